Source: an optimization exercise on an open RTL-to-GDS flow (aim: small area, a short achievable clock period and few clock cycles). Production flows keep margins and buffers that such runs may drop. At most, simulation tests tie the RTL to the original design; equivalence was not proved. Runs are listed by start time; runs that overlapped did not see each other's results, and the first one shown may already differ from the original design. Not every run is shown, and edits may drop behaviour that the tests do not exercise. For runs 3, 4, 15, 17, 19, 25 and 26, only the layout was checked, not whether the RTL still works. Power and IR drop assume default switching activity.

--- design/flow/run.sh ---
#!/bin/bash
# synth_recipe.tcl (not shown) runs the flow's synth.tcl, then flattens the netlist and writes it again
# the make line also repeats each setting of config.mk as NAME=value (left out here)
make -C /OpenROAD-flow-scripts/flow DESIGN_CONFIG=/design/flow/config.mk WORK_HOME=/design/flow/orfs CLKGATE_MAP_FILE= SYNTH_SCRIPT=/design/flow/synth_recipe.tcl finish
--- design/flow/config.mk ---
export PLATFORM = sky130hd
export DESIGN_NAME = happy_face
export DESIGN_NICKNAME = happy_face
export VERILOG_FILES = /design/flow/design.v
export SDC_FILE = /design/flow/constraint.sdc
export NUM_CORES = 4
export LEC_CHECK = 0
export CAP_MARGIN = 20
export CORE_MARGIN = 2
export CORE_UTILIZATION = 40
export SLEW_MARGIN = 20
--- design/flow/constraint.sdc ---
create_clock -name core_clock -period 20.0 [get_ports {__clock}]
set_input_delay 4.0000 -clock core_clock [delete_from_list [all_inputs] [get_ports {__clock}]]
set_output_delay 4.0000 -clock core_clock [all_outputs]
set_load 0.01 [all_outputs]
--- design/flow/design.v ---
module happy_face (
    input wire signed [31:0] s_x,
    input wire signed [31:0] s_y,
    input wire signed [31:0] height,
    input wire __clock,  
    input wire __reset,  
    input wire __start,  
    input wire __ready,  
    output reg __valid,  
    output reg __done,  
    output reg signed [31:0] __output_0,
    output reg signed [31:0] __output_1
);
    localparam _state0_assign0 = 0;
    localparam _state10_assign0 = 1;
    localparam _state11_while = 2;
    localparam _state11_while0_assign0 = 3;
    localparam _state11_while1 = 4;
    localparam _state11_while1_then1_assign0 = 5;
    localparam _state11_while2_assign0 = 6;
    localparam _state11_while3_assign0 = 7;
    localparam _state11_while4_assign0 = 8;
    localparam _state11_while5_assign0 = 9;
    localparam _state11_while6_assign0 = 10;
    localparam _state11_while7_assign0 = 11;
    localparam _state11_while8_assign0 = 12;
    localparam _state11_while9_assign0 = 13;
    localparam _state12_assign0 = 14;
    localparam _state13_assign0 = 15;
    localparam _state14_assign0 = 16;
    localparam _state15_assign0 = 17;
    localparam _state16_assign0 = 18;
    localparam _state17_while = 19;
    localparam _state17_while0_while = 20;
    localparam _state17_while0_while0_assign0 = 21;
    localparam _state17_while0_while1 = 22;
    localparam _state17_while1_assign0 = 23;
    localparam _state17_while2 = 24;
    localparam _state18_assign0 = 25;
    localparam _state19_assign0 = 26;
    localparam _state1_assign0 = 27;
    localparam _state20_assign0 = 28;
    localparam _state21_while = 29;
    localparam _state21_while0_while = 30;
    localparam _state21_while0_while0_assign0 = 31;
    localparam _state21_while0_while1 = 32;
    localparam _state21_while1_assign0 = 33;
    localparam _state21_while2 = 34;
    localparam _state2_assign0 = 35;
    localparam _state3_assign0 = 36;
    localparam _state4_assign0 = 37;
    localparam _state5_assign0 = 38;
    localparam _state6_assign0 = 39;
    localparam _state7_assign0 = 40;
    localparam _state8_assign0 = 41;
    localparam _state9_assign0 = 42;
    localparam _state_done = 43;
    localparam _state_done_assign0 = 44;
    localparam _state_idle = 45;
    reg [31:0] _state;
    reg signed [31:0] _x;
    reg signed [31:0] _y;
    reg signed [31:0] _d;
    reg signed [31:0] _rectangle_width;
    reg signed [31:0] _rectangle_height;
    reg signed [31:0] _i;
    reg signed [31:0] _j;
    reg signed [31:0] _s_x;
    reg signed [31:0] _s_y;
    reg signed [31:0] _height;
    always @(posedge __clock) begin
        if (__ready) begin
            __valid <= 0;
            __done <= 0;
        end
        if ((__reset || __start)) begin
            _state <= _state_idle;
            __done <= 0;
            __valid <= 0;
        end
        if (__start) begin
            _s_x <= s_x;
            _s_y <= s_y;
            _height <= height;
            _state <= _state0_assign0;
        end else begin
            if ((!__reset && (__ready || !(__valid)))) begin
                case (_state)
                    _state0_assign0: begin
                        _x <= $signed(0);
                        _state <= _state1_assign0;
                    end
                    _state1_assign0: begin
                        _y <= _height;
                        _state <= _state2_assign0;
                    end
                    _state2_assign0: begin
                        _d <= $signed($signed(3) - $signed($signed(2) * _height));
                        _state <= _state3_assign0;
                    end
                    _state3_assign0: begin
                        __output_0 <= $signed(_s_x + _x);
                        __output_1 <= $signed(_s_y + _y);
                        __valid <= 1;
                        _state <= _state4_assign0;
                    end
                    _state4_assign0: begin
                        __output_0 <= $signed(_s_x + _x);
                        __output_1 <= $signed(_s_y - _y);
                        __valid <= 1;
                        _state <= _state5_assign0;
                    end
                    _state5_assign0: begin
                        __output_0 <= $signed(_s_x - _x);
                        __output_1 <= $signed(_s_y + _y);
                        __valid <= 1;
                        _state <= _state6_assign0;
                    end
                    _state6_assign0: begin
                        __output_0 <= $signed(_s_x - _x);
                        __output_1 <= $signed(_s_y - _y);
                        __valid <= 1;
                        _state <= _state7_assign0;
                    end
                    _state7_assign0: begin
                        __output_0 <= $signed(_s_x + _y);
                        __output_1 <= $signed(_s_y + _x);
                        __valid <= 1;
                        _state <= _state8_assign0;
                    end
                    _state8_assign0: begin
                        __output_0 <= $signed(_s_x + _y);
                        __output_1 <= $signed(_s_y - _x);
                        __valid <= 1;
                        _state <= _state9_assign0;
                    end
                    _state9_assign0: begin
                        __output_0 <= $signed(_s_x - _y);
                        __output_1 <= $signed(_s_y + _x);
                        __valid <= 1;
                        _state <= _state10_assign0;
                    end
                    _state10_assign0: begin
                        __output_0 <= $signed(_s_x - _y);
                        __output_1 <= $signed(_s_y - _x);
                        __valid <= 1;
                        _state <= _state11_while;
                    end
                    _state11_while: begin
                        if ((_y >= _x)) begin
                            _state <= _state11_while0_assign0;
                        end else begin
                            _state <= _state12_assign0;
                        end
                    end
                    _state12_assign0: begin
                        _rectangle_width <= ($signed($signed(_height % $signed(3)) === $signed(0)) ? $signed(_height / $signed(3)) : $signed($signed(_height / $signed(3)) - $signed(($signed(_height < $signed(0)) ^ $signed($signed(3) < $signed(0))) & $signed(1))));
                        _state <= _state13_assign0;
                    end
                    _state13_assign0: begin
                        _rectangle_height <= ($signed($signed(_height % $signed(3)) === $signed(0)) ? $signed(_height / $signed(3)) : $signed($signed(_height / $signed(3)) - $signed(($signed(_height < $signed(0)) ^ $signed($signed(3) < $signed(0))) & $signed(1))));
                        _state <= _state14_assign0;
                    end
                    _state14_assign0: begin
                        _x <= $signed(_s_x + $signed(10));
                        _state <= _state15_assign0;
                    end
                    _state15_assign0: begin
                        _y <= $signed(_s_y + $signed(5));
                        _state <= _state16_assign0;
                    end
                    _state16_assign0: begin
                        _i <= $signed(0);
                        _j <= $signed(0);
                        _state <= _state17_while;
                    end
                    _state17_while: begin
                        if ((_i < _rectangle_width)) begin
                            _state <= _state17_while0_while;
                        end else begin
                            _state <= _state18_assign0;
                        end
                    end
                    _state18_assign0: begin
                        _x <= $signed(_s_x - $signed(10));
                        _state <= _state19_assign0;
                    end
                    _state19_assign0: begin
                        _y <= $signed(_s_y + $signed(5));
                        _state <= _state20_assign0;
                    end
                    _state20_assign0: begin
                        _i <= $signed(0);
                        _j <= $signed(0);
                        _state <= _state21_while;
                    end
                    _state21_while: begin
                        if ((_i < _rectangle_width)) begin
                            _state <= _state21_while0_while;
                        end else begin
                            _state <= _state_done_assign0;
                        end
                    end
                    _state_done_assign0: begin
                        __done <= 1;
                        __valid <= 1;
                        _state <= _state_idle;
                    end
                    _state21_while0_while: begin
                        if ((_j < _rectangle_height)) begin
                            _state <= _state21_while0_while0_assign0;
                        end else begin
                            _state <= _state21_while1_assign0;
                        end
                    end
                    _state21_while1_assign0: begin
                        _j <= $signed(0);
                        _state <= _state21_while2;
                    end
                    _state21_while2: begin
                        _i <= $signed(_i + $signed(1));
                        _state <= _state21_while;
                    end
                    _state21_while0_while0_assign0: begin
                        __output_0 <= $signed(_x + _i);
                        __output_1 <= $signed(_y + _j);
                        __valid <= 1;
                        _state <= _state21_while0_while1;
                    end
                    _state21_while0_while1: begin
                        _j <= $signed(_j + $signed(1));
                        _state <= _state21_while0_while;
                    end
                    _state17_while0_while: begin
                        if ((_j < _rectangle_height)) begin
                            _state <= _state17_while0_while0_assign0;
                        end else begin
                            _state <= _state17_while1_assign0;
                        end
                    end
                    _state17_while1_assign0: begin
                        _j <= $signed(0);
                        _state <= _state17_while2;
                    end
                    _state17_while2: begin
                        _i <= $signed(_i + $signed(1));
                        _state <= _state17_while;
                    end
                    _state17_while0_while0_assign0: begin
                        __output_0 <= $signed(_x + _i);
                        __output_1 <= $signed(_y + _j);
                        __valid <= 1;
                        _state <= _state17_while0_while1;
                    end
                    _state17_while0_while1: begin
                        _j <= $signed(_j + $signed(1));
                        _state <= _state17_while0_while;
                    end
                    _state11_while0_assign0: begin
                        _x <= $signed(_x + $signed(1));
                        _state <= _state11_while1;
                    end
                    _state11_while1: begin
                        if ((_d > $signed(0))) begin
                            _y <= $signed(_y - $signed(1));
                            _state <= _state11_while1_then1_assign0;
                        end else begin
                            _d <= $signed($signed(_d + $signed($signed(4) * _x)) + $signed(6));
                            _state <= _state11_while2_assign0;
                        end
                    end
                    _state11_while1_then1_assign0: begin
                        _d <= $signed($signed(_d + $signed($signed(4) * $signed(_x - _y))) + $signed(10));
                        _state <= _state11_while2_assign0;
                    end
                    _state11_while2_assign0: begin
                        __output_0 <= $signed(_s_x + _x);
                        __output_1 <= $signed(_s_y + _y);
                        __valid <= 1;
                        _state <= _state11_while3_assign0;
                    end
                    _state11_while3_assign0: begin
                        __output_0 <= $signed(_s_x + _x);
                        __output_1 <= $signed(_s_y - _y);
                        __valid <= 1;
                        _state <= _state11_while4_assign0;
                    end
                    _state11_while4_assign0: begin
                        __output_0 <= $signed(_s_x - _x);
                        __output_1 <= $signed(_s_y + _y);
                        __valid <= 1;
                        _state <= _state11_while5_assign0;
                    end
                    _state11_while5_assign0: begin
                        __output_0 <= $signed(_s_x - _x);
                        __output_1 <= $signed(_s_y - _y);
                        __valid <= 1;
                        _state <= _state11_while6_assign0;
                    end
                    _state11_while6_assign0: begin
                        __output_0 <= $signed(_s_x + _y);
                        __output_1 <= $signed(_s_y + _x);
                        __valid <= 1;
                        _state <= _state11_while7_assign0;
                    end
                    _state11_while7_assign0: begin
                        __output_0 <= $signed(_s_x + _y);
                        __output_1 <= $signed(_s_y - _x);
                        __valid <= 1;
                        _state <= _state11_while8_assign0;
                    end
                    _state11_while8_assign0: begin
                        __output_0 <= $signed(_s_x - _y);
                        __output_1 <= $signed(_s_y + _x);
                        __valid <= 1;
                        _state <= _state11_while9_assign0;
                    end
                    _state11_while9_assign0: begin
                        __output_0 <= $signed(_s_x - _y);
                        __output_1 <= $signed(_s_y - _x);
                        __valid <= 1;
                        _state <= _state11_while;
                    end
                endcase
            end
        end
    end
endmodule
==> results of run 1 <==
[stage by stage]
step | power (mW) | setup slack (ns) | hold WS, ns
2_1_floorplan | 3.89 | 7.19 | 0.408
6_report | 6.18 | 3.79 | 0.442
3_3_place_gp | 5.14 | 4.28 | 0.425
3_5_place_dp | 5.14 | 4.04 | 0.425
4_1_cts | 6.13 | 4.02 | 0.442
5_1_grt | 6.59 | 2.43 | 0.461
[cells in the final DEF (no fill, tap or decap), types with 12 or more instances in the layout]
cell type,synthesis,routed
sky130_fd_sc_hd__and4_1,15,15
sky130_fd_sc_hd__or3_1,40,40
sky130_fd_sc_hd__dfxtp_1,34,34
sky130_fd_sc_hd__clkdlybuf4s50_1,0,164
sky130_fd_sc_hd__nor2_1,407,401
sky130_fd_sc_hd__o21ai_0,382,381
sky130_fd_sc_hd__o221ai_1,13,13
sky130_fd_sc_hd__nor3_1,106,104
sky130_fd_sc_hd__mux2i_1,13,13
sky130_fd_sc_hd__a21boi_0,30,30
sky130_fd_sc_hd__nand4_1,62,62
sky130_fd_sc_hd__and2_1,73,74
sky130_fd_sc_hd__o21bai_1,73,73
sky130_fd_sc_hd__nand2b_1,76,75
sky130_fd_sc_hd__nand3_1,209,209
sky130_fd_sc_hd__a31oi_1,22,19
sky130_fd_sc_hd__nor4_1,31,29
sky130_fd_sc_hd__nor2b_1,48,48
sky130_fd_sc_hd__o21ai_1,12,12
sky130_fd_sc_hd__inv_1,383,382
sky130_fd_sc_hd__a21o_1,60,60
sky130_fd_sc_hd__a221oi_1,15,15
sky130_fd_sc_hd__a211oi_1,17,16
sky130_fd_sc_hd__ha_1,406,406
sky130_fd_sc_hd__xnor2_1,318,316
sky130_fd_sc_hd__clkbuf_16,0,51
sky130_fd_sc_hd__and3_1,42,42
sky130_fd_sc_hd__o311ai_0,15,15
sky130_fd_sc_hd__buf_4,5,80
sky130_fd_sc_hd__o211ai_1,16,16
sky130_fd_sc_hd__nand2_1,350,350
sky130_fd_sc_hd__xor2_1,161,160
sky130_fd_sc_hd__o31ai_1,38,38
sky130_fd_sc_hd__a21oi_1,363,360
sky130_fd_sc_hd__a2111oi_0,12,12
sky130_fd_sc_hd__a22oi_1,62,62
sky130_fd_sc_hd__edfxtp_1,384,384
sky130_fd_sc_hd__o22ai_1,68,68
sky130_fd_sc_hd__o21a_1,16,16
[power by group]
part           total, mW  internal [mW]  switching (mW)  leakage, nW
combinational       3.91           1.40            2.51         13.0
clock              0.961          0.540           0.421        0.800
sequential          1.31           1.17           0.136         3.85
[worst min-delay path by stage]
| stage | slack, ns | startpoint | cells after the start | end |
|---|---|---|---|---|
| final | 0.44 | _state[31] | 2 | _state[31] |
| after global routing | 0.46 | _state[31] | 2 | _state[31] |
| after CTS | 0.44 | _state[31] | 2 | _state[31] |
| after detailed placement | 0.43 | _state[31] | 2 | _state[31] |
| after global placement | 0.43 | _state[31] | 2 | _state[31] |
| after floorplan | 0.41 | _state[31] | 2 | _state[31] |
[critical path, delay by kind of cell, from the launching register on]
| kind | cells | cell delay [ns] |
|---|---|---|
| AOI/OAI and AO/OA | 15 | 4.62 |
| and+or+nand+nor | 23 | 6.31 |
| DFF | 1 | 0.70 |
| xor gates and xnor gates | 3 | 0.74 |
| adders and majority gates | 5 | 1.46 |
| buffers and inverters | 7 | 1.41 |
| muxes | 2 | 0.64 |
[area by class of cell]
type,instances,area share (%)
diodes,2,0.0111
clock buffers,57,2.87
clock inverters,38,0.854
inverters,386,3.20
multi-input cells,3784,57.4
flip-flops and latches,418,27.0
well taps,1298,3.59
repair buffers,247,5.12
[cell families (layout without fill, tap and decap cells)]
family | Yosys count | in the layout
buffers and inverters | 578 | 728
other | 0 | 2
DFF | 418 | 418
AOI/OAI and AO/OA | 1341 | 1341
muxes | 18 | 18
xor gates and xnor gates | 481 | 481
and+or+nand+nor | 1530 | 1530
adders and majority gates | 414 | 414
[metal layers]
metal / up-vias / global-route usage (%)
met5: - / 0
met4: 0 / 11.3
li1: 17600 / -
met1: 17600 / 40.9
met2: 1815 / 44.5
met3: 247 / 4.72
==> results.txt, run 1 <==
----------------------------------------------------
[Synthesis]
  Share of Yosys cell area claimed by the top area cell type ... 28.6%
  Number of enable-type register cells in the synthesized netlist ... 384
  Most repeated cell in the gate-level netlist after synthesis ... sky130_fd_sc_hd__nor2_1
  Cells taking the most area after synthesis ... sky130_fd_sc_hd__edfxtp_1, sky130_fd_sc_hd__ha_1, sky130_fd_sc_hd__xnor2_1
  Multiplexer fraction of the synthesized cell area ... 0.478%
  Share of flip-flops with an asynchronous set or reset after synthesis ... 0%
  Warning count from the yosys run ... 1
  Post-synthesis adder-cell area fraction ... 13.0%
  Library cell with the largest summed area after synthesis ... sky130_fd_sc_hd__edfxtp_1
  Most common library cells after synthesis ... sky130_fd_sc_hd__nor2_1, sky130_fd_sc_hd__ha_1, sky130_fd_sc_hd__edfxtp_1
  Proportion of synthesized chip area in sequential cells ... 30.3%
  Main flop type after synthesis ... sky130_fd_sc_hd__edfxtp_1
  Simple-gate share of the synthesized area ... 18.7%
  Post-Synthesis Cell Area ... 40,300 um2
  XOR/XNOR share of the synthesized area ... 10.5%
  Combinational family with the most area after synthesis ... compound AO/OA/AOI/OAI gates
  Number of nets in the synthesized netlist ... 5,294
  Flop and latch count out of synthesis ... 418
  Mean area per synthesized cell ... 8.43 um2
  Area fraction in compound gates after synthesis ... 21.4%
  Unique cell type count in the Yosys netlist ... 118
  Synthesized instance count ... 4,780

[Detailed routing]
  Detailed-route wire length per cell ... 24.6 um
  Number of design-rule violations left by the first detailed-router iteration ... 4,231
  Number of optimization iterations in the first detailed-route pass ... 8
  Post-route ant nets ... 0
  Routed metal-1 wire length ... 66.8 mm
  Number of design rule violations left after detail routing ... 0
  Via count ... 37,200
  Total met3 wirelength after detailed routing ... 14.0 mm
  Number of vias per cell after detailed routing ... 5.98
  WL final ... 153 mm
  Top layer in use ... met4
  Met2 routed WL ... 65.9 mm

[Clock network]
  Number of hold buffers added after cts ... 0
  Clock transition at the registers of the reported paths ... 0.07 ns
  Number of clock sinks ... 418
  TritonCTS clock tree ... yes
  Clock tree buffer depth ... 3
  Number of CTS-inserted buffers ... 51
  Clock latency reported for the late side of the worst-skew pair ... 0.66 ns
  H-tree depth reported by CTS ... 2
  Number of instances resized during post-cts repair ... 0
  Root buf cell ... sky130_fd_sc_hd__clkbuf_16
  Number of setup buffers added after CTS ... 0

[Timing]
  Unrepaired setup endpoints after global routing ... no
  Final setup violation count ... 0
  Final hold violations ... 0
  Worst Clk Skew ... 0.0264 ns
  Total negative setup slack ... 0 ns
  Share of the clock period used by the worst path after layout ... 81.0%
  Pins Over Slew Limit ... 0
  Slew at the pin with the worst max-slew slack ... 1.20 ns
  Clock period minus worst slack ... 16.21 ns
  Worst-case headroom to the max-slew limit ... 19.8%
  Highest attainable clock frequency ... 61.7 MHz

[Place]
  Cell Count Post-Placement ... 6,131
  Placer congestion estimate ... 0.983
  Buffers on Ports ... 165
  Placed Area ... 43,500 um2
  HPWL after DPL ... 122 mm

[Global routing]
  First-pass GRT wire length ... 226 mm
  Total GRT Usage ... 29.1%
  Maximum number of pins on one net before global-route repair ... 130
  Number of antenna violations at the first check in global routing ... 1
  Final global-route overflow total ... 0
  Vias in the first global route ... 34,700

[Floorplan]
  Die extent in x ... 321 um
  Cell row count ... 116
  Io pins ... 166
  Effective utilization at floorplan ... 40.3%
  Core Area ... 100,000 um2
  Die Height ... 321 um
  Die area ... 103,000 um2

[Worst setup path]
  Slowest cell on crit path ... sky130_fd_sc_hd__edfxtp_1
  Launch instance of the worst register-to-register path ... _height[0]
  Worst EP arrival ... 16.59 ns
  Crit path launch type ... register
  Worst reg2reg endpoint ... _rectangle_height[28]
  Category of the most critical setup path ... register to register
  Worst endpoint required time ... 20.38 ns
  Cell type with the highest occurrence count on the critical path ... sky130_fd_sc_hd__ha_1
  Endpoint of the worst setup timing path ... _rectangle_height[28]
  Critical path peak fanout ... 20
  Launching element of the worst setup path ... _height[0]
  Setup slack on the worst flop-to-flop path ... 3.79 ns
  Worst r2r path cells ... 55
  Worst path max stage delay ... 0.70 ns
  Type of destination of the critical path ... register

[Power and ir drop]
  Cell area power density ... 137 nW/um2
  Worst supply voltage drop on vdd ... 0.156 mV
  Leakage power total ... 17.6 nW

[Flow run]
  Max-cap check violation count ... 0

[Finish]
  Final standard cell utilization of the core ... 45.2%
  Post-route non-filler standard cell count ... 6,230
  Fraction of layout cells with a size suffix above 1 ... 5.50%
  Finished layout cell area ... 45,200 um2
  Final #Nets ... 5,402
  Multi-input logic area ... 26,000 um2
  Register cell area after layout ... 12,200 um2
  Number of inserted filler cells in the final layout ... 9,760
  Layout area overhead ... 12.3%

[Outcome]
  Status ... finished clean

[Worst hold path]
  Min-Delay Path Class ... register to register

----------------------------------------------------
Testbench counts, summed over its fixed seeds: cycles 82,970.
==> run 2, diff against run 1 <==
==> design/flow/design.v (replaced) <==
module happy_face (
    input wire signed [31:0] s_x,
    input wire signed [31:0] s_y,
    input wire signed [31:0] height,
    input wire __clock,
    input wire __reset,
    input wire __start,
    input wire __ready,
    output reg __valid,
    output reg __done,
    output reg signed [31:0] __output_0,
    output reg signed [31:0] __output_1
);
    localparam [2:0] IDLE = 3'd0, INIT = 3'd1, CIRC = 3'd2, EPRE = 3'd3,
                     EYE = 3'd4, ESW = 3'd5, DONE = 3'd6, NEGM = 3'd7;
    reg [2:0] ph;
    reg [2:0] k;       
    reg eye;           
    reg neg;           
    reg decf;          
    reg [9:0] x;       
    reg [10:0] y;      
    reg [11:0] g;      
    reg [8:0] q;       
    wire adv = __ready | ~__valid;
    wire [31:0] hfull = {neg, q, x, ~g[11], y};
    reg [9:0] div3;
    reg [1:0] r3;
    reg [2:0] t3;
    integer b;
    always @* begin
        r3 = 2'd0;
        for (b = 9; b >= 0; b = b - 1) begin
            t3 = {r3, y[b]};
            div3[b] = (t3 >= 3'd3);
            r3 = div3[b] ? (t3 - 3'd3) : t3[1:0];
        end
    end
    wire [9:0] xinc = x + 10'd1;
    wire dec = ~g[11] & (|g[10:0]);
    wire signed [11:0] ys = {y[10], y};
    wire signed [11:0] xs = {2'b00, x};
    wire cont = ys >= xs;
    wire [11:0] S = xs + ys;
    wire [11:0] Sd = S - {11'd0, dec};
    wire lastrow = (xinc == {1'b0, q});
    wire lastcol = (y == 11'd1);
    wire qz = (q == 9'd0);
    wire [3:0] n = {eye, k};
    wire [11:0] y2m = y[10] ? 12'd2 : {y, 1'b0};
    wire ysg = y[10];
    reg [11:0] p0, p1;
    reg hi0, hi1, inv0, inv1, c0, c1, en0, en1;
    always @* begin
        p0 = 12'd0; p1 = 12'd0;
        hi0 = 1'b0; hi1 = 1'b0;
        inv0 = 1'b0; inv1 = 1'b0;
        c0 = 1'b0; c1 = 1'b0;
        en0 = 1'b0; en1 = 1'b0;
        case (ph)
            INIT: begin
                p1 = hfull[11:0]; hi1 = 1'b1; en1 = 1'b1;
            end
            CIRC: begin
                en0 = 1'b1; en1 = 1'b1;
                case (k)
                    3'd0: begin p1 = y2m; inv1 = ~ysg; c1 = ~ysg; en0 = 1'b0; end
                    3'd1: begin p0 = {1'b0, x, 1'b0}; inv0 = 1'b1; c0 = 1'b1;
                                p1 = y2m; inv1 = ysg; c1 = ysg; end
                    3'd2: begin p1 = y2m; inv1 = ~ysg; c1 = ~ysg; en0 = 1'b0; end
                    3'd3: begin p0 = S; p1 = S; end
                    3'd4: begin p1 = {1'b0, x, 1'b0}; inv1 = 1'b1; c1 = 1'b1; en0 = 1'b0; end
                    3'd5: begin p0 = y2m; inv0 = ~ysg; c0 = ~ysg;
                                p1 = {1'b0, x, 1'b0}; end
                    3'd6: begin p1 = {1'b0, x, 1'b0}; inv1 = 1'b1; c1 = 1'b1; en0 = 1'b0; end
                    default: begin
                        if (cont) begin
                            p0 = S; c0 = 1'b1; p1 = Sd ^ {12{Sd[11]}}; inv1 = Sd[11];
                        end else begin
                            p0 = {1'b0, y}; p1 = {2'b00, x};
                            en0 = ~(neg | qz); en1 = ~(neg | qz);
                        end
                    end
                endcase
            end
            EPRE: begin
                p0 = 12'd10; p1 = 12'd5; en0 = 1'b1; en1 = 1'b1;
            end
            EYE: begin
                en0 = 1'b1; en1 = 1'b1;
                if (!lastrow) begin
                    c1 = 1'b1; en0 = 1'b0;
                end else if (!lastcol) begin
                    c0 = 1'b1; p1 = {2'b00, x}; inv1 = 1'b1; c1 = 1'b1;
                end else if (!eye) begin
                    p0 = {2'b00, x}; inv0 = 1'b1; c0 = 1'b1;
                    p1 = {2'b00, x}; inv1 = 1'b1; c1 = 1'b1;
                end else begin
                    en0 = 1'b0; en1 = 1'b0;
                end
            end
            ESW: begin
                p0 = 12'd20; inv0 = 1'b1; c0 = 1'b1; en0 = 1'b1;
            end
            NEGM: begin
                p0 = hfull[11:0]; p1 = hfull[11:0]; hi0 = 1'b1; hi1 = 1'b1;
                case (n)
                    4'd0, 4'd1, 4'd4, 4'd5: begin inv1 = 1'b1; c1 = 1'b1; en1 = 1'b1; end
                    4'd2, 4'd3: en1 = 1'b1;
                    4'd6: begin en0 = 1'b1; en1 = 1'b1; end
                    4'd8, 4'd9: begin inv0 = 1'b1; c0 = 1'b1; en0 = 1'b1; end
                    default: ;
                endcase
            end
            default: ;
        endcase
    end
    wire [19:0] hh = hfull[31:12] & {20{neg}};
    wire [31:0] d0 = {hi0 ? hh : 20'd0, p0} ^ {32{inv0}};
    wire [31:0] d1 = {hi1 ? hh : 20'd0, p1} ^ {32{inv1}};
    wire [31:0] sum0 = __output_0 + d0 + {31'd0, c0};
    wire [31:0] sum1 = __output_1 + d1 + {31'd0, c1};
    always @(posedge __clock) begin
        if (__start) begin
            __output_0 <= s_x;
            __output_1 <= s_y;
        end else if (!__reset && adv) begin
            if (en0) __output_0 <= sum0;
            if (en1) __output_1 <= sum1;
        end
    end
    always @(posedge __clock) begin
        if (__start) begin
            y <= height[10:0];
            g <= ~height[11:0];
            x <= height[21:12];
            q <= height[30:22];
            neg <= height[31];
            ph <= INIT;
            __valid <= 1'b0;
            __done <= 1'b0;
        end else if (__reset) begin
            ph <= IDLE;
            __valid <= 1'b0;
            __done <= 1'b0;
        end else if (adv) begin
            case (ph)
                INIT: begin
                    __valid <= 1'b1;
                    k <= 3'd0;
                    eye <= 1'b0;
                    decf <= 1'b0;
                    if (neg) begin
                        ph <= NEGM;
                    end else begin
                        ph <= CIRC;
                        q <= div3[8:0];
                    end
                end
                CIRC: begin
                    k <= k + 3'd1;
                    if (k == 3'd0) g <= g + {1'b0, xinc, 1'b1};
                    if (k == 3'd1 && decf) g <= g + 12'd4;
                    if (k == 3'd7) begin
                        if (cont) begin
                            x <= xinc;
                            y <= y - {10'd0, dec};
                            if (dec) g <= g + {~y, 1'b1} + 12'd1;
                            decf <= dec;
                        end else if (neg | qz) begin
                            ph <= DONE;
                            __done <= 1'b1;
                        end else begin
                            ph <= EPRE;
                            __valid <= 1'b0;
                            x <= 10'd0;
                            y <= {2'b00, q};
                        end
                    end
                end
                EPRE: begin
                    ph <= EYE;
                    __valid <= 1'b1;
                end
                EYE: begin
                    if (!lastrow) begin
                        x <= xinc;
                    end else if (!lastcol) begin
                        x <= 10'd0;
                        y <= y - 11'd1;
                    end else if (!eye) begin
                        ph <= ESW;
                        __valid <= 1'b0;
                        x <= 10'd0;
                        y <= {2'b00, q};
                        eye <= 1'b1;
                    end else begin
                        ph <= DONE;
                        __done <= 1'b1;
                    end
                end
                ESW: begin
                    ph <= EYE;
                    __valid <= 1'b1;
                end
                NEGM: begin
                    {eye, k} <= n + 4'd1;
                    case (n)
                        4'd0, 4'd2, 4'd4, 4'd8: __valid <= 1'b0;
                        4'd11: begin __done <= 1'b1; ph <= DONE; end
                        default: __valid <= 1'b1;
                    endcase
                end
                DONE: begin
                    ph <= IDLE;
                    __valid <= 1'b0;
                    __done <= 1'b0;
                end
                default: __valid <= 1'b0;
            endcase
        end
    end
endmodule
==> run 2 against run 1 <==
  * Still clean on timing, DRC and antenna
  * Non-clock buffer count down 60
  * Routed wire length down 68%
  * Synthesized area down 65%
  * Hold slack improved by 0.11 ns
  * Count of clock-buffer cells in the layout is 37 lower
  * Core utilization rose by 3.0 points
  * Die area is 64% lower
  * Combinational power shrank 84%
  * Critical path type unchanged
  * Highest routed layer unchanged
==> results.txt, run 2 <==
----------------------------------------------------
[Timing]
  Slew at the pin with the worst max-slew slack ... 0.988 ns (-0.208 ns)
  Pins Over Slew Limit ... 0 (unchanged)
  Final hold violations ... 0 (unchanged)
  Total negative setup slack ... 0 ns (unchanged)
  Post-route setup slack ... 12.19 ns (+8.39 ns)
  Share of the clock period used by the worst path after layout ... 39.1% (-42 points)
  Clock period minus worst slack ... 7.81 ns (-8.39 ns)
  Unrepaired setup endpoints after global routing ... no
  Highest attainable clock frequency ... 128 MHz (+110%)
  Worst Clk Skew ... 0.0178 ns (-0.00855 ns)
  Final setup violation count ... 0 (unchanged)
  Worst-case headroom to the max-slew limit ... 33.9% (+14 points)
  Min Hold Slack ... 0.557 ns (+0.115 ns)

[Place]
  Worst setup timing slack at the placement stage ... 12.40 ns (+8.37 ns)
  HPWL after DPL ... 37.1 mm (-70%)
  Placed Area ... 16,100 um2 (-63%)
  Buffers on Ports ... 165 (unchanged)
  Placer congestion estimate ... 1.01 (+2.3%)

[Detailed routing]
  Number of design-rule violations left by the first detailed-router iteration ... 1,295 (-69%)
  Number of optimization iterations in the first detailed-route pass ... 9 (+1)
  Routed metal-1 wire length ... 22.0 mm (-67%)
  Number of vias per cell after detailed routing ... 5.90 (-1.3%)
  Total met3 wirelength after detailed routing ... 3.49 mm (-75%)
  Via count ... 13,800 (-63%)
  Top layer in use ... met4
  Number of design rule violations left after detail routing ... 0 (unchanged)
  WL final ... 49.5 mm (-68%)
  Detailed-route wire length per cell ... 21.1 um (-14%)
  Post-route ant nets ... 0 (unchanged)
  Met2 routed WL ... 22.2 mm (-66%)

[Worst setup path]
  Critical path peak fanout ... 13 (-35%)
  Type of destination of the critical path ... register
  Worst path max stage delay ... 0.83 ns (+0.13 ns)
  Kind of cell adding the most delay to the critical path ... compound AO/OA/AOI/OAI gates
  Crit path launch type ... register
  Slowest cell on crit path ... sky130_fd_sc_hd__o31ai_2
  Buffers & Inverters on Critical Path ... 1 (-6)
  Setup slack on the worst flop-to-flop path ... 12.19 ns (+8.39 ns)
  Category of the most critical setup path ... register to register
  Worst endpoint required time ... 20.18 ns (-0.20 ns)
  Worst EP arrival ... 7.99 ns (-8.60 ns)

[Power and ir drop]
  Leakage power total ... 6.58 nW (-63%)
  Cell area power density ... 79.5 nW/um2 (-42%)
  Share of total power in the clock network ... 24.6% (+9.1 points)
  Internal power of the cells ... 0.800 mW (-74%)
  Switching power as a share of total power ... 39.6% (-10 points)
  Portion of total power attributed to combinational logic ... 47.3% (-16 points)
  Net switching power ... 0.525 mW (-83%)
  Seq pwr share ... 28.1% (+6.9 points)
  Worst supply voltage drop on vdd ... 0.0648 mV (-58%)

[Floorplan]
  Io pins ... 166 (unchanged)
  Die area ... 36,700 um2 (-64%)
  Cell row count ... 68 (-41%)
  Core Area ... 34,500 um2 (-65%)
  Effective utilization at floorplan ... 40.7% (+0.43 points)
  Die Height ... 191 um (-40%)
  Die extent in x ... 191 um (-40%)

[Finish]
  Fraction of layout cells with a size suffix above 1 ... 4.44% (-1.1 points)
  Biggest regs ... __output_0 x32, __output_1 x32, g x12
  Layout area overhead ... 18.5%
  Most frequent cells in the layout ... sky130_fd_sc_hd__nand2_1, sky130_fd_sc_hd__clkdlybuf4s50_1, sky130_fd_sc_hd__o21ai_0, sky130_fd_sc_hd__a21oi_1, sky130_fd_sc_hd__ha_1
  Leading cell type in the layout, fill and taps excluded ... sky130_fd_sc_hd__nand2_1
  Final standard cell utilization of the core ... 48.3% (+3.0 points)
  Number of diodes ... 0 (-2)
  Final #Nets ... 2,108 (-61%)
  Finished layout cell area ... 16,700 um2 (-63%)
  Number of inserted filler cells in the final layout ... 3,387 (-65%)

[Global routing]
  Total GRT Usage ... 27.2% (-1.8 points)
  Number of antenna violations at the first check in global routing ... 0 (-1)
  Final global-route overflow total ... 0 (unchanged)
  Maximum number of pins on one net before global-route repair ... 121 (-6.9%)
  First-pass GRT wire length ... 76.4 mm (-66%)
  Vias in the first global route ... 13,400 (-61%)

[Synthesis]
  Main flop type after synthesis ... sky130_fd_sc_hd__edfxtp_1
  Number of enable-type register cells in the synthesized netlist ... 112 (-71%)
  Warning count from the yosys run ... 1 (unchanged)
  Share of flip-flops with an asynchronous set or reset after synthesis ... 0% (unchanged)
  Most common library cells after synthesis ... sky130_fd_sc_hd__nand2_1, sky130_fd_sc_hd__o21ai_0, sky130_fd_sc_hd__a21oi_1
  Flop and latch count out of synthesis ... 117 (-72%)
  Cells taking the most area after synthesis ... sky130_fd_sc_hd__edfxtp_1, sky130_fd_sc_hd__ha_1, sky130_fd_sc_hd__xnor2_1
  Unique cell type count in the Yosys netlist ... 86 (-27%)
  Library cell with the largest summed area after synthesis ... sky130_fd_sc_hd__edfxtp_1
  Most repeated cell in the gate-level netlist after synthesis ... sky130_fd_sc_hd__nand2_1
  Mean area per synthesized cell ... 7.93 um2 (-5.8%)
  Post-Synthesis Cell Area ... 14,100 um2 (-65%)
  Proportion of synthesized chip area in sequential cells ... 24.6% (-5.7 points)
  Synthesized instance count ... 1,772 (-63%)
  Share of Yosys cell area claimed by the top area cell type ... 23.9% (-4.7 points)
  Number of nets in the synthesized netlist ... 2,001 (-62%)

[Clock network]
  Clock latency reported for the late side of the worst-skew pair ... 0.46 ns (-0.20 ns)
  Number of CTS-inserted buffers ... 17 (-67%)
  Number of clock sinks ... 117 (-72%)
  Number of instances resized during post-cts repair ... 0 (unchanged)
  TritonCTS clock tree ... yes
  H-tree depth reported by CTS ... 4 (+2)
  Root buf cell ... sky130_fd_sc_hd__clkbuf_16
  Number of setup buffers added after CTS ... 0 (unchanged)
  Number of hold buffers added after cts ... 0 (unchanged)
  Clock transition at the registers of the reported paths ... 0.06 ns (about the same)
  Clock tree buffer depth ... 2 (-1)

[Flow run]
  Max-cap check violation count ... 0 (unchanged)

[Worst hold path]
  Min-Delay Path Class ... register to register

[Outcome]
  Status ... finished clean

----------------------------------------------------
## run 2: cells by family after synthesis
family / share of synthesized area, %
compound gates: 27.2
buf+inv: 5.26
fa+ha+maj: 11.9
mux: 1.40
simple gates: 18.3
flops: 24.6
xor+xnor: 11.4
## run 2: final cells by class
cell class                 count  area [um2]  share of cell area, %
sequential                   117        3460                   20.8
multi-input combinational   1468        9880                   59.3
timing repair buffer         187        1830                   11.0
tap                          455         569                   3.42
inverter                      88         330                   1.98
clock buffer                  20         437                   2.62
clock inverter                12         160                  0.961
## run 2: final timing paths
kind,cells after the start,end,from
setup reg to reg,25,__output_1[28],x[2]
hold / removal,2,__done,__done
hold reg to reg,2,__done,__done
setup / recovery,25,__output_1[28],x[2]
## run 2: worst min-delay path, cell delays in order (launching register included)
cell and delay, ns:
sky130_fd_sc_hd__dfxtp_1 0.33, sky130_fd_sc_hd__a21oi_1 0.13, sky130_fd_sc_hd__nor4_1 0.05
## run 2: through the flow
stage | power (mW) | std cells
after global routing | 1.41 | 2347
after CTS | 1.32 | 2346
after global placement | 0.986 | 2314
final | 1.32 | 2347
after detailed placement | 0.990 | 2314
after floorplan | 0.790 | 1772
## run 2: power groups by stage
stage                     Combinational, mW  Clock [mW]  Sequential (mW)
final                                 0.626       0.326            0.372
after floorplan                       0.434           0            0.356
after global routing                  0.694       0.340            0.376
after CTS                             0.620       0.331            0.371
after global placement                0.612           0            0.374
after detailed placement              0.615           0            0.375
## run 2: routing by layer
layer,vias to the layer above,track usage [%]
met3,96,5.09
met4,0,11.0
met2,578,43.6
li1,6698,-
met1,6469,36.1
met5,-,0
Testbench counts for the RTL of run 2, summed over its fixed seeds: cycles 31,968.
==> run 3, diff against run 2 <==
--- a/design/flow/design.v
+++ b/design/flow/design.v
@@ -25,2 +25,25 @@
     wire adv = __ready | ~__valid;
+    function automatic [12:0] add12(input [11:0] a, input [11:0] b, input ci);
+        reg c;
+        integer i;
+        begin
+            c = ci;
+            for (i = 0; i < 12; i = i + 1) begin
+                add12[i] = a[i] ^ b[i] ^ c;
+                c = (a[i] & b[i]) | (c & (a[i] ^ b[i]));
+            end
+            add12[12] = c;
+        end
+    endfunction
+    function automatic [31:0] add32(input [31:0] a, input [31:0] b, input ci);
+        reg c;
+        integer i;
+        begin
+            c = ci;
+            for (i = 0; i < 32; i = i + 1) begin
+                add32[i] = a[i] ^ b[i] ^ c;
+                c = (a[i] & b[i]) | (c & (a[i] ^ b[i]));
+            end
+        end
+    endfunction
     wire [31:0] hfull = {neg, q, x, ~g[11], y};
@@ -38,3 +61,4 @@
     end
-    wire [9:0] xinc = x + 10'd1;
+    wire [12:0] xinc_f = add12({2'b00, x}, 12'd0, 1'b1);
+    wire [9:0] xinc = xinc_f[9:0];
     wire dec = ~g[11] & (|g[10:0]);
@@ -42,5 +66,8 @@
     wire signed [11:0] xs = {2'b00, x};
-    wire cont = ys >= xs;
-    wire [11:0] S = xs + ys;
-    wire [11:0] Sd = S - {11'd0, dec};
+    wire [12:0] cmp_f = add12(ys, ~xs, 1'b1);
+    wire cont = ~cmp_f[11];
+    wire [12:0] S_f = add12(xs, ys, 1'b0);
+    wire [11:0] S = S_f[11:0];
+    wire [12:0] Sd_f = add12(S, {12{dec}}, 1'b0);
+    wire [11:0] Sd = Sd_f[11:0];
     wire lastrow = (xinc == {1'b0, q});
@@ -49,2 +76,5 @@
     wire [3:0] n = {eye, k};
+    wire [11:0] gop = (k == 3'd0) ? {1'b0, xinc, 1'b1} : (k == 3'd1) ? 12'd4 : {~y, 1'b1};
+    wire [12:0] gsum = add12(g, gop, k[2]);
+    wire [12:0] ydec = add12({1'b0, y}, {12{dec | (ph == EYE)}}, 1'b0);
     wire [11:0] y2m = y[10] ? 12'd2 : {y, 1'b0};
@@ -120,4 +150,4 @@
     wire [31:0] d1 = {hi1 ? hh : 20'd0, p1} ^ {32{inv1}};
-    wire [31:0] sum0 = __output_0 + d0 + {31'd0, c0};
-    wire [31:0] sum1 = __output_1 + d1 + {31'd0, c1};
+    wire [31:0] sum0 = add32(__output_0, d0, c0);
+    wire [31:0] sum1 = add32(__output_1, d1, c1);
     always @(posedge __clock) begin
@@ -161,4 +191,3 @@
                     k <= k + 3'd1;
-                    if (k == 3'd0) g <= g + {1'b0, xinc, 1'b1};
-                    if (k == 3'd1 && decf) g <= g + 12'd4;
+                    if (k == 3'd0 || (k == 3'd1 && decf)) g <= gsum[11:0];
                     if (k == 3'd7) begin
@@ -166,4 +195,4 @@
                             x <= xinc;
-                            y <= y - {10'd0, dec};
-                            if (dec) g <= g + {~y, 1'b1} + 12'd1;
+                            y <= ydec[10:0];
+                            if (dec) g <= gsum[11:0];
                             decf <= dec;
@@ -189,3 +218,3 @@
                         x <= 10'd0;
-                        y <= y - 11'd1;
+                        y <= ydec[10:0];
                     end else if (!eye) begin
==> run 3 against run 2 <==
  * Maximum frequency shrank 60%
  * Global-route usage shrank 0.64 points
  * Sequential power grew 3%
  * Die area shrank 18%
  * Register-to-register slack lost 12 ns
  * Non-clock buffer count grew 20
  * Sequential share of layout area grew 3.3 points
  * First-iteration DRC count shrank 28%
  * Flip-flop and latch count is the same
  * Count of clock-buffer cells in the layout shrank 1
  * Critical endpoint is now __output_1[31]
==> results.txt, run 3 <==
----------------------------------------------------
[Outcome]
  Status ... finished clean

[Synthesis]
  Number of enable-type register cells in the synthesized netlist ... 112 (unchanged)
  Flop and latch count out of synthesis ... 117 (unchanged)
  Number of nets in the synthesized netlist ... 1,440 (-28%)
  Main flop type after synthesis ... sky130_fd_sc_hd__edfxtp_1
  Most repeated cell in the gate-level netlist after synthesis ... sky130_fd_sc_hd__inv_1
  Library cell with the largest summed area after synthesis ... sky130_fd_sc_hd__edfxtp_1
  Cells taking the most area after synthesis ... sky130_fd_sc_hd__edfxtp_1, sky130_fd_sc_hd__fa_1, sky130_fd_sc_hd__mux2i_1
  Warning count from the yosys run ... 1 (unchanged)
  Most common library cells after synthesis ... sky130_fd_sc_hd__inv_1, sky130_fd_sc_hd__edfxtp_1, sky130_fd_sc_hd__fa_1
  Mean area per synthesized cell ... 9.59 um2 (+21%)
  Proportion of synthesized chip area in sequential cells ... 30.0% (+5.4 points)
  Share of flip-flops with an asynchronous set or reset after synthesis ... 0% (unchanged)
  Unique cell type count in the Yosys netlist ... 73 (-15%)
  Synthesized instance count ... 1,204 (-32%)
  Share of Yosys cell area claimed by the top area cell type ... 29.1% (+5.2 points)
  Post-Synthesis Cell Area ... 11,500 um2 (-18%)

[Global routing]
  Total GRT Usage ... 26.6% (-0.64 points)
  Maximum number of pins on one net before global-route repair ... 86 (-29%)
  Number of antenna violations at the first check in global routing ... 0 (unchanged)
  First-pass GRT wire length ... 60.8 mm (-20%)
  Final global-route overflow total ... 0 (unchanged)
  Vias in the first global route ... 9,893 (-26%)

[Place]
  Buffers on Ports ... 165 (unchanged)
  HPWL after DPL ... 29.7 mm (-20%)
  Cell Count Post-Placement ... 1,708 (-26%)
  Placer congestion estimate ... 1.00 (-0.41%)

[Clock network]
  Clock transition at the registers of the reported paths ... 0.06 ns (about the same)
  TritonCTS clock tree ... yes
  Clock tree buffer depth ... 2 (unchanged)
  Number of CTS-inserted buffers ... 17 (unchanged)
  H-tree depth reported by CTS ... 4 (unchanged)
  Number of clock sinks ... 117 (unchanged)
  Root buf cell ... sky130_fd_sc_hd__clkbuf_16
  Number of hold buffers added after cts ... 0 (unchanged)
  Clock latency reported for the late side of the worst-skew pair ... 0.43 ns (-0.03 ns)

[Worst setup path]
  Worst path max stage delay ... 0.51 ns (-0.32 ns)
  Crit. path cell count ... 59 (+140%)
  Crit path launch type ... register
  Type of destination of the critical path ... register
  Kind of cell adding the most delay to the critical path ... adder cells
  Setup slack on the worst flop-to-flop path ... 0.63 ns (-11.56 ns)
  Slowest cell on crit path ... sky130_fd_sc_hd__fa_1
  Launch instance of the worst register-to-register path ... y[0]
  Worst r2r path cells ... 59 (+140%)
  Worst endpoint required time ... 20.15 ns (-0.03 ns)
  Cell type with the highest occurrence count on the critical path ... sky130_fd_sc_hd__fa_1
  Buffers & Inverters on Critical Path ... 5 (+4)
  Worst EP arrival ... 19.52 ns (+11.53 ns)
  Worst reg2reg endpoint ... __output_1[31]
  Category of the most critical setup path ... register to register
  Critical path peak fanout ... 5 (-8)

[Floorplan]
  Die Height ... 174 um (-9.2%)
  Die area ... 30,200 um2 (-18%)
  Die extent in x ... 174 um (-9.2%)
  Cell row count ... 62 (-8.8%)
  Core Area ... 28,500 um2 (-17%)
  Io pins ... 166 (unchanged)
  Effective utilization at floorplan ... 40.4% (-0.25 points)

[Finish]
  Number of diodes ... 0 (unchanged)
  Final #Nets ... 1,588 (-25%)
  Biggest regs ... __output_0 x32, __output_1 x32, g x12
  Post-route non-filler standard cell count ... 1,749 (-25%)
  Fraction of layout cells with a size suffix above 1 ... 7.77% (+3.3 points)
  Layout area overhead ... 24.5%
  Final standard cell utilization of the core ... 50.4% (+2.1 points)
  Leading cell type in the layout, fill and taps excluded ... sky130_fd_sc_hd__inv_1
  Most frequent cells in the layout ... sky130_fd_sc_hd__inv_1, sky130_fd_sc_hd__clkdlybuf4s50_1, sky130_fd_sc_hd__edfxtp_1, sky130_fd_sc_hd__fa_1, sky130_fd_sc_hd__nand2_1

[Worst hold path]
  Min-Delay Path Class ... register to register
  Launch point of the worst hold path ... __valid
  Number of stages on the worst hold path ... 2 (unchanged)
  Destination of the worst hold path ... __valid

[Timing]
  Slew at the pin with the worst max-slew slack ... 0.924 ns (-0.0641 ns)
  Worst-case headroom to the max-slew limit ... 38.0% (+4.1 points)
  Worst Clk Skew ... 0.0146 ns (-0.00324 ns)
  Share of the clock period used by the worst path after layout ... 96.9% (+58 points)
  Final hold violations ... 0 (unchanged)
  Highest attainable clock frequency ... 51.6 MHz (-60%)
  Final setup violation count ... 0 (unchanged)
  Min Hold Slack ... 0.501 ns (-0.0560 ns)
  Pins Over Slew Limit ... 0 (unchanged)
  Clock period minus worst slack ... 19.37 ns (+11.56 ns)

[Power and ir drop]
  Worst supply voltage drop on vdd ... 0.0497 mV (-23%)
  Cell area power density ... 91.9 nW/um2 (+16%)
  Leakage power total ... 5.75 nW (-13%)

[Detailed routing]
  Number of optimization iterations in the first detailed-route pass ... 6 (-3)
  Detailed-route wire length per cell ... 22.8 um (+8.0%)
  Number of vias per cell after detailed routing ... 5.51 (-6.5%)
  Number of design rule violations left after detail routing ... 0 (unchanged)
  Post-route ant nets ... 0 (unchanged)
  Via count ... 9,645 (-30%)
  WL final ... 39.8 mm (-20%)
  Number of design-rule violations left by the first detailed-router iteration ... 932 (-28%)

[Flow run]
  Max-cap check violation count ... 0 (unchanged)

----------------------------------------------------
## run 3: cell types whose count changed in the layout (fill, tap and decap cells not counted), sizes merged, moves of 25 or more
cell   delta
nand2   -121
o21ai   -104
inv      +96
fa       +93
a21oi    -89
ha       -86
mux2i    +61
xnor2    -40
nor2     -37
a21o     -35
nand3    -35
xor2     -25
## run 3: kinds of logic (layout without fill, tap and decap cells)
kind of cell / Yosys count / in the layout / synth area share, %
XOR/XNOR: 101 / 101 / 7.66
AND/OR/NAND/NOR: 266 / 266 / 10.3
flip-flops: 117 / 117 / 30.0
AO/OA/AOI/OAI: 248 / 248 / 15.2
adder cells (fa/ha/maj): 137 / 137 / 21.3
buffers and inverters: 259 / 420 / 8.79
multiplexers: 76 / 76 / 6.71
## run 3: metal layers
metal	GRT usage, %	vias to the layer above	routed length (um)
li1	-	4409	-
met1	36.2	4717	17100
met2	42.4	451	18500
met3	5.18	68	3030
met4	9.45	0	1190
met5	0	-	0
## run 3: worst max-delay path by stage
stage,start,endpoint,slack [ns]
after global routing,y[0],__output_1[31],-0.03
after floorplan,g[0],__output_1[31],0.59
final,y[0],__output_1[31],0.63
after detailed placement,y[0],__output_1[31],0.24
after CTS,y[0],__output_1[31],0.27
after global placement,y[0],__output_1[31],0.59
## run 3: timing repair
| action | in CTS | in global routing |
|---|---|---|
| gates resized for setup | 0 | 10 |
| buffers inserted | 0 | 9 |
| setup endpoints to repair | 0 | 2 |
## run 3: stage by stage
stage          worst slack (ns)  TNS, ns  area (um2)  power (mW)
2_1_floorplan             0.585        0       11500       0.747
3_3_place_gp              0.591        0       13600       0.969
3_5_place_dp              0.241        0       13600       0.978
4_1_cts                   0.269        0       14300        1.32
5_1_grt                 -0.0320  -0.0320       14400        1.41
6_report                  0.629        0       14400        1.32
## run 3: worst min-delay path, stage by stage, from the launching register on
cell and delay (ns):
sky130_fd_sc_hd__dfxtp_1 0.33, sky130_fd_sc_hd__nand3_1 0.06, sky130_fd_sc_hd__o21ai_0 0.07
## run 3: cell type report
type | instances | area, um2
clock buffer | 19 | 433
fill | 2679 | 14200
tap | 384 | 480
sequential | 117 | 3460
clock inverter | 13 | 180
inverter | 181 | 679
multi-input combinational | 828 | 7150
timing repair buffer | 207 | 1990
## run 3: power breakdown
| group | leakage (nW) | switching (mW) | internal [mW] |
|---|---|---|---|
| sequential | 1.14 | 0.0513 | 0.332 |
| combinational | 4.32 | 0.323 | 0.277 |
| clock | 0.295 | 0.128 | 0.209 |
==> run 4, diff against run 3 <==
==> design/flow/design.v (replaced) <==
module happy_face (
    input wire signed [31:0] s_x,
    input wire signed [31:0] s_y,
    input wire signed [31:0] height,
    input wire __clock,
    input wire __reset,
    input wire __start,
    input wire __ready,
    output reg __valid,
    output reg __done,
    output reg signed [31:0] __output_0,
    output reg signed [31:0] __output_1
);
    localparam [2:0] IDLE = 3'd0, INIT = 3'd1, CIRC = 3'd2, EPRE = 3'd3,
                     EYE = 3'd4, ESW = 3'd5, DONE = 3'd6, NEGM = 3'd7;
    reg [2:0] ph;
    reg [2:0] k;       
    reg eye;           
    reg neg;           
    reg decr;          
    reg contf;         
    reg lastcolf;      
    reg [9:0] x;       
    reg [10:0] y;      
    reg [11:0] s;      
    reg [11:0] g;      
    reg [9:0] q;       
    wire adv = __ready | ~__valid;
    wire go = ~__start & ~__reset & adv;
    wire iINIT = (ph == INIT);
    wire iCIRC = (ph == CIRC);
    wire iEPRE = (ph == EPRE);
    wire iEYE = (ph == EYE);
    wire iESW = (ph == ESW);
    wire iDONE = (ph == DONE);
    wire iNEGM = (ph == NEGM);
    wire k0 = (k == 3'd0), k1 = (k == 3'd1), k2 = (k == 3'd2), k3 = (k == 3'd3);
    wire k4 = (k == 3'd4), k5 = (k == 3'd5), k6 = (k == 3'd6), k7 = (k == 3'd7);
    wire [3:0] n = {eye, k};
    reg [9:0] div3;
    reg [1:0] r3;
    reg [2:0] t3;
    integer b;
    always @* begin
        r3 = 2'd0;
        for (b = 9; b >= 0; b = b - 1) begin
            t3 = {r3, y[b]};
            div3[b] = (t3 >= 3'd3);
            r3 = div3[b] ? (t3 - 3'd3) : t3[1:0];
        end
    end
    reg [9:0] xinc;
    reg [10:0] ydec;
    reg [11:0] sinc;
    reg [11:0] sd;
    reg [12:0] sz;     
    integer i;
    always @* begin
        for (i = 0; i < 10; i = i + 1) xinc[i] = x[i] ^ (&(x | ~((10'd1 << i) - 10'd1)));
        for (i = 0; i < 11; i = i + 1) ydec[i] = y[i] ^ (~|(y & ((11'd1 << i) - 11'd1)));
        for (i = 0; i < 12; i = i + 1) sinc[i] = s[i] ^ (&(s | ~((12'd1 << i) - 12'd1)));
        for (i = 0; i < 13; i = i + 1) sz[i] = ~|(s & ((13'd1 << i) - 13'd1));
        for (i = 0; i < 12; i = i + 1) sd[i] = s[i] ^ (decr & sz[i]);
    end
    wire bneg = decr & sz[12];
    wire dec_now = ~g[11] & (|g[10:0]);         
    wire [11:0] ycmp = {y[10], y} - {2'b00, x};
    wire cont_now = ~ycmp[11];                   
    wire qz = (q == 10'd0);
    wire [11:0] gop = k1 ? {~ydec, 1'b1} : {1'b0, xinc, 1'b1};
    wire [11:0] gsum;
    hf_add12 u_gadd (.a(g), .b(gop), .ci(k1), .s(gsum));
    wire [11:0] x2 = {1'b0, x, 1'b0};
    wire [11:0] y2 = y[10] ? 12'd2 : {y, 1'b0};    
    wire ysg = y[10];
    wire lastrow = (y == 11'd0);
    wire s0_x2 = iCIRC & k1;
    wire s0_s = (iCIRC & (k3 | (k7 & contf))) | iNEGM;
    wire s0_y2 = iCIRC & k5;
    wire s0_y = iCIRC & k7 & ~contf;
    wire s0_sd = iEYE & lastrow & lastcolf;
    wire [11:0] p0 = ({12{s0_x2}} & x2) | ({12{s0_s}} & s) | ({12{s0_y2}} & y2) |
                     ({12{s0_y}} & {1'b0, y}) | ({12{s0_sd}} & sd) |
                     (iEPRE ? 12'd10 : 12'd0) | (iESW ? 12'd20 : 12'd0);
    wire s1_y2 = iCIRC & (k0 | k1 | k2);
    wire s1_s = (iCIRC & k3) | iINIT | iNEGM;
    wire s1_x2 = iCIRC & (k4 | k5 | k6);
    wire s1_sd = (iCIRC & k7 & contf & ~bneg) | (iEYE & lastrow);
    wire s1_x = iCIRC & k7 & ~contf;
    wire [11:0] p1 = ({12{s1_y2}} & y2) | ({12{s1_s}} & s) | ({12{s1_x2}} & x2) |
                     ({12{s1_sd}} & sd) | ({12{s1_x}} & {2'b00, x}) |
                     (iEPRE ? 12'd5 : 12'd0);
    reg inv0, inv1, c0, c1, en0, en1;
    always @* begin
        inv0 = 1'b0; inv1 = 1'b0; c0 = 1'b0; c1 = 1'b0; en0 = 1'b0; en1 = 1'b0;
        case (ph)
            INIT: en1 = 1'b1;
            CIRC: begin
                case (k)
                    3'd0: begin en1 = 1'b1; inv1 = ~ysg; c1 = ~ysg; end
                    3'd1: begin en0 = 1'b1; inv0 = 1'b1; c0 = 1'b1;
                                en1 = 1'b1; inv1 = ysg; c1 = ysg; end
                    3'd2: begin en1 = 1'b1; inv1 = ~ysg; c1 = ~ysg; end
                    3'd3: begin en0 = 1'b1; en1 = 1'b1; end
                    3'd4: begin en1 = 1'b1; inv1 = 1'b1; c1 = 1'b1; end
                    3'd5: begin en0 = 1'b1; inv0 = ~ysg; c0 = ~ysg; en1 = 1'b1; end
                    3'd6: begin en1 = 1'b1; inv1 = 1'b1; c1 = 1'b1; end
                    default: begin
                        if (contf) begin
                            en0 = 1'b1; c0 = 1'b1; en1 = 1'b1; inv1 = bneg;
                        end else begin
                            en0 = ~qz; en1 = ~qz;
                        end
                    end
                endcase
            end
            EPRE: begin en0 = 1'b1; en1 = 1'b1; end
            EYE: begin
                if (!lastrow) begin
                    en1 = 1'b1; c1 = 1'b1;
                end else if (!lastcolf) begin
                    en0 = 1'b1; c0 = 1'b1; en1 = 1'b1; inv1 = 1'b1; c1 = 1'b1;
                end else if (!eye) begin
                    en0 = 1'b1; inv0 = 1'b1; c0 = 1'b1; en1 = 1'b1; inv1 = 1'b1; c1 = 1'b1;
                end
            end
            ESW: begin en0 = 1'b1; inv0 = 1'b1; c0 = 1'b1; end
            NEGM: begin
                case (n)
                    4'd0, 4'd1, 4'd4, 4'd5: begin en1 = 1'b1; inv1 = 1'b1; c1 = 1'b1; end
                    4'd2, 4'd3: en1 = 1'b1;
                    4'd6: begin en0 = 1'b1; en1 = 1'b1; end
                    4'd8, 4'd9: begin en0 = 1'b1; inv0 = 1'b1; c0 = 1'b1; end
                    default: ;
                endcase
            end
            default: ;
        endcase
    end
    wire [19:0] hh = {q, x} & {20{neg & (iINIT | iNEGM)}};
    wire [31:0] d0 = {hh, p0} ^ {32{inv0}};
    wire [31:0] d1 = {hh, p1} ^ {32{inv1}};
    wire [31:0] sum0, sum1;
    hf_add32 u_add0 (.a(__output_0), .b(d0), .ci(c0), .s(sum0));
    hf_add32 u_add1 (.a(__output_1), .b(d1), .ci(c1), .s(sum1));
    always @(posedge __clock) begin
        if (__start) begin
            __output_0 <= s_x;
            __output_1 <= s_y;
        end else if (go) begin
            if (en0) __output_0 <= sum0;
            if (en1) __output_1 <= sum1;
        end
    end
    wire exit_eye = iCIRC & k7 & ~contf & ~qz;
    wire col_next = iEYE & lastrow & ~lastcolf;
    wire eye_switch = iEYE & lastrow & lastcolf & ~eye;
    wire x_inc = (iCIRC & k7 & contf) | col_next;
    wire x_clr = exit_eye | eye_switch;
    wire [9:0] x_next = x_inc ? xinc : (x_clr ? 10'd0 : x);
    always @(posedge __clock) begin
        if (__start) begin
            x <= height[21:12];
            y <= height[10:0];
            s <= height[11:0];
            g <= ~height[11:0];
            q <= height[31:22];
            neg <= height[31];
        end else if (go) begin
            if (x_inc | x_clr) x <= x_next;
            if ((iCIRC & k7 & contf & decr) | (iEYE & ~lastrow)) y <= ydec;
            if (iEPRE | col_next | eye_switch) y <= sd[10:0];
            if (iCIRC & k7 & contf & ~decr) s <= sinc;
            if (exit_eye) s <= {2'b00, q};
            if ((iCIRC & k0) | (iCIRC & k1 & decr)) g <= gsum;
            if (iINIT & ~neg) q <= div3;
            if (iEPRE | iEYE) lastcolf <= (x_next == sd[9:0]);
        end
    end
    always @(posedge __clock) begin
        if (__start) begin
            ph <= INIT;
            __valid <= 1'b0;
            __done <= 1'b0;
        end else if (__reset) begin
            ph <= IDLE;
            __valid <= 1'b0;
            __done <= 1'b0;
        end else if (adv) begin
            case (ph)
                INIT: begin
                    __valid <= 1'b1;
                    k <= 3'd0;
                    eye <= 1'b0;
                    decr <= 1'b0;
                    ph <= neg ? NEGM : CIRC;
                end
                CIRC: begin
                    k <= k + 3'd1;
                    if (k2) begin
                        decr <= dec_now;
                        contf <= cont_now;
                    end
                    if (k7 & ~contf) begin
                        if (qz) begin
                            ph <= DONE;
                            __done <= 1'b1;
                        end else begin
                            ph <= EPRE;
                            __valid <= 1'b0;
                            decr <= 1'b1;
                        end
                    end
                end
                EPRE: begin
                    ph <= EYE;
                    __valid <= 1'b1;
                end
                EYE: begin
                    if (lastrow & lastcolf) begin
                        if (!eye) begin
                            ph <= ESW;
                            __valid <= 1'b0;
                            eye <= 1'b1;
                        end else begin
                            ph <= DONE;
                            __done <= 1'b1;
                        end
                    end
                end
                ESW: begin
                    ph <= EYE;
                    __valid <= 1'b1;
                end
                NEGM: begin
                    {eye, k} <= n + 4'd1;
                    case (n)
                        4'd0, 4'd2, 4'd4, 4'd8: __valid <= 1'b0;
                        4'd11: begin __done <= 1'b1; ph <= DONE; end
                        default: __valid <= 1'b1;
                    endcase
                end
                DONE: begin
                    ph <= IDLE;
                    __valid <= 1'b0;
                    __done <= 1'b0;
                end
                default: __valid <= 1'b0;
            endcase
        end
    end
endmodule
module hf_add32 (
    input wire [31:0] a,
    input wire [31:0] b,
    input wire ci,
    output wire [31:0] s
);
    wire [31:0] p = a ^ b;
    wire [31:0] g = a & b;
    wire gc0 = g[0] | (p[0] & ci);
    wire G1 = g[1] | (p[1] & gc0);
    wire G2 = g[3] | (p[3] & g[2]);
    wire P2 = p[3] & p[2];
    wire G3 = g[5] | (p[5] & g[4]);
    wire P3 = p[5] & p[4];
    wire G4 = g[7] | (p[7] & g[6]);
    wire P4 = p[7] & p[6];
    wire G5 = g[9] | (p[9] & g[8]);
    wire P5 = p[9] & p[8];
    wire G6 = g[11] | (p[11] & g[10]);
    wire P6 = p[11] & p[10];
    wire G7 = g[13] | (p[13] & g[12]);
    wire P7 = p[13] & p[12];
    wire G8 = g[15] | (p[15] & g[14]);
    wire P8 = p[15] & p[14];
    wire G9 = g[17] | (p[17] & g[16]);
    wire P9 = p[17] & p[16];
    wire G10 = g[19] | (p[19] & g[18]);
    wire P10 = p[19] & p[18];
    wire G11 = g[21] | (p[21] & g[20]);
    wire P11 = p[21] & p[20];
    wire G12 = g[23] | (p[23] & g[22]);
    wire P12 = p[23] & p[22];
    wire G13 = g[25] | (p[25] & g[24]);
    wire P13 = p[25] & p[24];
    wire G14 = g[27] | (p[27] & g[26]);
    wire P14 = p[27] & p[26];
    wire G15 = g[29] | (p[29] & g[28]);
    wire P15 = p[29] & p[28];
    wire G16 = g[31] | (p[31] & g[30]);
    wire P16 = p[31] & p[30];
    wire G17 = G2 | (P2 & G1);
    wire G18 = G4 | (P4 & G3);
    wire P18 = P4 & P3;
    wire G19 = G6 | (P6 & G5);
    wire P19 = P6 & P5;
    wire G20 = G8 | (P8 & G7);
    wire P20 = P8 & P7;
    wire G21 = G10 | (P10 & G9);
    wire P21 = P10 & P9;
    wire G22 = G12 | (P12 & G11);
    wire P22 = P12 & P11;
    wire G23 = G14 | (P14 & G13);
    wire P23 = P14 & P13;
    wire G24 = G16 | (P16 & G15);
    wire P24 = P16 & P15;
    wire G25 = G18 | (P18 & G17);
    wire G26 = G20 | (P20 & G19);
    wire P26 = P20 & P19;
    wire G27 = G22 | (P22 & G21);
    wire P27 = P22 & P21;
    wire G28 = G24 | (P24 & G23);
    wire P28 = P24 & P23;
    wire G29 = G26 | (P26 & G25);
    wire G30 = G28 | (P28 & G27);
    wire P30 = P28 & P27;
    wire G31 = G30 | (P30 & G29);
    wire G32 = G27 | (P27 & G29);
    wire G33 = G19 | (P19 & G25);
    wire G34 = G21 | (P21 & G29);
    wire G35 = G23 | (P23 & G32);
    wire G36 = G3 | (P3 & G17);
    wire G37 = G5 | (P5 & G25);
    wire G38 = G7 | (P7 & G33);
    wire G39 = G9 | (P9 & G29);
    wire G40 = G11 | (P11 & G34);
    wire G41 = G13 | (P13 & G32);
    wire G42 = G15 | (P15 & G35);
    wire G43 = g[2] | (p[2] & G1);
    wire G44 = g[4] | (p[4] & G17);
    wire G45 = g[6] | (p[6] & G36);
    wire G46 = g[8] | (p[8] & G25);
    wire G47 = g[10] | (p[10] & G37);
    wire G48 = g[12] | (p[12] & G33);
    wire G49 = g[14] | (p[14] & G38);
    wire G50 = g[16] | (p[16] & G29);
    wire G51 = g[18] | (p[18] & G39);
    wire G52 = g[20] | (p[20] & G34);
    wire G53 = g[22] | (p[22] & G40);
    wire G54 = g[24] | (p[24] & G32);
    wire G55 = g[26] | (p[26] & G41);
    wire G56 = g[28] | (p[28] & G35);
    wire G57 = g[30] | (p[30] & G42);
    assign s[0] = p[0] ^ ci;
    assign s[1] = p[1] ^ gc0;
    assign s[2] = p[2] ^ G1;
    assign s[3] = p[3] ^ G43;
    assign s[4] = p[4] ^ G17;
    assign s[5] = p[5] ^ G44;
    assign s[6] = p[6] ^ G36;
    assign s[7] = p[7] ^ G45;
    assign s[8] = p[8] ^ G25;
    assign s[9] = p[9] ^ G46;
    assign s[10] = p[10] ^ G37;
    assign s[11] = p[11] ^ G47;
    assign s[12] = p[12] ^ G33;
    assign s[13] = p[13] ^ G48;
    assign s[14] = p[14] ^ G38;
    assign s[15] = p[15] ^ G49;
    assign s[16] = p[16] ^ G29;
    assign s[17] = p[17] ^ G50;
    assign s[18] = p[18] ^ G39;
    assign s[19] = p[19] ^ G51;
    assign s[20] = p[20] ^ G34;
    assign s[21] = p[21] ^ G52;
    assign s[22] = p[22] ^ G40;
    assign s[23] = p[23] ^ G53;
    assign s[24] = p[24] ^ G32;
    assign s[25] = p[25] ^ G54;
    assign s[26] = p[26] ^ G41;
    assign s[27] = p[27] ^ G55;
    assign s[28] = p[28] ^ G35;
    assign s[29] = p[29] ^ G56;
    assign s[30] = p[30] ^ G42;
    assign s[31] = p[31] ^ G57;
endmodule
module hf_add12 (
    input wire [11:0] a,
    input wire [11:0] b,
    input wire ci,
    output wire [11:0] s
);
    wire [11:0] p = a ^ b;
    wire [11:0] g = a & b;
    wire gc0 = g[0] | (p[0] & ci);
    wire G1 = g[1] | (p[1] & gc0);
    wire G2 = g[3] | (p[3] & g[2]);
    wire P2 = p[3] & p[2];
    wire G3 = g[5] | (p[5] & g[4]);
    wire P3 = p[5] & p[4];
    wire G4 = g[7] | (p[7] & g[6]);
    wire P4 = p[7] & p[6];
    wire G5 = g[9] | (p[9] & g[8]);
    wire P5 = p[9] & p[8];
    wire G6 = g[11] | (p[11] & g[10]);
    wire P6 = p[11] & p[10];
    wire G7 = G2 | (P2 & G1);
    wire G8 = G4 | (P4 & G3);
    wire P8 = P4 & P3;
    wire G9 = G6 | (P6 & G5);
    wire P9 = P6 & P5;
    wire G10 = G8 | (P8 & G7);
    wire G11 = G9 | (P9 & G10);
    wire G12 = G3 | (P3 & G7);
    wire G13 = G5 | (P5 & G10);
    wire G14 = g[2] | (p[2] & G1);
    wire G15 = g[4] | (p[4] & G7);
    wire G16 = g[6] | (p[6] & G12);
    wire G17 = g[8] | (p[8] & G10);
    wire G18 = g[10] | (p[10] & G13);
    assign s[0] = p[0] ^ ci;
    assign s[1] = p[1] ^ gc0;
    assign s[2] = p[2] ^ G1;
    assign s[3] = p[3] ^ G14;
    assign s[4] = p[4] ^ G7;
    assign s[5] = p[5] ^ G15;
    assign s[6] = p[6] ^ G12;
    assign s[7] = p[7] ^ G16;
    assign s[8] = p[8] ^ G10;
    assign s[9] = p[9] ^ G17;
    assign s[10] = p[10] ^ G13;
    assign s[11] = p[11] ^ G18;
endmodule
==> run 4 against run 3 <==
  * Maximum frequency increased to 2.5 times the previous value
  * Clock skew grew 0.00094 ns
  * Core utilization decreased by 1.2 points
  * Hold slack improved by 0.016 ns
  * Cell count grew 9.0%
  * Still clean on timing, DRC and antenna
  * Flip-flop and latch count is 15 higher
  * Setup slack better by 12 ns
  * Sequential power rose by 6.0%
  * Via count rose by 9.9%
  * First-iteration DRC count increased by 28%
==> results.txt, run 4 <==
----------------------------------------------------
[Outcome]
  Status ... finished clean

[Detailed routing]
  WL final ... 38.2 mm (-4.1%)
  Post-route ant nets ... 0 (unchanged)
  Number of optimization iterations in the first detailed-route pass ... 10 (+4)
  Number of design-rule violations left by the first detailed-router iteration ... 1,195 (+28%)
  Number of design rule violations left after detail routing ... 0 (unchanged)
  Detailed-route wire length per cell ... 20.0 um (-12%)
  Number of vias per cell after detailed routing ... 5.56 (+0.81%)
  Via count ... 10,600 (+9.9%)

[Worst setup path]
  Worst EP arrival ... 7.86 ns (-11.66 ns)
  Worst endpoint required time ... 20.14 ns (about the same)
  Buffers & Inverters on Critical Path ... 3 (-2)
  Type of destination of the critical path ... register
  Worst path max stage delay ... 0.54 ns (+0.03 ns)
  Crit path launch type ... register
  Critical path peak fanout ... 32 (+27)
  Category of the most critical setup path ... register to register
  Kind of cell adding the most delay to the critical path ... compound AO/OA/AOI/OAI gates
  Slowest cell on crit path ... sky130_fd_sc_hd__edfxtp_1

[Synthesis]
  Main flop type after synthesis ... sky130_fd_sc_hd__edfxtp_1
  Unique cell type count in the Yosys netlist ... 83 (+14%)
  Mean area per synthesized cell ... 9.04 um2 (-5.8%)
  Most common library cells after synthesis ... sky130_fd_sc_hd__nand2_1, sky130_fd_sc_hd__o21ai_0, sky130_fd_sc_hd__edfxtp_1
  Flop and latch count out of synthesis ... 132 (+13%)
  Share of Yosys cell area claimed by the top area cell type ... 30.9% (+1.8 points)
  Library cell with the largest summed area after synthesis ... sky130_fd_sc_hd__edfxtp_1
  Synthesized instance count ... 1,366 (+13%)
  Cells taking the most area after synthesis ... sky130_fd_sc_hd__edfxtp_1, sky130_fd_sc_hd__ha_1, sky130_fd_sc_hd__fa_1
  Most repeated cell in the gate-level netlist after synthesis ... sky130_fd_sc_hd__nand2_1
  Proportion of synthesized chip area in sequential cells ... 31.7% (+1.7 points)
  Number of nets in the synthesized netlist ... 1,609 (+12%)
  Warning count from the yosys run ... 1 (unchanged)
  Post-Synthesis Cell Area ... 12,300 um2 (+6.9%)
  Share of flip-flops with an asynchronous set or reset after synthesis ... 0% (unchanged)
  Number of enable-type register cells in the synthesized netlist ... 127 (+13%)

[Power and ir drop]
  Portion of total power attributed to combinational logic ... 37.1% (-8.4 points)
  Leakage power total ... 6.16 nW (+7.1%)
  Seq pwr share ... 34.4% (+5.4 points)
  Switching power as a share of total power ... 35.6% (-2.5 points)
  Total power of the final layout ... 1.18 mW (-10%)
  Share of total power in the clock network ... 28.6% (+3.1 points)
  Net switching power ... 0.422 mW (-16%)
  Internal power of the cells ... 0.763 mW (-6.7%)
  Worst supply voltage drop on vdd ... 0.0518 mV (+4.3%)
  Cell area power density ... 78.9 nW/um2 (-14%)

[Finish]
  Layout area overhead ... 21.6%
  Multi-input logic area ... 7770 um2 (+8.6%)
  Number of inserted filler cells in the final layout ... 2,936 (+9.6%)
  Fraction of layout cells with a size suffix above 1 ... 6.42% (-1.3 points)
  Leading cell type in the layout, fill and taps excluded ... sky130_fd_sc_hd__nand2_1
  Final #Nets ... 1,741 (+9.6%)
  Register cell area after layout ... 3910 um2 (+13%)
  Biggest regs ... __output_0 x32, __output_1 x32
  Number of diodes ... 0 (unchanged)
  Most frequent cells in the layout ... sky130_fd_sc_hd__nand2_1, sky130_fd_sc_hd__clkdlybuf4s50_1, sky130_fd_sc_hd__o21ai_0, sky130_fd_sc_hd__edfxtp_1, sky130_fd_sc_hd__inv_1

[Global routing]
  Vias in the first global route ... 10,400 (+5.4%)
  First-pass GRT wire length ... 58.8 mm (-3.2%)
  Maximum number of pins on one net before global-route repair ... 98 (+14%)
  Final global-route overflow total ... 0 (unchanged)
  Total GRT Usage ... 23.3% (-3.3 points)
  Number of antenna violations at the first check in global routing ... 0 (unchanged)

[Floorplan]
  Core Area ... 30,500 um2 (+6.9%)
  Effective utilization at floorplan ... 40.5% (about the same)
  Die Height ... 180 um (+3.3%)
  Io pins ... 166 (unchanged)
  Cell row count ... 64 (+3.2%)
  Die area ... 32,300 um2 (+6.7%)
  Die extent in x ... 180 um (+3.3%)

[Clock network]
  Number of clock sinks ... 132 (+13%)
  Clock transition at the registers of the reported paths ... 0.06 ns (about the same)
  Clock latency reported for the late side of the worst-skew pair ... 0.43 ns (about the same)
  Clock tree buffer depth ... 2 (unchanged)
  Number of hold buffers added after cts ... 0 (unchanged)
  Number of instances resized during post-cts repair ... 0 (unchanged)
  Number of setup buffers added after CTS ... 0 (unchanged)
  H-tree depth reported by CTS ... 4 (unchanged)
  Number of CTS-inserted buffers ... 17 (unchanged)
  Root buf cell ... sky130_fd_sc_hd__clkbuf_16
  TritonCTS clock tree ... yes

[Flow run]
  Max-cap check violation count ... 0 (unchanged)

[Timing]
  Worst Clk Skew ... 0.0155 ns (+0.000943 ns)
  Unrepaired setup endpoints after global routing ... no
  Highest attainable clock frequency ... 130 MHz (+150%)
  Slew at the pin with the worst max-slew slack ... 1.19 ns (+0.264 ns)
  Worst-case headroom to the max-slew limit ... 20.6% (-17 points)
  Share of the clock period used by the worst path after layout ... 38.6% (-58 points)
  Total negative setup slack ... 0 ns (unchanged)
  Final setup violation count ... 0 (unchanged)
  Pins Over Slew Limit ... 0 (unchanged)
  Clock period minus worst slack ... 7.71 ns (-11.66 ns)
  Final hold violations ... 0 (unchanged)

[Place]
  HPWL after DPL ... 29.8 mm (+0.25%)
  Placer congestion estimate ... 0.964 (-3.7%)
  Buffers on Ports ... 165 (unchanged)

[Worst hold path]
  Min-Delay Path Class ... register to register

----------------------------------------------------
run 4: changes by cell type in the layout (fill, tap and decap cells not counted), sizes merged, moves of 15 or more:
cell,delta
o21ai,+100
nand2,+83
ha,+67
fa,-60
mux2i,-59
inv,-58
xor2,+44
buf,-27
a21o,+22
a221oi,-22
edfxtp,+15
run 4: final cells by class:
type	instances	share of cell area [%]
clock buffer	18	2.86
clock inverter	14	1.18
inverter	120	3.00
multi-input combinational	1048	51.8
sequential	132	26.1
tap	396	3.30
timing repair buffer	179	11.8
run 4: worst register-to-register path, delay by kind of cell (launching register included):
family          cells  cell delay (ns)
compound gates     11             2.28
simple gates        7             2.10
fa+ha+maj           4             1.16
xor+xnor            4             0.73
buf+inv             3             0.63
flops               1             0.54
run 4: cells by family (layout without fill, tap and decap cells):
logic type,count (synthesis),in the layout,share of synthesized area (%)
flops,132,132,31.7
xor+xnor,141,141,10.0
buf+inv,186,331,5.92
fa+ha+maj,143,143,16.9
simple gates,363,363,13.6
compound gates,372,372,19.2
mux,29,29,2.58
run 4: final timing paths:
path | from | end | slack [ns] | depth (start not counted)
max | y[1] | __output_0[31] | 12.29 | 29
min | __done | __done | 0.52 | 2
max reg2reg | y[1] | __output_0[31] | 12.29 | 29
min reg2reg | __done | __done | 0.52 | 2
run 4: power by group through the flow:
stage / Combinational [mW] / Sequential (mW) / Clock, mW
after global placement: 0.430 / 0.412 / 0
final: 0.439 / 0.407 / 0.339
after floorplan: 0.287 / 0.399 / 0
after global routing: 0.493 / 0.412 / 0.354
after detailed placement: 0.438 / 0.412 / 0
after CTS: 0.441 / 0.406 / 0.343
run 4: through the flow:
step / utilization (%) / instances / hold WS [ns] / setup WS [ns] / instance area [um2]
2_1_floorplan: - / 1366 / 0.531 / 12.45 / 12300
3_3_place_gp: 47.1 / 1874 / 0.509 / 12.54 / 14400
3_5_place_dp: 47.1 / 1874 / 0.511 / 12.32 / 14400
4_1_cts: 49.1 / 1906 / 0.520 / 12.28 / 15000
5_1_grt: 49.2 / 1907 / 0.556 / 11.64 / 15000
6_report: 49.2 / 1907 / 0.517 / 12.29 / 15000
run 4: metal layers:
layer	up-vias	GRT usage, %	wire length (um)
met5	-	0	0
li1	5099	-	-
met3	49	4.01	2320
met1	5063	31.9	17400
met4	0	6.18	783
met2	391	38.0	17700
==> run 5, diff against run 4 <==
--- a/design/flow/design.v
+++ b/design/flow/design.v
@@ -27,2 +27,6 @@
     reg [9:0] q;       
+    reg [1:0] r3;      
+    reg lastrowf;      
+    reg bnegf;         
+    reg qzf;           
     wire adv = __ready | ~__valid;
@@ -39,14 +43,2 @@
     wire [3:0] n = {eye, k};
-    reg [9:0] div3;
-    reg [1:0] r3;
-    reg [2:0] t3;
-    integer b;
-    always @* begin
-        r3 = 2'd0;
-        for (b = 9; b >= 0; b = b - 1) begin
-            t3 = {r3, y[b]};
-            div3[b] = (t3 >= 3'd3);
-            r3 = div3[b] ? (t3 - 3'd3) : t3[1:0];
-        end
-    end
     reg [9:0] xinc;
@@ -64,3 +56,3 @@
     end
-    wire bneg = decr & sz[12];
+    wire bneg = bnegf;
     wire dec_now = ~g[11] & (|g[10:0]);         
@@ -68,3 +60,22 @@
     wire cont_now = ~ycmp[11];                   
-    wire qz = (q == 10'd0);
+    wire qz = qzf;
+    wire [3:0] dv = {r3, q[9:8]};
+    reg [1:0] qd, rn;
+    always @* begin
+        case (dv)
+            4'd0: begin qd = 2'd0; rn = 2'd0; end
+            4'd1: begin qd = 2'd0; rn = 2'd1; end
+            4'd2: begin qd = 2'd0; rn = 2'd2; end
+            4'd3: begin qd = 2'd1; rn = 2'd0; end
+            4'd4: begin qd = 2'd1; rn = 2'd1; end
+            4'd5: begin qd = 2'd1; rn = 2'd2; end
+            4'd6: begin qd = 2'd2; rn = 2'd0; end
+            4'd7: begin qd = 2'd2; rn = 2'd1; end
+            4'd8: begin qd = 2'd2; rn = 2'd2; end
+            4'd9: begin qd = 2'd3; rn = 2'd0; end
+            4'd10: begin qd = 2'd3; rn = 2'd1; end
+            default: begin qd = 2'd3; rn = 2'd2; end
+        endcase
+    end
+    wire divstep = iCIRC & (x == 10'd0) & (k0 | k1 | k2 | k3 | k4);
     wire [11:0] gop = k1 ? {~ydec, 1'b1} : {1'b0, xinc, 1'b1};
@@ -75,3 +86,3 @@
     wire ysg = y[10];
-    wire lastrow = (y == 11'd0);
+    wire lastrow = lastrowf;
     wire s0_x2 = iCIRC & k1;
@@ -160,2 +171,5 @@
     wire [9:0] x_next = x_inc ? xinc : (x_clr ? 10'd0 : x);
+    wire y_dn = (iCIRC & k7 & contf & decr) | (iEYE & ~lastrow);
+    wire y_ld = iEPRE | col_next | eye_switch;
+    wire [10:0] y_next = y_ld ? sd[10:0] : (y_dn ? ydec : y);
     always @(posedge __clock) begin
@@ -170,4 +184,3 @@
             if (x_inc | x_clr) x <= x_next;
-            if ((iCIRC & k7 & contf & decr) | (iEYE & ~lastrow)) y <= ydec;
-            if (iEPRE | col_next | eye_switch) y <= sd[10:0];
+            if (y_dn | y_ld) y <= y_next;
             if (iCIRC & k7 & contf & ~decr) s <= sinc;
@@ -175,3 +188,13 @@
             if ((iCIRC & k0) | (iCIRC & k1 & decr)) g <= gsum;
-            if (iINIT & ~neg) q <= div3;
+            if (iINIT & ~neg) begin
+                q <= y[9:0];
+                r3 <= 2'd0;
+            end
+            if (divstep) begin
+                q <= {q[7:0], qd};
+                r3 <= rn;
+            end
+            if (iCIRC & k5) qzf <= (q == 10'd0);
+            if (iCIRC & k2) bnegf <= dec_now & sz[12];
+            if (iEPRE | iEYE) lastrowf <= (y_next == 11'd0);
             if (iEPRE | iEYE) lastcolf <= (x_next == sd[9:0]);
==> run 5 against run 4 <==
  * Critical path type unchanged
  * Clock power decreased by 1%
  * Hold slack improved by 0.0042 ns
  * First-iteration DRC count is 15% lower
  * Largest cell class unchanged
  * Die area increased by 2.9%
  * Setup slack gained 1.3 ns
  * Design area rose by 1.9%
  * Highest routed layer unchanged
==> results.txt, run 5 <==
----------------------------------------------------
[Synthesis]
  Share of flip-flops with an asynchronous set or reset after synthesis ... 0% (unchanged)
  Flop and latch count out of synthesis ... 137 (+3.8%)
  Number of nets in the synthesized netlist ... 1,665 (+3.5%)
  Main flop type after synthesis ... sky130_fd_sc_hd__edfxtp_1
  Library cell with the largest summed area after synthesis ... sky130_fd_sc_hd__edfxtp_1
  Number of enable-type register cells in the synthesized netlist ... 132 (+3.9%)
  Synthesized instance count ... 1,423 (+4.2%)
  Post-Synthesis Cell Area ... 12,700 um2 (+2.9%)
  Warning count from the yosys run ... 1 (unchanged)
  Most repeated cell in the gate-level netlist after synthesis ... sky130_fd_sc_hd__nand2_1
  Proportion of synthesized chip area in sequential cells ... 32.0% (+0.28 points)
  Mean area per synthesized cell ... 8.93 um2 (-1.2%)
  Share of Yosys cell area claimed by the top area cell type ... 31.2% (+0.30 points)
  Cells taking the most area after synthesis ... sky130_fd_sc_hd__edfxtp_1, sky130_fd_sc_hd__ha_1, sky130_fd_sc_hd__fa_1
  Most common library cells after synthesis ... sky130_fd_sc_hd__nand2_1, sky130_fd_sc_hd__o21ai_0, sky130_fd_sc_hd__edfxtp_1
  Unique cell type count in the Yosys netlist ... 81 (-2.4%)

[Global routing]
  Number of antenna violations at the first check in global routing ... 0 (unchanged)
  Total GRT Usage ... 25.0% (+1.8 points)
  First-pass GRT wire length ... 63.3 mm (+7.6%)
  Maximum number of pins on one net before global-route repair ... 99 (+1.0%)
  Vias in the first global route ... 11,000 (+5.1%)
  Final global-route overflow total ... 0 (unchanged)

[Finish]
  Number of diodes ... 0 (unchanged)
  Number of inserted filler cells in the final layout ... 2,980 (+1.5%)
  Register cell area after layout ... 4060 um2 (+3.8%)
  Biggest regs ... __output_0 x32, __output_1 x32
  Fraction of layout cells with a size suffix above 1 ... 5.85% (-0.57 points)
  Post-route non-filler standard cell count ... 1,958 (+2.7%)
  Final standard cell utilization of the core ... 48.7% (-0.49 points)
  Multi-input logic area ... 7970 um2 (+2.6%)
  Leading cell type in the layout, fill and taps excluded ... sky130_fd_sc_hd__nand2_1
  Layout area overhead ... 20.4%
  Most frequent cells in the layout ... sky130_fd_sc_hd__nand2_1, sky130_fd_sc_hd__clkdlybuf4s50_1, sky130_fd_sc_hd__o21ai_0, sky130_fd_sc_hd__edfxtp_1, sky130_fd_sc_hd__inv_1
  Final #Nets ... 1,785 (+2.5%)

[Floorplan]
  Die extent in x ... 182 um (+1.4%)
  Cell row count ... 65 (+1.6%)
  Io pins ... 166 (unchanged)
  Die area ... 33,200 um2 (+2.9%)
  Die Height ... 182 um (+1.4%)
  Effective utilization at floorplan ... 40.5% (about the same)
  Core Area ... 31,400 um2 (+2.9%)

[Clock network]
  Number of hold buffers added after cts ... 0 (unchanged)
  Clock latency reported for the late side of the worst-skew pair ... 0.44 ns (about the same)
  Clock transition at the registers of the reported paths ... 0.06 ns (about the same)
  TritonCTS clock tree ... yes
  Clock tree buffer depth ... 2 (unchanged)
  Number of CTS-inserted buffers ... 17 (unchanged)
  Root buf cell ... sky130_fd_sc_hd__clkbuf_16
  Number of clock sinks ... 137 (+3.8%)
  Number of setup buffers added after CTS ... 0 (unchanged)
  H-tree depth reported by CTS ... 4 (unchanged)
  Number of instances resized during post-cts repair ... 0 (unchanged)

[Flow run]
  Max-cap check violation count ... 0 (unchanged)

[Detailed routing]
  WL final ... 41.3 mm (+8.3%)
  Detailed-route wire length per cell ... 21.1 um (+5.4%)
  Via count ... 11,100 (+4.4%)
  Number of design rule violations left after detail routing ... 0 (unchanged)
  Number of vias per cell after detailed routing ... 5.65 (+1.7%)
  Number of optimization iterations in the first detailed-route pass ... 5 (-5)
  Number of design-rule violations left by the first detailed-router iteration ... 1,015 (-15%)
  Post-route ant nets ... 0 (unchanged)

[Place]
  Buffers on Ports ... 165 (unchanged)
  Placer congestion estimate ... 0.938 (-2.6%)
  Cell Count Post-Placement ... 1,926 (+2.8%)
  Worst setup timing slack at the placement stage ... 13.62 ns (+1.30 ns)
  HPWL after DPL ... 32.1 mm (+7.7%)

[Worst hold path]
  Number of stages on the worst hold path ... 2 (unchanged)
  Min-Delay Path Class ... register to register

[Power and ir drop]
  Switching power as a share of total power ... 35.8% (+0.24 points)
  Internal power of the cells ... 0.787 mW (+3.2%)
  Worst supply voltage drop on vdd ... 0.0507 mV (-2.1%)
  Portion of total power attributed to combinational logic ... 37.5% (+0.4 points)
  Share of total power in the clock network ... 27.3% (-1.3 points)
  Seq pwr share ... 35.2% (+0.8 points)
  Net switching power ... 0.440 mW (+4.3%)
  Leakage power total ... 6.00 nW (-2.7%)
  Cell area power density ... 80.3 nW/um2 (+1.7%)
  Total power of the final layout ... 1.23 mW (+3.6%)

[Timing]
  Worst-case headroom to the max-slew limit ... 29.6% (+9.1 points)
  Final setup violation count ... 0 (unchanged)
  Highest attainable clock frequency ... 157 MHz (+21%)
  Clock period minus worst slack ... 6.38 ns (-1.33 ns)
  Total negative setup slack ... 0 ns (unchanged)
  Unrepaired setup endpoints after global routing ... no
  Pins Over Slew Limit ... 0 (unchanged)
  Share of the clock period used by the worst path after layout ... 31.9% (-6.7 points)
  Slew at the pin with the worst max-slew slack ... 1.05 ns (-0.137 ns)
  Worst Clk Skew ... 0.0152 ns (-0.000257 ns)
  Post-route setup slack ... 13.62 ns (+1.33 ns)
  Final hold violations ... 0 (unchanged)

[Worst setup path]
  Critical path peak fanout ... 19 (-41%)
  Crit path launch type ... register
  Worst EP arrival ... 6.54 ns (-1.32 ns)
  Worst r2r path cells ... 23 (-21%)
  Worst endpoint required time ... 20.16 ns (+0.02 ns)
  Type of destination of the critical path ... register
  Category of the most critical setup path ... register to register

[Outcome]
  Status ... finished clean

----------------------------------------------------
run 5: cell types whose count changed after synthesis, moves of 8 or more:
cell,previous run,this run
sky130_fd_sc_hd__a21oi_1,60,90
sky130_fd_sc_hd__nor2_1,77,93
sky130_fd_sc_hd__inv_1,119,104
sky130_fd_sc_hd__a21o_1,27,15
sky130_fd_sc_hd__a222oi_1,14,2
sky130_fd_sc_hd__a211oi_1,4,12
sky130_fd_sc_hd__a221oi_1,5,13
sky130_fd_sc_hd__buf_2,5,13
sky130_fd_sc_hd__mux2i_1,10,18
sky130_fd_sc_hd__xor2_1,65,73
run 5: cell type report:
class | instances | area share, %
Clock inverter | 15 | 1.16
Clock buffer | 17 | 2.78
Multi-Input combinational cell | 1103 | 52.1
Tap cell | 402 | 3.29
Sequential cell | 137 | 26.6
Inverter | 106 | 2.60
Timing Repair Buffer | 178 | 11.4
run 5: cell families (layout without fill, tap and decap cells):
kind of cell	Yosys count	in the layout	synth area share, %
AND/OR/NAND/NOR	398	398	14.6
AO/OA/AOI/OAI	386	386	18.7
buffers and inverters	183	316	5.68
adder cells (fa/ha/maj)	142	142	16.3
XOR/XNOR	142	142	9.79
flip-flops	137	137	32.0
multiplexers	35	35	2.92
run 5: worst max-delay path, stage by stage, from the launching register on:
cell and delay [ns]:
sky130_fd_sc_hd__edfxtp_1 0.48, sky130_fd_sc_hd__inv_1 0.24, sky130_fd_sc_hd__ha_1 0.42, sky130_fd_sc_hd__nand2_1 0.54, sky130_fd_sc_hd__nor2_1 0.69, sky130_fd_sc_hd__a222oi_1 0.20, sky130_fd_sc_hd__nand2_1 0.12, sky130_fd_sc_hd__a21oi_1 0.07
sky130_fd_sc_hd__xnor2_1 0.15, sky130_fd_sc_hd__ha_1 0.34, sky130_fd_sc_hd__o21ai_0 0.24, sky130_fd_sc_hd__a21oi_1 0.07, sky130_fd_sc_hd__o21ai_0 0.25, sky130_fd_sc_hd__a21oi_1 0.12, sky130_fd_sc_hd__a21oi_1 0.38, sky130_fd_sc_hd__o21ai_0 0.27
sky130_fd_sc_hd__a211oi_1 0.28, sky130_fd_sc_hd__nor2_1 0.10, sky130_fd_sc_hd__o41ai_1 0.36, sky130_fd_sc_hd__fa_1 0.27, sky130_fd_sc_hd__xnor2_1 0.13, sky130_fd_sc_hd__xnor2_1 0.16, sky130_fd_sc_hd__xnor2_1 0.14, sky130_fd_sc_hd__o21ai_0 0.08
run 5: power groups by stage:
stage	sequential (mW)	combinational, mW	clock, mW
6_report	0.432	0.461	0.335
5_1_grt	0.437	0.518	0.347
3_3_place_gp	0.437	0.451	0
4_1_cts	0.431	0.462	0.338
3_5_place_dp	0.437	0.459	0
2_1_floorplan	0.418	0.295	0
run 5: stage by stage:
| step | hold WS (ns) | area, um2 |
|---|---|---|
| 2_1_floorplan | 0.532 | 12700 |
| 3_3_place_gp | 0.506 | 14700 |
| 3_5_place_dp | 0.518 | 14700 |
| 4_1_cts | 0.527 | 15300 |
| 5_1_grt | 0.599 | 15300 |
| 6_report | 0.522 | 15300 |
run 5: layer usage:
layer,global-route usage [%],share of wire [%]
met5,0,0
met4,9.90,3.5
met3,4.17,6.6
met2,41.7,47
met1,32.5,43
run 5: path summary, 6_finish.rpt:
check	slack [ns]	start	end
setup / recovery	13.62	k[1]	__output_0[31]
hold / removal	0.52	__done	__done
setup reg to reg	13.62	k[1]	__output_0[31]
hold reg to reg	0.52	__done	__done
Testbench counts for the RTL of run 5, summed over its fixed seeds: cycles 31,968.
==> run 6, diff against run 5 <==
==> design/flow/flow/run.sh (new file) <==
#!/bin/bash
# Standard layout, with plain buffers on the ports instead of delay buffers and no dummy
# loads in the clock tree.
set -euo pipefail
export BUFFER_PORTS_ARGS="-buffer_cell sky130_fd_sc_hd__buf_1"
export CTS_ARGS="-sink_clustering_enable -repair_clock_nets -dont_use_dummy_load"
bash standard.sh > standard.log 2>&1
==> design/flow/standard.sh (new file) <==
#!/bin/bash
# synth_recipe.tcl (not shown) runs the flow's synth.tcl, then flattens the netlist and writes it again
# the make line also repeats each setting of config.mk as NAME=value (left out here)
make -C /OpenROAD-flow-scripts/flow DESIGN_CONFIG=/design/flow/config.mk WORK_HOME=/design/flow/orfs CLKGATE_MAP_FILE= SYNTH_SCRIPT=/design/flow/synth_recipe.tcl "${@:-finish}"
removed: design/flow/run.sh
==> run 6 against run 5 <==
  * Largest cell class unchanged
  * Die area unchanged
  * Flip-flop and latch count unchanged
  * Sequential power about the same
  * Critical path type unchanged
  * Setup slack improved by 0.11 ns
  * Synthesized cell count unchanged
  * Design area decreased by 7.6%
==> results.txt, run 6 <==
----------------------------------------------------
[Outcome]
  Status ... finished clean

[Place]
  Buffers on Ports ... 165 (unchanged)
  Worst setup timing slack at the placement stage ... 13.46 ns (-0.157 ns)
  Cell Count Post-Placement ... 1,927 (+0.052%)
  Placed Area ... 13,700 um2 (-6.9%)
  HPWL after DPL ... 31.6 mm (-1.5%)
  Placer congestion estimate ... 0.984 (+4.9%)

[Worst setup path]
  Buffers & Inverters on Critical Path ... 1 (unchanged)
  Slowest cell on crit path ... sky130_fd_sc_hd__dfxtp_1
  Category of the most critical setup path ... register to register
  Setup slack on the worst flop-to-flop path ... 13.73 ns (+0.11 ns)
  Worst EP arrival ... 6.43 ns (-0.11 ns)
  Worst r2r path cells ... 22 (-4.3%)
  Critical path peak fanout ... 23 (+4)
  Kind of cell adding the most delay to the critical path ... compound AO/OA/AOI/OAI gates
  Crit path launch type ... register
  Crit. path cell count ... 22 (-4.3%)
  Worst reg2reg endpoint ... __output_0[31]
  Worst path max stage delay ... 0.82 ns (+0.13 ns)
  Launch instance of the worst register-to-register path ... ph[0]
  Worst endpoint required time ... 20.15 ns (about the same)
  Launching element of the worst setup path ... ph[0]
  Endpoint of the worst setup timing path ... __output_0[31]
  Type of destination of the critical path ... register
  Critical path cell sequence ... nand4bb_1 -> inv_1 -> nand2_1 -> nor2_1 -> a221oi_1 -> xor2_1 -> fa_1 -> fa_1 -> nand2b_1 -> a21oi_1 -> o21ai_0 -> a21oi_1 -> a21oi_1 -> o21ai_0 -> a211oi_1 -> nor2_1 -> o41ai_1 -> fa_1 -> xnor2_1 -> xnor2_1 -> xnor2_1 -> o21ai_0

[Synthesis]
  Most common library cells after synthesis ... sky130_fd_sc_hd__nand2_1, sky130_fd_sc_hd__o21ai_0, sky130_fd_sc_hd__edfxtp_1
  Proportion of synthesized chip area in sequential cells ... 32.0% (unchanged)
  Mean area per synthesized cell ... 8.93 um2 (unchanged)
  Flop and latch count out of synthesis ... 137 (unchanged)
  Number of nets in the synthesized netlist ... 1,665 (unchanged)
  Synthesized instance count ... 1,423 (unchanged)
  Most repeated cell in the gate-level netlist after synthesis ... sky130_fd_sc_hd__nand2_1
  Unique cell type count in the Yosys netlist ... 81 (unchanged)
  Cells taking the most area after synthesis ... sky130_fd_sc_hd__edfxtp_1, sky130_fd_sc_hd__ha_1, sky130_fd_sc_hd__fa_1
  Main flop type after synthesis ... sky130_fd_sc_hd__edfxtp_1
  Warning count from the yosys run ... 1 (unchanged)
  Library cell with the largest summed area after synthesis ... sky130_fd_sc_hd__edfxtp_1
  Share of Yosys cell area claimed by the top area cell type ... 31.2% (unchanged)
  Share of flip-flops with an asynchronous set or reset after synthesis ... 0% (unchanged)
  Number of enable-type register cells in the synthesized netlist ... 132 (unchanged)
  Post-Synthesis Cell Area ... 12,700 um2 (unchanged)

[Clock network]
  TritonCTS clock tree ... yes
  Number of clock sinks ... 137 (unchanged)
  Number of CTS-inserted buffers ... 17 (unchanged)
  Clock latency reported for the late side of the worst-skew pair ... 0.45 ns (about the same)
  Root buf cell ... sky130_fd_sc_hd__clkbuf_16
  Clock transition at the registers of the reported paths ... 0.05 ns (about the same)
  Number of hold buffers added after cts ... 0 (unchanged)
  Number of instances resized during post-cts repair ... 0 (unchanged)
  H-tree depth reported by CTS ... 4 (unchanged)
  Clock tree buffer depth ... 2 (unchanged)
  Number of setup buffers added after CTS ... 0 (unchanged)

[Detailed routing]
  Post-route ant nets ... 0 (unchanged)
  Number of optimization iterations in the first detailed-route pass ... 8 (+3)
  Routed metal-1 wire length ... 17.3 mm (-2.7%)
  Detailed-route wire length per cell ... 20.9 um (-1.1%)
  Number of design rule violations left after detail routing ... 0 (unchanged)
  Number of vias per cell after detailed routing ... 5.70 (+0.88%)
  Met2 routed WL ... 18.9 mm (-2.5%)
  Via count ... 11,100 (+0.21%)
  Total met3 wirelength after detailed routing ... 2.90 mm (+5.6%)
  Top layer in use ... met4
  Number of design-rule violations left by the first detailed-router iteration ... 984 (-3.1%)
  WL final ... 40.6 mm (-1.8%)

[Finish]
  Fraction of layout cells with a size suffix above 1 ... 5.12% (-0.73 points)
  Biggest regs ... __output_0 x32, __output_1 x32
  Most frequent cells in the layout ... sky130_fd_sc_hd__nand2_1, sky130_fd_sc_hd__buf_1, sky130_fd_sc_hd__o21ai_0, sky130_fd_sc_hd__edfxtp_1, sky130_fd_sc_hd__inv_1
  Final standard cell utilization of the core ... 45.0% (-3.7 points)
  Leading cell type in the layout, fill and taps excluded ... sky130_fd_sc_hd__nand2_1
  Finished layout cell area ... 14,100 um2 (-7.6%)
  Final #Nets ... 1,787 (+0.11%)
  Layout area overhead ... 11.2%
  Number of diodes ... 0 (unchanged)
  Post-route non-filler standard cell count ... 1,945 (-0.66%)

[Timing]
  Worst Clk Skew ... 0.0267 ns (+0.0114 ns)
  Pins Over Slew Limit ... 0 (unchanged)
  Share of the clock period used by the worst path after layout ... 31.4% (-0.54 points)
  Highest attainable clock frequency ... 159 MHz (+1.7%)
  Final setup violation count ... 0 (unchanged)
  Final hold violations ... 0 (unchanged)
  Unrepaired setup endpoints after global routing ... no
  Total negative setup slack ... 0 ns (unchanged)
  Slew at the pin with the worst max-slew slack ... 1.08 ns (+0.0269 ns)
  Worst-case headroom to the max-slew limit ... 27.3% (-2.3 points)
  Post-route setup slack ... 13.73 ns (+0.107 ns)
  Clock period minus worst slack ... 6.27 ns (-0.107 ns)
  Min Hold Slack ... 0.521 ns (-0.000732 ns)

[Power and ir drop]
  Leakage power total ... 5.50 nW (-8.4%)
  Share of total power in the clock network ... 23.5% (-3.8 points)
  Portion of total power attributed to combinational logic ... 37.7% (+0.2 points)
  Total power of the final layout ... 1.12 mW (-9.1%)
  Internal power of the cells ... 0.696 mW (-12%)
  Net switching power ... 0.419 mW (-4.8%)
  Worst supply voltage drop on vdd ... 0.0537 mV (+5.9%)
  Switching power as a share of total power ... 37.6% (+1.7 points)
  Seq pwr share ... 38.7% (+3.5 points)
  Cell area power density ... 78.9 nW/um2 (-1.7%)

[Floorplan]
  Effective utilization at floorplan ... 40.5% (unchanged)
  Die Height ... 182 um (unchanged)
  Die extent in x ... 182 um (unchanged)
  Cell row count ... 65 (unchanged)
  Core Area ... 31,400 um2 (unchanged)
  Die area ... 33,200 um2 (unchanged)
  Io pins ... 166 (unchanged)

[Global routing]
  Vias in the first global route ... 11,100 (+0.93%)
  Final global-route overflow total ... 0 (unchanged)
  Total GRT Usage ... 24.6% (-0.45 points)
  First-pass GRT wire length ... 62.3 mm (-1.5%)
  Maximum number of pins on one net before global-route repair ... 86 (-13%)
  Number of antenna violations at the first check in global routing ... 0 (unchanged)

[Worst hold path]
  Min-Delay Path Class ... register to register

[Flow run]
  Max-cap check violation count ... 0 (unchanged)

----------------------------------------------------
[run 6: cell counts after synthesis]
Identical to the previous run, type by type.
[run 6: final cells by class]
type	instances	area (um2)
timing repair buffer	180	756
fill	3152	17300
clock buffer	17	425
sequential	137	4060
tap	402	503
inverter	106	398
multi-input combinational	1103	7980
[run 6: power by group through the flow]
| stage | Combinational (mW) | Clock [mW] | Sequential [mW] |
|---|---|---|---|
| after global routing | 0.478 | 0.276 | 0.436 |
| after floorplan | 0.295 | 0 | 0.418 |
| after global placement | 0.408 | 0 | 0.435 |
| after detailed placement | 0.419 | 0 | 0.436 |
| final | 0.421 | 0.263 | 0.432 |
| after CTS | 0.422 | 0.268 | 0.430 |
[run 6: worst min path at each step]
stage / from / cells after the start / endpoint
6_report: __done / 2 / __done
5_1_grt: __done / 2 / __done
4_1_cts: __done / 2 / __done
2_1_floorplan: __done / 2 / __done
3_5_place_dp: __done / 2 / __done
3_3_place_gp: __done / 2 / __done
[run 6: per-layer routing]
layer  vias to the layer above  track usage (%)
met5                         -                0
met4                         0             9.90
met3                       100             3.85
met2                       477             40.7
met1                      5259             32.2
li1                       5257                -
[run 6: kinds of logic after synthesis]
kind of cell | Yosys count | synth area share (%)
AND/OR/NAND/NOR | 398 | 14.6
multiplexers | 35 | 2.92
adder cells (fa/ha/maj) | 142 | 16.3
buffers and inverters | 183 | 5.68
AO/OA/AOI/OAI | 386 | 18.7
XOR/XNOR | 142 | 9.79
flip-flops | 137 | 32.0
[run 6: worst register-to-register path: stages, from the launching register on]
cell	delay (ns)
sky130_fd_sc_hd__dfxtp_1	0.82
sky130_fd_sc_hd__nand4bb_1	0.41
sky130_fd_sc_hd__inv_1	0.12
sky130_fd_sc_hd__nand2_1	0.45
sky130_fd_sc_hd__nor2_1	0.08
sky130_fd_sc_hd__a221oi_1	0.54
sky130_fd_sc_hd__xor2_1	0.18
sky130_fd_sc_hd__fa_1	0.43
sky130_fd_sc_hd__fa_1	0.42
sky130_fd_sc_hd__nand2b_1	0.17
sky130_fd_sc_hd__a21oi_1	0.12
sky130_fd_sc_hd__o21ai_0	0.12
sky130_fd_sc_hd__a21oi_1	0.20
sky130_fd_sc_hd__a21oi_1	0.19
sky130_fd_sc_hd__o21ai_0	0.37
sky130_fd_sc_hd__a211oi_1	0.14
sky130_fd_sc_hd__nor2_1	0.18
sky130_fd_sc_hd__o41ai_1	0.11
sky130_fd_sc_hd__fa_1	0.41
sky130_fd_sc_hd__xnor2_1	0.18
sky130_fd_sc_hd__xnor2_1	0.16
sky130_fd_sc_hd__xnor2_1	0.14
sky130_fd_sc_hd__o21ai_0	0.08
==> run 7, diff against run 6 <==
==> design/flow/flow/run.sh (replaced) <==
#!/bin/bash
# Standard layout, with plain buffers on the ports instead of delay buffers, no dummy loads in
# the clock tree, and timing repair that aims well below the clock period.
set -euo pipefail
export BUFFER_PORTS_ARGS="-buffer_cell sky130_fd_sc_hd__buf_1"
export CTS_ARGS="-sink_clustering_enable -repair_clock_nets -dont_use_dummy_load"
export SETUP_SLACK_MARGIN=14.5
export TNS_END_PERCENT=0
bash standard.sh > standard.log 2>&1
==> run 7 against run 6 <==
  * Still clean
  * Cell count up 1.1%
  * Critical path depth shrank 19
  * Flip-flop and latch count is the same
  * Critical path type is now primary input to register
  * Largest power group unchanged
  * Highest routed layer unchanged
==> results.txt, run 7 <==
----------------------------------------------------
[Synthesis]
  Mean area per synthesized cell ... 8.93 um2 (unchanged)
  Unique cell type count in the Yosys netlist ... 81 (unchanged)
  Proportion of synthesized chip area in sequential cells ... 32.0% (unchanged)
  Share of flip-flops with an asynchronous set or reset after synthesis ... 0% (unchanged)
  Most common library cells after synthesis ... sky130_fd_sc_hd__nand2_1, sky130_fd_sc_hd__o21ai_0, sky130_fd_sc_hd__edfxtp_1
  Library cell with the largest summed area after synthesis ... sky130_fd_sc_hd__edfxtp_1
  Main flop type after synthesis ... sky130_fd_sc_hd__edfxtp_1
  Number of enable-type register cells in the synthesized netlist ... 132 (unchanged)
  Flop and latch count out of synthesis ... 137 (unchanged)
  Most repeated cell in the gate-level netlist after synthesis ... sky130_fd_sc_hd__nand2_1
  Post-Synthesis Cell Area ... 12,700 um2 (unchanged)
  Synthesized instance count ... 1,423 (unchanged)
  Share of Yosys cell area claimed by the top area cell type ... 31.2% (unchanged)
  Warning count from the yosys run ... 1 (unchanged)
  Cells taking the most area after synthesis ... sky130_fd_sc_hd__edfxtp_1, sky130_fd_sc_hd__ha_1, sky130_fd_sc_hd__fa_1
  Number of nets in the synthesized netlist ... 1,665 (unchanged)

[Worst setup path]
  Worst reg2reg endpoint ... __output_0[31]
  Buffers & Inverters on Critical Path ... 1 (unchanged)
  Launch instance of the worst register-to-register path ... s[0]
  Setup slack on the worst flop-to-flop path ... 14.48 ns (+0.75 ns)
  Crit path launch type ... primary input
  Kind of cell adding the most delay to the critical path ... compound AO/OA/AOI/OAI gates
  Worst path max stage delay ... 0.81 ns (about the same)
  Critical path peak fanout ... 42 (+83%)
  Crit. path cell count ... 3 (-86%)
  Worst r2r path cells ... 25 (+14%)
  Type of destination of the critical path ... register
  Worst endpoint required time ... 20.06 ns (-0.09 ns)
  Worst EP arrival ... 5.78 ns (-0.65 ns)
  Critical path cell sequence ... clkbuf_4 -> or3_4 -> o21ai_2
  Slowest cell on crit path ... sky130_fd_sc_hd__o21ai_2
  Category of the most critical setup path ... primary input to register

[Clock network]
  TritonCTS clock tree ... yes
  Number of CTS-inserted buffers ... 17 (unchanged)
  Clock tree buffer depth ... 2 (unchanged)
  Root buf cell ... sky130_fd_sc_hd__clkbuf_16
  Clock latency reported for the late side of the worst-skew pair ... 0.45 ns (about the same)
  Clock transition at the registers of the reported paths ... 0.06 ns (about the same)
  H-tree depth reported by CTS ... 4 (unchanged)
  Number of clock sinks ... 137 (unchanged)

[Flow run]
  Max-cap check violation count ... 0 (unchanged)

[Finish]
  Most frequent cells in the layout ... sky130_fd_sc_hd__nand2_1, sky130_fd_sc_hd__buf_1, sky130_fd_sc_hd__o21ai_0, sky130_fd_sc_hd__edfxtp_1, sky130_fd_sc_hd__inv_1
  Final standard cell utilization of the core ... 46.3% (+1.3 points)
  Biggest regs ... __output_0 x32, __output_1 x32
  Fraction of layout cells with a size suffix above 1 ... 8.82% (+3.7 points)
  Final #Nets ... 1,808 (+1.2%)
  Finished layout cell area ... 14,600 um2 (+3.0%)
  Leading cell type in the layout, fill and taps excluded ... sky130_fd_sc_hd__nand2_1
  Number of diodes ... 0 (unchanged)
  Layout area overhead ... 14.5%

[Worst hold path]
  Launch point of the worst hold path ... __done
  Destination of the worst hold path ... __done
  Number of stages on the worst hold path ... 2 (unchanged)
  Min-Delay Path Class ... register to register

[Power and ir drop]
  Internal power of the cells ... 0.701 mW (+0.65%)
  Portion of total power attributed to combinational logic ... 38.0% (+0.3 points)
  Seq pwr share ... 38.8% (about the same)
  Worst supply voltage drop on vdd ... 0.0569 mV (+5.9%)
  Switching power as a share of total power ... 37.5% (-0.082 points)
  Cell area power density ... 77.0 nW/um2 (-2.4%)
  Share of total power in the clock network ... 23.2% (-0.3 points)
  Total power of the final layout ... 1.12 mW (+0.52%)
  Net switching power ... 0.420 mW (+0.30%)
  Leakage power total ... 5.69 nW (+3.6%)

[Detailed routing]
  Total met3 wirelength after detailed routing ... 3.11 mm (+7.2%)
  Top layer in use ... met4
  Number of vias per cell after detailed routing ... 5.72 (+0.33%)
  Detailed-route wire length per cell ... 21.5 um (+3.2%)
  Met2 routed WL ... 19.2 mm (+1.8%)
  Routed metal-1 wire length ... 18.7 mm (+8.2%)
  WL final ... 42.3 mm (+4.3%)
  Number of design-rule violations left by the first detailed-router iteration ... 1,032 (+4.9%)
  Via count ... 11,300 (+1.4%)
  Post-route ant nets ... 0 (unchanged)
  Number of design rule violations left after detail routing ... 0 (unchanged)
  Number of optimization iterations in the first detailed-route pass ... 7 (-1)

[Global routing]
  Vias in the first global route ... 10,700 (-3.2%)
  First-pass GRT wire length ... 63.5 mm (+1.9%)
  Number of antenna violations at the first check in global routing ... 0 (unchanged)
  Final global-route overflow total ... 0 (unchanged)
  Maximum number of pins on one net before global-route repair ... 83 (-3.5%)
  Total GRT Usage ... 25.3% (+0.77 points)

[Timing]
  Min Hold Slack ... 0.526 ns (+0.00549 ns)
  Unrepaired setup endpoints after global routing ... yes
  Worst-case headroom to the max-slew limit ... 30.8% (+3.4 points)
  Total negative setup slack ... 0 ns (unchanged)
  Slew at the pin with the worst max-slew slack ... 1.04 ns (-0.0398 ns)
  Final hold violations ... 0 (unchanged)
  Highest attainable clock frequency ... 175 MHz (+9.6%)
  Worst Clk Skew ... 0.0205 ns (-0.00612 ns)
  Clock period minus worst slack ... 5.72 ns (-0.550 ns)
  Final setup violation count ... 0 (unchanged)
  Pins Over Slew Limit ... 0 (unchanged)
  Share of the clock period used by the worst path after layout ... 28.6% (-2.8 points)

[Floorplan]
  Core Area ... 31,400 um2 (unchanged)
  Cell row count ... 65 (unchanged)
  Effective utilization at floorplan ... 40.5% (unchanged)
  Die extent in x ... 182 um (unchanged)
  Io pins ... 166 (unchanged)
  Die area ... 33,200 um2 (unchanged)
  Die Height ... 182 um (unchanged)

[Outcome]
  Status ... finished clean

[Place]
  Placed Area ... 13,700 um2 (-0.10%)
  Buffers on Ports ... 165 (unchanged)
  HPWL after DPL ... 31.8 mm (+0.66%)
  Placer congestion estimate ... 0.950 (-3.5%)

----------------------------------------------------
==> run 7: cell counts after synthesis <==
Identical to the previous run, type by type.
==> run 7: kinds of logic after synthesis <==
kind of cell	after synthesis	share of synthesized area (%)
AO/OA/AOI/OAI	386	18.7
AND/OR/NAND/NOR	398	14.6
flip-flops	137	32.0
buffers and inverters	183	5.68
XOR/XNOR	142	9.79
adder cells (fa/ha/maj)	142	16.3
multiplexers	35	2.92
==> run 7: worst max path at each step <==
stage                endpoint  slack, ns  startpoint
2_1_floorplan            g[0]      14.31     __start
3_3_place_gp    __output_1[8]      13.61     __start
3_5_place_dp    __output_1[8]      13.56     __start
4_1_cts        __output_0[31]      14.17        s[0]
5_1_grt        __output_1[31]      14.16        s[0]
6_report       __output_1[11]      14.28     __start
==> run 7: per-layer routing <==
metal | vias to the layer above | GRT usage, %
met5 | - | 0
met3 | 79 | 4.19
met2 | 504 | 40.1
met4 | 0 | 9.32
met1 | 5358 | 35.0
li1 | 5309 | -
==> run 7: worst min-delay path, stage by stage (launching register included) <==
cell,delay (ns)
sky130_fd_sc_hd__dfxtp_1,0.31
sky130_fd_sc_hd__a21oi_1,0.12
sky130_fd_sc_hd__nor4_1,0.06
==> run 7: repair_timing <==
action / CTS / global route
setup endpoints to repair: 128 / 151
setup buffers: 5 / 17
gates cloned: 3 / 0
hold buffers: 0 / 0
resized for setup: 25 / 35
pin swaps: 4 / 11
==> run 7: through the flow <==
step	instances	worst slack, ns
2_1_floorplan	1423	14.31
3_3_place_gp	1923	13.61
3_5_place_dp	1923	13.56
4_1_cts	1948	14.17
5_1_grt	1966	14.16
6_report	1966	14.28
==> run 7: final cells by class <==
cell class,count,area [um2]
Tap cell,402,503
Timing Repair Buffer,199,950
Sequential cell,137,4070
Fill cell,3130,16800
Inverter,106,398
Clock buffer,17,425
Multi-Input combinational cell,1105,8200
==> run 7: power groups by stage <==
stage	clock [mW]	sequential (mW)	combinational [mW]
floorplan	0	0.417	0.297
global placement	0	0.438	0.401
detailed placement	0	0.438	0.410
CTS	0.266	0.433	0.419
global route	0.275	0.439	0.481
finish	0.260	0.434	0.426
==> run 8, diff against run 7 <==
--- a/design/flow/design.v
+++ b/design/flow/design.v
@@ -16,3 +16,3 @@
     reg [2:0] ph;
-    reg [2:0] k;       
+    reg [7:0] k;       
     reg eye;           
@@ -40,5 +40,4 @@
     wire iNEGM = (ph == NEGM);
-    wire k0 = (k == 3'd0), k1 = (k == 3'd1), k2 = (k == 3'd2), k3 = (k == 3'd3);
-    wire k4 = (k == 3'd4), k5 = (k == 3'd5), k6 = (k == 3'd6), k7 = (k == 3'd7);
-    wire [3:0] n = {eye, k};
+    wire k0 = k[0], k1 = k[1], k2 = k[2], k3 = k[3];
+    wire k4 = k[4], k5 = k[5], k6 = k[6], k7 = k[7];
     reg [9:0] xinc;
@@ -109,19 +108,17 @@
             CIRC: begin
-                case (k)
-                    3'd0: begin en1 = 1'b1; inv1 = ~ysg; c1 = ~ysg; end
-                    3'd1: begin en0 = 1'b1; inv0 = 1'b1; c0 = 1'b1;
-                                en1 = 1'b1; inv1 = ysg; c1 = ysg; end
-                    3'd2: begin en1 = 1'b1; inv1 = ~ysg; c1 = ~ysg; end
-                    3'd3: begin en0 = 1'b1; en1 = 1'b1; end
-                    3'd4: begin en1 = 1'b1; inv1 = 1'b1; c1 = 1'b1; end
-                    3'd5: begin en0 = 1'b1; inv0 = ~ysg; c0 = ~ysg; en1 = 1'b1; end
-                    3'd6: begin en1 = 1'b1; inv1 = 1'b1; c1 = 1'b1; end
-                    default: begin
-                        if (contf) begin
-                            en0 = 1'b1; c0 = 1'b1; en1 = 1'b1; inv1 = bneg;
-                        end else begin
-                            en0 = ~qz; en1 = ~qz;
-                        end
+                if (k0) begin en1 = 1'b1; inv1 = ~ysg; c1 = ~ysg; end
+                if (k1) begin en0 = 1'b1; inv0 = 1'b1; c0 = 1'b1;
+                              en1 = 1'b1; inv1 = ysg; c1 = ysg; end
+                if (k2) begin en1 = 1'b1; inv1 = ~ysg; c1 = ~ysg; end
+                if (k3) begin en0 = 1'b1; en1 = 1'b1; end
+                if (k4) begin en1 = 1'b1; inv1 = 1'b1; c1 = 1'b1; end
+                if (k5) begin en0 = 1'b1; inv0 = ~ysg; c0 = ~ysg; en1 = 1'b1; end
+                if (k6) begin en1 = 1'b1; inv1 = 1'b1; c1 = 1'b1; end
+                if (k7) begin
+                    if (contf) begin
+                        en0 = 1'b1; c0 = 1'b1; en1 = 1'b1; inv1 = bneg;
+                    end else begin
+                        en0 = ~qz; en1 = ~qz;
                     end
-                endcase
+                end
             end
@@ -139,9 +136,6 @@
             NEGM: begin
-                case (n)
-                    4'd0, 4'd1, 4'd4, 4'd5: begin en1 = 1'b1; inv1 = 1'b1; c1 = 1'b1; end
-                    4'd2, 4'd3: en1 = 1'b1;
-                    4'd6: begin en0 = 1'b1; en1 = 1'b1; end
-                    4'd8, 4'd9: begin en0 = 1'b1; inv0 = 1'b1; c0 = 1'b1; end
-                    default: ;
-                endcase
+                if (~eye & (k0 | k1 | k4 | k5)) begin en1 = 1'b1; inv1 = 1'b1; c1 = 1'b1; end
+                if (~eye & (k2 | k3)) en1 = 1'b1;
+                if (~eye & k6) begin en0 = 1'b1; en1 = 1'b1; end
+                if (eye & (k0 | k1)) begin en0 = 1'b1; inv0 = 1'b1; c0 = 1'b1; end
             end
@@ -172,3 +166,3 @@
     wire y_dn = (iCIRC & k7 & contf & decr) | (iEYE & ~lastrow);
-    wire y_ld = iEPRE | col_next | eye_switch;
+    wire y_ld = iINIT | iEPRE | col_next | eye_switch;
     wire [10:0] y_next = y_ld ? sd[10:0] : (y_dn ? ydec : y);
@@ -177,3 +171,2 @@
             x <= height[21:12];
-            y <= height[10:0];
             s <= height[11:0];
@@ -189,3 +182,3 @@
             if (iINIT & ~neg) begin
-                q <= y[9:0];
+                q <= s[9:0];
                 r3 <= 2'd0;
@@ -207,2 +200,3 @@
             __done <= 1'b0;
+            decr <= 1'b0;
         end else if (__reset) begin
@@ -215,3 +209,3 @@
                     __valid <= 1'b1;
-                    k <= 3'd0;
+                    k <= 8'd1;
                     eye <= 1'b0;
@@ -221,3 +215,3 @@
                 CIRC: begin
-                    k <= k + 3'd1;
+                    k <= {k[6:0], k[7]};
                     if (k2) begin
@@ -258,8 +252,10 @@
                 NEGM: begin
-                    {eye, k} <= n + 4'd1;
-                    case (n)
-                        4'd0, 4'd2, 4'd4, 4'd8: __valid <= 1'b0;
-                        4'd11: begin __done <= 1'b1; ph <= DONE; end
-                        default: __valid <= 1'b1;
-                    endcase
+                    k <= {k[6:0], k[7]};
+                    if (k7) eye <= 1'b1;
+                    if (eye & k3) begin
+                        __done <= 1'b1;
+                        ph <= DONE;
+                    end else begin
+                        __valid <= ~((~eye & (k0 | k2 | k4)) | (eye & k0));
+                    end
                 end
--- a/design/flow/flow/run.sh
+++ b/design/flow/flow/run.sh
@@ -7,3 +7,2 @@
 export SETUP_SLACK_MARGIN=14.5
-export TNS_END_PERCENT=0
 bash standard.sh > standard.log 2>&1
==> run 8 against run 7 <==
  * Cell count is 0.81% lower
  * Register-to-register slack better by 0.06 ns
  * First-iteration DRC count is 9.7% higher
  * Critical path depth is 1 higher
  * Sequential share of layout area is 0.33 points higher
  * Die area is 1.6% lower
  * Largest power group is now combinational cells
  * Global-route usage is 0.14 points higher
  * Synthesized area is 1.6% lower
  * Core utilization is 2.2 points higher
  * Highest routed layer unchanged
  * Still clean on timing, DRC and antenna
  * Design area is 2.3% higher
  * Maximum frequency is 4.6% higher
==> results.txt, run 8 <==
----------------------------------------------------
[Place]
  Placer congestion estimate ... 0.971 (+2.3%)
  HPWL after DPL ... 31.0 mm (-2.7%)
  Buffers on Ports ... 165 (unchanged)

[Detailed routing]
  Number of design-rule violations left by the first detailed-router iteration ... 1,132 (+9.7%)
  Post-route ant nets ... 0 (unchanged)
  WL final ... 41.8 mm (-1.3%)
  Via count ... 11,300 (+0.23%)
  Detailed-route wire length per cell ... 21.4 um (-0.51%)
  Number of optimization iterations in the first detailed-route pass ... 9 (+2)
  Number of design rule violations left after detail routing ... 0 (unchanged)
  Number of vias per cell after detailed routing ... 5.78 (+1.1%)

[Timing]
  Clock period minus worst slack ... 5.47 ns (-0.251 ns)
  Highest attainable clock frequency ... 183 MHz (+4.6%)
  Slew at the pin with the worst max-slew slack ... 1.04 ns (-0.000325 ns)
  Final setup violation count ... 0 (unchanged)
  Final hold violations ... 0 (unchanged)
  Unrepaired setup endpoints after global routing ... yes
  Worst-case headroom to the max-slew limit ... 30.4% (-0.36 points)
  Total negative setup slack ... 0 ns (unchanged)
  Worst Clk Skew ... 0.0283 ns (+0.00778 ns)
  Pins Over Slew Limit ... 0 (unchanged)
  Share of the clock period used by the worst path after layout ... 27.4% (-1.3 points)

[Clock network]
  Number of CTS-inserted buffers ... 17 (unchanged)
  Root buf cell ... sky130_fd_sc_hd__clkbuf_16
  Clock tree buffer depth ... 2 (unchanged)
  H-tree depth reported by CTS ... 4 (unchanged)
  Clock latency reported for the late side of the worst-skew pair ... 0.45 ns (about the same)
  Number of clock sinks ... 142 (+3.6%)
  Clock transition at the registers of the reported paths ... 0.06 ns (about the same)
  TritonCTS clock tree ... yes
  Number of hold buffers added after cts ... 0 (unchanged)

[Global routing]
  Grt met3 use ... 4.62% (+0.43 points)
  Total GRT Usage ... 25.5% (+0.14 points)
  First-pass GRT wire length ... 63.8 mm (+0.37%)
  Number of antenna violations at the first check in global routing ... 0 (unchanged)
  Most utilized layer in the global route result ... met2
  Met1 layer usage reported by global route ... 35.1% (+0.12 points)
  Final global-route overflow total ... 0 (unchanged)
  Vias in the first global route ... 10,800 (+0.67%)
  Maximum number of pins on one net before global-route repair ... 66 (-20%)
  Met2 track utilization from global routing ... 39.3% (-0.76 points)

[Synthesis]
  Synthesized instance count ... 1,377 (-3.2%)
  Proportion of synthesized chip area in sequential cells ... 33.6% (+1.6 points)
  Unique cell type count in the Yosys netlist ... 73 (-9.9%)
  Cells taking the most area after synthesis ... sky130_fd_sc_hd__edfxtp_1, sky130_fd_sc_hd__ha_1, sky130_fd_sc_hd__fa_1
  Most repeated cell in the gate-level netlist after synthesis ... sky130_fd_sc_hd__nand2_1
  Mean area per synthesized cell ... 9.08 um2 (+1.7%)
  Most common library cells after synthesis ... sky130_fd_sc_hd__nand2_1, sky130_fd_sc_hd__edfxtp_1, sky130_fd_sc_hd__o21ai_0
  Share of flip-flops with an asynchronous set or reset after synthesis ... 0% (unchanged)
  Number of nets in the synthesized netlist ... 1,611 (-3.2%)
  Number of enable-type register cells in the synthesized netlist ... 136 (+3.0%)
  Main flop type after synthesis ... sky130_fd_sc_hd__edfxtp_1
  Library cell with the largest summed area after synthesis ... sky130_fd_sc_hd__edfxtp_1
  Warning count from the yosys run ... 1 (unchanged)
  Post-Synthesis Cell Area ... 12,500 um2 (-1.6%)
  Flop and latch count out of synthesis ... 142 (+3.6%)
  Share of Yosys cell area claimed by the top area cell type ... 32.7% (+1.5 points)

[Worst setup path]
  Type of destination of the critical path ... register
  Critical path cell sequence ... clkbuf_4 -> nor3_2 -> o21ai_0 -> nand2_2
  Crit path launch type ... primary input
  Slowest cell on crit path ... sky130_fd_sc_hd__nor3_2
  Critical path peak fanout ... 51 (+21%)
  Worst EP arrival ... 5.58 ns (-0.20 ns)
  Worst path max stage delay ... 0.54 ns (-0.27 ns)
  Category of the most critical setup path ... primary input to register
  Buffers & Inverters on Critical Path ... 1 (unchanged)
  Kind of cell adding the most delay to the critical path ... simple AND/OR/NAND/NOR gates
  Worst endpoint required time ... 20.11 ns (+0.05 ns)
  Setup slack on the worst flop-to-flop path ... 14.54 ns (+0.06 ns)
  Crit. path cell count ... 4 (+1)
  Worst r2r path cells ... 24 (-4.0%)

[Power and ir drop]
  Seq pwr share ... 38.0% (-0.8 points)
  Internal power of the cells ... 0.719 mW (+2.6%)
  Net switching power ... 0.424 mW (+0.82%)
  Share of total power in the clock network ... 23.3% (about the same)
  Leakage power total ... 5.74 nW (+0.88%)
  Switching power as a share of total power ... 37.1% (-0.41 points)
  Portion of total power attributed to combinational logic ... 38.7% (+0.7 points)
  Cell area power density ... 76.7 nW/um2 (-0.37%)
  Worst supply voltage drop on vdd ... 0.0464 mV (-18%)

[Floorplan]
  Io pins ... 166 (unchanged)
  Die area ... 32,700 um2 (-1.6%)
  Effective utilization at floorplan ... 40.8% (+0.29 points)
  Die Height ... 181 um (-0.79%)
  Core Area ... 30,700 um2 (-2.3%)
  Die extent in x ... 181 um (-0.79%)
  Cell row count ... 64 (-1.5%)

[Finish]
  Final standard cell utilization of the core ... 48.5% (+2.2 points)
  Fraction of layout cells with a size suffix above 1 ... 12.0% (+3.2 points)
  Most frequent cells in the layout ... sky130_fd_sc_hd__nand2_1, sky130_fd_sc_hd__buf_1, sky130_fd_sc_hd__edfxtp_1, sky130_fd_sc_hd__o21ai_0, sky130_fd_sc_hd__ha_1
  Final #Nets ... 1,790 (-1.0%)
  Biggest regs ... __output_0 x32, __output_1 x32
  Leading cell type in the layout, fill and taps excluded ... sky130_fd_sc_hd__nand2_1
  Number of diodes ... 0 (unchanged)
  Layout area overhead ... 19.1%

[Outcome]
  Status ... finished clean

[Worst hold path]
  Number of stages on the worst hold path ... 2 (unchanged)
  Min-Delay Path Class ... register to register

[Flow run]
  Max-cap check violation count ... 0 (unchanged)

----------------------------------------------------
run 8: changes by cell type in the layout (fill, tap and decap cells not counted), sizes merged, moves of 9 or more:
cell	delta
a211oi	-9
a222oi	+11
and3	+10
buf	+31
inv	-12
nor2	-9
nor2b	+10
o21ai	-19
xnor2	-17
xor2	+13
run 8: worst paths after layout:
| check | to | from |
|---|---|---|
| max | s[5] | __start |
| min | __done | __done |
| max reg2reg | __output_0[31] | s[1] |
| min reg2reg | __done | __done |
run 8: cells by family after synthesis:
logic type / after synthesis / synth area share (%)
mux: 31 / 2.64
compound gates: 359 / 17.9
xor+xnor: 138 / 9.67
flops: 142 / 33.6
buf+inv: 167 / 5.14
simple gates: 406 / 15.2
fa+ha+maj: 134 / 15.8
run 8: per-layer routing:
layer  vias up  wire, um  part of all wire [%]
met5         -         0                     0
met4         0      1780                   4.3
met3        94      3420                   8.2
met2       529     18700                    45
met1      5373     17900                    43
li1       5280         -                     -
run 8: cell type report:
type	instances	area (um2)
well taps	396	495
clock buffers	17	425
flip-flops and latches	142	4210
fillers	2965	15800
multi-input cells	1069	8070
inverters	95	364
repair buffers	231	1320
run 8: per-stage QoR:
stage | total power, mW | std cells | hold slack, ns | cell area (um2) | worst slack [ns]
global placement | 0.833 | 1877 | 0.495 | 13500 | 13.38
finish | 1.14 | 1950 | 0.506 | 14900 | 14.53
detailed placement | 0.842 | 1878 | 0.504 | 13500 | 13.49
CTS | 1.12 | 1917 | 0.510 | 14400 | 14.33
floorplan | 0.712 | 1377 | 0.519 | 12600 | 14.38
global route | 1.22 | 1950 | 0.538 | 14900 | 14.40
run 8: power groups by stage:
stage	logic, mW	registers (mW)	clock network [mW]
floorplan	0.284	0.427	0
global placement	0.394	0.439	0
detailed placement	0.402	0.440	0
CTS	0.421	0.433	0.271
global route	0.501	0.439	0.281
finish	0.442	0.434	0.266
run 8: worst register-to-register path, stage by stage, from the launching register on:
cell and delay, ns:
sky130_fd_sc_hd__edfxtp_1 0.42, sky130_fd_sc_hd__inv_2 0.09, sky130_fd_sc_hd__ha_4 0.14, sky130_fd_sc_hd__or4b_4 0.48, sky130_fd_sc_hd__nor4_4 0.32, sky130_fd_sc_hd__and2b_2 0.26
sky130_fd_sc_hd__nor2b_4 0.19, sky130_fd_sc_hd__o21ai_2 0.06, sky130_fd_sc_hd__nand2_1 0.06, sky130_fd_sc_hd__o21ai_1 0.07, sky130_fd_sc_hd__xnor2_1 0.15, sky130_fd_sc_hd__ha_1 0.34
sky130_fd_sc_hd__and2_4 0.17, sky130_fd_sc_hd__o2111ai_2 0.09, sky130_fd_sc_hd__a211oi_2 0.20, sky130_fd_sc_hd__a311oi_2 0.10, sky130_fd_sc_hd__o31ai_2 0.37, sky130_fd_sc_hd__a41oi_2 0.19
sky130_fd_sc_hd__a211o_1 0.33, sky130_fd_sc_hd__o21a_1 0.20, sky130_fd_sc_hd__fa_2 0.38, sky130_fd_sc_hd__xor2_1 0.16, sky130_fd_sc_hd__xnor2_1 0.19, sky130_fd_sc_hd__xnor2_1 0.14
sky130_fd_sc_hd__o21ai_1 0.07
run 8: timing repair:
action	in CTS	in global routing
endpoints found under the setup margin	149	15
resized for setup	50	63
hold endpoints to repair	0	0
gates cloned	4	1
pin swaps	9	36
buffers inserted	18	32
Testbench counts for the RTL of run 8, summed over its fixed seeds: cycles 31,968.
==> run 9, diff against run 8 <==
--- a/design/flow/config.mk
+++ b/design/flow/config.mk
@@ -9,3 +9,3 @@
 export CORE_MARGIN = 2
-export CORE_UTILIZATION = 40
+export CORE_UTILIZATION = 65
 export SLEW_MARGIN = 20
==> run 9 against run 8 <==
  * Maximum frequency is 0.43% lower
  * Routed wire length fell by 2.6%
  * Count of clock-buffer cells in the layout unchanged
==> results.txt, run 9 <==
----------------------------------------------------
[Outcome]
  Status ... finished clean

[Power and ir drop]
  Worst supply voltage drop on vdd ... 0.0587 mV (+26%)
  Internal power of the cells ... 0.720 mW (+0.16%)
  Seq pwr share ... 38.0% (about the same)
  Total power of the final layout ... 1.14 mW (about the same)
  Leakage power total ... 5.74 nW (about the same)
  Share of total power in the clock network ... 22.8% (-0.5 points)
  Net switching power ... 0.423 mW (about the same)
  Portion of total power attributed to combinational logic ... 39.3% (+0.6 points)
  Switching power as a share of total power ... 37.0% (-0.058 points)
  Cell area power density ... 77.7 nW/um2 (+1.3%)

[Clock network]
  Clock transition at the registers of the reported paths ... 0.06 ns (about the same)
  Number of CTS-inserted buffers ... 17 (unchanged)
  Number of hold buffers added after cts ... 0 (unchanged)
  Clock tree buffer depth ... 2 (unchanged)
  H-tree depth reported by CTS ... 4 (unchanged)
  Number of clock sinks ... 142 (unchanged)
  Root buf cell ... sky130_fd_sc_hd__clkbuf_16
  Clock latency reported for the late side of the worst-skew pair ... 0.43 ns (-0.02 ns)
  TritonCTS clock tree ... yes

[Global routing]
  Final global-route overflow total ... 0 (unchanged)
  Total GRT Usage ... 38.2% (+13 points)
  Maximum number of pins on one net before global-route repair ... 78 (+18%)
  Number of antenna violations at the first check in global routing ... 0 (unchanged)
  First-pass GRT wire length ... 59.2 mm (-7.2%)
  Vias in the first global route ... 10,800 (+0.34%)

[Place]
  Placer congestion estimate ... 1.04 (+7.4%)
  Cell Count Post-Placement ... 1,716 (-8.6%)
  HPWL after DPL ... 28.4 mm (-8.3%)
  Worst setup timing slack at the placement stage ... 13.65 ns (+0.161 ns)
  Buffers on Ports ... 165 (unchanged)

[Synthesis]
  Unique cell type count in the Yosys netlist ... 73 (unchanged)
  Post-Synthesis Cell Area ... 12,500 um2 (unchanged)
  Multiplexer fraction of the synthesized cell area ... 2.64% (unchanged)
  Proportion of synthesized chip area in sequential cells ... 33.6% (unchanged)
  Cells taking the most area after synthesis ... sky130_fd_sc_hd__edfxtp_1, sky130_fd_sc_hd__ha_1, sky130_fd_sc_hd__fa_1
  XOR/XNOR share of the synthesized area ... 9.67% (unchanged)
  Area fraction in compound gates after synthesis ... 17.9% (unchanged)
  Most repeated cell in the gate-level netlist after synthesis ... sky130_fd_sc_hd__nand2_1
  Number of enable-type register cells in the synthesized netlist ... 136 (unchanged)
  Flop and latch count out of synthesis ... 142 (unchanged)
  Library cell with the largest summed area after synthesis ... sky130_fd_sc_hd__edfxtp_1
  Share of Yosys cell area claimed by the top area cell type ... 32.7% (unchanged)
  Main flop type after synthesis ... sky130_fd_sc_hd__edfxtp_1
  Synthesized instance count ... 1,377 (unchanged)
  Number of nets in the synthesized netlist ... 1,611 (unchanged)
  Warning count from the yosys run ... 1 (unchanged)
  Post-synthesis adder-cell area fraction ... 15.8% (unchanged)
  Combinational family with the most area after synthesis ... compound AO/OA/AOI/OAI gates
  Share of flip-flops with an asynchronous set or reset after synthesis ... 0% (unchanged)
  Most common library cells after synthesis ... sky130_fd_sc_hd__nand2_1, sky130_fd_sc_hd__edfxtp_1, sky130_fd_sc_hd__o21ai_0
  Simple-gate share of the synthesized area ... 15.2% (unchanged)
  Mean area per synthesized cell ... 9.08 um2 (unchanged)

[Detailed routing]
  Detailed-route wire length per cell ... 22.7 um (+5.8%)
  Number of design-rule violations left by the first detailed-router iteration ... 1,578 (+39%)
  Number of vias per cell after detailed routing ... 6.58 (+14%)
  Number of design rule violations left after detail routing ... 0 (unchanged)
  Via count ... 11,800 (+4.7%)
  Post-route ant nets ... 0 (unchanged)
  WL final ... 40.7 mm (-2.6%)
  Number of optimization iterations in the first detailed-route pass ... 9 (unchanged)

[Timing]
  Pins Over Slew Limit ... 0 (unchanged)
  Final setup violation count ... 0 (unchanged)
  Slew at the pin with the worst max-slew slack ... 1.23 ns (+0.191 ns)
  Clock period minus worst slack ... 5.49 ns (+0.0238 ns)
  Total negative setup slack ... 0 ns (unchanged)
  Min Hold Slack ... 0.500 ns (-0.00629 ns)
  Post-route setup slack ... 14.51 ns (-0.0238 ns)
  Unrepaired setup endpoints after global routing ... yes
  Worst-case headroom to the max-slew limit ... 17.5% (-13 points)
  Highest attainable clock frequency ... 182 MHz (-0.43%)
  Worst Clk Skew ... 0.0250 ns (-0.00333 ns)
  Share of the clock period used by the worst path after layout ... 27.5% (+0.12 points)
  Final hold violations ... 0 (unchanged)

[Finish]
  Register cell area after layout ... 4210 um2 (unchanged)
  Multi-input logic area ... 8080 um2 (about the same)
  Layout area overhead ... 17.7%
  Biggest regs ... __output_0 x32, __output_1 x32
  Number of diodes ... 0 (unchanged)
  Most frequent cells in the layout ... sky130_fd_sc_hd__nand2_1, sky130_fd_sc_hd__buf_1, sky130_fd_sc_hd__edfxtp_1, sky130_fd_sc_hd__o21ai_0, sky130_fd_sc_hd__ha_1
  Number of inserted filler cells in the final layout ... 1,301 (-56%)
  Leading cell type in the layout, fill and taps excluded ... sky130_fd_sc_hd__nand2_1
  Post-route non-filler standard cell count ... 1,795 (-7.9%)
  Final #Nets ... 1,797 (+0.39%)
  Fraction of layout cells with a size suffix above 1 ... 12.1% (+0.074 points)

[Worst setup path]
  Category of the most critical setup path ... register to register
  Worst endpoint required time ... 20.15 ns (+0.04 ns)
  Endpoint of the worst setup timing path ... __output_0[31]
  Worst reg2reg endpoint ... __output_0[31]
  Worst r2r path cells ... 21 (-13%)
  Slowest cell on crit path ... sky130_fd_sc_hd__edfxtp_1
  Critical path peak fanout ... 10 (-80%)
  Launch instance of the worst register-to-register path ... k[7]
  Worst path max stage delay ... 0.46 ns (-0.08 ns)
  Launching element of the worst setup path ... k[7]
  Critical path cell sequence ... buf_4 -> nand2b_1 -> nor2_4 -> buf_8 -> a221oi_4 -> xnor2_2 -> fa_1 -> fa_1 -> nor2b_2 -> o2111ai_2 -> a211oi_2 -> a311oi_4 -> o31ai_4 -> a41oi_2 -> a211o_1 -> o21a_1 -> fa_2 -> xor2_1 -> xnor2_1 -> xnor2_1 -> o21ai_0
  Crit path launch type ... register
  Setup slack on the worst flop-to-flop path ... 14.51 ns (-0.03 ns)
  Type of destination of the critical path ... register
  Worst EP arrival ... 5.65 ns (+0.07 ns)

[Floorplan]
  Die area ... 20,400 um2 (-38%)
  Core Area ... 18,800 um2 (-39%)
  Die extent in x ... 143 um (-21%)
  Cell row count ... 50 (-22%)
  Io pins ... 166 (unchanged)
  Effective utilization at floorplan ... 66.6% (+26 points)
  Die Height ... 143 um (-21%)

[Flow run]
  Max-cap check violation count ... 0 (unchanged)

[Worst hold path]
  Min-Delay Path Class ... register to register

----------------------------------------------------
## run 9: worst min path at each step
stage | from | cells after the start | slack, ns | end
2_1_floorplan | __done | 2 | 0.52 | __done
3_3_place_gp | __done | 2 | 0.49 | __done
3_5_place_dp | __done | 2 | 0.50 | __done
4_1_cts | __done | 2 | 0.50 | __done
5_1_grt | __done | 2 | 0.55 | __done
6_report | __done | 2 | 0.50 | __done
## run 9: cell type report
class | count | area share [%]
inverters | 95 | 2.46
repair buffers | 236 | 9.10
multi-input cells | 1071 | 54.9
clock buffers | 17 | 2.89
well taps | 234 | 1.99
flip-flops and latches | 142 | 28.6
## run 9: kinds of logic (layout without fill, tap and decap cells)
logic type,Yosys count,count (layout)
AO/OA/AOI/OAI,359,361
XOR/XNOR,138,138
adder cells (fa/ha/maj),134,134
buffers and inverters,167,348
flip-flops,142,142
multiplexers,31,31
AND/OR/NAND/NOR,406,407
## run 9: worst max-delay path, delay by kind of cell, from the launching register on
kind / cells / cell delay (ns)
buffers and inverters: 2 / 0.34
xor gates and xnor gates: 4 / 0.60
AOI/OAI and AO/OA: 9 / 2.04
and+or+nand+nor: 3 / 0.59
DFF: 1 / 0.46
adders and majority gates: 3 / 1.18
## run 9: power by group through the flow
stage	Combinational (mW)	Clock, mW	Sequential, mW
floorplan	0.284	0	0.427
global placement	0.382	0	0.437
CTS	0.410	0.258	0.431
global route	0.499	0.270	0.438
detailed placement	0.394	0	0.437
finish	0.449	0.260	0.434
## run 9: routing by layer
layer	part of all wire, %	vias up	track usage, %	wire, um
li1	-	5294	-	-
met1	40	5483	53.8	16200
met2	43	876	58.0	17600
met3	12	155	7.75	4830
met4	5.0	0	15.6	2040
met5	0	-	0	0
## run 9: repair_timing
action                     4_1_cts  5_1_grt
pin swaps                        6       20
resized for setup               24       83
gates cloned                     3        5
setup endpoints to repair      177      213
buffers inserted                14       39
## run 9: metrics by stage
step,utilization (%),area [um2]
2_1_floorplan,-,12600
3_3_place_gp,70.7,13300
3_5_place_dp,70.7,13300
4_1_cts,74.5,14000
5_1_grt,78.4,14700
6_report,78.4,14700
==> run 10, diff against run 9 <==
==> design/flow/design.v: back to that of run 5 <==
--- a/design/flow/config.mk
+++ b/design/flow/config.mk
@@ -9,3 +9,3 @@
 export CORE_MARGIN = 2
-export CORE_UTILIZATION = 65
+export CORE_UTILIZATION = 40
 export SLEW_MARGIN = 20
==> run 10 against run 9 <==
  * Still clean on timing, DRC and antenna
  * Power up 0.34%
  * Design area up 2.6%
  * Sequential share of layout area down 1.7 points
  * Via count down 2.2%
  * Synthesized cell count up 3.3%
  * Register-to-register slack better by 0.17 ns
  * Synthesized area up 1.6%
  * Cell count up 11%
  * Critical path depth down 17
  * Setup slack better by 0.093 ns
  * Critical path type is now primary input to register
  * Critical endpoint is now __output_0[6]
==> results.txt, run 10 <==
----------------------------------------------------
[Detailed routing]
  WL final ... 42.1 mm (+3.5%)
  Number of design rule violations left after detail routing ... 0 (unchanged)
  Number of vias per cell after detailed routing ... 5.78 (-12%)
  Post-route ant nets ... 0 (unchanged)
  Number of design-rule violations left by the first detailed-router iteration ... 1,145 (-27%)
  Number of optimization iterations in the first detailed-route pass ... 5 (-4)
  Via count ... 11,500 (-2.2%)
  Detailed-route wire length per cell ... 21.1 um (-7.0%)

[Floorplan]
  Die Height ... 182 um (+28%)
  Cell row count ... 65 (+30%)
  Io pins ... 166 (unchanged)
  Effective utilization at floorplan ... 40.5% (-26 points)
  Die area ... 33,200 um2 (+63%)
  Core Area ... 31,400 um2 (+67%)
  Die extent in x ... 182 um (+28%)

[Clock network]
  Clock latency reported for the late side of the worst-skew pair ... 0.45 ns (+0.02 ns)
  H-tree depth reported by CTS ... 4 (unchanged)
  Number of hold buffers added after cts ... 0 (unchanged)
  Number of CTS-inserted buffers ... 17 (unchanged)
  Root buf cell ... sky130_fd_sc_hd__clkbuf_16
  TritonCTS clock tree ... yes
  Number of clock sinks ... 137 (-3.5%)
  Clock tree buffer depth ... 2 (unchanged)
  Clock transition at the registers of the reported paths ... 0.06 ns (about the same)

[Power and ir drop]
  Leakage power total ... 5.94 nW (+3.4%)
  Cell area power density ... 76.0 nW/um2 (-2.2%)
  Worst supply voltage drop on vdd ... 0.0567 mV (-3.4%)

[Finish]
  Most frequent cells in the layout ... sky130_fd_sc_hd__nand2_1, sky130_fd_sc_hd__buf_1, sky130_fd_sc_hd__o21ai_0, sky130_fd_sc_hd__edfxtp_1, sky130_fd_sc_hd__inv_1
  Number of diodes ... 0 (unchanged)
  Final #Nets ... 1,840 (+2.4%)
  Biggest regs ... __output_0 x32, __output_1 x32
  Fraction of layout cells with a size suffix above 1 ... 12.5% (+0.36 points)
  Leading cell type in the layout, fill and taps excluded ... sky130_fd_sc_hd__nand2_1
  Final standard cell utilization of the core ... 48.1% (-30 points)
  Layout area overhead ... 18.8%

[Synthesis]
  Share of Yosys cell area claimed by the top area cell type ... 31.2% (-1.5 points)
  Synthesized instance count ... 1,423 (+3.3%)
  Flop and latch count out of synthesis ... 137 (-3.5%)
  Warning count from the yosys run ... 1 (unchanged)
  Library cell with the largest summed area after synthesis ... sky130_fd_sc_hd__edfxtp_1
  Share of flip-flops with an asynchronous set or reset after synthesis ... 0% (unchanged)
  Cells taking the most area after synthesis ... sky130_fd_sc_hd__edfxtp_1, sky130_fd_sc_hd__ha_1, sky130_fd_sc_hd__fa_1
  Proportion of synthesized chip area in sequential cells ... 32.0% (-1.6 points)
  Main flop type after synthesis ... sky130_fd_sc_hd__edfxtp_1
  Unique cell type count in the Yosys netlist ... 81 (+11%)
  Most repeated cell in the gate-level netlist after synthesis ... sky130_fd_sc_hd__nand2_1
  Mean area per synthesized cell ... 8.93 um2 (-1.6%)
  Post-Synthesis Cell Area ... 12,700 um2 (+1.6%)
  Number of nets in the synthesized netlist ... 1,665 (+3.4%)
  Number of enable-type register cells in the synthesized netlist ... 132 (-2.9%)
  Most common library cells after synthesis ... sky130_fd_sc_hd__nand2_1, sky130_fd_sc_hd__o21ai_0, sky130_fd_sc_hd__edfxtp_1

[Worst setup path]
  Worst EP arrival ... 5.59 ns (-0.06 ns)
  Setup slack on the worst flop-to-flop path ... 14.68 ns (+0.17 ns)
  Worst endpoint required time ... 20.19 ns (+0.04 ns)
  Critical path peak fanout ... 87 (+77)
  Crit path launch type ... primary input
  Slowest cell on crit path ... sky130_fd_sc_hd__buf_4
  Worst path max stage delay ... 0.39 ns (-0.07 ns)
  Type of destination of the critical path ... register
  Category of the most critical setup path ... primary input to register
  Kind of cell adding the most delay to the critical path ... buffers and inverters
  Buffers & Inverters on Critical Path ... 3 (+1)
  Critical path cell sequence ... buf_4 -> buf_8 -> buf_12 -> mux2_2

[Timing]
  Highest attainable clock frequency ... 185 MHz (+1.7%)
  Final hold violations ... 0 (unchanged)
  Final setup violation count ... 0 (unchanged)
  Clock period minus worst slack ... 5.40 ns (-0.0928 ns)
  Worst Clk Skew ... 0.0162 ns (-0.00877 ns)
  Share of the clock period used by the worst path after layout ... 27.0% (-0.46 points)
  Worst-case headroom to the max-slew limit ... 38.0% (+20 points)
  Total negative setup slack ... 0 ns (unchanged)
  Unrepaired setup endpoints after global routing ... yes
  Pins Over Slew Limit ... 0 (unchanged)
  Slew at the pin with the worst max-slew slack ... 0.921 ns (-0.308 ns)

[Place]
  Placer congestion estimate ... 0.960 (-8.0%)
  Buffers on Ports ... 165 (unchanged)
  HPWL after DPL ... 31.2 mm (+9.9%)

[Global routing]
  Number of antenna violations at the first check in global routing ... 0 (unchanged)
  Vias in the first global route ... 11,000 (+1.5%)
  Maximum number of pins on one net before global-route repair ... 88 (+13%)
  First-pass GRT wire length ... 62.9 mm (+6.3%)
  Final global-route overflow total ... 0 (unchanged)
  Total GRT Usage ... 25.1% (-13 points)

[Worst hold path]
  Min-Delay Path Class ... register to register

[Outcome]
  Status ... finished clean

[Flow run]
  Max-cap check violation count ... 0 (unchanged)

----------------------------------------------------
[run 10: cell types whose count changed in the layout (fill, tap and decap cells not counted), sizes merged, moves of 7 or more]
| cell | delta |
|---|---|
| nor2b | -10 |
| o21ai | +18 |
| xor2 | -13 |
| a211oi | +9 |
| a222oi | -11 |
| nor2 | +9 |
| ha | +8 |
| nand2 | +7 |
| xnor2 | +17 |
| and3 | -10 |
| inv | +11 |
[run 10: worst paths after layout]
check	start	to	cells past startpoint
min	__done	__done	2
max reg2reg	k[1]	__output_1[31]	27
max	__start	__output_0[6]	4
min reg2reg	__done	__done	2
[run 10: worst reg2reg max path, cell delays in order, from the launching register on]
cell and delay, ns:
sky130_fd_sc_hd__edfxtp_1 0.44, sky130_fd_sc_hd__buf_6 0.15, sky130_fd_sc_hd__buf_6 0.11, sky130_fd_sc_hd__ha_4 0.18, sky130_fd_sc_hd__nor2_4 0.11, sky130_fd_sc_hd__nand2_1 0.05
sky130_fd_sc_hd__o21a_1 0.12, sky130_fd_sc_hd__a31oi_1 0.15, sky130_fd_sc_hd__nor2_1 0.09, sky130_fd_sc_hd__a311oi_4 0.34, sky130_fd_sc_hd__buf_12 0.17, sky130_fd_sc_hd__xor2_4 0.08
sky130_fd_sc_hd__fa_2 0.41, sky130_fd_sc_hd__fa_2 0.41, sky130_fd_sc_hd__nand2b_4 0.16, sky130_fd_sc_hd__a21oi_2 0.15, sky130_fd_sc_hd__o21ai_2 0.09, sky130_fd_sc_hd__a21oi_2 0.21
sky130_fd_sc_hd__a21oi_4 0.10, sky130_fd_sc_hd__o21ai_4 0.19, sky130_fd_sc_hd__a211oi_2 0.09, sky130_fd_sc_hd__nor2_2 0.20, sky130_fd_sc_hd__o41ai_4 0.11, sky130_fd_sc_hd__fa_2 0.42
sky130_fd_sc_hd__xor2_2 0.17, sky130_fd_sc_hd__xnor2_2 0.15, sky130_fd_sc_hd__xnor2_1 0.16, sky130_fd_sc_hd__o21ai_1 0.07
[run 10: metal layers]
layer  track usage, %  wire, um  vias to the layer above
li1                 -         -                     5373
met5                0         0                        -
met2             39.7     19200                      490
met4             10.4      1640                        0
met1             34.0     18500                     5585
met3             4.27      2810                      101
[run 10: power breakdown]
| group | switching, mW | internal (mW) |
|---|---|---|
| logic | 0.257 | 0.195 |
| clock network | 0.116 | 0.147 |
| registers | 0.0587 | 0.374 |
[run 10: cell type report]
| class | count | area (um2) |
|---|---|---|
| fillers | 3080 | 16300 |
| well taps | 402 | 503 |
| repair buffers | 231 | 1250 |
| inverters | 106 | 398 |
| clock buffers | 17 | 425 |
| flip-flops and latches | 137 | 4070 |
| multi-input cells | 1105 | 8440 |
[run 10: kinds of logic (layout without fill, tap and decap cells)]
kind of cell,after synthesis,after routing,synth area share (%)
AO/OA/AOI/OAI,386,388,18.7
XOR/XNOR,142,142,9.79
adder cells (fa/ha/maj),142,142,16.3
buffers and inverters,183,354,5.68
flip-flops,137,137,32.0
multiplexers,35,35,2.92
AND/OR/NAND/NOR,398,398,14.6
[run 10: what timing repair did]
action                                  4_1_cts  5_1_grt
cloned                                        3        1
endpoints found under the setup margin      137       68
buffers inserted                             23       30
pin swaps                                    10       27
resized for setup                            36       74
[run 10: metrics by stage]
step / cells / cell area [um2] / hold WS (ns) / power, mW / setup slack [ns]
detailed placement: 1923 / 13700 / 0.573 / 0.847 / 13.53
CTS: 1966 / 14500 / 0.587 / 1.13 / 14.25
global route: 1998 / 15100 / 0.603 / 1.22 / 14.42
global placement: 1923 / 13700 / 0.537 / 0.837 / 13.56
floorplan: 1423 / 12800 / 0.532 / 0.715 / 14.31
finish: 1998 / 15100 / 0.589 / 1.15 / 14.60
Testbench counts for the RTL of run 10, summed over its fixed seeds: cycles 31,968.
==> run 11, diff against run 10 <==
==> design/flow/design.v: back to that of run 8 <==
==> design/flow/flow/run.sh (replaced) <==
#!/bin/bash
# Standard layout, with plain buffers on the ports instead of delay buffers, a clock tree of
# smaller buffers without dummy loads, and timing repair that aims well below the clock period.
set -euo pipefail
export BUFFER_PORTS_ARGS="-buffer_cell sky130_fd_sc_hd__buf_1"
export CTS_ARGS="-sink_clustering_enable -repair_clock_nets -dont_use_dummy_load -buf_list {sky130_fd_sc_hd__clkbuf_4 sky130_fd_sc_hd__clkbuf_8}"
export SETUP_SLACK_MARGIN=14.5
bash standard.sh > standard.log 2>&1
==> run 11 against run 10 <==
  * Largest cell class unchanged
  * Synthesized area fell by 1.6%
  * Count of clock-buffer cells in the layout did not move
  * Global-route usage barely moved
==> results.txt, run 11 <==
----------------------------------------------------
[Clock network]
  Clock transition at the registers of the reported paths ... 0.10 ns (+0.04 ns)
  H-tree depth reported by CTS ... 4 (unchanged)
  Number of clock sinks ... 142 (+3.6%)
  Clock latency reported for the late side of the worst-skew pair ... 0.49 ns (+0.04 ns)
  Root buf cell ... sky130_fd_sc_hd__clkbuf_8
  TritonCTS clock tree ... yes
  Number of CTS-inserted buffers ... 17 (unchanged)
  Clock tree buffer depth ... 2 (unchanged)

[Finish]
  Most frequent cells in the layout ... sky130_fd_sc_hd__nand2_1, sky130_fd_sc_hd__buf_1, sky130_fd_sc_hd__edfxtp_1, sky130_fd_sc_hd__o21ai_0, sky130_fd_sc_hd__ha_1
  Layout area overhead ... 17.9%
  Biggest regs ... __output_0 x32, __output_1 x32
  Final #Nets ... 1,801 (-2.1%)
  Post-route non-filler standard cell count ... 1,961 (-1.9%)
  Number of inserted filler cells in the final layout ... 2,995 (-2.8%)
  Leading cell type in the layout, fill and taps excluded ... sky130_fd_sc_hd__nand2_1
  Number of diodes ... 0 (unchanged)
  Fraction of layout cells with a size suffix above 1 ... 12.2% (-0.26 points)
  Final standard cell utilization of the core ... 48.1% (about the same)
  Finished layout cell area ... 14,700 um2 (-2.3%)

[Synthesis]
  Combinational family with the most area after synthesis ... compound AO/OA/AOI/OAI gates
  Number of enable-type register cells in the synthesized netlist ... 136 (+3.0%)
  Proportion of synthesized chip area in sequential cells ... 33.6% (+1.6 points)
  Warning count from the yosys run ... 1 (unchanged)
  Share of Yosys cell area claimed by the top area cell type ... 32.7% (+1.5 points)
  Synthesized instance count ... 1,377 (-3.2%)
  Multiplexer fraction of the synthesized cell area ... 2.64% (-0.28 points)
  Share of flip-flops with an asynchronous set or reset after synthesis ... 0% (unchanged)
  Post-synthesis adder-cell area fraction ... 15.8% (-0.53 points)
  Post-Synthesis Cell Area ... 12,500 um2 (-1.6%)
  Cells taking the most area after synthesis ... sky130_fd_sc_hd__edfxtp_1, sky130_fd_sc_hd__ha_1, sky130_fd_sc_hd__fa_1
  Area fraction in compound gates after synthesis ... 17.9% (-0.83 points)
  Number of nets in the synthesized netlist ... 1,611 (-3.2%)
  Unique cell type count in the Yosys netlist ... 73 (-9.9%)
  Most repeated cell in the gate-level netlist after synthesis ... sky130_fd_sc_hd__nand2_1
  Mean area per synthesized cell ... 9.08 um2 (+1.7%)
  Main flop type after synthesis ... sky130_fd_sc_hd__edfxtp_1
  Library cell with the largest summed area after synthesis ... sky130_fd_sc_hd__edfxtp_1
  Simple-gate share of the synthesized area ... 15.2% (+0.67 points)
  Most common library cells after synthesis ... sky130_fd_sc_hd__nand2_1, sky130_fd_sc_hd__edfxtp_1, sky130_fd_sc_hd__o21ai_0
  Flop and latch count out of synthesis ... 142 (+3.6%)
  XOR/XNOR share of the synthesized area ... 9.67% (-0.12 points)

[Worst setup path]
  Worst EP arrival ... 5.68 ns (+0.09 ns)
  Worst path max stage delay ... 0.49 ns (+0.10 ns)
  Cell type with the highest occurrence count on the critical path ... sky130_fd_sc_hd__xnor2_1
  Crit path launch type ... register
  Type of destination of the critical path ... register
  Critical path cell sequence ... inv_1 -> ha_4 -> or4b_4 -> nor4_4 -> and2b_2 -> nor2b_4 -> o21ai_1 -> nand2_1 -> o21ai_1 -> xnor2_1 -> ha_1 -> and2_4 -> o2111ai_1 -> a211oi_2 -> a311oi_2 -> o31ai_2 -> a41oi_2 -> a211o_1 -> o21a_1 -> fa_2 -> xor2_1 -> xnor2_1 -> xnor2_1 -> o21ai_0
  Critical path peak fanout ... 5 (-94%)
  Slowest cell on crit path ... sky130_fd_sc_hd__or4b_4
  Category of the most critical setup path ... register to register
  Worst endpoint required time ... 20.22 ns (+0.03 ns)

[Detailed routing]
  Number of optimization iterations in the first detailed-route pass ... 5 (unchanged)
  Detailed-route wire length per cell ... 21.4 um (+1.3%)
  Via count ... 11,300 (-1.9%)
  Number of design-rule violations left by the first detailed-router iteration ... 1,169 (+2.1%)
  Number of design rule violations left after detail routing ... 0 (unchanged)
  Post-route ant nets ... 0 (unchanged)
  Number of vias per cell after detailed routing ... 5.78 (about the same)
  WL final ... 41.9 mm (-0.53%)

[Place]
  Placed Area ... 13,500 um2 (-1.1%)
  Cell Count Post-Placement ... 1,878 (-2.3%)
  Buffers on Ports ... 165 (unchanged)
  HPWL after DPL ... 31.0 mm (-0.81%)
  Worst setup timing slack at the placement stage ... 13.49 ns (-0.0413 ns)
  Placer congestion estimate ... 0.971 (+1.2%)

[Timing]
  Unrepaired setup endpoints after global routing ... yes
  Total negative setup slack ... 0 ns (unchanged)
  Highest attainable clock frequency ... 183 MHz (-1.0%)
  Final setup violation count ... 0 (unchanged)
  Worst Clk Skew ... 0.0468 ns (+0.0306 ns)
  Clock period minus worst slack ... 5.46 ns (+0.0550 ns)
  Pins Over Slew Limit ... 0 (unchanged)
  Slew at the pin with the worst max-slew slack ... 1.03 ns (+0.106 ns)
  Worst-case headroom to the max-slew limit ... 31.2% (-6.8 points)
  Post-route setup slack ... 14.54 ns (-0.0550 ns)
  Min Hold Slack ... 0.510 ns (-0.0792 ns)
  Share of the clock period used by the worst path after layout ... 27.3% (+0.27 points)
  Final hold violations ... 0 (unchanged)

[Global routing]
  Number of antenna violations at the first check in global routing ... 0 (unchanged)
  Maximum number of pins on one net before global-route repair ... 66 (-25%)
  First-pass GRT wire length ... 63.1 mm (+0.20%)
  Vias in the first global route ... 10,700 (-2.5%)
  Final global-route overflow total ... 0 (unchanged)
  Total GRT Usage ... 25.1% (about the same)

[Floorplan]
  Core Area ... 30,700 um2 (-2.3%)
  Die Height ... 181 um (-0.79%)
  Io pins ... 166 (unchanged)
  Effective utilization at floorplan ... 40.8% (+0.29 points)
  Cell row count ... 64 (-1.5%)
  Die area ... 32,700 um2 (-1.6%)
  Die extent in x ... 181 um (-0.79%)

[Power and ir drop]
  Cell area power density ... 71.8 nW/um2 (-5.5%)
  Total power of the final layout ... 1.06 mW (-7.7%)
  Leakage power total ... 5.69 nW (-4.2%)
  Worst supply voltage drop on vdd ... 0.0369 mV (-35%)

[Outcome]
  Status ... finished clean

[Worst hold path]
  Min-Delay Path Class ... register to register

[Flow run]
  Max-cap check violation count ... 0 (unchanged)

----------------------------------------------------
[run 11: cell count changes after synthesis, moves of 7 or more]
| cell | previous run | this run |
|---|---|---|
| sky130_fd_sc_hd__a222oi_1 | 2 | 13 |
| sky130_fd_sc_hd__xor2_1 | 73 | 86 |
| sky130_fd_sc_hd__a211oi_1 | 12 | 3 |
| sky130_fd_sc_hd__nand2_1 | 182 | 175 |
| sky130_fd_sc_hd__o21ai_0 | 152 | 131 |
| sky130_fd_sc_hd__and3_1 | 8 | 18 |
| sky130_fd_sc_hd__nor2b_1 | 10 | 20 |
| sky130_fd_sc_hd__buf_2 | 13 | 6 |
| sky130_fd_sc_hd__nor2_1 | 93 | 85 |
| sky130_fd_sc_hd__inv_1 | 104 | 93 |
| sky130_fd_sc_hd__ha_1 | 102 | 94 |
| sky130_fd_sc_hd__xnor2_1 | 69 | 52 |
[run 11: cell type report]
cell class	count	area [um2]	area share, %
Timing Repair Buffer	242	1400	9.50
Sequential cell	142	4210	28.6
Tap cell	396	495	3.36
Inverter	95	364	2.47
Multi-Input combinational cell	1069	8030	54.5
Clock buffer	17	234	1.59
[run 11: where the power goes]
part           leakage, nW  switching, mW  internal (mW)
sequential            1.38         0.0507          0.383
clock                0.122          0.109         0.0750
combinational         4.19          0.253          0.188
total                 5.69          0.413          0.645
[run 11: path summary, 6_finish.rpt]
| path | cells past startpoint | slack, ns | startpoint | end |
|---|---|---|---|---|
| worst max-delay path | 24 | 14.54 | s[1] | __output_0[31] |
| worst min-delay path | 2 | 0.51 | __done | __done |
| worst max register to register | 24 | 14.54 | s[1] | __output_0[31] |
| worst min register to register | 2 | 0.51 | __done | __done |
[run 11: cell families after synthesis]
family | Yosys count
AOI/OAI and AO/OA | 359
xor gates and xnor gates | 138
muxes | 31
DFF | 142
and+or+nand+nor | 406
buffers and inverters | 167
adders and majority gates | 134
[run 11: worst max-delay path, delay by kind of cell, from the launching register on]
family / cells / cell delay (ns)
xor gates and xnor gates: 4 / 0.63
AOI/OAI and AO/OA: 10 / 1.72
buffers and inverters: 1 / 0.11
DFF: 1 / 0.41
and+or+nand+nor: 6 / 1.49
adders and majority gates: 3 / 0.83
[run 11: metal layers]
metal	global-route usage [%]	wire, um	share of wire [%]	vias up
li1	-	-	-	5277
met4	10.4	1700	4.1	0
met5	0	0	0	-
met3	4.33	3260	7.8	97
met1	35.0	18100	43	5417
met2	38.5	18800	45	540
[run 11: timing repair]
action	CTS	global route
hold endpoints to repair	0	0
resized for setup	33	69
cloned	2	4
pin swaps	7	31
endpoints found under the setup margin	148	47
buffers inserted	14	46
hold buffers	0	0
Testbench counts for the RTL of run 11, summed over its fixed seeds: cycles 31,968.
==> run 12, diff against run 11 <==
--- a/design/flow/flow/run.sh
+++ b/design/flow/flow/run.sh
@@ -6,3 +6,3 @@
 export CTS_ARGS="-sink_clustering_enable -repair_clock_nets -dont_use_dummy_load -buf_list {sky130_fd_sc_hd__clkbuf_4 sky130_fd_sc_hd__clkbuf_8}"
-export SETUP_SLACK_MARGIN=14.5
+export SETUP_SLACK_MARGIN=14
 bash standard.sh > standard.log 2>&1
==> run 12 against run 11 <==
  * Still clean on timing, DRC and antenna
  * Routed wire length decreased by 5.2%
  * Hold slack got worse by 0.0069 ns
  * Register-to-register slack got worse by 0.18 ns
==> results.txt, run 12 <==
----------------------------------------------------
[Timing]
  Slew at the pin with the worst max-slew slack ... 1.00 ns (-0.0267 ns)
  Final hold violations ... 0 (unchanged)
  Pins Over Slew Limit ... 0 (unchanged)
  Clock period minus worst slack ... 5.89 ns (+0.438 ns)
  Worst-case headroom to the max-slew limit ... 33.1% (+1.9 points)
  Final setup violation count ... 0 (unchanged)
  Unrepaired setup endpoints after global routing ... yes
  Total negative setup slack ... 0 ns (unchanged)
  Share of the clock period used by the worst path after layout ... 29.5% (+2.2 points)
  Worst Clk Skew ... 0.0509 ns (+0.00408 ns)
  Highest attainable clock frequency ... 170 MHz (-7.4%)

[Floorplan]
  Core Area ... 30,700 um2 (unchanged)
  Die area ... 32,700 um2 (unchanged)
  Effective utilization at floorplan ... 40.8% (unchanged)
  Die Height ... 181 um (unchanged)
  Cell row count ... 64 (unchanged)
  Io pins ... 166 (unchanged)
  Die extent in x ... 181 um (unchanged)

[Detailed routing]
  WL final ... 39.7 mm (-5.2%)
  Detailed-route wire length per cell ... 20.8 um (-2.7%)
  Number of optimization iterations in the first detailed-route pass ... 7 (+2)
  Number of design rule violations left after detail routing ... 0 (unchanged)
  Number of vias per cell after detailed routing ... 5.73 (-0.84%)
  Post-route ant nets ... 0 (unchanged)
  Via count ... 10,900 (-3.4%)
  Number of design-rule violations left by the first detailed-router iteration ... 1,080 (-7.6%)

[Worst setup path]
  Worst path max stage delay ... 0.92 ns (+0.43 ns)
  Critical path peak fanout ... 32 (+27)
  Worst r2r path cells ... 23 (-4.2%)
  Category of the most critical setup path ... primary input to register
  Critical path cell sequence ... clkbuf_4 -> or3_1 -> o21ai_4
  Slowest cell on crit path ... sky130_fd_sc_hd__o21ai_4
  Crit path launch type ... primary input
  Launch instance of the worst register-to-register path ... s[0]
  Worst reg2reg endpoint ... __output_0[31]
  Setup slack on the worst flop-to-flop path ... 14.36 ns (-0.18 ns)
  Kind of cell adding the most delay to the critical path ... compound AO/OA/AOI/OAI gates
  Worst EP arrival ... 5.95 ns (+0.27 ns)
  Buffers & Inverters on Critical Path ... 1 (unchanged)
  Worst endpoint required time ... 20.06 ns (-0.16 ns)
  Type of destination of the critical path ... register

[Synthesis]
  Number of nets in the synthesized netlist ... 1,611 (unchanged)
  Proportion of synthesized chip area in sequential cells ... 33.6% (unchanged)
  Warning count from the yosys run ... 1 (unchanged)
  Share of Yosys cell area claimed by the top area cell type ... 32.7% (unchanged)
  Number of enable-type register cells in the synthesized netlist ... 136 (unchanged)
  Post-Synthesis Cell Area ... 12,500 um2 (unchanged)
  Unique cell type count in the Yosys netlist ... 73 (unchanged)
  Flop and latch count out of synthesis ... 142 (unchanged)
  Library cell with the largest summed area after synthesis ... sky130_fd_sc_hd__edfxtp_1
  Synthesized instance count ... 1,377 (unchanged)
  Main flop type after synthesis ... sky130_fd_sc_hd__edfxtp_1
  Mean area per synthesized cell ... 9.08 um2 (unchanged)
  Cells taking the most area after synthesis ... sky130_fd_sc_hd__edfxtp_1, sky130_fd_sc_hd__ha_1, sky130_fd_sc_hd__fa_1
  Share of flip-flops with an asynchronous set or reset after synthesis ... 0% (unchanged)
  Most repeated cell in the gate-level netlist after synthesis ... sky130_fd_sc_hd__nand2_1
  Most common library cells after synthesis ... sky130_fd_sc_hd__nand2_1, sky130_fd_sc_hd__edfxtp_1, sky130_fd_sc_hd__o21ai_0

[Global routing]
  Maximum number of pins on one net before global-route repair ... 149 (+130%)
  Total GRT Usage ... 24.1% (-0.96 points)
  Final global-route overflow total ... 0 (unchanged)
  First-pass GRT wire length ... 61.2 mm (-2.9%)
  Vias in the first global route ... 10,600 (-1.1%)
  Number of antenna violations at the first check in global routing ... 0 (unchanged)

[Place]
  Placer congestion estimate ... 0.958 (-1.4%)
  Buffers on Ports ... 165 (unchanged)
  HPWL after DPL ... 30.8 mm (-0.66%)
  Placed Area ... 13,500 um2 (+0.14%)

[Finish]
  Finished layout cell area ... 14,000 um2 (-5.2%)
  Final #Nets ... 1,750 (-2.8%)
  Most frequent cells in the layout ... sky130_fd_sc_hd__nand2_1, sky130_fd_sc_hd__buf_1, sky130_fd_sc_hd__edfxtp_1, sky130_fd_sc_hd__o21ai_0, sky130_fd_sc_hd__ha_1
  Fraction of layout cells with a size suffix above 1 ... 6.61% (-5.6 points)
  Number of diodes ... 0 (unchanged)
  Leading cell type in the layout, fill and taps excluded ... sky130_fd_sc_hd__nand2_1
  Multi-input logic area ... 7780 um2 (-3.1%)
  Number of inserted filler cells in the final layout ... 3,034 (+1.3%)
  Layout area overhead ... 11.8%
  Register cell area after layout ... 4210 um2 (-0.15%)
  Biggest regs ... __output_0 x32, __output_1 x32

[Outcome]
  Status ... finished clean

[Clock network]
  TritonCTS clock tree ... yes
  Clock latency reported for the late side of the worst-skew pair ... 0.49 ns (about the same)
  Clock tree buffer depth ... 2 (unchanged)
  Number of CTS-inserted buffers ... 17 (unchanged)
  Number of clock sinks ... 142 (unchanged)
  Clock transition at the registers of the reported paths ... 0.06 ns (-0.04 ns)
  Root buf cell ... sky130_fd_sc_hd__clkbuf_8
  H-tree depth reported by CTS ... 4 (unchanged)

[Power and ir drop]
  Leakage power total ... 5.34 nW (-6.1%)
  Total power of the final layout ... 1.02 mW (-3.6%)
  Worst supply voltage drop on vdd ... 0.0332 mV (-10%)
  Cell area power density ... 73.0 nW/um2 (+1.7%)

[Worst hold path]
  Launch point of the worst hold path ... __done
  Number of stages on the worst hold path ... 2 (unchanged)
  Min-Delay Path Class ... register to register
  Destination of the worst hold path ... __done

[Flow run]
  Max-cap check violation count ... 0 (unchanged)

----------------------------------------------------
[run 12: cell counts after synthesis]
Identical to the previous run, type by type.
[run 12: through the flow]
stage / cells / hold slack, ns / util [%] / setup WS, ns
floorplan: 1377 / 0.519 / - / 13.95
global placement: 1880 / 0.500 / 44.0 / 13.52
detailed placement: 1881 / 0.499 / 44.1 / 13.61
CTS: 1899 / 0.507 / 45.0 / 14.02
global route: 1910 / 0.538 / 45.6 / 13.96
finish: 1910 / 0.503 / 45.6 / 14.11
[run 12: worst register-to-register path, stage by stage, from the launching register on]
cell	delay (ns)
sky130_fd_sc_hd__edfxtp_1	0.44
sky130_fd_sc_hd__inv_1	0.11
sky130_fd_sc_hd__ha_1	0.20
sky130_fd_sc_hd__nand3b_1	0.17
sky130_fd_sc_hd__nor3_2	0.28
sky130_fd_sc_hd__nand2_1	0.20
sky130_fd_sc_hd__nor2_1	0.36
sky130_fd_sc_hd__nor2_1	0.20
sky130_fd_sc_hd__o211ai_1	0.36
sky130_fd_sc_hd__xnor2_1	0.12
sky130_fd_sc_hd__ha_1	0.35
sky130_fd_sc_hd__o21a_1	0.16
sky130_fd_sc_hd__o2111ai_1	0.12
sky130_fd_sc_hd__a211oi_2	0.25
sky130_fd_sc_hd__a311oi_2	0.10
sky130_fd_sc_hd__o31ai_2	0.29
sky130_fd_sc_hd__a41oi_1	0.18
sky130_fd_sc_hd__a211o_1	0.32
sky130_fd_sc_hd__o21a_1	0.21
sky130_fd_sc_hd__fa_1	0.40
sky130_fd_sc_hd__xor2_1	0.19
sky130_fd_sc_hd__xnor2_1	0.16
sky130_fd_sc_hd__xnor2_1	0.13
sky130_fd_sc_hd__o21ai_0	0.08
[run 12: worst max-delay path by stage]
stage                       start             end  slack, ns  depth (start not counted)
final                     __start   __output_0[5]      14.11                          3
after global routing         s[0]  __output_0[31]      13.96                         24
after CTS                   ph[1]  __output_0[31]      14.02                         21
after detailed placement     s[1]  __output_0[31]      13.61                         24
after global placement    __start  __output_1[19]      13.52                          3
after floorplan           __start   __output_1[0]      13.95                          4
[run 12: where the power goes]
group	internal (mW)	switching [mW]	total, mW	leakage [nW]
Combinational	0.169	0.238	0.407	3.84
Sequential	0.383	0.0514	0.434	1.38
Clock	0.0749	0.104	0.179	0.122
[run 12: kinds of logic after synthesis]
family	count (synthesis)	share of synthesized area [%]
AOI/OAI and AO/OA	359	17.9
xor gates and xnor gates	138	9.67
adders and majority gates	134	15.8
buffers and inverters	167	5.14
DFF	142	33.6
muxes	31	2.64
and+or+nand+nor	406	15.2
[run 12: repair_timing]
action	4_1_cts	5_1_grt
endpoints found under the hold margin	0	0
buffers inserted	1	10
pin swaps	1	2
hold buffers	0	0
setup endpoints to repair	4	4
cloned	0	1
resized for setup	10	23
[run 12: area by class of cell]
cell class / count / share of cell area, %
multi-input combinational: 1068 / 55.7
sequential: 142 / 30.1
clock buffer: 17 / 1.67
tap: 396 / 3.55
inverter: 95 / 2.57
timing repair buffer: 192 / 6.44
[run 12: metal layers]
layer / global-route usage, % / share of wire [%] / up-vias
met5: 0 / 0 / -
met4: 9.55 / 3.5 / 0
met3: 3.77 / 6.6 / 77
met2: 37.8 / 45 / 461
met1: 33.4 / 45 / 5235
li1: - / - / 5171
==> run 13, diff against run 12 <==
--- a/design/flow/flow/run.sh
+++ b/design/flow/flow/run.sh
@@ -6,3 +6,3 @@
 export CTS_ARGS="-sink_clustering_enable -repair_clock_nets -dont_use_dummy_load -buf_list {sky130_fd_sc_hd__clkbuf_4 sky130_fd_sc_hd__clkbuf_8}"
-export SETUP_SLACK_MARGIN=14
+export SETUP_SLACK_MARGIN=15
 bash standard.sh > standard.log 2>&1
==> run 13 against run 12 <==
  * Count of clock-buffer cells in the layout did not move
  * Core utilization rose by 6.9 points
  * Largest power group is now combinational cells
  * Clock power hardly changed
  * Maximum frequency rose by 13%
  * Non-clock buffer count is 167 higher
  * Register-to-register slack gained 0.43 ns
  * Combinational power increased by 31%
  * Hold slack worse by 0.0039 ns
  * Routed wire length rose by 9.4%
  * Design area rose by 15%
  * Synthesized area unchanged
  * First-iteration DRC count rose by 16%
==> results.txt, run 13 <==
----------------------------------------------------
[Timing]
  Highest attainable clock frequency ... 192 MHz (+13%)
  Pins Over Slew Limit ... 0 (unchanged)
  Unrepaired setup endpoints after global routing ... yes
  Worst-case headroom to the max-slew limit ... 33.7% (+0.61 points)
  Min Hold Slack ... 0.499 ns (-0.00392 ns)
  Share of the clock period used by the worst path after layout ... 26.0% (-3.4 points)
  Final setup violation count ... 0 (unchanged)
  Post-route setup slack ... 14.79 ns (+0.684 ns)
  Worst Clk Skew ... 0.0503 ns (-0.000610 ns)
  Clock period minus worst slack ... 5.21 ns (-0.684 ns)
  Final hold violations ... 0 (unchanged)
  Total negative setup slack ... 0 ns (unchanged)
  Slew at the pin with the worst max-slew slack ... 0.994 ns (-0.00543 ns)

[Place]
  Worst setup timing slack at the placement stage ... 13.61 ns (+0.000700 ns)
  HPWL after DPL ... 30.5 mm (-0.97%)
  Buffers on Ports ... 165 (unchanged)
  Cell Count Post-Placement ... 1,879 (-0.11%)
  Placer congestion estimate ... 0.982 (+2.6%)
  Placed Area ... 13,600 um2 (+0.21%)

[Worst hold path]
  Min-Delay Path Class ... register to register

[Worst setup path]
  Worst endpoint required time ... 20.24 ns (+0.18 ns)
  Critical path peak fanout ... 6 (-81%)
  Crit path launch type ... register
  Type of destination of the critical path ... register
  Category of the most critical setup path ... register to register
  Worst EP arrival ... 5.45 ns (-0.50 ns)

[Synthesis]
  Main flop type after synthesis ... sky130_fd_sc_hd__edfxtp_1
  Number of enable-type register cells in the synthesized netlist ... 136 (unchanged)
  Mean area per synthesized cell ... 9.08 um2 (unchanged)
  Proportion of synthesized chip area in sequential cells ... 33.6% (unchanged)
  Warning count from the yosys run ... 1 (unchanged)
  Most common library cells after synthesis ... sky130_fd_sc_hd__nand2_1, sky130_fd_sc_hd__edfxtp_1, sky130_fd_sc_hd__o21ai_0
  Library cell with the largest summed area after synthesis ... sky130_fd_sc_hd__edfxtp_1
  Cells taking the most area after synthesis ... sky130_fd_sc_hd__edfxtp_1, sky130_fd_sc_hd__ha_1, sky130_fd_sc_hd__fa_1
  Share of Yosys cell area claimed by the top area cell type ... 32.7% (unchanged)
  Share of flip-flops with an asynchronous set or reset after synthesis ... 0% (unchanged)
  Most repeated cell in the gate-level netlist after synthesis ... sky130_fd_sc_hd__nand2_1
  Flop and latch count out of synthesis ... 142 (unchanged)
  Unique cell type count in the Yosys netlist ... 73 (unchanged)
  Post-Synthesis Cell Area ... 12,500 um2 (unchanged)
  Synthesized instance count ... 1,377 (unchanged)
  Number of nets in the synthesized netlist ... 1,611 (unchanged)

[Global routing]
  Total GRT Usage ... 26.2% (+2.1 points)
  Vias in the first global route ... 11,600 (+9.5%)
  Final global-route overflow total ... 0 (unchanged)
  Number of antenna violations at the first check in global routing ... 0 (unchanged)
  First-pass GRT wire length ... 66.1 mm (+8.0%)
  Maximum number of pins on one net before global-route repair ... 88 (-41%)

[Clock network]
  Clock tree buffer depth ... 2 (unchanged)
  Root buf cell ... sky130_fd_sc_hd__clkbuf_8
  Number of clock sinks ... 142 (unchanged)
  H-tree depth reported by CTS ... 4 (unchanged)
  Clock latency reported for the late side of the worst-skew pair ... 0.49 ns (about the same)
  Number of CTS-inserted buffers ... 17 (unchanged)
  TritonCTS clock tree ... yes
  Clock transition at the registers of the reported paths ... 0.10 ns (+0.04 ns)

[Finish]
  Layout area overhead ... 28.8%
  Number of diodes ... 0 (unchanged)
  Final #Nets ... 1,919 (+9.7%)
  Fraction of layout cells with a size suffix above 1 ... 23.1% (+16 points)
  Biggest regs ... __output_0 x32, __output_1 x32
  Final standard cell utilization of the core ... 52.5% (+6.9 points)
  Post-route non-filler standard cell count ... 2,079 (+8.8%)
  Leading cell type in the layout, fill and taps excluded ... sky130_fd_sc_hd__nand2_1
  Most frequent cells in the layout ... sky130_fd_sc_hd__nand2_1, sky130_fd_sc_hd__buf_4, sky130_fd_sc_hd__edfxtp_1, sky130_fd_sc_hd__o21ai_0, sky130_fd_sc_hd__buf_1
  Finished layout cell area ... 16,100 um2 (+15%)

[Detailed routing]
  Number of optimization iterations in the first detailed-route pass ... 7 (unchanged)
  Number of design-rule violations left by the first detailed-router iteration ... 1,256 (+16%)
  Via count ... 11,900 (+8.9%)
  Detailed-route wire length per cell ... 20.9 um (+0.55%)
  Number of design rule violations left after detail routing ... 0 (unchanged)
  Post-route ant nets ... 0 (unchanged)
  Number of vias per cell after detailed routing ... 5.73 (about the same)
  WL final ... 43.4 mm (+9.4%)

[Floorplan]
  Die extent in x ... 181 um (unchanged)
  Effective utilization at floorplan ... 40.8% (unchanged)
  Cell row count ... 64 (unchanged)
  Core Area ... 30,700 um2 (unchanged)
  Io pins ... 166 (unchanged)
  Die area ... 32,700 um2 (unchanged)
  Die Height ... 181 um (unchanged)

[Outcome]
  Status ... finished clean

[Power and ir drop]
  Switching power as a share of total power ... 37.9% (-0.65 points)
  Internal power of the cells ... 0.707 mW (+13%)
  Share of total power in the clock network ... 15.9% (-1.6 points)
  Net switching power ... 0.431 mW (+9.6%)
  Seq pwr share ... 37.2% (-5.4 points)
  Cell area power density ... 70.7 nW/um2 (-3.2%)
  Leakage power total ... 6.55 nW (+23%)
  Portion of total power attributed to combinational logic ... 46.9% (+7.0 points)
  Worst supply voltage drop on vdd ... 0.0330 mV (-0.55%)
  Total power of the final layout ... 1.14 mW (+12%)

[Flow run]
  Max-cap check violation count ... 0 (unchanged)

----------------------------------------------------
==> run 13: cell count changes in the layout (fill, tap and decap cells not counted), sizes merged <==
cell,previous run,this run
o21ai,138,140
inv,95,94
clkbuf,19,69
clkinv,0,1
bufbuf,0,4
buf,190,303
==> run 13: what timing repair did <==
item / in CTS / in global routing
gates resized for setup: 112 / 97
endpoints found under the setup margin: 257 / 183
cloned: 10 / 2
hold buffers: 0 / 0
setup buffers: 127 / 43
pin swaps: 38 / 31
==> run 13: worst paths after layout <==
check,startpoint,endpoint,slack [ns],cells past startpoint
worst max-delay path,s[1],__output_0[31],14.79,24
worst min-delay path,__done,__done,0.50,2
worst max register to register,s[1],__output_0[31],14.79,24
worst min register to register,__done,__done,0.50,2
==> run 13: area by class of cell <==
type                       instances  area [um2]
multi-input combinational       1070        8210
sequential                       142        4210
tap                              396         495
clock buffer                      17         234
inverter                          95         367
timing repair buffer             359        2580
fill                            2811       14600
==> run 13: layer usage <==
metal / part of all wire (%) / vias up / global-route usage (%)
li1: - / 5514 / -
met1: 42 / 5675 / 35.0
met2: 45 / 606 / 41.2
met3: 8.8 / 123 / 5.24
met4: 4.5 / 0 / 11.6
met5: 0 / - / 0
==> run 13: power by group through the flow <==
| stage | logic, mW | registers [mW] | clock network (mW) |
|---|---|---|---|
| after floorplan | 0.287 | 0.427 | 0 |
| after global placement | 0.392 | 0.440 | 0 |
| after detailed placement | 0.401 | 0.440 | 0 |
| after CTS | 0.498 | 0.421 | 0.185 |
| final | 0.534 | 0.423 | 0.181 |
| after global routing | 0.595 | 0.426 | 0.196 |
==> run 13: worst max-delay path: stages, from the launching register on <==
cell and delay, ns:
sky130_fd_sc_hd__edfxtp_1 0.44, sky130_fd_sc_hd__inv_2 0.10, sky130_fd_sc_hd__ha_4 0.14, sky130_fd_sc_hd__or4b_4 0.48, sky130_fd_sc_hd__nor4_4 0.22, sky130_fd_sc_hd__and2b_2 0.27, sky130_fd_sc_hd__nor2b_4 0.18, sky130_fd_sc_hd__o21ai_1 0.07
sky130_fd_sc_hd__nand2_1 0.08, sky130_fd_sc_hd__o21ai_2 0.07, sky130_fd_sc_hd__xnor2_1 0.14, sky130_fd_sc_hd__ha_1 0.32, sky130_fd_sc_hd__and2_4 0.15, sky130_fd_sc_hd__o2111ai_2 0.09, sky130_fd_sc_hd__a211oi_2 0.19, sky130_fd_sc_hd__a311oi_2 0.09
sky130_fd_sc_hd__o31ai_2 0.34, sky130_fd_sc_hd__a41oi_2 0.18, sky130_fd_sc_hd__a211o_1 0.30, sky130_fd_sc_hd__o21a_1 0.21, sky130_fd_sc_hd__fa_2 0.37, sky130_fd_sc_hd__xor2_2 0.16, sky130_fd_sc_hd__xnor2_1 0.19, sky130_fd_sc_hd__xnor2_1 0.14
sky130_fd_sc_hd__o21ai_1 0.07
==> run 13: cells by family (layout without fill, tap and decap cells) <==
| group | Yosys count | in the layout | share of synthesized area, % |
|---|---|---|---|
| compound gates | 359 | 361 | 17.9 |
| simple gates | 406 | 406 | 15.2 |
| xor+xnor | 138 | 138 | 9.67 |
| flops | 142 | 142 | 33.6 |
| mux | 31 | 31 | 2.64 |
| buf+inv | 167 | 471 | 5.14 |
| fa+ha+maj | 134 | 134 | 15.8 |
==> run 14, diff against run 13 <==
--- a/design/flow/flow/run.sh
+++ b/design/flow/flow/run.sh
@@ -6,3 +6,4 @@
 export CTS_ARGS="-sink_clustering_enable -repair_clock_nets -dont_use_dummy_load -buf_list {sky130_fd_sc_hd__clkbuf_4 sky130_fd_sc_hd__clkbuf_8}"
-export SETUP_SLACK_MARGIN=15
+export SETUP_SLACK_MARGIN=14.5
+export TNS_END_PERCENT=30
 bash standard.sh > standard.log 2>&1
==> run 14 against run 13 <==
  * Still clean
  * Sequential power is 3% higher
  * Sequential share of layout area is 2.7 points higher
  * Non-clock buffer count is 129 lower
  * Core utilization is 4.9 points lower
  * Clock power hardly changed
  * Routed wire length is 3.1% lower
  * Flip-flop and latch count stayed put
  * Design area is 9.4% lower
  * Setup slack worse by 0.36 ns
  * Largest power group is now sequential cells
==> results.txt, run 14 <==
----------------------------------------------------
[Global routing]
  First-pass GRT wire length ... 62.7 mm (-5.2%)
  Vias in the first global route ... 10,700 (-7.4%)
  Total GRT Usage ... 25.0% (-1.2 points)
  Number of antenna violations at the first check in global routing ... 0 (unchanged)
  Maximum number of pins on one net before global-route repair ... 89 (+1.1%)
  Final global-route overflow total ... 0 (unchanged)

[Floorplan]
  Die area ... 32,700 um2 (unchanged)
  Effective utilization at floorplan ... 40.8% (unchanged)
  Io pins ... 166 (unchanged)
  Core Area ... 30,700 um2 (unchanged)
  Die Height ... 181 um (unchanged)
  Die extent in x ... 181 um (unchanged)
  Cell row count ... 64 (unchanged)

[Finish]
  Leading cell type in the layout, fill and taps excluded ... sky130_fd_sc_hd__nand2_1
  Layout area overhead ... 16.7%
  Final #Nets ... 1,789 (-6.8%)
  Fraction of layout cells with a size suffix above 1 ... 11.0% (-12 points)
  Biggest regs ... __output_0 x32, __output_1 x32
  Most frequent cells in the layout ... sky130_fd_sc_hd__nand2_1, sky130_fd_sc_hd__buf_1, sky130_fd_sc_hd__edfxtp_1, sky130_fd_sc_hd__o21ai_0, sky130_fd_sc_hd__ha_1
  Post-route non-filler standard cell count ... 1,949 (-6.3%)
  Final standard cell utilization of the core ... 47.5% (-4.9 points)
  Number of inserted filler cells in the final layout ... 3,032 (+7.9%)
  Number of diodes ... 0 (unchanged)

[Power and ir drop]
  Worst supply voltage drop on vdd ... 0.0327 mV (-0.93%)
  Switching power as a share of total power ... 38.9% (+0.99 points)
  Seq pwr share ... 41.4% (+4.2 points)
  Portion of total power attributed to combinational logic ... 41.4% (-5.5 points)
  Internal power of the cells ... 0.642 mW (-9.2%)
  Leakage power total ... 5.61 nW (-14%)
  Net switching power ... 0.408 mW (-5.3%)
  Share of total power in the clock network ... 17.2% (+1.3 points)
  Cell area power density ... 72.0 nW/um2 (+1.8%)

[Detailed routing]
  Number of design rule violations left after detail routing ... 0 (unchanged)
  Detailed-route wire length per cell ... 21.6 um (+3.4%)
  Number of vias per cell after detailed routing ... 5.77 (+0.62%)
  Number of optimization iterations in the first detailed-route pass ... 8 (+1)
  Number of design-rule violations left by the first detailed-router iteration ... 1,298 (+3.3%)
  WL final ... 42.1 mm (-3.1%)
  Post-route ant nets ... 0 (unchanged)
  Via count ... 11,200 (-5.7%)

[Place]
  Cell Count Post-Placement ... 1,880 (+0.053%)
  HPWL after DPL ... 31.5 mm (+3.5%)
  Buffers on Ports ... 165 (unchanged)
  Placer congestion estimate ... 0.977 (-0.54%)
  Worst setup timing slack at the placement stage ... 13.54 ns (-0.0643 ns)

[Synthesis]
  Number of nets in the synthesized netlist ... 1,611 (unchanged)
  Post-synthesis adder-cell area fraction ... 15.8% (unchanged)
  Combinational family with the most area after synthesis ... compound AO/OA/AOI/OAI gates
  Warning count from the yosys run ... 1 (unchanged)
  Most repeated cell in the gate-level netlist after synthesis ... sky130_fd_sc_hd__nand2_1
  Mean area per synthesized cell ... 9.08 um2 (unchanged)
  Library cell with the largest summed area after synthesis ... sky130_fd_sc_hd__edfxtp_1
  Main flop type after synthesis ... sky130_fd_sc_hd__edfxtp_1
  Simple-gate share of the synthesized area ... 15.2% (unchanged)
  Synthesized instance count ... 1,377 (unchanged)
  Flop and latch count out of synthesis ... 142 (unchanged)
  Unique cell type count in the Yosys netlist ... 73 (unchanged)
  Cells taking the most area after synthesis ... sky130_fd_sc_hd__edfxtp_1, sky130_fd_sc_hd__ha_1, sky130_fd_sc_hd__fa_1
  Area fraction in compound gates after synthesis ... 17.9% (unchanged)
  Share of flip-flops with an asynchronous set or reset after synthesis ... 0% (unchanged)
  Post-Synthesis Cell Area ... 12,500 um2 (unchanged)
  Share of Yosys cell area claimed by the top area cell type ... 32.7% (unchanged)
  Proportion of synthesized chip area in sequential cells ... 33.6% (unchanged)
  Most common library cells after synthesis ... sky130_fd_sc_hd__nand2_1, sky130_fd_sc_hd__edfxtp_1, sky130_fd_sc_hd__o21ai_0
  XOR/XNOR share of the synthesized area ... 9.67% (unchanged)
  Number of enable-type register cells in the synthesized netlist ... 136 (unchanged)
  Multiplexer fraction of the synthesized cell area ... 2.64% (unchanged)

[Timing]
  Worst-case headroom to the max-slew limit ... 29.3% (-4.4 points)
  Pins Over Slew Limit ... 0 (unchanged)
  Final hold violations ... 0 (unchanged)
  Unrepaired setup endpoints after global routing ... yes
  Worst Clk Skew ... 0.0552 ns (+0.00494 ns)
  Share of the clock period used by the worst path after layout ... 27.8% (+1.8 points)
  Slew at the pin with the worst max-slew slack ... 1.06 ns (+0.0609 ns)
  Post-route setup slack ... 14.43 ns (-0.359 ns)
  Highest attainable clock frequency ... 180 MHz (-6.4%)
  Clock period minus worst slack ... 5.57 ns (+0.359 ns)
  Total negative setup slack ... 0 ns (unchanged)
  Final setup violation count ... 0 (unchanged)

[Worst hold path]
  Min-Delay Path Class ... register to register

[Worst setup path]
  Type of destination of the critical path ... register
  Worst EP arrival ... 5.68 ns (+0.23 ns)
  Critical path peak fanout ... 12 (+6)
  Launch instance of the worst register-to-register path ... k[7]
  Worst endpoint required time ... 20.11 ns (-0.13 ns)
  Crit path launch type ... primary input
  Endpoint of the worst setup timing path ... s[4]
  Setup slack on the worst flop-to-flop path ... 14.48 ns (-0.31 ns)
  Category of the most critical setup path ... primary input to register
  Worst reg2reg endpoint ... __output_0[31]
  Worst r2r path cells ... 21 (-13%)
  Launching element of the worst setup path ... __reset

[Clock network]
  Number of CTS-inserted buffers ... 17 (unchanged)
  Root buf cell ... sky130_fd_sc_hd__clkbuf_8
  Clock tree buffer depth ... 2 (unchanged)
  H-tree depth reported by CTS ... 4 (unchanged)
  Clock transition at the registers of the reported paths ... 0.07 ns (-0.03 ns)
  Clock latency reported for the late side of the worst-skew pair ... 0.49 ns (about the same)
  TritonCTS clock tree ... yes
  Number of clock sinks ... 142 (unchanged)

[Outcome]
  Status ... finished clean

[Flow run]
  Max-cap check violation count ... 0 (unchanged)

----------------------------------------------------
==> run 14: cells by family after synthesis <==
family / count (synthesis)
xor+xnor: 138
fa+ha+maj: 134
mux: 31
simple gates: 406
buf+inv: 167
compound gates: 359
flops: 142
==> run 14: how the worst min path moves through the flow <==
| stage | from | endpoint | slack [ns] | cells past startpoint |
|---|---|---|---|---|
| global placement | __done | __done | 0.51 | 2 |
| detailed placement | __done | __done | 0.51 | 2 |
| finish | __done | __done | 0.51 | 2 |
| CTS | __done | __done | 0.52 | 2 |
| floorplan | __done | __done | 0.52 | 2 |
| global route | __done | __done | 0.59 | 2 |
==> run 14: metal layers <==
layer  up-vias  GRT usage [%]  wire length (um)  part of all wire [%]
li1       5252              -                 -                     -
met1      5420           34.7             18500                    44
met2       493           39.7             19300                    46
met3        77           3.69              2930                   6.9
met4         0           8.74              1340                   3.2
met5         -              0                 0                     0
==> run 14: metrics by stage <==
| stage | cell area [um2] | hold WS, ns | power [mW] |
|---|---|---|---|
| detailed placement | 13500 | 0.511 | 0.844 |
| floorplan | 12600 | 0.519 | 0.711 |
| global placement | 13500 | 0.511 | 0.836 |
| CTS | 14000 | 0.517 | 1.03 |
| finish | 14600 | 0.514 | 1.05 |
| global route | 14600 | 0.591 | 1.12 |
==> run 14: critical path: stages <==
cell and delay [ns]:
sky130_fd_sc_hd__buf_1 0.18, sky130_fd_sc_hd__nor3_1 0.65, sky130_fd_sc_hd__o21ai_0 0.35, sky130_fd_sc_hd__nand2_1 0.48
==> run 14: what timing repair did <==
action | CTS | global route
pin swaps | 5 | 21
setup buffers | 12 | 34
hold buffers | 0 | 0
resized for setup | 27 | 62
endpoints found under the setup margin | 196 | 191
cloned | 2 | 4
==> run 14: power groups by stage <==
stage / Clock (mW) / Sequential [mW] / Combinational, mW
after floorplan: 0 / 0.427 / 0.284
after global placement: 0 / 0.440 / 0.396
after detailed placement: 0 / 0.440 / 0.404
after CTS: 0.184 / 0.433 / 0.415
after global routing: 0.193 / 0.440 / 0.490
final: 0.181 / 0.435 / 0.434
==> run 14: final cells by class <==
cell class / count / area (um2) / area share (%)
inverter: 95 / 364 / 2.50
timing repair buffer: 230 / 1310 / 8.97
multi-input combinational: 1069 / 7970 / 54.6
sequential: 142 / 4210 / 28.9
tap: 396 / 495 / 3.40
clock buffer: 17 / 234 / 1.60
==> run 15, diff against run 14 <==
--- a/design/flow/design.v
+++ b/design/flow/design.v
@@ -30,3 +30,2 @@
     reg bnegf;         
-    reg qzf;           
     wire adv = __ready | ~__valid;
@@ -59,3 +58,3 @@
     wire cont_now = ~ycmp[11];                   
-    wire qz = qzf;
+    wire qz = (q == 10'd0);
     wire [3:0] dv = {r3, q[9:8]};
@@ -120,3 +119,3 @@
                     end else begin
-                        en0 = ~qz; en1 = ~qz;
+                        en0 = 1'b1; en1 = 1'b1;
                     end
@@ -189,3 +188,2 @@
             end
-            if (iCIRC & k5) qzf <= (q == 10'd0);
             if (iCIRC & k2) bnegf <= dec_now & sz[12];
--- a/design/flow/flow/run.sh
+++ b/design/flow/flow/run.sh
@@ -7,3 +7,2 @@
 export SETUP_SLACK_MARGIN=14.5
-export TNS_END_PERCENT=30
 bash standard.sh > standard.log 2>&1
==> run 15 against run 14 <==
  * Critical endpoint is now s[6]
  * First-iteration DRC count increased by 2.1%
  * Critical path depth grew 1
  * Clock power barely moved
  * Core utilization down 0.55 points
  * Flip-flop and latch count decreased by 1
  * Critical path type unchanged
  * Routed wire length decreased by 3.0%
  * Die area grew 0.13%
  * Via count shrank 0.86%
==> results.txt, run 15 <==
----------------------------------------------------
[Power and ir drop]
  Switching power as a share of total power ... 38.6% (-0.26 points)
  Share of total power in the clock network ... 17.3% (about the same)
  Cell area power density ... 72.5 nW/um2 (+0.77%)
  Worst supply voltage drop on vdd ... 0.0345 mV (+5.7%)
  Portion of total power attributed to combinational logic ... 41.6% (+0.2 points)
  Total power of the final layout ... 1.05 mW (-0.40%)
  Internal power of the cells ... 0.642 mW (about the same)
  Net switching power ... 0.404 mW (-1.1%)
  Seq pwr share ... 41.1% (-0.3 points)
  Leakage power total ... 5.56 nW (-0.81%)

[Floorplan]
  Die area ... 32,700 um2 (+0.13%)
  Die extent in x ... 181 um (about the same)
  Cell row count ... 64 (unchanged)
  Core Area ... 30,700 um2 (unchanged)
  Effective utilization at floorplan ... 40.8% (+0.053 points)
  Io pins ... 166 (unchanged)
  Die Height ... 181 um (about the same)

[Worst hold path]
  Number of stages on the worst hold path ... 2 (unchanged)
  Launch point of the worst hold path ... __done
  Destination of the worst hold path ... __done
  Min-Delay Path Class ... register to register

[Timing]
  Clock period minus worst slack ... 5.39 ns (-0.177 ns)
  Unrepaired setup endpoints after global routing ... yes
  Share of the clock period used by the worst path after layout ... 27.0% (-0.89 points)
  Pins Over Slew Limit ... 0 (unchanged)
  Worst-case headroom to the max-slew limit ... 47.5% (+18 points)
  Worst Clk Skew ... 0.0205 ns (-0.0347 ns)
  Highest attainable clock frequency ... 185 MHz (+3.3%)
  Slew at the pin with the worst max-slew slack ... 0.781 ns (-0.274 ns)
  Final hold violations ... 0 (unchanged)
  Post-route setup slack ... 14.61 ns (+0.177 ns)
  Final setup violation count ... 0 (unchanged)
  Total negative setup slack ... 0 ns (unchanged)

[Global routing]
  Maximum number of pins on one net before global-route repair ... 99 (+11%)
  Number of antenna violations at the first check in global routing ... 1 (+1)
  Vias in the first global route ... 10,800 (+0.79%)
  First-pass GRT wire length ... 61.4 mm (-2.0%)
  Final global-route overflow total ... 0 (unchanged)
  Total GRT Usage ... 24.3% (-0.64 points)

[Worst setup path]
  Worst EP arrival ... 5.52 ns (-0.16 ns)
  Type of destination of the critical path ... register
  Launch instance of the worst register-to-register path ... s[5]
  Slowest cell on crit path ... sky130_fd_sc_hd__nor3_1
  Worst reg2reg endpoint ... __output_0[31]
  Worst endpoint required time ... 20.12 ns (about the same)
  Setup slack on the worst flop-to-flop path ... 14.68 ns (+0.20 ns)
  Worst path max stage delay ... 0.48 ns (-0.17 ns)
  Category of the most critical setup path ... primary input to register
  Launching element of the worst setup path ... __start
  Critical path peak fanout ... 99 (+87)
  Critical path cell sequence ... buf_8 -> buf_16 -> nor3_1 -> nand2_1 -> nand2_2
  Crit path launch type ... primary input
  Worst r2r path cells ... 21 (unchanged)

[Synthesis]
  Unique cell type count in the Yosys netlist ... 76 (+4.1%)
  Number of nets in the synthesized netlist ... 1,602 (-0.56%)
  Flop and latch count out of synthesis ... 141 (-0.70%)
  Library cell with the largest summed area after synthesis ... sky130_fd_sc_hd__edfxtp_1
  Warning count from the yosys run ... 1 (unchanged)
  Most common library cells after synthesis ... sky130_fd_sc_hd__nand2_1, sky130_fd_sc_hd__o21ai_0, sky130_fd_sc_hd__edfxtp_1
  Share of Yosys cell area claimed by the top area cell type ... 32.4% (-0.28 points)
  Share of flip-flops with an asynchronous set or reset after synthesis ... 0% (unchanged)
  Mean area per synthesized cell ... 9.15 um2 (+0.79%)
  Number of enable-type register cells in the synthesized netlist ... 135 (-0.74%)
  Main flop type after synthesis ... sky130_fd_sc_hd__edfxtp_1
  Cells taking the most area after synthesis ... sky130_fd_sc_hd__edfxtp_1, sky130_fd_sc_hd__ha_1, sky130_fd_sc_hd__fa_1
  Synthesized instance count ... 1,368 (-0.65%)
  Proportion of synthesized chip area in sequential cells ... 33.3% (-0.28 points)
  Most repeated cell in the gate-level netlist after synthesis ... sky130_fd_sc_hd__nand2_1
  Post-Synthesis Cell Area ... 12,500 um2 (+0.13%)

[Detailed routing]
  Via count ... 11,100 (-0.86%)
  WL final ... 40.8 mm (-3.0%)
  Number of design-rule violations left by the first detailed-router iteration ... 1,325 (+2.1%)
  Post-route ant nets ... 0 (unchanged)
  Number of vias per cell after detailed routing ... 5.81 (+0.69%)
  Number of design rule violations left after detail routing ... 0 (unchanged)
  Number of optimization iterations in the first detailed-route pass ... 8 (unchanged)
  Detailed-route wire length per cell ... 21.3 um (-1.5%)

[Finish]
  Layout area overhead ... 15.2%
  Final #Nets ... 1,758 (-1.7%)
  Most frequent cells in the layout ... sky130_fd_sc_hd__nand2_1, sky130_fd_sc_hd__buf_1, sky130_fd_sc_hd__o21ai_0, sky130_fd_sc_hd__edfxtp_1, sky130_fd_sc_hd__ha_1
  Post-route non-filler standard cell count ... 1,919 (-1.5%)
  Leading cell type in the layout, fill and taps excluded ... sky130_fd_sc_hd__nand2_1
  Fraction of layout cells with a size suffix above 1 ... 10.6% (-0.43 points)
  Biggest regs ... __output_0 x32, __output_1 x32

[Clock network]
  Clock transition at the registers of the reported paths ... 0.08 ns (about the same)
  Number of CTS-inserted buffers ... 17 (unchanged)
  Number of clock sinks ... 141 (-0.70%)
  TritonCTS clock tree ... yes
  Number of hold buffers added after cts ... 0 (unchanged)
  Clock latency reported for the late side of the worst-skew pair ... 0.47 ns (-0.02 ns)
  Clock tree buffer depth ... 2 (unchanged)
  H-tree depth reported by CTS ... 4 (unchanged)
  Root buf cell ... sky130_fd_sc_hd__clkbuf_8

[Place]
  Cell Count Post-Placement ... 1,856 (-1.3%)
  Placer congestion estimate ... 0.979 (+0.19%)
  Buffers on Ports ... 165 (unchanged)
  HPWL after DPL ... 30.1 mm (-4.7%)
  Worst setup timing slack at the placement stage ... 12.48 ns (-1.06 ns)

[Outcome]
  Status ... finished clean

[Flow run]
  Max-cap check violation count ... 0 (unchanged)

----------------------------------------------------
[run 15: worst max-delay path: cells and delay by family]
family,cells,cell delay [ns]
AND/OR/NAND/NOR,3,0.90
buffers and inverters,2,0.50
[run 15: worst max path at each step]
stage                     depth (start not counted)             end
after floorplan                                   4   __output_0[0]
after global placement                            4   __output_1[7]
after detailed placement                          4   __output_1[8]
after CTS                                         5            g[3]
after global routing                             24  __output_1[31]
final                                             5            s[6]
[run 15: power by group through the flow]
stage	Combinational, mW	Sequential (mW)	Clock, mW
global route	0.492	0.435	0.193
floorplan	0.287	0.425	0
finish	0.435	0.429	0.181
detailed placement	0.399	0.438	0
global placement	0.388	0.437	0
CTS	0.423	0.429	0.184
[run 15: repair_timing]
action / 4_1_cts / 5_1_grt
endpoints found under the setup margin: 218 / 130
buffers inserted: 23 / 15
gates cloned: 3 / 3
gates resized for setup: 61 / 30
pin swaps: 13 / 9
[run 15: cells by family after synthesis]
| family | Yosys count | share of synthesized area (%) |
|---|---|---|
| mux | 35 | 3.02 |
| compound gates | 367 | 18.1 |
| simple gates | 379 | 14.0 |
| fa+ha+maj | 134 | 15.8 |
| flops | 141 | 33.4 |
| xor+xnor | 140 | 9.95 |
| buf+inv | 172 | 5.74 |
[run 15: stage by stage]
stage	cell area (um2)	util, %	hold WS (ns)
3_3_place_gp	13400	43.6	0.508
2_1_floorplan	12600	-	0.532
5_1_grt	14400	47.0	0.592
4_1_cts	14100	46.0	0.538
3_5_place_dp	13400	43.6	0.528
6_report	14400	47.0	0.530
[run 15: layout make-up]
class,count,area [um2]
antenna,1,2.50
timing repair buffer,213,1160
tap,396,495
fill,2986,16300
multi-input combinational,1059,7990
inverter,92,353
sequential,141,4190
clock buffer,17,234
[run 15: metal layers]
layer	up-vias	wire length, um	track usage (%)
met5	-	0	0
met2	562	18300	38.2
li1	5166	-	-
met1	5301	17300	32.5
met3	116	3500	5.20
met4	0	1740	10.3
==> run 16, diff against run 15 <==
--- a/design/flow/design.v
+++ b/design/flow/design.v
@@ -30,2 +30,3 @@
     reg bnegf;         
+    reg qzf;           
     wire adv = __ready | ~__valid;
@@ -58,3 +59,3 @@
     wire cont_now = ~ycmp[11];                   
-    wire qz = (q == 10'd0);
+    wire qz = qzf;
     wire [3:0] dv = {r3, q[9:8]};
@@ -119,3 +120,3 @@
                     end else begin
-                        en0 = 1'b1; en1 = 1'b1;
+                        en0 = ~qz; en1 = ~qz;
                     end
@@ -188,2 +189,3 @@
             end
+            if (iCIRC & k5) qzf <= (q == 10'd0);
             if (iCIRC & k2) bnegf <= dec_now & sz[12];
--- a/design/flow/flow/run.sh
+++ b/design/flow/flow/run.sh
@@ -6,3 +6,3 @@
 export CTS_ARGS="-sink_clustering_enable -repair_clock_nets -dont_use_dummy_load -buf_list {sky130_fd_sc_hd__clkbuf_4 sky130_fd_sc_hd__clkbuf_8}"
-export SETUP_SLACK_MARGIN=14.5
+export SETUP_SLACK_MARGIN=15
 bash standard.sh > standard.log 2>&1
--- a/design/flow/config.mk
+++ b/design/flow/config.mk
@@ -7,2 +7,3 @@
 export LEC_CHECK = 0
+export ABC_AREA = 1
 export CAP_MARGIN = 20
==> run 16 against run 15 <==
  * Still clean on timing, DRC and antenna
  * Combinational power increased by about 50%
  * Clock skew is 0.027 ns higher
  * Flip-flop and latch count up 1
  * Setup slack improved by 0.28 ns
  * Highest routed layer unchanged
==> results.txt, run 16 <==
----------------------------------------------------
[Synthesis]
  Unique cell type count in the Yosys netlist ... 48 (-37%)
  Cells taking the most area after synthesis ... sky130_fd_sc_hd__edfxtp_1, sky130_fd_sc_hd__nand2_1, sky130_fd_sc_hd__ha_1
  Most common library cells after synthesis ... sky130_fd_sc_hd__nand2_1, sky130_fd_sc_hd__inv_1, sky130_fd_sc_hd__edfxtp_1
  Flop and latch count out of synthesis ... 142 (+0.71%)
  Share of flip-flops with an asynchronous set or reset after synthesis ... 0% (unchanged)
  Synthesized instance count ... 1,703 (+24%)
  Mean area per synthesized cell ... 7.64 um2 (-16%)
  Proportion of synthesized chip area in sequential cells ... 32.3% (-1.1 points)
  Number of enable-type register cells in the synthesized netlist ... 136 (+0.74%)
  Library cell with the largest summed area after synthesis ... sky130_fd_sc_hd__edfxtp_1
  Share of Yosys cell area claimed by the top area cell type ... 31.4% (-1.0 points)
  Number of nets in the synthesized netlist ... 1,937 (+21%)
  Main flop type after synthesis ... sky130_fd_sc_hd__edfxtp_1
  Most repeated cell in the gate-level netlist after synthesis ... sky130_fd_sc_hd__nand2_1
  Post-Synthesis Cell Area ... 13,000 um2 (+4.0%)
  Warning count from the yosys run ... 1 (unchanged)

[Clock network]
  Clock tree buffer depth ... 2 (unchanged)
  Root buf cell ... sky130_fd_sc_hd__clkbuf_8
  TritonCTS clock tree ... yes
  Number of CTS-inserted buffers ... 17 (unchanged)
  Number of hold buffers added after cts ... 0 (unchanged)
  H-tree depth reported by CTS ... 4 (unchanged)
  Clock transition at the registers of the reported paths ... 0.08 ns (about the same)
  Clock latency reported for the late side of the worst-skew pair ... 0.51 ns (+0.04 ns)
  Number of clock sinks ... 142 (+0.71%)

[Timing]
  Worst Clk Skew ... 0.0474 ns (+0.0269 ns)
  Slew at the pin with the worst max-slew slack ... 1.08 ns (+0.300 ns)
  Total negative setup slack ... 0 ns (unchanged)
  Highest attainable clock frequency ... 196 MHz (+5.5%)
  Share of the clock period used by the worst path after layout ... 25.6% (-1.4 points)
  Worst-case headroom to the max-slew limit ... 27.7% (-20 points)
  Clock period minus worst slack ... 5.11 ns (-0.279 ns)
  Final setup violation count ... 0 (unchanged)
  Unrepaired setup endpoints after global routing ... yes
  Pins Over Slew Limit ... 0 (unchanged)
  Final hold violations ... 0 (unchanged)

[Floorplan]
  Die area ... 34,000 um2 (+3.9%)
  Die extent in x ... 184 um (+1.9%)
  Core Area ... 32,300 um2 (+5.3%)
  Cell row count ... 66 (+3.1%)
  Io pins ... 166 (unchanged)
  Effective utilization at floorplan ... 40.3% (-0.49 points)
  Die Height ... 184 um (+1.9%)

[Detailed routing]
  Post-route ant nets ... 0 (unchanged)
  Via count ... 12,800 (+15%)
  Detailed-route wire length per cell ... 19.4 um (-8.7%)
  Number of design rule violations left after detail routing ... 0 (unchanged)
  WL final ... 46.7 mm (+14%)
  Number of optimization iterations in the first detailed-route pass ... 5 (-3)
  Number of design-rule violations left by the first detailed-router iteration ... 1,098 (-17%)
  Number of vias per cell after detailed routing ... 5.34 (-8.1%)

[Finish]
  Leading cell type in the layout, fill and taps excluded ... sky130_fd_sc_hd__nand2_1
  Final #Nets ... 2,198 (+25%)
  Number of inserted filler cells in the final layout ... 3,264 (+9.3%)
  Final standard cell utilization of the core ... 48.7% (+1.7 points)
  Most frequent cells in the layout ... sky130_fd_sc_hd__nand2_1, sky130_fd_sc_hd__inv_1, sky130_fd_sc_hd__edfxtp_1, sky130_fd_sc_hd__buf_4
  Number of diodes ... 0 (-1)
  Fraction of layout cells with a size suffix above 1 ... 15.1% (+4.6 points)
  Layout area overhead ... 20.7%
  Biggest regs ... __output_0 x32, __output_1 x32

[Worst setup path]
  Setup slack on the worst flop-to-flop path ... 15.17 ns (+0.49 ns)
  Worst EP arrival ... 1.11 ns (-4.41 ns)
  Worst path max stage delay ... 0.46 ns (-0.02 ns)
  Crit path launch type ... register
  Category of the most critical setup path ... register to output port
  Slowest cell on crit path ... sky130_fd_sc_hd__edfxtp_1
  Critical path peak fanout ... 2 (-98%)
  Kind of cell adding the most delay to the critical path ... flip-flops
  Buffers & Inverters on Critical Path ... 1 (-1)
  Critical path cell sequence ... clkbuf_2
  Worst endpoint required time ... 16.00 ns (-4.12 ns)
  Type of destination of the critical path ... output port

[Global routing]
  Vias in the first global route ... 12,300 (+14%)
  Number of antenna violations at the first check in global routing ... 0 (-1)
  First-pass GRT wire length ... 69.4 mm (+13%)
  Total GRT Usage ... 27.2% (+2.8 points)
  Maximum number of pins on one net before global-route repair ... 85 (-14%)
  Final global-route overflow total ... 0 (unchanged)

[Outcome]
  Status ... finished clean

[Power and ir drop]
  Leakage power total ... 7.45 nW (+34%)
  Cell area power density ... 80.7 nW/um2 (+11%)
  Worst supply voltage drop on vdd ... 0.0366 mV (+5.8%)

[Place]
  Placer congestion estimate ... 1.04 (+6.7%)
  HPWL after DPL ... 35.5 mm (+18%)
  Buffers on Ports ... 165 (unchanged)

[Worst hold path]
  Min-Delay Path Class ... register to register

[Flow run]
  Max-cap check violation count ... 0 (unchanged)

----------------------------------------------------
## run 16: cell types whose count changed in the layout (fill, tap and decap cells not counted), sizes merged, moves of 25 or more
cell / previous run / this run
nand2: 183 / 444
inv: 91 / 228
nand3: 6 / 114
nor2: 70 / 135
xnor2: 76 / 17
clkbuf: 20 / 74
o21ai: 161 / 121
buf: 210 / 240
xor2: 64 / 89
## run 16: layer usage
metal / global-route usage (%) / vias up / part of all wire (%)
met5: 0 / - / 0
met4: 13.1 / 0 / 4.5
met3: 4.88 / 103 / 8.4
met2: 44.2 / 600 / 46
met1: 34.9 / 5985 / 41
li1: - / 6140 / -
## run 16: what timing repair did
action,CTS,global route
pin swaps,9,6
endpoints found under the setup margin,289,156
cloned,3,2
resized for setup,54,92
hold endpoints to repair,0,0
setup buffers,77,42
## run 16: path summary, 6_finish.rpt
kind | end | cells past startpoint | start
max | __output_1[29] | 1 | __output_1[29]
min | __done | 2 | __done
max reg2reg | __output_1[31] | 26 | s[0]
min reg2reg | __done | 2 | __done
## run 16: power by group
part,switching (mW),total (mW),internal [mW]
clock network,0.106,0.180,0.0747
registers,0.0388,0.434,0.395
logic,0.379,0.654,0.274
total,0.524,1.27,0.745
## run 16: layout make-up
type                    instances  area, um2  share of cell area, %
clock buffers                  17        234                   1.49
inverters                     233        907                   5.77
multi-input cells            1273       7890                   50.2
flip-flops and latches        142       4220                   26.8
well taps                     442        553                   3.52
repair buffers                297       1910                   12.2
## run 16: cells by family after synthesis
group	share of synthesized area, %
compound gates	12.4
xor+xnor	7.13
fa+ha+maj	15.2
buf+inv	8.68
flops	32.3
simple gates	24.3
## run 16: metrics by stage
| step | area (um2) | instances | hold WS [ns] | total power [mW] | setup slack (ns) |
|---|---|---|---|---|---|
| global route | 15700 | 2404 | 0.485 | 1.37 | 14.85 |
| finish | 15700 | 2404 | 0.444 | 1.27 | 14.89 |
| CTS | 15200 | 2360 | 0.451 | 1.24 | 14.86 |
| floorplan | 13100 | 1703 | 0.467 | 0.829 | 14.42 |
| detailed placement | 14100 | 2263 | 0.443 | 0.999 | 13.70 |
| global placement | 14100 | 2262 | 0.440 | 0.986 | 13.53 |
Testbench counts for the RTL of run 16, summed over its fixed seeds: cycles 31,968.
==> run 17, diff against run 16 <==
--- a/design/flow/design.v
+++ b/design/flow/design.v
@@ -279,118 +279,110 @@
     wire [31:0] g = a & b;
-    wire gc0 = g[0] | (p[0] & ci);
-    wire G1 = g[1] | (p[1] & gc0);
-    wire G2 = g[3] | (p[3] & g[2]);
-    wire P2 = p[3] & p[2];
-    wire G3 = g[5] | (p[5] & g[4]);
-    wire P3 = p[5] & p[4];
-    wire G4 = g[7] | (p[7] & g[6]);
-    wire P4 = p[7] & p[6];
-    wire G5 = g[9] | (p[9] & g[8]);
-    wire P5 = p[9] & p[8];
-    wire G6 = g[11] | (p[11] & g[10]);
-    wire P6 = p[11] & p[10];
-    wire G7 = g[13] | (p[13] & g[12]);
-    wire P7 = p[13] & p[12];
-    wire G8 = g[15] | (p[15] & g[14]);
-    wire P8 = p[15] & p[14];
-    wire G9 = g[17] | (p[17] & g[16]);
-    wire P9 = p[17] & p[16];
-    wire G10 = g[19] | (p[19] & g[18]);
-    wire P10 = p[19] & p[18];
-    wire G11 = g[21] | (p[21] & g[20]);
-    wire P11 = p[21] & p[20];
-    wire G12 = g[23] | (p[23] & g[22]);
-    wire P12 = p[23] & p[22];
-    wire G13 = g[25] | (p[25] & g[24]);
-    wire P13 = p[25] & p[24];
-    wire G14 = g[27] | (p[27] & g[26]);
-    wire P14 = p[27] & p[26];
-    wire G15 = g[29] | (p[29] & g[28]);
-    wire P15 = p[29] & p[28];
-    wire G16 = g[31] | (p[31] & g[30]);
-    wire P16 = p[31] & p[30];
-    wire G17 = G2 | (P2 & G1);
-    wire G18 = G4 | (P4 & G3);
-    wire P18 = P4 & P3;
-    wire G19 = G6 | (P6 & G5);
-    wire P19 = P6 & P5;
-    wire G20 = G8 | (P8 & G7);
-    wire P20 = P8 & P7;
-    wire G21 = G10 | (P10 & G9);
-    wire P21 = P10 & P9;
-    wire G22 = G12 | (P12 & G11);
-    wire P22 = P12 & P11;
-    wire G23 = G14 | (P14 & G13);
-    wire P23 = P14 & P13;
-    wire G24 = G16 | (P16 & G15);
-    wire P24 = P16 & P15;
-    wire G25 = G18 | (P18 & G17);
-    wire G26 = G20 | (P20 & G19);
-    wire P26 = P20 & P19;
-    wire G27 = G22 | (P22 & G21);
-    wire P27 = P22 & P21;
-    wire G28 = G24 | (P24 & G23);
-    wire P28 = P24 & P23;
-    wire G29 = G26 | (P26 & G25);
-    wire G30 = G28 | (P28 & G27);
-    wire P30 = P28 & P27;
-    wire G31 = G30 | (P30 & G29);
-    wire G32 = G27 | (P27 & G29);
-    wire G33 = G19 | (P19 & G25);
-    wire G34 = G21 | (P21 & G29);
-    wire G35 = G23 | (P23 & G32);
-    wire G36 = G3 | (P3 & G17);
-    wire G37 = G5 | (P5 & G25);
-    wire G38 = G7 | (P7 & G33);
-    wire G39 = G9 | (P9 & G29);
-    wire G40 = G11 | (P11 & G34);
-    wire G41 = G13 | (P13 & G32);
-    wire G42 = G15 | (P15 & G35);
-    wire G43 = g[2] | (p[2] & G1);
-    wire G44 = g[4] | (p[4] & G17);
-    wire G45 = g[6] | (p[6] & G36);
-    wire G46 = g[8] | (p[8] & G25);
-    wire G47 = g[10] | (p[10] & G37);
-    wire G48 = g[12] | (p[12] & G33);
-    wire G49 = g[14] | (p[14] & G38);
-    wire G50 = g[16] | (p[16] & G29);
-    wire G51 = g[18] | (p[18] & G39);
-    wire G52 = g[20] | (p[20] & G34);
-    wire G53 = g[22] | (p[22] & G40);
-    wire G54 = g[24] | (p[24] & G32);
-    wire G55 = g[26] | (p[26] & G41);
-    wire G56 = g[28] | (p[28] & G35);
-    wire G57 = g[30] | (p[30] & G42);
+    wire c1 = g[0] | (p[0] & ci);
+    wire g10 = g[1] | (p[1] & g[0]) | (p[1] & p[0] & ci);
+    wire G1 = g[2] | (p[2] & g10);
+    wire G2 = g[4] | (p[4] & g[3]);
+    wire P2 = p[4] & p[3];
+    wire G3 = g[6] | (p[6] & g[5]);
+    wire P3 = p[6] & p[5];
+    wire G4 = g[8] | (p[8] & g[7]);
+    wire P4 = p[8] & p[7];
+    wire G5 = g[10] | (p[10] & g[9]);
+    wire P5 = p[10] & p[9];
+    wire G6 = g[12] | (p[12] & g[11]);
+    wire P6 = p[12] & p[11];
+    wire G7 = g[14] | (p[14] & g[13]);
+    wire P7 = p[14] & p[13];
+    wire G8 = g[16] | (p[16] & g[15]);
+    wire P8 = p[16] & p[15];
+    wire G9 = g[18] | (p[18] & g[17]);
+    wire P9 = p[18] & p[17];
+    wire G10 = g[20] | (p[20] & g[19]);
+    wire P10 = p[20] & p[19];
+    wire G11 = g[22] | (p[22] & g[21]);
+    wire P11 = p[22] & p[21];
+    wire G12 = g[24] | (p[24] & g[23]);
+    wire P12 = p[24] & p[23];
+    wire G13 = g[26] | (p[26] & g[25]);
+    wire P13 = p[26] & p[25];
+    wire G14 = g[28] | (p[28] & g[27]);
+    wire P14 = p[28] & p[27];
+    wire G15 = g[30] | (p[30] & g[29]);
+    wire P15 = p[30] & p[29];
+    wire G16 = G2 | (P2 & G1);
+    wire G17 = G4 | (P4 & G3);
+    wire P17 = P4 & P3;
+    wire G18 = G6 | (P6 & G5);
+    wire P18 = P6 & P5;
+    wire G19 = G8 | (P8 & G7);
+    wire P19 = P8 & P7;
+    wire G20 = G10 | (P10 & G9);
+    wire P20 = P10 & P9;
+    wire G21 = G12 | (P12 & G11);
+    wire P21 = P12 & P11;
+    wire G22 = G14 | (P14 & G13);
+    wire P22 = P14 & P13;
+    wire G23 = G17 | (P17 & G16);
+    wire G24 = G19 | (P19 & G18);
+    wire P24 = P19 & P18;
+    wire G25 = G21 | (P21 & G20);
+    wire P25 = P21 & P20;
+    wire G26 = G24 | (P24 & G23);
+    wire G27 = G25 | (P25 & G26);
+    wire G28 = G18 | (P18 & G23);
+    wire G29 = G20 | (P20 & G26);
+    wire G30 = G22 | (P22 & G27);
+    wire G31 = G3 | (P3 & G16);
+    wire G32 = G5 | (P5 & G23);
+    wire G33 = G7 | (P7 & G28);
+    wire G34 = G9 | (P9 & G26);
+    wire G35 = G11 | (P11 & G29);
+    wire G36 = G13 | (P13 & G27);
+    wire G37 = G15 | (P15 & G30);
+    wire G38 = g[3] | (p[3] & G1);
+    wire G39 = g[5] | (p[5] & G16);
+    wire G40 = g[7] | (p[7] & G31);
+    wire G41 = g[9] | (p[9] & G23);
+    wire G42 = g[11] | (p[11] & G32);
+    wire G43 = g[13] | (p[13] & G28);
+    wire G44 = g[15] | (p[15] & G33);
+    wire G45 = g[17] | (p[17] & G26);
+    wire G46 = g[19] | (p[19] & G34);
+    wire G47 = g[21] | (p[21] & G29);
+    wire G48 = g[23] | (p[23] & G35);
+    wire G49 = g[25] | (p[25] & G27);
+    wire G50 = g[27] | (p[27] & G36);
+    wire G51 = g[29] | (p[29] & G30);
+    wire G52 = g[31] | (p[31] & G37);
     assign s[0] = p[0] ^ ci;
-    assign s[1] = p[1] ^ gc0;
-    assign s[2] = p[2] ^ G1;
-    assign s[3] = p[3] ^ G43;
-    assign s[4] = p[4] ^ G17;
-    assign s[5] = p[5] ^ G44;
-    assign s[6] = p[6] ^ G36;
-    assign s[7] = p[7] ^ G45;
-    assign s[8] = p[8] ^ G25;
-    assign s[9] = p[9] ^ G46;
-    assign s[10] = p[10] ^ G37;
-    assign s[11] = p[11] ^ G47;
-    assign s[12] = p[12] ^ G33;
-    assign s[13] = p[13] ^ G48;
-    assign s[14] = p[14] ^ G38;
-    assign s[15] = p[15] ^ G49;
-    assign s[16] = p[16] ^ G29;
-    assign s[17] = p[17] ^ G50;
-    assign s[18] = p[18] ^ G39;
-    assign s[19] = p[19] ^ G51;
-    assign s[20] = p[20] ^ G34;
-    assign s[21] = p[21] ^ G52;
-    assign s[22] = p[22] ^ G40;
-    assign s[23] = p[23] ^ G53;
-    assign s[24] = p[24] ^ G32;
-    assign s[25] = p[25] ^ G54;
-    assign s[26] = p[26] ^ G41;
-    assign s[27] = p[27] ^ G55;
-    assign s[28] = p[28] ^ G35;
-    assign s[29] = p[29] ^ G56;
-    assign s[30] = p[30] ^ G42;
-    assign s[31] = p[31] ^ G57;
+    assign s[1] = p[1] ^ c1;
+    assign s[2] = p[2] ^ g10;
+    assign s[3] = p[3] ^ G1;
+    assign s[4] = p[4] ^ G38;
+    assign s[5] = p[5] ^ G16;
+    assign s[6] = p[6] ^ G39;
+    assign s[7] = p[7] ^ G31;
+    assign s[8] = p[8] ^ G40;
+    assign s[9] = p[9] ^ G23;
+    assign s[10] = p[10] ^ G41;
+    assign s[11] = p[11] ^ G32;
+    assign s[12] = p[12] ^ G42;
+    assign s[13] = p[13] ^ G28;
+    assign s[14] = p[14] ^ G43;
+    assign s[15] = p[15] ^ G33;
+    assign s[16] = p[16] ^ G44;
+    assign s[17] = p[17] ^ G26;
+    assign s[18] = p[18] ^ G45;
+    assign s[19] = p[19] ^ G34;
+    assign s[20] = p[20] ^ G46;
+    assign s[21] = p[21] ^ G29;
+    assign s[22] = p[22] ^ G47;
+    assign s[23] = p[23] ^ G35;
+    assign s[24] = p[24] ^ G48;
+    assign s[25] = p[25] ^ G27;
+    assign s[26] = p[26] ^ G49;
+    assign s[27] = p[27] ^ G36;
+    assign s[28] = p[28] ^ G50;
+    assign s[29] = p[29] ^ G30;
+    assign s[30] = p[30] ^ G51;
+    assign s[31] = p[31] ^ G37;
 endmodule
@@ -404,40 +396,36 @@
     wire [11:0] g = a & b;
-    wire gc0 = g[0] | (p[0] & ci);
-    wire G1 = g[1] | (p[1] & gc0);
-    wire G2 = g[3] | (p[3] & g[2]);
-    wire P2 = p[3] & p[2];
-    wire G3 = g[5] | (p[5] & g[4]);
-    wire P3 = p[5] & p[4];
-    wire G4 = g[7] | (p[7] & g[6]);
-    wire P4 = p[7] & p[6];
-    wire G5 = g[9] | (p[9] & g[8]);
-    wire P5 = p[9] & p[8];
-    wire G6 = g[11] | (p[11] & g[10]);
-    wire P6 = p[11] & p[10];
-    wire G7 = G2 | (P2 & G1);
-    wire G8 = G4 | (P4 & G3);
-    wire P8 = P4 & P3;
-    wire G9 = G6 | (P6 & G5);
-    wire P9 = P6 & P5;
-    wire G10 = G8 | (P8 & G7);
-    wire G11 = G9 | (P9 & G10);
-    wire G12 = G3 | (P3 & G7);
-    wire G13 = G5 | (P5 & G10);
-    wire G14 = g[2] | (p[2] & G1);
-    wire G15 = g[4] | (p[4] & G7);
-    wire G16 = g[6] | (p[6] & G12);
-    wire G17 = g[8] | (p[8] & G10);
-    wire G18 = g[10] | (p[10] & G13);
+    wire c1 = g[0] | (p[0] & ci);
+    wire g10 = g[1] | (p[1] & g[0]) | (p[1] & p[0] & ci);
+    wire G1 = g[2] | (p[2] & g10);
+    wire G2 = g[4] | (p[4] & g[3]);
+    wire P2 = p[4] & p[3];
+    wire G3 = g[6] | (p[6] & g[5]);
+    wire P3 = p[6] & p[5];
+    wire G4 = g[8] | (p[8] & g[7]);
+    wire P4 = p[8] & p[7];
+    wire G5 = g[10] | (p[10] & g[9]);
+    wire P5 = p[10] & p[9];
+    wire G6 = G2 | (P2 & G1);
+    wire G7 = G4 | (P4 & G3);
+    wire P7 = P4 & P3;
+    wire G8 = G7 | (P7 & G6);
+    wire G9 = G3 | (P3 & G6);
+    wire G10 = G5 | (P5 & G8);
+    wire G11 = g[3] | (p[3] & G1);
+    wire G12 = g[5] | (p[5] & G6);
+    wire G13 = g[7] | (p[7] & G9);
+    wire G14 = g[9] | (p[9] & G8);
+    wire G15 = g[11] | (p[11] & G10);
     assign s[0] = p[0] ^ ci;
-    assign s[1] = p[1] ^ gc0;
-    assign s[2] = p[2] ^ G1;
-    assign s[3] = p[3] ^ G14;
-    assign s[4] = p[4] ^ G7;
-    assign s[5] = p[5] ^ G15;
+    assign s[1] = p[1] ^ c1;
+    assign s[2] = p[2] ^ g10;
+    assign s[3] = p[3] ^ G1;
+    assign s[4] = p[4] ^ G11;
+    assign s[5] = p[5] ^ G6;
     assign s[6] = p[6] ^ G12;
-    assign s[7] = p[7] ^ G16;
-    assign s[8] = p[8] ^ G10;
-    assign s[9] = p[9] ^ G17;
-    assign s[10] = p[10] ^ G13;
-    assign s[11] = p[11] ^ G18;
+    assign s[7] = p[7] ^ G9;
+    assign s[8] = p[8] ^ G13;
+    assign s[9] = p[9] ^ G8;
+    assign s[10] = p[10] ^ G14;
+    assign s[11] = p[11] ^ G10;
 endmodule
--- a/design/flow/flow/run.sh
+++ b/design/flow/flow/run.sh
@@ -6,3 +6,3 @@
 export CTS_ARGS="-sink_clustering_enable -repair_clock_nets -dont_use_dummy_load -buf_list {sky130_fd_sc_hd__clkbuf_4 sky130_fd_sc_hd__clkbuf_8}"
-export SETUP_SLACK_MARGIN=15
+export SETUP_SLACK_MARGIN=14.5
 bash standard.sh > standard.log 2>&1
==> run 17 against run 16 <==
  * Core utilization is 3.2 points lower
  * Via count is 8.3% lower
  * Flip-flop and latch count stayed put
  * Critical path type is now primary input to register
  * Largest power group unchanged
==> results.txt, run 17 <==
----------------------------------------------------
[Detailed routing]
  Post-route ant nets ... 0 (unchanged)
  Number of vias per cell after detailed routing ... 5.47 (+2.4%)
  Number of optimization iterations in the first detailed-route pass ... 5 (unchanged)
  Via count ... 11,800 (-8.3%)
  Number of design-rule violations left by the first detailed-router iteration ... 1,100 (+0.18%)
  WL final ... 43.0 mm (-7.9%)
  Number of design rule violations left after detail routing ... 0 (unchanged)
  Detailed-route wire length per cell ... 20.0 um (+2.9%)

[Power and ir drop]
  Seq pwr share ... 39.8% (+5.6 points)
  Internal power of the cells ... 0.633 mW (-15%)
  Portion of total power attributed to combinational logic ... 43.3% (-8.2 points)
  Cell area power density ... 74.8 nW/um2 (-7.3%)
  Net switching power ... 0.443 mW (-16%)
  Worst supply voltage drop on vdd ... 0.0489 mV (+34%)
  Share of total power in the clock network ... 16.9% (+2.7 points)
  Leakage power total ... 6.38 nW (-14%)
  Switching power as a share of total power ... 41.1% (-0.16 points)

[Worst setup path]
  Kind of cell adding the most delay to the critical path ... buffers and inverters
  Worst EP arrival ... 5.57 ns (+4.46 ns)
  Type of destination of the critical path ... register
  Worst endpoint required time ... 20.13 ns (+4.13 ns)
  Category of the most critical setup path ... primary input to register
  Setup slack on the worst flop-to-flop path ... 14.78 ns (-0.39 ns)
  Crit. path cell count ... 7 (+6)
  Launch instance of the worst register-to-register path ... s[0]
  Critical path cell sequence ... clkbuf_8 -> nor2_1 -> inv_1 -> nor2_4 -> nor2_1 -> a41oi_4 -> buf_6
  Crit path launch type ... primary input
  Launching element of the worst setup path ... __start
  Buffers & Inverters on Critical Path ... 3 (+2)
  Worst r2r path cells ... 24 (-7.7%)
  Worst path max stage delay ... 0.33 ns (-0.13 ns)
  Slowest cell on crit path ... sky130_fd_sc_hd__buf_6
  Critical path peak fanout ... 78 (+76)
  Cell type with the highest occurrence count on the critical path ... sky130_fd_sc_hd__nor2_1

[Worst hold path]
  Launch point of the worst hold path ... ph[0]
  Min-Delay Path Class ... register to register
  Number of stages on the worst hold path ... 2 (unchanged)

[Timing]
  Worst Clk Skew ... 0.0354 ns (-0.0120 ns)
  Pins Over Slew Limit ... 0 (unchanged)
  Slew at the pin with the worst max-slew slack ... 0.916 ns (-0.165 ns)
  Total negative setup slack ... 0 ns (unchanged)
  Final setup violation count ... 0 (unchanged)
  Clock period minus worst slack ... 5.44 ns (+0.325 ns)
  Final hold violations ... 0 (unchanged)
  Unrepaired setup endpoints after global routing ... yes
  Share of the clock period used by the worst path after layout ... 27.2% (+1.6 points)
  Worst-case headroom to the max-slew limit ... 38.5% (+11 points)
  Highest attainable clock frequency ... 184 MHz (-6.0%)
  Post-route setup slack ... 14.56 ns (-0.325 ns)

[Clock network]
  TritonCTS clock tree ... yes
  Number of clock sinks ... 142 (unchanged)
  Number of hold buffers added after cts ... 0 (unchanged)
  Number of CTS-inserted buffers ... 17 (unchanged)
  H-tree depth reported by CTS ... 4 (unchanged)
  Root buf cell ... sky130_fd_sc_hd__clkbuf_8
  Clock tree buffer depth ... 2 (unchanged)
  Clock latency reported for the late side of the worst-skew pair ... 0.49 ns (-0.02 ns)
  Clock transition at the registers of the reported paths ... 0.10 ns (+0.02 ns)

[Global routing]
  Number of antenna violations at the first check in global routing ... 1 (+1)
  Vias in the first global route ... 11,300 (-8.4%)
  Maximum number of pins on one net before global-route repair ... 108 (+27%)
  Final global-route overflow total ... 0 (unchanged)
  First-pass GRT wire length ... 65.0 mm (-6.4%)
  Total GRT Usage ... 25.7% (-1.5 points)

[Flow run]
  Max-cap check violation count ... 0 (unchanged)

[Synthesis]
  Most common library cells after synthesis ... sky130_fd_sc_hd__nand2_1, sky130_fd_sc_hd__inv_1, sky130_fd_sc_hd__edfxtp_1
  Flop and latch count out of synthesis ... 142 (unchanged)
  Number of nets in the synthesized netlist ... 1,837 (-5.2%)
  Unique cell type count in the Yosys netlist ... 58 (+21%)
  Share of flip-flops with an asynchronous set or reset after synthesis ... 0% (unchanged)
  Warning count from the yosys run ... 1 (unchanged)
  Library cell with the largest summed area after synthesis ... sky130_fd_sc_hd__edfxtp_1
  Cells taking the most area after synthesis ... sky130_fd_sc_hd__edfxtp_1, sky130_fd_sc_hd__nand2_1, sky130_fd_sc_hd__ha_1
  Most repeated cell in the gate-level netlist after synthesis ... sky130_fd_sc_hd__nand2_1
  Mean area per synthesized cell ... 8.07 um2 (+5.5%)
  Synthesized instance count ... 1,601 (-6.0%)
  Number of enable-type register cells in the synthesized netlist ... 136 (unchanged)
  Share of Yosys cell area claimed by the top area cell type ... 31.6% (+0.26 points)
  Main flop type after synthesis ... sky130_fd_sc_hd__edfxtp_1
  Proportion of synthesized chip area in sequential cells ... 32.6% (+0.26 points)
  Post-Synthesis Cell Area ... 12,900 um2 (-0.81%)

[Place]
  Buffers on Ports ... 165 (unchanged)
  Placer congestion estimate ... 0.991 (-5.2%)
  Worst setup timing slack at the placement stage ... 13.25 ns (-0.442 ns)
  HPWL after DPL ... 33.9 mm (-4.3%)

[Outcome]
  Status ... finished clean

[Finish]
  Biggest regs ... __output_0 x32, __output_1 x32
  Leading cell type in the layout, fill and taps excluded ... sky130_fd_sc_hd__nand2_1
  Fraction of layout cells with a size suffix above 1 ... 7.38% (-7.8 points)
  Most frequent cells in the layout ... sky130_fd_sc_hd__nand2_1, sky130_fd_sc_hd__inv_1, sky130_fd_sc_hd__buf_1, sky130_fd_sc_hd__edfxtp_1, sky130_fd_sc_hd__nor2_1
  Final #Nets ... 1,987 (-9.6%)
  Layout area overhead ... 11.4%

[Floorplan]
  Io pins ... 166 (unchanged)
  Effective utilization at floorplan ... 40.8% (+0.50 points)
  Die area ... 33,700 um2 (-0.79%)
  Cell row count ... 65 (-1.5%)
  Core Area ... 31,600 um2 (-2.0%)
  Die Height ... 184 um (-0.40%)
  Die extent in x ... 184 um (-0.40%)

----------------------------------------------------
-- run 17: power by group through the flow --
| stage | clock network [mW] | logic (mW) | registers (mW) |
|---|---|---|---|
| after global placement | 0 | 0.445 | 0.434 |
| after floorplan | 0 | 0.323 | 0.430 |
| after global routing | 0.197 | 0.533 | 0.433 |
| final | 0.182 | 0.466 | 0.428 |
| after detailed placement | 0 | 0.456 | 0.435 |
| after CTS | 0.187 | 0.464 | 0.429 |
-- run 17: logic make-up (layout without fill, tap and decap cells) --
family / Yosys count / after routing / synth area share (%)
AND/OR/NAND/NOR: 615 / 615 / 20.4
flip-flops: 142 / 142 / 32.6
buffers and inverters: 272 / 419 / 8.41
AO/OA/AOI/OAI: 313 / 314 / 14.1
multiplexers: 2 / 2 / 0.155
other: 0 / 1 / 0
XOR/XNOR: 121 / 121 / 8.96
adder cells (fa/ha/maj): 136 / 136 / 15.3
-- run 17: repair_timing --
action | CTS | global route
gates resized for setup | 17 | 14
setup buffers | 5 | 5
pin swaps | 2 | 1
gates cloned | 1 | 0
endpoints found under the setup margin | 174 | 104
-- run 17: final cells by class --
class / instances / area (um2)
antenna: 1 / 2.50
inverter: 223 / 851
fill: 3187 / 17300
timing repair buffer: 179 / 792
tap: 402 / 503
multi-input combinational: 1188 / 7790
clock buffer: 17 / 234
sequential: 142 / 4210
-- run 17: worst paths after layout --
path / end
setup / recovery: __output_0[17]
hold / removal: __valid
setup reg to reg: __output_0[28]
hold reg to reg: __valid
-- run 17: worst reg2reg max path: cells and delay by family (launching register included) --
family                   cells  cell delay, ns
buffers and inverters        4            0.41
flip-flops                   1            0.54
XOR/XNOR                     3            1.11
adder cells (fa/ha/maj)      4            1.36
AND/OR/NAND/NOR              8            0.84
AO/OA/AOI/OAI                5            0.72
-- run 17: per-stage QoR --
stage                     std cells  utilization, %  hold WS, ns  instance area, um2  total power [mW]
final                          2152            45.4        0.520               14400              1.08
after global routing           2152            45.4        0.548               14400              1.16
after CTS                      2146            45.1        0.521               14300              1.08
after detailed placement       2123            43.8        0.508               13900             0.891
after global placement         2123            43.8        0.513               13900             0.879
after floorplan                1601               -        0.520               13000             0.753
-- run 17: metal layers --
metal	up-vias	share of wire, %	wire (um)	GRT usage [%]
met5	-	0	0	0
met4	0	3.3	1440	9.09
met3	83	8.2	3550	5.71
met2	502	44	19100	40.1
met1	5535	44	18900	35.2
li1	5643	-	-	-
==> run 18, diff against run 17 <==
==> design/flow/design.v: back to that of run 8 <==
==> run 18 against run 17 <==
  * Die area increased by 0.80%
  * Synthesized cell count increased by 6.4%
  * Sequential share of layout area decreased by 0.30 points
  * Sequential power increased by 4.7%
  * Non-clock buffer count increased by 7
  * Maximum frequency increased by 1.9%
  * Combinational power increased by 18%
  * Critical path type unchanged
  * Critical endpoint is now __output_1[27]
  * Largest cell class unchanged
  * Largest power group unchanged
  * Highest routed layer unchanged
==> results.txt, run 18 <==
----------------------------------------------------
[Worst hold path]
  Min-Delay Path Class ... register to register
  Number of stages on the worst hold path ... 2 (unchanged)
  Launch point of the worst hold path ... __done
  Destination of the worst hold path ... __done

[Timing]
  Highest attainable clock frequency ... 187 MHz (+1.9%)
  Clock period minus worst slack ... 5.34 ns (-0.100 ns)
  Unrepaired setup endpoints after global routing ... yes
  Share of the clock period used by the worst path after layout ... 26.7% (-0.50 points)
  Worst Clk Skew ... 0.0422 ns (+0.00678 ns)
  Slew at the pin with the worst max-slew slack ... 1.04 ns (+0.124 ns)
  Final setup violation count ... 0 (unchanged)
  Pins Over Slew Limit ... 0 (unchanged)
  Worst-case headroom to the max-slew limit ... 30.5% (-8.0 points)
  Total negative setup slack ... 0 ns (unchanged)
  Final hold violations ... 0 (unchanged)

[Detailed routing]
  Number of design rule violations left after detail routing ... 0 (unchanged)
  Number of design-rule violations left by the first detailed-router iteration ... 1,158 (+5.3%)
  Number of optimization iterations in the first detailed-route pass ... 5 (unchanged)
  WL final ... 44.5 mm (+3.4%)
  Detailed-route wire length per cell ... 19.4 um (-2.9%)
  Number of vias per cell after detailed routing ... 5.42 (-0.88%)
  Via count ... 12,400 (+5.6%)
  Post-route ant nets ... 0 (unchanged)

[Power and ir drop]
  Leakage power total ... 6.63 nW (+4.0%)
  Total power of the final layout ... 1.18 mW (+9.3%)
  Worst supply voltage drop on vdd ... 0.0392 mV (-20%)
  Cell area power density ... 81.0 nW/um2 (+8.3%)

[Global routing]
  Maximum number of pins on one net before global-route repair ... 90 (-17%)
  Total GRT Usage ... 26.3% (+0.63 points)
  Vias in the first global route ... 11,900 (+5.2%)
  Number of antenna violations at the first check in global routing ... 0 (-1)
  First-pass GRT wire length ... 67.3 mm (+3.5%)
  Final global-route overflow total ... 0 (unchanged)

[Worst setup path]
  Worst r2r path cells ... 28 (+17%)
  Setup slack on the worst flop-to-flop path ... 14.83 ns (+0.05 ns)
  Type of destination of the critical path ... register
  Worst EP arrival ... 5.47 ns (-0.10 ns)
  Worst reg2reg endpoint ... __output_1[31]
  Category of the most critical setup path ... primary input to register
  Worst endpoint required time ... 20.14 ns (about the same)
  Critical path peak fanout ... 52 (-33%)
  Launch instance of the worst register-to-register path ... k[7]
  Crit path launch type ... primary input

[Floorplan]
  Die area ... 34,000 um2 (+0.80%)
  Die extent in x ... 184 um (+0.40%)
  Core Area ... 32,300 um2 (+2.1%)
  Cell row count ... 66 (+1.5%)
  Io pins ... 166 (unchanged)
  Die Height ... 184 um (+0.40%)
  Effective utilization at floorplan ... 40.3% (-0.50 points)

[Clock network]
  Number of clock sinks ... 142 (unchanged)
  Clock latency reported for the late side of the worst-skew pair ... 0.51 ns (+0.02 ns)
  Root buf cell ... sky130_fd_sc_hd__clkbuf_8
  Clock transition at the registers of the reported paths ... 0.08 ns (-0.02 ns)
  Clock tree buffer depth ... 2 (unchanged)
  Number of CTS-inserted buffers ... 17 (unchanged)
  Number of hold buffers added after cts ... 0 (unchanged)
  TritonCTS clock tree ... yes
  H-tree depth reported by CTS ... 4 (unchanged)

[Synthesis]
  Share of Yosys cell area claimed by the top area cell type ... 31.4% (-0.26 points)
  Share of flip-flops with an asynchronous set or reset after synthesis ... 0% (unchanged)
  Library cell with the largest summed area after synthesis ... sky130_fd_sc_hd__edfxtp_1
  Number of enable-type register cells in the synthesized netlist ... 136 (unchanged)
  Post-Synthesis Cell Area ... 13,000 um2 (+0.81%)
  Number of nets in the synthesized netlist ... 1,937 (+5.4%)
  Most common library cells after synthesis ... sky130_fd_sc_hd__nand2_1, sky130_fd_sc_hd__inv_1, sky130_fd_sc_hd__edfxtp_1
  Proportion of synthesized chip area in sequential cells ... 32.3% (-0.26 points)
  Warning count from the yosys run ... 1 (unchanged)
  Cells taking the most area after synthesis ... sky130_fd_sc_hd__edfxtp_1, sky130_fd_sc_hd__nand2_1, sky130_fd_sc_hd__ha_1
  Main flop type after synthesis ... sky130_fd_sc_hd__edfxtp_1
  Most repeated cell in the gate-level netlist after synthesis ... sky130_fd_sc_hd__nand2_1
  Unique cell type count in the Yosys netlist ... 48 (-17%)
  Synthesized instance count ... 1,703 (+6.4%)
  Flop and latch count out of synthesis ... 142 (unchanged)
  Mean area per synthesized cell ... 7.64 um2 (-5.2%)

[Finish]
  Biggest regs ... __output_0 x32, __output_1 x32
  Multi-input logic area ... 7840 um2 (+0.66%)
  Final #Nets ... 2,086 (+5.0%)
  Fraction of layout cells with a size suffix above 1 ... 5.51% (-1.9 points)
  Register cell area after layout ... 4210 um2 (about the same)
  Number of diodes ... 0 (-1)
  Number of inserted filler cells in the final layout ... 3,348 (+5.1%)
  Leading cell type in the layout, fill and taps excluded ... sky130_fd_sc_hd__nand2_1
  Final standard cell utilization of the core ... 45.0% (-0.50 points)
  Layout area overhead ... 11.5%
  Most frequent cells in the layout ... sky130_fd_sc_hd__nand2_1, sky130_fd_sc_hd__inv_1, sky130_fd_sc_hd__buf_1, sky130_fd_sc_hd__edfxtp_1, sky130_fd_sc_hd__o21ai_0

[Outcome]
  Status ... finished clean

[Place]
  Buffers on Ports ... 165 (unchanged)
  HPWL after DPL ... 35.3 mm (+3.9%)
  Placer congestion estimate ... 1.01 (+2.2%)

[Flow run]
  Max-cap check violation count ... 0 (unchanged)

----------------------------------------------------
-- run 18: cell count changes after synthesis, sizes merged, moves of 8 or more --
cell,previous run,this run
nand2,367,443
nand3,48,114
o21ai,143,121
xor2,107,89
inv,220,231
buf,14,23
o221ai,11,3
o22ai,20,12
-- run 18: stage by stage --
step / hold WS (ns) / std cells / setup WS [ns] / cell area [um2]
2_1_floorplan: 0.467 / 1703 / 14.42 / 13100
3_3_place_gp: 0.441 / 2263 / 13.48 / 14100
3_5_place_dp: 0.447 / 2263 / 13.69 / 14100
4_1_cts: 0.459 / 2280 / 14.43 / 14400
5_1_grt: 0.500 / 2292 / 14.49 / 14500
6_report: 0.459 / 2292 / 14.66 / 14500
-- run 18: critical path: stages --
cell                       delay (ns)
sky130_fd_sc_hd__clkbuf_8        0.29
sky130_fd_sc_hd__buf_6           0.39
sky130_fd_sc_hd__nor2_4          0.13
sky130_fd_sc_hd__a41oi_4         0.18
sky130_fd_sc_hd__buf_4           0.43
-- run 18: worst max-delay path by stage --
stage          depth (start not counted)  startpoint             end  slack, ns
2_1_floorplan                          6     __start   __output_1[0]      14.42
6_report                               5     __start  __output_1[27]      14.66
4_1_cts                               29        k[1]  __output_1[31]      14.43
3_5_place_dp                           6     __start            x[3]      13.69
3_3_place_gp                           4     __start            s[1]      13.48
5_1_grt                               28       ph[0]  __output_1[31]      14.49
-- run 18: cell type report --
| cell class | instances | area share (%) |
|---|---|---|
| multi-input combinational | 1272 | 54.0 |
| sequential | 142 | 29.0 |
| inverter | 233 | 6.11 |
| timing repair buffer | 186 | 5.49 |
| tap | 442 | 3.81 |
| clock buffer | 17 | 1.61 |
-- run 18: timing repair --
action	CTS	global route
gates resized for setup	8	16
setup buffers	0	12
setup endpoints to repair	116	8
pin swaps	0	2
-- run 18: metal layers --
layer / track usage (%) / up-vias / wire length, um
li1: - / 5910 / -
met1: 34.9 / 5831 / 18900
met2: 42.0 / 573 / 20400
met3: 4.09 / 104 / 3310
met4: 12.9 / 0 / 1950
met5: 0 / - / 0
-- run 18: where the power goes --
group          switching (mW)  total, mW  internal, mW
Combinational           0.343      0.548         0.205
Sequential             0.0516      0.448         0.396
Clock                   0.106      0.180        0.0746
Total                   0.501       1.18         0.676
-- run 18: cell families (layout without fill, tap and decap cells) --
| group | after synthesis | after routing | synth area share (%) |
|---|---|---|---|
| flip-flops | 142 | 142 | 32.3 |
| AND/OR/NAND/NOR | 751 | 751 | 24.3 |
| AO/OA/AOI/OAI | 281 | 281 | 12.4 |
| buffers and inverters | 289 | 436 | 8.68 |
| adder cells (fa/ha/maj) | 134 | 134 | 15.2 |
| XOR/XNOR | 106 | 106 | 7.13 |
Testbench counts for the RTL of run 18, summed over its fixed seeds: cycles 31,968.
==> run 19, diff against run 18 <==
--- a/design/flow/design.v
+++ b/design/flow/design.v
@@ -30,3 +30,2 @@
     reg bnegf;         
-    reg qzf;           
     wire adv = __ready | ~__valid;
@@ -59,3 +58,3 @@
     wire cont_now = ~ycmp[11];                   
-    wire qz = qzf;
+    wire qz = (q == 10'd0);
     wire [3:0] dv = {r3, q[9:8]};
@@ -120,3 +119,3 @@
                     end else begin
-                        en0 = ~qz; en1 = ~qz;
+                        en0 = 1'b1; en1 = 1'b1;
                     end
@@ -189,3 +188,2 @@
             end
-            if (iCIRC & k5) qzf <= (q == 10'd0);
             if (iCIRC & k2) bnegf <= dec_now & sz[12];
==> run 19 against run 18 <==
  * Register-to-register slack improved by 0.08 ns
  * Critical path type unchanged
  * Core utilization is 0.94 points higher
  * Critical path depth increased by 1
  * Die area decreased by 1.3%
  * Still clean
  * Synthesized cell count is 3.7% lower
  * Clock skew hardly changed
  * Cell count decreased by 3.8%
  * Non-clock buffer count rose by 8
  * Sequential share of layout area fell by 0.13 points
  * Flip-flop and latch count fell by 1
  * Highest routed layer unchanged
  * Design area is 0.23% lower
  * Combinational power hardly changed
==> results.txt, run 19 <==
----------------------------------------------------
[Timing]
  Highest attainable clock frequency ... 187 MHz (-0.29%)
  Final hold violations ... 0 (unchanged)
  Worst Clk Skew ... 0.0424 ns (+0.000219 ns)
  Unrepaired setup endpoints after global routing ... no
  Pins Over Slew Limit ... 0 (unchanged)
  Clock period minus worst slack ... 5.35 ns (+0.0154 ns)
  Final setup violation count ... 0 (unchanged)
  Slew at the pin with the worst max-slew slack ... 1.19 ns (+0.150 ns)
  Worst-case headroom to the max-slew limit ... 18.6% (-12 points)
  Min Hold Slack ... 0.467 ns (+0.00765 ns)
  Share of the clock period used by the worst path after layout ... 26.8% (+0.077 points)
  Total negative setup slack ... 0 ns (unchanged)

[Clock network]
  Clock latency reported for the late side of the worst-skew pair ... 0.50 ns (about the same)
  Root buf cell ... sky130_fd_sc_hd__clkbuf_8
  Clock transition at the registers of the reported paths ... 0.07 ns (about the same)
  Number of clock sinks ... 141 (-0.70%)
  Number of CTS-inserted buffers ... 17 (unchanged)
  H-tree depth reported by CTS ... 4 (unchanged)
  TritonCTS clock tree ... yes
  Number of hold buffers added after cts ... 0 (unchanged)
  Clock tree buffer depth ... 2 (unchanged)

[Flow run]
  Max-cap check violation count ... 0 (unchanged)

[Power and ir drop]
  Cell area power density ... 81.2 nW/um2 (+0.16%)
  Total power of the final layout ... 1.18 mW (about the same)
  Leakage power total ... 6.70 nW (+1.1%)
  Worst supply voltage drop on vdd ... 0.0385 mV (-1.7%)

[Synthesis]
  Main flop type after synthesis ... sky130_fd_sc_hd__edfxtp_1
  Library cell with the largest summed area after synthesis ... sky130_fd_sc_hd__edfxtp_1
  Post-Synthesis Cell Area ... 12,800 um2 (-1.3%)
  Share of Yosys cell area claimed by the top area cell type ... 31.6% (+0.19 points)
  Synthesized instance count ... 1,640 (-3.7%)
  Most common library cells after synthesis ... sky130_fd_sc_hd__nand2_1, sky130_fd_sc_hd__inv_1, sky130_fd_sc_hd__edfxtp_1
  Cells taking the most area after synthesis ... sky130_fd_sc_hd__edfxtp_1, sky130_fd_sc_hd__nand2_1, sky130_fd_sc_hd__ha_1
  Flop and latch count out of synthesis ... 141 (-0.70%)
  Mean area per synthesized cell ... 7.83 um2 (+2.5%)
  Warning count from the yosys run ... 1 (unchanged)
  Number of enable-type register cells in the synthesized netlist ... 135 (-0.74%)
  Unique cell type count in the Yosys netlist ... 53 (+10%)
  Number of nets in the synthesized netlist ... 1,874 (-3.3%)
  Most repeated cell in the gate-level netlist after synthesis ... sky130_fd_sc_hd__nand2_1
  Proportion of synthesized chip area in sequential cells ... 32.5% (+0.20 points)
  Share of flip-flops with an asynchronous set or reset after synthesis ... 0% (unchanged)

[Worst setup path]
  Worst EP arrival ... 5.54 ns (+0.07 ns)
  Worst r2r path cells ... 24 (-14%)
  Kind of cell adding the most delay to the critical path ... buffers and inverters
  Setup slack on the worst flop-to-flop path ... 14.91 ns (+0.08 ns)
  Type of destination of the critical path ... register
  Crit path launch type ... primary input
  Critical path cell sequence ... buf_8 -> buf_16 -> clkinvlp_4 -> buf_6 -> o21ai_0 -> buf_4
  Launch instance of the worst register-to-register path ... k[7]
  Critical path peak fanout ... 69 (+33%)
  Worst reg2reg endpoint ... __output_0[31]
  Category of the most critical setup path ... primary input to register
  Buffers & Inverters on Critical Path ... 5 (+2)
  Slowest cell on crit path ... sky130_fd_sc_hd__buf_16
  Worst endpoint required time ... 20.19 ns (+0.05 ns)
  Worst path max stage delay ... 0.30 ns (-0.13 ns)

[Place]
  Buffers on Ports ... 165 (unchanged)
  HPWL after DPL ... 34.9 mm (-1.2%)
  Placer congestion estimate ... 0.997 (-1.5%)

[Floorplan]
  Cell row count ... 65 (-1.5%)
  Die Height ... 183 um (-0.65%)
  Die extent in x ... 183 um (-0.65%)
  Die area ... 33,600 um2 (-1.3%)
  Io pins ... 166 (unchanged)
  Core Area ... 31,600 um2 (-2.3%)
  Effective utilization at floorplan ... 40.7% (+0.39 points)

[Finish]
  Final standard cell utilization of the core ... 45.9% (+0.94 points)
  Number of diodes ... 0 (unchanged)
  Layout area overhead ... 12.7%
  Leading cell type in the layout, fill and taps excluded ... sky130_fd_sc_hd__nand2_1
  Most frequent cells in the layout ... sky130_fd_sc_hd__nand2_1, sky130_fd_sc_hd__inv_1, sky130_fd_sc_hd__buf_1, sky130_fd_sc_hd__edfxtp_1, sky130_fd_sc_hd__nor2_1
  Fraction of layout cells with a size suffix above 1 ... 7.10% (+1.6 points)
  Biggest regs ... __output_0 x32, __output_1 x32
  Final #Nets ... 2,039 (-2.3%)

[Global routing]
  Met2 track utilization from global routing ... 42.4% (+0.36 points)
  Final global-route overflow total ... 0 (unchanged)
  Vias in the first global route ... 11,400 (-3.9%)
  First-pass GRT wire length ... 67.4 mm (+0.24%)
  Most utilized layer in the global route result ... met2
  Met1 layer usage reported by global route ... 36.6% (+1.8 points)
  Maximum number of pins on one net before global-route repair ... 70 (-22%)
  Total GRT Usage ... 26.8% (+0.48 points)
  Grt met3 use ... 4.01% (-0.079 points)
  Number of antenna violations at the first check in global routing ... 0 (unchanged)

[Worst hold path]
  Launch point of the worst hold path ... __valid
  Destination of the worst hold path ... __valid
  Min-Delay Path Class ... register to register
  Number of stages on the worst hold path ... 2 (unchanged)

[Detailed routing]
  Post-route ant nets ... 0 (unchanged)
  Number of design rule violations left after detail routing ... 0 (unchanged)
  Number of vias per cell after detailed routing ... 5.50 (+1.6%)
  Number of optimization iterations in the first detailed-route pass ... 8 (+3)
  WL final ... 45.2 mm (+1.6%)
  Number of design-rule violations left by the first detailed-router iteration ... 1,052 (-9.2%)
  Via count ... 12,100 (-2.3%)
  Detailed-route wire length per cell ... 20.5 um (+5.6%)

[Outcome]
  Status ... finished clean

----------------------------------------------------
-- run 19: cell type report --
class	count	area, um2
well taps	402	503
repair buffers	194	950
fillers	3252	17100
inverters	231	883
clock buffers	17	234
multi-input cells	1220	7730
flip-flops and latches	141	4180
-- run 19: metal layers --
metal  share of wire [%]  vias to the layer above
met2                  45                      544
met5                   0                        -
met4                 4.0                        0
met1                  44                     5738
li1                    -                     5759
met3                 7.0                       96
-- run 19: logic make-up (layout without fill, tap and decap cells) --
logic type | count (synthesis) | count (layout) | synth area share (%)
compound gates | 310 | 310 | 14.1
xor+xnor | 108 | 108 | 7.42
fa+ha+maj | 134 | 134 | 15.4
flops | 141 | 141 | 32.5
simple gates | 666 | 668 | 21.8
buf+inv | 281 | 442 | 8.84
-- run 19: per-stage QoR --
stage / setup WS (ns) / area [um2] / instances
global route: 14.51 / 14500 / 2205
CTS: 14.51 / 14200 / 2188
floorplan: 14.32 / 12900 / 1640
global placement: 12.77 / 13800 / 2163
detailed placement: 12.90 / 13800 / 2164
finish: 14.65 / 14500 / 2205
-- run 19: worst max-delay path by stage --
stage | depth (start not counted) | startpoint | endpoint | slack [ns]
2_1_floorplan | 5 | __start | q[0] | 14.32
3_3_place_gp | 4 | __start | __output_0[20] | 12.77
3_5_place_dp | 6 | __start | q[7] | 12.90
4_1_cts | 25 | k[1] | __output_1[31] | 14.51
5_1_grt | 8 | __start | x[9] | 14.51
6_report | 6 | __start | q[7] | 14.65
-- run 19: worst reg2reg max path, cell delays in order (launching register included) --
cell and delay (ns):
sky130_fd_sc_hd__edfxtp_1 0.46, sky130_fd_sc_hd__nand2_1 0.20, sky130_fd_sc_hd__nand3b_4 0.26, sky130_fd_sc_hd__nand2_2 0.24
sky130_fd_sc_hd__nor2_1 0.27, sky130_fd_sc_hd__and3_1 0.33, sky130_fd_sc_hd__fa_1 0.43, sky130_fd_sc_hd__fa_1 0.39
sky130_fd_sc_hd__inv_1 0.10, sky130_fd_sc_hd__nand3_1 0.09, sky130_fd_sc_hd__o211ai_1 0.16, sky130_fd_sc_hd__nand2_1 0.09
sky130_fd_sc_hd__nand2_1 0.16, sky130_fd_sc_hd__nand2_1 0.07, sky130_fd_sc_hd__nand2_1 0.11, sky130_fd_sc_hd__nand2_1 0.06
sky130_fd_sc_hd__nand2_1 0.09, sky130_fd_sc_hd__nand2_1 0.05, sky130_fd_sc_hd__nand2_1 0.09, sky130_fd_sc_hd__a21boi_0 0.13
sky130_fd_sc_hd__fa_1 0.43, sky130_fd_sc_hd__xnor2_1 0.19, sky130_fd_sc_hd__xor2_1 0.19, sky130_fd_sc_hd__xor2_1 0.20
sky130_fd_sc_hd__o21ai_1 0.08
-- run 19: report_power, final --
group / internal, mW / switching [mW]
logic: 0.208 / 0.342
registers: 0.393 / 0.0502
clock network: 0.0748 / 0.107
total: 0.676 / 0.500
-- run 19: timing repair --
item / 4_1_cts / 5_1_grt
endpoints found under the setup margin: 196 / 77
gates cloned: 2 / 1
buffers inserted: 5 / 16
pin swaps: 1 / 5
resized for setup: 21 / 28
==> run 20, diff against run 19 <==
--- a/design/flow/design.v
+++ b/design/flow/design.v
@@ -277,118 +277,110 @@
     wire [31:0] g = a & b;
-    wire gc0 = g[0] | (p[0] & ci);
-    wire G1 = g[1] | (p[1] & gc0);
-    wire G2 = g[3] | (p[3] & g[2]);
-    wire P2 = p[3] & p[2];
-    wire G3 = g[5] | (p[5] & g[4]);
-    wire P3 = p[5] & p[4];
-    wire G4 = g[7] | (p[7] & g[6]);
-    wire P4 = p[7] & p[6];
-    wire G5 = g[9] | (p[9] & g[8]);
-    wire P5 = p[9] & p[8];
-    wire G6 = g[11] | (p[11] & g[10]);
-    wire P6 = p[11] & p[10];
-    wire G7 = g[13] | (p[13] & g[12]);
-    wire P7 = p[13] & p[12];
-    wire G8 = g[15] | (p[15] & g[14]);
-    wire P8 = p[15] & p[14];
-    wire G9 = g[17] | (p[17] & g[16]);
-    wire P9 = p[17] & p[16];
-    wire G10 = g[19] | (p[19] & g[18]);
-    wire P10 = p[19] & p[18];
-    wire G11 = g[21] | (p[21] & g[20]);
-    wire P11 = p[21] & p[20];
-    wire G12 = g[23] | (p[23] & g[22]);
-    wire P12 = p[23] & p[22];
-    wire G13 = g[25] | (p[25] & g[24]);
-    wire P13 = p[25] & p[24];
-    wire G14 = g[27] | (p[27] & g[26]);
-    wire P14 = p[27] & p[26];
-    wire G15 = g[29] | (p[29] & g[28]);
-    wire P15 = p[29] & p[28];
-    wire G16 = g[31] | (p[31] & g[30]);
-    wire P16 = p[31] & p[30];
-    wire G17 = G2 | (P2 & G1);
-    wire G18 = G4 | (P4 & G3);
-    wire P18 = P4 & P3;
-    wire G19 = G6 | (P6 & G5);
-    wire P19 = P6 & P5;
-    wire G20 = G8 | (P8 & G7);
-    wire P20 = P8 & P7;
-    wire G21 = G10 | (P10 & G9);
-    wire P21 = P10 & P9;
-    wire G22 = G12 | (P12 & G11);
-    wire P22 = P12 & P11;
-    wire G23 = G14 | (P14 & G13);
-    wire P23 = P14 & P13;
-    wire G24 = G16 | (P16 & G15);
-    wire P24 = P16 & P15;
-    wire G25 = G18 | (P18 & G17);
-    wire G26 = G20 | (P20 & G19);
-    wire P26 = P20 & P19;
-    wire G27 = G22 | (P22 & G21);
-    wire P27 = P22 & P21;
-    wire G28 = G24 | (P24 & G23);
-    wire P28 = P24 & P23;
-    wire G29 = G26 | (P26 & G25);
-    wire G30 = G28 | (P28 & G27);
-    wire P30 = P28 & P27;
-    wire G31 = G30 | (P30 & G29);
-    wire G32 = G27 | (P27 & G29);
-    wire G33 = G19 | (P19 & G25);
-    wire G34 = G21 | (P21 & G29);
-    wire G35 = G23 | (P23 & G32);
-    wire G36 = G3 | (P3 & G17);
-    wire G37 = G5 | (P5 & G25);
-    wire G38 = G7 | (P7 & G33);
-    wire G39 = G9 | (P9 & G29);
-    wire G40 = G11 | (P11 & G34);
-    wire G41 = G13 | (P13 & G32);
-    wire G42 = G15 | (P15 & G35);
-    wire G43 = g[2] | (p[2] & G1);
-    wire G44 = g[4] | (p[4] & G17);
-    wire G45 = g[6] | (p[6] & G36);
-    wire G46 = g[8] | (p[8] & G25);
-    wire G47 = g[10] | (p[10] & G37);
-    wire G48 = g[12] | (p[12] & G33);
-    wire G49 = g[14] | (p[14] & G38);
-    wire G50 = g[16] | (p[16] & G29);
-    wire G51 = g[18] | (p[18] & G39);
-    wire G52 = g[20] | (p[20] & G34);
-    wire G53 = g[22] | (p[22] & G40);
-    wire G54 = g[24] | (p[24] & G32);
-    wire G55 = g[26] | (p[26] & G41);
-    wire G56 = g[28] | (p[28] & G35);
-    wire G57 = g[30] | (p[30] & G42);
+    wire c1 = g[0] | (p[0] & ci);
+    wire g10 = g[1] | (p[1] & g[0]) | (p[1] & p[0] & ci);
+    wire G1 = g[2] | (p[2] & g10);
+    wire G2 = g[4] | (p[4] & g[3]);
+    wire P2 = p[4] & p[3];
+    wire G3 = g[6] | (p[6] & g[5]);
+    wire P3 = p[6] & p[5];
+    wire G4 = g[8] | (p[8] & g[7]);
+    wire P4 = p[8] & p[7];
+    wire G5 = g[10] | (p[10] & g[9]);
+    wire P5 = p[10] & p[9];
+    wire G6 = g[12] | (p[12] & g[11]);
+    wire P6 = p[12] & p[11];
+    wire G7 = g[14] | (p[14] & g[13]);
+    wire P7 = p[14] & p[13];
+    wire G8 = g[16] | (p[16] & g[15]);
+    wire P8 = p[16] & p[15];
+    wire G9 = g[18] | (p[18] & g[17]);
+    wire P9 = p[18] & p[17];
+    wire G10 = g[20] | (p[20] & g[19]);
+    wire P10 = p[20] & p[19];
+    wire G11 = g[22] | (p[22] & g[21]);
+    wire P11 = p[22] & p[21];
+    wire G12 = g[24] | (p[24] & g[23]);
+    wire P12 = p[24] & p[23];
+    wire G13 = g[26] | (p[26] & g[25]);
+    wire P13 = p[26] & p[25];
+    wire G14 = g[28] | (p[28] & g[27]);
+    wire P14 = p[28] & p[27];
+    wire G15 = g[30] | (p[30] & g[29]);
+    wire P15 = p[30] & p[29];
+    wire G16 = G2 | (P2 & G1);
+    wire G17 = G4 | (P4 & G3);
+    wire P17 = P4 & P3;
+    wire G18 = G6 | (P6 & G5);
+    wire P18 = P6 & P5;
+    wire G19 = G8 | (P8 & G7);
+    wire P19 = P8 & P7;
+    wire G20 = G10 | (P10 & G9);
+    wire P20 = P10 & P9;
+    wire G21 = G12 | (P12 & G11);
+    wire P21 = P12 & P11;
+    wire G22 = G14 | (P14 & G13);
+    wire P22 = P14 & P13;
+    wire G23 = G17 | (P17 & G16);
+    wire G24 = G19 | (P19 & G18);
+    wire P24 = P19 & P18;
+    wire G25 = G21 | (P21 & G20);
+    wire P25 = P21 & P20;
+    wire G26 = G24 | (P24 & G23);
+    wire G27 = G25 | (P25 & G26);
+    wire G28 = G18 | (P18 & G23);
+    wire G29 = G20 | (P20 & G26);
+    wire G30 = G22 | (P22 & G27);
+    wire G31 = G3 | (P3 & G16);
+    wire G32 = G5 | (P5 & G23);
+    wire G33 = G7 | (P7 & G28);
+    wire G34 = G9 | (P9 & G26);
+    wire G35 = G11 | (P11 & G29);
+    wire G36 = G13 | (P13 & G27);
+    wire G37 = G15 | (P15 & G30);
+    wire G38 = g[3] | (p[3] & G1);
+    wire G39 = g[5] | (p[5] & G16);
+    wire G40 = g[7] | (p[7] & G31);
+    wire G41 = g[9] | (p[9] & G23);
+    wire G42 = g[11] | (p[11] & G32);
+    wire G43 = g[13] | (p[13] & G28);
+    wire G44 = g[15] | (p[15] & G33);
+    wire G45 = g[17] | (p[17] & G26);
+    wire G46 = g[19] | (p[19] & G34);
+    wire G47 = g[21] | (p[21] & G29);
+    wire G48 = g[23] | (p[23] & G35);
+    wire G49 = g[25] | (p[25] & G27);
+    wire G50 = g[27] | (p[27] & G36);
+    wire G51 = g[29] | (p[29] & G30);
+    wire G52 = g[31] | (p[31] & G37);
     assign s[0] = p[0] ^ ci;
-    assign s[1] = p[1] ^ gc0;
-    assign s[2] = p[2] ^ G1;
-    assign s[3] = p[3] ^ G43;
-    assign s[4] = p[4] ^ G17;
-    assign s[5] = p[5] ^ G44;
-    assign s[6] = p[6] ^ G36;
-    assign s[7] = p[7] ^ G45;
-    assign s[8] = p[8] ^ G25;
-    assign s[9] = p[9] ^ G46;
-    assign s[10] = p[10] ^ G37;
-    assign s[11] = p[11] ^ G47;
-    assign s[12] = p[12] ^ G33;
-    assign s[13] = p[13] ^ G48;
-    assign s[14] = p[14] ^ G38;
-    assign s[15] = p[15] ^ G49;
-    assign s[16] = p[16] ^ G29;
-    assign s[17] = p[17] ^ G50;
-    assign s[18] = p[18] ^ G39;
-    assign s[19] = p[19] ^ G51;
-    assign s[20] = p[20] ^ G34;
-    assign s[21] = p[21] ^ G52;
-    assign s[22] = p[22] ^ G40;
-    assign s[23] = p[23] ^ G53;
-    assign s[24] = p[24] ^ G32;
-    assign s[25] = p[25] ^ G54;
-    assign s[26] = p[26] ^ G41;
-    assign s[27] = p[27] ^ G55;
-    assign s[28] = p[28] ^ G35;
-    assign s[29] = p[29] ^ G56;
-    assign s[30] = p[30] ^ G42;
-    assign s[31] = p[31] ^ G57;
+    assign s[1] = p[1] ^ c1;
+    assign s[2] = p[2] ^ g10;
+    assign s[3] = p[3] ^ G1;
+    assign s[4] = p[4] ^ G38;
+    assign s[5] = p[5] ^ G16;
+    assign s[6] = p[6] ^ G39;
+    assign s[7] = p[7] ^ G31;
+    assign s[8] = p[8] ^ G40;
+    assign s[9] = p[9] ^ G23;
+    assign s[10] = p[10] ^ G41;
+    assign s[11] = p[11] ^ G32;
+    assign s[12] = p[12] ^ G42;
+    assign s[13] = p[13] ^ G28;
+    assign s[14] = p[14] ^ G43;
+    assign s[15] = p[15] ^ G33;
+    assign s[16] = p[16] ^ G44;
+    assign s[17] = p[17] ^ G26;
+    assign s[18] = p[18] ^ G45;
+    assign s[19] = p[19] ^ G34;
+    assign s[20] = p[20] ^ G46;
+    assign s[21] = p[21] ^ G29;
+    assign s[22] = p[22] ^ G47;
+    assign s[23] = p[23] ^ G35;
+    assign s[24] = p[24] ^ G48;
+    assign s[25] = p[25] ^ G27;
+    assign s[26] = p[26] ^ G49;
+    assign s[27] = p[27] ^ G36;
+    assign s[28] = p[28] ^ G50;
+    assign s[29] = p[29] ^ G30;
+    assign s[30] = p[30] ^ G51;
+    assign s[31] = p[31] ^ G37;
 endmodule
@@ -402,40 +394,36 @@
     wire [11:0] g = a & b;
-    wire gc0 = g[0] | (p[0] & ci);
-    wire G1 = g[1] | (p[1] & gc0);
-    wire G2 = g[3] | (p[3] & g[2]);
-    wire P2 = p[3] & p[2];
-    wire G3 = g[5] | (p[5] & g[4]);
-    wire P3 = p[5] & p[4];
-    wire G4 = g[7] | (p[7] & g[6]);
-    wire P4 = p[7] & p[6];
-    wire G5 = g[9] | (p[9] & g[8]);
-    wire P5 = p[9] & p[8];
-    wire G6 = g[11] | (p[11] & g[10]);
-    wire P6 = p[11] & p[10];
-    wire G7 = G2 | (P2 & G1);
-    wire G8 = G4 | (P4 & G3);
-    wire P8 = P4 & P3;
-    wire G9 = G6 | (P6 & G5);
-    wire P9 = P6 & P5;
-    wire G10 = G8 | (P8 & G7);
-    wire G11 = G9 | (P9 & G10);
-    wire G12 = G3 | (P3 & G7);
-    wire G13 = G5 | (P5 & G10);
-    wire G14 = g[2] | (p[2] & G1);
-    wire G15 = g[4] | (p[4] & G7);
-    wire G16 = g[6] | (p[6] & G12);
-    wire G17 = g[8] | (p[8] & G10);
-    wire G18 = g[10] | (p[10] & G13);
+    wire c1 = g[0] | (p[0] & ci);
+    wire g10 = g[1] | (p[1] & g[0]) | (p[1] & p[0] & ci);
+    wire G1 = g[2] | (p[2] & g10);
+    wire G2 = g[4] | (p[4] & g[3]);
+    wire P2 = p[4] & p[3];
+    wire G3 = g[6] | (p[6] & g[5]);
+    wire P3 = p[6] & p[5];
+    wire G4 = g[8] | (p[8] & g[7]);
+    wire P4 = p[8] & p[7];
+    wire G5 = g[10] | (p[10] & g[9]);
+    wire P5 = p[10] & p[9];
+    wire G6 = G2 | (P2 & G1);
+    wire G7 = G4 | (P4 & G3);
+    wire P7 = P4 & P3;
+    wire G8 = G7 | (P7 & G6);
+    wire G9 = G3 | (P3 & G6);
+    wire G10 = G5 | (P5 & G8);
+    wire G11 = g[3] | (p[3] & G1);
+    wire G12 = g[5] | (p[5] & G6);
+    wire G13 = g[7] | (p[7] & G9);
+    wire G14 = g[9] | (p[9] & G8);
+    wire G15 = g[11] | (p[11] & G10);
     assign s[0] = p[0] ^ ci;
-    assign s[1] = p[1] ^ gc0;
-    assign s[2] = p[2] ^ G1;
-    assign s[3] = p[3] ^ G14;
-    assign s[4] = p[4] ^ G7;
-    assign s[5] = p[5] ^ G15;
+    assign s[1] = p[1] ^ c1;
+    assign s[2] = p[2] ^ g10;
+    assign s[3] = p[3] ^ G1;
+    assign s[4] = p[4] ^ G11;
+    assign s[5] = p[5] ^ G6;
     assign s[6] = p[6] ^ G12;
-    assign s[7] = p[7] ^ G16;
-    assign s[8] = p[8] ^ G10;
-    assign s[9] = p[9] ^ G17;
-    assign s[10] = p[10] ^ G13;
-    assign s[11] = p[11] ^ G18;
+    assign s[7] = p[7] ^ G9;
+    assign s[8] = p[8] ^ G13;
+    assign s[9] = p[9] ^ G8;
+    assign s[10] = p[10] ^ G14;
+    assign s[11] = p[11] ^ G10;
 endmodule
==> run 20 against run 19 <==
  * Still clean
  * Cell count down 1.8%
  * Count of clock-buffer cells in the layout unchanged
  * Die area down 0.83%
  * Design area down 2.6%
  * Non-clock buffer count down 15
  * Setup slack worse by 0.11 ns
==> results.txt, run 20 <==
----------------------------------------------------
[Global routing]
  Vias in the first global route ... 11,500 (+0.71%)
  Maximum number of pins on one net before global-route repair ... 101 (+44%)
  Final global-route overflow total ... 0 (unchanged)
  Total GRT Usage ... 25.5% (-1.4 points)
  First-pass GRT wire length ... 64.4 mm (-4.5%)
  Number of antenna violations at the first check in global routing ... 0 (unchanged)

[Synthesis]
  Cells taking the most area after synthesis ... sky130_fd_sc_hd__edfxtp_1, sky130_fd_sc_hd__nand2_1, sky130_fd_sc_hd__ha_1
  Post-Synthesis Cell Area ... 12,700 um2 (-0.85%)
  Flop and latch count out of synthesis ... 141 (unchanged)
  Most repeated cell in the gate-level netlist after synthesis ... sky130_fd_sc_hd__nand2_1
  Library cell with the largest summed area after synthesis ... sky130_fd_sc_hd__edfxtp_1
  Unique cell type count in the Yosys netlist ... 55 (+3.8%)
  Proportion of synthesized chip area in sequential cells ... 32.8% (+0.28 points)
  Most common library cells after synthesis ... sky130_fd_sc_hd__nand2_1, sky130_fd_sc_hd__inv_1, sky130_fd_sc_hd__edfxtp_1
  Share of flip-flops with an asynchronous set or reset after synthesis ... 0% (unchanged)
  Main flop type after synthesis ... sky130_fd_sc_hd__edfxtp_1
  Warning count from the yosys run ... 1 (unchanged)
  Share of Yosys cell area claimed by the top area cell type ... 31.8% (+0.27 points)
  Number of enable-type register cells in the synthesized netlist ... 135 (unchanged)
  Synthesized instance count ... 1,612 (-1.7%)
  Mean area per synthesized cell ... 7.90 um2 (+0.87%)
  Number of nets in the synthesized netlist ... 1,848 (-1.4%)

[Power and ir drop]
  Cell area power density ... 75.4 nW/um2 (-7.1%)
  Leakage power total ... 6.31 nW (-5.8%)
  Worst supply voltage drop on vdd ... 0.0354 mV (-8.1%)
  Total power of the final layout ... 1.06 mW (-9.5%)

[Timing]
  Highest attainable clock frequency ... 183 MHz (-2.0%)
  Pins Over Slew Limit ... 0 (unchanged)
  Worst Clk Skew ... 0.0359 ns (-0.00656 ns)
  Slew at the pin with the worst max-slew slack ... 0.989 ns (-0.201 ns)
  Final hold violations ... 0 (unchanged)
  Clock period minus worst slack ... 5.46 ns (+0.107 ns)
  Unrepaired setup endpoints after global routing ... yes
  Worst-case headroom to the max-slew limit ... 33.4% (+15 points)
  Total negative setup slack ... 0 ns (unchanged)
  Final setup violation count ... 0 (unchanged)
  Share of the clock period used by the worst path after layout ... 27.3% (+0.53 points)

[Finish]
  Leading cell type in the layout, fill and taps excluded ... sky130_fd_sc_hd__nand2_1
  Number of diodes ... 0 (unchanged)
  Most frequent cells in the layout ... sky130_fd_sc_hd__nand2_1, sky130_fd_sc_hd__inv_1, sky130_fd_sc_hd__buf_1, sky130_fd_sc_hd__edfxtp_1, sky130_fd_sc_hd__o21ai_0
  Final #Nets ... 2,001 (-1.9%)
  Fraction of layout cells with a size suffix above 1 ... 5.05% (-2.1 points)
  Layout area overhead ... 10.7%
  Final standard cell utilization of the core ... 44.8% (-1.1 points)
  Number of inserted filler cells in the final layout ... 3,244 (-0.25%)
  Biggest regs ... __output_0 x32, __output_1 x32

[Worst setup path]
  Cell type with the highest occurrence count on the critical path ... sky130_fd_sc_hd__nor2_4
  Worst reg2reg endpoint ... __output_0[28]
  Slowest cell on crit path ... sky130_fd_sc_hd__o21ai_2
  Critical path peak fanout ... 33 (-52%)
  Category of the most critical setup path ... primary input to register
  Critical path cell sequence ... clkbuf_4 -> nor2_4 -> inv_2 -> nor2_4 -> inv_1 -> o21ai_2
  Worst r2r path cells ... 23 (-4.2%)
  Setup slack on the worst flop-to-flop path ... 14.88 ns (-0.03 ns)
  Crit path launch type ... primary input
  Worst endpoint required time ... 20.11 ns (-0.08 ns)
  Type of destination of the critical path ... register
  Worst EP arrival ... 5.57 ns (+0.03 ns)
  Worst path max stage delay ... 0.56 ns (+0.26 ns)
  Launch instance of the worst register-to-register path ... s[0]

[Clock network]
  Root buf cell ... sky130_fd_sc_hd__clkbuf_8
  H-tree depth reported by CTS ... 4 (unchanged)
  Number of clock sinks ... 141 (unchanged)
  TritonCTS clock tree ... yes
  Clock transition at the registers of the reported paths ... 0.08 ns (about the same)
  Clock tree buffer depth ... 2 (unchanged)
  Number of hold buffers added after cts ... 0 (unchanged)
  Clock latency reported for the late side of the worst-skew pair ... 0.50 ns (about the same)
  Number of CTS-inserted buffers ... 17 (unchanged)

[Worst hold path]
  Launch point of the worst hold path ... __done
  Destination of the worst hold path ... __done
  Number of stages on the worst hold path ... 2 (unchanged)
  Min-Delay Path Class ... register to register

[Detailed routing]
  Detailed-route wire length per cell ... 19.6 um (-4.6%)
  Number of vias per cell after detailed routing ... 5.47 (-0.58%)
  Via count ... 11,800 (-2.4%)
  WL final ... 42.4 mm (-6.3%)
  Number of design-rule violations left by the first detailed-router iteration ... 989 (-6.0%)
  Number of design rule violations left after detail routing ... 0 (unchanged)
  Number of optimization iterations in the first detailed-route pass ... 5 (-3)
  Post-route ant nets ... 0 (unchanged)

[Floorplan]
  Cell row count ... 65 (unchanged)
  Die Height ... 182 um (-0.42%)
  Die extent in x ... 182 um (-0.42%)
  Die area ... 33,300 um2 (-0.83%)
  Io pins ... 166 (unchanged)
  Core Area ... 31,500 um2 (-0.26%)
  Effective utilization at floorplan ... 40.5% (-0.24 points)

[Place]
  Placer congestion estimate ... 0.966 (-3.1%)
  Buffers on Ports ... 165 (unchanged)
  HPWL after DPL ... 33.6 mm (-3.5%)

[Outcome]
  Status ... finished clean

[Flow run]
  Max-cap check violation count ... 0 (unchanged)

----------------------------------------------------
## run 20: metal layers
layer / vias to the layer above / wire length (um) / GRT usage [%]
li1: 5695 / - / -
met4: 0 / 1730 / 10.9
met3: 85 / 3050 / 4.23
met1: 5572 / 18100 / 33.6
met5: - / 0 / 0
met2: 496 / 19400 / 41.4
## run 20: critical path, delay by kind of cell
| kind | cells | cell delay, ns |
|---|---|---|
| buffers and inverters | 3 | 0.66 |
| AO/OA/AOI/OAI | 1 | 0.56 |
| AND/OR/NAND/NOR | 2 | 0.32 |
## run 20: repair_timing
item	4_1_cts	5_1_grt
cloned	0	1
setup buffers	0	9
setup endpoints to repair	104	64
pin swaps	0	2
resized for setup	6	10
## run 20: report_power, final
part / internal, mW / switching (mW)
clock network: 0.0747 / 0.105
logic: 0.170 / 0.286
registers: 0.384 / 0.0440
total: 0.629 / 0.435
## run 20: logic make-up (layout without fill, tap and decap cells)
| group | Yosys count | in the layout | synth area share (%) |
|---|---|---|---|
| AND/OR/NAND/NOR | 618 | 619 | 20.6 |
| buffers and inverters | 281 | 431 | 8.60 |
| XOR/XNOR | 115 | 115 | 7.91 |
| adder cells (fa/ha/maj) | 136 | 136 | 15.5 |
| flip-flops | 141 | 141 | 32.8 |
| AO/OA/AOI/OAI | 321 | 321 | 14.6 |
## run 20: worst max path at each step
stage	startpoint	end	slack [ns]	depth (start not counted)
5_1_grt	__start	x[9]	14.50	6
3_3_place_gp	__start	__output_0[3]	13.62	4
4_1_cts	__start	__output_0[13]	14.44	4
2_1_floorplan	__start	__output_0[0]	14.46	6
3_5_place_dp	__start	__output_0[7]	13.55	4
6_report	__start	x[9]	14.54	6
## run 20: cell type report
| cell class | count | area (um2) | area share, % |
|---|---|---|---|
| clock buffer | 17 | 234 | 1.66 |
| timing repair buffer | 179 | 732 | 5.19 |
| sequential | 141 | 4180 | 29.6 |
| tap | 402 | 503 | 3.57 |
| inverter | 235 | 895 | 6.34 |
| multi-input combinational | 1191 | 7560 | 53.6 |
## run 20: stage by stage
| step | worst slack, ns | cell area, um2 | std cells | hold slack (ns) |
|---|---|---|---|---|
| finish | 14.54 | 14100 | 2165 | 0.494 |
| global route | 14.50 | 14100 | 2165 | 0.547 |
| CTS | 14.44 | 14000 | 2155 | 0.506 |
| detailed placement | 13.55 | 13700 | 2138 | 0.486 |
| global placement | 13.62 | 13700 | 2138 | 0.498 |
| floorplan | 14.46 | 12800 | 1612 | 0.525 |
Testbench counts for the RTL of run 20, summed over its fixed seeds: cycles 31,968.
==> run 21, diff against run 20 <==
--- a/design/flow/flow/run.sh
+++ b/design/flow/flow/run.sh
@@ -6,3 +6,3 @@
 export CTS_ARGS="-sink_clustering_enable -repair_clock_nets -dont_use_dummy_load -buf_list {sky130_fd_sc_hd__clkbuf_4 sky130_fd_sc_hd__clkbuf_8}"
-export SETUP_SLACK_MARGIN=14.5
+export SETUP_SLACK_MARGIN=15
 bash standard.sh > standard.log 2>&1
==> run 21 against run 20 <==
  * Still clean
  * Setup slack improved by 0.36 ns
  * Count of clock-buffer cells in the layout unchanged
  * Critical endpoint is now __output_0[3]
  * Synthesized cell count is the same
==> results.txt, run 21 <==
----------------------------------------------------
[Outcome]
  Status ... finished clean

[Finish]
  Biggest regs ... __output_0 x32, __output_1 x32
  Register cell area after layout ... 4190 um2 (+0.21%)
  Leading cell type in the layout, fill and taps excluded ... sky130_fd_sc_hd__nand2_1
  Final #Nets ... 2,135 (+6.7%)
  Number of inserted filler cells in the final layout ... 3,010 (-7.2%)
  Fraction of layout cells with a size suffix above 1 ... 16.1% (+11 points)
  Most frequent cells in the layout ... sky130_fd_sc_hd__nand2_1, sky130_fd_sc_hd__inv_1, sky130_fd_sc_hd__edfxtp_1, sky130_fd_sc_hd__o21ai_0, sky130_fd_sc_hd__buf_4
  Multi-input logic area ... 7750 um2 (+2.5%)
  Layout area overhead ... 24.0%

[Detailed routing]
  Top layer in use ... met4
  Detailed-route wire length per cell ... 19.9 um (+1.7%)
  Post-route ant nets ... 0 (unchanged)
  Total met3 wirelength after detailed routing ... 3.45 mm (+13%)
  WL final ... 45.8 mm (+8.1%)
  Routed metal-1 wire length ... 19.3 mm (+6.5%)
  Number of design rule violations left after detail routing ... 0 (unchanged)
  Number of design-rule violations left by the first detailed-router iteration ... 1,141 (+15%)
  Number of vias per cell after detailed routing ... 5.44 (-0.64%)
  Met2 routed WL ... 21.1 mm (+8.7%)
  Via count ... 12,500 (+5.6%)
  Number of optimization iterations in the first detailed-route pass ... 6 (+1)

[Clock network]
  Number of clock sinks ... 141 (unchanged)
  Clock latency reported for the late side of the worst-skew pair ... 0.50 ns (about the same)
  Clock tree buffer depth ... 2 (unchanged)
  Number of CTS-inserted buffers ... 17 (unchanged)
  Clock transition at the registers of the reported paths ... 0.08 ns (about the same)
  TritonCTS clock tree ... yes
  H-tree depth reported by CTS ... 4 (unchanged)
  Root buf cell ... sky130_fd_sc_hd__clkbuf_8

[Worst setup path]
  Worst reg2reg endpoint ... __output_0[28]
  Launch instance of the worst register-to-register path ... s[0]
  Slowest cell on crit path ... sky130_fd_sc_hd__a41oi_4
  Launching element of the worst setup path ... __start
  Critical path peak fanout ... 8 (-76%)
  Type of destination of the critical path ... register
  Critical path cell sequence ... clkbuf_16 -> buf_16 -> nor2_4 -> inv_2 -> nor2_4 -> buf_6 -> nor2_4 -> a41oi_4 -> buf_12 -> buf_12 -> buf_16
  Cell type with the highest occurrence count on the critical path ... sky130_fd_sc_hd__nor2_4
  Category of the most critical setup path ... primary input to register
  Endpoint of the worst setup timing path ... __output_0[3]
  Worst r2r path cells ... 25 (+8.7%)
  Crit path launch type ... primary input
  Worst EP arrival ... 5.29 ns (-0.28 ns)
  Setup slack on the worst flop-to-flop path ... 15.28 ns (+0.40 ns)
  Worst endpoint required time ... 20.19 ns (+0.08 ns)
  Worst path max stage delay ... 0.19 ns (-0.37 ns)

[Timing]
  Min Hold Slack ... 0.497 ns (+0.00221 ns)
  Final setup violation count ... 0 (unchanged)
  Highest attainable clock frequency ... 196 MHz (+7.1%)
  Slew at the pin with the worst max-slew slack ... 0.928 ns (-0.0605 ns)
  Clock period minus worst slack ... 5.10 ns (-0.362 ns)
  Share of the clock period used by the worst path after layout ... 25.5% (-1.8 points)
  Final hold violations ... 0 (unchanged)
  Unrepaired setup endpoints after global routing ... yes
  Pins Over Slew Limit ... 0 (unchanged)
  Worst Clk Skew ... 0.0425 ns (+0.00663 ns)
  Total negative setup slack ... 0 ns (unchanged)
  Worst-case headroom to the max-slew limit ... 37.5% (+4.1 points)

[Power and ir drop]
  Worst supply voltage drop on vdd ... 0.0351 mV (-0.78%)
  Cell area power density ... 73.3 nW/um2 (-2.9%)
  Leakage power total ... 7.33 nW (+16%)

[Synthesis]
  Most common library cells after synthesis ... sky130_fd_sc_hd__nand2_1, sky130_fd_sc_hd__inv_1, sky130_fd_sc_hd__edfxtp_1
  Post-Synthesis Cell Area ... 12,700 um2 (unchanged)
  Most repeated cell in the gate-level netlist after synthesis ... sky130_fd_sc_hd__nand2_1
  Library cell with the largest summed area after synthesis ... sky130_fd_sc_hd__edfxtp_1
  Cells taking the most area after synthesis ... sky130_fd_sc_hd__edfxtp_1, sky130_fd_sc_hd__nand2_1, sky130_fd_sc_hd__ha_1
  Main flop type after synthesis ... sky130_fd_sc_hd__edfxtp_1
  Share of Yosys cell area claimed by the top area cell type ... 31.8% (unchanged)
  Synthesized instance count ... 1,612 (unchanged)
  Flop and latch count out of synthesis ... 141 (unchanged)
  Mean area per synthesized cell ... 7.90 um2 (unchanged)
  Share of flip-flops with an asynchronous set or reset after synthesis ... 0% (unchanged)
  Number of nets in the synthesized netlist ... 1,848 (unchanged)
  Warning count from the yosys run ... 1 (unchanged)
  Number of enable-type register cells in the synthesized netlist ... 135 (unchanged)
  Proportion of synthesized chip area in sequential cells ... 32.8% (unchanged)
  Unique cell type count in the Yosys netlist ... 55 (unchanged)

[Global routing]
  Total GRT Usage ... 26.9% (+1.4 points)
  Number of antenna violations at the first check in global routing ... 0 (unchanged)
  Vias in the first global route ... 11,900 (+3.7%)
  First-pass GRT wire length ... 67.8 mm (+5.3%)
  Maximum number of pins on one net before global-route repair ... 102 (+0.99%)
  Final global-route overflow total ... 0 (unchanged)

[Floorplan]
  Die area ... 33,300 um2 (unchanged)
  Io pins ... 166 (unchanged)
  Die extent in x ... 182 um (unchanged)
  Die Height ... 182 um (unchanged)
  Core Area ... 31,500 um2 (unchanged)
  Cell row count ... 65 (unchanged)
  Effective utilization at floorplan ... 40.5% (unchanged)

[Place]
  Buffers on Ports ... 165 (unchanged)
  Placer congestion estimate ... 1.03 (+6.2%)
  HPWL after DPL ... 33.4 mm (-0.71%)

[Worst hold path]
  Launch point of the worst hold path ... __done
  Min-Delay Path Class ... register to register

[Flow run]
  Max-cap check violation count ... 0 (unchanged)

----------------------------------------------------
run 21: cell counts after synthesis:
Identical to the previous run, type by type.
run 21: layout make-up:
type / instances / share of cell area, %
Antenna cell: 1 / 0.0158
Clock buffer: 17 / 1.48
Inverter: 235 / 5.72
Multi-Input combinational cell: 1191 / 49.1
Sequential cell: 141 / 26.5
Tap cell: 402 / 3.19
Timing Repair Buffer: 311 / 13.9
Timing Repair inverter: 2 / 0.0951
run 21: what timing repair did:
action,4_1_cts,5_1_grt
buffers inserted,83,48
pin swaps,7,9
endpoints found under the hold margin,0,0
gates cloned,9,3
gates resized for setup,44,99
hold buffers,0,0
endpoints found under the setup margin,279,200
run 21: logic make-up (layout without fill, tap and decap cells):
logic type | count (synthesis) | in the layout | share of synthesized area [%]
adder cells (fa/ha/maj) | 136 | 136 | 15.5
buffers and inverters | 281 | 565 | 8.60
flip-flops | 141 | 141 | 32.8
other | 0 | 1 | 0
XOR/XNOR | 115 | 115 | 7.91
AND/OR/NAND/NOR | 618 | 619 | 20.6
AO/OA/AOI/OAI | 321 | 321 | 14.6
run 21: stage by stage:
stage / total power [mW] / setup WS [ns] / util, % / std cells / area (um2)
2_1_floorplan: 0.748 / 14.46 / - / 1612 / 12800
3_3_place_gp: 0.874 / 13.79 / 43.8 / 2139 / 13800
3_5_place_dp: 0.886 / 13.72 / 43.8 / 2139 / 13800
4_1_cts: 1.12 / 14.88 / 47.9 / 2248 / 15100
5_1_grt: 1.24 / 14.88 / 50.2 / 2299 / 15800
6_report: 1.16 / 14.90 / 50.2 / 2300 / 15800
run 21: worst max-delay path, delay by kind of cell:
kind	cells	cell delay, ns
buffers and inverters	7	0.86
AND/OR/NAND/NOR	3	0.22
AO/OA/AOI/OAI	1	0.19
run 21: report_power, final:
part           leakage, nW  switching, mW  internal, mW
Sequential            1.35         0.0345         0.383
Combinational         5.86          0.321         0.239
Clock                0.122          0.105        0.0747
Total                 7.33          0.460         0.697
run 21: how the worst min path moves through the flow:
stage | end | slack [ns] | depth (start not counted)
floorplan | __done | 0.52 | 2
global placement | __done | 0.50 | 2
detailed placement | __done | 0.48 | 2
CTS | __done | 0.50 | 2
global route | __valid | 0.53 | 1
finish | __done | 0.50 | 2
run 21: routing by layer:
layer | global-route usage, % | up-vias
met5 | 0 | -
met4 | 11.3 | 0
met3 | 4.51 | 110
met2 | 44.1 | 577
met1 | 35.2 | 5856
li1 | - | 5963
==> run 22, diff against run 21 <==
--- a/design/flow/flow/run.sh
+++ b/design/flow/flow/run.sh
@@ -6,3 +6,3 @@
 export CTS_ARGS="-sink_clustering_enable -repair_clock_nets -dont_use_dummy_load -buf_list {sky130_fd_sc_hd__clkbuf_4 sky130_fd_sc_hd__clkbuf_8}"
-export SETUP_SLACK_MARGIN=15
+export SETUP_SLACK_MARGIN=14.75
 bash standard.sh > standard.log 2>&1
==> run 22 against run 21 <==
  * Synthesized area did not move
  * Register-to-register slack got worse by 0.23 ns
  * Flip-flop and latch count did not move
  * Sequential share of layout area rose by 2.6 points
  * Design area fell by 9.0%
  * First-iteration DRC count fell by 3.1%
  * Setup slack got worse by 0.12 ns
  * Die area did not move
  * Critical endpoint is now __output_1[12]
  * Highest routed layer is now met5
==> results.txt, run 22 <==
----------------------------------------------------
[Outcome]
  Status ... finished clean

[Worst setup path]
  Worst endpoint required time ... 20.15 ns (-0.04 ns)
  Crit path launch type ... primary input
  Category of the most critical setup path ... primary input to register
  Worst r2r path cells ... 25 (unchanged)
  Slowest cell on crit path ... sky130_fd_sc_hd__bufinv_8
  Worst EP arrival ... 5.37 ns (+0.08 ns)
  Critical path cell sequence ... clkbuf_8 -> buf_16 -> nor2_2 -> inv_1 -> o41ai_1 -> bufinv_8
  Type of destination of the critical path ... register
  Crit. path cell count ... 6 (-5)
  Buffers & Inverters on Critical Path ... 4 (-3)
  Worst path max stage delay ... 0.36 ns (+0.17 ns)
  Kind of cell adding the most delay to the critical path ... buffers and inverters
  Critical path peak fanout ... 70 (+62)
  Launch instance of the worst register-to-register path ... ph[0]
  Launching element of the worst setup path ... __start

[Global routing]
  Maximum number of pins on one net before global-route repair ... 71 (-30%)
  Vias in the first global route ... 11,400 (-3.9%)
  Final global-route overflow total ... 0 (unchanged)
  Total GRT Usage ... 26.3% (-0.55 points)
  Number of antenna violations at the first check in global routing ... 2 (+2)
  First-pass GRT wire length ... 65.9 mm (-2.9%)

[Worst hold path]
  Min-Delay Path Class ... register to register
  Launch point of the worst hold path ... __done
  Number of stages on the worst hold path ... 2 (unchanged)

[Synthesis]
  Post-Synthesis Cell Area ... 12,700 um2 (unchanged)
  Most repeated cell in the gate-level netlist after synthesis ... sky130_fd_sc_hd__nand2_1
  Multiplexer fraction of the synthesized cell area ... 0% (unchanged)
  Number of nets in the synthesized netlist ... 1,848 (unchanged)
  XOR/XNOR share of the synthesized area ... 7.91% (unchanged)
  Proportion of synthesized chip area in sequential cells ... 32.8% (unchanged)
  Mean area per synthesized cell ... 7.90 um2 (unchanged)
  Main flop type after synthesis ... sky130_fd_sc_hd__edfxtp_1
  Cells taking the most area after synthesis ... sky130_fd_sc_hd__edfxtp_1, sky130_fd_sc_hd__nand2_1, sky130_fd_sc_hd__ha_1
  Share of Yosys cell area claimed by the top area cell type ... 31.8% (unchanged)
  Area fraction in compound gates after synthesis ... 14.6% (unchanged)
  Combinational family with the most area after synthesis ... simple AND/OR/NAND/NOR gates
  Flop and latch count out of synthesis ... 141 (unchanged)
  Share of flip-flops with an asynchronous set or reset after synthesis ... 0% (unchanged)
  Number of enable-type register cells in the synthesized netlist ... 135 (unchanged)
  Simple-gate share of the synthesized area ... 20.6% (unchanged)
  Library cell with the largest summed area after synthesis ... sky130_fd_sc_hd__edfxtp_1
  Most common library cells after synthesis ... sky130_fd_sc_hd__nand2_1, sky130_fd_sc_hd__inv_1, sky130_fd_sc_hd__edfxtp_1
  Warning count from the yosys run ... 1 (unchanged)
  Unique cell type count in the Yosys netlist ... 55 (unchanged)
  Post-synthesis adder-cell area fraction ... 15.5% (unchanged)
  Synthesized instance count ... 1,612 (unchanged)

[Finish]
  Fraction of layout cells with a size suffix above 1 ... 6.15% (-9.9 points)
  Layout area overhead ... 12.8%
  Post-route non-filler standard cell count ... 2,173 (-5.5%)
  Final #Nets ... 2,009 (-5.9%)
  Biggest regs ... __output_0 x32, __output_1 x32
  Finished layout cell area ... 14,400 um2 (-9.0%)
  Number of diodes ... 0 (-1)
  Leading cell type in the layout, fill and taps excluded ... sky130_fd_sc_hd__nand2_1
  Most frequent cells in the layout ... sky130_fd_sc_hd__nand2_1, sky130_fd_sc_hd__inv_1, sky130_fd_sc_hd__buf_1, sky130_fd_sc_hd__edfxtp_1, sky130_fd_sc_hd__o21ai_0

[Place]
  Worst setup timing slack at the placement stage ... 13.67 ns (-0.0539 ns)
  Placer congestion estimate ... 0.979 (-4.5%)
  Placed Area ... 13,800 um2 (about the same)
  Buffers on Ports ... 165 (unchanged)
  Cell Count Post-Placement ... 2,139 (unchanged)
  HPWL after DPL ... 34.0 mm (+1.7%)

[Detailed routing]
  WL final ... 43.5 mm (-5.0%)
  Number of optimization iterations in the first detailed-route pass ... 6 (unchanged)
  Number of design rule violations left after detail routing ... 0 (unchanged)
  Post-route ant nets ... 0 (unchanged)
  Number of design-rule violations left by the first detailed-router iteration ... 1,106 (-3.1%)
  Number of vias per cell after detailed routing ... 5.48 (+0.76%)
  Via count ... 11,900 (-4.8%)
  Detailed-route wire length per cell ... 20.0 um (+0.58%)

[Flow run]
  Max-cap check violation count ... 0 (unchanged)

[Power and ir drop]
  Total power of the final layout ... 1.08 mW (-6.9%)
  Share of total power in the clock network ... 16.7% (+1.2 points)
  Seq pwr share ... 39.7% (+3.6 points)
  Switching power as a share of total power ... 41.0% (+1.2 points)
  Net switching power ... 0.441 mW (-4.1%)
  Internal power of the cells ... 0.636 mW (-8.7%)
  Cell area power density ... 75.0 nW/um2 (+2.3%)
  Leakage power total ... 6.40 nW (-13%)
  Worst supply voltage drop on vdd ... 0.0343 mV (-2.4%)
  Portion of total power attributed to combinational logic ... 43.6% (-4.8 points)

[Timing]
  Final setup violation count ... 0 (unchanged)
  Total negative setup slack ... 0 ns (unchanged)
  Final hold violations ... 0 (unchanged)
  Highest attainable clock frequency ... 192 MHz (-2.3%)
  Clock period minus worst slack ... 5.22 ns (+0.122 ns)
  Post-route setup slack ... 14.78 ns (-0.122 ns)
  Unrepaired setup endpoints after global routing ... yes
  Worst Clk Skew ... 0.0317 ns (-0.0108 ns)
  Slew at the pin with the worst max-slew slack ... 0.977 ns (+0.0490 ns)
  Pins Over Slew Limit ... 0 (unchanged)
  Worst-case headroom to the max-slew limit ... 34.2% (-3.3 points)
  Share of the clock period used by the worst path after layout ... 26.1% (+0.61 points)

[Clock network]
  H-tree depth reported by CTS ... 4 (unchanged)
  Number of hold buffers added after cts ... 0 (unchanged)
  Root buf cell ... sky130_fd_sc_hd__clkbuf_8
  Number of clock sinks ... 141 (unchanged)
  Clock latency reported for the late side of the worst-skew pair ... 0.50 ns (about the same)
  Clock tree buffer depth ... 2 (unchanged)
  Clock transition at the registers of the reported paths ... 0.08 ns (about the same)
  Number of CTS-inserted buffers ... 17 (unchanged)
  TritonCTS clock tree ... yes

[Floorplan]
  Die area ... 33,300 um2 (unchanged)
  Core Area ... 31,500 um2 (unchanged)
  Io pins ... 166 (unchanged)
  Cell row count ... 65 (unchanged)
  Die Height ... 182 um (unchanged)
  Die extent in x ... 182 um (unchanged)
  Effective utilization at floorplan ... 40.5% (unchanged)

----------------------------------------------------
run 22: cell counts after synthesis:
No cell type changed its count.
run 22: tightest hold or removal path: cells and delay by family, from the launching register on:
family	cells	cell delay, ns
AND/OR/NAND/NOR	1	0.07
flip-flops	1	0.33
AO/OA/AOI/OAI	1	0.07
run 22: final cells by class:
cell class | count | area [um2]
clock buffer | 17 | 234
fill | 3208 | 17100
inverter | 235 | 911
multi-input combinational | 1191 | 7650
sequential | 141 | 4180
tap | 402 | 503
timing repair buffer | 187 | 893
run 22: final timing paths:
check	end	slack, ns
hold reg to reg	__done	0.50
setup reg to reg	__output_0[30]	15.05
setup / recovery	__output_1[12]	14.78
hold / removal	__done	0.50
run 22: repair_timing:
action | in CTS | in global routing
pin swaps | 1 | 4
cloned | 1 | 1
endpoints found under the setup margin | 119 | 120
resized for setup | 8 | 36
setup buffers | 1 | 14
run 22: through the flow:
stage	util, %	hold WS [ns]
global placement	43.7	0.486
finish	45.7	0.497
floorplan	-	0.525
CTS	44.7	0.499
detailed placement	43.7	0.476
global route	45.7	0.508
run 22: per-layer routing:
metal / wire length [um] / track usage (%) / up-vias
met2: 19300 / 40.9 / 486
met5: 32 / 0 / -
met4: 2020 / 12.5 / 4
li1: - / - / 5715
met1: 18900 / 35.5 / 5609
met3: 3270 / 4.99 / 91
run 22: power by group through the flow:
stage | logic, mW | clock network [mW] | registers [mW]
after floorplan | 0.318 | 0 | 0.429
after global placement | 0.443 | 0 | 0.433
after detailed placement | 0.455 | 0 | 0.433
after CTS | 0.461 | 0.185 | 0.427
after global routing | 0.537 | 0.193 | 0.432
final | 0.470 | 0.180 | 0.428
run 22: kinds of logic after synthesis:
| family | count (synthesis) |
|---|---|
| xor+xnor | 115 |
| compound gates | 321 |
| fa+ha+maj | 136 |
| simple gates | 618 |
| flops | 141 |
| buf+inv | 281 |
==> run 23, diff against run 22 <==
--- a/design/flow/config.mk
+++ b/design/flow/config.mk
@@ -10,3 +10,3 @@
 export CORE_MARGIN = 2
-export CORE_UTILIZATION = 40
+export CORE_UTILIZATION = 55
 export SLEW_MARGIN = 20
==> run 23 against run 22 <==
  * Setup slack lost 0.012 ns
  * Register-to-register slack improved by 0.02 ns
  * Design area decreased by 1.5%
  * Hold slack better by 0.017 ns
  * Power fell by 1.0%
  * Clock power about the same
  * Critical path depth stayed put
  * Critical path type unchanged
  * Critical endpoint is now k[1]
==> results.txt, run 23 <==
----------------------------------------------------
[Synthesis]
  Mean area per synthesized cell ... 7.90 um2 (unchanged)
  Proportion of synthesized chip area in sequential cells ... 32.8% (unchanged)
  Number of nets in the synthesized netlist ... 1,848 (unchanged)
  Main flop type after synthesis ... sky130_fd_sc_hd__edfxtp_1
  Warning count from the yosys run ... 1 (unchanged)
  Most common library cells after synthesis ... sky130_fd_sc_hd__nand2_1, sky130_fd_sc_hd__inv_1, sky130_fd_sc_hd__edfxtp_1
  Flop and latch count out of synthesis ... 141 (unchanged)
  Cells taking the most area after synthesis ... sky130_fd_sc_hd__edfxtp_1, sky130_fd_sc_hd__nand2_1, sky130_fd_sc_hd__ha_1
  Most repeated cell in the gate-level netlist after synthesis ... sky130_fd_sc_hd__nand2_1
  Library cell with the largest summed area after synthesis ... sky130_fd_sc_hd__edfxtp_1
  Synthesized instance count ... 1,612 (unchanged)
  Share of Yosys cell area claimed by the top area cell type ... 31.8% (unchanged)
  Post-Synthesis Cell Area ... 12,700 um2 (unchanged)
  Share of flip-flops with an asynchronous set or reset after synthesis ... 0% (unchanged)
  Number of enable-type register cells in the synthesized netlist ... 135 (unchanged)
  Unique cell type count in the Yosys netlist ... 55 (unchanged)

[Finish]
  Number of diodes ... 0 (unchanged)
  Layout area overhead ... 11.2%
  Biggest regs ... __output_0 x32, __output_1 x32
  Fraction of layout cells with a size suffix above 1 ... 5.67% (-0.49 points)
  Final standard cell utilization of the core ... 62.3% (+17 points)
  Final #Nets ... 2,003 (-0.30%)
  Most frequent cells in the layout ... sky130_fd_sc_hd__nand2_1, sky130_fd_sc_hd__inv_1, sky130_fd_sc_hd__buf_1, sky130_fd_sc_hd__edfxtp_1, sky130_fd_sc_hd__o21ai_0
  Finished layout cell area ... 14,200 um2 (-1.5%)
  Number of inserted filler cells in the final layout ... 2,130 (-34%)
  Post-route non-filler standard cell count ... 2,050 (-5.7%)
  Multi-input logic area ... 7660 um2 (about the same)
  Leading cell type in the layout, fill and taps excluded ... sky130_fd_sc_hd__nand2_1
  Register cell area after layout ... 4180 um2 (about the same)

[Timing]
  Final hold violations ... 0 (unchanged)
  Total negative setup slack ... 0 ns (unchanged)
  Final setup violation count ... 0 (unchanged)
  Worst-case headroom to the max-slew limit ... 38.5% (+4.3 points)
  Min Hold Slack ... 0.514 ns (+0.0170 ns)
  Pins Over Slew Limit ... 0 (unchanged)
  Clock period minus worst slack ... 5.23 ns (+0.0118 ns)
  Unrepaired setup endpoints after global routing ... yes
  Share of the clock period used by the worst path after layout ... 26.2% (+0.059 points)
  Highest attainable clock frequency ... 191 MHz (-0.23%)
  Worst Clk Skew ... 0.0327 ns (+0.00106 ns)
  Slew at the pin with the worst max-slew slack ... 0.913 ns (-0.0641 ns)

[Worst setup path]
  Critical path peak fanout ... 67 (-4.3%)
  Setup slack on the worst flop-to-flop path ... 15.07 ns (+0.02 ns)
  Category of the most critical setup path ... primary input to register
  Crit path launch type ... primary input
  Launching element of the worst setup path ... __start
  Endpoint of the worst setup timing path ... k[1]
  Launch instance of the worst register-to-register path ... s[0]
  Type of destination of the critical path ... register
  Worst r2r path cells ... 25 (unchanged)
  Worst reg2reg endpoint ... __output_0[28]
  Worst endpoint required time ... 20.12 ns (-0.03 ns)
  Worst EP arrival ... 5.35 ns (-0.02 ns)

[Clock network]
  Number of CTS-inserted buffers ... 17 (unchanged)
  H-tree depth reported by CTS ... 4 (unchanged)
  Root buf cell ... sky130_fd_sc_hd__clkbuf_8
  Clock tree buffer depth ... 2 (unchanged)
  Clock transition at the registers of the reported paths ... 0.08 ns (about the same)
  Clock latency reported for the late side of the worst-skew pair ... 0.46 ns (-0.04 ns)
  TritonCTS clock tree ... yes
  Number of clock sinks ... 141 (unchanged)

[Global routing]
  Final global-route overflow total ... 0 (unchanged)
  Vias in the first global route ... 11,100 (-3.0%)
  Total GRT Usage ... 32.8% (+6.5 points)
  Number of antenna violations at the first check in global routing ... 0 (-2)
  Maximum number of pins on one net before global-route repair ... 108 (+52%)
  First-pass GRT wire length ... 60.7 mm (-7.9%)

[Detailed routing]
  Number of optimization iterations in the first detailed-route pass ... 11 (+5)
  Detailed-route wire length per cell ... 19.7 um (-1.8%)
  Number of design-rule violations left by the first detailed-router iteration ... 1,192 (+7.8%)
  Via count ... 11,900 (-0.32%)
  Number of design rule violations left after detail routing ... 0 (unchanged)
  Number of vias per cell after detailed routing ... 5.79 (+5.7%)
  WL final ... 40.3 mm (-7.4%)
  Post-route ant nets ... 0 (unchanged)

[Floorplan]
  Die area ... 24,400 um2 (-27%)
  Die Height ... 156 um (-14%)
  Cell row count ... 55 (-15%)
  Die extent in x ... 156 um (-14%)
  Effective utilization at floorplan ... 56.1% (+16 points)
  Core Area ... 22,700 um2 (-28%)
  Io pins ... 166 (unchanged)

[Place]
  Placed Area ... 13,600 um2 (-1.2%)
  Placer congestion estimate ... 1.01 (+3.1%)
  Cell Count Post-Placement ... 2,021 (-5.5%)
  HPWL after DPL ... 31.2 mm (-8.0%)
  Buffers on Ports ... 165 (unchanged)

[Worst hold path]
  Number of stages on the worst hold path ... 2 (unchanged)
  Min-Delay Path Class ... register to register

[Power and ir drop]
  Leakage power total ... 6.38 nW (-0.36%)
  Worst supply voltage drop on vdd ... 0.0383 mV (+12%)
  Cell area power density ... 75.3 nW/um2 (+0.48%)

[Outcome]
  Status ... finished clean

[Flow run]
  Max-cap check violation count ... 0 (unchanged)

----------------------------------------------------
==> run 23: cell count changes in the layout (fill, tap and decap cells not counted), sizes merged <==
cell / delta
inv: +2
buf: -5
clkinvlp: -2
bufbuf: -1
==> run 23: area by class of cell <==
type	count	area share (%)
clock buffers	17	1.65
repair buffers	181	5.81
multi-input cells	1191	54.1
inverters	235	6.43
flip-flops and latches	141	29.5
well taps	285	2.52
==> run 23: cells by family after synthesis <==
family / synth area share (%)
AND/OR/NAND/NOR: 20.6
AO/OA/AOI/OAI: 14.6
XOR/XNOR: 7.91
buffers and inverters: 8.60
flip-flops: 32.8
adder cells (fa/ha/maj): 15.5
==> run 23: worst max-delay path: stages <==
cell,delay (ns)
sky130_fd_sc_hd__clkbuf_16,0.23
sky130_fd_sc_hd__nor2_4,0.14
sky130_fd_sc_hd__inv_2,0.07
sky130_fd_sc_hd__nor2_4,0.17
sky130_fd_sc_hd__inv_1,0.32
sky130_fd_sc_hd__o22ai_4,0.40
==> run 23: worst min-delay path by stage <==
stage,to,from,slack (ns)
global placement,__done,__done,0.48
finish,__done,__done,0.51
floorplan,__done,__done,0.52
CTS,__done,__done,0.51
global route,__valid,__valid,0.56
detailed placement,__done,__done,0.49
==> run 23: through the flow <==
| stage | power, mW | setup WS (ns) |
|---|---|---|
| CTS | 1.06 | 14.75 |
| floorplan | 0.747 | 14.46 |
| finish | 1.07 | 14.77 |
| global route | 1.15 | 14.72 |
| global placement | 0.867 | 13.38 |
| detailed placement | 0.881 | 13.30 |
==> run 23: what timing repair did <==
item / in CTS / in global routing
pin swaps: 1 / 4
endpoints found under the setup margin: 207 / 108
hold buffers: 0 / 0
setup buffers: 2 / 9
gates resized for setup: 12 / 25
gates cloned: 0 / 1
==> run 23: power by group <==
part	internal, mW	total (mW)	switching, mW
clock	0.0750	0.179	0.104
sequential	0.384	0.426	0.0420
combinational	0.173	0.461	0.288
==> run 23: metal layers <==
metal | global-route usage (%) | share of wire (%) | up-vias
li1 | - | - | 5701
met5 | 0 | 0 | -
met3 | 5.50 | 8.3 | 108
met4 | 12.5 | 4.0 | 0
met1 | 44.0 | 42 | 5497
met2 | 53.5 | 46 | 561
==> run 24, diff against run 23 <==
--- a/design/flow/design.v
+++ b/design/flow/design.v
@@ -28,3 +28,2 @@
     reg [1:0] r3;      
-    reg lastrowf;      
     reg bnegf;         
@@ -84,3 +83,3 @@
     wire ysg = y[10];
-    wire lastrow = lastrowf;
+    wire lastrow = (y == 11'd0);
     wire s0_x2 = iCIRC & k1;
@@ -189,3 +188,2 @@
             if (iCIRC & k2) bnegf <= dec_now & sz[12];
-            if (iEPRE | iEYE) lastrowf <= (y_next == 11'd0);
             if (iEPRE | iEYE) lastcolf <= (x_next == sd[9:0]);
==> run 24 against run 23 <==
  * Still clean on timing, DRC and antenna
  * Count of clock-buffer cells in the layout stayed put
  * Global-route usage is 0.48 points higher
  * Synthesized cell count is 0.74% lower
  * Clock power hardly changed
  * Combinational power is 7.8% higher
  * Non-clock buffer count is 12 higher
  * Critical endpoint is now q[2]
  * Largest cell class unchanged
  * Largest power group unchanged
==> results.txt, run 24 <==
----------------------------------------------------
[Outcome]
  Status ... finished clean

[Finish]
  Most frequent cells in the layout ... sky130_fd_sc_hd__nand2_1, sky130_fd_sc_hd__inv_1, sky130_fd_sc_hd__buf_1, sky130_fd_sc_hd__o21ai_0, sky130_fd_sc_hd__edfxtp_1
  Final #Nets ... 1,996 (-0.35%)
  Biggest regs ... __output_0 x32, __output_1 x32
  Number of inserted filler cells in the final layout ... 2,118 (-0.56%)
  Final standard cell utilization of the core ... 62.8% (+0.43 points)
  Leading cell type in the layout, fill and taps excluded ... sky130_fd_sc_hd__nand2_1
  Finished layout cell area ... 14,200 um2 (about the same)
  Layout area overhead ... 12.1%
  Number of diodes ... 0 (unchanged)
  Fraction of layout cells with a size suffix above 1 ... 6.48% (+0.82 points)

[Power and ir drop]
  Leakage power total ... 6.46 nW (+1.4%)
  Worst supply voltage drop on vdd ... 0.0437 mV (+14%)
  Cell area power density ... 79.0 nW/um2 (+4.9%)
  Switching power as a share of total power ... 41.3% (+0.61 points)
  Share of total power in the clock network ... 16.2% (-0.6 points)
  Internal power of the cells ... 0.657 mW (+3.9%)
  Net switching power ... 0.463 mW (+6.5%)
  Seq pwr share ... 39.4% (-0.5 points)
  Portion of total power attributed to combinational logic ... 44.4% (+1.1 points)

[Synthesis]
  Multiplexer fraction of the synthesized cell area ... 0% (unchanged)
  XOR/XNOR share of the synthesized area ... 8.46% (+0.56 points)
  Share of flip-flops with an asynchronous set or reset after synthesis ... 0% (unchanged)
  Post-Synthesis Cell Area ... 12,600 um2 (-0.76%)
  Combinational family with the most area after synthesis ... simple AND/OR/NAND/NOR gates
  Most common library cells after synthesis ... sky130_fd_sc_hd__nand2_1, sky130_fd_sc_hd__inv_1, sky130_fd_sc_hd__o21ai_0
  Number of enable-type register cells in the synthesized netlist ... 134 (-0.74%)
  Most repeated cell in the gate-level netlist after synthesis ... sky130_fd_sc_hd__nand2_1
  Mean area per synthesized cell ... 7.90 um2 (about the same)
  Unique cell type count in the Yosys netlist ... 53 (-3.6%)
  Share of Yosys cell area claimed by the top area cell type ... 31.8% (about the same)
  Warning count from the yosys run ... 1 (unchanged)
  Flop and latch count out of synthesis ... 140 (-0.71%)
  Library cell with the largest summed area after synthesis ... sky130_fd_sc_hd__edfxtp_1
  Number of nets in the synthesized netlist ... 1,835 (-0.70%)
  Synthesized instance count ... 1,600 (-0.74%)
  Post-synthesis adder-cell area fraction ... 15.6% (+0.019 points)
  Cells taking the most area after synthesis ... sky130_fd_sc_hd__edfxtp_1, sky130_fd_sc_hd__nand2_1, sky130_fd_sc_hd__ha_1
  Area fraction in compound gates after synthesis ... 14.3% (-0.25 points)
  Proportion of synthesized chip area in sequential cells ... 32.8% (about the same)
  Main flop type after synthesis ... sky130_fd_sc_hd__edfxtp_1
  Simple-gate share of the synthesized area ... 20.3% (-0.32 points)

[Clock network]
  TritonCTS clock tree ... yes
  Number of hold buffers added after cts ... 0 (unchanged)
  Clock latency reported for the late side of the worst-skew pair ... 0.48 ns (+0.02 ns)
  Number of clock sinks ... 140 (-0.71%)
  Root buf cell ... sky130_fd_sc_hd__clkbuf_8
  Clock transition at the registers of the reported paths ... 0.09 ns (about the same)
  Clock tree buffer depth ... 2 (unchanged)
  H-tree depth reported by CTS ... 4 (unchanged)
  Number of CTS-inserted buffers ... 17 (unchanged)

[Worst hold path]
  Launch point of the worst hold path ... __valid
  Number of stages on the worst hold path ... 2 (unchanged)
  Destination of the worst hold path ... __valid
  Min-Delay Path Class ... register to register

[Worst setup path]
  Category of the most critical setup path ... primary input to register
  Crit path launch type ... primary input
  Worst path max stage delay ... 0.26 ns (-0.14 ns)
  Setup slack on the worst flop-to-flop path ... 15.01 ns (-0.06 ns)
  Critical path cell sequence ... clkbuf_8 -> nor2_1 -> inv_1 -> nor2_2 -> inv_2 -> o21ai_4 -> buf_12
  Launch instance of the worst register-to-register path ... y[5]
  Slowest cell on crit path ... sky130_fd_sc_hd__clkbuf_8
  Buffers & Inverters on Critical Path ... 4 (+1)
  Worst EP arrival ... 5.28 ns (-0.07 ns)
  Worst r2r path cells ... 27 (+8.0%)
  Kind of cell adding the most delay to the critical path ... buffers and inverters
  Type of destination of the critical path ... register
  Worst endpoint required time ... 20.17 ns (+0.05 ns)
  Worst reg2reg endpoint ... __output_1[28]
  Critical path peak fanout ... 54 (-19%)

[Timing]
  Total negative setup slack ... 0 ns (unchanged)
  Share of the clock period used by the worst path after layout ... 25.6% (-0.59 points)
  Min Hold Slack ... 0.483 ns (-0.0305 ns)
  Worst Clk Skew ... 0.0318 ns (-0.000920 ns)
  Final setup violation count ... 0 (unchanged)
  Post-route setup slack ... 14.89 ns (+0.118 ns)
  Final hold violations ... 0 (unchanged)
  Slew at the pin with the worst max-slew slack ... 0.976 ns (+0.0624 ns)
  Worst-case headroom to the max-slew limit ... 34.7% (-3.8 points)
  Pins Over Slew Limit ... 0 (unchanged)
  Highest attainable clock frequency ... 196 MHz (+2.3%)
  Clock period minus worst slack ... 5.11 ns (-0.118 ns)
  Unrepaired setup endpoints after global routing ... yes

[Place]
  Placed Area ... 13,500 um2 (-0.97%)
  Placer congestion estimate ... 1.02 (+1.0%)
  HPWL after DPL ... 31.1 mm (-0.54%)
  Buffers on Ports ... 165 (unchanged)
  Worst setup timing slack at the placement stage ... 13.51 ns (+0.213 ns)

[Global routing]
  Total GRT Usage ... 33.3% (+0.48 points)
  Number of antenna violations at the first check in global routing ... 0 (unchanged)
  Maximum number of pins on one net before global-route repair ... 118 (+9.3%)
  Vias in the first global route ... 11,200 (+0.99%)
  First-pass GRT wire length ... 61.2 mm (+0.90%)
  Final global-route overflow total ... 0 (unchanged)

[Floorplan]
  Die Height ... 156 um (-0.37%)
  Io pins ... 166 (unchanged)
  Die area ... 24,200 um2 (-0.74%)
  Cell row count ... 55 (unchanged)
  Effective utilization at floorplan ... 56.0% (-0.085 points)
  Core Area ... 22,600 um2 (-0.61%)
  Die extent in x ... 156 um (-0.37%)

[Detailed routing]
  Post-route ant nets ... 0 (unchanged)
  WL final ... 40.5 mm (+0.40%)
  Detailed-route wire length per cell ... 19.8 um (+0.69%)
  Number of design-rule violations left by the first detailed-router iteration ... 1,082 (-9.2%)
  Number of design rule violations left after detail routing ... 0 (unchanged)
  Number of optimization iterations in the first detailed-route pass ... 6 (-5)
  Number of vias per cell after detailed routing ... 5.76 (-0.52%)
  Via count ... 11,800 (-0.81%)

[Flow run]
  Max-cap check violation count ... 0 (unchanged)

----------------------------------------------------
[run 24: through the flow]
stage / instances / power, mW
floorplan: 1600 / 0.784
finish: 2044 / 1.12
CTS: 2032 / 1.12
global route: 2044 / 1.21
detailed placement: 2002 / 0.925
global placement: 2002 / 0.909
[run 24: worst reg2reg max path: cells and delay by family, from the launching register on]
kind / cells / cell delay, ns
and+or+nand+nor: 14 / 1.84
AOI/OAI and AO/OA: 5 / 0.59
adders and majority gates: 3 / 1.13
buffers and inverters: 3 / 0.35
DFF: 1 / 0.52
xor gates and xnor gates: 2 / 0.31
[run 24: power groups by stage]
stage	clock (mW)	sequential, mW	combinational, mW
2_1_floorplan	0	0.444	0.339
3_3_place_gp	0	0.446	0.463
3_5_place_dp	0	0.447	0.477
4_1_cts	0.185	0.440	0.491
5_1_grt	0.193	0.446	0.570
6_report	0.182	0.441	0.497
[run 24: routing by layer]
layer | GRT usage (%) | part of all wire, % | vias up
li1 | - | - | 5652
met1 | 43.9 | 41 | 5451
met2 | 55.4 | 47 | 570
met3 | 5.25 | 8.3 | 98
met4 | 13.0 | 3.7 | 0
met5 | 0 | 0 | -
[run 24: cell families (layout without fill, tap and decap cells)]
family / after synthesis / count (layout)
XOR/XNOR: 117 / 117
adder cells (fa/ha/maj): 135 / 135
buffers and inverters: 270 / 428
flip-flops: 140 / 140
AND/OR/NAND/NOR: 619 / 620
AO/OA/AOI/OAI: 319 / 319
[run 24: timing repair]
item / 4_1_cts / 5_1_grt
buffers inserted: 12 / 10
pin swaps: 4 / 4
endpoints found under the setup margin: 139 / 53
gates cloned: 1 / 2
resized for setup: 16 / 26
[run 24: worst max-delay path by stage]
| stage | end | slack (ns) | from | cells after the start |
|---|---|---|---|---|
| detailed placement | __output_1[25] | 13.51 | __start | 5 |
| global placement | __output_1[28] | 13.54 | __start | 5 |
| global route | __output_1[28] | 14.68 | y[1] | 28 |
| finish | q[2] | 14.89 | __start | 7 |
| CTS | q[2] | 14.76 | __start | 6 |
| floorplan | __output_1[0] | 14.64 | __start | 6 |
[run 24: cell type report]
| cell class | count | area (um2) | area share (%) |
|---|---|---|---|
| multi-input combinational | 1191 | 7610 | 53.7 |
| sequential | 140 | 4150 | 29.3 |
| timing repair buffer | 193 | 973 | 6.87 |
| inverter | 217 | 838 | 5.92 |
| tap | 285 | 357 | 2.52 |
| clock buffer | 17 | 234 | 1.65 |
| timing repair inverter | 1 | 7.51 | 0.0530 |
Testbench counts for the RTL of run 24, summed over its fixed seeds: cycles 31,968.
==> run 25, diff against run 24 <==
--- a/design/flow/design.v
+++ b/design/flow/design.v
@@ -21,3 +21,2 @@
     reg contf;         
-    reg lastcolf;      
     reg [9:0] x;       
@@ -84,2 +83,3 @@
     wire lastrow = (y == 11'd0);
+    wire lastcolf = (x == sd[9:0]);
     wire s0_x2 = iCIRC & k1;
@@ -188,3 +188,2 @@
             if (iCIRC & k2) bnegf <= dec_now & sz[12];
-            if (iEPRE | iEYE) lastcolf <= (x_next == sd[9:0]);
         end
==> run 25 against run 24 <==
  * Sequential share of layout area shrank 0.77 points
  * Non-clock buffer count up 22
  * Power grew 17%
  * Cell count decreased by 3.2%
  * Via count down 0.78%
  * Combinational power up 33%
==> results.txt, run 25 <==
----------------------------------------------------
[Outcome]
  Status ... finished clean

[Timing]
  Pins Over Slew Limit ... 0 (unchanged)
  Unrepaired setup endpoints after global routing ... yes
  Clock period minus worst slack ... 5.18 ns (+0.0701 ns)
  Total negative setup slack ... 0 ns (unchanged)
  Worst Clk Skew ... 0.0310 ns (-0.000836 ns)
  Slew at the pin with the worst max-slew slack ... 0.880 ns (-0.0955 ns)
  Highest attainable clock frequency ... 193 MHz (-1.4%)
  Final setup violation count ... 0 (unchanged)
  Worst-case headroom to the max-slew limit ... 41.2% (+6.5 points)
  Share of the clock period used by the worst path after layout ... 25.9% (+0.35 points)
  Final hold violations ... 0 (unchanged)

[Floorplan]
  Cell row count ... 55 (unchanged)
  Io pins ... 166 (unchanged)
  Core Area ... 22,600 um2 (unchanged)
  Die area ... 24,100 um2 (-0.49%)
  Die Height ... 155 um (-0.25%)
  Die extent in x ... 155 um (-0.25%)
  Effective utilization at floorplan ... 55.7% (-0.28 points)

[Synthesis]
  Mean area per synthesized cell ... 8.37 um2 (+5.9%)
  Library cell with the largest summed area after synthesis ... sky130_fd_sc_hd__edfxtp_1
  XOR/XNOR share of the synthesized area ... 9.14% (+0.68 points)
  Combinational family with the most area after synthesis ... simple AND/OR/NAND/NOR gates
  Post-Synthesis Cell Area ... 12,600 um2 (-0.50%)
  Most repeated cell in the gate-level netlist after synthesis ... sky130_fd_sc_hd__nand2_1
  Area fraction in compound gates after synthesis ... 15.1% (+0.74 points)
  Number of nets in the synthesized netlist ... 1,738 (-5.3%)
  Share of Yosys cell area claimed by the top area cell type ... 31.8% (-0.077 points)
  Post-synthesis adder-cell area fraction ... 15.6% (+0.079 points)
  Synthesized instance count ... 1,503 (-6.1%)
  Number of enable-type register cells in the synthesized netlist ... 133 (-0.75%)
  Simple-gate share of the synthesized area ... 19.2% (-1.0 points)
  Most common library cells after synthesis ... sky130_fd_sc_hd__nand2_1, sky130_fd_sc_hd__inv_1, sky130_fd_sc_hd__edfxtp_1
  Flop and latch count out of synthesis ... 139 (-0.71%)
  Unique cell type count in the Yosys netlist ... 62 (+17%)
  Share of flip-flops with an asynchronous set or reset after synthesis ... 0% (unchanged)
  Cells taking the most area after synthesis ... sky130_fd_sc_hd__edfxtp_1, sky130_fd_sc_hd__ha_1, sky130_fd_sc_hd__nand2_1
  Proportion of synthesized chip area in sequential cells ... 32.7% (-0.072 points)
  Multiplexer fraction of the synthesized cell area ... 0.159% (+0.16 points)
  Warning count from the yosys run ... 1 (unchanged)
  Main flop type after synthesis ... sky130_fd_sc_hd__edfxtp_1

[Power and ir drop]
  Leakage power total ... 6.38 nW (-1.3%)
  Worst supply voltage drop on vdd ... 0.0397 mV (-9.0%)
  Net switching power ... 0.565 mW (+22%)
  Portion of total power attributed to combinational logic ... 50.5% (+6.1 points)
  Seq pwr share ... 35.6% (-3.8 points)
  Internal power of the cells ... 0.741 mW (+13%)
  Share of total power in the clock network ... 13.9% (-2.3 points)
  Cell area power density ... 90.4 nW/um2 (+14%)
  Switching power as a share of total power ... 43.3% (+1.9 points)

[Global routing]
  Number of antenna violations at the first check in global routing ... 0 (unchanged)
  Final global-route overflow total ... 0 (unchanged)
  Maximum number of pins on one net before global-route repair ... 72 (-39%)
  Vias in the first global route ... 11,100 (-1.2%)
  First-pass GRT wire length ... 61.2 mm (about the same)
  Total GRT Usage ... 33.3% (-0.070 points)

[Worst setup path]
  Critical path peak fanout ... 71 (+31%)
  Slowest cell on crit path ... sky130_fd_sc_hd__clkbuf_8
  Worst path max stage delay ... 0.32 ns (+0.06 ns)
  Category of the most critical setup path ... primary input to register
  Cell type with the highest occurrence count on the critical path ... sky130_fd_sc_hd__buf_12
  Critical path cell sequence ... clkbuf_8 -> buf_12 -> nor2_2 -> inv_2 -> nand2_2 -> clkinvlp_4 -> buf_12
  Type of destination of the critical path ... register
  Kind of cell adding the most delay to the critical path ... buffers and inverters
  Crit path launch type ... primary input
  Worst EP arrival ... 5.35 ns (+0.07 ns)
  Worst endpoint required time ... 20.16 ns (about the same)
  Buffers & Inverters on Critical Path ... 5 (+1)

[Finish]
  Leading cell type in the layout, fill and taps excluded ... sky130_fd_sc_hd__nand2_1
  Number of diodes ... 0 (unchanged)
  Fraction of layout cells with a size suffix above 1 ... 14.2% (+7.7 points)
  Biggest regs ... __output_0 x32, __output_1 x32
  Most frequent cells in the layout ... sky130_fd_sc_hd__nand2_1, sky130_fd_sc_hd__buf_1, sky130_fd_sc_hd__inv_1, sky130_fd_sc_hd__edfxtp_1, sky130_fd_sc_hd__o21ai_0
  Final standard cell utilization of the core ... 64.0% (+1.2 points)
  Number of inserted filler cells in the final layout ... 2,120 (+0.094%)
  Layout area overhead ... 14.9%
  Final #Nets ... 1,931 (-3.3%)

[Place]
  HPWL after DPL ... 30.6 mm (-1.6%)
  Placer congestion estimate ... 0.998 (-2.1%)
  Buffers on Ports ... 165 (unchanged)

[Clock network]
  Number of clock sinks ... 139 (-0.71%)
  Clock transition at the registers of the reported paths ... 0.09 ns (about the same)
  Root buf cell ... sky130_fd_sc_hd__clkbuf_8
  Number of CTS-inserted buffers ... 17 (unchanged)
  Clock tree buffer depth ... 2 (unchanged)
  H-tree depth reported by CTS ... 4 (unchanged)
  TritonCTS clock tree ... yes
  Clock latency reported for the late side of the worst-skew pair ... 0.48 ns (about the same)

[Detailed routing]
  Via count ... 11,700 (-0.78%)
  Post-route ant nets ... 0 (unchanged)
  WL final ... 40.3 mm (-0.45%)
  Number of optimization iterations in the first detailed-route pass ... 7 (+1)
  Number of design-rule violations left by the first detailed-router iteration ... 1,339 (+24%)
  Number of vias per cell after detailed routing ... 5.90 (+2.5%)
  Number of design rule violations left after detail routing ... 0 (unchanged)
  Detailed-route wire length per cell ... 20.4 um (+2.8%)

[Worst hold path]
  Min-Delay Path Class ... register to register

[Flow run]
  Max-cap check violation count ... 0 (unchanged)

----------------------------------------------------
==> run 25: changes by cell type in the layout (fill, tap and decap cells not counted), sizes merged, moves of 9 or more <==
cell    change
nand2      -72
nand3      -13
inv        -13
o31ai       +9
o21ai      -10
a21oi      -19
a211oi      +9
buf        +22
==> run 25: layout make-up <==
cell class / count / area, um2 / share of cell area (%)
repair inverters: 3 / 22.5 / 0.156
flip-flops and latches: 139 / 4120 / 28.5
multi-input cells: 1112 / 7790 / 54.0
clock buffers: 17 / 234 / 1.62
well taps: 285 / 357 / 2.47
inverters: 208 / 795 / 5.50
repair buffers: 215 / 1130 / 7.82
==> run 25: path summary, 6_finish.rpt <==
| path | from | end | slack (ns) | cells past startpoint |
|---|---|---|---|---|
| worst min register to register | __done | __done | 0.46 | 2 |
| worst max-delay path | __start | __output_1[10] | 14.82 | 7 |
| worst min-delay path | __done | __done | 0.46 | 2 |
| worst max register to register | s[0] | __output_0[29] | 14.95 | 34 |
==> run 25: cells by family (layout without fill, tap and decap cells) <==
logic type | count (synthesis) | after routing
AND/OR/NAND/NOR | 544 | 545
AO/OA/AOI/OAI | 315 | 315
buffers and inverters | 253 | 443
flip-flops | 139 | 139
adder cells (fa/ha/maj) | 135 | 135
XOR/XNOR | 115 | 115
multiplexers | 2 | 2
==> run 25: tightest hold or removal path, stage by stage (launching register included) <==
cell and delay (ns):
sky130_fd_sc_hd__dfxtp_1 0.32, sky130_fd_sc_hd__nand2_1 0.06, sky130_fd_sc_hd__a21oi_1 0.05
==> run 25: through the flow <==
stage | instances | total power, mW | worst slack, ns | hold slack, ns | cell area [um2]
after floorplan | 1503 | 0.899 | 14.65 | 0.480 | 12700
after global placement | 1916 | 1.07 | 13.54 | 0.451 | 13400
after detailed placement | 1916 | 1.08 | 13.49 | 0.452 | 13400
after CTS | 1954 | 1.28 | 14.74 | 0.468 | 14000
after global routing | 1979 | 1.41 | 14.67 | 0.497 | 14400
final | 1979 | 1.31 | 14.82 | 0.465 | 14400
==> run 25: routing by layer <==
| layer | global-route usage [%] | vias to the layer above | share of wire (%) |
|---|---|---|---|
| met5 | 0 | - | 0 |
| met4 | 13.2 | 0 | 4.6 |
| met3 | 5.65 | 142 | 8.1 |
| met2 | 55.7 | 600 | 47 |
| met1 | 43.1 | 5480 | 40 |
| li1 | - | 5457 | - |
==> run 25: power by group through the flow <==
stage | logic [mW] | clock network, mW | registers [mW]
6_report | 0.659 | 0.181 | 0.465
5_1_grt | 0.745 | 0.191 | 0.471
4_1_cts | 0.631 | 0.181 | 0.464
3_5_place_dp | 0.606 | 0 | 0.471
3_3_place_gp | 0.596 | 0 | 0.470
2_1_floorplan | 0.430 | 0 | 0.469
==> run 25: repair_timing <==
| action | 4_1_cts | 5_1_grt |
|---|---|---|
| gates cloned | 4 | 1 |
| hold buffers | 0 | 0 |
| setup endpoints to repair | 182 | 86 |
| resized for setup | 38 | 50 |
| buffers inserted | 17 | 24 |
| pin swaps | 6 | 24 |
==> run 26, diff against run 25 <==
--- a/design/flow/design.v
+++ b/design/flow/design.v
@@ -21,2 +21,3 @@
     reg contf;         
+    reg lastcolf;      
     reg [9:0] x;       
@@ -26,3 +27,2 @@
     reg [9:0] q;       
-    reg [1:0] r3;      
     reg bnegf;         
@@ -57,21 +57,14 @@
     wire qz = (q == 10'd0);
-    wire [3:0] dv = {r3, q[9:8]};
-    reg [1:0] qd, rn;
+    reg [9:0] div3;
+    reg [1:0] r3c;
+    reg [2:0] t3c;
+    integer bb;
     always @* begin
-        case (dv)
-            4'd0: begin qd = 2'd0; rn = 2'd0; end
-            4'd1: begin qd = 2'd0; rn = 2'd1; end
-            4'd2: begin qd = 2'd0; rn = 2'd2; end
-            4'd3: begin qd = 2'd1; rn = 2'd0; end
-            4'd4: begin qd = 2'd1; rn = 2'd1; end
-            4'd5: begin qd = 2'd1; rn = 2'd2; end
-            4'd6: begin qd = 2'd2; rn = 2'd0; end
-            4'd7: begin qd = 2'd2; rn = 2'd1; end
-            4'd8: begin qd = 2'd2; rn = 2'd2; end
-            4'd9: begin qd = 2'd3; rn = 2'd0; end
-            4'd10: begin qd = 2'd3; rn = 2'd1; end
-            default: begin qd = 2'd3; rn = 2'd2; end
-        endcase
+        r3c = 2'd0;
+        for (bb = 9; bb >= 0; bb = bb - 1) begin
+            t3c = {r3c, s[bb]};
+            div3[bb] = (t3c >= 3'd3);
+            r3c = div3[bb] ? (t3c - 3'd3) : t3c[1:0];
+        end
     end
-    wire divstep = iCIRC & (x == 10'd0) & (k0 | k1 | k2 | k3 | k4);
     wire [11:0] gop = k1 ? {~ydec, 1'b1} : {1'b0, xinc, 1'b1};
@@ -83,3 +76,2 @@
     wire lastrow = (y == 11'd0);
-    wire lastcolf = (x == sd[9:0]);
     wire s0_x2 = iCIRC & k1;
@@ -179,11 +171,5 @@
             if ((iCIRC & k0) | (iCIRC & k1 & decr)) g <= gsum;
-            if (iINIT & ~neg) begin
-                q <= s[9:0];
-                r3 <= 2'd0;
-            end
-            if (divstep) begin
-                q <= {q[7:0], qd};
-                r3 <= rn;
-            end
+            if (iINIT & ~neg) q <= div3;
             if (iCIRC & k2) bnegf <= dec_now & sz[12];
+            if (iEPRE | iEYE) lastcolf <= (x_next == sd[9:0]);
         end
==> run 26 against run 25 <==
  * Still clean
  * Combinational power is about 10% higher
  * Clock power hardly changed
  * Critical path depth is 1 lower
  * Register-to-register slack worse by 0.26 ns
  * Sequential power is 3% lower
  * Synthesized cell count is 2.0% lower
  * Non-clock buffer count is 63 higher
  * Maximum frequency is 2.4% lower
  * Setup slack worse by 0.13 ns
  * Hold slack better by 0.030 ns
  * Highest routed layer unchanged
==> results.txt, run 26 <==
----------------------------------------------------
[Timing]
  Unrepaired setup endpoints after global routing ... yes
  Slew at the pin with the worst max-slew slack ... 1.04 ns (+0.161 ns)
  Worst Clk Skew ... 0.0355 ns (+0.00452 ns)
  Worst-case headroom to the max-slew limit ... 30.0% (-11 points)
  Post-route setup slack ... 14.69 ns (-0.127 ns)
  Total negative setup slack ... 0 ns (unchanged)
  Highest attainable clock frequency ... 188 MHz (-2.4%)
  Final hold violations ... 0 (unchanged)
  Clock period minus worst slack ... 5.31 ns (+0.127 ns)
  Pins Over Slew Limit ... 0 (unchanged)
  Final setup violation count ... 0 (unchanged)
  Share of the clock period used by the worst path after layout ... 26.6% (+0.64 points)

[Place]
  HPWL after DPL ... 28.1 mm (-8.2%)
  Worst setup timing slack at the placement stage ... 13.47 ns (-0.0171 ns)
  Buffers on Ports ... 165 (unchanged)
  Placer congestion estimate ... 0.979 (-1.9%)

[Detailed routing]
  WL final ... 39.3 mm (-2.5%)
  Post-route ant nets ... 0 (unchanged)
  Via count ... 11,600 (-0.86%)
  Number of design-rule violations left by the first detailed-router iteration ... 1,285 (-4.0%)
  Detailed-route wire length per cell ... 19.6 um (-3.9%)
  Number of optimization iterations in the first detailed-route pass ... 9 (+2)
  Number of vias per cell after detailed routing ... 5.77 (-2.2%)
  Number of design rule violations left after detail routing ... 0 (unchanged)

[Synthesis]
  Post-Synthesis Cell Area ... 12,300 um2 (-2.3%)
  Main flop type after synthesis ... sky130_fd_sc_hd__edfxtp_1
  Cells taking the most area after synthesis ... sky130_fd_sc_hd__edfxtp_1, sky130_fd_sc_hd__ha_1, sky130_fd_sc_hd__nand2_1
  Proportion of synthesized chip area in sequential cells ... 33.2% (+0.52 points)
  Warning count from the yosys run ... 1 (unchanged)
  Share of flip-flops with an asynchronous set or reset after synthesis ... 0% (unchanged)
  Synthesized instance count ... 1,473 (-2.0%)
  Share of Yosys cell area claimed by the top area cell type ... 32.3% (+0.50 points)
  Unique cell type count in the Yosys netlist ... 58 (-6.5%)
  Flop and latch count out of synthesis ... 138 (-0.72%)
  Number of enable-type register cells in the synthesized netlist ... 132 (-0.75%)
  Most repeated cell in the gate-level netlist after synthesis ... sky130_fd_sc_hd__nand2_1
  Library cell with the largest summed area after synthesis ... sky130_fd_sc_hd__edfxtp_1
  Mean area per synthesized cell ... 8.34 um2 (-0.30%)
  Most common library cells after synthesis ... sky130_fd_sc_hd__nand2_1, sky130_fd_sc_hd__inv_1, sky130_fd_sc_hd__edfxtp_1
  Number of nets in the synthesized netlist ... 1,710 (-1.6%)

[Finish]
  Fraction of layout cells with a size suffix above 1 ... 18.2% (+4.0 points)
  Most frequent cells in the layout ... sky130_fd_sc_hd__nand2_1, sky130_fd_sc_hd__inv_1, sky130_fd_sc_hd__buf_1, sky130_fd_sc_hd__edfxtp_1, sky130_fd_sc_hd__o21ai_0
  Final #Nets ... 1,965 (+1.8%)
  Biggest regs ... __output_0 x32, __output_1 x32
  Leading cell type in the layout, fill and taps excluded ... sky130_fd_sc_hd__nand2_1
  Layout area overhead ... 22.9%

[Floorplan]
  Effective utilization at floorplan ... 56.1% (+0.42 points)
  Core Area ... 21,900 um2 (-3.0%)
  Die Height ... 153 um (-1.1%)
  Io pins ... 166 (unchanged)
  Die extent in x ... 153 um (-1.1%)
  Cell row count ... 54 (-1.8%)
  Die area ... 23,600 um2 (-2.2%)

[Power and ir drop]
  Share of total power in the clock network ... 13.2% (-0.7 points)
  Seq pwr share ... 33.4% (-2.2 points)
  Leakage power total ... 6.88 nW (+7.8%)
  Portion of total power attributed to combinational logic ... 53.4% (+2.9 points)
  Net switching power ... 0.578 mW (+2.4%)
  Worst supply voltage drop on vdd ... 0.0405 mV (+2.1%)
  Cell area power density ... 89.9 nW/um2 (-0.52%)
  Switching power as a share of total power ... 42.6% (-0.65 points)
  Internal power of the cells ... 0.779 mW (+5.2%)

[Worst hold path]
  Min-Delay Path Class ... register to register

[Worst setup path]
  Worst EP arrival ... 5.41 ns (+0.06 ns)
  Crit path launch type ... primary input
  Worst endpoint required time ... 20.10 ns (-0.06 ns)
  Critical path peak fanout ... 58 (-18%)
  Critical path cell sequence ... clkbuf_16 -> buf_4 -> nor2_1 -> o21ai_0 -> nand2_1 -> inv_1
  Category of the most critical setup path ... primary input to register
  Slowest cell on crit path ... sky130_fd_sc_hd__buf_4
  Type of destination of the critical path ... register
  Setup slack on the worst flop-to-flop path ... 14.69 ns (-0.26 ns)
  Worst path max stage delay ... 0.42 ns (+0.10 ns)

[Clock network]
  H-tree depth reported by CTS ... 4 (unchanged)
  Number of CTS-inserted buffers ... 17 (unchanged)
  TritonCTS clock tree ... yes
  Clock latency reported for the late side of the worst-skew pair ... 0.47 ns (about the same)
  Number of clock sinks ... 138 (-0.72%)
  Clock transition at the registers of the reported paths ... 0.09 ns (about the same)
  Root buf cell ... sky130_fd_sc_hd__clkbuf_8
  Clock tree buffer depth ... 2 (unchanged)

[Global routing]
  Maximum number of pins on one net before global-route repair ... 59 (-18%)
  First-pass GRT wire length ... 59.4 mm (-3.0%)
  Number of antenna violations at the first check in global routing ... 1 (+1)
  Vias in the first global route ... 10,900 (-1.5%)
  Total GRT Usage ... 32.2% (-1.0 points)
  Final global-route overflow total ... 0 (unchanged)

[Outcome]
  Status ... finished clean

[Flow run]
  Max-cap check violation count ... 0 (unchanged)

----------------------------------------------------
[run 26: power groups by stage]
stage               Sequential (mW)  Clock [mW]  Combinational, mW
floorplan                     0.458           0              0.424
global route                  0.460       0.192              0.812
finish                        0.453       0.180              0.725
detailed placement            0.459           0              0.591
CTS                           0.451       0.180              0.668
global placement              0.458           0              0.570
[run 26: what timing repair did]
item                       in CTS  in global routing
buffers inserted               76                 29
setup endpoints to repair     203                103
pin swaps                      40                 54
gates cloned                    3                  3
gates resized for setup        83                 97
hold endpoints to repair        0                  0
hold buffers                    0                  0
[run 26: metal layers]
layer | vias to the layer above | global-route usage [%] | wire [um]
met1 | 5444 | 44.5 | 16200
li1 | 5451 | - | -
met5 | - | 0 | 0
met2 | 605 | 51.3 | 18000
met3 | 78 | 6.35 | 3680
met4 | 0 | 10.3 | 1370
[run 26: area by class of cell]
| class | instances | area, um2 |
|---|---|---|
| Multi-Input combinational cell | 1046 | 7810 |
| Fill cell | 1845 | 6790 |
| Sequential cell | 138 | 4090 |
| Timing Repair Buffer | 278 | 1650 |
| Inverter | 246 | 961 |
| Tap cell | 280 | 350 |
| Clock buffer | 17 | 234 |
| Timing Repair inverter | 1 | 6.26 |
| Antenna cell | 1 | 2.50 |
[run 26: final timing paths]
kind	to	cells after the start	startpoint
min reg2reg	__done	2	__done
min	__done	2	__done
max reg2reg	g[9]	39	y[1]
max	s[6]	6	__start
[run 26: worst max-delay path: cells and delay by family]
kind                   cells  cell delay, ns
AND/OR/NAND/NOR            2            0.25
AO/OA/AOI/OAI              1            0.10
buffers and inverters      3            1.01
[run 26: through the flow]
step | utilization (%) | area, um2 | instances | total power [mW] | hold slack, ns
5_1_grt | 69.0 | 15100 | 2006 | 1.46 | 0.551
3_3_place_gp | 60.3 | 13200 | 1878 | 1.03 | 0.460
6_report | 69.0 | 15100 | 2007 | 1.36 | 0.494
2_1_floorplan | - | 12400 | 1473 | 0.882 | 0.488
3_5_place_dp | 60.3 | 13200 | 1878 | 1.05 | 0.476
4_1_cts | 66.1 | 14500 | 1974 | 1.30 | 0.488
[run 26: cells by family (layout without fill, tap and decap cells)]
logic type / Yosys count / count (layout) / share of synthesized area [%]
muxes: 3 / 3 / 0.244
DFF: 138 / 138 / 33.2
adders and majority gates: 137 / 137 / 16.2
buffers and inverters: 292 / 542 / 9.28
and+or+nand+nor: 469 / 472 / 16.3
xor gates and xnor gates: 124 / 124 / 9.27
AOI/OAI and AO/OA: 310 / 310 / 15.4
other: 0 / 1 / 0
==> run 27, diff against run 26 <==
--- a/design/flow/design.v
+++ b/design/flow/design.v
@@ -27,2 +27,3 @@
     reg [9:0] q;       
+    reg [1:0] r3;      
     reg bnegf;         
@@ -57,14 +58,21 @@
     wire qz = (q == 10'd0);
-    reg [9:0] div3;
-    reg [1:0] r3c;
-    reg [2:0] t3c;
-    integer bb;
+    wire [3:0] dv = {r3, q[9:8]};
+    reg [1:0] qd, rn;
     always @* begin
-        r3c = 2'd0;
-        for (bb = 9; bb >= 0; bb = bb - 1) begin
-            t3c = {r3c, s[bb]};
-            div3[bb] = (t3c >= 3'd3);
-            r3c = div3[bb] ? (t3c - 3'd3) : t3c[1:0];
-        end
+        case (dv)
+            4'd0: begin qd = 2'd0; rn = 2'd0; end
+            4'd1: begin qd = 2'd0; rn = 2'd1; end
+            4'd2: begin qd = 2'd0; rn = 2'd2; end
+            4'd3: begin qd = 2'd1; rn = 2'd0; end
+            4'd4: begin qd = 2'd1; rn = 2'd1; end
+            4'd5: begin qd = 2'd1; rn = 2'd2; end
+            4'd6: begin qd = 2'd2; rn = 2'd0; end
+            4'd7: begin qd = 2'd2; rn = 2'd1; end
+            4'd8: begin qd = 2'd2; rn = 2'd2; end
+            4'd9: begin qd = 2'd3; rn = 2'd0; end
+            4'd10: begin qd = 2'd3; rn = 2'd1; end
+            default: begin qd = 2'd3; rn = 2'd2; end
+        endcase
     end
+    wire divstep = iCIRC & (x == 10'd0) & (k0 | k1 | k2 | k3 | k4);
     wire [11:0] gop = k1 ? {~ydec, 1'b1} : {1'b0, xinc, 1'b1};
@@ -171,3 +179,10 @@
             if ((iCIRC & k0) | (iCIRC & k1 & decr)) g <= gsum;
-            if (iINIT & ~neg) q <= div3;
+            if (iINIT & ~neg) begin
+                q <= s[9:0];
+                r3 <= 2'd0;
+            end
+            if (divstep) begin
+                q <= {q[7:0], qd};
+                r3 <= rn;
+            end
             if (iCIRC & k2) bnegf <= dec_now & sz[12];
--- a/design/flow/flow/run.sh
+++ b/design/flow/flow/run.sh
@@ -6,3 +6,3 @@
 export CTS_ARGS="-sink_clustering_enable -repair_clock_nets -dont_use_dummy_load -buf_list {sky130_fd_sc_hd__clkbuf_4 sky130_fd_sc_hd__clkbuf_8}"
-export SETUP_SLACK_MARGIN=14.75
+export SETUP_SLACK_MARGIN=14.9
 bash standard.sh > standard.log 2>&1
==> run 27 against run 26 <==
  * Critical path depth unchanged
  * Power down 16%
  * Flip-flop and latch count up 2
  * Clock skew down 0.0038 ns
  * Routed wire length up 3.3%
  * Register-to-register slack better by 0.43 ns
  * Clock power about the same
  * Hold slack better by 0.0099 ns
==> results.txt, run 27 <==
----------------------------------------------------
[Outcome]
  Status ... finished clean

[Synthesis]
  Most repeated cell in the gate-level netlist after synthesis ... sky130_fd_sc_hd__nand2_1
  Post-Synthesis Cell Area ... 12,600 um2 (+2.9%)
  Proportion of synthesized chip area in sequential cells ... 32.8% (-0.45 points)
  Main flop type after synthesis ... sky130_fd_sc_hd__edfxtp_1
  Number of nets in the synthesized netlist ... 1,835 (+7.3%)
  Unique cell type count in the Yosys netlist ... 53 (-8.6%)
  Cells taking the most area after synthesis ... sky130_fd_sc_hd__edfxtp_1, sky130_fd_sc_hd__nand2_1, sky130_fd_sc_hd__ha_1
  Warning count from the yosys run ... 1 (unchanged)
  Number of enable-type register cells in the synthesized netlist ... 134 (+1.5%)
  Synthesized instance count ... 1,600 (+8.6%)
  Flop and latch count out of synthesis ... 140 (+1.4%)
  Mean area per synthesized cell ... 7.90 um2 (-5.3%)
  Most common library cells after synthesis ... sky130_fd_sc_hd__nand2_1, sky130_fd_sc_hd__inv_1, sky130_fd_sc_hd__o21ai_0
  Library cell with the largest summed area after synthesis ... sky130_fd_sc_hd__edfxtp_1
  Share of Yosys cell area claimed by the top area cell type ... 31.8% (-0.42 points)
  Share of flip-flops with an asynchronous set or reset after synthesis ... 0% (unchanged)

[Power and ir drop]
  Leakage power total ... 6.67 nW (-3.1%)
  Cell area power density ... 78.2 nW/um2 (-13%)
  Switching power as a share of total power ... 41.0% (-1.6 points)
  Internal power of the cells ... 0.671 mW (-14%)
  Total power of the final layout ... 1.14 mW (-16%)
  Seq pwr share ... 38.3% (+4.9 points)
  Portion of total power attributed to combinational logic ... 45.7% (-7.7 points)
  Share of total power in the clock network ... 16.0% (+2.8 points)
  Worst supply voltage drop on vdd ... 0.0419 mV (+3.3%)
  Net switching power ... 0.465 mW (-20%)

[Worst setup path]
  Worst r2r path cells ... 28 (-28%)
  Launch instance of the worst register-to-register path ... y[1]
  Category of the most critical setup path ... primary input to register
  Worst EP arrival ... 5.29 ns (-0.12 ns)
  Critical path peak fanout ... 46 (-21%)
  Worst reg2reg endpoint ... __output_1[28]
  Worst endpoint required time ... 20.19 ns (+0.09 ns)
  Crit path launch type ... primary input
  Type of destination of the critical path ... register
  Endpoint of the worst setup timing path ... __output_1[30]
  Launching element of the worst setup path ... __start
  Setup slack on the worst flop-to-flop path ... 15.12 ns (+0.43 ns)

[Global routing]
  Vias in the first global route ... 11,000 (+1.1%)
  Maximum number of pins on one net before global-route repair ... 77 (+31%)
  First-pass GRT wire length ... 60.8 mm (+2.5%)
  Number of antenna violations at the first check in global routing ... 0 (-1)
  Final global-route overflow total ... 0 (unchanged)
  Total GRT Usage ... 33.1% (+0.94 points)

[Detailed routing]
  Via count ... 12,000 (+3.5%)
  Post-route ant nets ... 0 (unchanged)
  Detailed-route wire length per cell ... 19.5 um (-0.19%)
  Number of optimization iterations in the first detailed-route pass ... 7 (-2)
  Number of design-rule violations left by the first detailed-router iteration ... 1,362 (+6.0%)
  Number of vias per cell after detailed routing ... 5.77 (about the same)
  WL final ... 40.6 mm (+3.3%)
  Number of design rule violations left after detail routing ... 0 (unchanged)

[Finish]
  Fraction of layout cells with a size suffix above 1 ... 8.76% (-9.4 points)
  Leading cell type in the layout, fill and taps excluded ... sky130_fd_sc_hd__nand2_1
  Final #Nets ... 2,029 (+3.3%)
  Number of inserted filler cells in the final layout ... 2,069 (+12%)
  Most frequent cells in the layout ... sky130_fd_sc_hd__nand2_1, sky130_fd_sc_hd__inv_1, sky130_fd_sc_hd__buf_1, sky130_fd_sc_hd__o21ai_0, sky130_fd_sc_hd__edfxtp_1
  Number of diodes ... 0 (-1)
  Biggest regs ... __output_0 x32, __output_1 x32
  Layout area overhead ... 14.9%
  Finished layout cell area ... 14,500 um2 (-3.8%)

[Timing]
  Worst Clk Skew ... 0.0317 ns (-0.00383 ns)
  Clock period minus worst slack ... 5.10 ns (-0.215 ns)
  Slew at the pin with the worst max-slew slack ... 0.928 ns (-0.113 ns)
  Post-route setup slack ... 14.90 ns (+0.215 ns)
  Worst-case headroom to the max-slew limit ... 37.9% (+7.9 points)
  Highest attainable clock frequency ... 196 MHz (+4.2%)
  Pins Over Slew Limit ... 0 (unchanged)
  Final hold violations ... 0 (unchanged)
  Share of the clock period used by the worst path after layout ... 25.5% (-1.1 points)
  Final setup violation count ... 0 (unchanged)
  Unrepaired setup endpoints after global routing ... no
  Total negative setup slack ... 0 ns (unchanged)

[Floorplan]
  Cell row count ... 55 (+1.9%)
  Core Area ... 22,600 um2 (+3.1%)
  Effective utilization at floorplan ... 56.0% (-0.14 points)
  Die area ... 24,200 um2 (+2.8%)
  Die Height ... 156 um (+1.4%)
  Die extent in x ... 156 um (+1.4%)
  Io pins ... 166 (unchanged)

[Clock network]
  Clock transition at the registers of the reported paths ... 0.10 ns (about the same)
  TritonCTS clock tree ... yes
  Number of CTS-inserted buffers ... 17 (unchanged)
  H-tree depth reported by CTS ... 4 (unchanged)
  Clock latency reported for the late side of the worst-skew pair ... 0.47 ns (about the same)
  Clock tree buffer depth ... 2 (unchanged)
  Number of clock sinks ... 140 (+1.4%)
  Root buf cell ... sky130_fd_sc_hd__clkbuf_8

[Place]
  HPWL after DPL ... 30.8 mm (+9.9%)
  Placed Area ... 13,500 um2 (+2.0%)
  Worst setup timing slack at the placement stage ... 13.58 ns (+0.116 ns)
  Buffers on Ports ... 165 (unchanged)
  Placer congestion estimate ... 1.05 (+7.0%)

[Worst hold path]
  Min-Delay Path Class ... register to register

[Flow run]
  Max-cap check violation count ... 0 (unchanged)

----------------------------------------------------
run 27: cell families after synthesis:
kind of cell	synth area share, %
AO/OA/AOI/OAI	14.3
buffers and inverters	8.57
XOR/XNOR	8.46
adder cells (fa/ha/maj)	15.6
flip-flops	32.8
AND/OR/NAND/NOR	20.3
run 27: cell type report:
type	count	area (um2)	share of cell area [%]
Sequential cell	140	4150	28.6
Tap cell	285	357	2.45
Timing Repair inverter	1	7.51	0.0517
Timing Repair Buffer	226	1310	8.98
Inverter	217	836	5.75
Multi-Input combinational cell	1191	7640	52.6
Clock buffer	17	234	1.61
run 27: per-stage QoR:
stage | util [%] | cells | hold WS [ns]
after floorplan | - | 1600 | 0.483
after global placement | 59.7 | 2003 | 0.462
after detailed placement | 59.7 | 2003 | 0.477
after CTS | 62.5 | 2041 | 0.498
after global routing | 64.4 | 2077 | 0.528
final | 64.4 | 2077 | 0.504
run 27: power by group through the flow:
stage,sequential (mW),combinational [mW],clock (mW)
after floorplan,0.444,0.339,0
final,0.435,0.520,0.181
after CTS,0.437,0.499,0.181
after global routing,0.440,0.590,0.190
after detailed placement,0.446,0.476,0
after global placement,0.446,0.466,0
run 27: worst min-delay path by stage:
stage	startpoint	end	slack, ns	cells after the start
after floorplan	ph[1]	ph[1]	0.48	2
after global placement	__valid	__valid	0.46	2
after detailed placement	__valid	__valid	0.48	2
after CTS	__valid	__valid	0.50	2
after global routing	ph[1]	ph[1]	0.53	2
final	__valid	__valid	0.50	2
run 27: what timing repair did:
item / in CTS / in global routing
endpoints found under the setup margin: 183 / 82
cloned: 5 / 0
pin swaps: 4 / 6
gates resized for setup: 26 / 33
hold buffers: 0 / 0
buffers inserted: 16 / 36
run 27: per-layer routing:
metal / share of wire, % / global-route usage [%] / up-vias
li1: - / - / 5718
met1: 42 / 44.7 / 5541
met2: 45 / 52.8 / 604
met3: 8.7 / 6.28 / 119
met4: 4.3 / 13.5 / 0
met5: 0 / 0 / -
run 27: worst max-delay path: stages:
cell	delay [ns]
sky130_fd_sc_hd__clkbuf_16	0.20
sky130_fd_sc_hd__inv_8	0.29
sky130_fd_sc_hd__nand4_1	0.16
sky130_fd_sc_hd__nand2_2	0.23
sky130_fd_sc_hd__clkinvlp_4	0.15
sky130_fd_sc_hd__buf_12	0.17
Testbench counts for the RTL of run 27, summed over its fixed seeds: cycles 31,968.
==> run 28, diff against run 27 <==
--- a/design/flow/flow/run.sh
+++ b/design/flow/flow/run.sh
@@ -6,3 +6,3 @@
 export CTS_ARGS="-sink_clustering_enable -repair_clock_nets -dont_use_dummy_load -buf_list {sky130_fd_sc_hd__clkbuf_4 sky130_fd_sc_hd__clkbuf_8}"
-export SETUP_SLACK_MARGIN=14.9
+export SETUP_SLACK_MARGIN=14.6
 bash standard.sh > standard.log 2>&1
==> run 28 against run 27 <==
  * Power is 1.1% lower
  * Design area is 2.1% lower
  * Global-route usage is 0.36 points higher
  * Die area stayed put
  * Maximum frequency is 3.4% lower
  * Routed wire length is 0.78% higher
  * Non-clock buffer count is 24 lower
  * Core utilization is 1.3 points lower
  * Setup slack worse by 0.18 ns
  * Clock power hardly changed
  * Synthesized cell count stayed put
  * Still clean on timing, DRC and antenna
  * Combinational power is 3% lower
==> results.txt, run 28 <==
----------------------------------------------------
[Synthesis]
  Share of Yosys cell area claimed by the top area cell type ... 31.8% (unchanged)
  Number of enable-type register cells in the synthesized netlist ... 134 (unchanged)
  Synthesized instance count ... 1,600 (unchanged)
  Most repeated cell in the gate-level netlist after synthesis ... sky130_fd_sc_hd__nand2_1
  Flop and latch count out of synthesis ... 140 (unchanged)
  Warning count from the yosys run ... 1 (unchanged)
  Share of flip-flops with an asynchronous set or reset after synthesis ... 0% (unchanged)
  Number of nets in the synthesized netlist ... 1,835 (unchanged)
  Library cell with the largest summed area after synthesis ... sky130_fd_sc_hd__edfxtp_1
  Main flop type after synthesis ... sky130_fd_sc_hd__edfxtp_1
  Mean area per synthesized cell ... 7.90 um2 (unchanged)
  Most common library cells after synthesis ... sky130_fd_sc_hd__nand2_1, sky130_fd_sc_hd__inv_1, sky130_fd_sc_hd__o21ai_0
  Unique cell type count in the Yosys netlist ... 53 (unchanged)
  Proportion of synthesized chip area in sequential cells ... 32.8% (unchanged)
  Cells taking the most area after synthesis ... sky130_fd_sc_hd__edfxtp_1, sky130_fd_sc_hd__nand2_1, sky130_fd_sc_hd__ha_1
  Post-Synthesis Cell Area ... 12,600 um2 (unchanged)

[Clock network]
  Number of hold buffers added after cts ... 0 (unchanged)
  Clock transition at the registers of the reported paths ... 0.07 ns (-0.03 ns)
  Number of clock sinks ... 140 (unchanged)
  Number of CTS-inserted buffers ... 17 (unchanged)
  TritonCTS clock tree ... yes
  Clock latency reported for the late side of the worst-skew pair ... 0.47 ns (about the same)
  Clock tree buffer depth ... 2 (unchanged)
  Root buf cell ... sky130_fd_sc_hd__clkbuf_8
  H-tree depth reported by CTS ... 4 (unchanged)

[Worst setup path]
  Worst endpoint required time ... 20.16 ns (-0.03 ns)
  Launching element of the worst setup path ... __start
  Buffers & Inverters on Critical Path ... 5 (+1)
  Worst path max stage delay ... 0.34 ns (+0.05 ns)
  Critical path peak fanout ... 102 (+120%)
  Kind of cell adding the most delay to the critical path ... buffers and inverters
  Category of the most critical setup path ... primary input to register
  Critical path cell sequence ... clkbuf_16 -> buf_12 -> nor2_4 -> inv_1 -> nand2_1 -> clkinvlp_4 -> buf_12
  Type of destination of the critical path ... register
  Crit path launch type ... primary input
  Worst EP arrival ... 5.43 ns (+0.14 ns)
  Slowest cell on crit path ... sky130_fd_sc_hd__clkbuf_16
  Launch instance of the worst register-to-register path ... ph[1]
  Cell type with the highest occurrence count on the critical path ... sky130_fd_sc_hd__buf_12

[Power and ir drop]
  Total power of the final layout ... 1.12 mW (-1.1%)
  Portion of total power attributed to combinational logic ... 44.7% (-1.0 points)
  Share of total power in the clock network ... 16.2% (+0.2 points)
  Worst supply voltage drop on vdd ... 0.0406 mV (-3.1%)
  Seq pwr share ... 39.1% (+0.8 points)
  Switching power as a share of total power ... 41.3% (+0.38 points)
  Cell area power density ... 79.0 nW/um2 (+1.0%)
  Internal power of the cells ... 0.659 mW (-1.7%)
  Net switching power ... 0.465 mW (-0.13%)
  Leakage power total ... 6.50 nW (-2.5%)

[Timing]
  Worst Clk Skew ... 0.0391 ns (+0.00749 ns)
  Total negative setup slack ... 0 ns (unchanged)
  Pins Over Slew Limit ... 0 (unchanged)
  Slew at the pin with the worst max-slew slack ... 0.896 ns (-0.0325 ns)
  Worst-case headroom to the max-slew limit ... 40.1% (+2.2 points)
  Min Hold Slack ... 0.470 ns (-0.0339 ns)
  Final hold violations ... 0 (unchanged)
  Share of the clock period used by the worst path after layout ... 26.4% (+0.89 points)
  Clock period minus worst slack ... 5.27 ns (+0.178 ns)
  Highest attainable clock frequency ... 190 MHz (-3.4%)
  Final setup violation count ... 0 (unchanged)
  Unrepaired setup endpoints after global routing ... yes

[Detailed routing]
  Number of optimization iterations in the first detailed-route pass ... 6 (-1)
  Number of design rule violations left after detail routing ... 0 (unchanged)
  Number of vias per cell after detailed routing ... 5.85 (+1.5%)
  WL final ... 40.9 mm (+0.78%)
  Via count ... 12,000 (+0.40%)
  Number of design-rule violations left by the first detailed-router iteration ... 1,238 (-9.1%)
  Detailed-route wire length per cell ... 19.9 um (+1.9%)
  Post-route ant nets ... 0 (unchanged)

[Finish]
  Final standard cell utilization of the core ... 63.0% (-1.3 points)
  Final #Nets ... 2,007 (-1.1%)
  Layout area overhead ... 12.6%
  Leading cell type in the layout, fill and taps excluded ... sky130_fd_sc_hd__nand2_1
  Biggest regs ... __output_0 x32, __output_1 x32
  Most frequent cells in the layout ... sky130_fd_sc_hd__nand2_1, sky130_fd_sc_hd__inv_1, sky130_fd_sc_hd__buf_1, sky130_fd_sc_hd__o21ai_0, sky130_fd_sc_hd__edfxtp_1
  Number of diodes ... 0 (unchanged)
  Fraction of layout cells with a size suffix above 1 ... 6.84% (-1.9 points)
  Finished layout cell area ... 14,200 um2 (-2.1%)

[Floorplan]
  Effective utilization at floorplan ... 56.0% (unchanged)
  Die extent in x ... 156 um (unchanged)
  Io pins ... 166 (unchanged)
  Core Area ... 22,600 um2 (unchanged)
  Die Height ... 156 um (unchanged)
  Die area ... 24,200 um2 (unchanged)
  Cell row count ... 55 (unchanged)

[Flow run]
  Max-cap check violation count ... 0 (unchanged)

[Global routing]
  Total GRT Usage ... 33.5% (+0.36 points)
  First-pass GRT wire length ... 61.8 mm (+1.6%)
  Maximum number of pins on one net before global-route repair ... 103 (+34%)
  Number of antenna violations at the first check in global routing ... 0 (unchanged)
  Final global-route overflow total ... 0 (unchanged)
  Vias in the first global route ... 11,100 (+0.58%)

[Place]
  Placed Area ... 13,400 um2 (-0.53%)
  Buffers on Ports ... 165 (unchanged)
  HPWL after DPL ... 31.0 mm (+0.58%)
  Placer congestion estimate ... 1.04 (-0.81%)

[Worst hold path]
  Min-Delay Path Class ... register to register
  Launch point of the worst hold path ... __valid

[Outcome]
  Status ... finished clean

----------------------------------------------------
## run 28: cell counts after synthesis
No cell type changed its count.
## run 28: logic make-up after synthesis
| group | synth area share, % |
|---|---|
| xor+xnor | 8.46 |
| simple gates | 20.3 |
| flops | 32.8 |
| buf+inv | 8.57 |
| compound gates | 14.3 |
| fa+ha+maj | 15.6 |
## run 28: worst paths after layout
check | end | slack, ns | depth (start not counted)
setup / recovery | __output_1[11] | 14.73 | 7
hold / removal | __valid | 0.47 | 2
setup reg to reg | __output_1[28] | 14.97 | 27
hold reg to reg | __valid | 0.47 | 2
## run 28: worst min-delay path, cell delays in order, from the launching register on
cell and delay, ns:
sky130_fd_sc_hd__dfxtp_1 0.31, sky130_fd_sc_hd__inv_1 0.06, sky130_fd_sc_hd__a21oi_1 0.05
## run 28: routing by layer
layer  global-route usage [%]  vias to the layer above  routed length (um)
met5                        0                        -                   0
met4                     13.5                        0                1630
met3                     5.17                      109                3500
met2                     53.9                      585               18500
met1                     45.6                     5650               17300
li1                         -                     5686                   -
## run 28: cell type report
| class | instances | area, um2 |
|---|---|---|
| multi-input combinational | 1193 | 7630 |
| tap | 285 | 357 |
| timing repair buffer | 202 | 1020 |
| clock buffer | 17 | 234 |
| fill | 2071 | 8340 |
| inverter | 217 | 835 |
| timing repair inverter | 1 | 7.51 |
| sequential | 140 | 4150 |
## run 28: timing repair
item	4_1_cts	5_1_grt
setup buffers	10	22
pin swaps	3	6
endpoints found under the hold margin	0	0
setup endpoints to repair	203	106
cloned	2	3
gates resized for setup	20	29
## run 28: metrics by stage
stage / setup WS (ns) / std cells
global route: 14.55 / 2055
finish: 14.73 / 2055
floorplan: 14.52 / 1600
CTS: 14.64 / 2029
detailed placement: 12.88 / 2000
global placement: 12.96 / 2000
## run 28: power by group through the flow
stage,clock (mW),combinational (mW),sequential (mW)
finish,0.182,0.503,0.440
floorplan,0,0.337,0.444
detailed placement,0,0.477,0.446
CTS,0.183,0.492,0.439
global placement,0,0.466,0.446
global route,0.189,0.576,0.445
==> run 29, diff against run 28 <==
--- a/design/flow/flow/run.sh
+++ b/design/flow/flow/run.sh
@@ -6,3 +6,3 @@
 export CTS_ARGS="-sink_clustering_enable -repair_clock_nets -dont_use_dummy_load -buf_list {sky130_fd_sc_hd__clkbuf_4 sky130_fd_sc_hd__clkbuf_8}"
-export SETUP_SLACK_MARGIN=14.6
+export SETUP_SLACK_MARGIN=14.75
 bash standard.sh > standard.log 2>&1
--- a/design/flow/config.mk
+++ b/design/flow/config.mk
@@ -10,3 +10,3 @@
 export CORE_MARGIN = 2
-export CORE_UTILIZATION = 55
+export CORE_UTILIZATION = 70
 export SLEW_MARGIN = 20
==> run 29 against run 28 <==
  * Still clean on timing, DRC and antenna
  * Die area shrank 21%
  * Hold slack improved by 0.0054 ns
  * Synthesized cell count unchanged
  * Register-to-register slack lost 0.22 ns
  * Cell count decreased by 2.4%
  * Synthesized area did not move
  * Largest power group unchanged
  * Highest routed layer unchanged
==> results.txt, run 29 <==
----------------------------------------------------
[Finish]
  Number of inserted filler cells in the final layout ... 1,174 (-43%)
  Fraction of layout cells with a size suffix above 1 ... 8.16% (+1.3 points)
  Most frequent cells in the layout ... sky130_fd_sc_hd__nand2_1, sky130_fd_sc_hd__inv_1, sky130_fd_sc_hd__buf_1, sky130_fd_sc_hd__o21ai_0, sky130_fd_sc_hd__edfxtp_1
  Finished layout cell area ... 14,400 um2 (+1.3%)
  Number of diodes ... 0 (unchanged)
  Biggest regs ... __output_0 x32, __output_1 x32
  Leading cell type in the layout, fill and taps excluded ... sky130_fd_sc_hd__nand2_1
  Layout area overhead ... 14.0%
  Final standard cell utilization of the core ... 80.8% (+18 points)
  Final #Nets ... 2,014 (+0.35%)

[Detailed routing]
  Detailed-route wire length per cell ... 22.6 um (+13%)
  Number of design rule violations left after detail routing ... 0 (unchanged)
  Number of design-rule violations left by the first detailed-router iteration ... 2,163 (+75%)
  Number of optimization iterations in the first detailed-route pass ... 9 (+3)
  Via count ... 13,100 (+9.0%)
  Number of vias per cell after detailed routing ... 6.54 (+12%)
  WL final ... 45.3 mm (+11%)
  Post-route ant nets ... 0 (unchanged)

[Place]
  Placer congestion estimate ... 1.03 (-0.46%)
  Buffers on Ports ... 165 (unchanged)
  Placed Area ... 13,400 um2 (-0.10%)
  HPWL after DPL ... 31.4 mm (+1.3%)

[Timing]
  Clock period minus worst slack ... 5.25 ns (-0.0234 ns)
  Worst Clk Skew ... 0.0279 ns (-0.0113 ns)
  Final setup violation count ... 0 (unchanged)
  Worst-case headroom to the max-slew limit ... 36.4% (-3.6 points)
  Pins Over Slew Limit ... 0 (unchanged)
  Slew at the pin with the worst max-slew slack ... 0.950 ns (+0.0538 ns)
  Highest attainable clock frequency ... 190 MHz (+0.45%)
  Total negative setup slack ... 0 ns (unchanged)
  Unrepaired setup endpoints after global routing ... yes
  Final hold violations ... 0 (unchanged)
  Share of the clock period used by the worst path after layout ... 26.3% (-0.12 points)

[Synthesis]
  Unique cell type count in the Yosys netlist ... 53 (unchanged)
  Share of flip-flops with an asynchronous set or reset after synthesis ... 0% (unchanged)
  Cells taking the most area after synthesis ... sky130_fd_sc_hd__edfxtp_1, sky130_fd_sc_hd__nand2_1, sky130_fd_sc_hd__ha_1
  Library cell with the largest summed area after synthesis ... sky130_fd_sc_hd__edfxtp_1
  Flop and latch count out of synthesis ... 140 (unchanged)
  Most repeated cell in the gate-level netlist after synthesis ... sky130_fd_sc_hd__nand2_1
  Mean area per synthesized cell ... 7.90 um2 (unchanged)
  Share of Yosys cell area claimed by the top area cell type ... 31.8% (unchanged)
  Most common library cells after synthesis ... sky130_fd_sc_hd__nand2_1, sky130_fd_sc_hd__inv_1, sky130_fd_sc_hd__o21ai_0
  Post-Synthesis Cell Area ... 12,600 um2 (unchanged)
  Number of enable-type register cells in the synthesized netlist ... 134 (unchanged)
  Warning count from the yosys run ... 1 (unchanged)
  Number of nets in the synthesized netlist ... 1,835 (unchanged)
  Main flop type after synthesis ... sky130_fd_sc_hd__edfxtp_1
  Proportion of synthesized chip area in sequential cells ... 32.8% (unchanged)
  Synthesized instance count ... 1,600 (unchanged)

[Clock network]
  Number of CTS-inserted buffers ... 17 (unchanged)
  Clock tree buffer depth ... 2 (unchanged)
  Root buf cell ... sky130_fd_sc_hd__clkbuf_8
  Clock transition at the registers of the reported paths ... 0.09 ns (+0.02 ns)
  Number of hold buffers added after cts ... 0 (unchanged)
  Number of clock sinks ... 140 (unchanged)
  TritonCTS clock tree ... yes
  H-tree depth reported by CTS ... 4 (unchanged)
  Clock latency reported for the late side of the worst-skew pair ... 0.48 ns (about the same)

[Flow run]
  Max-cap check violation count ... 0 (unchanged)

[Worst setup path]
  Slowest cell on crit path ... sky130_fd_sc_hd__edfxtp_1
  Category of the most critical setup path ... register to register
  Critical path cell sequence ... inv_1 -> ha_1 -> nand3_1 -> nor2_2 -> nand3_1 -> xor2_1 -> inv_1 -> a21oi_1 -> o21ai_0 -> xor2_1 -> ha_1 -> nand4_1 -> nor3_1 -> nand2_1 -> nand2_2 -> inv_1 -> nor2_1 -> nor2_2 -> inv_1 -> a31oi_2 -> fa_1 -> xor2_1 -> o21ai_0
  Critical path peak fanout ... 6 (-94%)
  Cell type with the highest occurrence count on the critical path ... sky130_fd_sc_hd__inv_1
  Crit path launch type ... register
  Type of destination of the critical path ... register
  Worst endpoint required time ... 20.23 ns (+0.07 ns)
  Worst path max stage delay ... 0.48 ns (+0.14 ns)
  Worst EP arrival ... 5.48 ns (+0.05 ns)

[Floorplan]
  Die extent in x ... 138 um (-11%)
  Effective utilization at floorplan ... 70.8% (+15 points)
  Core Area ... 17,800 um2 (-21%)
  Cell row count ... 49 (-11%)
  Die area ... 19,100 um2 (-21%)
  Io pins ... 166 (unchanged)
  Die Height ... 138 um (-11%)

[Global routing]
  Final global-route overflow total ... 0 (unchanged)
  Maximum number of pins on one net before global-route repair ... 47 (-54%)
  First-pass GRT wire length ... 67.8 mm (+9.7%)
  Vias in the first global route ... 12,400 (+12%)
  Total GRT Usage ... 45.8% (+12 points)
  Number of antenna violations at the first check in global routing ... 0 (unchanged)

[Power and ir drop]
  Cell area power density ... 81.4 nW/um2 (+3.0%)
  Worst supply voltage drop on vdd ... 0.0622 mV (+53%)
  Leakage power total ... 6.62 nW (+1.8%)

[Worst hold path]
  Min-Delay Path Class ... register to register

[Outcome]
  Status ... finished clean

----------------------------------------------------
==> run 29: per-stage QoR <==
| step | cells | setup WS [ns] | total power, mW | hold WS (ns) |
|---|---|---|---|---|
| 2_1_floorplan | 1600 | 14.64 | 0.784 | 0.483 |
| 3_3_place_gp | 1945 | 12.96 | 0.898 | 0.458 |
| 3_5_place_dp | 1945 | 12.90 | 0.934 | 0.464 |
| 4_1_cts | 1982 | 14.77 | 1.13 | 0.475 |
| 5_1_grt | 2006 | 14.60 | 1.24 | 0.483 |
| 6_report | 2006 | 14.75 | 1.17 | 0.476 |
==> run 29: area by class of cell <==
type | instances | area (um2) | area share (%)
timing repair buffer | 209 | 1180 | 8.16
clock buffer | 17 | 234 | 1.62
multi-input combinational | 1193 | 7730 | 53.6
sequential | 140 | 4150 | 28.8
tap | 229 | 287 | 1.99
inverter | 217 | 833 | 5.78
timing repair inverter | 1 | 7.51 | 0.0521
==> run 29: path summary, 6_finish.rpt <==
check / endpoint / cells after the start / slack, ns / from
worst min register to register: __valid / 2 / 0.48 / __valid
worst max-delay path: __output_1[24] / 23 / 14.75 / s[0]
worst max register to register: __output_1[24] / 23 / 14.75 / s[0]
worst min-delay path: __valid / 2 / 0.48 / __valid
==> run 29: where the power goes <==
| group | switching, mW | internal [mW] |
|---|---|---|
| Combinational | 0.347 | 0.202 |
| Sequential | 0.0500 | 0.392 |
| Clock | 0.108 | 0.0749 |
| Total | 0.504 | 0.669 |
==> run 29: timing repair <==
item,in CTS,in global routing
pin swaps,5,9
gates resized for setup,31,37
gates cloned,6,2
buffers inserted,14,21
endpoints found under the setup margin,192,96
==> run 29: cell families (layout without fill, tap and decap cells) <==
group,count (synthesis),count (layout),share of synthesized area [%]
adder cells (fa/ha/maj),135,135,15.6
flip-flops,140,140,32.8
AO/OA/AOI/OAI,319,320,14.3
buffers and inverters,270,444,8.57
AND/OR/NAND/NOR,619,621,20.3
XOR/XNOR,117,117,8.46
==> run 29: per-layer routing <==
metal / vias up / part of all wire, % / wire length, um / global-route usage (%)
met1: 6009 / 34 / 15500 / 57.7
met5: - / 0 / 0 / 0
met4: 0 / 7.0 / 3150 / 25.5
met3: 285 / 13 / 5970 / 9.42
li1: 5701 / - / - / -
met2: 1118 / 46 / 20600 / 74.2
==> run 29: critical path: cells and delay by family, from the launching register on <==
family / cells / cell delay, ns
and+or+nand+nor: 9 / 1.52
adders and majority gates: 3 / 1.03
xor gates and xnor gates: 3 / 0.77
buffers and inverters: 4 / 0.60
AOI/OAI and AO/OA: 4 / 0.60
DFF: 1 / 0.48
==> run 30, diff against run 29 <==
--- a/design/flow/config.mk
+++ b/design/flow/config.mk
@@ -10,3 +10,4 @@
 export CORE_MARGIN = 2
-export CORE_UTILIZATION = 70
+export CORE_UTILIZATION = 55
+export GPL_ROUTABILITY_DRIVEN = 0
 export SLEW_MARGIN = 20
==> run 30 against run 29 <==
  * Via count shrank 9.3%
  * Power shrank 4.9%
  * Combinational power shrank 9.7%
  * Routed wire length shrank 13%
  * Sequential share of layout area grew 0.29 points
  * Critical path depth shrank 15
  * Die area grew 26%
  * Synthesized cell count is the same
  * Sequential power is essentially flat
  * Clock power shrank 2%
  * Critical endpoint is now x[2]
==> results.txt, run 30 <==
----------------------------------------------------
[Power and ir drop]
  Total power of the final layout ... 1.12 mW (-4.9%)
  Cell area power density ... 78.2 nW/um2 (-3.9%)
  Leakage power total ... 6.54 nW (-1.2%)
  Worst supply voltage drop on vdd ... 0.0431 mV (-31%)

[Global routing]
  Vias in the first global route ... 11,000 (-11%)
  Final global-route overflow total ... 0 (unchanged)
  Maximum number of pins on one net before global-route repair ... 107 (+130%)
  First-pass GRT wire length ... 59.8 mm (-12%)
  Number of antenna violations at the first check in global routing ... 0 (unchanged)
  Total GRT Usage ... 32.2% (-14 points)

[Timing]
  Post-route setup slack ... 14.84 ns (+0.0918 ns)
  Slew at the pin with the worst max-slew slack ... 0.958 ns (+0.00788 ns)
  Pins Over Slew Limit ... 0 (unchanged)
  Worst Clk Skew ... 0.0243 ns (-0.00357 ns)
  Clock period minus worst slack ... 5.16 ns (-0.0918 ns)
  Total negative setup slack ... 0 ns (unchanged)
  Worst-case headroom to the max-slew limit ... 35.9% (-0.53 points)
  Unrepaired setup endpoints after global routing ... yes
  Share of the clock period used by the worst path after layout ... 25.8% (-0.46 points)
  Final hold violations ... 0 (unchanged)
  Final setup violation count ... 0 (unchanged)
  Highest attainable clock frequency ... 194 MHz (+1.8%)

[Finish]
  Leading cell type in the layout, fill and taps excluded ... sky130_fd_sc_hd__nand2_1
  Final #Nets ... 2,013 (-0.050%)
  Post-route non-filler standard cell count ... 2,062 (+2.8%)
  Biggest regs ... __output_0 x32, __output_1 x32
  Layout area overhead ... 12.9%
  Fraction of layout cells with a size suffix above 1 ... 7.43% (-0.73 points)
  Finished layout cell area ... 14,300 um2 (-1.0%)
  Most frequent cells in the layout ... sky130_fd_sc_hd__nand2_1, sky130_fd_sc_hd__inv_1, sky130_fd_sc_hd__buf_1, sky130_fd_sc_hd__o21ai_0, sky130_fd_sc_hd__edfxtp_1

[Synthesis]
  Number of enable-type register cells in the synthesized netlist ... 134 (unchanged)
  Unique cell type count in the Yosys netlist ... 53 (unchanged)
  Share of Yosys cell area claimed by the top area cell type ... 31.8% (unchanged)
  Post-Synthesis Cell Area ... 12,600 um2 (unchanged)
  Synthesized instance count ... 1,600 (unchanged)
  Most repeated cell in the gate-level netlist after synthesis ... sky130_fd_sc_hd__nand2_1
  Proportion of synthesized chip area in sequential cells ... 32.8% (unchanged)
  Mean area per synthesized cell ... 7.90 um2 (unchanged)
  Share of flip-flops with an asynchronous set or reset after synthesis ... 0% (unchanged)
  Cells taking the most area after synthesis ... sky130_fd_sc_hd__edfxtp_1, sky130_fd_sc_hd__nand2_1, sky130_fd_sc_hd__ha_1
  Main flop type after synthesis ... sky130_fd_sc_hd__edfxtp_1
  Flop and latch count out of synthesis ... 140 (unchanged)
  Number of nets in the synthesized netlist ... 1,835 (unchanged)
  Most common library cells after synthesis ... sky130_fd_sc_hd__nand2_1, sky130_fd_sc_hd__inv_1, sky130_fd_sc_hd__o21ai_0
  Warning count from the yosys run ... 1 (unchanged)
  Library cell with the largest summed area after synthesis ... sky130_fd_sc_hd__edfxtp_1

[Worst setup path]
  Kind of cell adding the most delay to the critical path ... buffers and inverters
  Critical path peak fanout ... 64 (+58)
  Category of the most critical setup path ... primary input to register
  Type of destination of the critical path ... register
  Worst path max stage delay ... 0.35 ns (-0.13 ns)
  Crit path launch type ... primary input
  Worst endpoint required time ... 20.21 ns (-0.02 ns)
  Buffers & Inverters on Critical Path ... 5 (+1)
  Worst EP arrival ... 5.37 ns (-0.11 ns)
  Slowest cell on crit path ... sky130_fd_sc_hd__buf_8
  Critical path cell sequence ... clkbuf_4 -> buf_8 -> nor2_1 -> inv_1 -> nor2_2 -> inv_2 -> o21ai_4 -> buf_12
  Setup slack on the worst flop-to-flop path ... 14.98 ns (+0.23 ns)

[Floorplan]
  Die area ... 24,200 um2 (+26%)
  Die extent in x ... 156 um (+12%)
  Effective utilization at floorplan ... 56.0% (-15 points)
  Io pins ... 166 (unchanged)
  Die Height ... 156 um (+12%)
  Core Area ... 22,600 um2 (+27%)
  Cell row count ... 55 (+12%)

[Detailed routing]
  Post-route ant nets ... 0 (unchanged)
  Top layer in use ... met4
  Met2 routed WL ... 17.8 mm (-13%)
  Number of optimization iterations in the first detailed-route pass ... 6 (-3)
  Via count ... 11,900 (-9.3%)
  Detailed-route wire length per cell ... 19.1 um (-15%)
  Number of design rule violations left after detail routing ... 0 (unchanged)
  Number of design-rule violations left by the first detailed-router iteration ... 1,230 (-43%)
  Number of vias per cell after detailed routing ... 5.77 (-12%)
  Routed metal-1 wire length ... 16.2 mm (+4.4%)
  Total met3 wirelength after detailed routing ... 3.69 mm (-38%)
  WL final ... 39.5 mm (-13%)

[Clock network]
  Clock transition at the registers of the reported paths ... 0.08 ns (about the same)
  Clock tree buffer depth ... 2 (unchanged)
  TritonCTS clock tree ... yes
  Root buf cell ... sky130_fd_sc_hd__clkbuf_8
  Number of clock sinks ... 140 (unchanged)
  H-tree depth reported by CTS ... 4 (unchanged)
  Clock latency reported for the late side of the worst-skew pair ... 0.46 ns (-0.02 ns)
  Number of CTS-inserted buffers ... 17 (unchanged)

[Worst hold path]
  Min-Delay Path Class ... register to register

[Place]
  Placed Area ... 13,500 um2 (+0.58%)
  Buffers on Ports ... 165 (unchanged)
  Worst setup timing slack at the placement stage ... 13.88 ns (+0.983 ns)
  Cell Count Post-Placement ... 2,002 (+2.9%)
  HPWL after DPL ... 30.2 mm (-3.8%)

[Outcome]
  Status ... finished clean

[Flow run]
  Max-cap check violation count ... 0 (unchanged)

----------------------------------------------------
run 30: cell counts after synthesis:
Identical to the previous run, type by type.
run 30: path summary, 6_finish.rpt:
check / start / endpoint / cells after the start
worst min register to register: __valid / __valid / 2
worst max register to register: ph[1] / __output_1[28] / 25
worst min-delay path: __valid / __valid / 2
worst max-delay path: __start / x[2] / 8
run 30: repair_timing:
item / CTS / global route
cloned: 1 / 2
pin swaps: 2 / 6
setup buffers: 6 / 33
endpoints found under the setup margin: 175 / 157
gates resized for setup: 11 / 32
hold buffers: 0 / 0
run 30: metal layers:
| metal | vias to the layer above | global-route usage [%] |
|---|---|---|
| met5 | - | 0 |
| met4 | 0 | 14.6 |
| met3 | 122 | 5.94 |
| met2 | 621 | 51.7 |
| met1 | 5466 | 42.7 |
| li1 | 5684 | - |
run 30: layout make-up:
cell class | instances | area, um2
Fill cell | 2135 | 8300
Multi-Input combinational cell | 1191 | 7620
Sequential cell | 140 | 4150
Timing Repair Buffer | 210 | 1070
Inverter | 217 | 838
Tap cell | 285 | 357
Clock buffer | 17 | 234
Timing Repair inverter | 1 | 7.51
Antenna cell | 1 | 2.50
run 30: logic make-up (layout without fill, tap and decap cells):
family	count (synthesis)	in the layout	synth area share, %
simple gates	619	620	20.3
compound gates	319	319	14.3
buf+inv	270	445	8.57
flops	140	140	32.8
fa+ha+maj	135	135	15.6
xor+xnor	117	117	8.46
other cells	0	1	0
run 30: worst register-to-register path: cells and delay by family, from the launching register on:
kind | cells | cell delay, ns
simple gates | 11 | 1.43
fa+ha+maj | 3 | 1.11
compound gates | 5 | 0.92
buf+inv | 4 | 0.56
flops | 1 | 0.39
xor+xnor | 2 | 0.32
run 30: metrics by stage:
stage | hold WS, ns | utilization, %
global placement | 0.465 | 59.7
finish | 0.481 | 63.2
CTS | 0.486 | 61.3
global route | 0.532 | 63.2
floorplan | 0.483 | -
detailed placement | 0.474 | 59.7
run 30: power breakdown:
group,leakage [nW],internal (mW),switching (mW)
clock,0.122,0.0750,0.104
combinational,5.06,0.190,0.306
sequential,1.36,0.392,0.0492
total,6.54,0.657,0.459

==> afterwards: timing with drivers on the ports <==
No port has a modelled driver above. Below, the same layouts with a new extraction and two added sets of constraints.
Step 1, drivers: a clkbuf_16 drives __clock and a buf_2 each remaining input, both assumed.
Step 2 times the ports against the registers' clock, not the clock port: input delays grow and output delays shrink by t, the midpoint of the rising clock arrivals with the driver on.
Three values: no drivers, after step 1, after step 2; two values: the first two.
run	shift t [ns]	setup WS [ns]	worst register clock-pin slew, ns
run 1	0.724	3.794 / 3.794 / 3.794	0.07 / 0.07
run 2	0.499	12.186 / 12.186 / 12.186	0.06 / 0.06
run 3	0.470	0.629 / 0.629 / 0.629	0.07 / 0.07
run 4	0.474	12.287 / 12.287 / 12.287	0.07 / 0.07
run 5	0.485	13.621 / 13.621 / 13.621	0.07 / 0.07
run 6	0.483	13.728 / 13.728 / 13.512	0.08 / 0.08
run 7	0.492	14.278 / 14.310 / 13.818	0.07 / 0.07
run 8	0.485	14.530 / 14.541 / 14.075	0.08 / 0.08
run 9	0.467	14.506 / 14.506 / 14.118	0.07 / 0.07
run 10	0.491	14.599 / 14.628 / 14.136	0.06 / 0.06
run 11	0.514	14.544 / 14.544 / 14.062	0.11 / 0.11
run 12	0.510	14.106 / 14.122 / 13.612	0.11 / 0.11
run 13	0.509	14.790 / 14.790 / 14.333	0.11 / 0.11
run 14	0.511	14.431 / 14.457 / 13.946	0.11 / 0.11
run 15	0.500	14.609 / 14.608 / 14.108	0.08 / 0.08
run 16	0.532	14.888 / 14.842 / 14.435	0.10 / 0.10
run 17	0.516	14.563 / 14.580 / 14.064	0.10 / 0.10
run 18	0.530	14.663 / 14.666 / 14.135	0.09 / 0.09
run 19	0.530	14.648 / 14.648 / 14.117	0.10 / 0.10
run 20	0.528	14.541 / 14.560 / 14.032	0.09 / 0.09
run 21	0.524	14.904 / 14.863 / 14.340	0.10 / 0.10
run 22	0.534	14.782 / 14.795 / 14.260	0.10 / 0.10
run 23	0.487	14.770 / 14.763 / 14.276	0.09 / 0.09
run 24	0.506	14.888 / 14.848 / 14.398	0.09 / 0.09
run 25	0.508	14.817 / 14.830 / 14.323	0.09 / 0.09
run 26	0.502	14.690 / 14.677 / 14.175	0.09 / 0.09
run 27	0.496	14.905 / 14.887 / 14.415	0.10 / 0.10
run 28	0.494	14.726 / 14.719 / 14.225	0.09 / 0.09
run 29	0.509	14.750 / 14.750 / 14.285	0.09 / 0.09
run 30	0.495	14.841 / 14.860 / 14.370	0.09 / 0.09
After both steps every run listed still meets setup and hold. The setup slack of run 21, which loses most, moves by -0.041 ns with the drivers and by -0.564 ns with both steps.
